Source: an optimization exercise on an open RTL-to-GDS flow (aim: small area and a short achievable clock period). Production flows keep margins and buffers that such runs may drop. The RTL was checked by simulation tests, not by an equivalence proof against the original design. Runs are listed by start time; runs that overlapped did not see each other's results, and the first one shown may already differ from the original design. Not every run is shown, and edits may drop behaviour that the tests do not exercise. No driver is modelled on the clock port, so clocking that relies on it looks cheaper here than on a real chip.

### design/flow/run.sh
#!/bin/bash
# synth_recipe.tcl (not shown) runs the flow's synth.tcl, then flattens the netlist and writes it again
# the make line also repeats each setting of config.mk as NAME=value (left out here)
make -C /OpenROAD-flow-scripts/flow DESIGN_CONFIG=/design/flow/config.mk WORK_HOME=/design/flow/orfs CLKGATE_MAP_FILE= SYNTH_SCRIPT=/design/flow/synth_recipe.tcl finish
### design/flow/config.mk
export PLATFORM = sky130hd
export DESIGN_NAME = adc_to_vga
export DESIGN_NICKNAME = adc_to_vga
export VERILOG_FILES = /design/flow/design.v
export SDC_FILE = /design/flow/constraint.sdc
export NUM_CORES = 4
export LEC_CHECK = 0
export CAP_MARGIN = 20
export CORE_MARGIN = 2
export CORE_UTILIZATION = 40
export SLEW_MARGIN = 20
### design/flow/constraint.sdc
create_clock -name core_clock -period 120.0 [get_ports {clock}]
set_input_delay 24.0000 -clock core_clock [delete_from_list [all_inputs] [get_ports {clock}]]
set_output_delay 24.0000 -clock core_clock [all_outputs]
set_load 0.01 [all_outputs]
### design/flow/design.v
module ADC	#(parameter CODING = 1'b1, parameter RANGE = 1'b0) 
	(clock, reset, ADC_CS_N, ADC_DIN, ADC_SCLK, ADC_DOUT,serial_parallel_data); 
	input clock, reset;
	reg [11:0] data;         
	output reg ADC_CS_N;          
	output reg ADC_DIN;           
	output reg ADC_SCLK;          
	input ADC_DOUT;               
	integer temp;
	output reg [11:0] serial_parallel_data;
	parameter QUIET0 = 3'b000, QUIET1 = 3'b001, QUIET2 = 3'b010;
	parameter CYCLE0 = 3'b100, CYCLE1 = 3'b101, CYCLE2 = 3'b110, CYCLE3 = 3'b111;
	reg [2:0] state;    
	reg [2:0] addr;     
	reg [3:0] count;    
	reg [14:0] buffer;  
	integer counter_clk;
	reg clk;
	wire [3:0] count_incr;  
	reg ctrl;               
	assign count_incr = count + 1'b1;
	always @(*)
		case (count)
			4'b0000:  
				ctrl = 1'b1;
			4'b0001:  
				ctrl = 1'b0;
			4'b0010:  
				ctrl = 1'b0;
			4'b0011:  
				ctrl = 0;  
			4'b0100:  
				ctrl = 0;  
			4'b0101:  
				ctrl = 0;  
			4'b0110:  
				ctrl = 1'b1;
			4'b0111:  
				ctrl = 1'b1;
			4'b1000:  
				ctrl = 1'b0;
			4'b1001:  
				ctrl = 1'b0;
			4'b1010:  
				ctrl = RANGE;
			4'b1011:  
				ctrl = CODING;
			default:  
				ctrl = 1'b0;
		endcase
	always @(posedge clock) begin
		if(reset) begin
			counter_clk <= 'd0;
		end else if(counter_clk == 'd4) begin
			counter_clk <= 'd0;
		end else begin
			counter_clk <= counter_clk + 1;
		end
	end
	always @(*) clk = (counter_clk == 'd4);
	always @(posedge clock)
		if (reset)
			begin
				ADC_CS_N <= 1'b1;
				ADC_DIN <= 1'b0;
				ADC_SCLK <= 1'b1;
				state <= QUIET0;
				addr <= 3'b0;
				count <= 4'b0;
				buffer <= 15'b0;
				data <= 12'b0;
				serial_parallel_data <= 12'b0;
			end
		else if (clk)
			begin
				case (state)
					QUIET0:  
						begin
							state <= QUIET1;
							data <= buffer[11:0];
							serial_parallel_data <= data[11:0];
						end
					QUIET1:
						begin
							state <= QUIET2;
						end
					QUIET2:  
						begin
							state <= CYCLE0;
							ADC_CS_N <= 1'b0;
							ADC_DIN <= ctrl;
							count <= count_incr;
						end
					CYCLE0:  
						begin
							state <= CYCLE1;
							ADC_SCLK <= 1'b0;
						end
					CYCLE1:
						begin
							state <= CYCLE2;
						end
					CYCLE2:  
						begin
							state <= CYCLE3;
							ADC_SCLK <= 1'b1;
						end
					CYCLE3:  
						begin
							if (count == 4'b1111)  
								begin
									state <= QUIET0;
									ADC_CS_N <= 1'b1;
									addr <= addr + 1'b1;
								end
							else
								begin
									state <= CYCLE0;
								end
							ADC_DIN <= ctrl;
							buffer <= {buffer[13:0], ADC_DOUT};
							count <= count_incr;
						end
				endcase
			end
endmodule
module magnitude(voltage,clk,reset,amp,dc_offset);
input [11:0] voltage; 
input clk;
input reset;
output reg [11:0] amp;
integer counter;
output reg [13:0] dc_offset;
reg [11:0] max;
reg [11:0] min;
always @(posedge clk)
begin
	if(reset)
	begin
		amp <= 12'b0; 
		max <= 12'b0;
		min <= 12'b111111111111;
		dc_offset <= 14'b0;
		counter <= 'd0;
	end
	else
	begin
	if(max<voltage) max<=voltage;
	else max<=max;
	if(min>voltage) min<=voltage;
	else min<=min;
	amp<=(max-min);
	dc_offset<=(max+min)/2;
	counter<=counter+1;
	if(counter==999999)
	begin
		amp <= 12'b0; 
		max <= 12'b0;
		min <= 12'b111111111111;
		counter <= 'd0;
	end
	end
end
endmodule
module frequency(clk,reset,data,freq_out,mean);
	input clk;
	input reset;
	input [13:0] mean;
	input [11:0] data;
	output reg [31:0] freq_out;
	reg [1:0] mode;
	integer counter;
	localparam integer freq_const = 'd50000000;   
	always @(posedge clk) begin
		if(reset) begin
			counter <= 'd0;
			mode <= 2'b00;
			freq_out <= 32'b0;
		end else if(data < mean && mode == 2'b00) begin
			counter <= counter + 'd1;
		end else if(data > mean && mode == 2'b00) begin
			freq_out <=  freq_const / counter;
			counter <= 'd1;
			mode <= 2'b11;
		end else if(data > mean && mode == 2'b11) begin
			counter <= counter + 'd1; 
			mode <= 2'b01;
		end else if(data > mean && mode == 2'b01) begin
			counter <= counter + 'd1;
		end else if(data < mean && mode == 2'b01) begin
			counter <= counter + 'd1;
			mode <= 2'b00;
		end
	end	
endmodule
module hvsync_generator(
    input clk,
    input reset,
    input ce,
    output vga_h_sync,
    output vga_v_sync,
    output reg inDisplayArea,
    output reg [9:0] CounterX,
    output reg [8:0] CounterY
  );
    reg vga_HS, vga_VS;
    wire CounterXmaxed = (CounterX == 800);  
    wire CounterYmaxed = (CounterY == 525);  
    always @(posedge clk)
    if (reset)
      CounterX <= 0;
    else if (ce)
    begin
    if (CounterXmaxed)
      CounterX <= 0;
    else
      CounterX <= CounterX + 1;
    end
    always @(posedge clk)
    if (reset)
      CounterY <= 0;
    else if (ce)
    begin
      if (CounterXmaxed)
      begin
        if(CounterYmaxed)
          CounterY <= 0;
        else
          CounterY <= CounterY + 1;
      end
    end
    always @(posedge clk)
    if (reset)
    begin
      vga_HS <= 1'b0;
      vga_VS <= 1'b0;
    end
    else if (ce)
    begin
      vga_HS <= (CounterX > (640 + 16) && (CounterX < (640 + 16 + 96)));    
      vga_VS <= (CounterY > (480 + 10) && (CounterY < (480 + 10 + 2)));    
    end
    always @(posedge clk)
    if (reset)
      inDisplayArea <= 1'b0;
    else if (ce)
    begin
        inDisplayArea <= (CounterX < 640) && (CounterY < 480);
    end
    assign vga_h_sync = ~vga_HS;
    assign vga_v_sync = ~vga_VS;
endmodule
module vga(vpp,offset,freq,clk,reset, vga_h_sync, vga_v_sync, vga_R, vga_G, vga_B, vga_clk, vga_blank, vga_sync,dalgalar,a_sayisi);
input clk;
input reset;
input wire [11:0] vpp,offset,freq;
input [1:0] dalgalar;
output vga_h_sync, vga_v_sync, vga_clk, vga_blank, vga_sync;
output reg [7:0] vga_R,vga_G,vga_B;
input [1:0] a_sayisi;
wire inDisplayArea;
wire [9:0] CounterX;
wire [8:0] CounterY;
reg bal;
reg [7:0] red,blue,green;
reg clk_25;
wire pix_ce = ~clk_25;  
integer vpp_sayi1;
integer vpp_sayi2;
integer vrms_sayi1;
integer vrms_sayi2;
integer offset_sayi1;
integer offset_sayi2;
integer freq_sayi1;
integer freq_sayi2;
integer freq_sayi3;
integer freq_sayi4;
integer freq_sayi5;
integer voltdiv1;
integer voltdiv2;
integer timediv1;
integer timediv2;
integer timediv3;
integer timediv4;
integer timediv5;
integer timediv6;
reg [31:0] vpp_reg;
reg [31:0] offset_reg;
reg [31:0] freq_reg;
integer a1, a2, a3,a4,a5,a6,a7,a8;
integer b1,b2,b3,b4,b5,b6,b7;
integer c1,c2,c3,c4,c5,c6,c7,c8;
integer d1,d2,d3,d4,d5,d6,d7;
integer e1,e2,e3,e4,e5,e6,e7,e8;
integer f1,f2,f3,f4,f5,f6,f7;
integer k1,k2,k3,k4,k5,k6,k7;
integer m1,m2,m3,m4,m5,m6,m7;
integer n1,n2,n3,n4,n5,n6,n7;
integer p1,p2,p3,p4,p5,p6,p7;
integer r1,r2,r3,r4,r5,r6,r7;
integer v1,v2,v3,v4,v5,v6,v7,v8;
integer S1,S2,S3,S4,S5,S6,S7;
integer t1,t2,t3,t4,t5,t6,t7;
integer g1,g2,g3,g4,g5,g6,g7;
integer h1,h2,h3,h4,h5,h6,h7;
integer y1,y2,y3,y4,y5,y6,y7;
integer l1,l2,l3,l4,l5,l6,l7;
integer u1,u2,u3,u4,u5,u6,u7;
integer a;
always @(posedge clk)
begin
	if(reset) clk_25 <= 1'b0;
	else clk_25 <= ~clk_25;
end
hvsync_generator hvsync(.clk(clk), .reset(reset), .ce(pix_ce), .vga_h_sync(vga_h_sync), .vga_v_sync(vga_v_sync), 
                            .inDisplayArea(inDisplayArea), .CounterX(CounterX), .CounterY(CounterY));
always @(*) begin
	vrms_sayi1 = 0;
	vrms_sayi2 = 0;
	{v1,v2,v3,v4,v5,v6,v7,v8} = 0;
	{S1,S2,S3,S4,S5,S6,S7} = 0;
	{t1,t2,t3,t4,t5,t6,t7} = 0;
	{g1,g2,g3,g4,g5,g6,g7} = 0;
	{h1,h2,h3,h4,h5,h6,h7} = 0;
	{y1,y2,y3,y4,y5,y6,y7} = 0;
	{l1,l2,l3,l4,l5,l6,l7} = 0;
	{u1,u2,u3,u4,u5,u6,u7} = 0;
	vpp_reg =(50*vpp)/4096;
	vpp_sayi1 = vpp_reg/10;
	vpp_sayi2 = vpp_reg%10;
	offset_reg = (50*offset)/4096;
	offset_sayi1 = offset_reg/10;
	offset_sayi2 = offset_reg%10;
	freq_sayi5 = freq%10;
	freq_sayi4 = (freq/10)%10;
	freq_sayi3 = (freq/100)%10;
	freq_sayi2 = (freq/1000)%10;
	freq_sayi1 = (freq/10000)%10;								 
	case(a_sayisi)
		2'b00: a<=0;
		2'b01: a<=1;
		2'b10: a<=-1;
		2'b11: a<=2;
		default: a<=0;
	endcase				 
end
always @(posedge clk)
if(reset) begin
  red <= 8'h00;green <= 8'h00;blue <= 8'h00;
  vga_R <= 8'h00;
  vga_G <= 8'h00;
  vga_B <= 8'h00;
end
else if(pix_ce)
begin
  if(inDisplayArea)begin
		if(CounterY==0 || CounterY==479) begin
			if(0<=CounterX && CounterX<680) begin
				green <= 8'h00;red <= 8'hFF;blue <= 8'h00;		 
			end
			else begin
				red <= 8'h00;green <= 8'h00;blue <= 8'h00;  end
		end
		if(CounterX==0 || CounterX==679) begin 					 
			if(0<=CounterY && CounterY<480) begin
				green <= 8'h00;red <= 8'hFF;blue <= 8'h00;
				end
			end
		else begin
			red <= 8'h00;green <= 8'h00;blue <= 8'h00;  end	
		if((CounterY==41 )||(CounterY ==439))
			begin
			if(51 < CounterX && CounterX< 601) begin
				green <= 8'h00;red <= 8'hFF;blue <= 8'hFF;
				end
			else begin
				red <= 8'h00;green <= 8'h00;blue <= 8'h00;
				end
			end
		if((CounterX == 41)||(CounterX==600))		 
			begin
			if(40<CounterY && CounterY<440)
				begin
				green <= 8'h00;red <= 8'hFF;blue <= 8'hFF;
				end
			else begin
				red <= 8'h00;green <= 8'h00;blue <= 8'h00;  end
			end 
		if(42<CounterX && CounterX<52)    
			begin
			if(CounterY==41 || CounterY==80 || CounterY==120 || CounterY==160 || CounterY==200 || CounterY==240 || CounterY==280
						|| CounterY==320 || CounterY==360 || CounterY==400 || CounterY==439)
						begin
						green <= 8'h00;red <= 8'hFF;blue <= 8'hFF;
						end
			else begin
					red <= 8'h00;green <= 8'h00;blue <= 8'h00;
					end
			end
		if(41<CounterY && CounterY<50) begin    
			if(CounterX==41 || CounterX==80 || CounterX==120 || CounterX==160 || CounterX==200 || CounterX==240 || CounterX==280 ||
						CounterX==320 || CounterX==360 || CounterX==400 || CounterX==440 || CounterX==480 || CounterX==520 || CounterX==560 || CounterX==600)
						begin
							green <= 8'h00;red <= 8'hFF;blue <= 8'hFF;
						end
				else begin
					red <= 8'h00;green <= 8'h00;blue <= 8'h00;
				end
		end
			case(vpp_sayi1)
			0: begin
				a1 = (CounterY==450 && (CounterX>79  && CounterX<91));
				a2 = (CounterX==90  && (CounterY>449 && CounterY<460));
				a3 = (CounterX==90  && (CounterY>459 && CounterY<471));
				a4 = (CounterY==470 && (CounterX>79  && CounterX<91));
				a5 = (CounterX==79  && (CounterY>459 && CounterY<471));
				a6 = (CounterX==79  && (CounterY>449 && CounterY<460));
				a7 = 0;
				a8 = ((468<CounterY && CounterY<471) && (CounterX>93 && CounterX<96));
			end
			1: begin
				a1 = 0;
				a2 = (CounterX==90  && (CounterY>449 && CounterY<460));
				a3 = (CounterX==90  && (CounterY>459 && CounterY<471));
				a4 = 0;
				a5 = 0;
				a6 = 0;
				a7 = 0;
				a8 = ((468<CounterY && CounterY<471) && (CounterX>93 && CounterX<96));
			end
			2: begin
				a1 = (CounterY==450 && (CounterX>79  && CounterX<91));
				a2 = (CounterX==90  && (CounterY>449 && CounterY<460));
				a3 = 0;
				a4 = (CounterY==470 && (CounterX>79  && CounterX<91));
				a5 = (CounterX==79  && (CounterY>459 && CounterY<471));
				a6 = 0;
				a7 = (CounterY==460 && (CounterX>79  && CounterX<91));
				a8 = ((468<CounterY && CounterY<471) && (CounterX>93 && CounterX<96));
			end
			3: begin
				a1 = (CounterY==450 && (CounterX>79  && CounterX<91));
				a2 = (CounterX==90  && (CounterY>449 && CounterY<460));
				a3 = (CounterX==90  && (CounterY>459 && CounterY<471));
				a4 = (CounterY==470 && (CounterX>79  && CounterX<91));
				a5 = 0;
				a6 = 0;
				a7 = (CounterY==460 && (CounterX>79  && CounterX<91));
				a8 = ((468<CounterY && CounterY<471) && (CounterX>93 && CounterX<96));
			end
			4: begin
				a1 = 0;
				a2 = (CounterX==90  && (CounterY>449 && CounterY<460));
				a3 = (CounterX==90  && (CounterY>459 && CounterY<471));
				a4 = 0;
				a5 = 0;
				a6 = (CounterX==79  && (CounterY>449 && CounterY<460));
				a7 = (CounterY==460 && (CounterX>79  && CounterX<91));
				a8 = ((468<CounterY && CounterY<471) && (CounterX>93 && CounterX<96));
			end
			5: begin
				a1 = (CounterY==450 && (CounterX>79  && CounterX<91));
				a2 = 0;
				a3 = (CounterX==90  && (CounterY>459 && CounterY<471));
				a4 = (CounterY==470 && (CounterX>79  && CounterX<91));
				a5 = 0;
				a6 = (CounterX==79  && (CounterY>449 && CounterY<460));
				a7 = (CounterY==460 && (CounterX>79  && CounterX<91));
				a8 = ((468<CounterY && CounterY<471) && (CounterX>93 && CounterX<96));
			end
			6: begin
				a1 = (CounterY==450 && (CounterX>79  && CounterX<91));
				a2 = 0;
				a3 = (CounterX==90  && (CounterY>459 && CounterY<471));
				a4 = (CounterY==470 && (CounterX>79  && CounterX<91));
				a5 = (CounterX==79  && (CounterY>459 && CounterY<471));
				a6 = (CounterX==79  && (CounterY>449 && CounterY<460));
				a7 = (CounterY==460 && (CounterX>79  && CounterX<91));
				a8 = ((468<CounterY && CounterY<471) && (CounterX>93 && CounterX<96));
			end
			7: begin
				a1 = (CounterY==450 && (CounterX>79  && CounterX<91));
				a2 = (CounterX==90  && (CounterY>449 && CounterY<460));
				a3 = (CounterX==90  && (CounterY>459 && CounterY<471));
				a4 = 0;
				a5 = 0;
				a6 = 0;
				a7 = 0;
				a8 = ((468<CounterY && CounterY<471) && (CounterX>93 && CounterX<96));
			end
			8: begin
				a1 = (CounterY==450 && (CounterX>79  && CounterX<91));
				a2 = (CounterX==90  && (CounterY>449 && CounterY<460));
				a3 = (CounterX==90  && (CounterY>459 && CounterY<471));
				a4 = (CounterY==470 && (CounterX>79  && CounterX<91));
				a5 = (CounterX==79  && (CounterY>459 && CounterY<471));
				a6 = (CounterX==79  && (CounterY>449 && CounterY<460));
				a7 = (CounterY==460 && (CounterX>79  && CounterX<91));
				a8 = ((468<CounterY && CounterY<471) && (CounterX>93 && CounterX<96));
			end
			9: begin
				a1 = (CounterY==450 && (CounterX>79 && CounterX<91));
				a2 = (CounterX==90 && (CounterY>449 && CounterY<460));
				a3 = (CounterX==90 && (CounterY>459 && CounterY<471));
				a4 = (CounterY==470 && (CounterX>79 && CounterX<91));
				a5 = 0;
				a6 = (CounterX==79 && (CounterY>449 && CounterY<460));
				a7 = (CounterY==460 && (CounterX>79  && CounterX<91));
				a8 = ((468<CounterY && CounterY<471) && (CounterX>93 && CounterX<96));
			end
			default: begin
				a1 = (CounterY==450 && (CounterX>79 && CounterX<91));
				a2 = (CounterX==90 && (CounterY>449 && CounterY<460));
				a3 = (CounterX==90 && (CounterY>459 && CounterY<471));
				a4 = (CounterY==470 && (CounterX>79 && CounterX<91));
				a5 = (CounterX==79 && (CounterY>459 && CounterY<471));
				a6 = (CounterX==79 && (CounterY>449 && CounterY<460));
				a7 = 0;
				a8 = ((468<CounterY && CounterY<471) && (CounterX>93 && CounterX<96));			
			end
		endcase
			case(vpp_sayi2)
			0: begin
				b1 = (CounterY==450 && (CounterX>98  && CounterX<108));
				b2 = (CounterX==108 && (CounterY>449 && CounterY<460));
				b3 = (CounterX==108 && (CounterY>459 && CounterY<471));
				b4 = (CounterY==470 && (CounterX>98 && CounterX<108));
				b5 = (CounterX==98 && (CounterY>459 && CounterY<471));
				b6 = (CounterX==98 && (CounterY>449 && CounterY<460));
				b7 = 0;
			end
			1: begin
				b1 = 0;
				b2 = (CounterX==108 && (CounterY>449 && CounterY<460));
				b3 = (CounterX==108 && (CounterY>459 && CounterY<471));
				b4 = 0;
				b5 = 0;
				b6 = 0;
				b7 = 0;
			end
			2: begin
				b1 = (CounterY==450 && (CounterX>98  && CounterX<108));
				b2 = (CounterX==108 && (CounterY>449 && CounterY<460));
				b3 = 0;
				b4 = (CounterY==470 && (CounterX>98 && CounterX<108));
				b5 = (CounterX==98 && (CounterY>459 && CounterY<471));
				b6 = 0;
				b7 = (CounterY==460 && (CounterX>98  && CounterX<108));
			end
			3: begin
				b1 = (CounterY==450 && (CounterX>98  && CounterX<108));
				b2 = (CounterX==108 && (CounterY>449 && CounterY<460));
				b3 = (CounterX==108 && (CounterY>459 && CounterY<471));
				b4 = (CounterY==470 && (CounterX>98 && CounterX<108));
				b5 = 0;
				b6 = 0;
				b7 = (CounterY==460 && (CounterX>98  && CounterX<108));
			end
			4: begin
				b1 = 0;
				b2 = (CounterX==108 && (CounterY>449 && CounterY<460));
				b3 = (CounterX==108 && (CounterY>459 && CounterY<471));
				b4 = 0;
				b5 = 0;
				b6 = (CounterX==98 && (CounterY>449 && CounterY<460));
				b7 = (CounterY==460 && (CounterX>98  && CounterX<108));
			end
			5: begin
				b1 = (CounterY==450 && (CounterX>98  && CounterX<108));
				b2 = 0;
				b3 = (CounterX==108 && (CounterY>459 && CounterY<471));
				b4 = (CounterY==470 && (CounterX>98 && CounterX<108));
				b5 = 0;
				b6 = (CounterX==98 && (CounterY>449 && CounterY<460));
				b7 = (CounterY==460 && (CounterX>98  && CounterX<108));
			end
			6: begin
				b1 = (CounterY==450 && (CounterX>98  && CounterX<108));
				b2 = 0;
				b3 = (CounterX==108 && (CounterY>459 && CounterY<471));
				b4 = (CounterY==470 && (CounterX>98 && CounterX<108));
				b5 = (CounterX==98 && (CounterY>459 && CounterY<471));
				b6 = (CounterX==98 && (CounterY>449 && CounterY<460));
				b7 = (CounterY==460 && (CounterX>98  && CounterX<108));
			end
			7: begin
				b1 = (CounterY==450 && (CounterX>98  && CounterX<108));
				b2 = (CounterX==108 && (CounterY>449 && CounterY<460));
				b3 = (CounterX==108 && (CounterY>459 && CounterY<471));
				b4 = 0;
				b5 = 0;
				b6 = 0;
				b7 = 0;
			end
			8: begin
				b1 = (CounterY==450 && (CounterX>98  && CounterX<108));
				b2 = (CounterX==108 && (CounterY>449 && CounterY<460));
				b3 = (CounterX==108 && (CounterY>459 && CounterY<471));
				b4 = (CounterY==470 && (CounterX>98 && CounterX<108));
				b5 = (CounterX==98 && (CounterY>459 && CounterY<471));
				b6 = (CounterX==98 && (CounterY>449 && CounterY<460));
				b7 = (CounterY==460 && (CounterX>98  && CounterX<108));
			end
			9: begin
				b1 = (CounterY==450 && (CounterX>98  && CounterX<108));
				b2 = (CounterX==108 && (CounterY>449 && CounterY<460));
				b3 = (CounterX==108 && (CounterY>459 && CounterY<471));
				b4 = (CounterY==470 && (CounterX>98 && CounterX<108));
				b5 = 0;
				b6 = (CounterX==98 && (CounterY>449 && CounterY<460));
				b7 = (CounterY==460 && (CounterX>98  && CounterX<108));
			end 
			default: begin
				b1 = (CounterY==450 && (CounterX>98  && CounterX<108));
				b2 = (CounterX==108 && (CounterY>449 && CounterY<460));
				b3 = (CounterX==108 && (CounterY>459 && CounterY<471));
				b4 = (CounterY==470 && (CounterX>98 && CounterX<108));
				b5 = (CounterX==98 && (CounterY>459 && CounterY<471));
				b6 = (CounterX==98 && (CounterY>449 && CounterY<460));
				b7 = (CounterY==460 && (CounterX>98  && CounterX<108));
			end
		endcase
		case(vrms_sayi1)
			0:begin
				c1 = (CounterY==450 && (CounterX>158  && CounterX<168));
				c2 = (CounterX==168 && (CounterY>449 && CounterY<460));
				c3 = (CounterX==168 && (CounterY>459 && CounterY<471));
				c4 = (CounterY==470 && (CounterX>158 && CounterX<168));
				c5 = (CounterX==158 && (CounterY>459 && CounterY<471));
				c6 = (CounterX==158 && (CounterY>449 && CounterY<460));
				c7 = 0;
				c8 = ((468<CounterY && CounterY<471) && (CounterX>170 && CounterX<173));						
			end
			1:begin
				c1 = 0;
				c2 = (CounterX==168 && (CounterY>449 && CounterY<460));
				c3 = (CounterX==168 && (CounterY>459 && CounterY<471));
				c4 = 0;
				c5 = 0;
				c6 = 0;
				c7 = 0;
				c8 = ((468<CounterY && CounterY<471) && (CounterX>170 && CounterX<173));						
			end
			2:begin
				c1 = (CounterY==450 && (CounterX>158  && CounterX<168));
				c2 = (CounterX==168 && (CounterY>449 && CounterY<460));
				c3 = 0;
				c4 = (CounterY==470 && (CounterX>158 && CounterX<168));
				c5 = (CounterX==158 && (CounterY>459 && CounterY<471));
				c6 = 0;
				c7 = (CounterY==460 && (CounterX>158  && CounterX<168));
				c8 = ((468<CounterY && CounterY<471) && (CounterX>170 && CounterX<173));						
			end
			3:begin
				c1 = (CounterY==450 && (CounterX>158  && CounterX<168));
				c2 = (CounterX==168 && (CounterY>449 && CounterY<460));
				c3 = (CounterX==168 && (CounterY>459 && CounterY<471));
				c4 = (CounterY==470 && (CounterX>158 && CounterX<168));
				c5 = 0;
				c6 = 0;
				c7 = (CounterY==460 && (CounterX>158  && CounterX<168));
				c8 = ((468<CounterY && CounterY<471) && (CounterX>170 && CounterX<173));						
			end
			4:begin
				c1 = 0;
				c2 = (CounterX==168 && (CounterY>449 && CounterY<460));
				c3 = (CounterX==168 && (CounterY>459 && CounterY<471));
				c4 = 0;
				c5 = 0;
				c6 = (CounterX==158 && (CounterY>449 && CounterY<460));
				c7 = (CounterY==460 && (CounterX>158  && CounterX<168));
				c8 = ((468<CounterY && CounterY<471) && (CounterX>170 && CounterX<173));						
			end			
			5:begin
				c1 = (CounterY==450 && (CounterX>158  && CounterX<168));
				c2 = 0;
				c3 = (CounterX==168 && (CounterY>459 && CounterY<471));
				c4 = (CounterY==470 && (CounterX>158 && CounterX<168));
				c5 = 0;
				c6 = (CounterX==158 && (CounterY>449 && CounterY<460));
				c7 = (CounterY==460 && (CounterX>158  && CounterX<168));
				c8 = ((468<CounterY && CounterY<471) && (CounterX>170 && CounterX<173));						
			end
			6:begin
				c1 = (CounterY==450 && (CounterX>158  && CounterX<168));
				c2 = 0;
				c3 = (CounterX==168 && (CounterY>459 && CounterY<471));
				c4 = (CounterY==470 && (CounterX>158 && CounterX<168));
				c5 = (CounterX==158 && (CounterY>459 && CounterY<471));
				c6 = (CounterX==158 && (CounterY>449 && CounterY<460));
				c7 = (CounterY==460 && (CounterX>158  && CounterX<168));
				c8 = ((468<CounterY && CounterY<471) && (CounterX>170 && CounterX<173));						
			end			
			7:begin
				c1 = (CounterY==450 && (CounterX>158  && CounterX<168));
				c2 = (CounterX==168 && (CounterY>449 && CounterY<460));
				c3 = (CounterX==168 && (CounterY>459 && CounterY<471));
				c4 = 0;
				c5 = 0;
				c6 = 0;
				c7 = 0;
				c8 = ((468<CounterY && CounterY<471) && (CounterX>170 && CounterX<173));						
			end			
			8:begin
				c1 = (CounterY==450 && (CounterX>158  && CounterX<168));
				c2 = (CounterX==168 && (CounterY>449 && CounterY<460));
				c3 = (CounterX==168 && (CounterY>459 && CounterY<471));
				c4 = (CounterY==470 && (CounterX>158 && CounterX<168));
				c5 = (CounterX==158 && (CounterY>459 && CounterY<471));
				c6 = (CounterX==158 && (CounterY>449 && CounterY<460));
				c7 = (CounterY==460 && (CounterX>158  && CounterX<168));
				c8 = ((468<CounterY && CounterY<471) && (CounterX>170 && CounterX<173));						
			end
			9:begin
				c1 = (CounterY==450 && (CounterX>158  && CounterX<168));
				c2 = (CounterX==168 && (CounterY>449 && CounterY<460));
				c3 = (CounterX==168 && (CounterY>459 && CounterY<471));
				c4 = (CounterY==470 && (CounterX>158 && CounterX<168));
				c5 = 0;
				c6 = (CounterX==158 && (CounterY>449 && CounterY<460));
				c7 = (CounterY==460 && (CounterX>158  && CounterX<168));
				c8 = ((468<CounterY && CounterY<471) && (CounterX>170 && CounterX<173));						
			end			
			default: begin
				c1 = (CounterY==450 && (CounterX>158  && CounterX<168));
				c2 = (CounterX==168 && (CounterY>449 && CounterY<460));
				c3 = (CounterX==168 && (CounterY>459 && CounterY<471));
				c4 = (CounterY==470 && (CounterX>158 && CounterX<168));
				c5 = (CounterX==158 && (CounterY>459 && CounterY<471));
				c6 = (CounterX==158 && (CounterY>449 && CounterY<460));
				c7 = 0;
				c8 = ((468<CounterY && CounterY<471) && (CounterX>170 && CounterX<173));				
				end		
		endcase
		case(vrms_sayi2)
			0: begin
				d1 = (CounterY==450 && (CounterX>177  && CounterX<187));
				d2 = (CounterX==187 && (CounterY>449  && CounterY<460));
				d3 = (CounterX==187 && (CounterY>459  && CounterY<471));
				d4 = (CounterY==470 && (CounterX>177  && CounterX<187));
				d5 = (CounterX==177 && (CounterY>459  && CounterY<471));
				d6 = (CounterX==177 && (CounterY>449  && CounterY<460));
				d7 = 0;			
				end
			1: begin
				d1 = 0;
				d2 = (CounterX==187 && (CounterY>449  && CounterY<460));
				d3 = (CounterX==187 && (CounterY>459  && CounterY<471));
				d4 = 0;
				d5 = 0;
				d6 = 0;
				d7 = 0;			
				end	
			2: begin
				d1 = (CounterY==450 && (CounterX>177  && CounterX<187));
				d2 = (CounterX==187 && (CounterY>449  && CounterY<460));
				d3 = 0;
				d4 = (CounterY==470 && (CounterX>177  && CounterX<187));
				d5 = (CounterX==177 && (CounterY>459  && CounterY<471));
				d6 = 0;
				d7 = (CounterY==460 && (CounterX>177  && CounterX<187));			
				end			
			3: begin
				d1 = (CounterY==450 && (CounterX>177  && CounterX<187));
				d2 = (CounterX==187 && (CounterY>449  && CounterY<460));
				d3 = (CounterX==187 && (CounterY>459  && CounterY<471));
				d4 = (CounterY==470 && (CounterX>177  && CounterX<187));
				d5 = 0;
				d6 = 0;
				d7 = (CounterY==460 && (CounterX>177  && CounterX<187));			
				end	
			4: begin
				d1 = 0;
				d2 = (CounterX==187 && (CounterY>449  && CounterY<460));
				d3 = (CounterX==187 && (CounterY>459  && CounterY<471));
				d4 = 0;
				d5 = 0;
				d6 = (CounterX==177 && (CounterY>449  && CounterY<460));
				d7 = (CounterY==460 && (CounterX>177  && CounterX<187));			
				end	
			5: begin
				d1 = (CounterY==450 && (CounterX>177  && CounterX<187));
				d2 = 0;
				d3 = (CounterX==187 && (CounterY>459  && CounterY<471));
				d4 = (CounterY==470 && (CounterX>177  && CounterX<187));
				d5 = 0;
				d6 = (CounterX==177 && (CounterY>449  && CounterY<460));
				d7 = (CounterY==460 && (CounterX>177  && CounterX<187));			
				end	
			6: begin
				d1 = (CounterY==450 && (CounterX>177  && CounterX<187));
				d2 = 0;
				d3 = (CounterX==187 && (CounterY>459  && CounterY<471));
				d4 = (CounterY==470 && (CounterX>177  && CounterX<187));
				d5 = (CounterX==177 && (CounterY>459  && CounterY<471));
				d6 = (CounterX==177 && (CounterY>449  && CounterY<460));
				d7 = (CounterY==460 && (CounterX>177  && CounterX<187));			
				end			
			7: begin
				d1 = (CounterY==450 && (CounterX>177  && CounterX<187));
				d2 = (CounterX==187 && (CounterY>449  && CounterY<460));
				d3 = (CounterX==187 && (CounterY>459  && CounterY<471));
				d4 = 0;
				d5 = 0;
				d6 = 0;
				d7 = 0;			
				end	
			8: begin
				d1 = (CounterY==450 && (CounterX>177  && CounterX<187));
				d2 = (CounterX==187 && (CounterY>449  && CounterY<460));
				d3 = (CounterX==187 && (CounterY>459  && CounterY<471));
				d4 = (CounterY==470 && (CounterX>177  && CounterX<187));
				d5 = (CounterX==177 && (CounterY>459  && CounterY<471));
				d6 = (CounterX==177 && (CounterY>449  && CounterY<460));
				d7 = (CounterY==460 && (CounterX>177  && CounterX<187));			
				end	
			9: begin
				d1 = (CounterY==450 && (CounterX>177  && CounterX<187));
				d2 = (CounterX==187 && (CounterY>449  && CounterY<460));
				d3 = (CounterX==187 && (CounterY>459  && CounterY<471));
				d4 = (CounterY==470 && (CounterX>177  && CounterX<187));
				d5 = 0;
				d6 = (CounterX==177 && (CounterY>449  && CounterY<460));
				d7 = (CounterY==460 && (CounterX>177  && CounterX<187));			
				end	
			default: begin
				d1 = (CounterY==450 && (CounterX>177  && CounterX<187));
				d2 = (CounterX==187 && (CounterY>449  && CounterY<460));
				d3 = (CounterX==187 && (CounterY>459  && CounterY<471));
				d4 = (CounterY==470 && (CounterX>177  && CounterX<187));
				d5 = (CounterX==177 && (CounterY>459  && CounterY<471));
				d6 = (CounterX==177 && (CounterY>449  && CounterY<460));
				d7 = (CounterY==460 && (CounterX>177  && CounterX<187));			
				end
		endcase
		case(offset_sayi1)
			0: begin
				e1 = (CounterY==450 && (CounterX>247  && CounterX<257));
				e2 = (CounterX==257 && (CounterY>449  && CounterY<460));
				e3 = (CounterX==257 && (CounterY>459  && CounterY<471));
				e4 = (CounterY==470 && (CounterX>247  && CounterX<257));
				e5 = (CounterX==247 && (CounterY>459  && CounterY<471));
				e6 = (CounterX==247 && (CounterY>449  && CounterY<460));
				e7 = 0;
				e8 = ((468<CounterY && CounterY<471)  && (CounterX>260 && CounterX<263));
			end
			1: begin
				e1 = 0;
				e2 = (CounterX==257 && (CounterY>449  && CounterY<460));
				e3 = (CounterX==257 && (CounterY>459  && CounterY<471));
				e4 = 0;
				e5 = 0;
				e6 = 0;
				e7 = 0;
				e8 = ((468<CounterY && CounterY<471)  && (CounterX>260 && CounterX<263));
			end
			2: begin
				e1 = (CounterY==450 && (CounterX>247  && CounterX<257));
				e2 = (CounterX==257 && (CounterY>449  && CounterY<460));
				e3 = 0;
				e4 = (CounterY==470 && (CounterX>247  && CounterX<257));
				e5 = (CounterX==247 && (CounterY>459  && CounterY<471));
				e6 = 0;
				e7 = (CounterY==460 && (CounterX>247  && CounterX<257));
				e8 = ((468<CounterY && CounterY<471)  && (CounterX>260 && CounterX<263));
			end
			3: begin
				e1 = (CounterY==450 && (CounterX>247  && CounterX<257));
				e2 = (CounterX==257 && (CounterY>449  && CounterY<460));
				e3 = (CounterX==257 && (CounterY>459  && CounterY<471));
				e4 = (CounterY==470 && (CounterX>247  && CounterX<257));
				e5 = 0;
				e6 = 0;
				e7 = (CounterY==460 && (CounterX>247  && CounterX<257));
				e8 = ((468<CounterY && CounterY<471)  && (CounterX>260 && CounterX<263));
			end			
			4: begin
				e1 = 0;
				e2 = (CounterX==257 && (CounterY>449  && CounterY<460));
				e3 = (CounterX==257 && (CounterY>459  && CounterY<471));
				e4 = 0;
				e5 = 0;
				e6 = (CounterX==247 && (CounterY>449  && CounterY<460));
				e7 = (CounterY==460 && (CounterX>247  && CounterX<257));
				e8 = ((468<CounterY && CounterY<471)  && (CounterX>260 && CounterX<263));
			end		
			5: begin
				e1 = (CounterY==450 && (CounterX>247  && CounterX<257));
				e2 = 0;
				e3 = (CounterX==257 && (CounterY>459  && CounterY<471));
				e4 = (CounterY==470 && (CounterX>247  && CounterX<257));
				e5 = 0;
				e6 = (CounterX==247 && (CounterY>449  && CounterY<460));
				e7 = (CounterY==460 && (CounterX>247  && CounterX<257));
				e8 = ((468<CounterY && CounterY<471)  && (CounterX>260 && CounterX<263));
			end		
			6: begin
				e1 = (CounterY==450 && (CounterX>247  && CounterX<257));
				e2 = 0;
				e3 = (CounterX==257 && (CounterY>459  && CounterY<471));
				e4 = (CounterY==470 && (CounterX>247  && CounterX<257));
				e5 = (CounterX==247 && (CounterY>459  && CounterY<471));
				e6 = (CounterX==247 && (CounterY>449  && CounterY<460));
				e7 = (CounterY==460 && (CounterX>247  && CounterX<257));
				e8 = ((468<CounterY && CounterY<471)  && (CounterX>260 && CounterX<263));
			end				
			7: begin
				e1 = (CounterY==450 && (CounterX>247  && CounterX<257));
				e2 = (CounterX==257 && (CounterY>449  && CounterY<460));
				e3 = (CounterX==257 && (CounterY>459  && CounterY<471));
				e4 = 0;
				e5 = 0;
				e6 = 0;
				e7 = 0;
				e8 = ((468<CounterY && CounterY<471)  && (CounterX>260 && CounterX<263));
			end			
			8: begin
				e1 = (CounterY==450 && (CounterX>247  && CounterX<257));
				e2 = (CounterX==257 && (CounterY>449  && CounterY<460));
				e3 = (CounterX==257 && (CounterY>459  && CounterY<471));
				e4 = (CounterY==470 && (CounterX>247  && CounterX<257));
				e5 = (CounterX==247 && (CounterY>459  && CounterY<471));
				e6 = (CounterX==247 && (CounterY>449  && CounterY<460));
				e7 = (CounterY==460 && (CounterX>247  && CounterX<257));
				e8 = ((468<CounterY && CounterY<471)  && (CounterX>260 && CounterX<263));
			end		
			9: begin
				e1 = (CounterY==450 && (CounterX>247  && CounterX<257));
				e2 = (CounterX==257 && (CounterY>449  && CounterY<460));
				e3 = (CounterX==257 && (CounterY>459  && CounterY<471));
				e4 = (CounterY==470 && (CounterX>247  && CounterX<257));
				e5 = 0;
				e6 = (CounterX==247 && (CounterY>449  && CounterY<460));
				e7 = (CounterY==460 && (CounterX>247  && CounterX<257));
				e8 = ((468<CounterY && CounterY<471)  && (CounterX>260 && CounterX<263));
			end			
			default: begin
				e1 = (CounterY==450 && (CounterX>247  && CounterX<257));
				e2 = (CounterX==257 && (CounterY>449  && CounterY<460));
				e3 = (CounterX==257 && (CounterY>459  && CounterY<471));
				e4 = (CounterY==470 && (CounterX>247  && CounterX<257));
				e5 = (CounterX==247 && (CounterY>459  && CounterY<471));
				e6 = (CounterX==247 && (CounterY>449  && CounterY<460));
				e7 = (CounterY==460 && (CounterX>247  && CounterX<257));
				e8 = ((468<CounterY && CounterY<471)  && (CounterX>260 && CounterX<263));
			end
		endcase
		case(offset_sayi2)
			0: begin
				f1 = (CounterY==450 && (CounterX>268  && CounterX<278));
				f2 = (CounterX==278 && (CounterY>449  && CounterY<460));
				f3 = (CounterX==278 && (CounterY>459  && CounterY<471));
				f4 = (CounterY==470 && (CounterX>268  && CounterX<278));
				f5 = (CounterX==268 && (CounterY>459  && CounterY<471));
				f6 = (CounterX==268 && (CounterY>449  && CounterY<460));
				f7 = 0;		
			end
			1: begin
				f1 = 0;
				f2 = (CounterX==278 && (CounterY>449  && CounterY<460));
				f3 = (CounterX==278 && (CounterY>459  && CounterY<471));
				f4 = 0;
				f5 = 0;
				f6 = 0;
				f7 = 0;		
			end		
			2: begin
				f1 = (CounterY==450 && (CounterX>268  && CounterX<278));
				f2 = (CounterX==278 && (CounterY>449  && CounterY<460));
				f3 = 0;
				f4 = (CounterY==470 && (CounterX>268  && CounterX<278));
				f5 = (CounterX==268 && (CounterY>459  && CounterY<471));
				f6 = 0;
				f7 = (CounterY==460 && (CounterX>268  && CounterX<278));		
			end		
			3: begin
				f1 = (CounterY==450 && (CounterX>268  && CounterX<278));
				f2 = (CounterX==278 && (CounterY>449  && CounterY<460));
				f3 = (CounterX==278 && (CounterY>459  && CounterY<471));
				f4 = 0;
				f5 = 0;
				f6 = (CounterX==268 && (CounterY>449  && CounterY<460));
				f7 = (CounterY==460 && (CounterX>268  && CounterX<278));		
			end		
			4: begin
				f1 = 0;
				f2 = (CounterX==278 && (CounterY>449  && CounterY<460));
				f3 = (CounterX==278 && (CounterY>459  && CounterY<471));
				f4 = 0;
				f5 = 0;
				f6 = (CounterX==268 && (CounterY>449  && CounterY<460));
				f7 = (CounterY==460 && (CounterX>268  && CounterX<278));		
			end		
			5: begin
				f1 = (CounterY==450 && (CounterX>268  && CounterX<278));
				f2 = 0;
				f3 = (CounterX==278 && (CounterY>459  && CounterY<471));
				f4 = (CounterY==470 && (CounterX>268  && CounterX<278));
				f5 = 0;
				f6 = (CounterX==268 && (CounterY>449  && CounterY<460));
				f7 = (CounterY==460 && (CounterX>268  && CounterX<278));		
			end		
			6: begin
				f1 = (CounterY==450 && (CounterX>268  && CounterX<278));
				f2 = 0;
				f3 = (CounterX==278 && (CounterY>459  && CounterY<471));
				f4 = (CounterY==470 && (CounterX>268  && CounterX<278));
				f5 = (CounterX==268 && (CounterY>459  && CounterY<471));
				f6 = (CounterX==268 && (CounterY>449  && CounterY<460));
				f7 = (CounterY==460 && (CounterX>268  && CounterX<278));		
			end		
			7: begin
				f1 = (CounterY==450 && (CounterX>268  && CounterX<278));
				f2 = (CounterX==278 && (CounterY>449  && CounterY<460));
				f3 = (CounterX==278 && (CounterY>459  && CounterY<471));
				f4 = 0;
				f5 = 0;
				f6 = 0;
				f7 = 0;		
			end		
			8: begin
				f1 = (CounterY==450 && (CounterX>268  && CounterX<278));
				f2 = (CounterX==278 && (CounterY>449  && CounterY<460));
				f3 = (CounterX==278 && (CounterY>459  && CounterY<471));
				f4 = (CounterY==470 && (CounterX>268  && CounterX<278));
				f5 = (CounterX==268 && (CounterY>459  && CounterY<471));
				f6 = (CounterX==268 && (CounterY>449  && CounterY<460));
				f7 = (CounterY==460 && (CounterX>268  && CounterX<278));		
			end		
			9: begin
				f1 = (CounterY==450 && (CounterX>268  && CounterX<278));
				f2 = (CounterX==278 && (CounterY>449  && CounterY<460));
				f3 = (CounterX==278 && (CounterY>459  && CounterY<471));
				f4 = (CounterY==470 && (CounterX>268  && CounterX<278));
				f5 = 0;
				f6 = (CounterX==268 && (CounterY>449  && CounterY<460));
				f7 = (CounterY==460 && (CounterX>268  && CounterX<278));		
			end		
			default: begin
				f1 = (CounterY==450 && (CounterX>268  && CounterX<278));
				f2 = (CounterX==278 && (CounterY>449  && CounterY<460));
				f3 = (CounterX==278 && (CounterY>459  && CounterY<471));
				f4 = (CounterY==470 && (CounterX>268  && CounterX<278));
				f5 = (CounterX==268 && (CounterY>459  && CounterY<471));
				f6 = (CounterX==268 && (CounterY>449  && CounterY<460));
				f7 = (CounterY==460 && (CounterX>268  && CounterX<278));		
			end
		endcase
		case(freq_sayi1)
	0:begin
		k1 = (CounterY==450 && (CounterX>398 && CounterX<411));	
		k2 = (CounterX==410 && (CounterY>449 && CounterY<460));
		k3 = (CounterX==410 && (CounterY>459 && CounterY<471));
		k4 = (CounterY==470 && (CounterX>398 && CounterX<411));
		k5 = (CounterX==399 && (CounterY>459 && CounterY<471));
		k6 = (CounterX==399 && (CounterY>449 && CounterY<460));
		k7 = 0;
		end
	1:begin
		k1 = 0;	
		k2 = (CounterX==410 && (CounterY>449 && CounterY<460));
		k3 = (CounterX==410 && (CounterY>459 && CounterY<471));
		k4 = 0;
		k5 = 0;
		k6 = 0;
		k7 = 0;
		end
	2:begin
		k1 = (CounterY==450 && (CounterX>398 && CounterX<411));	
		k2 = (CounterX==410 && (CounterY>449 && CounterY<460));
		k3 = 0;
		k4 = (CounterY==470 && (CounterX>398 && CounterX<411));
		k5 = (CounterX==399 && (CounterY>459 && CounterY<471));
		k6 = 0;
		k7 = (CounterY==460 && (CounterX>398 && CounterX<411));
		end
	3:begin
		k1 = (CounterY==450 && (CounterX>398 && CounterX<411));	
		k2 = (CounterX==410 && (CounterY>449 && CounterY<460));
		k3 = (CounterX==410 && (CounterY>459 && CounterY<471));
		k4 = (CounterY==470 && (CounterX>398 && CounterX<411));
		k5 = 0;
		k6 = 0;
		k7 = (CounterY==460 && (CounterX>398 && CounterX<411));
		end		
	default : begin
		k1 = (CounterY==450 && (CounterX>398 && CounterX<411));	
		k2 = (CounterX==410 && (CounterY>449 && CounterY<460));
		k3 = (CounterX==410 && (CounterY>459 && CounterY<471));
		k4 = (CounterY==470 && (CounterX>398 && CounterX<411));
		k5 = (CounterX==399 && (CounterY>459 && CounterY<471));
		k6 = (CounterX==399 && (CounterY>449 && CounterY<460));
		k7 = 0;
		end
endcase
		case(freq_sayi2)
	0:begin
		m1 = (CounterY==450 && (CounterX>413 && CounterX<425));	
		m2 = (CounterX==425 && (CounterY>449 && CounterY<460));
		m3 = (CounterX==425 && (CounterY>459 && CounterY<471));
		m4 = (CounterY==470 && (CounterX>413 && CounterX<425));
		m5 = (CounterX==413 && (CounterY>459 && CounterY<471));
		m6 = (CounterX==413 && (CounterY>449 && CounterY<460));
		m7 = 0;
		end
	1:begin
		m1 = 0;	
		m2 = (CounterX==425 && (CounterY>449 && CounterY<460));
		m3 = (CounterX==425 && (CounterY>459 && CounterY<471));
		m4 = 0;
		m5 = 0;
		m6 = 0;
		m7 = 0;		
		end
	2:begin
		m1 = (CounterY==450 && (CounterX>413 && CounterX<425));	
		m2 = (CounterX==425 && (CounterY>449 && CounterY<460));
		m3 = 0;
		m4 = (CounterY==470 && (CounterX>413 && CounterX<425));
		m5 = (CounterX==413 && (CounterY>459 && CounterY<471));
		m6 = 0;
		m7 = (CounterY==460 && (CounterX>413 && CounterX<425));
		end
	3:begin
		m1 = (CounterY==450 && (CounterX>413 && CounterX<425));	
		m2 = (CounterX==425 && (CounterY>449 && CounterY<460));
		m3 = (CounterX==425 && (CounterY>459 && CounterY<471));
		m4 = (CounterY==470 && (CounterX>413 && CounterX<425));
		m5 = 0;
		m6 = 0;
		m7 = (CounterY==460 && (CounterX>413 && CounterX<425));
		end
	4:begin
		m1 = 0;	
		m2 = (CounterX==425 && (CounterY>449 && CounterY<460));
		m3 = (CounterX==425 && (CounterY>459 && CounterY<471));
		m4 = 0;
		m5 = (CounterX==413 && (CounterY>459 && CounterY<471));
		m6 = 0;
		m7 = (CounterY==460 && (CounterX>413 && CounterX<425));
		end
	5:begin
		m1 = (CounterY==450 && (CounterX>413 && CounterX<425));	
		m2 = 0;
		m3 = (CounterX==425 && (CounterY>459 && CounterY<471));
		m4 = (CounterY==470 && (CounterX>413 && CounterX<425));
		m5 = 0;
		m6 = (CounterX==413 && (CounterY>449 && CounterY<460));
		m7 = (CounterY==460 && (CounterX>413 && CounterX<425));
		end
	6:begin
		m1 = (CounterY==450 && (CounterX>413 && CounterX<425));	
		m2 = 0;
		m3 = (CounterX==425 && (CounterY>459 && CounterY<471));
		m4 = (CounterY==470 && (CounterX>413 && CounterX<425));
		m5 = (CounterX==413 && (CounterY>459 && CounterY<471));
		m6 = (CounterX==413 && (CounterY>449 && CounterY<460));
		m7 = (CounterY==460 && (CounterX>413 && CounterX<425));
		end
	7:begin
		m1 = (CounterY==450 && (CounterX>413 && CounterX<425));	
		m2 = (CounterX==425 && (CounterY>449 && CounterY<460));
		m3 = (CounterX==425 && (CounterY>459 && CounterY<471));
		m4 = 0;
		m5 = 0;
		m6 = 0;
		m7 = 0;
		end
	8:begin
		m1 = (CounterY==450 && (CounterX>413 && CounterX<425));	
		m2 = (CounterX==425 && (CounterY>449 && CounterY<460));
		m3 = (CounterX==425 && (CounterY>459 && CounterY<471));
		m4 = (CounterY==470 && (CounterX>413 && CounterX<425));
		m5 = (CounterX==413 && (CounterY>459 && CounterY<471));
		m6 = (CounterX==413 && (CounterY>449 && CounterY<460));
		m7 = (CounterY==460 && (CounterX>413 && CounterX<425));
		end	
	9:begin
		m1 = (CounterY==450 && (CounterX>413 && CounterX<425));	
		m2 = (CounterX==425 && (CounterY>449 && CounterY<460));
		m3 = (CounterX==425 && (CounterY>459 && CounterY<471));
		m4 = (CounterY==470 && (CounterX>413 && CounterX<425));
		m5 = 0;
		m6 = (CounterX==413 && (CounterY>449 && CounterY<460));
		m7 = (CounterY==460 && (CounterX>413 && CounterX<425));
		end
	default:begin
		m1 = (CounterY==450 && (CounterX>413 && CounterX<425));	
		m2 = (CounterX==425 && (CounterY>449 && CounterY<460));
		m3 = (CounterX==425 && (CounterY>459 && CounterY<471));
		m4 = (CounterY==470 && (CounterX>413 && CounterX<425));
		m5 = (CounterX==413 && (CounterY>459 && CounterY<471));
		m6 = (CounterX==413 && (CounterY>449 && CounterY<460));
		m7 = 0;
		end
endcase		
		case(freq_sayi3)
	0:begin
		n1 = (CounterY==450 && (CounterX>428 && CounterX<440));	
		n2 = (CounterX==440 && (CounterY>449 && CounterY<460));
		n3 = (CounterX==440 && (CounterY>459 && CounterY<471));
		n4 = (CounterY==470 && (CounterX>428 && CounterX<440));
		n5 = (CounterX==428 && (CounterY>459 && CounterY<471));
		n6 = (CounterX==428 && (CounterY>449 && CounterY<460));
		n7 = 0;
		end
	1:begin
		n1 = 0;	
		n2 = (CounterX==440 && (CounterY>449 && CounterY<460));
		n3 = (CounterX==440 && (CounterY>459 && CounterY<471));
		n4 = 0;
		n5 = 0;
		n6 = 0;
		n7 = 0;
		end	
	2:begin
		n1 = (CounterY==450 && (CounterX>428 && CounterX<440));	
		n2 = (CounterX==440 && (CounterY>449 && CounterY<460));
		n3 = 0;
		n4 = (CounterY==470 && (CounterX>428 && CounterX<440));
		n5 = (CounterX==428 && (CounterY>459 && CounterY<471));
		n6 = 0;
		n7 = (CounterY==460 && (CounterX>428 && CounterX<440));
		end	
	3:begin
		n1 = (CounterY==450 && (CounterX>428 && CounterX<440));	
		n2 = (CounterX==440 && (CounterY>449 && CounterY<460));
		n3 = (CounterX==440 && (CounterY>459 && CounterY<471));
		n4 = (CounterY==470 && (CounterX>428 && CounterX<440));
		n5 = 0;
		n6 = 0;
		n7 = (CounterY==460 && (CounterX>428 && CounterX<440));
		end	
	4:begin
		n1 = 0;	
		n2 = (CounterX==440 && (CounterY>449 && CounterY<460));
		n3 = (CounterX==440 && (CounterY>459 && CounterY<471));
		n4 = 0;
		n5 = 0;
		n6 = (CounterX==428 && (CounterY>449 && CounterY<460));
		n7 = (CounterY==460 && (CounterX>428 && CounterX<440));
		end	
	5:begin
		n1 = (CounterY==450 && (CounterX>428 && CounterX<440));	
		n2 = 0;
		n3 = (CounterX==440 && (CounterY>459 && CounterY<471));
		n4 = (CounterY==470 && (CounterX>428 && CounterX<440));
		n5 = 0;
		n6 = (CounterX==428 && (CounterY>449 && CounterY<460));
		n7 = (CounterY==460 && (CounterX>428 && CounterX<440));
		end	
	6:begin
		n1 = (CounterY==450 && (CounterX>428 && CounterX<440));	
		n2 = 0;
		n3 = (CounterX==440 && (CounterY>459 && CounterY<471));
		n4 = (CounterY==470 && (CounterX>428 && CounterX<440));
		n5 = (CounterX==428 && (CounterY>459 && CounterY<471));
		n6 = (CounterX==428 && (CounterY>449 && CounterY<460));
		n7 = (CounterY==460 && (CounterX>428 && CounterX<440));
		end	
	7:begin
		n1 = (CounterY==450 && (CounterX>428 && CounterX<440));	
		n2 = (CounterX==440 && (CounterY>449 && CounterY<460));
		n3 = (CounterX==440 && (CounterY>459 && CounterY<471));
		n4 = 0;
		n5 = 0;
		n6 = 0;
		n7 = 0;
		end	
	8:begin
		n1 = (CounterY==450 && (CounterX>428 && CounterX<440));	
		n2 = (CounterX==440 && (CounterY>449 && CounterY<460));
		n3 = (CounterX==440 && (CounterY>459 && CounterY<471));
		n4 = (CounterY==470 && (CounterX>428 && CounterX<440));
		n5 = (CounterX==428 && (CounterY>459 && CounterY<471));
		n6 = (CounterX==428 && (CounterY>449 && CounterY<460));
		n7 = (CounterY==460 && (CounterX>428 && CounterX<440));
		end	
	9:begin
		n1 = (CounterY==450 && (CounterX>428 && CounterX<440));	
		n2 = (CounterX==440 && (CounterY>449 && CounterY<460));
		n3 = (CounterX==440 && (CounterY>459 && CounterY<471));
		n4 = (CounterY==470 && (CounterX>428 && CounterX<440));
		n5 = 0;
		n6 = (CounterX==428 && (CounterY>449 && CounterY<460));
		n7 = (CounterY==460 && (CounterX>428 && CounterX<440));
		end	
	default:begin
		n1 = (CounterY==450 && (CounterX>428 && CounterX<440));	
		n2 = (CounterX==440 && (CounterY>449 && CounterY<460));
		n3 = (CounterX==440 && (CounterY>459 && CounterY<471));
		n4 = (CounterY==470 && (CounterX>428 && CounterX<440));
		n5 = (CounterX==428 && (CounterY>459 && CounterY<471));
		n6 = (CounterX==428 && (CounterY>449 && CounterY<460));
		n7 = 0;
		end	
endcase	
		case(freq_sayi4)
		0:begin
			p1 = (CounterY==450 && (CounterX>444 && CounterX<456));	
			p2 = (CounterX==456 && (CounterY>449 && CounterY<460));
			p3 = (CounterX==456 && (CounterY>459 && CounterY<471));
			p4 = (CounterY==470 && (CounterX>444 && CounterX<456));
			p5 = (CounterX==444 && (CounterY>459 && CounterY<471));
			p6 = (CounterX==444 && (CounterY>449 && CounterY<460));
			p7 = 0;
		end					
		1:begin
			p1 = 0;	
			p2 = (CounterX==456 && (CounterY>449 && CounterY<460));
			p3 = (CounterX==456 && (CounterY>459 && CounterY<471));
			p4 = 0;
			p5 = 0;
			p6 = 0;
			p7 = 0;
		end					
		2:begin
			p1 = (CounterY==450 && (CounterX>444 && CounterX<456));	
			p2 = (CounterX==456 && (CounterY>449 && CounterY<460));
			p3 = 0;
			p4 = (CounterY==470 && (CounterX>444 && CounterX<456));
			p5 = (CounterX==444 && (CounterY>459 && CounterY<471));
			p6 = 0;
			p7 = (CounterY==460 && (CounterX>444 && CounterX<456));
		end					
		3:begin
			p1 = (CounterY==450 && (CounterX>444 && CounterX<456));	
			p2 = (CounterX==456 && (CounterY>449 && CounterY<460));
			p3 = (CounterX==456 && (CounterY>459 && CounterY<471));
			p4 = (CounterY==470 && (CounterX>444 && CounterX<456));
			p5 = 0;
			p6 = 0;
			p7 = (CounterY==460 && (CounterX>444 && CounterX<456));
		end					
		4:begin
			p1 = 0;	
			p2 = (CounterX==456 && (CounterY>449 && CounterY<460));
			p3 = (CounterX==456 && (CounterY>459 && CounterY<471));
			p4 = 0;
			p5 = 0;
			p6 = (CounterX==444 && (CounterY>449 && CounterY<460));
			p7 = (CounterY==460 && (CounterX>444 && CounterX<456));
		end					
		5:begin
			p1 = (CounterY==450 && (CounterX>444 && CounterX<456));	
			p2 = 0;
			p3 = (CounterX==456 && (CounterY>459 && CounterY<471));
			p4 = (CounterY==470 && (CounterX>444 && CounterX<456));
			p5 = 0;
			p6 = (CounterX==444 && (CounterY>449 && CounterY<460));
			p7 = (CounterY==460 && (CounterX>444 && CounterX<456));
		end	
		6:begin
			p1 = (CounterY==450 && (CounterX>444 && CounterX<456));	
			p2 = 0;
			p3 = (CounterX==456 && (CounterY>459 && CounterY<471));
			p4 = (CounterY==470 && (CounterX>444 && CounterX<456));
			p5 = (CounterX==444 && (CounterY>459 && CounterY<471));
			p6 = (CounterX==444 && (CounterY>449 && CounterY<460));
			p7 = (CounterY==460 && (CounterX>444 && CounterX<456));
		end			
		7:begin
			p1 = (CounterY==450 && (CounterX>444 && CounterX<456));	
			p2 = (CounterX==456 && (CounterY>449 && CounterY<460));
			p3 = (CounterX==456 && (CounterY>459 && CounterY<471));
			p4 = 0;
			p5 = 0;
			p6 = 0;
			p7 = 0;
		end			
		8:begin
			p1 = (CounterY==450 && (CounterX>444 && CounterX<456));	
			p2 = (CounterX==456 && (CounterY>449 && CounterY<460));
			p3 = (CounterX==456 && (CounterY>459 && CounterY<471));
			p4 = (CounterY==470 && (CounterX>444 && CounterX<456));
			p5 = (CounterX==444 && (CounterY>459 && CounterY<471));
			p6 = (CounterX==444 && (CounterY>449 && CounterY<460));
			p7 = (CounterY==460 && (CounterX>444 && CounterX<456));
		end			
		9:begin
			p1 = (CounterY==450 && (CounterX>444 && CounterX<456));	
			p2 = (CounterX==456 && (CounterY>449 && CounterY<460));
			p3 = (CounterX==456 && (CounterY>459 && CounterY<471));
			p4 = (CounterY==470 && (CounterX>444 && CounterX<456));
			p5 = 0;
			p6 = (CounterX==444 && (CounterY>449 && CounterY<460));
			p7 = (CounterY==460 && (CounterX>444 && CounterX<456));
		end			
		default:begin
			p1 = (CounterY==450 && (CounterX>444 && CounterX<456));	
			p2 = (CounterX==456 && (CounterY>449 && CounterY<460));
			p3 = (CounterX==456 && (CounterY>459 && CounterY<471));
			p4 = (CounterY==470 && (CounterX>444 && CounterX<456));
			p5 = (CounterX==444 && (CounterY>459 && CounterY<471));
			p6 = (CounterX==444 && (CounterY>449 && CounterY<460));
			p7 = 0;
		end				
		endcase
		case(freq_sayi5)
		0:begin
			r1 = (CounterY==450 && (CounterX>458 && CounterX<470));	
			r2 = (CounterX==470 && (CounterY>449 && CounterY<460));
			r3 = (CounterX==470 && (CounterY>459 && CounterY<471));
			r4 = (CounterY==470 && (CounterX>458 && CounterX<470));
			r5 = (CounterX==458 && (CounterY>459 && CounterY<471));
			r6 = (CounterX==458 && (CounterY>449 && CounterY<460));
			r7 = 0;
		end
		1:begin
			r1 = 0;	
			r2 = (CounterX==470 && (CounterY>449 && CounterY<460));
			r3 = (CounterX==470 && (CounterY>459 && CounterY<471));
			r4 = 0;
			r5 = 0;
			r6 = 0;
			r7 = 0;
		end					
		2:begin
			r1 = (CounterY==450 && (CounterX>458 && CounterX<470));	
			r2 = (CounterX==470 && (CounterY>449 && CounterY<460));
			r3 = 0;
			r4 = (CounterY==470 && (CounterX>458 && CounterX<470));
			r5 = (CounterX==458 && (CounterY>459 && CounterY<471));
			r6 = 0;
			r7 = (CounterY==460 && (CounterX>458 && CounterX<470));
		end					
		3:begin
			r1 = (CounterY==450 && (CounterX>458 && CounterX<470));	
			r2 = (CounterX==470 && (CounterY>449 && CounterY<460));
			r3 = (CounterX==470 && (CounterY>459 && CounterY<471));
			r4 = (CounterY==470 && (CounterX>458 && CounterX<470));
			r5 = 0;
			r6 = 0;
			r7 = (CounterY==460 && (CounterX>458 && CounterX<470));
		end					
		4:begin
			r1 = 0;	
			r2 = (CounterX==470 && (CounterY>449 && CounterY<460));
			r3 = (CounterX==470 && (CounterY>459 && CounterY<471));
			r4 = 0;
			r5 = 0;
			r6 = (CounterX==458 && (CounterY>449 && CounterY<460));
			r7 = (CounterY==460 && (CounterX>458 && CounterX<470));
		end					
		5:begin
			r1 = (CounterY==450 && (CounterX>458 && CounterX<470));	
			r2 = 0;
			r3 = (CounterX==470 && (CounterY>459 && CounterY<471));
			r4 = (CounterY==470 && (CounterX>458 && CounterX<470));
			r5 = 0;
			r6 = (CounterX==458 && (CounterY>449 && CounterY<460));
			r7 = (CounterY==460 && (CounterX>458 && CounterX<470));
		end					
		6:begin
			r1 = (CounterY==450 && (CounterX>458 && CounterX<470));	
			r2 = 0;
			r3 = (CounterX==470 && (CounterY>459 && CounterY<471));
			r4 = (CounterY==470 && (CounterX>458 && CounterX<470));
			r5 = (CounterX==458 && (CounterY>459 && CounterY<471));
			r6 = (CounterX==458 && (CounterY>449 && CounterY<460));
			r7 = (CounterY==460 && (CounterX>458 && CounterX<470));
		end					
		7:begin
			r1 = (CounterY==450 && (CounterX>458 && CounterX<470));	
			r2 = (CounterX==470 && (CounterY>449 && CounterY<460));
			r3 = (CounterX==470 && (CounterY>459 && CounterY<471));
			r4 = 0;
			r5 = 0;
			r6 = 0;
			r7 = 0;
		end					
		8:begin
			r1 = (CounterY==450 && (CounterX>458 && CounterX<470));	
			r2 = (CounterX==470 && (CounterY>449 && CounterY<460));
			r3 = (CounterX==470 && (CounterY>459 && CounterY<471));
			r4 = (CounterY==470 && (CounterX>458 && CounterX<470));
			r5 = (CounterX==458 && (CounterY>459 && CounterY<471));
			r6 = (CounterX==458 && (CounterY>449 && CounterY<460));
			r7 = (CounterY==460 && (CounterX>458 && CounterX<470));
		end					
		9:begin
			r1 = (CounterY==450 && (CounterX>458 && CounterX<470));	
			r2 = (CounterX==470 && (CounterY>449 && CounterY<460));
			r3 = (CounterX==470 && (CounterY>459 && CounterY<471));
			r4 = (CounterY==470 && (CounterX>458 && CounterX<470));
			r5 = 0;
			r6 = (CounterX==458 && (CounterY>449 && CounterY<460));
			r7 = (CounterY==460 && (CounterX>458 && CounterX<470));
		end							
		default:begin
			r1 = (CounterY==450 && (CounterX>458 && CounterX<470));	
			r2 = (CounterX==470 && (CounterY>449 && CounterY<460));
			r3 = (CounterX==470 && (CounterY>459 && CounterY<471));
			r4 = (CounterY==470 && (CounterX>458 && CounterX<470));
			r5 = (CounterX==458 && (CounterY>459 && CounterY<471));
			r6 = (CounterX==458 && (CounterY>449 && CounterY<460));
			r7 = 0;
		end					
		endcase
		case(dalgalar)
		2'b10:begin
		if((CounterX == 80)||(CounterX==240)||(CounterX==400)||(CounterX==560))		
			begin
			if((121<CounterY && CounterY<279))
				begin
				green <= 8'hFF;red <= 8'h00;blue <= 8'h00;
				end
			end
		if((CounterY==121 ))		
			begin
			if((80 < CounterX && CounterX< 240)||(400< CounterX && CounterX< 560))begin
				green <= 8'hFF;red <= 8'h00;blue <= 8'h00;
				end
			end
		if((CounterY==279))
			begin
			if((52 < CounterX && CounterX< 80)||(240 < CounterX && CounterX< 400)||(560< CounterX && CounterX< 590))
				begin
				green <= 8'hFF;red <= 8'h00;blue <= 8'h00;
				end
		end		
		end 
		2'b01:begin 
			if(59<CounterX && CounterX<221 && 119< CounterY && CounterY<281) begin
				if(CounterY==(-CounterX+340)) begin
				green <= 8'hFF;red <= 8'h00;blue <= 8'h00; end
			end
			if(220<CounterX && CounterX<381 && 119< CounterY && CounterY<281)begin
				if(CounterY==(CounterX-100)) begin
				green <= 8'hFF;red <= 8'h00;blue <= 8'h00; end
			end
			if(380<CounterX && CounterX<541 && 119< CounterY && CounterY<281) begin
				if(CounterY==(-(CounterX-320)+340)) begin
				green <= 8'hFF;red <= 8'h00;blue <= 8'h00; end
			end
			if(540<CounterX && CounterX<580 && 119< CounterY && CounterY<281)begin
				if(CounterY==(2*(CounterX-320)-100))begin
				green <= 8'hFF;red <= 8'h00;blue <= 8'h00; end
			end
end	
		2'b11: begin
		if (CounterX >= (  104) && CounterX < (  106)&& CounterY>=( 176) && CounterY<=( 178) )
		begin
			red <= 8'b0;
			green <= 8'b11111111;
			blue <= 8'b0;
		end
			else if (CounterX >= (  109+a) && CounterX < (  111+a)&& CounterY>=( 189) && CounterY<=( 191) )
		begin
			red <= 8'b0;
			green <= 8'b11111111;
			blue <= 8'b0;
		end
		else if (CounterX >= (  114+2*a) && CounterX < (  116+2*a)&& CounterY>=( 202) && CounterY<=( 204) )
		begin
			red <= 8'b0;
			green <= 8'b11111111;
			blue <= 8'b0;
		end
		else if (CounterX >= (  119+3*a) && CounterX < (  121+3*a)&& CounterY>=( 216) && CounterY<=( 218) )
		begin
			red <= 8'b0;
			green <= 8'b11111111;
			blue <= 8'b0;
		end
			else if (CounterX >= (  124+4*a) && CounterX < (  126+4*a)&& CounterY>=( 231) && CounterY<=( 233) )
		begin
			red <= 8'b0;
			green <= 8'b11111111;
			blue <= 8'b0;
		end
			else if (CounterX >= (  129+5*a) && CounterX < (  131+5*a)&& CounterY>=( 245) && CounterY<=( 247) )
		begin
			red <= 8'b0;
			green <= 8'b11111111;
			blue <= 8'b0;
		end
			else if (CounterX >= (  134+6*a) && CounterX < (  136+6*a)&& CounterY>=( 258) && CounterY<=( 260) )
		begin
			red <= 8'b0;
			green <= 8'b11111111;
			blue <= 8'b0;
		end
			else if (CounterX >= (  140+7*a) && CounterX < (  142+7*a)&& CounterY>=( 270) && CounterY<=( 272) )
		begin
			red <= 8'b0;
			green <= 8'b11111111;
			blue <= 8'b0;
		end
			else if (CounterX >= (  146+8*a) && CounterX < (  148+8*a)&& CounterY>=( 281) && CounterY<=( 283) )
		begin
			red <= 8'b0;
			green <= 8'b11111111;
			blue <= 8'b0;
		end
			else if (CounterX >= (  152+9*a) && CounterX < (  154+9*a)&& CounterY>=( 290) && CounterY<=( 292) )
		begin
			red <= 8'b0;
			green <= 8'b11111111;
			blue <= 8'b0;
		end
		else if (CounterX >= (  158+10*a) && CounterX < (  160+10*a)&& CounterY>=( 297) && CounterY<=( 299) )
		begin
			red <= 8'b0;
			green <= 8'b11111111;
			blue <= 8'b0;
		end
			else if (CounterX >= (  164+11*a) && CounterX < (  166+11*a)&& CounterY>=( 301) && CounterY<=( 303) )
		begin
			red <= 8'b0;
			green <= 8'b11111111;
			blue <= 8'b0;
		end
			else if (CounterX >= (  170+12*a) && CounterX < (  172+13*a)&& CounterY>=( 303) && CounterY<=( 305) )
		begin
			red <= 8'b0;
			green <= 8'b11111111;
			blue <= 8'b0;
		end
			else if (CounterX >= (  176+14*a) && CounterX < (  178+14*a)&& CounterY>=( 303) && CounterY<=( 305) )
		begin
			red <= 8'b0;
			green <= 8'b11111111;
			blue <= 8'b0;
		end
			else if (CounterX >= (  182+15*a) && CounterX < (  184+15*a)&& CounterY>=( 299) && CounterY<=( 301) )
		begin
			red <= 8'b0;
			green <= 8'b11111111;
			blue <= 8'b0;
		end
			else if (CounterX >= (  188+16*a) && CounterX < (  190+16*a)&& CounterY>=( 294) && CounterY<=( 296) )
		begin
			red <= 8'b0;
			green <= 8'b11111111;
			blue <= 8'b0;
		end
			else if (CounterX >= (  194+17*a) && CounterX < (  196+17*a)&& CounterY>=( 286) && CounterY<=( 288) )
		begin
			red <= 8'b0;
			green <= 8'b11111111;
			blue <= 8'b0;
		end
			else if (CounterX >= (  200+18*a) && CounterX < (  202+18*a)&& CounterY>=( 276) && CounterY<=( 278) )
		begin
			red <= 8'b0;
			green <= 8'b11111111;
			blue <= 8'b0;
		end
			else if (CounterX >= (  206+19*a) && CounterX < (  208+19*a)&& CounterY>=( 264) && CounterY<=( 266) )
		begin
			red <= 8'b0;
			green <= 8'b11111111;
			blue <= 8'b0;
		end
			else if (CounterX >= (  212+20*a) && CounterX < (  214+20*a)&& CounterY>=( 251) && CounterY<=( 253) )
		begin
			red <= 8'b0;
			green <= 8'b11111111;
			blue <= 8'b0;
		end
			else if (CounterX >= (  218+21*a) && CounterX < (  220+21*a)&& CounterY>=( 239) && CounterY<=( 241) )
		begin
			red <= 8'b0;
			green <= 8'b11111111;
			blue <= 8'b0;
		end
			else if (CounterX >= (  224+22*a) && CounterX < (  226+22*a)&& CounterY>=( 223) && CounterY<=( 225) )
		begin
			red <= 8'b0;
			green <= 8'b11111111;
			blue <= 8'b0;
		end
			else if (CounterX >= (  230+23*a) && CounterX < (  232+23*a)&& CounterY>=( 209) && CounterY<=( 211) )
		begin
			red <= 8'b0;
			green <= 8'b11111111;
			blue <= 8'b0;
		end
			else if (CounterX >= (  236+24*a) && CounterX < (  238+24*a)&& CounterY>=( 195) && CounterY<=( 197) )
		begin
			red <= 8'b0;
			green <= 8'b11111111;
			blue <= 8'b0;
		end
			else if (CounterX >= (  242+25*a) && CounterX < (  244+25*a)&& CounterY>=( 182) && CounterY<=( 184) )
		begin
			red <= 8'b0;
			green <= 8'b11111111;
			blue <= 8'b0;
		end
		else if (CounterX >= (  248+26*a) && CounterX < (  250+26*a)&& CounterY>=( 171) && CounterY<=( 173) )
		begin
			red <= 8'b0;
			green <= 8'b11111111;
			blue <= 8'b0;
		end
			else if (CounterX >= (  254+27*a) && CounterX < (  256+27*a)&& CounterY>=( 161) && CounterY<=( 163) )
		begin
			red <= 8'b0;
			green <= 8'b11111111;
			blue <= 8'b0;
		end
			else if (CounterX >= (  260+28*a) && CounterX < (  262+28*a)&& CounterY>=( 153) && CounterY<=( 155) )
		begin
			red <= 8'b0;
			green <= 8'b11111111;
			blue <= 8'b0;
		end
			else if (CounterX >= (  266+29*a) && CounterX < (  268+29*a)&& CounterY>=( 147) && CounterY<=( 149) )
		begin
			red <= 8'b0;
			green <= 8'b11111111;
			blue <= 8'b0;
		end
			else if (CounterX >= (  272+30*a) && CounterX < (  274+30*a)&& CounterY>=( 144) && CounterY<=( 146) )
		begin
			red <= 8'b0;
			green <= 8'b11111111;
			blue <= 8'b0;
		end
			else if (CounterX >= (  278+31*a) && CounterX < (  280+31*a)&& CounterY>=( 143) && CounterY<=( 145) )
		begin
			red <= 8'b0;
			green <= 8'b11111111;
			blue <= 8'b0;
		end
			else if (CounterX >= (  284+32*a) && CounterX < (  286+32*a)&& CounterY>=( 145) && CounterY<=( 147) )
		begin
			red <= 8'b0;
			green <= 8'b11111111;
			blue <= 8'b0;
		end
			else if (CounterX >= (  290+33*a) && CounterX < (  292+33*a)&& CounterY>=( 150) && CounterY<=( 152) )
		begin
			red <= 8'b0;
			green <= 8'b11111111;
			blue <= 8'b0;
		end
		else if (CounterX >= (  296+34*a) && CounterX < (  298+34*a)&& CounterY>=( 156) && CounterY<=( 158) )
		begin
			red <= 8'b0;
			green <= 8'b11111111;
			blue <= 8'b0;
		end
			else if (CounterX >= (  302+35*a) && CounterX < (  304+35*a)&& CounterY>=( 166) && CounterY<=( 168) )
		begin
			red <= 8'b0;
			green <= 8'b11111111;
			blue <= 8'b0;
		end
			else if (CounterX >= (  308+36*a) && CounterX < (  310+36*a)&& CounterY>=( 176) && CounterY<=( 178) )
		begin
			red <= 8'b0;
			green <= 8'b11111111;
			blue <= 8'b0;
		end
			else if (CounterX >= (  314+37*a) && CounterX < (  316+37*a)&& CounterY>=( 188) && CounterY<=( 190) )
		begin
			red <= 8'b0;
			green <= 8'b11111111;
			blue <= 8'b0;
		end
			else if (CounterX >= (  320+38*a) && CounterX < (  322+38*a)&& CounterY>=( 202) && CounterY<=( 204) )
		begin
			red <= 8'b0;
			green <= 8'b11111111;
			blue <= 8'b0;
		end
			else if (CounterX >= (  326+39*a) && CounterX < (  328+39*a)&& CounterY>=( 216) && CounterY<=( 218) )
		begin
			red <= 8'b0;
			green <= 8'b11111111;
			blue <= 8'b0;
		end
			else if (CounterX >= (  332+40*a) && CounterX < (  334+40*a)&& CounterY>=( 232) && CounterY<=( 234) )
		begin
			red <= 8'b0;
			green <= 8'b11111111;
			blue <= 8'b0;
		end
			else if (CounterX >= (  338+41*a) && CounterX < (  340+41*a)&& CounterY>=( 244) && CounterY<=( 246) )
		begin
			red <= 8'b0;
			green <= 8'b11111111;
			blue <= 8'b0;
		end
			else if (CounterX >= (  344+42*a) && CounterX < (  346+42*a)&& CounterY>=( 258) && CounterY<=( 260) )
		begin
			red <= 8'b0;
			green <= 8'b11111111;
			blue <= 8'b0;
		end
			else if (CounterX >= (  350+43*a) && CounterX < (  352+43*a)&& CounterY>=( 270) && CounterY<=( 272) )
		begin
			red <= 8'b0;
			green <= 8'b11111111;
			blue <= 8'b0;
		end	
			else if (CounterX >= (  356+44*a) && CounterX < (  358+44*a)&& CounterY>=( 281) && CounterY<=( 283) )
		begin
			red <= 8'b0;
			green <= 8'b11111111;
			blue <= 8'b0;
		end
			else if (CounterX >= (  362+45*a) && CounterX < (  364+45*a)&& CounterY>=( 290) && CounterY<=( 292) )
		begin
			red <= 8'b0;
			green <= 8'b11111111;
			blue <= 8'b0;
		end
			else if (CounterX >= (  368+46*a) && CounterX < (  370+46*a)&& CounterY>=( 297) && CounterY<=( 299) )
		begin
			red <= 8'b0;
			green <= 8'b11111111;
			blue <= 8'b0;
		end
			else if (CounterX >= (  374+47*a) && CounterX < (  376+47*a)&& CounterY>=( 301) && CounterY<=( 303) )
		begin
			red <= 8'b0;
			green <= 8'b11111111;
			blue <= 8'b0;
		end
			else if (CounterX >= (  380+48*a) && CounterX < (  382+48*a)&& CounterY>=( 303) && CounterY<=( 305) )
		begin
			red <= 8'b0;
			green <= 8'b11111111;
			blue <= 8'b0;
		end
			else if (CounterX >= (  386+49*a) && CounterX < (  388+49*a)&& CounterY>=( 303) && CounterY<=( 305) )
		begin
			red <= 8'b0;
			green <= 8'b11111111;
			blue <= 8'b0;
		end
			else if (CounterX >= (  392+50*a) && CounterX < (  394+50*a)&& CounterY>=( 302) && CounterY<=( 304) )
		begin
			red <= 8'b0;
			green <= 8'b11111111;
			blue <= 8'b0;
		end
			else if (CounterX >= (  398+51*a) && CounterX < (  400+51*a)&& CounterY>=( 299) && CounterY<=( 301) )
		begin
			red <= 8'b0;
			green <= 8'b11111111;
			blue <= 8'b0;
		end
			else if (CounterX >= (  404+52*a) && CounterX < (  406+52*a)&& CounterY>=( 294) && CounterY<=( 296) )
		begin
			red <= 8'b0;
			green <= 8'b11111111;
			blue <= 8'b0;
		end
			else if (CounterX >= (  410+53*a) && CounterX < (  412+53*a)&& CounterY>=( 286) && CounterY<=( 288) )
		begin
			red <= 8'b0;
			green <= 8'b11111111;
			blue <= 8'b0;
		end
			else if (CounterX >= (  416+54*a) && CounterX < (  418+54*a)&& CounterY>=( 276) && CounterY<=( 278) )
		begin
			red <= 8'b0;
			green <= 8'b11111111;
			blue <= 8'b0;
		end
			else if (CounterX >= (  422+55*a) && CounterX < (  424+55*a)&& CounterY>=( 264) && CounterY<=( 266) )
		begin
			red <= 8'b0;
			green <= 8'b11111111;
			blue <= 8'b0;
		end
			else if (CounterX >= (  428+56*a) && CounterX < (  430+56*a)&& CounterY>=( 251) && CounterY<=( 253) )
		begin
			red <= 8'b0;
			green <= 8'b11111111;
			blue <= 8'b0;
		end
			else if (CounterX >= (  434+57*a) && CounterX < (  436+57*a)&& CounterY>=( 239) && CounterY<=( 241) )
		begin
			red <= 8'b0;
			green <= 8'b11111111;
			blue <= 8'b0;
		end
			else if (CounterX >= (  440+58*a) && CounterX < (  442+58*a)&& CounterY>=( 223) && CounterY<=( 225) )
		begin
			red <= 8'b0;
			green <= 8'b11111111;
			blue <= 8'b0;
		end
			else if (CounterX >= (  446+59*a) && CounterX < (  448+59*a)&& CounterY>=( 209) && CounterY<=( 211) )
		begin
			red <= 8'b0;
			green <= 8'b11111111;
			blue <= 8'b0;
		end
			else if (CounterX >= (  452+60*a) && CounterX < (  454+60*a)&& CounterY>=( 195) && CounterY<=( 197) )
		begin
			red <= 8'b0;
			green <= 8'b11111111;
			blue <= 8'b0;
		end
			else if (CounterX >= (  458+61*a) && CounterX < (  460+61*a)&& CounterY>=( 182) && CounterY<=( 184) )
		begin
			red <= 8'b0;
			green <= 8'b11111111;
			blue <= 8'b0;
		end
		else if (CounterX >= (  464+62*a) && CounterX < (  466+62*a)&& CounterY>=( 171) && CounterY<=( 173) )
		begin
			red <= 8'b0;
			green <= 8'b11111111;
			blue <= 8'b0;
		end
			else if (CounterX >= (  470+63*a) && CounterX < (  472+63*a)&& CounterY>=( 161) && CounterY<=( 163) )
		begin
			red <= 8'b0;
			green <= 8'b11111111;
			blue <= 8'b0;
		end
			else if (CounterX >= (  476+64*a) && CounterX < (  478+64*a)&& CounterY>=( 153) && CounterY<=( 155) )
		begin
			red <= 8'b0;
			green <= 8'b11111111;
			blue <= 8'b0;
		end
			else if (CounterX >= (  482+65*a) && CounterX < (  484+65*a)&& CounterY>=( 147) && CounterY<=( 149) )
		begin
			red <= 8'b0;
			green <= 8'b11111111;
			blue <= 8'b0;
		end
			else if (CounterX >= (  488+66*a) && CounterX < (  490+66*a)&& CounterY>=( 144) && CounterY<=( 146) )
		begin
			red <= 8'b0;
			green <= 8'b11111111;
			blue <= 8'b0;
		end
			else if (CounterX >= (  494+67*a) && CounterX < (  496+67*a)&& CounterY>=( 143) && CounterY<=( 145) )
		begin
			red <= 8'b0;
			green <= 8'b11111111;
			blue <= 8'b0;
		end
			else if (CounterX >= (  500+68*a) && CounterX < (  502+68*a)&& CounterY>=( 145) && CounterY<=( 147) )
		begin
			red <= 8'b0;
			green <= 8'b11111111;
			blue <= 8'b0;
		end
			else if (CounterX >= (  506+69*a) && CounterX < (  508+69*a)&& CounterY>=( 150) && CounterY<=( 152) )
		begin
			red <= 8'b0;
			green <= 8'b11111111;
			blue <= 8'b0;
		end
		else if (CounterX >= (  512+70*a) && CounterX < (  514+70*a)&& CounterY>=( 156) && CounterY<=( 158) )
		begin
			red <= 8'b0;
			green <= 8'b11111111;
			blue <= 8'b0;
		end
			else if (CounterX >= (  518+71*a) && CounterX < (  520+71*a)&& CounterY>=( 166) && CounterY<=( 168) )
		begin
			red <= 8'b0;
			green <= 8'b11111111;
			blue <= 8'b0;
		end
			else if (CounterX >= (  524+72*a) && CounterX < (  526+72*a)&& CounterY>=( 176) && CounterY<=( 178) )
		begin
			red <= 8'b0;
			green <= 8'b11111111;
			blue <= 8'b0;
		end
			else if (CounterX >= (  530+73*a) && CounterX < (  532+73*a)&& CounterY>=( 188) && CounterY<=( 190) )
		begin
			red <= 8'b0;
			green <= 8'b11111111;
			blue <= 8'b0;
		end
			else if (CounterX >= (  536+74*a) && CounterX < (  538+74*a)&& CounterY>=( 202) && CounterY<=( 204) )
		begin
			red <= 8'b0;
			green <= 8'b11111111;
			blue <= 8'b0;
		end
			else if (CounterX >= (  542+75*a) && CounterX < (  544+75*a)&& CounterY>=( 216) && CounterY<=( 218) )
		begin
			red <= 8'b0;
			green <= 8'b11111111;
			blue <= 8'b0;
		end
			else if (CounterX >= (  548+76*a) && CounterX < (  550+76*a)&& CounterY>=( 232) && CounterY<=( 234) )
		begin
			red <= 8'b0;
			green <= 8'b11111111;
			blue <= 8'b0;
		end
			else if (CounterX >= (  554+77*a) && CounterX < (  556+77*a)&& CounterY>=( 244) && CounterY<=( 246) )
		begin
			red <= 8'b0;
			green <= 8'b11111111;
			blue <= 8'b0;
		end
			else if (CounterX >= (  560+78*a) && CounterX < (  562+78*a)&& CounterY>=( 258) && CounterY<=( 260) )
		begin
			red <= 8'b0;
			green <= 8'b11111111;
			blue <= 8'b0;
		end
			else if (CounterX >= (  566+79*a) && CounterX < (  568+79*a)&& CounterY>=( 270) && CounterY<=( 272) )
		begin
			red <= 8'b0;
			green <= 8'b11111111;
			blue <= 8'b0;
		end	
			else if (CounterX >= (  572+80*a) && CounterX < (  574+80*a)&& CounterY>=( 281) && CounterY<=( 283) )
		begin
			red <= 8'b0;
			green <= 8'b11111111;
			blue <= 8'b0;
		end
			else if (CounterX >= (  578+81*a) && CounterX < (  580+81*a)&& CounterY>=( 290) && CounterY<=( 292) )
		begin
			red <= 8'b0;
			green <= 8'b11111111;
			blue <= 8'b0;
		end
			else if (CounterX >= (  584+82*a) && CounterX < (  586+82*a)&& CounterY>=( 297) && CounterY<=( 299) )
		begin
			red <= 8'b0;
			green <= 8'b11111111;
			blue <= 8'b0;
		end
			else if (CounterX >= (  590+83*a) && CounterX < (  592+83*a)&& CounterY>=( 301) && CounterY<=( 303) )
		begin
			red <= 8'b0;
			green <= 8'b11111111;
			blue <= 8'b0;
		end			
end
		endcase
		vga_B <= (blue) ? 8'hFF : 0;
		vga_R <= (a1||a2||a3||a4||a5||a6||a7||a8||b1||b2||b3||b4||b5||b6||b7||c1||c2||c3||c4||c5||c6||c7||c8||d1||d2||d3||d4||d5||d6||d7
					||e1||e2||e3||e4||e5||e6||e7||e8||f1||f2||f3||f4||f5||f6||f7||k1||k2||k3||k4||k5||k6||k7||m1||m2||m3||m4||m5||m6||m7
					||n1||n2||n3||n4||n5||n6||n7||p1||p2||p3||p4||p5||p6||p7||r1||r2||r3||r4||r5||r6||r7||v1||v2||v3||v4||v5||v6||v7||v8
					||S1||S2||S3||S4||S5||S6||S7||t1||t2||t3||t4||t5||t6||t7||g1||g2||g3||g4||g5||g6||g7||h1||h2||h3||h4||h5||h6||h7
					||y1||y2||y3||y4||y5||y6||y7||l1||l2||l3||l4||l5||l6||l7||u1||u2||u3||u4||u5||u6||u7||red) ? 8'hFF : 0;
		vga_G <= (green) ? 8'hFF : 0;
  end else begin
  vga_R <= 8'h00;
  vga_G <= 8'h00;
  vga_B <= 8'h00;
  end
end
assign vga_blank = vga_h_sync&vga_v_sync;
assign vga_sync = (vga_h_sync&vga_v_sync);
assign vga_clk = clk_25;
endmodule 
module adc_to_vga(clock, reset, ADC_CS_N, ADC_DIN, ADC_SCLK, ADC_DOUT, vga_R, vga_G,
vga_B, vga_clk, vga_blank, vga_sync, vga_h_sync, vga_v_sync, dalgalar, a_sayisi);
	output [7:0] vga_R, vga_G, vga_B; 
	output wire vga_clk, vga_blank, vga_sync, vga_h_sync, vga_v_sync;
	input clock, reset;
	input [1:0] a_sayisi, dalgalar;
	output wire ADC_CS_N;          
	output wire  ADC_DIN;           
	output wire ADC_SCLK;          
	input ADC_DOUT;               
	wire [11:0] serial_parallel_data;
	wire [11:0] signal_amp;
	wire  [13:0] signal_offset;
	wire  [31:0] signal_frequency;
ADC system_1(.clock(clock), .reset(reset), .ADC_CS_N(ADC_CS_N), .ADC_DIN(ADC_DIN), .ADC_SCLK(ADC_SCLK), .ADC_DOUT(ADC_DOUT), .serial_parallel_data(serial_parallel_data));
magnitude system_2(.voltage(serial_parallel_data), .clk(clock), .reset(reset), .dc_offset(signal_offset), .amp(signal_amp));
frequency system_3(.clk(clock), .reset(reset), .data(serial_parallel_data), .freq_out(signal_frequency), .mean(signal_offset));
vga system_4(.vpp(signal_amp), .offset(signal_offset), .freq(signal_frequency),.clk(clock), .reset(reset), .vga_h_sync(vga_h_sync), .vga_v_sync(vga_v_sync), 
.vga_R(vga_R), .vga_G(vga_G), .vga_B(vga_B), .vga_clk(vga_clk), .vga_blank(vga_blank), .vga_sync(vga_sync), .dalgalar(dalgalar), .a_sayisi(a_sayisi));
endmodule 
==> notes.md, run 1 <==
Worst R2R Start system_3.counter[7]$_SDFFE_PP0P_; max-slew violation count 0; total negative setup slack 0 ns; initial antenna violation count 7; worst min path class flop to flop; Die W 402.3 um; RD Place Congestion 1.050; initial drt markers 7344; CTS tree done; postcts setup bufs 0; I/O pins 39; Max-cap violations 0; final WL 253600 um; sequential area share after synthesis 0.08015; met3 routed WL 22050 um; metal2 WL 107800 um; crit path capture type flop; hold-fix buffers at CTS 0; Die Ht 402.3 um; Die Footprint 161800 um^2; min Tclk post-route 101.08 ns; # DRC 0; CTS Root Buffer Type clkbuf_16; top cell type by total area after synthesis ha_1; average wire per standard cell 22.70 um; fraction of layout cells with a size suffix above 1 0.05889; PortBufs 38; CP max stage delay 0.90 ns; Final Util 0.4255; nets@finish 10040; area grow syn2layout 5.988%; number of enable flip-flop cells after synthesis 0; Mapped Area 63440 um^2; clk sink count 254; Worst path slowest cell o41ai_1; drt first pass iters 7; Routed Antenna Nets 0; Core Box Area 158000 um^2; Rows 146; crit-path max FO 49; vias in the first global route 66140; FF+latch count, synth 254; Post-Synthesis Cells 9274; leading cell types in the layout, fill and taps excluded 1058 x nor2_1, 939 x ha_1, 887 x nand2_1, 704 x a21oi_1, 636 x o21ai_0; global route overflow 0; skew final 0.05147 ns; Starting Density 0.4015; first-pass GRT wire length 388000 um; top post-synthesis cells by area ha_1 19%, dfxtp_1 8.0%, nor2_1 6.3%; crit start category flop; via count 71120; slew margin rel. 0.1984; Post-synth ARST share 0; Final Hold Fails 0; post_cts resized 0; commonest non-fill, non-tap cell in the layout nor2_1; Ant. Diodes 0; Worst-Skew Late Latency 0.58 ns; unrepaired setup endpoints after global routing no; Primary FF master, synth dfxtp_1; post-detail-place hpwl 193300 um; Syn. warnings 7; Max Clk Rate 9.894 MHz; H-tree depth 2; Critical Path Source system_3.counter[7]$_SDFFE_PP0P_; Final setup viols 0; via/cell ratio 6.366; Req. time, crit path 120.44 ns; met1 wire length 111300 um; Yosys cell types 132; arrival time worst endpoint 101.52 ns; Worst Hold Launch system_4.green[6]$_SDFFE_PP0P_; outcome no timing/DRC/antenna violations; CP Class flop to flop; mean post-synth cell area 6.841 um^2; clk slew on worst S/H paths 0.06 ns; GRT Overall Usage 0.2983; most used cell, CP o21ai_0; largest net degree at the start of global routing 57; Period Utilization, post-route 0.8423; top sig layer met5; top cell type's share of synthesized area 0.1852; total clock buffers created by CTS 34; clock buffer depth 3; Worst Tran Pin Value 1.198 ns
[per-stage QoR]
step / setup slack, ns / hold slack [ns] / instance area (um^2) / instances
after CTS: 20.90 / 0.4509 / 67220 / 11170
after global placement: 23.81 / 0.4360 / 66090 / 11120
final: 18.92 / 0.4466 / 67240 / 11170
after floorplan: 29.10 / 0.4258 / 63460 / 9278
after detailed placement: 21.33 / 0.4430 / 66100 / 11120
after global routing: 9.195 / 0.4773 / 67240 / 11170
[registers in the layout, indices dropped and copies added (netlist names), 2 cells and up]
name and flops:
system_2.amp 12, system_1.buffer 12, system_1.state 3, system_4.blue 8, system_4.red 8, system_4.hvsync.CounterY 9, system_3.freq_out 12, system_4.hvsync.CounterX 10
system_3.mode 2, system_2.min 12, system_1.serial_parallel_data 12, system_3.counter 32, system_2.counter 32, system_1.counter_clk 32, system_2.max 12, system_4.green 8
system_1.count 4, system_2.dc_offset 12, system_1.data 12
[cell families after synthesis]
logic type,share of synthesized area
AOI/OAI and AO/OA,0.3004
and+or+nand+nor,0.2637
muxes,0.03477
other,0.0001184
adders and majority gates,0.1909
buffers and inverters,0.05956
xor gates and xnor gates,0.07047
DFF,0.08015
[routing by layer]
| metal | vias to the layer above | GRT usage |
|---|---|---|
| met5 | - | 0 |
| met4 | 6 | 0.1264 |
| met3 | 700 | 0.04193 |
| met2 | 3328 | 0.4649 |
| met1 | 33460 | 0.4090 |
| li1 | 33630 | - |
[cells in the mapped netlist (23+ instances only)]
library cell / number
o21a_1: 154
nor3_1: 284
a2111oi_0: 41
a21boi_0: 114
a221oi_1: 34
nand4_1: 120
o31a_1: 24
o31ai_1: 87
nor2b_1: 110
nor2_1: 1061
buf_1: 54
clkbuf_1: 318
mux2i_1: 94
a22oi_1: 29
ha_1: 939
nor3b_1: 25
a211oi_1: 90
nor4_1: 100
dfxtp_1: 254
o21ai_0: 637
and2_1: 73
nand2_1: 887
nand3_1: 298
mux2_2: 109
buf_2: 26
o211ai_1: 84
a21oi_1: 704
a41oi_1: 23
nand2b_1: 118
a211o_1: 44
or3_1: 85
o22ai_1: 58
a21o_1: 213
xor2_1: 190
buf_4: 29
or2_2: 66
a31oi_1: 117
and3_1: 106
o311ai_0: 24
o21bai_1: 81
or4_1: 32
xnor2_1: 311
a311oi_1: 46
nand3b_1: 37
inv_1: 514
[cell type report]
cell class / instances / area [um^2]
multi-input cells: 8065 / 54870
flip-flops and latches: 254 / 5094
clock inverters: 15 / 191.4
clock buffers: 42 / 932.1
repair buffers: 198 / 1579
inverters: 527 / 1978
fillers: 16380 / 90770
well taps: 2072 / 2592
[critical path, delay by kind of cell, from the launching register on]
family / cells / cell delay, ns
AO/OA/AOI/OAI: 311 / 66.31
AND/OR/NAND/NOR: 71 / 17.58
adder cells (fa/ha/maj): 31 / 9.88
buffers and inverters: 15 / 4.07
multiplexers: 6 / 1.85
XOR/XNOR: 2 / 0.59
flip-flops: 1 / 0.43
[final timing paths]
| check | end | slack, ns | cells after the start |
|---|---|---|---|
| worst min register to register | system_4.green[6]$_SDFFE_PP0P_ | 0.45 | 2 |
| worst max-delay path | system_3.freq_out[7]$_SDFFE_PP0P_ | 18.92 | 436 |
| worst min-delay path | system_4.green[6]$_SDFFE_PP0P_ | 0.45 | 2 |
| worst max register to register | system_3.freq_out[7]$_SDFFE_PP0P_ | 18.92 | 436 |
Power of run 1 is not shown: default switching activity piles up to over one toggle a cycle in this logic, so the estimate is an artifact.
==> run 2, diff against run 1 <==
==> design/flow/design.v (replaced) <==
module ADC(clock, reset, ADC_CS_N, ADC_DIN, ADC_SCLK, ADC_DOUT, serial_parallel_data, data, spdf_load);
	input clock, reset;
	output reg ADC_CS_N;
	output reg ADC_DIN;
	output reg ADC_SCLK;
	input ADC_DOUT;
	output reg [11:0] serial_parallel_data;
	output reg [11:0] data;
	output wire spdf_load;
	localparam QUIET0 = 3'b000, QUIET1 = 3'b001, QUIET2 = 3'b010;
	localparam CYCLE0 = 3'b100, CYCLE1 = 3'b101, CYCLE2 = 3'b110, CYCLE3 = 3'b111;
	reg [2:0] state;
	reg [3:0] count;
	reg [11:0] buffer;
	reg [2:0] cc;
	wire en = (cc == 3'd4);
	wire ctrl = (count == 4'd0) | (count == 4'd6) | (count == 4'd7) | (count == 4'd11);
	assign spdf_load = (state == CYCLE3) & (count == 4'd14) & (cc == 3'd1);
	always @(posedge clock)
		if (reset | en) cc <= 3'd0;
		else cc <= cc + 3'd1;
	always @(posedge clock)
		if (reset) begin
			ADC_CS_N <= 1'b1;
			ADC_DIN <= 1'b0;
			ADC_SCLK <= 1'b1;
			state <= QUIET0;
			count <= 4'b0;
			buffer <= 12'b0;
			data <= 12'b0;
			serial_parallel_data <= 12'b0;
		end else if (en) begin
			case (state)
				QUIET0: begin
					state <= QUIET1;
					data <= buffer;
					serial_parallel_data <= data;
				end
				QUIET1: state <= QUIET2;
				QUIET2: begin
					state <= CYCLE0;
					ADC_CS_N <= 1'b0;
					ADC_DIN <= ctrl;
					count <= count + 4'd1;
				end
				CYCLE0: begin
					state <= CYCLE1;
					ADC_SCLK <= 1'b0;
				end
				CYCLE1: state <= CYCLE2;
				CYCLE2: begin
					state <= CYCLE3;
					ADC_SCLK <= 1'b1;
				end
				default: begin  
					if (count == 4'b1111) begin
						state <= QUIET0;
						ADC_CS_N <= 1'b1;
					end else
						state <= CYCLE0;
					ADC_DIN <= ctrl;
					buffer <= {buffer[10:0], ADC_DOUT};
					count <= count + 4'd1;
				end
			endcase
		end
endmodule
module magnitude(voltage, clk, reset, win_f, amp, dc_offset);
	input [11:0] voltage;
	input clk;
	input reset;
	input [19:0] win_f;
	output reg [11:0] amp;
	output reg [11:0] dc_offset;
	reg [11:0] max;
	reg [11:0] min;
	wire win = (win_f == 20'd27);
	wire [12:0] sum = max + min;
	always @(posedge clk)
		if (reset) begin
			amp <= 12'b0;
			max <= 12'b0;
			min <= 12'hfff;
			dc_offset <= 12'b0;
		end else begin
			dc_offset <= sum[12:1];
			if (win) begin
				amp <= 12'b0;
				max <= 12'b0;
				min <= 12'hfff;
			end else begin
				amp <= max - min;
				if (max < voltage) max <= voltage;
				if (min > voltage) min <= voltage;
			end
		end
endmodule
module frequency(clk, reset, data, mean, next_data, spdf_load, win_f, freq_bcd);
	input clk;
	input reset;
	input [11:0] data;        
	input [11:0] mean;        
	input [11:0] next_data;   
	input spdf_load;          
	output reg [19:0] win_f;
	output reg [14:0] freq_bcd;
	localparam [25:0] NCONST = 26'd50000000;
	reg [1:0] mode;
	reg [4:0] csat;           
	wire lt = data < mean;
	wire gt = data > mean;
	wire m00 = (mode == 2'b00), m11 = (mode == 2'b11), m01 = (mode == 2'b01);
	wire xing = gt & m00;
	wire inc = (lt & (m00 | m01)) | (gt & (m11 | m01));
	reg [11:0] spd_f, max_f, min_f, dc_f;
	reg [1:0] mode_f;
	reg [31:0] cnt_f;
	wire [12:0] sum_f = max_f + min_f;
	wire lt_f = spd_f < dc_f;
	wire gt_f = spd_f > dc_f;
	wire m00_f = (mode_f == 2'b00), m11_f = (mode_f == 2'b11), m01_f = (mode_f == 2'b01);
	wire xing_f = gt_f & m00_f;
	wire inc_f = (lt_f & (m00_f | m01_f)) | (gt_f & (m11_f | m01_f));
	wire big_f = cnt_f[31] | (|cnt_f[30:5]) | (cnt_f[4:0] > 5'd27);
	wire start = xing_f & big_f;
	always @(posedge clk)
		if (reset) begin
			spd_f <= 12'd0;
			max_f <= 12'd0;
			min_f <= 12'd0;
			dc_f <= 12'd0;
			mode_f <= 2'b00;
			cnt_f <= 32'd1;
			win_f <= 20'd28;
		end else begin
			if (spdf_load) spd_f <= next_data;
			dc_f <= sum_f[12:1];
			if (win_f == 20'd999999) begin
				win_f <= 20'd0;
				max_f <= 12'd0;
				min_f <= 12'hfff;
			end else begin
				win_f <= win_f + 20'd1;
				if (max_f < spd_f) max_f <= spd_f;
				if (min_f > spd_f) min_f <= spd_f;
			end
			if (xing_f) begin
				cnt_f <= 32'd1;
				mode_f <= 2'b11;
			end else begin
				if (inc_f) cnt_f <= cnt_f + 32'd1;
				if (gt_f & m11_f) mode_f <= 2'b01;
				if (lt_f & m01_f) mode_f <= 2'b00;
			end
		end
	reg [25:0] dx;
	reg cin, inr, neg;
	reg [25:0] rem;
	reg [4:0] step;
	reg [14:0] bcd;
	wire nbit = NCONST[5'd25 - step];
	wire [26:0] r2 = {rem, nbit};
	wire [27:0] diff = {1'b0, r2} + {2'b11, dx} + {27'd0, cin};
	wire ge = inr & ~diff[27];
	wire qb = ge ^ neg;
	function [3:0] adj(input [3:0] d);
		adj = (d >= 4'd5) ? d + 4'd3 : d;
	endfunction
	wire [3:0] au = adj(bcd[3:0]), at = adj(bcd[7:4]), ah = adj(bcd[11:8]);
	wire [14:0] dd = {bcd[13:12], ah[3], ah[2:0], at[3], at[2:0], au[3], au[2:0], qb};
	wire u9 = (bcd[3:0] == 4'd9), t9 = (bcd[7:4] == 4'd9), h9 = (bcd[11:8] == 4'd9);
	wire wrap = (bcd == 15'h4095);
	wire [3:0] ui = u9 ? 4'd0 : bcd[3:0] + 4'd1;
	wire [3:0] ti = u9 ? (t9 ? 4'd0 : bcd[7:4] + 4'd1) : bcd[7:4];
	wire [3:0] hi = (u9 & t9) ? (h9 ? 4'd0 : bcd[11:8] + 4'd1) : bcd[11:8];
	wire [2:0] thi = (u9 & t9 & h9) ? bcd[14:12] + 3'd1 : bcd[14:12];
	wire [14:0] binc = wrap ? 15'd0 : {thi, hi, ti, ui};
	always @(posedge clk)
		if (start) begin
			dx <= cnt_f[31] ? cnt_f[25:0] : ~cnt_f[25:0];
			cin <= ~cnt_f[31];
			neg <= cnt_f[31];
			inr <= (cnt_f[31:26] == 6'd0) | (cnt_f[31:26] == 6'h3f);
			rem <= 26'd0;
			step <= 5'd0;
			bcd <= 15'd0;
		end else if (step < 5'd26) begin
			step <= step + 5'd1;
			if (ge) rem <= diff[25:0];
			else rem <= r2[25:0];
			if (step >= 5'd14) bcd <= dd;
		end else if (step == 5'd26) begin
			step <= 5'd27;
			if (neg) bcd <= binc;
		end
	reg [14:0] rom;
	always @(*)
		case (csat)
			5'd1: rom = 15'h0128;  
			5'd2: rom = 15'h2112;  
			5'd3: rom = 15'h0042;  
			5'd4: rom = 15'h3104;  
			5'd5: rom = 15'h1664;  
			5'd6: rom = 15'h2069;  
			5'd7: rom = 15'h3529;  
			5'd8: rom = 15'h3600;  
			5'd9: rom = 15'h1379;  
			5'd10: rom = 15'h2880;  
			5'd11: rom = 15'h2990;  
			5'd12: rom = 15'h1034;  
			5'd13: rom = 15'h0009;  
			5'd14: rom = 15'h3812;  
			5'd15: rom = 15'h3285;  
			5'd16: rom = 15'h3848;  
			5'd17: rom = 15'h0248;  
			5'd18: rom = 15'h0689;  
			5'd19: rom = 15'h1946;  
			5'd20: rom = 15'h1440;  
			5'd21: rom = 15'h1176;  
			5'd22: rom = 15'h3543;  
			5'd23: rom = 15'h3033;  
			5'd24: rom = 15'h2565;  
			5'd25: rom = 15'h1152;  
			5'd26: rom = 15'h2052;  
			5'd27: rom = 15'h0459;  
			default: rom = 15'h0000;
		endcase
	always @(posedge clk)
		if (reset) begin
			mode <= 2'b00;
			csat <= 5'd0;
			freq_bcd <= 15'd0;
		end else if (xing) begin
			freq_bcd <= (csat > 5'd27) ? bcd : rom;
			csat <= 5'd1;
			mode <= 2'b11;
		end else begin
			if (inc & (csat != 5'd31)) csat <= csat + 5'd1;
			if (gt & m11) mode <= 2'b01;
			if (lt & m01) mode <= 2'b00;
		end
endmodule
module hvsync_generator(
    input clk,
    input reset,
    input ce,
    output reg vga_h_sync,
    output reg vga_v_sync,
    output reg vga_blank,
    output reg inDisplayArea,
    output reg [9:0] CounterX,
    output reg [8:0] CounterY
  );
    wire CounterXmaxed = (CounterX == 10'd800);
    wire hs_n = ~((CounterX > 10'd656) && (CounterX < 10'd752));
    wire vs_n = ~(CounterY == 9'd491);
    always @(posedge clk)
    if (reset) begin
      CounterX <= 10'd0;
      CounterY <= 9'd0;
      vga_h_sync <= 1'b1;
      vga_v_sync <= 1'b1;
      vga_blank <= 1'b1;
      inDisplayArea <= 1'b0;
    end else if (ce) begin
      CounterX <= CounterXmaxed ? 10'd0 : CounterX + 10'd1;
      if (CounterXmaxed) CounterY <= CounterY + 9'd1;
      vga_h_sync <= hs_n;
      vga_v_sync <= vs_n;
      vga_blank <= hs_n & vs_n;
      inDisplayArea <= (CounterX < 10'd640) && (CounterY < 9'd480);
    end
endmodule
module vga(vpp, offset, freq_bcd, clk, reset, vga_h_sync, vga_v_sync, vga_R, vga_G, vga_B, vga_clk, vga_blank, vga_sync, dalgalar, a_sayisi);
input clk;
input reset;
input [11:0] vpp, offset;
input [14:0] freq_bcd;
input [1:0] dalgalar;
input [1:0] a_sayisi;
output vga_h_sync, vga_v_sync, vga_clk, vga_blank, vga_sync;
output [7:0] vga_R, vga_G, vga_B;
wire inDisplayArea;
wire [9:0] CounterX;
wire [8:0] CounterY;
reg clk_25;
reg mag, green;           
reg r_out, g_out, b_out;
wire pix_ce = ~clk_25;
always @(posedge clk)
	if (reset) clk_25 <= 1'b0;
	else clk_25 <= ~clk_25;
hvsync_generator hvsync(.clk(clk), .reset(reset), .ce(pix_ce), .vga_h_sync(vga_h_sync), .vga_v_sync(vga_v_sync),
	.vga_blank(vga_blank), .inDisplayArea(inDisplayArea), .CounterX(CounterX), .CounterY(CounterY));
wire x_tick = (CounterX == 10'd41) || ((CounterX[2:0] == 3'd0) && (CounterX >= 10'd80) && (CounterX <= 10'd600) &&
	((CounterX % 10'd40) == 10'd0));
wire y_tick = (CounterY == 9'd41) || (CounterY == 9'd439) || ((CounterY >= 9'd80) && (CounterY <= 9'd400) &&
	((CounterY % 9'd40) == 9'd0));
reg frame_m;
always @(*)
	if (CounterY > 9'd41 && CounterY < 9'd50) frame_m = x_tick;
	else if (CounterX > 10'd42 && CounterX < 10'd52) frame_m = y_tick;
	else if (CounterX == 10'd41 || CounterX == 10'd600) frame_m = (CounterY > 9'd40 && CounterY < 9'd440);
	else if (CounterY == 9'd41 || CounterY == 9'd439) frame_m = (CounterX > 10'd51 && CounterX < 10'd601);
	else frame_m = 1'b0;
wire sq = ((CounterX == 10'd80 || CounterX == 10'd240 || CounterX == 10'd400 || CounterX == 10'd560) &&
		CounterY > 9'd121 && CounterY < 9'd279) ||
	(CounterY == 9'd121 && ((CounterX > 10'd80 && CounterX < 10'd240) || (CounterX > 10'd400 && CounterX < 10'd560))) ||
	(CounterY == 9'd279 && ((CounterX > 10'd52 && CounterX < 10'd80) || (CounterX > 10'd240 && CounterX < 10'd400) ||
		(CounterX > 10'd560 && CounterX < 10'd590)));
wire [10:0] xpy = CounterX + CounterY;
wire [9:0] xmy = CounterX - CounterY;
wire ytri = CounterY > 9'd119 && CounterY < 9'd281;
wire tri_ = ytri && ((CounterX > 10'd59 && CounterX < 10'd221 && xpy == 11'd340) ||
	(CounterX > 10'd220 && CounterX < 10'd381 && xmy == 10'd100) ||
	(CounterX > 10'd380 && CounterX < 10'd541 && xpy == 11'd660));
wire [3:0] sine_lit;    
assign sine_lit[0] = (CounterX>=10'd104 && CounterX<10'd106 && CounterY>=9'd176 && CounterY<=9'd178) ||
	(CounterX>=10'd109 && CounterX<10'd111 && CounterY>=9'd189 && CounterY<=9'd191) ||
	(CounterX>=10'd114 && CounterX<10'd116 && CounterY>=9'd202 && CounterY<=9'd204) ||
	(CounterX>=10'd119 && CounterX<10'd121 && CounterY>=9'd216 && CounterY<=9'd218) ||
	(CounterX>=10'd124 && CounterX<10'd126 && CounterY>=9'd231 && CounterY<=9'd233) ||
	(CounterX>=10'd129 && CounterX<10'd131 && CounterY>=9'd245 && CounterY<=9'd247) ||
	(CounterX>=10'd134 && CounterX<10'd136 && CounterY>=9'd258 && CounterY<=9'd260) ||
	(CounterX>=10'd140 && CounterX<10'd142 && CounterY>=9'd270 && CounterY<=9'd272) ||
	(CounterX>=10'd146 && CounterX<10'd148 && CounterY>=9'd281 && CounterY<=9'd283) ||
	(CounterX>=10'd152 && CounterX<10'd154 && CounterY>=9'd290 && CounterY<=9'd292) ||
	(CounterX>=10'd158 && CounterX<10'd160 && CounterY>=9'd297 && CounterY<=9'd299) ||
	(CounterX>=10'd164 && CounterX<10'd166 && CounterY>=9'd301 && CounterY<=9'd303) ||
	(CounterX>=10'd170 && CounterX<10'd172 && CounterY>=9'd303 && CounterY<=9'd305) ||
	(CounterX>=10'd176 && CounterX<10'd178 && CounterY>=9'd303 && CounterY<=9'd305) ||
	(CounterX>=10'd182 && CounterX<10'd184 && CounterY>=9'd299 && CounterY<=9'd301) ||
	(CounterX>=10'd188 && CounterX<10'd190 && CounterY>=9'd294 && CounterY<=9'd296) ||
	(CounterX>=10'd194 && CounterX<10'd196 && CounterY>=9'd286 && CounterY<=9'd288) ||
	(CounterX>=10'd200 && CounterX<10'd202 && CounterY>=9'd276 && CounterY<=9'd278) ||
	(CounterX>=10'd206 && CounterX<10'd208 && CounterY>=9'd264 && CounterY<=9'd266) ||
	(CounterX>=10'd212 && CounterX<10'd214 && CounterY>=9'd251 && CounterY<=9'd253) ||
	(CounterX>=10'd218 && CounterX<10'd220 && CounterY>=9'd239 && CounterY<=9'd241) ||
	(CounterX>=10'd224 && CounterX<10'd226 && CounterY>=9'd223 && CounterY<=9'd225) ||
	(CounterX>=10'd230 && CounterX<10'd232 && CounterY>=9'd209 && CounterY<=9'd211) ||
	(CounterX>=10'd236 && CounterX<10'd238 && CounterY>=9'd195 && CounterY<=9'd197) ||
	(CounterX>=10'd242 && CounterX<10'd244 && CounterY>=9'd182 && CounterY<=9'd184) ||
	(CounterX>=10'd248 && CounterX<10'd250 && CounterY>=9'd171 && CounterY<=9'd173) ||
	(CounterX>=10'd254 && CounterX<10'd256 && CounterY>=9'd161 && CounterY<=9'd163) ||
	(CounterX>=10'd260 && CounterX<10'd262 && CounterY>=9'd153 && CounterY<=9'd155) ||
	(CounterX>=10'd266 && CounterX<10'd268 && CounterY>=9'd147 && CounterY<=9'd149) ||
	(CounterX>=10'd272 && CounterX<10'd274 && CounterY>=9'd144 && CounterY<=9'd146) ||
	(CounterX>=10'd278 && CounterX<10'd280 && CounterY>=9'd143 && CounterY<=9'd145) ||
	(CounterX>=10'd284 && CounterX<10'd286 && CounterY>=9'd145 && CounterY<=9'd147) ||
	(CounterX>=10'd290 && CounterX<10'd292 && CounterY>=9'd150 && CounterY<=9'd152) ||
	(CounterX>=10'd296 && CounterX<10'd298 && CounterY>=9'd156 && CounterY<=9'd158) ||
	(CounterX>=10'd302 && CounterX<10'd304 && CounterY>=9'd166 && CounterY<=9'd168) ||
	(CounterX>=10'd308 && CounterX<10'd310 && CounterY>=9'd176 && CounterY<=9'd178) ||
	(CounterX>=10'd314 && CounterX<10'd316 && CounterY>=9'd188 && CounterY<=9'd190) ||
	(CounterX>=10'd320 && CounterX<10'd322 && CounterY>=9'd202 && CounterY<=9'd204) ||
	(CounterX>=10'd326 && CounterX<10'd328 && CounterY>=9'd216 && CounterY<=9'd218) ||
	(CounterX>=10'd332 && CounterX<10'd334 && CounterY>=9'd232 && CounterY<=9'd234) ||
	(CounterX>=10'd338 && CounterX<10'd340 && CounterY>=9'd244 && CounterY<=9'd246) ||
	(CounterX>=10'd344 && CounterX<10'd346 && CounterY>=9'd258 && CounterY<=9'd260) ||
	(CounterX>=10'd350 && CounterX<10'd352 && CounterY>=9'd270 && CounterY<=9'd272) ||
	(CounterX>=10'd356 && CounterX<10'd358 && CounterY>=9'd281 && CounterY<=9'd283) ||
	(CounterX>=10'd362 && CounterX<10'd364 && CounterY>=9'd290 && CounterY<=9'd292) ||
	(CounterX>=10'd368 && CounterX<10'd370 && CounterY>=9'd297 && CounterY<=9'd299) ||
	(CounterX>=10'd374 && CounterX<10'd376 && CounterY>=9'd301 && CounterY<=9'd303) ||
	(CounterX>=10'd380 && CounterX<10'd382 && CounterY>=9'd303 && CounterY<=9'd305) ||
	(CounterX>=10'd386 && CounterX<10'd388 && CounterY>=9'd303 && CounterY<=9'd305) ||
	(CounterX>=10'd392 && CounterX<10'd394 && CounterY>=9'd302 && CounterY<=9'd304) ||
	(CounterX>=10'd398 && CounterX<10'd400 && CounterY>=9'd299 && CounterY<=9'd301) ||
	(CounterX>=10'd404 && CounterX<10'd406 && CounterY>=9'd294 && CounterY<=9'd296) ||
	(CounterX>=10'd410 && CounterX<10'd412 && CounterY>=9'd286 && CounterY<=9'd288) ||
	(CounterX>=10'd416 && CounterX<10'd418 && CounterY>=9'd276 && CounterY<=9'd278) ||
	(CounterX>=10'd422 && CounterX<10'd424 && CounterY>=9'd264 && CounterY<=9'd266) ||
	(CounterX>=10'd428 && CounterX<10'd430 && CounterY>=9'd251 && CounterY<=9'd253) ||
	(CounterX>=10'd434 && CounterX<10'd436 && CounterY>=9'd239 && CounterY<=9'd241) ||
	(CounterX>=10'd440 && CounterX<10'd442 && CounterY>=9'd223 && CounterY<=9'd225) ||
	(CounterX>=10'd446 && CounterX<10'd448 && CounterY>=9'd209 && CounterY<=9'd211) ||
	(CounterX>=10'd452 && CounterX<10'd454 && CounterY>=9'd195 && CounterY<=9'd197) ||
	(CounterX>=10'd458 && CounterX<10'd460 && CounterY>=9'd182 && CounterY<=9'd184) ||
	(CounterX>=10'd464 && CounterX<10'd466 && CounterY>=9'd171 && CounterY<=9'd173) ||
	(CounterX>=10'd470 && CounterX<10'd472 && CounterY>=9'd161 && CounterY<=9'd163) ||
	(CounterX>=10'd476 && CounterX<10'd478 && CounterY>=9'd153 && CounterY<=9'd155) ||
	(CounterX>=10'd482 && CounterX<10'd484 && CounterY>=9'd147 && CounterY<=9'd149) ||
	(CounterX>=10'd488 && CounterX<10'd490 && CounterY>=9'd144 && CounterY<=9'd146) ||
	(CounterX>=10'd494 && CounterX<10'd496 && CounterY>=9'd143 && CounterY<=9'd145) ||
	(CounterX>=10'd500 && CounterX<10'd502 && CounterY>=9'd145 && CounterY<=9'd147) ||
	(CounterX>=10'd506 && CounterX<10'd508 && CounterY>=9'd150 && CounterY<=9'd152) ||
	(CounterX>=10'd512 && CounterX<10'd514 && CounterY>=9'd156 && CounterY<=9'd158) ||
	(CounterX>=10'd518 && CounterX<10'd520 && CounterY>=9'd166 && CounterY<=9'd168) ||
	(CounterX>=10'd524 && CounterX<10'd526 && CounterY>=9'd176 && CounterY<=9'd178) ||
	(CounterX>=10'd530 && CounterX<10'd532 && CounterY>=9'd188 && CounterY<=9'd190) ||
	(CounterX>=10'd536 && CounterX<10'd538 && CounterY>=9'd202 && CounterY<=9'd204) ||
	(CounterX>=10'd542 && CounterX<10'd544 && CounterY>=9'd216 && CounterY<=9'd218) ||
	(CounterX>=10'd548 && CounterX<10'd550 && CounterY>=9'd232 && CounterY<=9'd234) ||
	(CounterX>=10'd554 && CounterX<10'd556 && CounterY>=9'd244 && CounterY<=9'd246) ||
	(CounterX>=10'd560 && CounterX<10'd562 && CounterY>=9'd258 && CounterY<=9'd260) ||
	(CounterX>=10'd566 && CounterX<10'd568 && CounterY>=9'd270 && CounterY<=9'd272) ||
	(CounterX>=10'd572 && CounterX<10'd574 && CounterY>=9'd281 && CounterY<=9'd283) ||
	(CounterX>=10'd578 && CounterX<10'd580 && CounterY>=9'd290 && CounterY<=9'd292) ||
	(CounterX>=10'd584 && CounterX<10'd586 && CounterY>=9'd297 && CounterY<=9'd299) ||
	(CounterX>=10'd590 && CounterX<10'd592 && CounterY>=9'd301 && CounterY<=9'd303);
assign sine_lit[1] = (CounterX>=10'd104 && CounterX<10'd106 && CounterY>=9'd176 && CounterY<=9'd178) ||
	(CounterX>=10'd110 && CounterX<10'd112 && CounterY>=9'd189 && CounterY<=9'd191) ||
	(CounterX>=10'd116 && CounterX<10'd118 && CounterY>=9'd202 && CounterY<=9'd204) ||
	(CounterX>=10'd122 && CounterX<10'd124 && CounterY>=9'd216 && CounterY<=9'd218) ||
	(CounterX>=10'd128 && CounterX<10'd130 && CounterY>=9'd231 && CounterY<=9'd233) ||
	(CounterX>=10'd134 && CounterX<10'd136 && CounterY>=9'd245 && CounterY<=9'd247) ||
	(CounterX>=10'd140 && CounterX<10'd142 && CounterY>=9'd258 && CounterY<=9'd260) ||
	(CounterX>=10'd147 && CounterX<10'd149 && CounterY>=9'd270 && CounterY<=9'd272) ||
	(CounterX>=10'd154 && CounterX<10'd156 && CounterY>=9'd281 && CounterY<=9'd283) ||
	(CounterX>=10'd161 && CounterX<10'd163 && CounterY>=9'd290 && CounterY<=9'd292) ||
	(CounterX>=10'd168 && CounterX<10'd170 && CounterY>=9'd297 && CounterY<=9'd299) ||
	(CounterX>=10'd175 && CounterX<10'd177 && CounterY>=9'd301 && CounterY<=9'd303) ||
	(CounterX>=10'd182 && CounterX<10'd185 && CounterY>=9'd303 && CounterY<=9'd305) ||
	(CounterX>=10'd190 && CounterX<10'd192 && CounterY>=9'd303 && CounterY<=9'd305) ||
	(CounterX>=10'd197 && CounterX<10'd199 && CounterY>=9'd299 && CounterY<=9'd301) ||
	(CounterX>=10'd204 && CounterX<10'd206 && CounterY>=9'd294 && CounterY<=9'd296) ||
	(CounterX>=10'd211 && CounterX<10'd213 && CounterY>=9'd286 && CounterY<=9'd288) ||
	(CounterX>=10'd218 && CounterX<10'd220 && CounterY>=9'd276 && CounterY<=9'd278) ||
	(CounterX>=10'd225 && CounterX<10'd227 && CounterY>=9'd264 && CounterY<=9'd266) ||
	(CounterX>=10'd232 && CounterX<10'd234 && CounterY>=9'd251 && CounterY<=9'd253) ||
	(CounterX>=10'd239 && CounterX<10'd241 && CounterY>=9'd239 && CounterY<=9'd241) ||
	(CounterX>=10'd246 && CounterX<10'd248 && CounterY>=9'd223 && CounterY<=9'd225) ||
	(CounterX>=10'd253 && CounterX<10'd255 && CounterY>=9'd209 && CounterY<=9'd211) ||
	(CounterX>=10'd260 && CounterX<10'd262 && CounterY>=9'd195 && CounterY<=9'd197) ||
	(CounterX>=10'd267 && CounterX<10'd269 && CounterY>=9'd182 && CounterY<=9'd184) ||
	(CounterX>=10'd274 && CounterX<10'd276 && CounterY>=9'd171 && CounterY<=9'd173) ||
	(CounterX>=10'd281 && CounterX<10'd283 && CounterY>=9'd161 && CounterY<=9'd163) ||
	(CounterX>=10'd288 && CounterX<10'd290 && CounterY>=9'd153 && CounterY<=9'd155) ||
	(CounterX>=10'd295 && CounterX<10'd297 && CounterY>=9'd147 && CounterY<=9'd149) ||
	(CounterX>=10'd302 && CounterX<10'd304 && CounterY>=9'd144 && CounterY<=9'd146) ||
	(CounterX>=10'd309 && CounterX<10'd311 && CounterY>=9'd143 && CounterY<=9'd145) ||
	(CounterX>=10'd316 && CounterX<10'd318 && CounterY>=9'd145 && CounterY<=9'd147) ||
	(CounterX>=10'd323 && CounterX<10'd325 && CounterY>=9'd150 && CounterY<=9'd152) ||
	(CounterX>=10'd330 && CounterX<10'd332 && CounterY>=9'd156 && CounterY<=9'd158) ||
	(CounterX>=10'd337 && CounterX<10'd339 && CounterY>=9'd166 && CounterY<=9'd168) ||
	(CounterX>=10'd344 && CounterX<10'd346 && CounterY>=9'd176 && CounterY<=9'd178) ||
	(CounterX>=10'd351 && CounterX<10'd353 && CounterY>=9'd188 && CounterY<=9'd190) ||
	(CounterX>=10'd358 && CounterX<10'd360 && CounterY>=9'd202 && CounterY<=9'd204) ||
	(CounterX>=10'd365 && CounterX<10'd367 && CounterY>=9'd216 && CounterY<=9'd218) ||
	(CounterX>=10'd372 && CounterX<10'd374 && CounterY>=9'd232 && CounterY<=9'd234) ||
	(CounterX>=10'd379 && CounterX<10'd381 && CounterY>=9'd244 && CounterY<=9'd246) ||
	(CounterX>=10'd386 && CounterX<10'd388 && CounterY>=9'd258 && CounterY<=9'd260) ||
	(CounterX>=10'd393 && CounterX<10'd395 && CounterY>=9'd270 && CounterY<=9'd272) ||
	(CounterX>=10'd400 && CounterX<10'd402 && CounterY>=9'd281 && CounterY<=9'd283) ||
	(CounterX>=10'd407 && CounterX<10'd409 && CounterY>=9'd290 && CounterY<=9'd292) ||
	(CounterX>=10'd414 && CounterX<10'd416 && CounterY>=9'd297 && CounterY<=9'd299) ||
	(CounterX>=10'd421 && CounterX<10'd423 && CounterY>=9'd301 && CounterY<=9'd303) ||
	(CounterX>=10'd428 && CounterX<10'd430 && CounterY>=9'd303 && CounterY<=9'd305) ||
	(CounterX>=10'd435 && CounterX<10'd437 && CounterY>=9'd303 && CounterY<=9'd305) ||
	(CounterX>=10'd442 && CounterX<10'd444 && CounterY>=9'd302 && CounterY<=9'd304) ||
	(CounterX>=10'd449 && CounterX<10'd451 && CounterY>=9'd299 && CounterY<=9'd301) ||
	(CounterX>=10'd456 && CounterX<10'd458 && CounterY>=9'd294 && CounterY<=9'd296) ||
	(CounterX>=10'd463 && CounterX<10'd465 && CounterY>=9'd286 && CounterY<=9'd288) ||
	(CounterX>=10'd470 && CounterX<10'd472 && CounterY>=9'd276 && CounterY<=9'd278) ||
	(CounterX>=10'd477 && CounterX<10'd479 && CounterY>=9'd264 && CounterY<=9'd266) ||
	(CounterX>=10'd484 && CounterX<10'd486 && CounterY>=9'd251 && CounterY<=9'd253) ||
	(CounterX>=10'd491 && CounterX<10'd493 && CounterY>=9'd239 && CounterY<=9'd241) ||
	(CounterX>=10'd498 && CounterX<10'd500 && CounterY>=9'd223 && CounterY<=9'd225) ||
	(CounterX>=10'd505 && CounterX<10'd507 && CounterY>=9'd209 && CounterY<=9'd211) ||
	(CounterX>=10'd512 && CounterX<10'd514 && CounterY>=9'd195 && CounterY<=9'd197) ||
	(CounterX>=10'd519 && CounterX<10'd521 && CounterY>=9'd182 && CounterY<=9'd184) ||
	(CounterX>=10'd526 && CounterX<10'd528 && CounterY>=9'd171 && CounterY<=9'd173) ||
	(CounterX>=10'd533 && CounterX<10'd535 && CounterY>=9'd161 && CounterY<=9'd163) ||
	(CounterX>=10'd540 && CounterX<10'd542 && CounterY>=9'd153 && CounterY<=9'd155) ||
	(CounterX>=10'd547 && CounterX<10'd549 && CounterY>=9'd147 && CounterY<=9'd149) ||
	(CounterX>=10'd554 && CounterX<10'd556 && CounterY>=9'd144 && CounterY<=9'd146) ||
	(CounterX>=10'd561 && CounterX<10'd563 && CounterY>=9'd143 && CounterY<=9'd145) ||
	(CounterX>=10'd568 && CounterX<10'd570 && CounterY>=9'd145 && CounterY<=9'd147) ||
	(CounterX>=10'd575 && CounterX<10'd577 && CounterY>=9'd150 && CounterY<=9'd152) ||
	(CounterX>=10'd582 && CounterX<10'd584 && CounterY>=9'd156 && CounterY<=9'd158) ||
	(CounterX>=10'd589 && CounterX<10'd591 && CounterY>=9'd166 && CounterY<=9'd168) ||
	(CounterX>=10'd596 && CounterX<10'd598 && CounterY>=9'd176 && CounterY<=9'd178) ||
	(CounterX>=10'd603 && CounterX<10'd605 && CounterY>=9'd188 && CounterY<=9'd190) ||
	(CounterX>=10'd610 && CounterX<10'd612 && CounterY>=9'd202 && CounterY<=9'd204) ||
	(CounterX>=10'd617 && CounterX<10'd619 && CounterY>=9'd216 && CounterY<=9'd218) ||
	(CounterX>=10'd624 && CounterX<10'd626 && CounterY>=9'd232 && CounterY<=9'd234) ||
	(CounterX>=10'd631 && CounterX<10'd633 && CounterY>=9'd244 && CounterY<=9'd246) ||
	(CounterX>=10'd638 && CounterX<10'd640 && CounterY>=9'd258 && CounterY<=9'd260);
assign sine_lit[2] = (CounterX>=10'd104 && CounterX<10'd106 && CounterY>=9'd176 && CounterY<=9'd178) ||
	(CounterX>=10'd108 && CounterX<10'd110 && CounterY>=9'd189 && CounterY<=9'd191) ||
	(CounterX>=10'd112 && CounterX<10'd114 && CounterY>=9'd202 && CounterY<=9'd204) ||
	(CounterX>=10'd116 && CounterX<10'd118 && CounterY>=9'd216 && CounterY<=9'd218) ||
	(CounterX>=10'd120 && CounterX<10'd122 && CounterY>=9'd231 && CounterY<=9'd233) ||
	(CounterX>=10'd124 && CounterX<10'd126 && CounterY>=9'd245 && CounterY<=9'd247) ||
	(CounterX>=10'd128 && CounterX<10'd130 && CounterY>=9'd258 && CounterY<=9'd260) ||
	(CounterX>=10'd133 && CounterX<10'd135 && CounterY>=9'd270 && CounterY<=9'd272) ||
	(CounterX>=10'd138 && CounterX<10'd140 && CounterY>=9'd281 && CounterY<=9'd283) ||
	(CounterX>=10'd143 && CounterX<10'd145 && CounterY>=9'd290 && CounterY<=9'd292) ||
	(CounterX>=10'd148 && CounterX<10'd150 && CounterY>=9'd297 && CounterY<=9'd299) ||
	(CounterX>=10'd153 && CounterX<10'd155 && CounterY>=9'd301 && CounterY<=9'd303) ||
	(CounterX>=10'd158 && CounterX<10'd159 && CounterY>=9'd303 && CounterY<=9'd305) ||
	(CounterX>=10'd162 && CounterX<10'd164 && CounterY>=9'd303 && CounterY<=9'd305) ||
	(CounterX>=10'd167 && CounterX<10'd169 && CounterY>=9'd299 && CounterY<=9'd301) ||
	(CounterX>=10'd172 && CounterX<10'd174 && CounterY>=9'd294 && CounterY<=9'd296) ||
	(CounterX>=10'd177 && CounterX<10'd179 && CounterY>=9'd286 && CounterY<=9'd288) ||
	(CounterX>=10'd182 && CounterX<10'd184 && CounterY>=9'd276 && CounterY<=9'd278) ||
	(CounterX>=10'd187 && CounterX<10'd189 && CounterY>=9'd264 && CounterY<=9'd266) ||
	(CounterX>=10'd192 && CounterX<10'd194 && CounterY>=9'd251 && CounterY<=9'd253) ||
	(CounterX>=10'd197 && CounterX<10'd199 && CounterY>=9'd239 && CounterY<=9'd241) ||
	(CounterX>=10'd202 && CounterX<10'd204 && CounterY>=9'd223 && CounterY<=9'd225) ||
	(CounterX>=10'd207 && CounterX<10'd209 && CounterY>=9'd209 && CounterY<=9'd211) ||
	(CounterX>=10'd212 && CounterX<10'd214 && CounterY>=9'd195 && CounterY<=9'd197) ||
	(CounterX>=10'd217 && CounterX<10'd219 && CounterY>=9'd182 && CounterY<=9'd184) ||
	(CounterX>=10'd222 && CounterX<10'd224 && CounterY>=9'd171 && CounterY<=9'd173) ||
	(CounterX>=10'd227 && CounterX<10'd229 && CounterY>=9'd161 && CounterY<=9'd163) ||
	(CounterX>=10'd232 && CounterX<10'd234 && CounterY>=9'd153 && CounterY<=9'd155) ||
	(CounterX>=10'd237 && CounterX<10'd239 && CounterY>=9'd147 && CounterY<=9'd149) ||
	(CounterX>=10'd242 && CounterX<10'd244 && CounterY>=9'd144 && CounterY<=9'd146) ||
	(CounterX>=10'd247 && CounterX<10'd249 && CounterY>=9'd143 && CounterY<=9'd145) ||
	(CounterX>=10'd252 && CounterX<10'd254 && CounterY>=9'd145 && CounterY<=9'd147) ||
	(CounterX>=10'd257 && CounterX<10'd259 && CounterY>=9'd150 && CounterY<=9'd152) ||
	(CounterX>=10'd262 && CounterX<10'd264 && CounterY>=9'd156 && CounterY<=9'd158) ||
	(CounterX>=10'd267 && CounterX<10'd269 && CounterY>=9'd166 && CounterY<=9'd168) ||
	(CounterX>=10'd272 && CounterX<10'd274 && CounterY>=9'd176 && CounterY<=9'd178) ||
	(CounterX>=10'd277 && CounterX<10'd279 && CounterY>=9'd188 && CounterY<=9'd190) ||
	(CounterX>=10'd282 && CounterX<10'd284 && CounterY>=9'd202 && CounterY<=9'd204) ||
	(CounterX>=10'd287 && CounterX<10'd289 && CounterY>=9'd216 && CounterY<=9'd218) ||
	(CounterX>=10'd292 && CounterX<10'd294 && CounterY>=9'd232 && CounterY<=9'd234) ||
	(CounterX>=10'd297 && CounterX<10'd299 && CounterY>=9'd244 && CounterY<=9'd246) ||
	(CounterX>=10'd302 && CounterX<10'd304 && CounterY>=9'd258 && CounterY<=9'd260) ||
	(CounterX>=10'd307 && CounterX<10'd309 && CounterY>=9'd270 && CounterY<=9'd272) ||
	(CounterX>=10'd312 && CounterX<10'd314 && CounterY>=9'd281 && CounterY<=9'd283) ||
	(CounterX>=10'd317 && CounterX<10'd319 && CounterY>=9'd290 && CounterY<=9'd292) ||
	(CounterX>=10'd322 && CounterX<10'd324 && CounterY>=9'd297 && CounterY<=9'd299) ||
	(CounterX>=10'd327 && CounterX<10'd329 && CounterY>=9'd301 && CounterY<=9'd303) ||
	(CounterX>=10'd332 && CounterX<10'd334 && CounterY>=9'd303 && CounterY<=9'd305) ||
	(CounterX>=10'd337 && CounterX<10'd339 && CounterY>=9'd303 && CounterY<=9'd305) ||
	(CounterX>=10'd342 && CounterX<10'd344 && CounterY>=9'd302 && CounterY<=9'd304) ||
	(CounterX>=10'd347 && CounterX<10'd349 && CounterY>=9'd299 && CounterY<=9'd301) ||
	(CounterX>=10'd352 && CounterX<10'd354 && CounterY>=9'd294 && CounterY<=9'd296) ||
	(CounterX>=10'd357 && CounterX<10'd359 && CounterY>=9'd286 && CounterY<=9'd288) ||
	(CounterX>=10'd362 && CounterX<10'd364 && CounterY>=9'd276 && CounterY<=9'd278) ||
	(CounterX>=10'd367 && CounterX<10'd369 && CounterY>=9'd264 && CounterY<=9'd266) ||
	(CounterX>=10'd372 && CounterX<10'd374 && CounterY>=9'd251 && CounterY<=9'd253) ||
	(CounterX>=10'd377 && CounterX<10'd379 && CounterY>=9'd239 && CounterY<=9'd241) ||
	(CounterX>=10'd382 && CounterX<10'd384 && CounterY>=9'd223 && CounterY<=9'd225) ||
	(CounterX>=10'd387 && CounterX<10'd389 && CounterY>=9'd209 && CounterY<=9'd211) ||
	(CounterX>=10'd392 && CounterX<10'd394 && CounterY>=9'd195 && CounterY<=9'd197) ||
	(CounterX>=10'd397 && CounterX<10'd399 && CounterY>=9'd182 && CounterY<=9'd184) ||
	(CounterX>=10'd402 && CounterX<10'd404 && CounterY>=9'd171 && CounterY<=9'd173) ||
	(CounterX>=10'd407 && CounterX<10'd409 && CounterY>=9'd161 && CounterY<=9'd163) ||
	(CounterX>=10'd412 && CounterX<10'd414 && CounterY>=9'd153 && CounterY<=9'd155) ||
	(CounterX>=10'd417 && CounterX<10'd419 && CounterY>=9'd147 && CounterY<=9'd149) ||
	(CounterX>=10'd422 && CounterX<10'd424 && CounterY>=9'd144 && CounterY<=9'd146) ||
	(CounterX>=10'd427 && CounterX<10'd429 && CounterY>=9'd143 && CounterY<=9'd145) ||
	(CounterX>=10'd432 && CounterX<10'd434 && CounterY>=9'd145 && CounterY<=9'd147) ||
	(CounterX>=10'd437 && CounterX<10'd439 && CounterY>=9'd150 && CounterY<=9'd152) ||
	(CounterX>=10'd442 && CounterX<10'd444 && CounterY>=9'd156 && CounterY<=9'd158) ||
	(CounterX>=10'd447 && CounterX<10'd449 && CounterY>=9'd166 && CounterY<=9'd168) ||
	(CounterX>=10'd452 && CounterX<10'd454 && CounterY>=9'd176 && CounterY<=9'd178) ||
	(CounterX>=10'd457 && CounterX<10'd459 && CounterY>=9'd188 && CounterY<=9'd190) ||
	(CounterX>=10'd462 && CounterX<10'd464 && CounterY>=9'd202 && CounterY<=9'd204) ||
	(CounterX>=10'd467 && CounterX<10'd469 && CounterY>=9'd216 && CounterY<=9'd218) ||
	(CounterX>=10'd472 && CounterX<10'd474 && CounterY>=9'd232 && CounterY<=9'd234) ||
	(CounterX>=10'd477 && CounterX<10'd479 && CounterY>=9'd244 && CounterY<=9'd246) ||
	(CounterX>=10'd482 && CounterX<10'd484 && CounterY>=9'd258 && CounterY<=9'd260) ||
	(CounterX>=10'd487 && CounterX<10'd489 && CounterY>=9'd270 && CounterY<=9'd272) ||
	(CounterX>=10'd492 && CounterX<10'd494 && CounterY>=9'd281 && CounterY<=9'd283) ||
	(CounterX>=10'd497 && CounterX<10'd499 && CounterY>=9'd290 && CounterY<=9'd292) ||
	(CounterX>=10'd502 && CounterX<10'd504 && CounterY>=9'd297 && CounterY<=9'd299) ||
	(CounterX>=10'd507 && CounterX<10'd509 && CounterY>=9'd301 && CounterY<=9'd303);
assign sine_lit[3] = (CounterX>=10'd104 && CounterX<10'd106 && CounterY>=9'd176 && CounterY<=9'd178) ||
	(CounterX>=10'd111 && CounterX<10'd113 && CounterY>=9'd189 && CounterY<=9'd191) ||
	(CounterX>=10'd118 && CounterX<10'd120 && CounterY>=9'd202 && CounterY<=9'd204) ||
	(CounterX>=10'd125 && CounterX<10'd127 && CounterY>=9'd216 && CounterY<=9'd218) ||
	(CounterX>=10'd132 && CounterX<10'd134 && CounterY>=9'd231 && CounterY<=9'd233) ||
	(CounterX>=10'd139 && CounterX<10'd141 && CounterY>=9'd245 && CounterY<=9'd247) ||
	(CounterX>=10'd146 && CounterX<10'd148 && CounterY>=9'd258 && CounterY<=9'd260) ||
	(CounterX>=10'd154 && CounterX<10'd156 && CounterY>=9'd270 && CounterY<=9'd272) ||
	(CounterX>=10'd162 && CounterX<10'd164 && CounterY>=9'd281 && CounterY<=9'd283) ||
	(CounterX>=10'd170 && CounterX<10'd172 && CounterY>=9'd290 && CounterY<=9'd292) ||
	(CounterX>=10'd178 && CounterX<10'd180 && CounterY>=9'd297 && CounterY<=9'd299) ||
	(CounterX>=10'd186 && CounterX<10'd188 && CounterY>=9'd301 && CounterY<=9'd303) ||
	(CounterX>=10'd194 && CounterX<10'd198 && CounterY>=9'd303 && CounterY<=9'd305) ||
	(CounterX>=10'd204 && CounterX<10'd206 && CounterY>=9'd303 && CounterY<=9'd305) ||
	(CounterX>=10'd212 && CounterX<10'd214 && CounterY>=9'd299 && CounterY<=9'd301) ||
	(CounterX>=10'd220 && CounterX<10'd222 && CounterY>=9'd294 && CounterY<=9'd296) ||
	(CounterX>=10'd228 && CounterX<10'd230 && CounterY>=9'd286 && CounterY<=9'd288) ||
	(CounterX>=10'd236 && CounterX<10'd238 && CounterY>=9'd276 && CounterY<=9'd278) ||
	(CounterX>=10'd244 && CounterX<10'd246 && CounterY>=9'd264 && CounterY<=9'd266) ||
	(CounterX>=10'd252 && CounterX<10'd254 && CounterY>=9'd251 && CounterY<=9'd253) ||
	(CounterX>=10'd260 && CounterX<10'd262 && CounterY>=9'd239 && CounterY<=9'd241) ||
	(CounterX>=10'd268 && CounterX<10'd270 && CounterY>=9'd223 && CounterY<=9'd225) ||
	(CounterX>=10'd276 && CounterX<10'd278 && CounterY>=9'd209 && CounterY<=9'd211) ||
	(CounterX>=10'd284 && CounterX<10'd286 && CounterY>=9'd195 && CounterY<=9'd197) ||
	(CounterX>=10'd292 && CounterX<10'd294 && CounterY>=9'd182 && CounterY<=9'd184) ||
	(CounterX>=10'd300 && CounterX<10'd302 && CounterY>=9'd171 && CounterY<=9'd173) ||
	(CounterX>=10'd308 && CounterX<10'd310 && CounterY>=9'd161 && CounterY<=9'd163) ||
	(CounterX>=10'd316 && CounterX<10'd318 && CounterY>=9'd153 && CounterY<=9'd155) ||
	(CounterX>=10'd324 && CounterX<10'd326 && CounterY>=9'd147 && CounterY<=9'd149) ||
	(CounterX>=10'd332 && CounterX<10'd334 && CounterY>=9'd144 && CounterY<=9'd146) ||
	(CounterX>=10'd340 && CounterX<10'd342 && CounterY>=9'd143 && CounterY<=9'd145) ||
	(CounterX>=10'd348 && CounterX<10'd350 && CounterY>=9'd145 && CounterY<=9'd147) ||
	(CounterX>=10'd356 && CounterX<10'd358 && CounterY>=9'd150 && CounterY<=9'd152) ||
	(CounterX>=10'd364 && CounterX<10'd366 && CounterY>=9'd156 && CounterY<=9'd158) ||
	(CounterX>=10'd372 && CounterX<10'd374 && CounterY>=9'd166 && CounterY<=9'd168) ||
	(CounterX>=10'd380 && CounterX<10'd382 && CounterY>=9'd176 && CounterY<=9'd178) ||
	(CounterX>=10'd388 && CounterX<10'd390 && CounterY>=9'd188 && CounterY<=9'd190) ||
	(CounterX>=10'd396 && CounterX<10'd398 && CounterY>=9'd202 && CounterY<=9'd204) ||
	(CounterX>=10'd404 && CounterX<10'd406 && CounterY>=9'd216 && CounterY<=9'd218) ||
	(CounterX>=10'd412 && CounterX<10'd414 && CounterY>=9'd232 && CounterY<=9'd234) ||
	(CounterX>=10'd420 && CounterX<10'd422 && CounterY>=9'd244 && CounterY<=9'd246) ||
	(CounterX>=10'd428 && CounterX<10'd430 && CounterY>=9'd258 && CounterY<=9'd260) ||
	(CounterX>=10'd436 && CounterX<10'd438 && CounterY>=9'd270 && CounterY<=9'd272) ||
	(CounterX>=10'd444 && CounterX<10'd446 && CounterY>=9'd281 && CounterY<=9'd283) ||
	(CounterX>=10'd452 && CounterX<10'd454 && CounterY>=9'd290 && CounterY<=9'd292) ||
	(CounterX>=10'd460 && CounterX<10'd462 && CounterY>=9'd297 && CounterY<=9'd299) ||
	(CounterX>=10'd468 && CounterX<10'd470 && CounterY>=9'd301 && CounterY<=9'd303) ||
	(CounterX>=10'd476 && CounterX<10'd478 && CounterY>=9'd303 && CounterY<=9'd305) ||
	(CounterX>=10'd484 && CounterX<10'd486 && CounterY>=9'd303 && CounterY<=9'd305) ||
	(CounterX>=10'd492 && CounterX<10'd494 && CounterY>=9'd302 && CounterY<=9'd304) ||
	(CounterX>=10'd500 && CounterX<10'd502 && CounterY>=9'd299 && CounterY<=9'd301) ||
	(CounterX>=10'd508 && CounterX<10'd510 && CounterY>=9'd294 && CounterY<=9'd296) ||
	(CounterX>=10'd516 && CounterX<10'd518 && CounterY>=9'd286 && CounterY<=9'd288) ||
	(CounterX>=10'd524 && CounterX<10'd526 && CounterY>=9'd276 && CounterY<=9'd278) ||
	(CounterX>=10'd532 && CounterX<10'd534 && CounterY>=9'd264 && CounterY<=9'd266) ||
	(CounterX>=10'd540 && CounterX<10'd542 && CounterY>=9'd251 && CounterY<=9'd253) ||
	(CounterX>=10'd548 && CounterX<10'd550 && CounterY>=9'd239 && CounterY<=9'd241) ||
	(CounterX>=10'd556 && CounterX<10'd558 && CounterY>=9'd223 && CounterY<=9'd225) ||
	(CounterX>=10'd564 && CounterX<10'd566 && CounterY>=9'd209 && CounterY<=9'd211) ||
	(CounterX>=10'd572 && CounterX<10'd574 && CounterY>=9'd195 && CounterY<=9'd197) ||
	(CounterX>=10'd580 && CounterX<10'd582 && CounterY>=9'd182 && CounterY<=9'd184) ||
	(CounterX>=10'd588 && CounterX<10'd590 && CounterY>=9'd171 && CounterY<=9'd173) ||
	(CounterX>=10'd596 && CounterX<10'd598 && CounterY>=9'd161 && CounterY<=9'd163) ||
	(CounterX>=10'd604 && CounterX<10'd606 && CounterY>=9'd153 && CounterY<=9'd155) ||
	(CounterX>=10'd612 && CounterX<10'd614 && CounterY>=9'd147 && CounterY<=9'd149) ||
	(CounterX>=10'd620 && CounterX<10'd622 && CounterY>=9'd144 && CounterY<=9'd146) ||
	(CounterX>=10'd628 && CounterX<10'd630 && CounterY>=9'd143 && CounterY<=9'd145) ||
	(CounterX>=10'd636 && CounterX<10'd638 && CounterY>=9'd145 && CounterY<=9'd147);
wire wave = (dalgalar == 2'b10) ? sq : (dalgalar == 2'b01) ? tri_ : (dalgalar == 2'b11) ? sine_lit[a_sayisi] : 1'b0;
wire sel_vpp = CounterX < 10'd200;
wire [11:0] vsel = sel_vpp ? vpp : offset;
wire [16:0] v25 = {vsel, 4'd0} + {vsel, 3'd0} + vsel;
wire [5:0] vr = v25[16:11];
wire [3:0] vt = vr / 6'd10;
wire [3:0] vu = vr % 6'd10;
reg [3:0] dig;
always @(*)
	if (CounterX <= 10'd95) dig = vt;
	else if (CounterX <= 10'd110) dig = vu;
	else if (CounterX < 10'd200) dig = 4'd0;
	else if (CounterX <= 10'd263) dig = vt;
	else if (CounterX <= 10'd280) dig = vu;
	else if (CounterX <= 10'd411) dig = 4'd0;
	else if (CounterX <= 10'd426) dig = {1'b0, freq_bcd[14:12]};
	else if (CounterX <= 10'd442) dig = freq_bcd[11:8];
	else if (CounterX <= 10'd457) dig = freq_bcd[7:4];
	else dig = freq_bcd[3:0];
wire posF = CounterX >= 10'd264 && CounterX <= 10'd280;
wire posM = CounterX >= 10'd412 && CounterX <= 10'd426;
wire isL = CounterX == 10'd79 || CounterX == 10'd98 || CounterX == 10'd158 || CounterX == 10'd177 || CounterX == 10'd247 ||
	CounterX == 10'd268 || CounterX == 10'd399 || CounterX == 10'd413 || CounterX == 10'd428 || CounterX == 10'd444 ||
	CounterX == 10'd458;
wire isR = CounterX == 10'd90 || CounterX == 10'd108 || CounterX == 10'd168 || CounterX == 10'd187 || CounterX == 10'd257 ||
	CounterX == 10'd278 || CounterX == 10'd410 || CounterX == 10'd425 || CounterX == 10'd440 || CounterX == 10'd456 ||
	CounterX == 10'd470;
wire isH = (CounterX >= 10'd80 && CounterX <= 10'd90) || (CounterX >= 10'd99 && CounterX <= 10'd107) ||
	(CounterX >= 10'd159 && CounterX <= 10'd167) || (CounterX >= 10'd178 && CounterX <= 10'd186) ||
	(CounterX >= 10'd248 && CounterX <= 10'd256) || (CounterX >= 10'd269 && CounterX <= 10'd277) ||
	(CounterX >= 10'd399 && CounterX <= 10'd410) || (CounterX >= 10'd414 && CounterX <= 10'd424) ||
	(CounterX >= 10'd429 && CounterX <= 10'd439) || (CounterX >= 10'd445 && CounterX <= 10'd455) ||
	(CounterX >= 10'd459 && CounterX <= 10'd469);
wire isD = (CounterX >= 10'd94 && CounterX <= 10'd95) || (CounterX >= 10'd171 && CounterX <= 10'd172) ||
	(CounterX >= 10'd261 && CounterX <= 10'd262);
reg [7:1] seg;
always @(*)
	case (dig)
		4'd0: seg = 7'b0111111;
		4'd1: seg = 7'b0000110;
		4'd2: seg = 7'b1011011;
		4'd3: seg = 7'b1001111;
		4'd4: seg = 7'b1100110;
		4'd5: seg = 7'b1101101;
		4'd6: seg = 7'b1111101;
		4'd7: seg = 7'b0000111;
		4'd8: seg = 7'b1111111;
		default: seg = 7'b1101111;
	endcase
wire f3 = posF && dig == 4'd3, m4 = posM && dig == 4'd4;
wire s1 = seg[1], s2 = seg[2], s3 = seg[3], s4 = seg[4] & ~f3, s5 = seg[5] | m4, s6 = (seg[6] & ~m4) | f3, s7 = seg[7];
wire yu = CounterY >= 9'd450 && CounterY <= 9'd459;
wire yl = CounterY >= 9'd460 && CounterY <= 9'd470;
wire digit = (CounterY == 9'd450 && isH && s1) || (isR && yu && s2) || (isR && yl && s3) ||
	(CounterY == 9'd470 && isH && s4) || (isL && yl && s5) || (isL && yu && s6) ||
	(CounterY == 9'd460 && isH && s7) || (isD && (CounterY == 9'd469 || CounterY == 9'd470));
always @(posedge clk)
	if (reset) begin
		mag <= 1'b0;
		green <= 1'b0;
		r_out <= 1'b0;
		g_out <= 1'b0;
		b_out <= 1'b0;
	end else if (pix_ce) begin
		if (inDisplayArea) begin
			green <= wave;
			mag <= ~wave & frame_m;
			r_out <= digit | mag;
			g_out <= green;
			b_out <= mag;
		end else begin
			r_out <= 1'b0;
			g_out <= 1'b0;
			b_out <= 1'b0;
		end
	end
assign vga_R = {8{r_out}};
assign vga_G = {8{g_out}};
assign vga_B = {8{b_out}};
assign vga_sync = vga_blank;
assign vga_clk = clk_25;
endmodule
module adc_to_vga(clock, reset, ADC_CS_N, ADC_DIN, ADC_SCLK, ADC_DOUT, vga_R, vga_G,
vga_B, vga_clk, vga_blank, vga_sync, vga_h_sync, vga_v_sync, dalgalar, a_sayisi);
	output [7:0] vga_R, vga_G, vga_B;
	output wire vga_clk, vga_blank, vga_sync, vga_h_sync, vga_v_sync;
	input clock, reset;
	input [1:0] a_sayisi, dalgalar;
	output wire ADC_CS_N;          
	output wire ADC_DIN;           
	output wire ADC_SCLK;          
	input ADC_DOUT;                
	wire [11:0] serial_parallel_data;
	wire [11:0] next_data;
	wire spdf_load;
	wire [11:0] signal_amp;
	wire [11:0] signal_offset;
	wire [19:0] win_f;
	wire [14:0] freq_bcd;
ADC system_1(.clock(clock), .reset(reset), .ADC_CS_N(ADC_CS_N), .ADC_DIN(ADC_DIN), .ADC_SCLK(ADC_SCLK), .ADC_DOUT(ADC_DOUT),
	.serial_parallel_data(serial_parallel_data), .data(next_data), .spdf_load(spdf_load));
magnitude system_2(.voltage(serial_parallel_data), .clk(clock), .reset(reset), .win_f(win_f), .dc_offset(signal_offset), .amp(signal_amp));
frequency system_3(.clk(clock), .reset(reset), .data(serial_parallel_data), .mean(signal_offset), .next_data(next_data),
	.spdf_load(spdf_load), .win_f(win_f), .freq_bcd(freq_bcd));
vga system_4(.vpp(signal_amp), .offset(signal_offset), .freq_bcd(freq_bcd), .clk(clock), .reset(reset), .vga_h_sync(vga_h_sync), .vga_v_sync(vga_v_sync),
.vga_R(vga_R), .vga_G(vga_G), .vga_B(vga_B), .vga_clk(vga_clk), .vga_blank(vga_blank), .vga_sync(vga_sync), .dalgalar(dalgalar), .a_sayisi(a_sayisi));
endmodule
==> notes.md, run 2 <==
outcome no timing/DRC/antenna violations; largest net degree at the start of global routing 83 (+46%); fraction of layout cells with a size suffix above 1 0.06721 (+0.008312); Req. time, crit path 120.51 ns (+0.07 ns); Rows 96 (-34%); CTS Root Buffer Type clkbuf_16; Worst R2R Start system_4.hvsync.CounterX[3]$_SDFFE_PP0N_; CP bufs+invs 1 (-14); max-slew violation count 0 (unchanged); Critical Path Stages 11 (-97%); Syn. warnings 5 (-2); via/cell ratio 6.494 (+2.0%); clk slew on worst S/H paths 0.07 ns (about the same); slew margin rel. 0.1096 (-0.08883); Reg with most FFs system_3.cnt_f; commonest non-fill, non-tap cell in the layout nor2_1; Die Footprint 71580 um^2 (-56%); Worst Tran Pin Value 1.333 ns (+0.1352 ns); CTS tree done; Mapped Area 27780 um^2 (-56%); skew final 0.04244 ns (-0.009035 ns); I/O pins 39 (unchanged); H-tree depth 2 (unchanged); arrival time worst endpoint 26.77 ns (-74.75 ns); RD Place Congestion 1.163 (+11%); FF+latch count, synth 325 (+28%); worst min path class flop to flop; Yosys cell types 105 (-20%); drt first pass iters 8 (+1); nets@finish 3910 (-61%); Primary FF master, synth dfxtp_1; Final Hold Fails 0 (unchanged); unrepaired setup endpoints after global routing no; post-detail-place hpwl 89740 um (-54%); global route overflow 0 (unchanged); mean post-synth cell area 7.391 um^2 (+8.0%); initial antenna violation count 13 (+6); Worst path slowest cell o21ai_1; crit path capture system_4.mag$_SDFFE_PP0P_; CP max stage delay 0.50 ns (-0.40 ns); critical path, cell by cell clkdlybuf4s50_1 > nand2_1 > a211oi_1 > o2111ai_1 > a2111oi_0 > nand4_1 > o32ai_1 > mux2i_1 > o21ai_1 > nand3_1 > o31ai_1; top post-synthesis cells by area dfxtp_1 21%, ha_1 9.6%, nor2_1 6.1%; Routed Antenna Nets 0 (unchanged); CP delay by family, top compound AO/OA/AOI/OAI gates; final WL 129400 um (-49%); Period Utilization, post-route 0.2188 (-0.6235); registers with the most flip-flops system_3.cnt_f (32), system_3.dx (26), system_3.rem (26); area grow syn2layout 9.574%; Core Box Area 68710 um^2 (-57%); postcts setup bufs 0 (unchanged); most common cell in the synthesized netlist nor2_1; R2R cell count 30 (-93%); clk sink count 325 (+28%); crit path capture type flop; # DRC 0 (unchanged); Max Clk Rate 38.09 MHz (+280%); hold-fix buffers at CTS 0 (unchanged); min Tclk post-route 26.26 ns (-74.82 ns); Final setup viols 0 (unchanged); vias in the first global route 27840 (-58%); top cell type's share of synthesized area 0.2133 (+0.02809); total negative setup slack 0 ns (unchanged); crit start category input port; initial drt markers 3846 (-48%); crit-path max FO 2 (-96%); max reg flops 32; top cell type by total area after synthesis dfxtp_1; Hold Path Stages 2 (unchanged); Max-cap violations 0 (unchanged); Die Ht 267.5 um (-33%); Post-Synthesis Cells 3759 (-59%); PortBufs 38 (unchanged); CP Class input port to flop; Post-synth ARST share 0 (unchanged); total clock buffers created by CTS 40 (+18%); post_cts resized 0 (unchanged); GRT Overall Usage 0.3555 (+0.05717); Starting Density 0.4044 (+0.002886); number of enable flip-flop cells after synthesis 29 (+29); Die W 267.5 um (-33%); flop2flop setup slack 112.18 ns (+93.26 ns); via count 30130 (-58%); synth cell count leaders 450 x nor2_1, 359 x nand2_1, 301 x a21oi_1; Critical Path Source a_sayisi[0]; Worst-Skew Late Latency 0.60 ns (+0.02 ns); sequential area share after synthesis 0.2446 (+0.1645); clock buffer depth 3 (unchanged); leading cell types in the layout, fill and taps excluded 444 x nor2_1, 359 x nand2_1, 300 x a21oi_1, 289 x dfxtp_1, 213 x ha_1; first-pass GRT wire length 189000 um (-51%); average wire per standard cell 27.90 um (+23%); Worst R2R End system_4.r_out$_SDFFE_PP0N_
run 2: cell types whose count changed after synthesis, sizes merged, moves of 134 or more:
cell / previous run / this run
a21o: 213 / 63
a21oi: 706 / 305
clkbuf: 318 / 176
ha: 939 / 214
inv: 523 / 160
nand2: 890 / 359
nand3: 299 / 143
nor2: 1061 / 454
nor3: 286 / 131
o21a: 155 / 17
o21ai: 657 / 203
xnor2: 314 / 103
xor2: 190 / 56
run 2: worst reg2reg max path: cells and delay by family, from the launching register on:
family                   cells  cell delay, ns
AND/OR/NAND/NOR              6            1.49
adder cells (fa/ha/maj)      4            1.43
multiplexers                 4            1.21
flip-flops                   1            0.30
AO/OA/AOI/OAI               13            2.48
buffers and inverters        3            0.86
run 2: routing by layer:
| metal | track usage | vias up | wire, um |
|---|---|---|---|
| li1 | - | 13510 | - |
| met1 | 0.4322 | 14120 | 50540 |
| met2 | 0.5159 | 1818 | 51930 |
| met3 | 0.1433 | 663 | 15890 |
| met4 | 0.2325 | 18 | 10950 |
| met5 | 0 | - | 111 |
run 2: layout make-up:
cell class / count / area (um^2)
fillers: 7157 / 38260
inverters: 165 / 619.3
clock inverters: 17 / 237.7
repair buffers: 135 / 1106
well taps: 931 / 1165
diodes: 3 / 7.507
clock buffers: 56 / 1131
multi-input cells: 3007 / 19370
flip-flops and latches: 325 / 6805
run 2: worst min path at each step:
stage,to,slack (ns),from
floorplan,system_3.win_f[0]$_SDFF_PP0_,0.42,system_3.win_f[0]$_SDFF_PP0_
CTS,system_1.data[11]$_SDFFE_PP0P_,0.46,system_1.buffer[11]$_SDFFE_PP0P_
global placement,system_3.win_f[0]$_SDFF_PP0_,0.43,system_3.win_f[0]$_SDFF_PP0_
finish,system_1.data[11]$_SDFFE_PP0P_,0.45,system_1.buffer[11]$_SDFFE_PP0P_
global route,system_1.data[11]$_SDFFE_PP0P_,0.48,system_1.buffer[11]$_SDFFE_PP0P_
detailed placement,system_3.win_f[0]$_SDFF_PP0_,0.44,system_3.win_f[0]$_SDFF_PP0_
run 2: cell families (layout without fill, tap and decap cells):
family | after synthesis | count (layout) | share of synthesized area
and+or+nand+nor | 1447 | 1447 | 0.2448
AOI/OAI and AO/OA | 1085 | 1085 | 0.2584
buffers and inverters | 427 | 373 | 0.06255
DFF | 325 | 325 | 0.2446
adders and majority gates | 229 | 229 | 0.1072
xor gates and xnor gates | 159 | 159 | 0.05012
muxes | 87 | 87 | 0.03234
other | 0 | 3 | 0
run 2: metrics by stage:
| step | std cells | setup WS (ns) | hold WS, ns | area, um^2 | util |
|---|---|---|---|---|---|
| after floorplan | 3759 | 94.34 | 0.4175 | 27780 | - |
| after global placement | 4560 | 93.31 | 0.4345 | 28980 | 0.4218 |
| after detailed placement | 4560 | 93.24 | 0.4437 | 28980 | 0.4219 |
| after CTS | 4633 | 93.85 | 0.4560 | 30350 | 0.4418 |
| after global routing | 4636 | 93.54 | 0.4767 | 30440 | 0.4430 |
| final | 4639 | 93.74 | 0.4496 | 30440 | 0.4431 |
Power of run 2 is not shown: the default activity estimate is doubtful for this run.
==> run 3, diff against run 2 <==
==> design/flow/design.v (replaced) <==
module ADC(clock, reset, ADC_CS_N, ADC_DIN, ADC_SCLK, ADC_DOUT, serial_parallel_data, data, spdf_load);
	input clock, reset;
	output reg ADC_CS_N;
	output reg ADC_DIN;
	output reg ADC_SCLK;
	input ADC_DOUT;
	output reg [11:0] serial_parallel_data;
	output reg [11:0] data;
	output wire spdf_load;
	localparam QUIET0 = 3'b000, QUIET1 = 3'b001, QUIET2 = 3'b010;
	localparam CYCLE0 = 3'b100, CYCLE1 = 3'b101, CYCLE2 = 3'b110, CYCLE3 = 3'b111;
	reg [2:0] state;
	reg [3:0] count;
	reg [11:0] buffer;
	reg [2:0] cc;
	wire en = (cc == 3'd4);
	wire ctrl = (count == 4'd0) | (count == 4'd6) | (count == 4'd7) | (count == 4'd11);
	wire [3:0] cnt_inc = {count[3] ^ (&count[2:0]), count[2] ^ (&count[1:0]), count[1] ^ count[0], ~count[0]};
	assign spdf_load = (state == CYCLE3) & (count == 4'd14) & (cc == 3'd1);
	always @(posedge clock)
		if (reset | en) cc <= 3'd0;
		else cc <= {cc[1] & cc[0] ^ cc[2], cc[1] ^ cc[0], ~cc[0]};
	always @(posedge clock)
		if (reset) begin
			ADC_CS_N <= 1'b1;
			ADC_DIN <= 1'b0;
			ADC_SCLK <= 1'b1;
			state <= QUIET0;
			count <= 4'b0;
			buffer <= 12'b0;
			data <= 12'b0;
			serial_parallel_data <= 12'b0;
		end else if (en) begin
			case (state)
				QUIET0: begin
					state <= QUIET1;
					data <= buffer;
					serial_parallel_data <= data;
				end
				QUIET1: state <= QUIET2;
				QUIET2: begin
					state <= CYCLE0;
					ADC_CS_N <= 1'b0;
					ADC_DIN <= ctrl;
					count <= cnt_inc;
				end
				CYCLE0: begin
					state <= CYCLE1;
					ADC_SCLK <= 1'b0;
				end
				CYCLE1: state <= CYCLE2;
				CYCLE2: begin
					state <= CYCLE3;
					ADC_SCLK <= 1'b1;
				end
				default: begin  
					if (count == 4'b1111) begin
						state <= QUIET0;
						ADC_CS_N <= 1'b1;
					end else
						state <= CYCLE0;
					ADC_DIN <= ctrl;
					buffer <= {buffer[10:0], ADC_DOUT};
					count <= cnt_inc;
				end
			endcase
		end
endmodule
module magnitude(voltage, clk, reset, win_f, amp, dc_offset);
	input [11:0] voltage;
	input clk;
	input reset;
	input [19:0] win_f;
	output reg [11:0] amp;
	output reg [11:0] dc_offset;
	function lt12(input [11:0] a, input [11:0] b);    
		integer i;
		begin
			lt12 = 1'b0;
			for (i = 0; i < 12; i = i + 1)
				lt12 = (~a[i] & b[i]) | ((~a[i] | b[i]) & lt12);
		end
	endfunction
	function [12:0] add12(input [11:0] a, input [11:0] b, input cin);
		integer i;
		reg c;
		begin
			c = cin;
			for (i = 0; i < 12; i = i + 1) begin
				add12[i] = a[i] ^ b[i] ^ c;
				c = (a[i] & b[i]) | (c & (a[i] ^ b[i]));
			end
			add12[12] = c;
		end
	endfunction
	reg [11:0] max;
	reg [11:0] min;
	wire win = (win_f == 20'd27);
	wire [12:0] sum = add12(max, min, 1'b0);
	wire [12:0] dif = add12(max, ~min, 1'b1);
	always @(posedge clk)
		if (reset) begin
			amp <= 12'b0;
			max <= 12'b0;
			min <= 12'hfff;
			dc_offset <= 12'b0;
		end else begin
			dc_offset <= sum[12:1];
			if (win) begin
				amp <= 12'b0;
				max <= 12'b0;
				min <= 12'hfff;
			end else begin
				amp <= dif[11:0];
				if (lt12(max, voltage)) max <= voltage;
				if (lt12(voltage, min)) min <= voltage;
			end
		end
endmodule
module frequency(clk, reset, data, mean, next_data, spdf_load, win_f, freq_bcd);
	input clk;
	input reset;
	input [11:0] data;        
	input [11:0] mean;        
	input [11:0] next_data;   
	input spdf_load;          
	output reg [19:0] win_f;
	output reg [14:0] freq_bcd;
	localparam [25:0] NCONST = 26'd50000000;
	function lt12(input [11:0] a, input [11:0] b);    
		integer i;
		begin
			lt12 = 1'b0;
			for (i = 0; i < 12; i = i + 1)
				lt12 = (~a[i] & b[i]) | ((~a[i] | b[i]) & lt12);
		end
	endfunction
	function [12:0] add12(input [11:0] a, input [11:0] b);
		integer i;
		reg c;
		begin
			c = 1'b0;
			for (i = 0; i < 12; i = i + 1) begin
				add12[i] = a[i] ^ b[i] ^ c;
				c = (a[i] & b[i]) | (c & (a[i] ^ b[i]));
			end
			add12[12] = c;
		end
	endfunction
	function [31:0] inc32(input [31:0] a);
		integer i;
		reg c;
		begin
			c = 1'b1;
			for (i = 0; i < 32; i = i + 1) begin
				inc32[i] = a[i] ^ c;
				c = c & a[i];
			end
		end
	endfunction
	reg [1:0] mode;
	reg [4:0] csat;           
	wire lt = lt12(data, mean);
	wire gt = lt12(mean, data);
	wire m00 = (mode == 2'b00), m11 = (mode == 2'b11), m01 = (mode == 2'b01);
	wire xing = gt & m00;
	wire inc = (lt & (m00 | m01)) | (gt & (m11 | m01));
	reg [11:0] spd_f, max_f, min_f, dc_f;
	reg [1:0] mode_f;
	reg [31:0] cnt_f;
	wire [12:0] sum_f = add12(max_f, min_f);
	wire lt_f = lt12(spd_f, dc_f);
	wire gt_f = lt12(dc_f, spd_f);
	wire m00_f = (mode_f == 2'b00), m11_f = (mode_f == 2'b11), m01_f = (mode_f == 2'b01);
	wire xing_f = gt_f & m00_f;
	wire inc_f = (lt_f & (m00_f | m01_f)) | (gt_f & (m11_f | m01_f));
	reg [4:0] step;
	reg [4:0] cnt_s;
	wire busy = (step != 5'd27);
	wire big_f = ~busy & (cnt_f[31] | (|cnt_f[30:5]) | (cnt_f[4:0] > 5'd27));
	wire start = xing_f & big_f;
	wire [31:0] cnt_s_inc = inc32({27'd0, cnt_s});
	wire [4:0] cnt_s_nx = xing_f ? 5'd1 : inc_f ? cnt_s_inc[4:0] : cnt_s;
	always @(posedge clk)
		if (reset) begin
			spd_f <= 12'd0;
			max_f <= 12'd0;
			min_f <= 12'd0;
			dc_f <= 12'd0;
			mode_f <= 2'b00;
			cnt_f <= 32'd1;
			win_f <= 20'd28;
		end else begin
			if (spdf_load) spd_f <= next_data;
			dc_f <= sum_f[12:1];
			if (win_f == 20'd999999) begin
				win_f <= 20'd0;
				max_f <= 12'd0;
				min_f <= 12'hfff;
			end else begin
				win_f <= inc32({12'd0, win_f});
				if (lt12(max_f, spd_f)) max_f <= spd_f;
				if (lt12(spd_f, min_f)) min_f <= spd_f;
			end
			if (busy) begin
				if (step == 5'd26) cnt_f <= {27'd0, cnt_s_nx};
			end else if (xing_f) begin
				if (~start) cnt_f <= 32'd1;
			end else if (inc_f)
				cnt_f <= inc32(cnt_f);
			if (xing_f)
				mode_f <= 2'b11;
			else begin
				if (gt_f & m11_f) mode_f <= 2'b01;
				if (lt_f & m01_f) mode_f <= 2'b00;
			end
		end
	always @(posedge clk)
		cnt_s <= cnt_s_nx;
	wire neg = cnt_f[31];
	wire cin = ~neg;
	wire [25:0] dx = neg ? cnt_f[25:0] : ~cnt_f[25:0];
	wire inr = (cnt_f[31:26] == 6'd0) | (cnt_f[31:26] == 6'h3f);
	reg [25:0] rem;
	reg [14:0] bcd;
	wire nbit = NCONST[5'd25 - step];
	wire [26:0] r2 = {rem, nbit};
	reg [27:0] diff;
	reg dc_;
	integer di;
	always @(*) begin
		dc_ = cin;
		for (di = 0; di < 26; di = di + 1) begin
			diff[di] = r2[di] ^ dx[di] ^ dc_;
			dc_ = (r2[di] & dx[di]) | (dc_ & (r2[di] ^ dx[di]));
		end
		diff[26] = ~(r2[26] ^ dc_);
		diff[27] = ~(r2[26] | dc_);
	end
	wire ge = inr & ~diff[27];
	wire qb = ge ^ neg;
	function [3:0] adj(input [3:0] d);
		adj = (d >= 4'd5) ? d + 4'd3 : d;
	endfunction
	wire [3:0] au = adj(bcd[3:0]), at = adj(bcd[7:4]), ah = adj(bcd[11:8]);
	wire [14:0] dd = {bcd[13:12], ah[3], ah[2:0], at[3], at[2:0], au[3], au[2:0], qb};
	wire u9 = (bcd[3:0] == 4'd9), t9 = (bcd[7:4] == 4'd9), h9 = (bcd[11:8] == 4'd9);
	wire wrap = (bcd == 15'h4095);
	wire [3:0] ui = u9 ? 4'd0 : bcd[3:0] + 4'd1;
	wire [3:0] ti = u9 ? (t9 ? 4'd0 : bcd[7:4] + 4'd1) : bcd[7:4];
	wire [3:0] hi = (u9 & t9) ? (h9 ? 4'd0 : bcd[11:8] + 4'd1) : bcd[11:8];
	wire [2:0] thi = (u9 & t9 & h9) ? bcd[14:12] + 3'd1 : bcd[14:12];
	wire [14:0] binc = wrap ? 15'd0 : {thi, hi, ti, ui};
	always @(posedge clk)
		if (reset)
			step <= 5'd27;
		else if (start) begin
			rem <= 26'd0;
			step <= 5'd0;
			bcd <= 15'd0;
		end else if (step < 5'd26) begin
			step <= inc32({27'd0, step});
			if (ge) rem <= diff[25:0];
			else rem <= r2[25:0];
			if (step >= 5'd14) bcd <= dd;
		end else if (step == 5'd26) begin
			step <= 5'd27;
			if (neg) bcd <= binc;
		end
	reg [14:0] rom;
	always @(*)
		case (csat)
			5'd1: rom = 15'h0128;  
			5'd2: rom = 15'h2112;  
			5'd3: rom = 15'h0042;  
			5'd4: rom = 15'h3104;  
			5'd5: rom = 15'h1664;  
			5'd6: rom = 15'h2069;  
			5'd7: rom = 15'h3529;  
			5'd8: rom = 15'h3600;  
			5'd9: rom = 15'h1379;  
			5'd10: rom = 15'h2880;  
			5'd11: rom = 15'h2990;  
			5'd12: rom = 15'h1034;  
			5'd13: rom = 15'h0009;  
			5'd14: rom = 15'h3812;  
			5'd15: rom = 15'h3285;  
			5'd16: rom = 15'h3848;  
			5'd17: rom = 15'h0248;  
			5'd18: rom = 15'h0689;  
			5'd19: rom = 15'h1946;  
			5'd20: rom = 15'h1440;  
			5'd21: rom = 15'h1176;  
			5'd22: rom = 15'h3543;  
			5'd23: rom = 15'h3033;  
			5'd24: rom = 15'h2565;  
			5'd25: rom = 15'h1152;  
			5'd26: rom = 15'h2052;  
			5'd27: rom = 15'h0459;  
			default: rom = 15'h0000;
		endcase
	always @(posedge clk)
		if (reset) begin
			mode <= 2'b00;
			csat <= 5'd0;
			freq_bcd <= 15'd0;
		end else if (xing) begin
			freq_bcd <= (csat > 5'd27) ? bcd : rom;
			csat <= 5'd1;
			mode <= 2'b11;
		end else begin
			if (inc & (csat != 5'd31)) csat <= inc32({27'd0, csat});
			if (gt & m11) mode <= 2'b01;
			if (lt & m01) mode <= 2'b00;
		end
endmodule
module hvsync_generator(
    input clk,
    input reset,
    input ce,
    output reg vga_h_sync,
    output reg vga_v_sync,
    output reg vga_blank,
    output reg inDisplayArea,
    output reg [9:0] CounterX,
    output reg [8:0] CounterY
  );
    reg [9:0] xinc;
    reg [8:0] yinc;
    reg cx, cy;
    integer i;
    always @(*) begin
      cx = 1'b1;
      for (i = 0; i < 10; i = i + 1) begin xinc[i] = CounterX[i] ^ cx; cx = cx & CounterX[i]; end
      cy = 1'b1;
      for (i = 0; i < 9; i = i + 1) begin yinc[i] = CounterY[i] ^ cy; cy = cy & CounterY[i]; end
    end
    wire CounterXmaxed = (CounterX == 10'd800);
    wire hs_n = ~((CounterX > 10'd656) && (CounterX < 10'd752));
    wire vs_n = ~(CounterY == 9'd491);
    always @(posedge clk)
    if (reset) begin
      CounterX <= 10'd0;
      CounterY <= 9'd0;
      vga_h_sync <= 1'b1;
      vga_v_sync <= 1'b1;
      vga_blank <= 1'b1;
      inDisplayArea <= 1'b0;
    end else if (ce) begin
      CounterX <= CounterXmaxed ? 10'd0 : xinc;
      if (CounterXmaxed) CounterY <= yinc;
      vga_h_sync <= hs_n;
      vga_v_sync <= vs_n;
      vga_blank <= hs_n & vs_n;
      inDisplayArea <= (CounterX < 10'd640) && (CounterY < 9'd480);
    end
endmodule
module vga(vpp, offset, freq_bcd, clk, reset, vga_h_sync, vga_v_sync, vga_R, vga_G, vga_B, vga_clk, vga_blank, vga_sync, dalgalar, a_sayisi);
input clk;
input reset;
input [11:0] vpp, offset;
input [14:0] freq_bcd;
input [1:0] dalgalar;
input [1:0] a_sayisi;
output vga_h_sync, vga_v_sync, vga_clk, vga_blank, vga_sync;
output [7:0] vga_R, vga_G, vga_B;
wire inDisplayArea;
wire [9:0] CounterX;
wire [8:0] CounterY;
reg clk_25;
reg [1:0] dal_r, a_r;     
reg r_out, g_out, b_out;
wire pix_ce = ~clk_25;
always @(posedge clk)
	if (reset) clk_25 <= 1'b0;
	else clk_25 <= ~clk_25;
hvsync_generator hvsync(.clk(clk), .reset(reset), .ce(pix_ce), .vga_h_sync(vga_h_sync), .vga_v_sync(vga_v_sync),
	.vga_blank(vga_blank), .inDisplayArea(inDisplayArea), .CounterX(CounterX), .CounterY(CounterY));
localparam D = 1;
wire x_tick = (CounterX == 10'd41 + D) || (CounterX == 10'd80 + D) || (CounterX == 10'd120 + D) || (CounterX == 10'd160 + D) ||
	(CounterX == 10'd200 + D) || (CounterX == 10'd240 + D) || (CounterX == 10'd280 + D) || (CounterX == 10'd320 + D) ||
	(CounterX == 10'd360 + D) || (CounterX == 10'd400 + D) || (CounterX == 10'd440 + D) || (CounterX == 10'd480 + D) ||
	(CounterX == 10'd520 + D) || (CounterX == 10'd560 + D) || (CounterX == 10'd600 + D);
wire y_tick = (CounterY == 9'd41) || (CounterY == 9'd80) || (CounterY == 9'd120) || (CounterY == 9'd160) ||
	(CounterY == 9'd200) || (CounterY == 9'd240) || (CounterY == 9'd280) || (CounterY == 9'd320) ||
	(CounterY == 9'd360) || (CounterY == 9'd400) || (CounterY == 9'd439);
reg frame_m;
always @(*)
	if (CounterY > 9'd41 && CounterY < 9'd50) frame_m = x_tick;
	else if (CounterX > 10'd42 + D && CounterX < 10'd52 + D) frame_m = y_tick;
	else if (CounterX == 10'd41 + D || CounterX == 10'd600 + D) frame_m = (CounterY > 9'd40 && CounterY < 9'd440);
	else if (CounterY == 9'd41 || CounterY == 9'd439) frame_m = (CounterX > 10'd51 + D && CounterX < 10'd601 + D);
	else frame_m = 1'b0;
wire sq = ((CounterX == 10'd80 + D || CounterX == 10'd240 + D || CounterX == 10'd400 + D || CounterX == 10'd560 + D) &&
		CounterY > 9'd121 && CounterY < 9'd279) ||
	(CounterY == 9'd121 && ((CounterX > 10'd80 + D && CounterX < 10'd240 + D) || (CounterX > 10'd400 + D && CounterX < 10'd560 + D))) ||
	(CounterY == 9'd279 && ((CounterX > 10'd52 + D && CounterX < 10'd80 + D) || (CounterX > 10'd240 + D && CounterX < 10'd400 + D) ||
		(CounterX > 10'd560 + D && CounterX < 10'd590 + D)));
reg [10:0] xpy;
reg [9:0] xmy;
reg ca, cs;
integer i;
always @(*) begin
	ca = 1'b0; cs = 1'b1;
	for (i = 0; i < 10; i = i + 1) begin
		xpy[i] = CounterX[i] ^ (i < 9 ? CounterY[i] : 1'b0) ^ ca;
		ca = (CounterX[i] & (i < 9 ? CounterY[i] : 1'b0)) | (ca & (CounterX[i] ^ (i < 9 ? CounterY[i] : 1'b0)));
		xmy[i] = CounterX[i] ^ ~(i < 9 ? CounterY[i] : 1'b0) ^ cs;
		cs = (CounterX[i] & ~(i < 9 ? CounterY[i] : 1'b0)) | (cs & (CounterX[i] ^ ~(i < 9 ? CounterY[i] : 1'b0)));
	end
	xpy[10] = ca;
end
wire ytri = CounterY > 9'd119 && CounterY < 9'd281;
wire tri_ = ytri && ((CounterX > 10'd59 + D && CounterX < 10'd221 + D && xpy == 11'd340 + D) ||
	(CounterX > 10'd220 + D && CounterX < 10'd381 + D && xmy == 10'd100 + D) ||
	(CounterX > 10'd380 + D && CounterX < 10'd541 + D && xpy == 11'd660 + D));
wire [5:0] k0, k1, k2, k3;
wire in0, in1, in2, in3, fp0, fp1, fp2, fp3;
sine_track #(.A(0))  st0(.clk(clk), .reset(reset), .ce(pix_ce), .X(CounterX), .p(k0), .fp(fp0), .inb(in0));
sine_track #(.A(1))  st1(.clk(clk), .reset(reset), .ce(pix_ce), .X(CounterX), .p(k1), .fp(fp1), .inb(in1));
sine_track #(.A(-1)) st2(.clk(clk), .reset(reset), .ce(pix_ce), .X(CounterX), .p(k2), .fp(fp2), .inb(in2));
sine_track #(.A(2))  st3(.clk(clk), .reset(reset), .ce(pix_ce), .X(CounterX), .p(k3), .fp(fp3), .inb(in3));
wire [5:0] ps = (a_r == 2'd0) ? k0 : (a_r == 2'd1) ? k1 : (a_r == 2'd2) ? k2 : k3;
wire fp_s = (a_r == 2'd0) ? fp0 : (a_r == 2'd1) ? fp1 : (a_r == 2'd2) ? fp2 : fp3;
wire ins = (a_r == 2'd0) ? in0 : (a_r == 2'd1) ? in1 : (a_r == 2'd2) ? in2 : in3;
reg [8:0] yb, yb2;       
always @(*)
	case (ps)
		6'd0: yb = 9'd176;
		6'd1: yb = 9'd188;
		6'd2: yb = 9'd202;
		6'd3: yb = 9'd216;
		6'd4: yb = 9'd232;
		6'd5: yb = 9'd244;
		6'd6: yb = 9'd258;
		6'd7: yb = 9'd270;
		6'd8: yb = 9'd281;
		6'd9: yb = 9'd290;
		6'd10: yb = 9'd297;
		6'd11: yb = 9'd301;
		6'd12: yb = 9'd303;
		6'd13: yb = 9'd303;
		6'd14: yb = 9'd302;
		6'd15: yb = 9'd299;
		6'd16: yb = 9'd294;
		6'd17: yb = 9'd286;
		6'd18: yb = 9'd276;
		6'd19: yb = 9'd264;
		6'd20: yb = 9'd251;
		6'd21: yb = 9'd239;
		6'd22: yb = 9'd223;
		6'd23: yb = 9'd209;
		6'd24: yb = 9'd195;
		6'd25: yb = 9'd182;
		6'd26: yb = 9'd171;
		6'd27: yb = 9'd161;
		6'd28: yb = 9'd153;
		6'd29: yb = 9'd147;
		6'd30: yb = 9'd144;
		6'd31: yb = 9'd143;
		6'd32: yb = 9'd145;
		6'd33: yb = 9'd150;
		6'd34: yb = 9'd156;
		6'd35: yb = 9'd166;
		default: yb = 9'd0;
	endcase
always @(*)
	if (1'b0) yb2 = yb;
	else if (fp_s && ps == 6'd1) yb2 = 9'd189;
	else if (fp_s && ps == 6'd4) yb2 = 9'd231;
	else if (fp_s && ps == 6'd5) yb2 = 9'd245;
	else yb2 = yb;
reg [8:0] yd;
reg cy;
integer n;
always @(*) begin
	cy = 1'b1;
	for (n = 0; n < 9; n = n + 1) begin
		yd[n] = CounterY[n] ^ ~yb2[n] ^ cy;
		cy = (CounterY[n] & ~yb2[n]) | (cy & (CounterY[n] ^ ~yb2[n]));
	end
end
wire sine = ins & (yd[8:2] == 7'd0) & (yd[1:0] != 2'd3);
wire wave = (dal_r == 2'b10) ? sq : (dal_r == 2'b01) ? tri_ : (dal_r == 2'b11) ? sine : 1'b0;
wire mag = ~wave & frame_m;
wire sel_vpp = CounterX < 10'd200;
wire [11:0] vsel = sel_vpp ? vpp : offset;
reg [15:0] v9;
reg [16:0] v25;
reg c9, c25;
integer j;
always @(*) begin
	c9 = 1'b0;
	for (j = 0; j < 15; j = j + 1) begin
		v9[j] = (j < 12 ? vsel[j] : 1'b0) ^ (j >= 3 ? vsel[j-3] : 1'b0) ^ c9;
		c9 = ((j < 12 ? vsel[j] : 1'b0) & (j >= 3 ? vsel[j-3] : 1'b0)) | (c9 & ((j < 12 ? vsel[j] : 1'b0) ^ (j >= 3 ? vsel[j-3] : 1'b0)));
	end
	v9[15] = c9;
	c25 = 1'b0;
	for (j = 0; j < 17; j = j + 1) begin
		v25[j] = (j < 16 ? v9[j] : 1'b0) ^ (j >= 4 && j < 16 ? vsel[j-4] : 1'b0) ^ c25;
		c25 = ((j < 16 ? v9[j] : 1'b0) & (j >= 4 && j < 16 ? vsel[j-4] : 1'b0)) | (c25 & ((j < 16 ? v9[j] : 1'b0) ^ (j >= 4 && j < 16 ? vsel[j-4] : 1'b0)));
	end
end
wire [5:0] vr = v25[16:11];
reg [3:0] vt, vu;
always @(*)
	case (vr)
		6'd0: {vt, vu} = 8'h00;
		6'd1: {vt, vu} = 8'h01;
		6'd2: {vt, vu} = 8'h02;
		6'd3: {vt, vu} = 8'h03;
		6'd4: {vt, vu} = 8'h04;
		6'd5: {vt, vu} = 8'h05;
		6'd6: {vt, vu} = 8'h06;
		6'd7: {vt, vu} = 8'h07;
		6'd8: {vt, vu} = 8'h08;
		6'd9: {vt, vu} = 8'h09;
		6'd10: {vt, vu} = 8'h10;
		6'd11: {vt, vu} = 8'h11;
		6'd12: {vt, vu} = 8'h12;
		6'd13: {vt, vu} = 8'h13;
		6'd14: {vt, vu} = 8'h14;
		6'd15: {vt, vu} = 8'h15;
		6'd16: {vt, vu} = 8'h16;
		6'd17: {vt, vu} = 8'h17;
		6'd18: {vt, vu} = 8'h18;
		6'd19: {vt, vu} = 8'h19;
		6'd20: {vt, vu} = 8'h20;
		6'd21: {vt, vu} = 8'h21;
		6'd22: {vt, vu} = 8'h22;
		6'd23: {vt, vu} = 8'h23;
		6'd24: {vt, vu} = 8'h24;
		6'd25: {vt, vu} = 8'h25;
		6'd26: {vt, vu} = 8'h26;
		6'd27: {vt, vu} = 8'h27;
		6'd28: {vt, vu} = 8'h28;
		6'd29: {vt, vu} = 8'h29;
		6'd30: {vt, vu} = 8'h30;
		6'd31: {vt, vu} = 8'h31;
		6'd32: {vt, vu} = 8'h32;
		6'd33: {vt, vu} = 8'h33;
		6'd34: {vt, vu} = 8'h34;
		6'd35: {vt, vu} = 8'h35;
		6'd36: {vt, vu} = 8'h36;
		6'd37: {vt, vu} = 8'h37;
		6'd38: {vt, vu} = 8'h38;
		6'd39: {vt, vu} = 8'h39;
		6'd40: {vt, vu} = 8'h40;
		6'd41: {vt, vu} = 8'h41;
		6'd42: {vt, vu} = 8'h42;
		6'd43: {vt, vu} = 8'h43;
		6'd44: {vt, vu} = 8'h44;
		6'd45: {vt, vu} = 8'h45;
		6'd46: {vt, vu} = 8'h46;
		6'd47: {vt, vu} = 8'h47;
		6'd48: {vt, vu} = 8'h48;
		6'd49: {vt, vu} = 8'h49;
		default: {vt, vu} = 8'h00;
	endcase
reg [3:0] dig;
always @(*)
	if (CounterX <= 10'd95) dig = vt;
	else if (CounterX <= 10'd110) dig = vu;
	else if (CounterX < 10'd200) dig = 4'd0;
	else if (CounterX <= 10'd263) dig = vt;
	else if (CounterX <= 10'd280) dig = vu;
	else if (CounterX <= 10'd411) dig = 4'd0;
	else if (CounterX <= 10'd426) dig = {1'b0, freq_bcd[14:12]};
	else if (CounterX <= 10'd442) dig = freq_bcd[11:8];
	else if (CounterX <= 10'd457) dig = freq_bcd[7:4];
	else dig = freq_bcd[3:0];
wire posF = CounterX >= 10'd264 && CounterX <= 10'd280;
wire posM = CounterX >= 10'd412 && CounterX <= 10'd426;
wire isL = CounterX == 10'd79 || CounterX == 10'd98 || CounterX == 10'd158 || CounterX == 10'd177 || CounterX == 10'd247 ||
	CounterX == 10'd268 || CounterX == 10'd399 || CounterX == 10'd413 || CounterX == 10'd428 || CounterX == 10'd444 ||
	CounterX == 10'd458;
wire isR = CounterX == 10'd90 || CounterX == 10'd108 || CounterX == 10'd168 || CounterX == 10'd187 || CounterX == 10'd257 ||
	CounterX == 10'd278 || CounterX == 10'd410 || CounterX == 10'd425 || CounterX == 10'd440 || CounterX == 10'd456 ||
	CounterX == 10'd470;
wire isH = (CounterX >= 10'd80 && CounterX <= 10'd90) || (CounterX >= 10'd99 && CounterX <= 10'd107) ||
	(CounterX >= 10'd159 && CounterX <= 10'd167) || (CounterX >= 10'd178 && CounterX <= 10'd186) ||
	(CounterX >= 10'd248 && CounterX <= 10'd256) || (CounterX >= 10'd269 && CounterX <= 10'd277) ||
	(CounterX >= 10'd399 && CounterX <= 10'd410) || (CounterX >= 10'd414 && CounterX <= 10'd424) ||
	(CounterX >= 10'd429 && CounterX <= 10'd439) || (CounterX >= 10'd445 && CounterX <= 10'd455) ||
	(CounterX >= 10'd459 && CounterX <= 10'd469);
wire isD = (CounterX >= 10'd94 && CounterX <= 10'd95) || (CounterX >= 10'd171 && CounterX <= 10'd172) ||
	(CounterX >= 10'd261 && CounterX <= 10'd262);
reg [7:1] seg;
always @(*)
	case (dig)
		4'd0: seg = 7'b0111111;
		4'd1: seg = 7'b0000110;
		4'd2: seg = 7'b1011011;
		4'd3: seg = 7'b1001111;
		4'd4: seg = 7'b1100110;
		4'd5: seg = 7'b1101101;
		4'd6: seg = 7'b1111101;
		4'd7: seg = 7'b0000111;
		4'd8: seg = 7'b1111111;
		default: seg = 7'b1101111;
	endcase
wire f3 = posF && dig == 4'd3, m4 = posM && dig == 4'd4;
wire s1 = seg[1], s2 = seg[2], s3 = seg[3], s4 = seg[4] & ~f3, s5 = seg[5] | m4, s6 = (seg[6] & ~m4) | f3, s7 = seg[7];
wire yu = CounterY >= 9'd450 && CounterY <= 9'd459;
wire yl = CounterY >= 9'd460 && CounterY <= 9'd470;
wire digit = (CounterY == 9'd450 && isH && s1) || (isR && yu && s2) || (isR && yl && s3) ||
	(CounterY == 9'd470 && isH && s4) || (isL && yl && s5) || (isL && yu && s6) ||
	(CounterY == 9'd460 && isH && s7) || (isD && (CounterY == 9'd469 || CounterY == 9'd470));
always @(posedge clk)
	if (reset) begin
		dal_r <= 2'b00;
		a_r <= 2'b00;
		r_out <= 1'b0;
		g_out <= 1'b0;
		b_out <= 1'b0;
	end else if (pix_ce) begin
		dal_r <= dalgalar;
		a_r <= a_sayisi;
		if (inDisplayArea) begin
			r_out <= digit | mag;
			g_out <= wave;
			b_out <= mag;
		end else begin
			r_out <= 1'b0;
			g_out <= 1'b0;
			b_out <= 1'b0;
		end
	end
assign vga_R = {8{r_out}};
assign vga_G = {8{g_out}};
assign vga_B = {8{b_out}};
assign vga_sync = vga_blank;
assign vga_clk = clk_25;
endmodule
module sine_track #(parameter integer A = 0) (input clk, input reset, input ce, input [9:0] X, output reg [5:0] p, output fp, output inb);
	reg [3:0] t;
	reg [1:0] per;
	reg on;
	assign fp = (per == 2'd0);
	wire [3:0] last = (fp && p < 6'd6) ? 4 + A : (fp && p < 6'd12) ? 5 + A : (fp && p == 6'd12) ? 5 + 2 * A : 5 + A;
	wire [3:0] wid = (fp && p == 6'd12) ? 2 + A : 2;
	assign inb = on & (t < wid);
	wire [5:0] pinc = {p[5] ^ (&p[4:0]), p[4] ^ (&p[3:0]), p[3] ^ (&p[2:0]), p[2] ^ (&p[1:0]), p[1] ^ p[0], ~p[0]};
	wire [3:0] tinc = {t[3] ^ (&t[2:0]), t[2] ^ (&t[1:0]), t[1] ^ t[0], ~t[0]};
	always @(posedge clk)
		if (reset) on <= 1'b0;
		else if (ce) begin
			if (X == 10'd104) begin
				on <= 1'b1;
				p <= 6'd0;
				per <= 2'd0;
				t <= 4'd0;
			end else if (on) begin
				if (t == last) begin
					t <= 4'd0;
					if (per == 2'd2 && p == 6'd11) on <= 1'b0;
					if (fp && p == 6'd13) p <= 6'd15;
					else if (p == 6'd35) begin
						p <= 6'd0;
						per <= {per[0], ~per[0]};
					end else
						p <= pinc;
				end else
					t <= tinc;
			end
		end
endmodule
module adc_to_vga(clock, reset, ADC_CS_N, ADC_DIN, ADC_SCLK, ADC_DOUT, vga_R, vga_G,
vga_B, vga_clk, vga_blank, vga_sync, vga_h_sync, vga_v_sync, dalgalar, a_sayisi);
	output [7:0] vga_R, vga_G, vga_B;
	output wire vga_clk, vga_blank, vga_sync, vga_h_sync, vga_v_sync;
	input clock, reset;
	input [1:0] a_sayisi, dalgalar;
	output wire ADC_CS_N;          
	output wire ADC_DIN;           
	output wire ADC_SCLK;          
	input ADC_DOUT;                
	wire [11:0] serial_parallel_data;
	wire [11:0] next_data;
	wire spdf_load;
	wire [11:0] signal_amp;
	wire [11:0] signal_offset;
	wire [19:0] win_f;
	wire [14:0] freq_bcd;
ADC system_1(.clock(clock), .reset(reset), .ADC_CS_N(ADC_CS_N), .ADC_DIN(ADC_DIN), .ADC_SCLK(ADC_SCLK), .ADC_DOUT(ADC_DOUT),
	.serial_parallel_data(serial_parallel_data), .data(next_data), .spdf_load(spdf_load));
magnitude system_2(.voltage(serial_parallel_data), .clk(clock), .reset(reset), .win_f(win_f), .dc_offset(signal_offset), .amp(signal_amp));
frequency system_3(.clk(clock), .reset(reset), .data(serial_parallel_data), .mean(signal_offset), .next_data(next_data),
	.spdf_load(spdf_load), .win_f(win_f), .freq_bcd(freq_bcd));
vga system_4(.vpp(signal_amp), .offset(signal_offset), .freq_bcd(freq_bcd), .clk(clock), .reset(reset), .vga_h_sync(vga_h_sync), .vga_v_sync(vga_v_sync),
.vga_R(vga_R), .vga_G(vga_G), .vga_B(vga_B), .vga_clk(vga_clk), .vga_blank(vga_blank), .vga_sync(vga_sync), .dalgalar(dalgalar), .a_sayisi(a_sayisi));
endmodule
==> notes.md, run 3 <==
clk slew on worst S/H paths 0.06 ns (about the same); Period Utilization, post-route 0.2146 (-0.004199); top cell type by total area after synthesis dfxtp_1; initial antenna violation count 0 (-13); Worst Tran Pin Value 1.008 ns (-0.3257 ns); Reg with most FFs system_3.cnt_f; Hold Path Stages 1 (-1); via/cell ratio 5.737 (-12%); crit start category flop; Syn. warnings 9 (+4); CP bufs+invs 1 (unchanged); clock buffer depth 3 (unchanged); Max Clk Rate 38.83 MHz (+2.0%); Ant. Diodes 0 (-3); post_cts resized 0 (unchanged); area grow syn2layout 9.365%; Req. time, crit path 96.00 ns (-24.51 ns); # DRC 0 (unchanged); final WL 62630 um (-52%); critical path, cell by cell clkdlybuf4s50_1; CP delay by family, top buffers and inverters; Primary FF master, synth dfxtp_1; Mapped Area 24730 um^2 (-11%); flop2flop setup slack 106.39 ns (-5.79 ns); Core Box Area 61370 um^2 (-11%); CP Class flop to output port; average wire per standard cell 17.30 um (-38%); Die W 252.6 um (-5.6%); mean post-synth cell area 8.614 um^2 (+17%); Worst R2R Start system_3.step[1]$_SDFFE_PP1N_; postcts setup bufs 0 (unchanged); post-route cell area 27050 um^2 (-11%); Final Hold Fails 0 (unchanged); hold-fix buffers at CTS 0 (unchanged); total negative setup slack 0 ns (unchanged); synth cell count leaders 266 x dfxtp_1, 261 x nor2_1, 240 x nand2_1; Post-synth ARST share 0 (unchanged); arrival time worst endpoint 1.75 ns (-25.02 ns); CTS tree done; pre-CTS WS 93.85 ns (+0.6140 ns); I/O pins 39 (unchanged); Worst R2R End system_3.bcd[0]$_SDFFCE_PP0P_; unrepaired setup endpoints after global routing no; outcome no timing/DRC/antenna violations; GRT Overall Usage 0.1944 (-0.1611); dpl cell area 25580 um^2 (-12%); global route overflow 0 (unchanged); top cell type's share of synthesized area 0.2153 (+0.002045); FF+latch count, synth 355 (+9.2%); worst min path class flop to flop; crit-path max FO 10 (+8); CTS Root Buffer Type clkbuf_16; RD Place Congestion 0.9181 (-21%); hold endpoint system_3.win_f[0]$_SDFF_PP0_; drt first pass iters 8 (unchanged); commonest non-fill, non-tap cell in the layout dfxtp_1; top post-synthesis cells by area dfxtp_1 22%, edfxtp_1 11%, ha_1 8.8%; R2R cell count 39 (+30%); min Tclk post-route 25.75 ns (-0.5039 ns); clk sink count 355 (+9.2%); Rows 91 (-5.2%); skew final 0.01529 ns (-0.02715 ns); fraction of layout cells with a size suffix above 1 0.05442 (-0.01279); number of enable flip-flop cells after synthesis 89 (+210%); nets@finish 3067 (-22%); registers with the most flip-flops system_3.cnt_f (32), system_3.rem (26), system_3.win_f (20); H-tree depth 2 (unchanged); max reg flops 32 (unchanged); crit path capture type output port; CP max stage delay 0.62 ns (+0.12 ns); Worst Hold Launch system_3.win_f[0]$_SDFF_PP0_; Fillers 5980 (-16%); Post-Synthesis Cells 2871 (-24%); Die Ht 252.6 um (-5.6%); Max-cap violations 0 (unchanged); Worst path slowest cell clkdlybuf4s50_1; most common cell in the synthesized netlist dfxtp_1; initial drt markers 1609 (-58%); Yosys cell types 94 (-10%); Die Footprint 63830 um^2 (-11%); vias in the first global route 20470 (-26%); leading cell types in the layout, fill and taps excluded 265 x dfxtp_1, 260 x nor2_1, 240 x nand2_1, 223 x a21oi_1, 195 x inv_1; first-pass GRT wire length 103400 um (-45%); Worst-Skew Late Latency 0.58 ns (-0.02 ns); Final setup viols 0 (unchanged); via count 20770 (-31%); total clock buffers created by CTS 44 (+10%); sequential area share after synthesis 0.3234 (+0.07877); post-detail-place hpwl 43850 um (-51%); PortBufs 38 (unchanged); largest net degree at the start of global routing 82 (-1.2%); Routed Antenna Nets 0 (unchanged); Starting Density 0.4030 (-0.001410); slew margin rel. 0.3262 (+0.2166); setup ws final 94.25 ns (+0.5039 ns); max-slew violation count 0 (unchanged)
## run 3: worst max path at each step
stage                                           start                       endpoint  cells after the start
after floorplan                                 reset  system_3.rem[0]$_SDFFCE_PP0P_                      4
after global placement                          reset    system_4.r_out$_SDFFE_PP0N_                      8
after detailed placement                        reset    system_4.r_out$_SDFFE_PP0N_                      8
after CTS                 system_4.b_out$_SDFFE_PP0N_                       vga_B[0]                      1
after global routing      system_4.r_out$_SDFFE_PP0N_                       vga_R[1]                      1
final                     system_4.r_out$_SDFFE_PP0N_                       vga_R[3]                      1
## run 3: per-stage QoR
| step | instances | utilization | hold WS [ns] |
|---|---|---|---|
| global route | 3620 | 0.4407 | 0.4603 |
| detailed placement | 3539 | 0.4168 | 0.4209 |
| global placement | 3539 | 0.4168 | 0.4119 |
| floorplan | 2871 | - | 0.3992 |
| finish | 3620 | 0.4407 | 0.4264 |
| CTS | 3620 | 0.4405 | 0.4291 |
## run 3: cell type report
class | instances | area, um^2 | share of cell area
Multi-Input combinational cell | 2120 | 15210 | 0.5623
Sequential cell | 355 | 7999 | 0.2958
Clock buffer | 61 | 1269 | 0.04691
Tap cell | 790 | 988.4 | 0.03655
Inverter | 202 | 758.2 | 0.02803
Timing Repair Buffer | 72 | 633.1 | 0.02341
Clock inverter | 20 | 190.2 | 0.007032
## run 3: cell families (layout without fill, tap and decap cells)
kind of cell,count (synthesis),after routing,synth area share
compound gates,712,712,0.1870
mux,91,91,0.04103
flops,355,355,0.3234
xor+xnor,71,71,0.02515
fa+ha+maj,270,270,0.1640
simple gates,976,976,0.1942
buf+inv,396,355,0.06522
## run 3: metal layers
layer	part of all wire	vias up	global-route usage	wire length (um)
met2	0.47	603	0.3328	29710
li1	-	10110	-	-
met1	0.45	9954	0.2550	28310
met5	0	-	0	0
met4	0.023	0	0.06069	1411
met3	0.051	103	0.02389	3193
Power of run 3 is not shown: the default activity estimate is doubtful for this run.
==> run 4, diff against run 3 <==
--- a/design/flow/design.v
+++ b/design/flow/design.v
@@ -414,15 +414,38 @@
 wire tri_ = ytri && ((CounterX > 10'd59 + D && CounterX < 10'd221 + D && xpy == 11'd340 + D) ||
 	(CounterX > 10'd220 + D && CounterX < 10'd381 + D && xmy == 10'd100 + D) ||
 	(CounterX > 10'd380 + D && CounterX < 10'd541 + D && xpy == 11'd660 + D));
-wire [5:0] k0, k1, k2, k3;
-wire in0, in1, in2, in3, fp0, fp1, fp2, fp3;
-sine_track #(.A(0))  st0(.clk(clk), .reset(reset), .ce(pix_ce), .X(CounterX), .p(k0), .fp(fp0), .inb(in0));
-sine_track #(.A(1))  st1(.clk(clk), .reset(reset), .ce(pix_ce), .X(CounterX), .p(k1), .fp(fp1), .inb(in1));
-sine_track #(.A(-1)) st2(.clk(clk), .reset(reset), .ce(pix_ce), .X(CounterX), .p(k2), .fp(fp2), .inb(in2));
-sine_track #(.A(2))  st3(.clk(clk), .reset(reset), .ce(pix_ce), .X(CounterX), .p(k3), .fp(fp3), .inb(in3));
-wire [5:0] ps = (a_r == 2'd0) ? k0 : (a_r == 2'd1) ? k1 : (a_r == 2'd2) ? k2 : k3;
-wire fp_s = (a_r == 2'd0) ? fp0 : (a_r == 2'd1) ? fp1 : (a_r == 2'd2) ? fp2 : fp3;
-wire ins = (a_r == 2'd0) ? in0 : (a_r == 2'd1) ? in1 : (a_r == 2'd2) ? in2 : in3;
+wire [3:0] sp6 = (a_r == 2'd0) ? 4'd6 : (a_r == 2'd1) ? 4'd7 : (a_r == 2'd2) ? 4'd5 : 4'd8;    
+wire seg1 = (a_r == 2'd0) ? (CounterX < 10'd135) : (a_r == 2'd1) ? (CounterX < 10'd141) :
+	(a_r == 2'd2) ? (CounterX < 10'd129) : (CounterX < 10'd147);                             
+wire seg3 = (a_r == 2'd0) ? (CounterX >= 10'd177) : (a_r == 2'd1) ? (CounterX >= 10'd190) :
+	(a_r == 2'd2) ? (CounterX >= 10'd163) : (CounterX >= 10'd203);                           
+wire [9:0] offp = seg1 ? 10'd105 : ~seg3 ? 10'd99 :
+	(a_r == 2'd0) ? 10'd99 : (a_r == 2'd1) ? 10'd100 : (a_r == 2'd2) ? 10'd98 : 10'd101;      
+wire [3:0] dv = seg1 ? ((a_r == 2'd0) ? 4'd5 : (a_r == 2'd1) ? 4'd6 : (a_r == 2'd2) ? 4'd4 : 4'd7) : sp6;
+reg [9:0] su;
+reg csu;
+integer m;
+always @(*) begin
+	csu = 1'b1;
+	for (m = 0; m < 10; m = m + 1) begin
+		su[m] = CounterX[m] ^ ~offp[m] ^ csu;
+		csu = (CounterX[m] & ~offp[m]) | (csu & (CounterX[m] ^ ~offp[m]));
+	end
+end
+reg [6:0] kq;
+reg [3:0] rr, tt;
+always @(*) begin
+	rr = {1'b0, su[9:7]};
+	for (m = 6; m >= 0; m = m - 1) begin
+		tt = {rr[2:0], su[m]};
+		kq[m] = (tt >= dv);
+		rr = kq[m] ? tt - dv : tt;
+	end
+end
+wire [3:0] wid = (~seg1 & ~seg3 & kq == 7'd12) ? ((a_r == 2'd0) ? 4'd2 : (a_r == 2'd1) ? 4'd3 : (a_r == 2'd2) ? 4'd1 : 4'd4) : 4'd2;
+wire ins = (CounterX >= 10'd105) && (rr < wid) && (kq <= 7'd82);
+wire fp_s = kq < 7'd35;
+wire [5:0] ps = (kq < 7'd14) ? kq[5:0] : (kq < 7'd35) ? kq[5:0] + 6'd1 : (kq < 7'd71) ? kq[5:0] - 6'd35 : kq[5:0] - 6'd7;
 reg [8:0] yb, yb2;       
 always @(*)
 	case (ps)
@@ -633,39 +656,6 @@
 assign vga_sync = vga_blank;
 assign vga_clk = clk_25;
 endmodule
-module sine_track #(parameter integer A = 0) (input clk, input reset, input ce, input [9:0] X, output reg [5:0] p, output fp, output inb);
-	reg [3:0] t;
-	reg [1:0] per;
-	reg on;
-	assign fp = (per == 2'd0);
-	wire [3:0] last = (fp && p < 6'd6) ? 4 + A : (fp && p < 6'd12) ? 5 + A : (fp && p == 6'd12) ? 5 + 2 * A : 5 + A;
-	wire [3:0] wid = (fp && p == 6'd12) ? 2 + A : 2;
-	assign inb = on & (t < wid);
-	wire [5:0] pinc = {p[5] ^ (&p[4:0]), p[4] ^ (&p[3:0]), p[3] ^ (&p[2:0]), p[2] ^ (&p[1:0]), p[1] ^ p[0], ~p[0]};
-	wire [3:0] tinc = {t[3] ^ (&t[2:0]), t[2] ^ (&t[1:0]), t[1] ^ t[0], ~t[0]};
-	always @(posedge clk)
-		if (reset) on <= 1'b0;
-		else if (ce) begin
-			if (X == 10'd104) begin
-				on <= 1'b1;
-				p <= 6'd0;
-				per <= 2'd0;
-				t <= 4'd0;
-			end else if (on) begin
-				if (t == last) begin
-					t <= 4'd0;
-					if (per == 2'd2 && p == 6'd11) on <= 1'b0;
-					if (fp && p == 6'd13) p <= 6'd15;
-					else if (p == 6'd35) begin
-						p <= 6'd0;
-						per <= {per[0], ~per[0]};
-					end else
-						p <= pinc;
-				end else
-					t <= tinc;
-			end
-		end
-endmodule
 module adc_to_vga(clock, reset, ADC_CS_N, ADC_DIN, ADC_SCLK, ADC_DOUT, vga_R, vga_G,
 vga_B, vga_clk, vga_blank, vga_sync, vga_h_sync, vga_v_sync, dalgalar, a_sayisi);
 	output [7:0] vga_R, vga_G, vga_B;
==> notes.md, run 4 <==
post-synthesis simple-gate area fraction 0.1934 (-0.0008118); # DRC 0 (unchanged); clk sink count 303 (-15%); pre-CTS WS 93.25 ns (-0.6041 ns); Mapped Area 23740 um^2 (-4.0%); Rows 89 (-2.2%); setup ws final 94.18 ns (-0.07150 ns); final WL 59960 um (-4.3%); CTS Root Buffer Type clkbuf_16; XOR/XNOR share of the synthesized area 0.02730 (+0.002155); via count 19810 (-4.6%); Reg with most FFs system_3.cnt_f; CTS tree done; Core Box Area 58800 um^2 (-4.2%); Worst R2R Start system_4.hvsync.CounterX[1]$_SDFFE_PP0N_; outcome no timing/DRC/antenna violations; Max Clk Rate 38.72 MHz (-0.28%); worst min path class flop to flop; Max-cap violations 0 (unchanged); global route overflow 0 (unchanged); PortBufs 38 (unchanged); mean post-synth cell area 8.436 um^2 (-2.1%); initial drt markers 1521 (-5.5%); top cell type's share of synthesized area 0.2209 (+0.005604); via/cell ratio 5.608 (-2.3%); registers with the most flip-flops system_3.cnt_f (32), system_3.rem (26), system_3.win_f (20); clock buffer depth 3 (unchanged); dpl cell area 24500 um^2 (-4.2%); number of enable flip-flop cells after synthesis 41 (-54%); most common cell in the synthesized netlist nor2_1; FF+latch count, synth 303 (-15%); Post-Synthesis Cells 2814 (-2.0%); postcts setup bufs 0 (unchanged); min Tclk post-route 25.82 ns (+0.07150 ns); Worst Hold Launch system_3.win_f[0]$_SDFF_PP0_; vias in the first global route 19460 (-4.9%); top cell type by total area after synthesis dfxtp_1; Yosys cell types 104 (+11%); Post-synth ARST share 0 (unchanged); Primary FF master, synth dfxtp_1; top post-synthesis cells by area dfxtp_1 22%, ha_1 10%, fa_1 8.6%; leading cell types in the layout, fill and taps excluded 308 x nor2_1, 262 x dfxtp_1, 249 x nand2_1, 205 x inv_1, 193 x ha_1; Starting Density 0.4038 (+0.0008065); Period Utilization, post-route 0.2152 (+0.0005958); slew margin rel. 0.2698 (-0.05640); Req. time, crit path 120.45 ns (+24.45 ns); Die Footprint 61320 um^2 (-3.9%); Syn. warnings 5 (-4); Routed Antenna Nets 0 (unchanged); H-tree depth 2 (unchanged); unrepaired setup endpoints after global routing no; Worst-Skew Late Latency 0.57 ns (about the same); crit path capture type flop; post-detail-place hpwl 43530 um (-0.73%); Ant. Diodes 0 (unchanged); Die W 247.6 um (-2.0%); Worst Tran Pin Value 1.068 ns (+0.06019 ns); max reg flops 32 (unchanged); Adder-Cell Fraction of Synth Area 0.1919 (+0.02792); area grow syn2layout 8.649%; commonest non-fill, non-tap cell in the layout nor2_1; skew final 0.02465 ns (+0.009364 ns); initial antenna violation count 0 (unchanged); Final setup viols 0 (unchanged); Die Ht 247.6 um (-2.0%); post_cts resized 0 (unchanged); post-route cell area 25790 um^2 (-4.6%); average wire per standard cell 16.97 um (-1.9%); GRT Overall Usage 0.1955 (+0.001148); hold-fix buffers at CTS 0 (unchanged); crit-path max FO 83 (+73); first-pass GRT wire length 98780 um (-4.4%); CP Class input port to flop; arrival time worst endpoint 26.27 ns (+24.52 ns); drt first pass iters 5 (-3); max-slew violation count 0 (unchanged); fraction of layout cells with a size suffix above 1 0.05942 (+0.005003); largest net degree at the start of global routing 84 (+2.4%); synth cell count leaders 309 x nor2_1, 262 x dfxtp_1, 249 x nand2_1; nets@finish 3036 (-1.0%); Final Hold Fails 0 (unchanged); Critical Path Source reset; total negative setup slack 0 ns (unchanged); I/O pins 39 (unchanged); clk slew on worst S/H paths 0.06 ns (about the same); sequential area share after synthesis 0.2728 (-0.05061); Fillers 5790 (-3.2%); crit start category input port; main combinational cell family by area after synthesis simple AND/OR/NAND/NOR gates; post-synthesis compound-gate area fraction 0.1790 (-0.008015); post-synthesis mux area share 0.06488 (+0.02385); total clock buffers created by CTS 36 (-18%); RD Place Congestion 0.9360 (+1.9%)
run 4: cell count changes after synthesis, sizes merged, moves of 11 or more:
cell / delta
nand3: -57
mux2i: +60
nor2: +49
edfxtp: -48
o21ai: -21
a21oi: -38
and3: -13
ha: +20
o311a: -13
buf: +11
clkbuf: -15
a31oi: -13
nand2b: +19
run 4: worst paths after layout:
kind	slack [ns]	cells after the start	end
worst max-delay path	94.18	7	system_3.cnt_f[31]$_SDFFE_PP0P_
worst min-delay path	0.42	1	system_3.win_f[0]$_SDFF_PP0_
worst max register to register	98.36	82	system_4.r_out$_SDFFE_PP0N_
worst min register to register	0.42	1	system_3.win_f[0]$_SDFF_PP0_
run 4: cell type report:
cell class	instances	area [um^2]	share of cell area
Clock inverter	18	306.5	0.01188
Clock buffer	46	978.4	0.03793
Timing Repair Buffer	72	633.1	0.02455
Tap cell	773	967.2	0.03750
Sequential cell	303	6476	0.2511
Multi-Input combinational cell	2112	15650	0.6066
Inverter	209	784.5	0.03041
run 4: routing by layer:
metal,track usage,up-vias,routed length (um)
met5,0,-,0
met4,0.07872,0,2251
met2,0.3343,544,28250
li1,-,9709,-
met3,0.02995,144,3142
met1,0.2463,9415,26310
run 4: cell families after synthesis:
| logic type | after synthesis |
|---|---|
| mux | 152 |
| fa+ha+maj | 305 |
| simple gates | 952 |
| flops | 303 |
| compound gates | 629 |
| buf+inv | 399 |
| xor+xnor | 74 |
run 4: through the flow:
| step | util | hold slack, ns | std cells |
|---|---|---|---|
| after floorplan | - | 0.3992 | 2814 |
| after global placement | 0.4166 | 0.4112 | 3469 |
| after detailed placement | 0.4166 | 0.4166 | 3469 |
| after CTS | 0.4385 | 0.4245 | 3533 |
| after global routing | 0.4387 | 0.4517 | 3533 |
| final | 0.4387 | 0.4196 | 3533 |
run 4: worst max-delay path: stages:
cell       delay, ns
buf_4           0.65
inv_1           0.24
buf_4           0.30
nand2_1         0.14
a2bb2oi_4       0.56
a211oi_1        0.12
a31o_1          0.21
Power of run 4 is not shown: the default activity estimate is doubtful for this run.
==> run 5, diff against run 4 <==
--- a/design/flow/config.mk
+++ b/design/flow/config.mk
@@ -8,4 +8,5 @@
 export CAP_MARGIN = 20
 export CORE_MARGIN = 2
 export CORE_UTILIZATION = 40
+export CTS_BUF_LIST = sky130_fd_sc_hd__clkbuf_4 sky130_fd_sc_hd__clkbuf_8
 export SLEW_MARGIN = 20
==> notes.md, run 5 <==
unrepaired setup endpoints after global routing no; clk sink count 303 (unchanged); Period Utilization, post-route 0.2151 (about the same); average wire per standard cell 16.88 um (-0.55%); mean post-synth cell area 8.436 um^2 (unchanged); initial drt markers 1524 (+0.20%); Mapped Area 23740 um^2 (unchanged); Critical Path Stages 1 (-6); slew margin rel. 0.2421 (-0.02768); via count 19960 (+0.74%); Worst-Skew Late Latency 0.66 ns (+0.09 ns); Post-synth ARST share 0 (unchanged); crit start category flop; R2R cell count 82 (unchanged); Final Hold Fails 0 (unchanged); global route overflow 0 (unchanged); Reg with most FFs system_3.cnt_f; FF+latch count, synth 303 (unchanged); top post-synthesis cells by area dfxtp_1 22%, ha_1 10%, fa_1 8.6%; post-detail-place hpwl 43530 um (unchanged); Core Box Area 58800 um^2 (unchanged); total negative setup slack 0 ns (unchanged); Rows 89 (unchanged); Worst Tran Pin Value 1.108 ns (+0.04048 ns); CTS tree done; CP bufs+invs 1 (-2); crit path capture type output port; CP delay by family, top buffers and inverters; nets@finish 3054 (+0.59%); top cell type's share of synthesized area 0.2209 (unchanged); CP Class flop to output port; Final setup viols 0 (unchanged); Req. time, crit path 96.00 ns (-24.45 ns); outcome no timing/DRC/antenna violations; I/O pins 39 (unchanged); synth cell count leaders 309 x nor2_1, 262 x dfxtp_1, 249 x nand2_1; Primary FF master, synth dfxtp_1; Routed Antenna Nets 0 (unchanged); flop2flop setup slack 98.30 ns (-0.06 ns); worst min path class flop to flop; first-pass GRT wire length 99050 um (+0.27%); final WL 60220 um (+0.43%); clk slew on worst S/H paths 0.06 ns (about the same); RD Place Congestion 0.9360 (unchanged); Max-cap violations 0 (unchanged); fraction of layout cells with a size suffix above 1 0.07299 (+0.01357); Worst Hold Launch system_3.win_f[0]$_SDFF_PP0_; Worst R2R Start system_4.hvsync.CounterX[1]$_SDFFE_PP0N_; Ant. Diodes 0 (unchanged); PortBufs 38 (unchanged); # DRC 0 (unchanged); number of enable flip-flop cells after synthesis 41 (unchanged); Hold Path Stages 1 (unchanged); clock buffer depth 3 (unchanged); Syn. warnings 5 (unchanged); sequential area share after synthesis 0.2728 (unchanged); Worst R2R End system_4.r_out$_SDFFE_PP0N_; Fillers 5817 (+0.47%); largest net degree at the start of global routing 84 (unchanged); crit-path max FO 9 (-89%); CTS Root Buffer Type clkbuf_8; most common cell in the synthesized netlist nor2_1; vias in the first global route 19560 (+0.51%); max reg flops 32 (unchanged); initial antenna violation count 0 (unchanged); Die Footprint 61320 um^2 (unchanged); arrival time worst endpoint 1.81 ns (-24.46 ns); skew final 0.04559 ns (+0.02094 ns); post_cts resized 0 (unchanged); postcts setup bufs 0 (unchanged); total clock buffers created by CTS 54 (+50%); critical path, cell by cell clkdlybuf4s50_1; CP max stage delay 0.62 ns (-0.03 ns); hold endpoint system_3.win_f[0]$_SDFF_PP0_; leading cell types in the layout, fill and taps excluded 308 x nor2_1, 262 x dfxtp_1, 249 x nand2_1, 205 x inv_1, 193 x ha_1; Die W 247.6 um (unchanged); Max Clk Rate 38.74 MHz (about the same); Yosys cell types 104 (unchanged); hold-fix buffers at CTS 0 (unchanged); drt first pass iters 6 (+1); Final Util 0.4369 (-0.001745); Post-Synthesis Cells 2814 (unchanged); max-slew violation count 0 (unchanged); commonest non-fill, non-tap cell in the layout nor2_1; top cell type by total area after synthesis dfxtp_1; GRT Overall Usage 0.1956 (about the same); registers with the most flip-flops system_3.cnt_f (32), system_3.rem (26), system_3.win_f (20); min Tclk post-route 25.81 ns (-0.01250 ns); H-tree depth 2 (unchanged); Starting Density 0.4038 (unchanged); Worst path slowest cell clkdlybuf4s50_1; via/cell ratio 5.594 (-0.25%); area grow syn2layout 8.217%; Die Ht 247.6 um (unchanged)
run 5: cell counts after synthesis:
Identical to the previous run, type by type.
run 5: worst max path at each step:
stage / from / endpoint / slack [ns]
5_1_grt: reset / system_3.cnt_f[31]$_SDFFE_PP0P_ / 94.06
4_1_cts: reset / system_3.cnt_f[31]$_SDFFE_PP0P_ / 93.97
2_1_floorplan: reset / system_3.rem[0]$_SDFFCE_PP0P_ / 94.04
6_report: system_4.r_out$_SDFFE_PP0N_ / vga_R[6] / 94.19
3_3_place_gp: reset / system_3.cnt_f[31]$_SDFFE_PP0P_ / 93.28
3_5_place_dp: reset / system_3.cnt_f[31]$_SDFFE_PP0P_ / 93.25
run 5: cell type report:
class                      count  area (um^2)  share of cell area
clock buffer                  84         1050             0.04086
clock inverter                15        132.6            0.005162
inverter                     209        784.5             0.03054
multi-input combinational   2112        15650              0.6091
sequential                   303         6476              0.2521
tap                          773        967.2             0.03765
timing repair buffer          72        633.1             0.02464
run 5: kinds of logic (layout without fill, tap and decap cells):
logic type | Yosys count | in the layout | synth area share
and+or+nand+nor | 952 | 952 | 0.1934
AOI/OAI and AO/OA | 629 | 629 | 0.1790
buffers and inverters | 399 | 380 | 0.07073
adders and majority gates | 305 | 305 | 0.1919
DFF | 303 | 303 | 0.2728
muxes | 152 | 152 | 0.06488
xor gates and xnor gates | 74 | 74 | 0.02730
run 5: worst register-to-register path, delay by kind of cell (launching register included):
kind	cells	cell delay [ns]
buffers and inverters	15	2.15
AO/OA/AOI/OAI	27	6.62
adder cells (fa/ha/maj)	24	7.62
AND/OR/NAND/NOR	11	2.38
multiplexers	5	2.04
flip-flops	1	0.71
run 5: routing by layer:
metal,vias to the layer above,wire length [um],GRT usage
met5,-,0,0
met4,0,1999,0.07291
met3,132,3042,0.03093
met2,552,28360,0.3355
met1,9527,26810,0.2470
li1,9748,-,-
run 5: per-stage QoR:
stage	hold WS, ns	cells	setup slack (ns)	instance area, um^2
CTS	0.4250	3568	93.97	25680
global route	0.4521	3568	94.06	25690
global placement	0.4112	3469	93.28	24500
finish	0.4202	3568	94.19	25690
detailed placement	0.4166	3469	93.25	24500
floorplan	0.3992	2814	94.04	23740
Power of run 5 is not shown: the default activity estimate is doubtful for this run.
==> run 6, diff against run 5 <==
--- a/design/flow/design.v
+++ b/design/flow/design.v
@@ -1,4 +1,4 @@
-module ADC(clock, reset, ADC_CS_N, ADC_DIN, ADC_SCLK, ADC_DOUT, serial_parallel_data, data, spdf_load);
+module ADC(clock, reset, ADC_CS_N, ADC_DIN, ADC_SCLK, ADC_DOUT, serial_parallel_data, data, spdf_load, spdf_new);
 	input clock, reset;
 	output reg ADC_CS_N;
 	output reg ADC_DIN;
@@ -7,6 +7,7 @@
 	output reg [11:0] serial_parallel_data;
 	output reg [11:0] data;
 	output wire spdf_load;
+	output wire spdf_new;    
 	localparam QUIET0 = 3'b000, QUIET1 = 3'b001, QUIET2 = 3'b010;
 	localparam CYCLE0 = 3'b100, CYCLE1 = 3'b101, CYCLE2 = 3'b110, CYCLE3 = 3'b111;
 	reg [2:0] state;
@@ -17,6 +18,7 @@
 	wire ctrl = (count == 4'd0) | (count == 4'd6) | (count == 4'd7) | (count == 4'd11);
 	wire [3:0] cnt_inc = {count[3] ^ (&count[2:0]), count[2] ^ (&count[1:0]), count[1] ^ count[0], ~count[0]};
 	assign spdf_load = (state == CYCLE3) & (count == 4'd14) & (cc == 3'd1);
+	assign spdf_new = (state == CYCLE3) & (count == 4'd14) & (cc == 3'd2);
 	always @(posedge clock)
 		if (reset | en) cc <= 3'd0;
 		else cc <= {cc[1] & cc[0] ^ cc[2], cc[1] ^ cc[0], ~cc[0]};
@@ -117,13 +119,14 @@
 			end
 		end
 endmodule
-module frequency(clk, reset, data, mean, next_data, spdf_load, win_f, freq_bcd);
+module frequency(clk, reset, data, mean, next_data, spdf_load, spdf_new, win_f, freq_bcd);
 	input clk;
 	input reset;
 	input [11:0] data;        
 	input [11:0] mean;        
 	input [11:0] next_data;   
 	input spdf_load;          
+	input spdf_new;           
 	output reg [19:0] win_f;
 	output reg [14:0] freq_bcd;
 	localparam [25:0] NCONST = 26'd50000000;
@@ -165,10 +168,12 @@
 	wire m00 = (mode == 2'b00), m11 = (mode == 2'b11), m01 = (mode == 2'b01);
 	wire xing = gt & m00;
 	wire inc = (lt & (m00 | m01)) | (gt & (m11 | m01));
-	reg [11:0] spd_f, max_f, min_f, dc_f;
+	reg [11:0] spd_f, max_g, min_g;
 	reg [1:0] mode_f;
 	reg [31:0] cnt_f;
-	wire [12:0] sum_f = add12(max_f, min_f);
+	wire [12:0] sum_f = add12(max_g, min_g);
+	wire [11:0] dc_f = sum_f[12:1];
+	wire [11:0] spd_g = spdf_new ? data : spd_f;
 	wire lt_f = lt12(spd_f, dc_f);
 	wire gt_f = lt12(dc_f, spd_f);
 	wire m00_f = (mode_f == 2'b00), m11_f = (mode_f == 2'b11), m01_f = (mode_f == 2'b01);
@@ -184,23 +189,21 @@
 	always @(posedge clk)
 		if (reset) begin
 			spd_f <= 12'd0;
-			max_f <= 12'd0;
-			min_f <= 12'd0;
-			dc_f <= 12'd0;
+			max_g <= 12'd0;
+			min_g <= 12'd0;
 			mode_f <= 2'b00;
 			cnt_f <= 32'd1;
 			win_f <= 20'd28;
 		end else begin
 			if (spdf_load) spd_f <= next_data;
-			dc_f <= sum_f[12:1];
-			if (win_f == 20'd999999) begin
-				win_f <= 20'd0;
-				max_f <= 12'd0;
-				min_f <= 12'hfff;
+			if (win_f == 20'd999999) win_f <= 20'd0;
+			else win_f <= inc32({12'd0, win_f});
+			if (win_f == 20'd0) begin     
+				max_g <= 12'd0;
+				min_g <= 12'hfff;
 			end else begin
-				win_f <= inc32({12'd0, win_f});
-				if (lt12(max_f, spd_f)) max_f <= spd_f;
-				if (lt12(spd_f, min_f)) min_f <= spd_f;
+				if (lt12(max_g, spd_g)) max_g <= spd_g;
+				if (lt12(spd_g, min_g)) min_g <= spd_g;
 			end
 			if (busy) begin
 				if (step == 5'd26) cnt_f <= {27'd0, cnt_s_nx};
@@ -631,15 +634,16 @@
 	(CounterY == 9'd470 && isH && s4) || (isL && yl && s5) || (isL && yu && s6) ||
 	(CounterY == 9'd460 && isH && s7) || (isD && (CounterY == 9'd469 || CounterY == 9'd470));
 always @(posedge clk)
+	if (pix_ce) begin
+		dal_r <= dalgalar;
+		a_r <= a_sayisi;
+	end
+always @(posedge clk)
 	if (reset) begin
-		dal_r <= 2'b00;
-		a_r <= 2'b00;
 		r_out <= 1'b0;
 		g_out <= 1'b0;
 		b_out <= 1'b0;
 	end else if (pix_ce) begin
-		dal_r <= dalgalar;
-		a_r <= a_sayisi;
 		if (inDisplayArea) begin
 			r_out <= digit | mag;
 			g_out <= wave;
@@ -668,16 +672,16 @@
 	input ADC_DOUT;                
 	wire [11:0] serial_parallel_data;
 	wire [11:0] next_data;
-	wire spdf_load;
+	wire spdf_load, spdf_new;
 	wire [11:0] signal_amp;
 	wire [11:0] signal_offset;
 	wire [19:0] win_f;
 	wire [14:0] freq_bcd;
 ADC system_1(.clock(clock), .reset(reset), .ADC_CS_N(ADC_CS_N), .ADC_DIN(ADC_DIN), .ADC_SCLK(ADC_SCLK), .ADC_DOUT(ADC_DOUT),
-	.serial_parallel_data(serial_parallel_data), .data(next_data), .spdf_load(spdf_load));
+	.serial_parallel_data(serial_parallel_data), .data(next_data), .spdf_load(spdf_load), .spdf_new(spdf_new));
 magnitude system_2(.voltage(serial_parallel_data), .clk(clock), .reset(reset), .win_f(win_f), .dc_offset(signal_offset), .amp(signal_amp));
 frequency system_3(.clk(clock), .reset(reset), .data(serial_parallel_data), .mean(signal_offset), .next_data(next_data),
-	.spdf_load(spdf_load), .win_f(win_f), .freq_bcd(freq_bcd));
+	.spdf_load(spdf_load), .spdf_new(spdf_new), .win_f(win_f), .freq_bcd(freq_bcd));
 vga system_4(.vpp(signal_amp), .offset(signal_offset), .freq_bcd(freq_bcd), .clk(clock), .reset(reset), .vga_h_sync(vga_h_sync), .vga_v_sync(vga_v_sync),
 .vga_R(vga_R), .vga_G(vga_G), .vga_B(vga_B), .vga_clk(vga_clk), .vga_blank(vga_blank), .vga_sync(vga_sync), .dalgalar(dalgalar), .a_sayisi(a_sayisi));
 endmodule
--- a/design/flow/config.mk
+++ b/design/flow/config.mk
@@ -8,5 +8,4 @@
 export CAP_MARGIN = 20
 export CORE_MARGIN = 2
 export CORE_UTILIZATION = 40
-export CTS_BUF_LIST = sky130_fd_sc_hd__clkbuf_4 sky130_fd_sc_hd__clkbuf_8
 export SLEW_MARGIN = 20
==> notes.md, run 6 <==
outcome no timing/DRC/antenna violations; clock buffer depth 3 (unchanged); arrival time worst endpoint 1.87 ns (+0.06 ns); CP Class flop to output port; CP max stage delay 0.57 ns (-0.05 ns); Post-synth ARST share 0 (unchanged); registers with the most flip-flops system_3.cnt_f (32), system_3.rem (26), system_3.win_f (20); post_cts resized 0 (unchanged); Routed Antenna Nets 0 (unchanged); most common cell in the synthesized netlist nand2_1; average wire per standard cell 18.08 um (+7.1%); top cell type by total area after synthesis dfxtp_1; max reg flops 32 (unchanged); post-detail-place hpwl 46210 um (+6.2%); FF+latch count, synth 291 (-4.0%); Post-Synthesis Cells 2776 (-1.4%); Max Clk Rate 38.65 MHz (-0.23%); GRT Overall Usage 0.2070 (+0.01144); I/O pins 39 (unchanged); Die Footprint 59970 um^2 (-2.2%); Primary FF master, synth dfxtp_1; global route overflow 0 (unchanged); Non-Filler Instances 3513 (-1.5%); initial antenna violation count 0 (unchanged); CP delay by family, top buffers and inverters; Worst-Skew Late Latency 0.56 ns (-0.10 ns); critical path, cell by cell buf_4 > clkdlybuf4s50_1; Die Ht 244.9 um (-1.1%); total negative setup slack 0 ns (unchanged); largest net degree at the start of global routing 52 (-38%); Final setup viols 0 (unchanged); Die W 244.9 um (-1.1%); Worst path slowest cell clkdlybuf4s50_1; sequential area share after synthesis 0.2704 (-0.002405); top cell type's share of synthesized area 0.2122 (-0.008762); PortBufs 38 (unchanged); Worst Hold Slack 0.4583 ns (+0.03805 ns); max-slew violation count 0 (unchanged); top post-synthesis cells by area dfxtp_1 21%, ha_1 11%, fa_1 8.8%; nets@finish 3025 (-0.95%); via count 20250 (+1.4%); Worst Tran Pin Value 1.090 ns (-0.01848 ns); Max-cap violations 0 (unchanged); drt first pass iters 5 (-1); area grow syn2layout 9.433%; unrepaired setup endpoints after global routing no; number of enable flip-flop cells after synthesis 45 (+9.8%); synth cell count leaders 279 x nand2_1, 272 x nor2_1, 246 x dfxtp_1; worst min path class flop to flop; Syn. warnings 5 (unchanged); clk slew on worst S/H paths 0.06 ns (about the same); H-tree depth 2 (unchanged); final WL 63530 um (+5.5%); crit-path max FO 8 (-1); CTS Root Buffer Type clkbuf_16; Ant. Diodes 0 (unchanged); Period Utilization, post-route 0.2156 (+0.0005000); Starting Density 0.4031 (-0.0006986); CTS tree done; total clock buffers created by CTS 37 (-31%); Rows 88 (-1.1%); min Tclk post-route 25.87 ns (+0.06000 ns); crit start category flop; CP bufs+invs 2 (+1); Core Box Area 57590 um^2 (-2.1%); initial drt markers 1552 (+1.8%); dpl cells 3446 (-0.66%); Req. time, crit path 96.00 ns (about the same); slew margin rel. 0.2724 (+0.03028); Final Hold Fails 0 (unchanged); leading cell types in the layout, fill and taps excluded 279 x nand2_1, 269 x nor2_1, 246 x dfxtp_1, 212 x inv_1, 195 x ha_1; clk sink count 291 (-4.0%); first-pass GRT wire length 102500 um (+3.5%); commonest non-fill, non-tap cell in the layout nand2_1; Mapped Area 23210 um^2 (-2.2%); fraction of layout cells with a size suffix above 1 0.05895 (-0.01404); hold-fix buffers at CTS 0 (unchanged); vias in the first global route 19730 (+0.86%); mean post-synth cell area 8.361 um^2 (-0.89%); via/cell ratio 5.763 (+3.0%); # DRC 0 (unchanged); skew final 0.01665 ns (-0.02894 ns); postcts setup bufs 0 (unchanged); Reg with most FFs system_3.cnt_f; RD Place Congestion 0.9362 (about the same); crit path capture type output port; Yosys cell types 95 (-8.7%)
[run 6: cell count changes after synthesis, moves of 16 or more]
cell	delta
mux2i_1	-33
nand2b_1	-24
dfxtp_1	-16
nor2_1	-37
nor2b_1	-17
nand2_1	+30
a21o_1	+22
[run 6: final timing paths]
kind                                             from  slack [ns]  cells after the start                             end
max                        system_4.clk_25$_SDFF_PP0_       94.13                      2                         vga_clk
max reg2reg  system_4.hvsync.CounterX[0]$_SDFFE_PP0N_       97.87                     86     system_4.g_out$_SDFFE_PP0N_
min reg2reg            system_3.max_g[7]$_SDFFE_PP0P_        0.46                      2  system_3.max_g[7]$_SDFFE_PP0P_
min                    system_3.max_g[7]$_SDFFE_PP0P_        0.46                      2  system_3.max_g[7]$_SDFFE_PP0P_
[run 6: kinds of logic (layout without fill, tap and decap cells)]
group | count (synthesis) | after routing | share of synthesized area
flops | 291 | 291 | 0.2704
xor+xnor | 68 | 68 | 0.02566
fa+ha+maj | 315 | 315 | 0.2009
simple gates | 914 | 914 | 0.1853
mux | 118 | 118 | 0.05153
compound gates | 677 | 677 | 0.1971
buf+inv | 393 | 365 | 0.06911
[run 6: through the flow]
stage | utilization | worst slack, ns | instance area (um^2)
finish | 0.4411 | 94.13 | 25400
global route | 0.4411 | 94.04 | 25400
CTS | 0.4408 | 94.08 | 25380
detailed placement | 0.4194 | 93.68 | 24150
global placement | 0.4194 | 93.72 | 24150
floorplan | - | 93.87 | 23210
[run 6: final cells by class]
type	instances	area (um^2)
clock buffer	42	974.7
clock inverter	24	257.7
fill	5545	32180
inverter	222	833.3
multi-input combinational	2092	15430
sequential	291	6276
tap	765	957.2
timing repair buffer	77	674.4
[run 6: layer usage]
layer / vias up / track usage / wire length (um)
met3: 134 / 0.02788 / 2942
met4: 0 / 0.08052 / 2263
li1: 9729 / - / -
met5: - / 0 / 0
met2: 589 / 0.3629 / 30800
met1: 9795 / 0.2568 / 27520
[run 6: worst min-delay path, stage by stage, from the launching register on]
cell	delay [ns]
dfxtp_1	0.31
nand2_1	0.05
mux2i_1	0.05
Power of run 6 is not shown: the default activity estimate is doubtful for this run.
==> run 7, diff against run 6 <==
==> design/flow/flow/run.sh (new file) <==
#!/bin/bash
# Layout: the standard ORFS flow (standard.sh, unchanged synthesis) with
# these ORFS variables changed:
#  - REMOVE_ABC_BUFFERS=1: floorplan removes the buffers synthesis inserted;
#    with the 120 ns clock they have nothing to do, and repair_design puts
#    back the ones that slew, capacitance or fanout need.
#  - ports are buffered with sky130_fd_sc_hd__buf_2 instead of the delay cell
#    buffer_ports picks by default.
#  - clock tree: no dummy loads, clkbuf_4/clkbuf_8 buffers.
# Each tool's log is in orfs/logs/; make's own output goes to standard.log.
set -euo pipefail
export REMOVE_ABC_BUFFERS=1
export BUFFER_PORTS_ARGS="-buffer_cell sky130_fd_sc_hd__buf_2"
export CTS_ARGS="-sink_clustering_enable -repair_clock_nets -dont_use_dummy_load -buf_list {sky130_fd_sc_hd__clkbuf_4 sky130_fd_sc_hd__clkbuf_8}"
bash standard.sh > standard.log 2>&1
==> design/flow/standard.sh (new file) <==
#!/bin/bash
# synth_recipe.tcl (not shown) runs the flow's synth.tcl, then flattens the netlist and writes it again
# the make line also repeats each setting of config.mk as NAME=value (left out here)
make -C /OpenROAD-flow-scripts/flow DESIGN_CONFIG=/design/flow/config.mk WORK_HOME=/design/flow/orfs CLKGATE_MAP_FILE= SYNTH_SCRIPT=/design/flow/synth_recipe.tcl "${@:-finish}"
--- a/design/flow/config.mk
+++ b/design/flow/config.mk
@@ -8,4 +8,5 @@
 export CAP_MARGIN = 20
 export CORE_MARGIN = 2
 export CORE_UTILIZATION = 40
+export GPL_TIMING_DRIVEN = 0
 export SLEW_MARGIN = 20
removed: design/flow/run.sh
==> notes.md, run 7 <==
outcome no timing/DRC/antenna violations; max-slew violation count 0 (unchanged); dpl cell area 24000 um^2 (-0.63%); via count 20160 (-0.42%); Syn. warnings 5 (unchanged); Critical Path Stages 1 (-1); # DRC 0 (unchanged); I/O pins 39 (unchanged); CP max stage delay 0.70 ns (+0.13 ns); Req. time, crit path 96.00 ns (about the same); Die W 244.9 um (unchanged); Max-cap violations 0 (unchanged); CTS tree done; largest net degree at the start of global routing 82 (+58%); nets@finish 3029 (+0.13%); PortBufs 38 (unchanged); Worst path slowest cell dfxtp_1; Worst Tran Pin Value 1.063 ns (-0.02630 ns); worst min path class flop to flop; total negative setup slack 0 ns (unchanged); initial drt markers 1360 (-12%); GRT Overall Usage 0.2075 (+0.0004537); area grow syn2layout 6.846%; crit path capture type output port; drt first pass iters 7 (+2); number of enable flip-flop cells after synthesis 45 (unchanged); crit-path max FO 15 (+7); Worst-Skew Late Latency 0.67 ns (+0.11 ns); Seq. cell area 6287 um^2 (+0.18%); CTS Root Buffer Type clkbuf_8; CP bufs+invs 1 (-1); top cell type by total area after synthesis dfxtp_1; RD Place Congestion 0.9194 (-1.8%); clk sink count 291 (unchanged); Fillers 5668 (+2.2%); leading cell types in the layout, fill and taps excluded 279 x nand2_1, 269 x nor2_1, 237 x dfxtp_1, 212 x inv_1, 195 x ha_1; Period Utilization, post-route 0.2131 (-0.002471); Rows 88 (unchanged); slew margin rel. 0.2901 (+0.01770); Max Clk Rate 39.10 MHz (+1.2%); multi-input logic area 15450 um^2 (+0.16%); Reg with most FFs system_3.cnt_f; H-tree depth 2 (unchanged); min Tclk post-route 25.58 ns (-0.2965 ns); Die Footprint 59970 um^2 (unchanged); postcts setup bufs 0 (unchanged); registers with the most flip-flops system_3.cnt_f (32), system_3.rem (26), system_3.win_f (20); total clock buffers created by CTS 57 (+54%); Starting Density 0.4031 (unchanged); Final setup viols 0 (unchanged); final WL 63070 um (-0.72%); via/cell ratio 5.780 (+0.29%); post_cts resized 0 (unchanged); most common cell in the synthesized netlist nand2_1; pre-CTS WS 93.53 ns (-0.1520 ns); R2R cell count 85 (-1.2%); synth cell count leaders 279 x nand2_1, 272 x nor2_1, 246 x dfxtp_1; post-route cell area 24800 um^2 (-2.4%); average wire per standard cell 18.08 um (about the same); unrepaired setup endpoints after global routing no; top post-synthesis cells by area dfxtp_1 21%, ha_1 11%, fa_1 8.8%; Primary FF master, synth dfxtp_1; Yosys cell types 95 (unchanged); setup ws final 94.42 ns (+0.2965 ns); CP delay by family, top flip-flops; vias in the first global route 19750 (+0.12%); hold-fix buffers at CTS 0 (unchanged); Mapped Area 23210 um^2 (unchanged); sequential area share after synthesis 0.2704 (unchanged); commonest non-fill, non-tap cell in the layout nand2_1; Post-Synthesis Cells 2776 (unchanged); CP Class flop to output port; Core Box Area 57590 um^2 (unchanged); first-pass GRT wire length 102700 um (+0.18%); critical path, cell by cell buf_2; max reg flops 32 (unchanged); Post-synth ARST share 0 (unchanged); fraction of layout cells with a size suffix above 1 0.06941 (+0.01046); arrival time worst endpoint 1.58 ns (-0.29 ns); Routed Antenna Nets 0 (unchanged); crit start category flop; Hold Path Stages 2 (unchanged); post-detail-place hpwl 45760 um (-0.98%); skew final 0.08374 ns (+0.06710 ns); Ant. Diodes 0 (unchanged); FF+latch count, synth 291 (unchanged); Die Ht 244.9 um (unchanged); initial antenna violation count 1 (+1); mean post-synth cell area 8.361 um^2 (unchanged); clock buffer depth 3 (unchanged); Worst Hold Slack 0.4593 ns (+0.0009770 ns); top cell type's share of synthesized area 0.2122 (unchanged); Final Hold Fails 0 (unchanged); global route overflow 0 (unchanged); clk slew on worst S/H paths 0.06 ns (about the same)
==> run 7: area by class of cell <==
type	count	share of cell area
Clock buffer	57	0.03163
Inverter	222	0.03365
Multi-Input combinational cell	2092	0.6231
Sequential cell	291	0.2535
Tap cell	765	0.03860
Timing Repair Buffer	61	0.01952
==> run 7: logic make-up after synthesis <==
logic type	synth area share
compound gates	0.1971
mux	0.05153
flops	0.2704
xor+xnor	0.02566
fa+ha+maj	0.2009
buf+inv	0.06911
simple gates	0.1853
==> run 7: per-stage QoR <==
stage	utilization	instances
3_5_place_dp	0.4167	3430
3_3_place_gp	0.4096	3408
4_1_cts	0.4303	3487
6_report	0.4307	3488
5_1_grt	0.4307	3488
2_1_floorplan	-	2605
==> run 7: path summary, 6_finish.rpt <==
check | from | to | slack, ns
max | system_4.clk_25$_SDFF_PP0_ | vga_clk | 94.42
min | system_1.buffer[7]$_SDFFE_PP0P_ | system_1.data[7]$_SDFFE_PP0P_ | 0.46
max reg2reg | system_4.hvsync.CounterX[1]$_SDFFE_PP0N_ | system_4.r_out$_SDFFE_PP0N_ | 96.58
min reg2reg | system_1.buffer[7]$_SDFFE_PP0P_ | system_1.data[7]$_SDFFE_PP0P_ | 0.46
==> run 7: per-layer routing <==
| metal | part of all wire | global-route usage |
|---|---|---|
| met1 | 0.43 | 0.2563 |
| met2 | 0.48 | 0.3628 |
| met3 | 0.053 | 0.02930 |
| met4 | 0.036 | 0.08321 |
| met5 | 0.00021 | 0 |
Power of run 7 is not shown: the default activity estimate is doubtful for this run.
==> run 8, diff against run 7 <==
--- a/design/flow/design.v
+++ b/design/flow/design.v
@@ -1,4 +1,4 @@
-module ADC(clock, reset, ADC_CS_N, ADC_DIN, ADC_SCLK, ADC_DOUT, serial_parallel_data, data, spdf_load, spdf_new);
+module ADC(clock, reset, ADC_CS_N, ADC_DIN, ADC_SCLK, ADC_DOUT, serial_parallel_data, data, late28, late27);
 	input clock, reset;
 	output reg ADC_CS_N;
 	output reg ADC_DIN;
@@ -6,8 +6,8 @@
 	input ADC_DOUT;
 	output reg [11:0] serial_parallel_data;
 	output reg [11:0] data;
-	output wire spdf_load;
-	output wire spdf_new;    
+	output wire late28;      
+	output wire late27;      
 	localparam QUIET0 = 3'b000, QUIET1 = 3'b001, QUIET2 = 3'b010;
 	localparam CYCLE0 = 3'b100, CYCLE1 = 3'b101, CYCLE2 = 3'b110, CYCLE3 = 3'b111;
 	reg [2:0] state;
@@ -17,8 +17,9 @@
 	wire en = (cc == 3'd4);
 	wire ctrl = (count == 4'd0) | (count == 4'd6) | (count == 4'd7) | (count == 4'd11);
 	wire [3:0] cnt_inc = {count[3] ^ (&count[2:0]), count[2] ^ (&count[1:0]), count[1] ^ count[0], ~count[0]};
-	assign spdf_load = (state == CYCLE3) & (count == 4'd14) & (cc == 3'd1);
-	assign spdf_new = (state == CYCLE3) & (count == 4'd14) & (cc == 3'd2);
+	wire last_cycles = (state == QUIET0) | (state[2] & (count == 4'd15));
+	assign late28 = last_cycles | ((state == CYCLE3) & (count == 4'd14) & (cc >= 3'd2));
+	assign late27 = last_cycles | ((state == CYCLE3) & (count == 4'd14) & (cc >= 3'd3));
 	always @(posedge clock)
 		if (reset | en) cc <= 3'd0;
 		else cc <= {cc[1] & cc[0] ^ cc[2], cc[1] ^ cc[0], ~cc[0]};
@@ -119,14 +120,14 @@
 			end
 		end
 endmodule
-module frequency(clk, reset, data, mean, next_data, spdf_load, spdf_new, win_f, freq_bcd);
+module frequency(clk, reset, data, mean, next_data, late28, late27, win_f, freq_bcd);
 	input clk;
 	input reset;
 	input [11:0] data;        
 	input [11:0] mean;        
 	input [11:0] next_data;   
-	input spdf_load;          
-	input spdf_new;           
+	input late28;             
+	input late27;             
 	output reg [19:0] win_f;
 	output reg [14:0] freq_bcd;
 	localparam [25:0] NCONST = 26'd50000000;
@@ -168,12 +169,13 @@
 	wire m00 = (mode == 2'b00), m11 = (mode == 2'b11), m01 = (mode == 2'b01);
 	wire xing = gt & m00;
 	wire inc = (lt & (m00 | m01)) | (gt & (m11 | m01));
-	reg [11:0] spd_f, max_g, min_g;
+	wire [11:0] spd_f = late28 ? next_data : data;
+	reg [11:0] max_g, min_g;
 	reg [1:0] mode_f;
 	reg [31:0] cnt_f;
 	wire [12:0] sum_f = add12(max_g, min_g);
 	wire [11:0] dc_f = sum_f[12:1];
-	wire [11:0] spd_g = spdf_new ? data : spd_f;
+	wire [11:0] spd_g = late27 ? next_data : data;
 	wire lt_f = lt12(spd_f, dc_f);
 	wire gt_f = lt12(dc_f, spd_f);
 	wire m00_f = (mode_f == 2'b00), m11_f = (mode_f == 2'b11), m01_f = (mode_f == 2'b01);
@@ -188,14 +190,12 @@
 	wire [4:0] cnt_s_nx = xing_f ? 5'd1 : inc_f ? cnt_s_inc[4:0] : cnt_s;
 	always @(posedge clk)
 		if (reset) begin
-			spd_f <= 12'd0;
 			max_g <= 12'd0;
 			min_g <= 12'd0;
 			mode_f <= 2'b00;
 			cnt_f <= 32'd1;
 			win_f <= 20'd28;
 		end else begin
-			if (spdf_load) spd_f <= next_data;
 			if (win_f == 20'd999999) win_f <= 20'd0;
 			else win_f <= inc32({12'd0, win_f});
 			if (win_f == 20'd0) begin     
@@ -377,6 +377,10 @@
 always @(posedge clk)
 	if (reset) clk_25 <= 1'b0;
 	else clk_25 <= ~clk_25;
+reg vclk;
+always @(posedge clk)
+	if (reset) vclk <= 1'b0;
+	else vclk <= ~vclk;
 hvsync_generator hvsync(.clk(clk), .reset(reset), .ce(pix_ce), .vga_h_sync(vga_h_sync), .vga_v_sync(vga_v_sync),
 	.vga_blank(vga_blank), .inDisplayArea(inDisplayArea), .CounterX(CounterX), .CounterY(CounterY));
 localparam D = 1;
@@ -509,7 +513,22 @@
 wire sine = ins & (yd[8:2] == 7'd0) & (yd[1:0] != 2'd3);
 wire wave = (dal_r == 2'b10) ? sq : (dal_r == 2'b01) ? tri_ : (dal_r == 2'b11) ? sine : 1'b0;
 wire mag = ~wave & frame_m;
-wire sel_vpp = CounterX < 10'd200;
+reg [3:0] slot;
+reg [4:0] col;
+wire [3:0] nslot = (CounterX == 10'd78) ? 4'd1 : (CounterX == 10'd97) ? 4'd2 : (CounterX == 10'd157) ? 4'd3 :
+	(CounterX == 10'd176) ? 4'd4 : (CounterX == 10'd246) ? 4'd5 : (CounterX == 10'd267) ? 4'd6 :
+	(CounterX == 10'd398) ? 4'd7 : (CounterX == 10'd412) ? 4'd8 : (CounterX == 10'd427) ? 4'd9 :
+	(CounterX == 10'd443) ? 4'd10 : (CounterX == 10'd457) ? 4'd11 : 4'd0;
+wire [4:0] colinc = {col[4] ^ (&col[3:0]), col[3] ^ (&col[2:0]), col[2] ^ (&col[1:0]), col[1] ^ col[0], ~col[0]};
+always @(posedge clk)
+	if (pix_ce) begin
+		if (nslot != 4'd0) begin
+			slot <= nslot;
+			col <= 5'd0;
+		end else if (col != 5'd31)
+			col <= colinc;
+	end
+wire sel_vpp = slot <= 4'd2;
 wire [11:0] vsel = sel_vpp ? vpp : offset;
 reg [15:0] v9;
 reg [16:0] v25;
@@ -586,32 +605,24 @@
 	endcase
 reg [3:0] dig;
 always @(*)
-	if (CounterX <= 10'd95) dig = vt;
-	else if (CounterX <= 10'd110) dig = vu;
-	else if (CounterX < 10'd200) dig = 4'd0;
-	else if (CounterX <= 10'd263) dig = vt;
-	else if (CounterX <= 10'd280) dig = vu;
-	else if (CounterX <= 10'd411) dig = 4'd0;
-	else if (CounterX <= 10'd426) dig = {1'b0, freq_bcd[14:12]};
-	else if (CounterX <= 10'd442) dig = freq_bcd[11:8];
-	else if (CounterX <= 10'd457) dig = freq_bcd[7:4];
-	else dig = freq_bcd[3:0];
-wire posF = CounterX >= 10'd264 && CounterX <= 10'd280;
-wire posM = CounterX >= 10'd412 && CounterX <= 10'd426;
-wire isL = CounterX == 10'd79 || CounterX == 10'd98 || CounterX == 10'd158 || CounterX == 10'd177 || CounterX == 10'd247 ||
-	CounterX == 10'd268 || CounterX == 10'd399 || CounterX == 10'd413 || CounterX == 10'd428 || CounterX == 10'd444 ||
-	CounterX == 10'd458;
-wire isR = CounterX == 10'd90 || CounterX == 10'd108 || CounterX == 10'd168 || CounterX == 10'd187 || CounterX == 10'd257 ||
-	CounterX == 10'd278 || CounterX == 10'd410 || CounterX == 10'd425 || CounterX == 10'd440 || CounterX == 10'd456 ||
-	CounterX == 10'd470;
-wire isH = (CounterX >= 10'd80 && CounterX <= 10'd90) || (CounterX >= 10'd99 && CounterX <= 10'd107) ||
-	(CounterX >= 10'd159 && CounterX <= 10'd167) || (CounterX >= 10'd178 && CounterX <= 10'd186) ||
-	(CounterX >= 10'd248 && CounterX <= 10'd256) || (CounterX >= 10'd269 && CounterX <= 10'd277) ||
-	(CounterX >= 10'd399 && CounterX <= 10'd410) || (CounterX >= 10'd414 && CounterX <= 10'd424) ||
-	(CounterX >= 10'd429 && CounterX <= 10'd439) || (CounterX >= 10'd445 && CounterX <= 10'd455) ||
-	(CounterX >= 10'd459 && CounterX <= 10'd469);
-wire isD = (CounterX >= 10'd94 && CounterX <= 10'd95) || (CounterX >= 10'd171 && CounterX <= 10'd172) ||
-	(CounterX >= 10'd261 && CounterX <= 10'd262);
+	case (slot)
+		4'd1, 4'd5: dig = vt;
+		4'd2, 4'd6: dig = vu;
+		4'd8: dig = {1'b0, freq_bcd[14:12]};
+		4'd9: dig = freq_bcd[11:8];
+		4'd10: dig = freq_bcd[7:4];
+		4'd11: dig = freq_bcd[3:0];
+		default: dig = 4'd0;
+	endcase
+wire posF = slot == 4'd6;
+wire posM = slot == 4'd8;
+wire [4:0] rcol = (slot == 4'd1 || slot == 4'd7) ? 5'd11 : (slot >= 4'd8) ? 5'd12 : 5'd10;
+wire [4:0] hend = (slot == 4'd1 || slot >= 4'd7) ? 5'd11 : 5'd9;
+wire isL = col == 5'd0;
+wire isR = col == rcol;
+wire isH = (col != 5'd0 || slot == 4'd7) && col <= hend;
+wire isD = (slot == 4'd1 && (col == 5'd15 || col == 5'd16)) || (slot == 4'd3 && (col == 5'd13 || col == 5'd14)) ||
+	(slot == 4'd5 && (col == 5'd14 || col == 5'd15));
 reg [7:1] seg;
 always @(*)
 	case (dig)
@@ -658,7 +669,7 @@
 assign vga_G = {8{g_out}};
 assign vga_B = {8{b_out}};
 assign vga_sync = vga_blank;
-assign vga_clk = clk_25;
+assign vga_clk = vclk;
 endmodule
 module adc_to_vga(clock, reset, ADC_CS_N, ADC_DIN, ADC_SCLK, ADC_DOUT, vga_R, vga_G,
 vga_B, vga_clk, vga_blank, vga_sync, vga_h_sync, vga_v_sync, dalgalar, a_sayisi);
@@ -672,16 +683,16 @@
 	input ADC_DOUT;                
 	wire [11:0] serial_parallel_data;
 	wire [11:0] next_data;
-	wire spdf_load, spdf_new;
+	wire late28, late27;
 	wire [11:0] signal_amp;
 	wire [11:0] signal_offset;
 	wire [19:0] win_f;
 	wire [14:0] freq_bcd;
 ADC system_1(.clock(clock), .reset(reset), .ADC_CS_N(ADC_CS_N), .ADC_DIN(ADC_DIN), .ADC_SCLK(ADC_SCLK), .ADC_DOUT(ADC_DOUT),
-	.serial_parallel_data(serial_parallel_data), .data(next_data), .spdf_load(spdf_load), .spdf_new(spdf_new));
+	.serial_parallel_data(serial_parallel_data), .data(next_data), .late28(late28), .late27(late27));
 magnitude system_2(.voltage(serial_parallel_data), .clk(clock), .reset(reset), .win_f(win_f), .dc_offset(signal_offset), .amp(signal_amp));
 frequency system_3(.clk(clock), .reset(reset), .data(serial_parallel_data), .mean(signal_offset), .next_data(next_data),
-	.spdf_load(spdf_load), .spdf_new(spdf_new), .win_f(win_f), .freq_bcd(freq_bcd));
+	.late28(late28), .late27(late27), .win_f(win_f), .freq_bcd(freq_bcd));
 vga system_4(.vpp(signal_amp), .offset(signal_offset), .freq_bcd(freq_bcd), .clk(clock), .reset(reset), .vga_h_sync(vga_h_sync), .vga_v_sync(vga_v_sync),
 .vga_R(vga_R), .vga_G(vga_G), .vga_B(vga_B), .vga_clk(vga_clk), .vga_blank(vga_blank), .vga_sync(vga_sync), .dalgalar(dalgalar), .a_sayisi(a_sayisi));
 endmodule
==> design/flow/flow/run.sh (replaced) <==
#!/bin/bash
# Layout: the standard ORFS flow (standard.sh, unchanged synthesis) with
# these ORFS variables changed:
#  - REMOVE_ABC_BUFFERS=1: floorplan removes the buffers synthesis inserted;
#    with the 120 ns clock they have nothing to do, and repair_design puts
#    back the ones that slew, capacitance or fanout need.
#  - ports are buffered with sky130_fd_sc_hd__buf_2 instead of the delay cell
#    buffer_ports picks by default.
#  - clock tree: no dummy loads, clkbuf_4/clkbuf_8 buffers, larger sink
#    clusters.
# Each tool's log is in orfs/logs/; make's own output goes to standard.log.
set -euo pipefail
export REMOVE_ABC_BUFFERS=1
export BUFFER_PORTS_ARGS="-buffer_cell sky130_fd_sc_hd__buf_2"
export CTS_ARGS="-sink_clustering_enable -repair_clock_nets -dont_use_dummy_load -sink_clustering_size 20 -sink_clustering_max_diameter 80 -buf_list {sky130_fd_sc_hd__clkbuf_8 sky130_fd_sc_hd__clkbuf_16}"
bash standard.sh > standard.log 2>&1
--- a/design/flow/config.mk
+++ b/design/flow/config.mk
@@ -7,6 +7,6 @@
 export LEC_CHECK = 0
 export CAP_MARGIN = 20
 export CORE_MARGIN = 2
-export CORE_UTILIZATION = 40
+export CORE_UTILIZATION = 60
 export GPL_TIMING_DRIVEN = 0
 export SLEW_MARGIN = 20
==> notes.md, run 8 <==
Post-synth ARST share 0 (unchanged); Routed Antenna Nets 0 (unchanged); Reg with most FFs system_3.cnt_f; number of enable flip-flop cells after synthesis 54 (+20%); crit path capture type output port; Yosys cell types 96 (+1.1%); I/O pins 39 (unchanged); via/cell ratio 5.972 (+3.3%); global route overflow 0 (unchanged); arrival time worst endpoint 1.17 ns (-0.41 ns); post-detail-place hpwl 38950 um (-15%); commonest non-fill, non-tap cell in the layout nor2_1; Worst Tran Pin Value 1.057 ns (-0.006325 ns); Period Utilization, post-route 0.2097 (-0.003386); average wire per standard cell 16.90 um (-6.5%); Starting Density 0.6079 (+0.2048); Req. time, crit path 96.00 ns (about the same); leading cell types in the layout, fill and taps excluded 259 x nor2_1, 245 x nand2_1, 232 x dfxtp_1, 216 x inv_1, 204 x ha_1; top post-synthesis cells by area dfxtp_1 21%, ha_1 11%, fa_1 8.9%; mean post-synth cell area 8.477 um^2 (+1.4%); Syn. warnings 5 (unchanged); CP max stage delay 0.44 ns (-0.26 ns); RD Place Congestion 0.9251 (+0.62%); Seq. cell area 6330 um^2 (+0.68%); clk sink count 289 (-0.69%); max-slew violation count 0 (unchanged); CP Class flop to output port; Ant. Diodes 0 (unchanged); clk slew on worst S/H paths 0.08 ns (+0.02 ns); Non-Filler Instances 3126 (-10%); sequential area share after synthesis 0.2763 (+0.005910); worst min path class flop to flop; crit-path max FO 9 (-6); CTS tree done; slew margin rel. 0.2943 (+0.004223); area grow syn2layout 4.531%; Die Ht 199.3 um (-19%); FF+latch count, synth 289 (-0.69%); total clock buffers created by CTS 23 (-60%); max reg flops 32 (unchanged); Core Box Area 37670 um^2 (-35%); synth cell count leaders 263 x nor2_1, 245 x nand2_1, 235 x dfxtp_1; dpl cell area 23340 um^2 (-2.7%); skew final 0.04114 ns (-0.04261 ns); CTS Root Buffer Type clkbuf_16; most common cell in the synthesized netlist nor2_1; min Tclk post-route 25.17 ns (-0.4063 ns); GRT Overall Usage 0.2699 (+0.06243); crit start category flop; PortBufs 38 (unchanged); Rows 71 (-19%); fraction of layout cells with a size suffix above 1 0.06233 (-0.007076); initial drt markers 1152 (-15%); outcome no timing/DRC/antenna violations; postcts setup bufs 0 (unchanged); Worst path slowest cell dfxtp_1; post_cts resized 0 (unchanged); multi-input logic area 15120 um^2 (-2.2%); drt first pass iters 5 (-2); dpl cells 3102 (-9.6%); via count 18670 (-7.4%); total negative setup slack 0 ns (unchanged); CP delay by family, top flip-flops; H-tree depth 1 (-1); nets@finish 2930 (-3.3%); # DRC 0 (unchanged); unrepaired setup endpoints after global routing no; registers with the most flip-flops system_3.cnt_f (32), system_3.rem (26), system_3.win_f (20); hold-fix buffers at CTS 0 (unchanged); top cell type's share of synthesized area 0.2055 (-0.006696); largest net degree at the start of global routing 98 (+20%); Worst-Skew Late Latency 0.57 ns (-0.10 ns); Max-cap violations 0 (unchanged); Post-Synthesis Cells 2701 (-2.7%); Max Clk Rate 39.73 MHz (+1.6%); final WL 52830 um (-16%); Mapped Area 22900 um^2 (-1.4%); Final setup viols 0 (unchanged); top cell type by total area after synthesis dfxtp_1; Die Footprint 39740 um^2 (-34%); initial antenna violation count 0 (-1); clock buffer depth 3 (unchanged); vias in the first global route 17990 (-8.9%); critical path, cell by cell buf_2; first-pass GRT wire length 89090 um (-13%); Final Hold Fails 0 (unchanged); Primary FF master, synth dfxtp_1; Die W 199.3 um (-19%); post-route cell area 23930 um^2 (-3.5%); CP bufs+invs 1 (unchanged); Fillers 3333 (-41%)
## run 8: cell count changes in the layout (fill, tap and decap cells not counted), moves of 10 or more
cell | before | now
a211o_1 | 16 | 5
and2_1 | 13 | 34
and3_1 | 29 | 10
clkbuf_16 | 0 | 23
clkbuf_8 | 57 | 0
mux2i_1 | 106 | 94
nand2_1 | 279 | 245
nand3_1 | 61 | 74
nor2_1 | 269 | 259
## run 8: layout make-up
type	instances	area share
Inverter	220	0.03450
Multi-Input combinational cell	2027	0.6316
Sequential cell	289	0.2645
Clock buffer	23	0.02405
Tap cell	511	0.02671
Timing Repair Buffer	56	0.01866
## run 8: metrics by stage
| stage | worst slack (ns) | hold WS, ns | utilization |
|---|---|---|---|
| 2_1_floorplan | 94.47 | 0.4223 | - |
| 3_3_place_gp | 92.05 | 0.3906 | 0.6101 |
| 3_5_place_dp | 94.29 | 0.4015 | 0.6196 |
| 4_1_cts | 94.80 | 0.4179 | 0.6349 |
| 5_1_grt | 94.70 | 0.4390 | 0.6354 |
| 6_report | 94.83 | 0.4171 | 0.6354 |
## run 8: worst reg2reg max path, delay by kind of cell (launching register included)
family / cells / cell delay [ns]
adder cells (fa/ha/maj): 23 / 8.19
multiplexers: 5 / 1.89
AND/OR/NAND/NOR: 9 / 2.07
flip-flops: 1 / 0.42
AO/OA/AOI/OAI: 37 / 9.51
buffers and inverters: 9 / 0.87
## run 8: kinds of logic (layout without fill, tap and decap cells)
kind of cell | count (synthesis) | count (layout) | synth area share
XOR/XNOR | 78 | 78 | 0.02984
buffers and inverters | 385 | 299 | 0.06869
flip-flops | 289 | 289 | 0.2763
adder cells (fa/ha/maj) | 319 | 319 | 0.2064
AND/OR/NAND/NOR | 888 | 888 | 0.1859
multiplexers | 122 | 122 | 0.05629
AO/OA/AOI/OAI | 620 | 620 | 0.1767
## run 8: path summary, 6_finish.rpt
kind / endpoint / slack (ns) / startpoint / depth (start not counted)
max reg2reg: system_4.b_out$_SDFFE_PP0N_ / 96.97 / system_4.hvsync.CounterX[1]$_SDFFE_PP0N_ / 83
min reg2reg: system_4.vclk$_SDFF_PP0_ / 0.42 / system_4.vclk$_SDFF_PP0_ / 1
min: system_4.vclk$_SDFF_PP0_ / 0.42 / system_4.vclk$_SDFF_PP0_ / 1
max: vga_R[7] / 94.83 / system_4.r_out$_SDFFE_PP0N_ / 1
## run 8: routing by layer
layer	vias up	routed length [um]	global-route usage
met5	-	0	0
met4	0	1404	0.07298
met3	90	2062	0.02852
met2	397	25930	0.4789
met1	8917	23430	0.3496
li1	9264	-	-
Power of run 8 is not shown: the default activity estimate is doubtful for this run.
==> run 9, diff against run 8 <==
--- a/design/flow/flow/run.sh
+++ b/design/flow/flow/run.sh
@@ -12,5 +12,5 @@
 set -euo pipefail
 export REMOVE_ABC_BUFFERS=1
 export BUFFER_PORTS_ARGS="-buffer_cell sky130_fd_sc_hd__buf_2"
-export CTS_ARGS="-sink_clustering_enable -repair_clock_nets -dont_use_dummy_load -sink_clustering_size 20 -sink_clustering_max_diameter 80 -buf_list {sky130_fd_sc_hd__clkbuf_8 sky130_fd_sc_hd__clkbuf_16}"
+export CTS_ARGS="-sink_clustering_enable -repair_clock_nets -dont_use_dummy_load -sink_clustering_size 15 -sink_clustering_max_diameter 80 -buf_list {sky130_fd_sc_hd__clkbuf_8}"
 bash standard.sh > standard.log 2>&1
--- a/design/flow/config.mk
+++ b/design/flow/config.mk
@@ -7,6 +7,6 @@
 export LEC_CHECK = 0
 export CAP_MARGIN = 20
 export CORE_MARGIN = 2
-export CORE_UTILIZATION = 60
+export CORE_UTILIZATION = 40
 export GPL_TIMING_DRIVEN = 0
 export SLEW_MARGIN = 20
==> notes.md, run 9 <==
outcome no timing/DRC/antenna violations; unrepaired setup endpoints after global routing no; CTS Root Buffer Type clkbuf_8; leading cell types in the layout, fill and taps excluded 260 x nor2_1, 245 x nand2_1, 232 x dfxtp_1, 216 x inv_1, 204 x ha_1; Routed Antenna Nets 0 (unchanged); CP bufs+invs 1 (unchanged); Post-synth ARST share 0 (unchanged); total clock buffers created by CTS 25 (+8.7%); post_cts resized 0 (unchanged); crit-path max FO 9 (unchanged); Period Utilization, post-route 0.2100 (+0.0002992); Rows 87 (+23%); Mapped Area 22900 um^2 (unchanged); Worst path slowest cell dfxtp_1; average wire per standard cell 15.82 um (-6.4%); Die Footprint 59170 um^2 (+49%); top cell type's share of synthesized area 0.2055 (unchanged); crit start category flop; clock buffer depth 3 (unchanged); CTS tree done; Core Box Area 56500 um^2 (+50%); Reg with most FFs system_3.cnt_f; multi-input logic area 15110 um^2 (about the same); Worst Tran Pin Value 1.086 ns (+0.02872 ns); most common cell in the synthesized netlist nor2_1; Final Hold Fails 0 (unchanged); Fillers 5574 (+67%); first-pass GRT wire length 90960 um (+2.1%); crit path capture type output port; PortBufs 38 (unchanged); slew margin rel. 0.2735 (-0.02086); FF+latch count, synth 289 (unchanged); global route overflow 0 (unchanged); largest net degree at the start of global routing 92 (-6.1%); arrival time worst endpoint 1.20 ns (+0.03 ns); max-slew violation count 0 (unchanged); # DRC 0 (unchanged); final WL 53370 um (+1.0%); Yosys cell types 96 (unchanged); Worst-Skew Late Latency 0.62 ns (+0.05 ns); top cell type by total area after synthesis dfxtp_1; GRT Overall Usage 0.1793 (-0.09058); Syn. warnings 5 (unchanged); worst min path class flop to flop; registers with the most flip-flops system_3.cnt_f (32), system_3.rem (26), system_3.win_f (20); synth cell count leaders 263 x nor2_1, 245 x nand2_1, 235 x dfxtp_1; CP delay by family, top flip-flops; post-detail-place hpwl 39770 um (+2.1%); sequential area share after synthesis 0.2763 (unchanged); fraction of layout cells with a size suffix above 1 0.06267 (+0.0003345); I/O pins 39 (unchanged); H-tree depth 1 (unchanged); initial drt markers 1397 (+21%); Post-Synthesis Cells 2701 (unchanged); clk slew on worst S/H paths 0.09 ns (about the same); Req. time, crit path 96.00 ns (about the same); CP max stage delay 0.45 ns (about the same); initial antenna violation count 1 (+1); vias in the first global route 18190 (+1.1%); via/cell ratio 5.578 (-6.6%); min Tclk post-route 25.20 ns (+0.03590 ns); commonest non-fill, non-tap cell in the layout nor2_1; Max Clk Rate 39.67 MHz (-0.14%); max reg flops 32 (unchanged); nets@finish 2932 (+0.068%); Die Ht 243.2 um (+22%); drt first pass iters 5 (unchanged); Starting Density 0.4053 (-0.2026); RD Place Congestion 0.9025 (-2.4%); via count 18820 (+0.81%); top post-synthesis cells by area dfxtp_1 21%, ha_1 11%, fa_1 8.9%; Final setup viols 0 (unchanged); Primary FF master, synth dfxtp_1; Seq. cell area 6330 um^2 (unchanged); Die W 243.2 um (+22%); hold-fix buffers at CTS 0 (unchanged); mean post-synth cell area 8.477 um^2 (unchanged); CP Class flop to output port; clk sink count 289 (unchanged); critical path, cell by cell buf_2; number of enable flip-flop cells after synthesis 54 (unchanged); Max-cap violations 0 (unchanged); postcts setup bufs 0 (unchanged); area grow syn2layout 4.809%; total negative setup slack 0 ns (unchanged); skew final 0.07859 ns (+0.03746 ns)
==> run 9: worst paths after layout <==
kind | end | slack [ns] | startpoint | cells after the start
worst max-delay path | vga_G[2] | 94.80 | system_4.g_out$_SDFFE_PP0N_ | 1
worst min-delay path | system_4.vclk$_SDFF_PP0_ | 0.42 | system_4.vclk$_SDFF_PP0_ | 1
worst max register to register | system_4.r_out$_SDFFE_PP0N_ | 96.28 | system_4.hvsync.CounterX[1]$_SDFFE_PP0N_ | 83
worst min register to register | system_4.vclk$_SDFF_PP0_ | 0.42 | system_4.vclk$_SDFF_PP0_ | 1
==> run 9: metrics by stage <==
| step | worst slack (ns) | hold WS [ns] | area (um^2) | util | cells |
|---|---|---|---|---|---|
| 2_1_floorplan | 94.47 | 0.4223 | 22150 | - | 2536 |
| 3_3_place_gp | 91.88 | 0.3898 | 23280 | 0.4122 | 3330 |
| 3_5_place_dp | 94.29 | 0.4049 | 23640 | 0.4184 | 3348 |
| 4_1_cts | 94.72 | 0.4233 | 23980 | 0.4245 | 3373 |
| 5_1_grt | 94.58 | 0.4304 | 24000 | 0.4248 | 3374 |
| 6_report | 94.80 | 0.4188 | 24000 | 0.4248 | 3374 |
==> run 9: cells by family (layout without fill, tap and decap cells) <==
logic type,Yosys count,count (layout),share of synthesized area
muxes,122,122,0.05629
AOI/OAI and AO/OA,620,620,0.1767
other,0,1,0
and+or+nand+nor,888,888,0.1859
adders and majority gates,319,319,0.2064
DFF,289,289,0.2763
buffers and inverters,385,301,0.06869
xor gates and xnor gates,78,78,0.02984
==> run 9: layer usage <==
metal	GRT usage	vias to the layer above	share of wire
met4	0.03717	0	0.015
met3	0.01869	48	0.044
met2	0.2942	416	0.45
li1	-	9254	-
met1	0.2547	9101	0.49
met5	0	-	0
==> run 9: final cells by class <==
type,instances,area share
sequential,289,0.2638
timing repair buffer,56,0.01814
antenna,1,0.0001043
clock buffer,25,0.01434
multi-input combinational,2027,0.6298
tap,756,0.03942
inverter,220,0.03441
Power of run 9 is not shown: the default activity estimate is doubtful for this run.
==> run 10, diff against run 9 <==
--- a/design/flow/design.v
+++ b/design/flow/design.v
@@ -421,14 +421,14 @@
 wire tri_ = ytri && ((CounterX > 10'd59 + D && CounterX < 10'd221 + D && xpy == 11'd340 + D) ||
 	(CounterX > 10'd220 + D && CounterX < 10'd381 + D && xmy == 10'd100 + D) ||
 	(CounterX > 10'd380 + D && CounterX < 10'd541 + D && xpy == 11'd660 + D));
-wire [3:0] sp6 = (a_r == 2'd0) ? 4'd6 : (a_r == 2'd1) ? 4'd7 : (a_r == 2'd2) ? 4'd5 : 4'd8;    
+wire [2:0] dc6 = (a_r == 2'd0) ? 3'd2 : (a_r == 2'd1) ? 3'd3 : (a_r == 2'd2) ? 3'd1 : 3'd4;    
 wire seg1 = (a_r == 2'd0) ? (CounterX < 10'd135) : (a_r == 2'd1) ? (CounterX < 10'd141) :
 	(a_r == 2'd2) ? (CounterX < 10'd129) : (CounterX < 10'd147);                             
 wire seg3 = (a_r == 2'd0) ? (CounterX >= 10'd177) : (a_r == 2'd1) ? (CounterX >= 10'd190) :
 	(a_r == 2'd2) ? (CounterX >= 10'd163) : (CounterX >= 10'd203);                           
 wire [9:0] offp = seg1 ? 10'd105 : ~seg3 ? 10'd99 :
 	(a_r == 2'd0) ? 10'd99 : (a_r == 2'd1) ? 10'd100 : (a_r == 2'd2) ? 10'd98 : 10'd101;      
-wire [3:0] dv = seg1 ? ((a_r == 2'd0) ? 4'd5 : (a_r == 2'd1) ? 4'd6 : (a_r == 2'd2) ? 4'd4 : 4'd7) : sp6;
+wire [2:0] dvc = seg1 ? dc6 - 3'd1 : dc6;
 reg [9:0] su;
 reg csu;
 integer m;
@@ -439,14 +439,30 @@
 		csu = (CounterX[m] & ~offp[m]) | (csu & (CounterX[m] ^ ~offp[m]));
 	end
 end
+function [2:0] dsub(input [3:0] t, input [2:0] dcode);
+	reg [3:0] d;
+	begin
+		d = t - ({1'b0, dcode} + 4'd4);
+		dsub = d[2:0];
+	end
+endfunction
+function [3:0] dstep(input [2:0] dcode, input [2:0] r, input b);
+	reg [3:0] t;
+	begin
+		t = {r, b};
+		if (t >= {1'b0, dcode} + 4'd4) dstep = {1'b1, dsub(t, dcode)};
+		else dstep = {1'b0, t[2:0]};
+	end
+endfunction
 reg [6:0] kq;
-reg [3:0] rr, tt;
+reg [2:0] rr;
+reg [3:0] st;
 always @(*) begin
-	rr = {1'b0, su[9:7]};
+	rr = su[9:7];
 	for (m = 6; m >= 0; m = m - 1) begin
-		tt = {rr[2:0], su[m]};
-		kq[m] = (tt >= dv);
-		rr = kq[m] ? tt - dv : tt;
+		st = dstep(dvc, rr, su[m]);
+		kq[m] = st[3];
+		rr = st[2:0];
 	end
 end
 wire [3:0] wid = (~seg1 & ~seg3 & kq == 7'd12) ? ((a_r == 2'd0) ? 4'd2 : (a_r == 2'd1) ? 4'd3 : (a_r == 2'd2) ? 4'd1 : 4'd4) : 4'd2;
--- a/design/flow/flow/run.sh
+++ b/design/flow/flow/run.sh
@@ -6,11 +6,14 @@
 #    back the ones that slew, capacitance or fanout need.
 #  - ports are buffered with sky130_fd_sc_hd__buf_2 instead of the delay cell
 #    buffer_ports picks by default.
+#  - RECOVER_POWER=100: after global routing, cells on paths with slack are
+#    made smaller.
 #  - clock tree: no dummy loads, clkbuf_4/clkbuf_8 buffers, larger sink
 #    clusters.
 # Each tool's log is in orfs/logs/; make's own output goes to standard.log.
 set -euo pipefail
 export REMOVE_ABC_BUFFERS=1
+export RECOVER_POWER=100
 export BUFFER_PORTS_ARGS="-buffer_cell sky130_fd_sc_hd__buf_2"
 export CTS_ARGS="-sink_clustering_enable -repair_clock_nets -dont_use_dummy_load -sink_clustering_size 15 -sink_clustering_max_diameter 80 -buf_list {sky130_fd_sc_hd__clkbuf_8}"
 bash standard.sh > standard.log 2>&1
==> notes.md, run 10 <==
Primary FF master, synth dfxtp_1; post-synthesis simple-gate area fraction 0.1765 (-0.009393); hold-fix buffers at CTS 0 (unchanged); CP max stage delay 2.24 ns (+1.79 ns); Post-Synthesis Cells 2665 (-1.3%); Rows 87 (unchanged); Req. time, crit path 120.42 ns (+24.42 ns); hold endpoint system_4.vclk$_SDFF_PP0_; post_cts resized 0 (unchanged); commonest non-fill, non-tap cell in the layout nor2_1; unrepaired setup endpoints after global routing no; Worst Hold Launch system_4.vclk$_SDFF_PP0_; worst min path class flop to flop; Fillers 5688 (+2.0%); drt first pass iters 5 (unchanged); Core Box Area 56170 um^2 (-0.58%); crit start category input port; Yosys cell types 83 (-14%); crit-path max FO 72 (+63); CTS tree done; R2R cell count 85 (+2.4%); Worst R2R Start system_4.hvsync.CounterX[1]$_SDFFE_PP0N_; post-synthesis mux area share 0.05563 (-0.0006549); Syn. warnings 5 (unchanged); slew margin rel. -1.163 (-1.437); via count 18330 (-2.6%); setup ws final 91.33 ns (-3.466 ns); Reg with most FFs system_3.cnt_f; Worst path slowest cell clkbuf_1; sequential area share after synthesis 0.2796 (+0.003300); FF+latch count, synth 289 (unchanged); PortBufs 38 (unchanged); clk sink count 289 (unchanged); Worst Hold Slack 0.4130 ns (-0.005804 ns); first-pass GRT wire length 88980 um (-2.2%); top cell type by total area after synthesis dfxtp_1; fraction of layout cells with a size suffix above 1 0.03774 (-0.02492); Die W 241.8 um (-0.58%); top cell type's share of synthesized area 0.2079 (+0.002454); Starting Density 0.4028 (-0.002455); number of enable flip-flop cells after synthesis 54 (unchanged); most used cell, CP clkbuf_1; max reg flops 32 (unchanged); Period Utilization, post-route 0.2389 (+0.02888); largest net degree at the start of global routing 73 (-21%); Die Footprint 58480 um^2 (-1.2%); Worst R2R End system_4.b_out$_SDFFE_PP0N_; clk slew on worst S/H paths 0.08 ns (about the same); GRT Overall Usage 0.1768 (-0.002482); postcts setup bufs 0 (unchanged); # DRC 0 (unchanged); critical path, cell by cell clkbuf_1 > clkbuf_1 > or2_0 > nor2_1; arrival time worst endpoint 29.09 ns (+27.89 ns); Ant. Diodes 0 (-1); SO Viols max-capacitance violations, max-slew violations; max-slew violation count 257 (+257); main combinational cell family by area after synthesis adder cells; flop2flop setup slack 98.47 ns (+2.19 ns); min Tclk post-route 28.67 ns (+3.466 ns); via/cell ratio 5.510 (-1.2%); Final Hold Fails 0 (unchanged); XOR/XNOR share of the synthesized area 0.02865 (-0.001192); CTS Root Buffer Type clkbuf_8; Final setup viols 0 (unchanged); total negative setup slack 0 ns (unchanged); global route overflow 0 (unchanged); total clock buffers created by CTS 26 (+4.0%); Max-cap violations 6 (+6); pre-CTS WS 94.41 ns (+0.1163 ns); initial antenna violation count 0 (-1); initial drt markers 1030 (-26%); Worst-Skew Late Latency 0.65 ns (+0.03 ns); mean post-synth cell area 8.490 um^2 (+0.15%); skew final 0.08687 ns (+0.008274 ns); area grow syn2layout 3.750%; clock buffer depth 3 (unchanged); RD Place Congestion 0.8803 (-2.5%); I/O pins 39 (unchanged); post-detail-place hpwl 38960 um (-2.0%); H-tree depth 1 (unchanged); Mapped Area 22630 um^2 (-1.2%); outcome complete, but fails checks; most common cell in the synthesized netlist nor2_1; nets@finish 2885 (-1.6%); Die Ht 241.8 um (-0.58%); post-synthesis compound-gate area fraction 0.1744 (-0.002258); Hold Path Stages 1 (unchanged); Worst Tran Pin Value 3.245 ns (+2.159 ns); Adder-Cell Fraction of Synth Area 0.2150 (+0.008658); leading cell types in the layout, fill and taps excluded 275 x nor2_1, 234 x dfxtp_1, 233 x nand2_1, 211 x inv_1, 204 x ha_1; average wire per standard cell 15.87 um (+0.36%); registers with the most flip-flops system_3.cnt_f (32), system_3.rem (26), system_3.win_f (20); top post-synthesis cells by area dfxtp_1 21%, ha_1 11%, fa_1 9.0%; CP Class input port to flop; Post-synth ARST share 0 (unchanged); synth cell count leaders 276 x nor2_1, 235 x dfxtp_1, 233 x nand2_1; Routed Antenna Nets 0 (unchanged); crit path capture type flop; final WL 52800 um (-1.1%); Max Clk Rate 34.88 MHz (-12%); vias in the first global route 17940 (-1.4%)
run 10: per-layer routing:
layer / vias to the layer above / part of all wire / GRT usage
met2: 376 / 0.49 / 0.3158
met3: 89 / 0.038 / 0.02031
met5: - / 0 / 0
met4: 0 / 0.025 / 0.04811
met1: 8749 / 0.44 / 0.2252
li1: 9112 / - / -
run 10: worst max-delay path by stage:
stage | startpoint | end | cells past startpoint
floorplan | reset | system_3.rem[0]$_SDFFCE_PP0P_ | 1
global placement | reset | system_3.rem[21]$_SDFFCE_PP0P_ | 2
detailed placement | reset | system_2.min[0]$_SDFFE_PP1P_ | 4
CTS | system_4.r_out$_SDFFE_PP0N_ | vga_R[0] | 1
global route | reset | system_4.hvsync.CounterX[9]$_SDFFE_PP0N_ | 4
finish | reset | system_4.hvsync.CounterX[7]$_SDFFE_PP0N_ | 4
run 10: critical path, delay by kind of cell:
family | cells | cell delay (ns)
AND/OR/NAND/NOR | 2 | 0.64
buffers and inverters | 2 | 4.35
run 10: cell type report:
class                      instances  area, um^2  share of cell area
multi-input combinational       1989       14750              0.6284
sequential                       289        6327              0.2695
tap                              756       945.9             0.04030
inverter                         214       803.3             0.03422
clock buffer                      26       357.8             0.01524
timing repair buffer              52       289.0             0.01231
run 10: cell families (layout without fill, tap and decap cells):
family / after synthesis / after routing
fa+ha+maj: 332 / 332
xor+xnor: 74 / 74
flops: 289 / 289
compound gates: 607 / 607
buf+inv: 387 / 292
mux: 121 / 121
simple gates: 855 / 855
run 10: per-stage QoR:
stage,std cells,utilization,area (um^2)
finish,3326,0.4179,23470
global route,3326,0.4179,23470
CTS,3326,0.4208,23640
detailed placement,3300,0.4144,23280
global placement,3286,0.4090,22980
floorplan,2492,-,21840
Power of run 10 is not shown: the default activity estimate is doubtful for this run.
==> run 11, diff against run 10 <==
--- a/design/flow/flow/run.sh
+++ b/design/flow/flow/run.sh
@@ -6,14 +6,11 @@
 #    back the ones that slew, capacitance or fanout need.
 #  - ports are buffered with sky130_fd_sc_hd__buf_2 instead of the delay cell
 #    buffer_ports picks by default.
-#  - RECOVER_POWER=100: after global routing, cells on paths with slack are
-#    made smaller.
 #  - clock tree: no dummy loads, clkbuf_4/clkbuf_8 buffers, larger sink
 #    clusters.
 # Each tool's log is in orfs/logs/; make's own output goes to standard.log.
 set -euo pipefail
 export REMOVE_ABC_BUFFERS=1
-export RECOVER_POWER=100
 export BUFFER_PORTS_ARGS="-buffer_cell sky130_fd_sc_hd__buf_2"
 export CTS_ARGS="-sink_clustering_enable -repair_clock_nets -dont_use_dummy_load -sink_clustering_size 15 -sink_clustering_max_diameter 80 -buf_list {sky130_fd_sc_hd__clkbuf_8}"
 bash standard.sh > standard.log 2>&1
==> notes.md, run 11 <==
outcome no timing/DRC/antenna violations; Critical Path Source system_4.r_out$_SDFFE_PP0N_; most common cell in the synthesized netlist nor2_1; Routed Antenna Nets 0 (unchanged); Worst-Skew Late Latency 0.65 ns (about the same); Final setup viols 0 (unchanged); Reg with most FFs system_3.cnt_f; Die W 241.8 um (unchanged); Mapped Area 22630 um^2 (unchanged); Worst R2R End system_4.g_out$_SDFFE_PP0N_; global route overflow 0 (unchanged); GRT Overall Usage 0.1768 (unchanged); R2R cell count 86 (+1.2%); min Tclk post-route 25.22 ns (-3.447 ns); Fillers 5653 (-0.62%); post_cts resized 0 (unchanged); Die Footprint 58480 um^2 (unchanged); leading cell types in the layout, fill and taps excluded 273 x nor2_1, 234 x dfxtp_1, 233 x nand2_1, 211 x inv_1, 204 x ha_1; CTS tree done; max reg flops 32 (unchanged); Worst Tran Pin Value 1.022 ns (-2.223 ns); area grow syn2layout 4.501%; Post-synth ARST share 0 (unchanged); top cell type's share of synthesized area 0.2079 (unchanged); average wire per standard cell 15.86 um (about the same); Hold Path Stages 1 (unchanged); CP delay by family, top flip-flops; skew final 0.08545 ns (-0.001422 ns); arrival time worst endpoint 1.22 ns (-27.87 ns); fraction of layout cells with a size suffix above 1 0.05681 (+0.01907); clk slew on worst S/H paths 0.09 ns (about the same); crit start category flop; mean post-synth cell area 8.490 um^2 (unchanged); Non-Filler Instances 3326 (unchanged); post-detail-place hpwl 38960 um (unchanged); Max Clk Rate 39.65 MHz (+14%); final WL 52770 um (about the same); CTS Root Buffer Type clkbuf_8; Syn. warnings 5 (unchanged); critical path, cell by cell buf_2; number of enable flip-flop cells after synthesis 54 (unchanged); clk sink count 289 (unchanged); vias in the first global route 17940 (unchanged); hold endpoint system_4.vclk$_SDFF_PP0_; total negative setup slack 0 ns (unchanged); via/cell ratio 5.498 (-0.21%); Req. time, crit path 96.00 ns (-24.42 ns); synth cell count leaders 276 x nor2_1, 235 x dfxtp_1, 233 x nand2_1; RD Place Congestion 0.8803 (unchanged); dpl cells 3300 (unchanged); Seq. cell area 6327 um^2 (unchanged); Worst Hold Launch system_4.vclk$_SDFF_PP0_; I/O pins 39 (unchanged); flop2flop setup slack 98.54 ns (+0.07 ns); total clock buffers created by CTS 26 (unchanged); pre-CTS WS 94.41 ns (unchanged); postcts setup bufs 0 (unchanged); Final Hold Fails 0 (unchanged); Die Ht 241.8 um (unchanged); top cell type by total area after synthesis dfxtp_1; drt first pass iters 5 (unchanged); Rows 87 (unchanged); initial drt markers 999 (-3.0%); FF+latch count, synth 289 (unchanged); PortBufs 38 (unchanged); initial antenna violation count 0 (unchanged); nets@finish 2885 (unchanged); H-tree depth 1 (unchanged); sequential area share after synthesis 0.2796 (unchanged); Ant. Diodes 0 (unchanged); clock buffer depth 3 (unchanged); worst min path class flop to flop; unrepaired setup endpoints after global routing no; via count 18290 (-0.21%); Period Utilization, post-route 0.2102 (-0.02873); crit path capture type output port; first-pass GRT wire length 88980 um (unchanged); CP bufs+invs 1 (-1); setup ws final 94.78 ns (+3.447 ns); Yosys cell types 83 (unchanged); Post-Synthesis Cells 2665 (unchanged); Max-cap violations 0 (-6); max-slew violation count 0 (-100%); multi-input logic area 14800 um^2 (+0.36%); largest net degree at the start of global routing 73 (unchanged); Worst R2R Start system_4.hvsync.CounterX[1]$_SDFFE_PP0N_; Primary FF master, synth dfxtp_1; commonest non-fill, non-tap cell in the layout nor2_1; slew margin rel. 0.3180 (+1.481); top post-synthesis cells by area dfxtp_1 21%, ha_1 11%, fa_1 9.0%; hold-fix buffers at CTS 0 (unchanged); crit-path max FO 9 (-88%); Starting Density 0.4028 (unchanged); registers with the most flip-flops system_3.cnt_f (32), system_3.rem (26), system_3.win_f (20); # DRC 0 (unchanged); CP Class flop to output port; Worst path slowest cell dfxtp_1; Core Box Area 56170 um^2 (unchanged); CP max stage delay 0.46 ns (-1.78 ns)
[run 11: layer usage]
layer  wire (um)  GRT usage
met5           0          0
met4        1266    0.04811
met3        1876    0.02031
met2       26080     0.3158
met1       23540     0.2252
[run 11: worst reg2reg max path: cells and delay by family, from the launching register on]
kind                       cells  cell delay [ns]
and+or+nand+nor                9             1.60
buffers and inverters         12             1.71
AOI/OAI and AO/OA             38             8.49
xor gates and xnor gates       1             0.17
muxes                          3             0.84
DFF                            1             0.44
adders and majority gates     23             8.17
[run 11: final cells by class]
cell class	instances	share of cell area
multi-input combinational	1989	0.6261
sequential	289	0.2676
tap	756	0.04001
inverter	214	0.03397
timing repair buffer	52	0.01715
clock buffer	26	0.01513
[run 11: worst max-delay path by stage]
stage	to	slack (ns)	depth (start not counted)
3_5_place_dp	system_2.min[0]$_SDFFE_PP1P_	94.41	4
3_3_place_gp	system_3.rem[21]$_SDFFCE_PP0P_	92.06	2
5_1_grt	vga_R[4]	94.69	1
4_1_cts	vga_R[0]	94.72	1
6_report	vga_R[0]	94.78	1
2_1_floorplan	system_3.rem[0]$_SDFFCE_PP0P_	94.47	1
[run 11: kinds of logic after synthesis]
| kind of cell | Yosys count | synth area share |
|---|---|---|
| and+or+nand+nor | 855 | 0.1765 |
| AOI/OAI and AO/OA | 607 | 0.1744 |
| buffers and inverters | 387 | 0.07023 |
| adders and majority gates | 332 | 0.2150 |
| DFF | 289 | 0.2796 |
| muxes | 121 | 0.05563 |
| xor gates and xnor gates | 74 | 0.02865 |
[run 11: stage by stage]
step	util	area (um^2)	hold slack, ns
after floorplan	-	21840	0.4229
after global placement	0.4090	22980	0.3911
after detailed placement	0.4144	23280	0.3930
after CTS	0.4208	23640	0.4109
after global routing	0.4209	23640	0.4192
final	0.4209	23640	0.4108
Power of run 11 is not shown: the default activity estimate is doubtful for this run.
==> run 12, diff against run 11 <==
--- a/design/flow/flow/run.sh
+++ b/design/flow/flow/run.sh
@@ -6,8 +6,8 @@
 #    back the ones that slew, capacitance or fanout need.
 #  - ports are buffered with sky130_fd_sc_hd__buf_2 instead of the delay cell
 #    buffer_ports picks by default.
-#  - clock tree: no dummy loads, clkbuf_4/clkbuf_8 buffers, larger sink
-#    clusters.
+#  - clock tree: no dummy loads, clkbuf_8 buffers, sink clusters of up to
+#    15 flip-flops within 80 um.
 # Each tool's log is in orfs/logs/; make's own output goes to standard.log.
 set -euo pipefail
 export REMOVE_ABC_BUFFERS=1
==> notes.md, run 12 <==
outcome no timing/DRC/antenna violations; number of enable flip-flop cells after synthesis 54 (unchanged); min Tclk post-route 25.22 ns (unchanged); vias in the first global route 17940 (unchanged); Worst Tran Pin Value 1.022 ns (unchanged); leading cell types in the layout, fill and taps excluded 273 x nor2_1, 234 x dfxtp_1, 233 x nand2_1, 211 x inv_1, 204 x ha_1; Yosys cell types 83 (unchanged); Worst path slowest cell dfxtp_1; clk sink count 289 (unchanged); synth cell count leaders 276 x nor2_1, 235 x dfxtp_1, 233 x nand2_1; CTS tree done; final WL 52770 um (unchanged); Final Hold Fails 0 (unchanged); setup ws final 94.78 ns (unchanged); Critical Path Source system_4.r_out$_SDFFE_PP0N_; initial antenna violation count 0 (unchanged); total negative setup slack 0 ns (unchanged); worst min path class flop to flop; Starting Density 0.4028 (unchanged); top cell type's share of synthesized area 0.2079 (unchanged); RD Place Congestion 0.8803 (unchanged); Fillers 5653 (unchanged); Worst-Skew Late Latency 0.65 ns (about the same); Primary FF master, synth dfxtp_1; hold-fix buffers at CTS 0 (unchanged); # DRC 0 (unchanged); Final setup viols 0 (unchanged); top cell type by total area after synthesis dfxtp_1; total clock buffers created by CTS 26 (unchanged); clock buffer depth 3 (unchanged); met1 GRT Util 0.2252 (unchanged); Worst Hold Launch system_4.vclk$_SDFF_PP0_; max reg flops 32 (unchanged); Max Clk Rate 39.65 MHz (unchanged); Reg with most FFs system_3.cnt_f; crit start category flop; Req. time, crit path 96.00 ns (about the same); CP max stage delay 0.46 ns (about the same); Post-synth ARST share 0 (unchanged); postcts setup bufs 0 (unchanged); Syn. warnings 5 (unchanged); Die Ht 241.8 um (unchanged); global route overflow 0 (unchanged); registers with the most flip-flops system_3.cnt_f (32), system_3.rem (26), system_3.win_f (20); CP bufs+invs 1 (unchanged); top post-synthesis cells by area dfxtp_1 21%, ha_1 11%, fa_1 9.0%; Seq. cell area 6327 um^2 (unchanged); Worst R2R Start system_4.hvsync.CounterX[1]$_SDFFE_PP0N_; Core Box Area 56170 um^2 (unchanged); multi-input logic area 14800 um^2 (unchanged); critical path, cell by cell buf_2; drt first pass iters 5 (unchanged); nets@finish 2885 (unchanged); arrival time worst endpoint 1.22 ns (about the same); Max-cap violations 0 (unchanged); Hold Path Stages 1 (unchanged); Die W 241.8 um (unchanged); skew final 0.08545 ns (unchanged); Rows 87 (unchanged); via/cell ratio 5.498 (unchanged); post-detail-place hpwl 38960 um (unchanged); crit path capture type output port; crit-path max FO 9 (unchanged); Die Footprint 58480 um^2 (unchanged); post-route cell area 23640 um^2 (unchanged); area grow syn2layout 4.501% (unchanged); Top Usage Layer GRT met2; Period Utilization, post-route 0.2102 (unchanged); Post-Synthesis Cells 2665 (unchanged); first-pass GRT wire length 88980 um (unchanged); unrepaired setup endpoints after global routing no; Ant. Diodes 0 (unchanged); pre-CTS WS 94.41 ns (unchanged); GR Util met2 0.3158 (unchanged); CTS Root Buffer Type clkbuf_8; Routed Antenna Nets 0 (unchanged); met3 Resource Use GR 0.02031 (unchanged); sequential area share after synthesis 0.2796 (unchanged); fraction of layout cells with a size suffix above 1 0.05681 (unchanged); average wire per standard cell 15.86 um (unchanged); CP Class flop to output port; I/O pins 39 (unchanged); H-tree depth 1 (unchanged); commonest non-fill, non-tap cell in the layout nor2_1; post_cts resized 0 (unchanged); CP delay by family, top flip-flops; R2R cell count 86 (unchanged); dpl cell area 23280 um^2 (unchanged); GRT Overall Usage 0.1768 (unchanged); most common cell in the synthesized netlist nor2_1; initial drt markers 999 (unchanged); clk slew on worst S/H paths 0.09 ns (about the same); largest net degree at the start of global routing 73 (unchanged); max-slew violation count 0 (unchanged); FF+latch count, synth 289 (unchanged); Critical Path Stages 1 (unchanged); mean post-synth cell area 8.490 um^2 (unchanged); PortBufs 38 (unchanged); slew margin rel. 0.3180 (unchanged); via count 18290 (unchanged); Mapped Area 22630 um^2 (unchanged)
run 12: cell counts in the layout (fill, tap and decap cells not counted):
No cell type changed its count.
run 12: final timing paths:
path                                  to  slack, ns
max reg2reg  system_4.g_out$_SDFFE_PP0N_      98.54
max                             vga_R[0]      94.78
min reg2reg     system_4.vclk$_SDFF_PP0_       0.41
min             system_4.vclk$_SDFF_PP0_       0.41
run 12: logic make-up (layout without fill, tap and decap cells):
kind of cell	Yosys count	count (layout)	synth area share
and+or+nand+nor	855	855	0.1765
xor gates and xnor gates	74	74	0.02865
AOI/OAI and AO/OA	607	607	0.1744
adders and majority gates	332	332	0.2150
buffers and inverters	387	292	0.07023
DFF	289	289	0.2796
muxes	121	121	0.05563
run 12: routing by layer:
metal	wire length, um	vias up
met4	1266	0
met3	1876	85
met1	23540	8740
met2	26080	354
li1	-	9108
met5	0	-
run 12: final cells by class:
cell class              count  area share
flip-flops and latches    289      0.2676
repair buffers             52     0.01715
clock buffers              26     0.01513
inverters                 214     0.03397
multi-input cells        1989      0.6261
well taps                 756     0.04001
run 12: per-stage QoR:
stage / hold WS, ns / std cells / util
floorplan: 0.4229 / 2492 / -
global placement: 0.3911 / 3286 / 0.4090
detailed placement: 0.3930 / 3300 / 0.4144
CTS: 0.4109 / 3326 / 0.4208
global route: 0.4192 / 3326 / 0.4209
finish: 0.4108 / 3326 / 0.4209
Power of run 12 is not shown: the default activity estimate is doubtful for this run.
==> run 13, diff against run 12 <==
--- a/design/flow/flow/run.sh
+++ b/design/flow/flow/run.sh
@@ -8,9 +8,14 @@
 #    buffer_ports picks by default.
 #  - clock tree: no dummy loads, clkbuf_8 buffers, sink clusters of up to
 #    15 flip-flops within 80 um.
-# Each tool's log is in orfs/logs/; make's own output goes to standard.log.
+# After clock tree synthesis, flow/upsize.tcl gives the flip-flops that drive
+# the colour outputs a stronger drive; then the standard flow continues.
+# make's output goes to standard_cts.log and standard.log, OpenROAD's for the
+# upsizing to upsize.log; each ORFS step's log is in orfs/logs/.
 set -euo pipefail
 export REMOVE_ABC_BUFFERS=1
 export BUFFER_PORTS_ARGS="-buffer_cell sky130_fd_sc_hd__buf_2"
 export CTS_ARGS="-sink_clustering_enable -repair_clock_nets -dont_use_dummy_load -sink_clustering_size 15 -sink_clustering_max_diameter 80 -buf_list {sky130_fd_sc_hd__clkbuf_8}"
+bash standard.sh cts > standard_cts.log 2>&1
+openroad -no_init -exit flow/upsize.tcl > upsize.log 2>&1
 bash standard.sh > standard.log 2>&1
==> design/flow/flow/upsize.tcl (new file) <==
# Give the three flip-flops that drive the 24 colour outputs (8 output
# buffers each) the strongest drive of their cell type, then legalize.
read_db orfs/results/sky130hd/adc_to_vga/base/4_cts.odb
set db [ord::get_db]
set block [ord::get_db_block]
set m4 [$db findMaster sky130_fd_sc_hd__dfxtp_4]
foreach inst [$block getInsts] {
  set n [$inst getName]
  if {[regexp {^system_4\.[rgb]_out\$} $n] && [[$inst getMaster] getName] == "sky130_fd_sc_hd__dfxtp_1"} {
    puts "upsizing $n"
    $inst swapMaster $m4
  }
}
detailed_placement
check_placement -verbose
write_db orfs/results/sky130hd/adc_to_vga/base/4_cts.odb
==> notes.md, run 13 <==
drt first pass iters 5 (unchanged); global route overflow 0 (unchanged); Die W 241.8 um (unchanged); min Tclk post-route 25.16 ns (-0.06380 ns); Worst Tran Pin Value 1.022 ns (+0.0005005 ns); fraction of layout cells with a size suffix above 1 0.05798 (+0.001167); sequential area share after synthesis 0.2796 (unchanged); total clock buffers created by CTS 26 (unchanged); initial antenna violation count 0 (unchanged); Final setup viols 0 (unchanged); worst min path class flop to flop; arrival time worst endpoint 1.16 ns (-0.06 ns); I/O pins 39 (unchanged); crit-path max FO 3 (-6); CP Class flop to output port; RD Place Congestion 0.8803 (unchanged); top cell type by total area after synthesis dfxtp_1; vias in the first global route 17940 (+0.0056%); CP max stage delay 0.37 ns (-0.09 ns); skew final 0.08614 ns (+0.0006897 ns); Post-synth ARST share 0 (unchanged); outcome no timing/DRC/antenna violations; Die Footprint 58480 um^2 (unchanged); area grow syn2layout 4.551% (about the same); Rows 87 (unchanged); Reg with most FFs system_3.cnt_f; via count 18260 (-0.14%); CTS tree done; Yosys cell types 83 (unchanged); Post-Synthesis Cells 2665 (unchanged); H-tree depth 1 (unchanged); Req. time, crit path 96.00 ns (about the same); slew margin rel. 0.3176 (-0.0003350); Final Hold Fails 0 (unchanged); top cell type's share of synthesized area 0.2079 (unchanged); Die Ht 241.8 um (unchanged); unrepaired setup endpoints after global routing no; Worst path slowest cell dfxtp_1; Ant. Diodes 0 (unchanged); leading cell types in the layout, fill and taps excluded 273 x nor2_1, 233 x nand2_1, 231 x dfxtp_1, 211 x inv_1, 204 x ha_1; CTS Root Buffer Type clkbuf_8; average wire per standard cell 15.86 um (about the same); clock buffer depth 3 (unchanged); post-detail-place hpwl 38960 um (unchanged); number of enable flip-flop cells after synthesis 54 (unchanged); clk slew on worst S/H paths 0.09 ns (about the same); FF+latch count, synth 289 (unchanged); crit path capture type output port; top post-synthesis cells by area dfxtp_1 21%, ha_1 11%, fa_1 9.0%; post_cts resized 0 (unchanged); clk sink count 289 (unchanged); Primary FF master, synth dfxtp_1; CP delay by family, top flip-flops; final WL 52750 um (about the same); CP bufs+invs 1 (unchanged); mean post-synth cell area 8.490 um^2 (unchanged); Routed Antenna Nets 0 (unchanged); crit start category flop; commonest non-fill, non-tap cell in the layout nor2_1; PortBufs 38 (unchanged); initial drt markers 979 (-2.0%); via/cell ratio 5.490 (-0.14%); most common cell in the synthesized netlist nor2_1; critical path, cell by cell buf_2; max reg flops 32 (unchanged); # DRC 0 (unchanged); GRT Overall Usage 0.1770 (about the same); nets@finish 2885 (unchanged); Period Utilization, post-route 0.2097 (-0.0005317); synth cell count leaders 276 x nor2_1, 235 x dfxtp_1, 233 x nand2_1; Core Box Area 56170 um^2 (unchanged); registers with the most flip-flops system_3.cnt_f (32), system_3.rem (26), system_3.win_f (20); Fillers 5657 (+0.071%); total negative setup slack 0 ns (unchanged); postcts setup bufs 0 (unchanged); largest net degree at the start of global routing 73 (unchanged); max-slew violation count 0 (unchanged); Worst-Skew Late Latency 0.65 ns (about the same); first-pass GRT wire length 89010 um (about the same); Starting Density 0.4028 (unchanged); Max-cap violations 0 (unchanged); Max Clk Rate 39.75 MHz (+0.25%); hold-fix buffers at CTS 0 (unchanged); Syn. warnings 5 (unchanged); Mapped Area 22630 um^2 (unchanged)
## run 13: cell counts after synthesis
Identical to the previous run, type by type.
## run 13: kinds of logic (layout without fill, tap and decap cells)
group | Yosys count | in the layout | synth area share
DFF | 289 | 289 | 0.2796
adders and majority gates | 332 | 332 | 0.2150
AOI/OAI and AO/OA | 607 | 607 | 0.1744
and+or+nand+nor | 855 | 855 | 0.1765
buffers and inverters | 387 | 292 | 0.07023
muxes | 121 | 121 | 0.05563
xor gates and xnor gates | 74 | 74 | 0.02865
## run 13: cell type report
cell class,count,area [um^2],share of cell area
multi-input combinational,1989,14800,0.6258
sequential,289,6339,0.2680
tap,756,945.9,0.03999
inverter,214,803.3,0.03396
timing repair buffer,52,405.4,0.01714
clock buffer,26,357.8,0.01513
## run 13: path summary, 6_finish.rpt
path	to	startpoint	slack, ns	depth (start not counted)
worst max register to register	system_4.g_out$_SDFFE_PP0N_	system_4.hvsync.CounterX[1]$_SDFFE_PP0N_	98.49	86
worst max-delay path	ADC_CS_N	system_1.ADC_CS_N$_SDFFE_PP1P_	94.84	1
worst min-delay path	system_4.vclk$_SDFF_PP0_	system_4.vclk$_SDFF_PP0_	0.41	1
worst min register to register	system_4.vclk$_SDFF_PP0_	system_4.vclk$_SDFF_PP0_	0.41	1
## run 13: stage by stage
stage | setup slack (ns) | cells | instance area (um^2) | utilization | hold slack (ns)
2_1_floorplan | 94.47 | 2492 | 21840 | - | 0.4229
3_3_place_gp | 92.06 | 3286 | 22980 | 0.4090 | 0.3911
3_5_place_dp | 94.41 | 3300 | 23280 | 0.4144 | 0.3930
4_1_cts | 94.72 | 3326 | 23640 | 0.4208 | 0.4109
5_1_grt | 94.74 | 3326 | 23660 | 0.4211 | 0.4192
6_report | 94.84 | 3326 | 23660 | 0.4211 | 0.4108
## run 13: layer usage
layer  track usage  vias to the layer above  share of wire
met5             0                        -              0
met4       0.04811                        0          0.024
met3       0.02031                       89          0.039
met2        0.3160                      381           0.49
met1        0.2253                     8683           0.44
li1              -                     9108              -
Power of run 13 is not shown: the default activity estimate is doubtful for this run.

[separate check: timing with driven ports]
The results above use ideal ports. As a check the final layouts listed here were re-extracted and re-timed, cells and wires unchanged. Step 1 assumes that a clkbuf_16 drives the clock port and a buf_2 every other input. Step 2 adds t to the input delays and takes it off the output delays; t is the mean of the earliest and latest rising clock arrival at the registers after step 1. Input paths then give back, and output paths get back, about the clock's delay inside the block. a / b / c = ideal ports / drivers / drivers and shift; a / b = the first two.
run | t (ns) | setup WS [ns] | clock arrival spread, ns | slew at the worst register clock pin (ns) | worst data-port slew with drivers (ns)
run 1 | 0.627 | 18.924 / 18.924 / 18.924 | 0.051 / 0.052 | 0.06 / 0.06 | 0.03
run 2 | 0.649 | 93.743 / 93.779 / 93.130 | 0.043 / 0.042 | 0.07 / 0.07 | 0.04
run 3 | 0.629 | 94.247 / 94.187 / 93.817 | 0.016 / 0.015 | 0.06 / 0.06 | 0.04
run 4 | 0.605 | 94.176 / 94.203 / 93.598 | 0.025 / 0.025 | 0.06 / 0.06 | 0.04
run 5 | 0.689 | 94.188 / 94.140 / 93.586 | 0.048 / 0.048 | 0.07 / 0.07 | 0.04
run 6 | 0.606 | 94.128 / 94.073 / 93.654 | 0.018 / 0.018 | 0.06 / 0.06 | 0.03
run 7 | 0.684 | 94.425 / 94.372 / 93.919 | 0.088 / 0.087 | 0.07 / 0.07 | 0.04
run 8 | 0.603 | 94.831 / 94.775 / 94.285 | 0.041 / 0.041 | 0.09 / 0.09 | 0.05
run 9 | 0.641 | 94.795 / 94.738 / 94.279 | 0.080 / 0.079 | 0.10 / 0.10 | 0.05
run 10 | 0.645 | 91.329 / 91.337 / 90.692 | 0.124 / 0.125 | 0.11 / 0.11 | 0.03
run 11 | 0.644 | 94.777 / 94.722 / 94.455 | 0.123 / 0.123 | 0.11 / 0.11 | 0.04
run 12 | 0.644 | 94.777 / 94.722 / 94.455 | 0.123 / 0.123 | 0.11 / 0.11 | 0.04
run 13 | 0.644 | 94.841 / 94.786 / 94.453 | 0.124 / 0.124 | 0.11 / 0.11 | 0.04
The setup slack of run 10, which loses most, moves by +0.008 ns with the drivers and by -0.637 ns with both steps.
